Background: an optimization exercise with open tools, aiming at small area, a short achievable clock period and few clock cycles. Do not read the settings as production practice. RTL that was checked went through simulation tests only; none was proved equivalent to the original. Runs are listed by start time; runs that overlapped did not see each other's results, and the first one shown may already differ from the original design. The series may have gaps, and a smaller design here may also do less where the tests do not look. The RTL of runs 1 and 2 was laid out without a check of its function.

File: run.sh
#!/bin/bash
# synth_recipe.tcl (not shown) runs the flow's synth.tcl, then flattens the netlist and writes it again
# the make line also repeats each setting of config.mk as NAME=value (left out here)
make -C /OpenROAD-flow-scripts/flow DESIGN_CONFIG=/design/flow/config.mk WORK_HOME=/design/flow/orfs CLKGATE_MAP_FILE= SYNTH_SCRIPT=/design/flow/synth_recipe.tcl finish
File: config.mk
export PLATFORM = sky130hd
export DESIGN_NAME = CHIP
export DESIGN_NICKNAME = CHIP
export VERILOG_FILES = /design/flow/design.v
export SDC_FILE = /design/flow/constraint.sdc
export NUM_CORES = 8
export LEC_CHECK = 0
export CAP_MARGIN = 20
export CORE_MARGIN = 2
export CORE_UTILIZATION = 30
export SETUP_SLACK_MARGIN = 1.0
export SLEW_MARGIN = 20
File: constraint.sdc
create_clock -name core_clock -period 12.0 [get_ports {clk}]
set_input_delay 2.4000 -clock core_clock [delete_from_list [all_inputs] [get_ports {clk}]]
set_output_delay 2.4000 -clock core_clock [all_outputs]
set_load 0.01 [all_outputs]
File: design.v
module CHIP(clk,
            rst_n,
            mem_wen_D,
            mem_addr_D,
            mem_wdata_D,
            mem_rdata_D,
            mem_addr_I,
            mem_rdata_I);
    input         clk, rst_n ;
    output        mem_wen_D  ;
    output reg [31:0] mem_addr_D ;
    output reg [31:0] mem_wdata_D;
    input  [31:0] mem_rdata_D;
    output [31:0] mem_addr_I ;
    input  [31:0] mem_rdata_I;
    reg    [31:0] PC          ;              
    reg   [31:0] PC_nxt      ;              
    wire          regWrite    ;              
    reg   [ 4:0] rs1, rs2, rd;              
    wire   [31:0] rs1_data    ;              
    wire   [31:0] rs2_data    ;              
    reg   [31:0] rd_data     ;              
    wire   [ 1:0] ALUOp;
    wire   [ 3:0] ALUaction;
    wire   [31:0] ALUin_B;
    wire   [31:0] ImmGen;
    wire          Branch;
    wire          MemRead;
    wire          MemtoReg;
    wire          MemWrite;
    wire          ALUSrc;
    wire          RegWrite;
    wire          jal;
    wire          jalr;
    wire          auipc;
    parameter S_IF = 3'd0, S_ID = 3'd1, S_EX = 3'd2, S_ME = 3'd3, S_WB = 3'd4;
    reg [2:0] state, state_nxt;
    wire [31:0] alu_result;
    wire [1:0] alu_compare;
    wire mul_ready;
    wire [31:0] mul_result;
    assign mem_addr_I = PC;
    assign ALUin_B = ALUSrc ? ImmGen : rs2_data;
    assign mem_wen_D = (MemWrite && (state == S_ME));
    assign regWrite = (state == S_WB) ? RegWrite : 0;
    reg_file reg0(                           
        .clk(clk),                           
        .rst_n(rst_n),                       
        .wen(regWrite),                      
        .a1(rs1),                            
        .a2(rs2),                            
        .aw(rd),                             
        .d(rd_data),                         
        .q1(rs1_data),                       
        .q2(rs2_data));                      
    control control0(
        .instruction(mem_rdata_I[6:0]),
        .Branch(Branch),
        .MemRead(MemRead),
        .MemtoReg(MemtoReg),
        .MemWrite(MemWrite),
        .ALUSrc(ALUSrc),
        .RegWrite(RegWrite),
        .jal(jal),
        .jalr(jalr),
        .auipc(auipc),
        .ALUOp(ALUOp)
    );
    IMMgenerator immgen0(
        .instruction(mem_rdata_I),
        .Imm(ImmGen)
    );
    ALUcontrol ALUcontrol0(
        .ALUOp(ALUOp),
        .funct3(mem_rdata_I[14:12]),
        .funct7_30(mem_rdata_I[30]),
        .funct7_25(mem_rdata_I[25]),
        .ALUaction(ALUaction)
    );
    ALU alu0(
        .mode(ALUaction),       
        .in_A(rs1_data),    
        .in_B(ALUin_B),      
        .result(alu_result),  
        .compare(alu_compare)
    );
    mulDiv muldiv0(
        .clk(clk),
        .rst_n(rst_n),
        .valid(state == S_EX && ALUaction[3:2] == 2'b11),
        .mode(ALUaction[0]),   
        .in_A(rs1_data), 
        .in_B(ALUin_B),
        .ready(mul_ready),
        .out(mul_result)
    );  
    always @(*) begin
        state_nxt = state;
        case(state)
            S_IF : state_nxt = S_ID;
            S_ID : state_nxt = S_EX;
            S_EX : begin
                if(ALUaction[3:2] == 2'b11) begin
                    if (mul_ready) state_nxt = S_ME;
                end
                else state_nxt = S_ME;
            end
            S_ME : state_nxt = S_WB;
            S_WB : state_nxt = S_IF;
        endcase
    end
    always @(*) begin
        PC_nxt = PC;
        rs1 = mem_rdata_I[19:15];
        rs2 = mem_rdata_I[24:20];
        rd = mem_rdata_I[11:7];
        mem_addr_D = alu_result;
        mem_wdata_D = rs2_data;
        if(auipc) rd_data = PC + (ImmGen << 12);
        else if(jal) rd_data = PC + 3'd4;
        else rd_data = (MemtoReg)? mem_rdata_D : (ALUaction[3:2] == 2'b11)? mul_result : alu_result;
        case(state)
            S_WB : begin
                if (jalr) PC_nxt = alu_result;
                else if(jal) PC_nxt = PC + $signed(ImmGen << 1);
                else if(Branch && alu_compare == 2'd1) PC_nxt = PC + $signed(ImmGen << 1);
                else if(Branch && alu_compare == 2'd2 && mem_rdata_I[14:12] == 3'b101) PC_nxt = PC + $signed(ImmGen << 1);
                else if(Branch && alu_compare == 2'd3 && mem_rdata_I[14:12] == 3'b100) PC_nxt = PC + $signed(ImmGen << 1);
                else PC_nxt = PC + 3'd4;
            end
            default : begin
            end
        endcase
    end
    always @(posedge clk or negedge rst_n) begin
        if (!rst_n) begin
            PC <= 32'h00010000;  
            state <= 3'b0;
        end
        else begin
            PC <= PC_nxt;
            state <= state_nxt;
        end
    end
endmodule
module reg_file(clk, rst_n, wen, a1, a2, aw, d, q1, q2);
    parameter BITS = 32;
    parameter word_depth = 32;
    parameter addr_width = 5;  
    input clk, rst_n, wen;  
    input [BITS-1:0] d;
    input [addr_width-1:0] a1, a2, aw;
    output [BITS-1:0] q1, q2;
    reg [BITS-1:0] mem [0:word_depth-1];
    reg [BITS-1:0] mem_nxt [0:word_depth-1];
    integer i;
    assign q1 = mem[a1];
    assign q2 = mem[a2];
    always @(*) begin
        for (i=0; i<word_depth; i=i+1)
            mem_nxt[i] = (wen && (aw == i)) ? d : mem[i];
    end
    always @(posedge clk or negedge rst_n) begin
        if (!rst_n) begin
            mem[0] <= 0;
            for (i=1; i<word_depth; i=i+1) begin
                case(i)
                    32'd2: mem[i] <= 32'hbffffff0;
                    32'd3: mem[i] <= 32'h10008000;
                    default: mem[i] <= 32'h0;
                endcase
            end
        end
        else begin
            mem[0] <= 0;
            for (i=1; i<word_depth; i=i+1)
                mem[i] <= mem_nxt[i];
        end
    end
endmodule
module mulDiv(clk, rst_n, valid, ready, mode, in_A, in_B, out);
    input clk, rst_n;
    input valid;
    input mode;        
    input [31:0] in_A, in_B;
    output ready;
    output [31:0] out;
    parameter IDLE = 3'd0;
    parameter MUL  = 3'd1;
    parameter DIV  = 3'd2;
    parameter OUT  = 3'd3;
    reg  [ 2:0] state, state_nxt;
    reg  [ 4:0] counter, counter_nxt;
    reg  [63:0] shreg, shreg_nxt;
    reg  [31:0] alu_in, alu_in_nxt;
    reg  [32:0] alu_out;
    reg  [32:0] alu;
    assign ready = (state == OUT);
    assign out = shreg[31:0];
    always @(*) begin
        case(state)
            IDLE: begin
                if (valid) begin
                    if (mode == 2'd0) state_nxt = MUL;
                    else if (mode == 2'd1) state_nxt = DIV;
                    else state_nxt = IDLE;
                end
                else state_nxt = IDLE; 
            end
            MUL : state_nxt = (counter == 5'd31) ? OUT : MUL; 
            DIV : state_nxt = (counter == 5'd31) ? OUT : DIV;
            OUT : state_nxt = IDLE;
            default : state_nxt = IDLE;
        endcase
    end
    always @(*) begin
        if (state == MUL || state == DIV) counter_nxt = counter + 1;
        else counter_nxt = 5'd0;
    end
    always @(*) begin
        case(state)
            IDLE: begin
                if (valid) alu_in_nxt = in_B;
                else       alu_in_nxt = 0;
            end
            OUT : alu_in_nxt = 0;
            default: alu_in_nxt = alu_in;
        endcase
    end
    always @(*)begin
        case(state)
            IDLE: alu_out = 33'd0; 
            MUL: alu_out = (shreg[0]) ? alu_in + shreg[63:32] : shreg[63:32];
            DIV: begin 
                if (shreg[63:32] >= alu_in) begin 
                    alu_out = shreg[63:32] - alu_in;
                    alu_out[32] = 1'b1;
                end
                else begin 
                    alu_out = shreg[63:32];
                    alu_out[32] = 1'b0;
                end
            end
            OUT : alu_out = 32'd0;  
            default : alu_out = 32'd0;
        endcase
    end
    always @(*) begin 
        shreg_nxt = shreg;
        if (state == IDLE && valid == 1'd1) begin
            if (state_nxt == DIV) shreg_nxt = in_A << 1;
            else shreg_nxt = in_A;
        end
        else if (state == MUL) begin  
            shreg_nxt = shreg >> 1;
            shreg_nxt[63:31] = alu_out;
        end
        else if (state == DIV) begin
            shreg_nxt = shreg;
            shreg_nxt[63:32] = alu_out[31:0];
            shreg_nxt =  shreg_nxt << 1;
            shreg_nxt[0] = alu_out[32];
            if (counter == 5'd31) shreg_nxt[63:32] = shreg_nxt[63:32] >> 1; 
        end
    end
    always @(posedge clk or negedge rst_n) begin
        if (!rst_n) begin
            state <= IDLE;
            shreg <= 64'd0;
            counter <= 5'd0;
            alu_in <= 32'd0;
        end
        else begin
            state <= state_nxt;
            shreg <= shreg_nxt;
            counter <= counter_nxt;
            alu_in <= alu_in_nxt;
        end
    end
endmodule
module ALU(mode, in_A, in_B, result, compare);
    input [3:0] mode;         
    input [31:0] in_A;        
    input [31:0] in_B;        
    output [31:0] result;     
    output [1:0] compare;     
    parameter AND       = 4'b0000;
    parameter OR        = 4'b0001;
    parameter ADD       = 4'b0010;
    parameter SUB       = 4'b0110;  
    parameter XOR       = 4'b0111;
    parameter SRLI      = 4'b1000;   
    parameter SLLI      = 4'b1001;   
    parameter SLTI      = 4'b1010;   
    reg  [31:0] alu_out;
    assign result = alu_out;
    assign compare = (mode == SUB)? ((alu_out == 1'd0)? 2'd1 : ((alu_out[31] == 1'd0)? 2'd2 : 2'd3)) : 1'd0;  
    always @(*)begin
        case(mode)
        AND: alu_out= in_A & in_B;
        OR : alu_out= in_A | in_B;
        ADD: alu_out= $signed(in_A) + $signed(in_B);
        SUB: alu_out= $signed(in_A) - $signed(in_B);
        XOR: alu_out= in_A ^ in_B;
        SRLI: alu_out = in_A >> in_B;
        SLLI: alu_out = in_A << in_B;
        SLTI: alu_out = (in_A < in_B);
        default: alu_out = 1'd0;
        endcase 
    end
endmodule
module control(
    input [6:0] instruction,
    output reg  Branch,
    output reg  MemRead,
    output reg  MemtoReg,
    output reg  MemWrite,
    output reg  ALUSrc,
    output reg  RegWrite,
    output reg  jal,
    output reg  jalr,
    output reg  auipc,
    output reg  [1:0] ALUOp
);
    always @(*) begin
        case(instruction)
            7'b0010111: begin   
                ALUSrc      = 1'b1;
                MemtoReg    = 1'b0;
                RegWrite    = 1'b1;
                MemRead     = 1'b0;
                MemWrite    = 1'b0;
                Branch      = 1'b0;
                jal         = 1'b0;
                jalr        = 1'b0;
                auipc       = 1'b1;
                ALUOp       = 2'd0;         
            end
            7'b1101111: begin   
                ALUSrc      = 1'b1;
                MemtoReg    = 1'b0;
                RegWrite    = 1'b1;
                MemRead     = 1'b0;
                MemWrite    = 1'b0;
                Branch      = 1'b0;
                jal         = 1'b1;
                jalr        = 1'b0;
                auipc       = 1'b0;
                ALUOp       = 2'd0;         
            end
            7'b1100111: begin   
                ALUSrc      = 1'b1;
                MemtoReg    = 1'b0;
                RegWrite    = 1'b1;
                MemRead     = 1'b0;
                MemWrite    = 1'b0;
                Branch      = 1'b0;
                jal         = 1'b0;
                jalr        = 1'b1;
                auipc       = 1'b0;
                ALUOp       = 2'd3;         
            end
            7'b1100011: begin   
                ALUSrc      = 1'b0;
                MemtoReg    = 1'b0;
                RegWrite    = 1'b0;
                MemRead     = 1'b0;
                MemWrite    = 1'b0;
                Branch      = 1'b1;
                jal         = 1'b0;
                jalr        = 1'b0;
                auipc       = 1'b0;
                ALUOp       = 2'b1;         
            end
            7'b0000011: begin   
                ALUSrc      = 1'b1;
                MemtoReg    = 1'b1;
                RegWrite    = 1'b1;
                MemRead     = 1'b1;
                MemWrite    = 1'b0;
                Branch      = 1'b0;
                jal         = 1'b0;
                jalr        = 1'b0;
                auipc       = 1'b0;
                ALUOp       = 2'd0;         
            end
            7'b0100011: begin   
                ALUSrc      = 1'b1;
                MemtoReg    = 1'b0;
                RegWrite    = 1'b0;
                MemRead     = 1'b0;
                MemWrite    = 1'b1;
                Branch      = 1'b0;
                jal         = 1'b0;
                jalr        = 1'b0;
                auipc       = 1'b0;
                ALUOp       = 2'd0;         
            end
            7'b0010011: begin   
                ALUSrc      = 1'b1;
                MemtoReg    = 1'b0;
                RegWrite    = 1'b1;
                MemRead     = 1'b0;
                MemWrite    = 1'b0;
                Branch      = 1'b0;
                jal         = 1'b0;
                jalr        = 1'b0;
                auipc       = 1'b0;
                ALUOp       = 2'd3;         
            end
            7'b0110011: begin   
                ALUSrc      = 1'b0;
                MemtoReg    = 1'b0;
                RegWrite    = 1'b1;
                MemRead     = 1'b0;
                MemWrite    = 1'b0;
                Branch      = 1'b0;
                jal         = 1'b0;
                jalr        = 1'b0;
                auipc       = 1'b0;
                ALUOp       = 2'd2;         
            end
            default: begin  
                ALUSrc      = 1'b0;
                MemtoReg    = 1'b0;
                RegWrite    = 1'b0;
                MemRead     = 1'b0;
                MemWrite    = 1'b0;
                Branch      = 1'b0;
                jal         = 1'b0;
                jalr        = 1'b0;
                auipc       = 1'b0;
                ALUOp       = 2'd0;         
            end
        endcase
    end
endmodule
module ALUcontrol(
    input       [1:0]   ALUOp,
    input       [2:0]   funct3,
    input               funct7_30,
    input               funct7_25,
    output reg  [3:0]   ALUaction
);
    parameter AND       = 4'b0000;
    parameter OR        = 4'b0001;
    parameter ADD       = 4'b0010;
    parameter SUB       = 4'b0110;  
    parameter XOR       = 4'b0111;
    parameter SRAI      = 4'b1000;   
    parameter SLLI      = 4'b1001;   
    parameter SLTI      = 4'b1010;   
    parameter MUL       = 4'b1100;
    parameter DIV       = 4'b1101;
    always @(*) begin
        case(ALUOp)
            2'b00: begin
                ALUaction = ADD;
            end
            2'b01: begin
                ALUaction = SUB;
            end
            2'b10: begin
                if      (funct3 == 3'b111) ALUaction = AND;
                else if (funct3 == 3'b110) ALUaction = OR;
                else if (funct3 == 3'b100) ALUaction = funct7_25 ? DIV : XOR;
                else begin  
                    if(funct7_25) ALUaction = MUL;
                    else ALUaction = funct7_30 ? SUB : ADD;
                end
            end
            2'b11: begin
                if      (funct3 == 3'b010) ALUaction = SLTI;
                else if (funct3 == 3'b101) ALUaction = SRAI;
                else if (funct3 == 3'b001) ALUaction = SLLI;
                else ALUaction = ADD;   
            end
        endcase
    end
endmodule
module IMMgenerator(
    input      [31:0]  instruction,
    output reg [31:0]  Imm
);
    always @(*) begin
        case(instruction[6:0])
            7'b0010111: begin   
                Imm <= {{11{instruction[31]}}, instruction[31:12]};
            end
            7'b1101111: begin   
                Imm <= {{11{instruction[31]}}, instruction[31], instruction[19:12], 
                               instruction[20], instruction[30:21]};
            end
            7'b1100111: begin   
                Imm <= {{20{instruction[31]}}, instruction[31:20]};
            end
            7'b1100011: begin   
                Imm <= {{20{instruction[31]}}, instruction[31],    instruction[7], 
                               instruction[30:25], instruction[11:8]};
            end
            7'b0000011: begin   
                Imm <= {{20{instruction[31]}}, instruction[31:20]};
            end
            7'b0100011: begin   
                Imm <= {{20{instruction[31]}}, instruction[31:25], instruction[11:7]};
            end
            7'b0010011: begin   
                Imm <= {{20{instruction[31]}}, instruction[31:20]};
            end
            default: begin  
                Imm <= {30'b0};
            end
        endcase
    end
endmodule
==> flow_summary_export.csv, run 1 <==
group,metric,value,unit
synthesis,synth_fa_ha_area_share,3.82,%
sta,report.final.slew_viol_count,0,
setup_path,crit_path_end_kind,"output pin",
synthesis,seq_area_frac_synth,37.3,%
synthesis,yosys.area_share.simple,24.3,%
setup_path,critPathLaunch,"mem_rdata_I[15]",
sta,setup_viol,0,
clock_network,clockRootBuffer,"clkbuf_16",
sta,worstMarginPinSlew,1.26,ns
floorplan,io_pins,163,
worst_hold_path,worstHoldStart,"muldiv0.counter[0]",
sta,period_needed,11.15,ns
outcome,outcome,"finished clean",
routing,drt_iter0_drc,15600,
sta,rsz0062_at_grt,"true",
synthesis,synthMuxAreaShare,2.58,%
synthesis,syn_area,75800,um^2
floorplan,start_util,30.2,%
synthesis,synth_cells,9431,
synthesis,yosys_warnings,9,
routing,route.detailed.drc,0,
synthesis,yosys.area_share.xor_xnor,1.50,%
routing,ant_nets,0,
synthesis,synth_compound_area_share,24.7,%
clock_network,clock-sinks,1130,
layout,n_fill_cell,26000,
setup_path,critPathMaxFanout,25,
floorplan,die_w,507,um
layout,area_growth,19.6,%
layout,final_cell_area,90700,um^2
clock_network,cts.clk_slew.worst_paths,0.06,ns
sta,finClkSkew,0.0752,ns
placement,dp.cells,12700,
synthesis,syn-mean-instance-area,8.04,um^2
layout,drive_gt1_share,14.1,%
grt,grt_max_degree,174,
floorplan,die-area,257000,um^2
routing,vias_per_cell,6.63,
setup_path,crit_required,9.60,ns
floorplan,coreArea,251000,um^2
synthesis,synth_top_flop_cell,"dfrtp_1",
grt,grt_use_met2,48.5,%
synthesis,post_synth_num_cell_types,108,
worst_hold_path,hold_class,"flip-flop to flip-flop",
sta,hold_viol_final,0,
layout,layoutNonFillerInstCount,13100,
flow_run,max_cap_violations,0,
setup_path,critical_path.startpoint_type,"input port",
synthesis,syn_nets,9725,
synthesis,synth_edf_count,0,
clock_network,htreeDepth,4,
sta,maxSlewHeadroom,15.6,%
grt,grt_pass1_wl,637000,um
clock_network,clk_path_buf_depth,3,
routing,drt-total-wl,466000,um
placement,place_area,84300,um^2
routing,dr.pass1.iters,10,
grt,met3_usage,14.5,%
clock_network,cts_made_buffers,135,
synthesis,synth-seq-cells,1130,
clock_network,cts_tree,"built",
grt,grt.total_usage,34.8,%
routing,wl_per_cell,35.6,um
grt,grt.busiest_layer,"met2",
setup_path,worstSetupPathType,"input port to output pin",
floorplan,rows,184,
grt,met1_usage,41.8,%
setup_path,r2r-start,"reg0.mem[19][9]",
setup_path,cp.arrival,8.75,ns
grt,grt_pass1_vias,79400,
grt,overflow,0,
placement,portBuffers,162,
synthesis,ys_async_sr_fraction,100,%
sta,fmax,89.7,MHz
sta,fin_crit_sh,92.9,%
grt,antenna_found_initial,53,
floorplan,die_h,507,um
placement,gp_congestion,1.10,
routing,vias,86700,
synthesis,synth_top_family_by_area,"compound AO/OA/AOI/OAI gates",
layout,fin_nets,9881,
clock_network,cts-hold-fix-buffers,0,
placement,dpl.hpwl,321000,um
clock_network,clock_latency,0.86,ns
cells by family (layout without fill, tap and decap cells):
logic type      count (synthesis)  count (layout)
other cells                     0              43
fa+ha+maj                     228             228
mux                           184             184
flops                        1130            1130
xor+xnor                      130             130
compound gates               2935            2935
buf+inv                      1086            1351
simple gates                 3738            3742
worst max-delay path, cell delays in order:
cell and delay (ns):
buf_4 0.22, buf_4 0.20, and2_4 0.26, buf_4 0.29
buf_4 0.26, buf_4 0.27, and3_1 0.21, a2111oi_0 0.50
nand4_1 0.27, nor4_4 0.29, buf_4 0.44, inv_1 0.15
ha_1 0.26, nand2b_1 0.22, and3_1 0.26, o21ai_1 0.22
a21oi_2 0.13, o21ai_0 0.31, a211oi_2 0.13, buf_4 0.16
a32oi_1 0.20, a31oi_1 0.14, or4_1 0.56, dlygate4sd2_1 0.31
cell usage in the layout, fill, tap and decap left out, drive strengths merged, types with 43 or more instances in the layout:
cell           instances
nor4                  63
o21ai               1314
ha                   222
mux2i                156
inv                  222
diode                 43
a2111oi              211
nand4                157
or3                   46
o211ai                81
buf                  727
a211oi               106
nor3                 115
clkinv                43
xnor2                 95
nand2               1457
nor2                 480
dfrtp               1100
nand2b                46
clkdlybuf4s50        141
a22oi                307
and3                 732
a31oi                 44
nand3                407
clkbuf               186
a221oi                98
a21oi                317
o22ai                 59
Yosys cell counts, types with 153 or more instances:
library cell,number,area [um^2]
nand2_1,1457,5470
a22oi_1,307,2300
inv_1,213,800
nand3_1,406,2030
mux2i_1,153,1530
clkbuf_1,724,2720
and3_1,732,4580
o21ai_0,1293,6470
a2111oi_0,208,1820
dfrtp_1,1100,27500
a21oi_1,315,1580
ha_1,222,2780
nor2_1,476,1790
nand4_1,157,982
cell type report:
type                            instances  area [um^2]  area share (%)
Sequential cell                      1130        28300            31.2
Clock inverter                         67          922            1.02
Antenna cell                           43          108           0.119
Multi-Input combinational cell       7219        44800            49.4
Timing Repair Buffer                  883         7820            8.62
Tap cell                             3348         4190            4.62
Inverter                              218          821           0.905
Clock buffer                          183         3720            4.10
metrics by stage:
| stage | util [%] | TNS [ns] | hold slack, ns | setup WS (ns) |
|---|---|---|---|---|
| 5_1_grt | 36.0 | 0 | 0.507 | 0.876 |
| 3_3_place_gp | 33.5 | -4.69 | 0.445 | -0.682 |
| 2_1_floorplan | - | 0 | 0.432 | 1.44 |
| 4_1_cts | 35.8 | 0 | 0.474 | 0.933 |
| 6_report | 36.1 | 0 | 0.467 | 0.852 |
| 3_5_place_dp | 33.5 | -2.85 | 0.464 | -0.516 |
sequential cells by signal, summed over array words and instances, names as in the netlist:
signal           cells
reg0.mem           992
muldiv0.shreg       64
PC                  32
muldiv0.alu_in      32
muldiv0.counter      5
state                3
muldiv0.state        2
metal layers:
layer,vias up,wire [um]
met1,41600,166000
met2,7744,184000
li1,34900,-
met4,42,48200
met3,2501,67200
met5,-,817
final timing paths:
check	to	slack, ns	cells after the start
min in group asynchronous	reg0.mem[12][13]	1.65	1
max in group asynchronous	reg0.mem[9][29]	7.98	4
worst max-delay path	mem_addr_D[28]	0.85	24
worst min register to register	muldiv0.counter[0]	0.47	1
worst max register to register	PC[20]	3.97	32
worst min-delay path	muldiv0.counter[0]	0.47	1
timing repair:
item                                    in CTS  in global routing
endpoints found under the setup margin      31                 25
cloned                                       5                  3
setup buffers                               30                 23
pin swaps                                   30                 34
endpoints found under the hold margin        0                  0
resized for setup                          169                 91
Power of run 1 is not shown: the default activity estimate is doubtful for this run.
==> run 2: changes to the inputs <==
==> design.v (replaced) <==
module CHIP(clk,
            rst_n,
            mem_wen_D,
            mem_addr_D,
            mem_wdata_D,
            mem_rdata_D,
            mem_addr_I,
            mem_rdata_I);
    input         clk, rst_n ;
    output        mem_wen_D  ;
    output [31:0] mem_addr_D ;
    output [31:0] mem_wdata_D;
    input  [31:0] mem_rdata_D;
    output [31:0] mem_addr_I ;
    input  [31:0] mem_rdata_I;
    reg  [31:0] pcF;
    reg         vD;
    reg  [31:0] irD, pcD;
    reg         vE;
    reg  [ 4:0] rdE;
    reg         wenE, loadE, storeE, brE, jalrE, mdE, divE;
    reg         brGE, brLT;
    reg         subE;
    reg         selAddE, selAndE, selOrE, selXorE, selSltE, selSllE, selSrlE;
    reg         fwdAE, fwdBE, fwdSE;
    reg  [31:0] opAE, opBE, sdE, tgtE;
    reg         wenM, loadM, storeM;
    reg  [ 4:0] rdM;
    reg  [31:0] resM, sdM;
    assign mem_addr_I  = pcF;
    assign mem_addr_D  = resM;
    assign mem_wdata_D = sdM;
    assign mem_wen_D   = storeM;
    wire [4:0] opc  = irD[6:2];
    wire [4:0] rs1D = irD[19:15];
    wire [4:0] rs2D = irD[24:20];
    wire [4:0] rdD  = irD[11:7];
    wire [2:0] f3D  = irD[14:12];
    wire isOP    = (opc == 5'b01100);
    wire isOPIMM = (opc == 5'b00100);
    wire isLOAD  = (opc == 5'b00000);
    wire isSTORE = (opc == 5'b01000);
    wire isAUIPC = (opc == 5'b00101);
    wire isJAL   = (opc == 5'b11011);
    wire isJALR  = (opc == 5'b11001);
    wire isBR    = (opc == 5'b11000);
    wire opLogic = (f3D == 3'b111) || (f3D == 3'b110);
    wire isMD    = isOP & irD[25] & ~opLogic;
    wire isDIV   = (f3D == 3'b100);
    wire usesRs1  = isOP | isOPIMM | isLOAD | isSTORE | isJALR | isBR;
    wire usesRs2  = isOP | isSTORE | isBR;
    wire writesRd = isOP | isOPIMM | isLOAD | isAUIPC | isJAL | isJALR;
    wire [31:0] immI = {{20{irD[31]}}, irD[31:20]};
    wire [31:0] immS = {{20{irD[31]}}, irD[31:25], irD[11:7]};
    wire [31:0] immB = {{20{irD[31]}}, irD[7], irD[30:25], irD[11:8], 1'b0};
    wire [31:0] immU = {irD[31:12], 12'b0};
    wire [31:0] immJ = {{12{irD[31]}}, irD[19:12], irD[20], irD[30:21], 1'b0};
    wire dSub = isBR | (isOP & ~irD[25] & irD[30] & (f3D != 3'b111) & (f3D != 3'b110) & (f3D != 3'b100));
    wire dAnd = isOP & (f3D == 3'b111);
    wire dOr  = isOP & (f3D == 3'b110);
    wire dXor = isOP & (f3D == 3'b100) & ~irD[25];
    wire dSlt = isOPIMM & (f3D == 3'b010);
    wire dSll = isOPIMM & (f3D == 3'b001);
    wire dSrl = isOPIMM & (f3D == 3'b101);
    wire dAdd = ~(dAnd | dOr | dXor | dSlt | dSll | dSrl);
    wire        wbEn = wenM;
    wire [31:0] wbData = loadM ? mem_rdata_D : resM;
    wire [31:0] rf1, rf2;
    regfile rf0(
        .clk(clk), .rst_n(rst_n),
        .we(wbEn), .wa(rdM), .wd(wbData),
        .ra1(rs1D), .ra2(rs2D),
        .q1(rf1), .q2(rf2));
    wire hitM1 = wenM & (rdM == rs1D);
    wire hitM2 = wenM & (rdM == rs2D);
    wire [31:0] rs1v = hitM1 ? (loadM ? mem_rdata_D : resM) : rf1;
    wire [31:0] rs2v = hitM2 ? (loadM ? mem_rdata_D : resM) : rf2;
    wire hitE1 = vE & wenE & (rdE == rs1D);
    wire hitE2 = vE & wenE & (rdE == rs2D);
    wire stallE;
    wire loadUse = vD & vE & loadE & wenE &
                   ((usesRs1 & (rdE == rs1D)) | (usesRs2 & (rdE == rs2D)));
    wire stallD  = stallE | loadUse;
    wire        takenE;
    wire [31:0] aluSum;
    wire        redirE = vE & (jalrE | (brE & takenE));
    wire [31:0] redirTgtE = jalrE ? aluSum : tgtE;
    wire        redirD = vD & isJAL & ~stallD & ~redirE;
    wire [31:0] tgtD   = pcD + (isJAL ? immJ : immB);
    always @(posedge clk or negedge rst_n) begin
        if (!rst_n) begin
            pcF <= 32'h00010000;
            vD  <= 1'b0;
        end
        else begin
            if (redirE)      pcF <= redirTgtE;
            else if (redirD) pcF <= tgtD;
            else if (!stallD) pcF <= pcF + 32'd4;
            if (redirE | redirD) vD <= 1'b0;
            else if (!stallD)    vD <= 1'b1;
        end
    end
    always @(posedge clk) begin
        if (!stallD) begin
            irD <= mem_rdata_I;
            pcD <= pcF;
        end
    end
    wire dAdvance = ~stallD & ~redirE;    
    always @(posedge clk or negedge rst_n) begin
        if (!rst_n) begin
            vE <= 1'b0;
            wenE <= 1'b0;
            loadE <= 1'b0;
            storeE <= 1'b0;
            brE <= 1'b0;
            jalrE <= 1'b0;
            mdE <= 1'b0;
        end
        else if (!stallE) begin
            vE     <= dAdvance & vD;
            wenE   <= dAdvance & vD & writesRd & (rdD != 5'd0);
            loadE  <= dAdvance & vD & isLOAD;
            storeE <= dAdvance & vD & isSTORE;
            brE    <= dAdvance & vD & isBR;
            jalrE  <= dAdvance & vD & isJALR;
            mdE    <= dAdvance & vD & isMD;
        end
    end
    always @(posedge clk) begin
        if (!stallE) begin
            rdE   <= rdD;
            divE  <= isDIV;
            brGE  <= (f3D == 3'b101);
            brLT  <= (f3D == 3'b100);
            subE  <= dSub | dSlt | isMD;
            selAddE <= dAdd;
            selAndE <= dAnd;
            selOrE  <= dOr;
            selXorE <= dXor;
            selSltE <= dSlt;
            selSllE <= dSll;
            selSrlE <= dSrl;
            fwdAE <= usesRs1 & hitE1;
            fwdBE <= (isOP | isBR) & hitE2;
            fwdSE <= isSTORE & hitE2;
            opAE  <= (isAUIPC | isJAL) ? pcD : rs1v;
            opBE  <= (isOP | isBR) ? rs2v :
                     isJAL   ? 32'd4 :
                     isSTORE ? immS :
                     isAUIPC ? immU : immI;
            sdE   <= rs2v;
            tgtE  <= tgtD;
        end
    end
    wire [31:0] A  = fwdAE ? resM : opAE;
    wire [31:0] B  = fwdBE ? resM : opBE;
    wire [31:0] SD = fwdSE ? resM : sdE;
    wire [32:0] addOut = {1'b0, A} + {1'b0, subE ? ~B : B} + {32'd0, subE};
    assign aluSum = addOut[31:0];
    wire   geu    = addOut[32];           
    wire   eqE    = (A == B);
    assign takenE = eqE | (brGE & ~aluSum[31]) | (brLT & aluSum[31]);
    wire [31:0] shl = A << B[4:0];
    wire [31:0] shr = A >> B[4:0];
    wire [31:0] aluRes = ({32{selAddE}} & aluSum)
                       | ({32{selAndE}} & (A & B))
                       | ({32{selOrE }} & (A | B))
                       | ({32{selXorE}} & (A ^ B))
                       | ({32{selSltE}} & {31'd0, ~geu})
                       | ({32{selSllE}} & shl)
                       | ({32{selSrlE}} & shr);
    wire        aZero = (A == 32'd0);
    wire        bZero = (B == 32'd0);
    wire        mdQuick = divE ? (bZero | ~geu) : (aZero | bZero);
    wire [31:0] mdQuickRes = (divE & bZero) ? 32'hFFFFFFFF : 32'd0;
    wire        mdDone;
    wire [31:0] mdRes;
    wire        mdStart = vE & mdE & ~mdQuick;
    muldiv md0(
        .clk(clk), .rst_n(rst_n),
        .start(mdStart), .div(divE), .swap(~geu),
        .a(A), .b(B),
        .done(mdDone), .res(mdRes));
    assign stallE = vE & mdE & ~mdQuick & ~mdDone;
    wire [31:0] resE = mdE ? (mdQuick ? mdQuickRes : mdRes) : aluRes;
    always @(posedge clk or negedge rst_n) begin
        if (!rst_n) begin
            wenM   <= 1'b0;
            loadM  <= 1'b0;
            storeM <= 1'b0;
        end
        else begin
            wenM   <= wenE & ~stallE;
            loadM  <= loadE & ~stallE;
            storeM <= storeE & ~stallE;
        end
    end
    always @(posedge clk) begin
        if (!stallE) begin
            rdM  <= rdE;
            resM <= resE;
            sdM  <= SD;
        end
    end
endmodule
module regfile(clk, rst_n, we, wa, wd, ra1, ra2, q1, q2);
    input         clk, rst_n, we;
    input  [ 4:0] wa, ra1, ra2;
    input  [31:0] wd;
    output [31:0] q1, q2;
    reg [31:0] r [0:31];
    reg [31:1] rv;
    integer i;
    always @(posedge clk) begin
        for (i = 1; i < 32; i = i + 1)
            if (we && wa == i) r[i] <= wd;
    end
    always @(posedge clk or negedge rst_n) begin
        if (!rst_n) rv <= 31'd0;
        else if (we && wa != 5'd0) rv[wa] <= 1'b1;
    end
    wire [31:0] rvx = {rv, 1'b0};
    wire [31:0] raw1 = r[ra1];
    wire [31:0] raw2 = r[ra2];
    wire [31:0] init1 = (ra1 == 5'd2) ? 32'hBFFFFFF0 : (ra1 == 5'd3) ? 32'h10008000 : 32'd0;
    wire [31:0] init2 = (ra2 == 5'd2) ? 32'hBFFFFFF0 : (ra2 == 5'd3) ? 32'h10008000 : 32'd0;
    assign q1 = rvx[ra1] ? raw1 : init1;
    assign q2 = rvx[ra2] ? raw2 : init2;
endmodule
module muldiv(clk, rst_n, start, div, swap, a, b, done, res);
    input         clk, rst_n;
    input         start, div, swap;
    input  [31:0] a, b;
    output        done;
    output [31:0] res;
    localparam IDLE = 2'd0, MUL = 2'd1, NORM = 2'd2, DIV = 2'd3;
    reg  [ 1:0] st;
    reg  [31:0] x;       
    reg  [31:0] y;       
    reg  [31:0] p;       
    reg  [ 4:0] cnt;
    wire [31:0] pp0 = y[0] ? x : 32'd0;
    wire [31:0] pp1 = y[1] ? {x[30:0], 1'b0} : 32'd0;
    wire [31:0] mulNext = p + pp0 + pp1;
    wire [31:0] xNext = {x[29:0], 2'b00};
    wire [31:0] yNext = {2'b00, y[31:2]};
    wire        mulLast = (yNext == 32'd0) | (xNext == 32'd0);
    wire [32:0] dif = {1'b0, p} - {1'b0, x};
    wire        qbit = ~dif[32];
    wire [31:0] qNext = {y[30:0], qbit};
    wire        divLast = (cnt == 5'd0);
    wire [31:0] sm;
    assign sm[31] = p[31];
    genvar g;
    generate
        for (g = 30; g >= 0; g = g - 1) begin : smear
            assign sm[g] = sm[g+1] | p[g];
        end
    endgenerate
    wire can1 = ~x[31] & ((({x[30:0], 1'b0}) & ~sm) == 32'd0);
    wire can4 = (x[31:28] == 4'd0) & ((({x[27:0], 4'b0}) & ~sm) == 32'd0);
    assign done = ((st == MUL) & mulLast) | (((st == DIV) | ((st == NORM) & ~can1)) & divLast);
    assign res  = (st == MUL) ? mulNext : qNext;
    always @(posedge clk or negedge rst_n) begin
        if (!rst_n) st <= IDLE;
        else begin
            case (st)
                IDLE: if (start) st <= div ? NORM : MUL;
                MUL:  if (mulLast) st <= IDLE;
                NORM: if (!can1) st <= divLast ? IDLE : DIV;
                DIV:  if (divLast) st <= IDLE;
            endcase
        end
    end
    always @(posedge clk) begin
        case (st)
            IDLE: begin
                cnt <= 5'd0;
                if (div) begin
                    p <= a;
                    x <= b;
                    y <= 32'd0;
                end
                else begin
                    p <= 32'd0;
                    x <= swap ? b : a;
                    y <= swap ? a : b;
                end
            end
            MUL: begin
                p <= mulNext;
                x <= xNext;
                y <= yNext;
            end
            default: begin    
                if (st == NORM && can4) begin
                    x <= {x[27:0], 4'b0};
                    cnt <= cnt + 5'd4;
                end
                else if (st == NORM && can1) begin
                    x <= {x[30:0], 1'b0};
                    cnt <= cnt + 5'd1;
                end
                else begin
                    if (qbit) p <= dif[31:0];
                    y <= qNext;
                    x <= {1'b0, x[31:1]};
                    cnt <= cnt - 5'd1;
                end
            end
        endcase
    end
endmodule
==> run 2 against run 1 <==
Net effect:
- wire length fell by 16%
- critical path depth decreased by 7
- sequential share of layout area is 16 points higher
- cell count is 18% lower
- core utilization decreased by 1.4 points
- synthesized cell count decreased by 25%
- worst hold slack better by 0.0067 ns
- flip-flop and latch count grew 316
- critical endpoint is now mdE
- largest cell class is now flip-flops and latches
==> flow_summary_export.csv, run 2 <==
group,metric,value,unit
synthesis,synth_top_flop_cell,"edfxtp_1",
routing,ant_nets,0,
setup_path,cp-endpoint,"mdE",
setup_path,crit_path_end_kind,"flip-flop",
setup_path,critPathLaunch,"fwdBE",
synthesis,syn_area,78600,um^2
synthesis,syn_nets,7346,
clock_network,clockRootBuffer,"clkbuf_16",
floorplan,die_w,516,um
sta,rsz0062_at_grt,"false",
worst_hold_path,worstHoldStart,"rf0.rv[1]",
sta,maxSlewHeadroom,6.21,%
synthesis,synth_area_leaders,"edfxtp_1 (51%), a22oi_1 (5.2%), ha_1 (3.3%), nand2_1 (3.1%), a21oi_1 (2.9%)",
sta,fin_crit_sh,58.5,%
routing,top_layer,"met5",
routing,wl_per_cell,36.5,um
outcome,outcome,"finished clean",
synthesis,yosysMostFrequentCell,"edfxtp_1",
synthesis,synth_common_cells,"edfxtp_1 (1,338), nand2_1 (646), a22oi_1 (543), nor2_1 (461), a21oi_1 (451)",
synthesis,syn-mean-instance-area,11.2,um^2
sta,setup_viol,0,
sta,worstMarginPinSlew,1.37,ns
synthesis,synth-seq-cells,1446,
clock_network,cts_setup_buffers,0,
synthesis,synth_cells,7038,
sta,finalSetupTns,0,ns
floorplan,start_util,30.2,%
synthesis,synth_edf_count,1338,
layout,regMostFlops,"rf0.r",
layout,largest_reg_flops,992,
grt,grt_max_degree,119,
routing,wl_met2,163000,um
layout,drive_gt1_share,10.2,%
routing,drt_iter0_drc,14100,
synthesis,seq_area_frac_synth,54.3,%
synthesis,ys_async_sr_fraction,5.26,%
sta,report.final.slew_viol_count,0,
routing,vias,70400,
sta,finClkSkew,0.0789,ns
clock_network,clock_latency,0.86,ns
setup_path,timing.rr.end,"mdE",
synthesis,synth_top_area_share,51.1,%
routing,drt-total-wl,391000,um
sta,hold_viol_final,0,
setup_path,r2r_cells,17,
grt,grt.total_usage,28.2,%
routing,wl_met1,137000,um
synthesis,yosys_warnings,36,
setup_path,crit_required,12.74,ns
clock_network,cts_resized,0,
worst_hold_path,hold_class,"flip-flop to flip-flop",
routing,route.detailed.drc,0,
floorplan,rows,187,
placement,dpl.hpwl,246000,um
synthesis,synth_top_area_cell,"edfxtp_1",
placement,portBuffers,160,
sta,fmax,142,MHz
synthesis,post_synth_num_cell_types,108,
routing,vias_per_cell,6.56,
grt,antenna_found_initial,27,
flow_run,max_cap_violations,0,
clock_network,clk_path_buf_depth,3,
sta,period_needed,7.02,ns
grt,grt_pass1_vias,65300,
clock_network,cts_tree,"built",
grt,grt_pass1_wl,529000,um
floorplan,coreArea,260000,um^2
routing,wl_met3,56700,um
clock_network,cts-hold-fix-buffers,0,
layout,area_growth,14.8,%
setup_path,critPathMaxFanout,78,
placement,gp_congestion,0.997,
floorplan,io_pins,163,
layout,final_cell_mix,"edfxtp_1 (1,338), nand2_1 (643), a22oi_1 (543)",
setup_path,r2r-start,"fwdBE",
layout,fin_nets,7395,
setup_path,critical_path.startpoint_type,"flip-flop",
routing,dr.pass1.iters,9,
setup_path,worstSetupPathType,"flip-flop to flip-flop",
grt,overflow,0,
floorplan,die-area,266000,um^2
clock_network,htreeDepth,4,
floorplan,die_h,516,um
layout,final_common_cell,"edfxtp_1",
setup_path,r2r_slack,4.98,ns
setup_path,cp.arrival,7.76,ns
clock_network,clock-sinks,1446,
clock_network,cts_made_buffers,147,
clock_network,cts.clk_slew.worst_paths,0.08,ns
## run 2: cell count changes after synthesis, moves of 187 or more
cell       delta
o21ai_0    -1039
a2111oi_0   -187
a22oi_1     +236
clkbuf_1    -352
nand2_1     -811
and3_1      -701
nand3_1     -273
dfrtp_1    -1025
edfxtp_1   +1338
## run 2: through the flow
step	std cells	cell area [um^2]	setup slack, ns	util, %	hold slack (ns)
after floorplan	7038	78600	2.82	-	0.437
after global placement	10400	85200	5.23	32.7	0.453
after detailed placement	10400	85200	5.16	32.7	0.455
after CTS	10700	90200	5.15	34.7	0.469
after global routing	10700	90300	4.75	34.7	0.516
final	10700	90300	4.98	34.7	0.474
## run 2: worst min path at each step
stage / end / slack, ns / cells past startpoint
after floorplan: rf0.rv[1] / 0.44 / 2
after global placement: rf0.rv[1] / 0.45 / 2
after detailed placement: rf0.rv[1] / 0.46 / 2
after CTS: rf0.rv[1] / 0.47 / 2
after global routing: rf0.rv[1] / 0.52 / 2
final: rf0.rv[1] / 0.47 / 2
## run 2: layer usage
layer	vias up	GRT usage (%)
li1	27800	-
met1	34200	34.6
met2	6585	41.1
met3	1759	9.87
met4	19	19.8
met5	-	0.505
## run 2: cell type report
| cell class | instances | area (um^2) |
|---|---|---|
| antenna | 16 | 40.0 |
| clock buffer | 180 | 3870 |
| clock inverter | 90 | 1120 |
| fill | 25700 | 170000 |
| inverter | 251 | 943 |
| multi-input combinational | 4847 | 33800 |
| sequential | 1446 | 42700 |
| tap | 3496 | 4370 |
| timing repair buffer | 394 | 3380 |
## run 2: cell families after synthesis
group	count (synthesis)	synth area share, %
AO/OA/AOI/OAI	2348	21.3
XOR/XNOR	173	1.93
adder cells (fa/ha/maj)	242	4.18
buffers and inverters	745	3.71
flip-flops	1446	54.3
multiplexers	269	3.89
AND/OR/NAND/NOR	1815	10.6
## run 2: worst max-delay path, stage by stage, from the launching register on
cell	delay [ns]
edfxtp_1	0.32
buf_4	0.59
mux2i_4	0.33
buf_4	0.60
xnor2_1	0.24
fa_1	0.50
a211oi_1	0.41
o21ai_1	0.21
nand4_1	0.28
a2111oi_2	0.19
o2111ai_1	0.66
a31oi_4	0.30
a21o_1	0.23
buf_4	0.26
clkinv_2	0.08
buf_4	0.82
nand3_2	0.37
o31ai_1	0.32
Power of run 2 is not shown: the default activity estimate is doubtful for this run.
==> run 3: changes to the inputs <==
--- a/design.v
+++ b/design.v
@@ -25,3 +25,3 @@
     reg         fwdAE, fwdBE, fwdSE;
-    reg  [31:0] opAE, opBE, sdE, tgtE;
+    reg  [31:0] opAE, opBE, sdE;
     reg         wenM, loadM, storeM;
@@ -49,5 +49,6 @@
     wire isDIV   = (f3D == 3'b100);
-    wire usesRs1  = isOP | isOPIMM | isLOAD | isSTORE | isJALR | isBR;
-    wire usesRs2  = isOP | isSTORE | isBR;
-    wire writesRd = isOP | isOPIMM | isLOAD | isAUIPC | isJAL | isJALR;
+    wire brSelf  = isBR & (rs1D == rs2D);
+    wire usesRs1  = isOP | isOPIMM | isLOAD | isSTORE | isJALR | (isBR & ~brSelf);
+    wire usesRs2  = isOP | isSTORE | (isBR & ~brSelf);
+    wire writesRd = (isOP | isOPIMM | isLOAD | isAUIPC | isJAL | isJALR) & (rdD != 5'd0);
     wire [31:0] immI = {{20{irD[31]}}, irD[31:20]};
@@ -57,6 +58,6 @@
     wire [31:0] immJ = {{12{irD[31]}}, irD[19:12], irD[20], irD[30:21], 1'b0};
-    wire dSub = isBR | (isOP & ~irD[25] & irD[30] & (f3D != 3'b111) & (f3D != 3'b110) & (f3D != 3'b100));
+    wire dSub = isBR | (isOP & ~irD[25] & irD[30] & ~opLogic & ~isDIV);
     wire dAnd = isOP & (f3D == 3'b111);
     wire dOr  = isOP & (f3D == 3'b110);
-    wire dXor = isOP & (f3D == 3'b100) & ~irD[25];
+    wire dXor = isOP & isDIV & ~irD[25];
     wire dSlt = isOPIMM & (f3D == 3'b010);
@@ -65,3 +66,2 @@
     wire dAdd = ~(dAnd | dOr | dXor | dSlt | dSll | dSrl);
-    wire        wbEn = wenM;
     wire [31:0] wbData = loadM ? mem_rdata_D : resM;
@@ -70,3 +70,3 @@
         .clk(clk), .rst_n(rst_n),
-        .we(wbEn), .wa(rdM), .wd(wbData),
+        .we(wenM), .wa(rdM), .wd(wbData),
         .ra1(rs1D), .ra2(rs2D),
@@ -75,15 +75,24 @@
     wire hitM2 = wenM & (rdM == rs2D);
-    wire [31:0] rs1v = hitM1 ? (loadM ? mem_rdata_D : resM) : rf1;
-    wire [31:0] rs2v = hitM2 ? (loadM ? mem_rdata_D : resM) : rf2;
-    wire hitE1 = vE & wenE & (rdE == rs1D);
-    wire hitE2 = vE & wenE & (rdE == rs2D);
-    wire stallE;
-    wire loadUse = vD & vE & loadE & wenE &
+    wire [31:0] rs1v = hitM1 ? wbData : rf1;
+    wire [31:0] rs2v = hitM2 ? wbData : rf2;
+    wire        mdBusy, mdDone, mdWen;
+    wire [ 4:0] mdRd;
+    wire [31:0] mdRes;
+    wire        inject = mdDone & ~vE;
+    wire        mdPend = mdBusy & ~inject & mdWen;
+    wire hitE1 = (vE & wenE & ~mdE & (rdE == rs1D)) | (inject & mdWen & (mdRd == rs1D));
+    wire hitE2 = (vE & wenE & ~mdE & (rdE == rs2D)) | (inject & mdWen & (mdRd == rs2D));
+    wire loadUse = vE & loadE & wenE &
                    ((usesRs1 & (rdE == rs1D)) | (usesRs2 & (rdE == rs2D)));
-    wire stallD  = stallE | loadUse;
+    wire mdDepE  = vE & mdE & wenE &
+                   ((usesRs1 & (rdE == rs1D)) | (usesRs2 & (rdE == rs2D)) | (writesRd & (rdE == rdD)));
+    wire mdDepU  = mdPend &
+                   ((usesRs1 & (mdRd == rs1D)) | (usesRs2 & (mdRd == rs2D)) | (writesRd & (mdRd == rdD)));
+    wire stallD  = vD & (loadUse | mdDepE | mdDepU);
     wire        takenE;
     wire [31:0] aluSum;
-    wire        redirE = vE & (jalrE | (brE & takenE));
-    wire [31:0] redirTgtE = jalrE ? aluSum : tgtE;
-    wire        redirD = vD & isJAL & ~stallD & ~redirE;
+    wire        mdReplay;
+    wire        redirE = vE & (jalrE | (brE & takenE) | mdReplay);
+    wire [31:0] redirTgtE = jalrE ? aluSum : sdE;
+    wire        redirD = vD & (isJAL | brSelf) & ~stallD & ~redirE;
     wire [31:0] tgtD   = pcD + (isJAL ? immJ : immB);
@@ -95,4 +104,4 @@
         else begin
-            if (redirE)      pcF <= redirTgtE;
-            else if (redirD) pcF <= tgtD;
+            if (redirE)       pcF <= redirTgtE;
+            else if (redirD)  pcF <= tgtD;
             else if (!stallD) pcF <= pcF + 32'd4;
@@ -108,3 +117,3 @@
     end
-    wire dAdvance = ~stallD & ~redirE;    
+    wire goE = vD & ~stallD & ~redirE;    
     always @(posedge clk or negedge rst_n) begin
@@ -119,10 +128,10 @@
         end
-        else if (!stallE) begin
-            vE     <= dAdvance & vD;
-            wenE   <= dAdvance & vD & writesRd & (rdD != 5'd0);
-            loadE  <= dAdvance & vD & isLOAD;
-            storeE <= dAdvance & vD & isSTORE;
-            brE    <= dAdvance & vD & isBR;
-            jalrE  <= dAdvance & vD & isJALR;
-            mdE    <= dAdvance & vD & isMD;
+        else begin
+            vE     <= goE;
+            wenE   <= goE & writesRd;
+            loadE  <= goE & isLOAD;
+            storeE <= goE & isSTORE;
+            brE    <= goE & isBR & ~brSelf;
+            jalrE  <= goE & isJALR;
+            mdE    <= goE & isMD;
         end
@@ -130,26 +139,23 @@
     always @(posedge clk) begin
-        if (!stallE) begin
-            rdE   <= rdD;
-            divE  <= isDIV;
-            brGE  <= (f3D == 3'b101);
-            brLT  <= (f3D == 3'b100);
-            subE  <= dSub | dSlt | isMD;
-            selAddE <= dAdd;
-            selAndE <= dAnd;
-            selOrE  <= dOr;
-            selXorE <= dXor;
-            selSltE <= dSlt;
-            selSllE <= dSll;
-            selSrlE <= dSrl;
-            fwdAE <= usesRs1 & hitE1;
-            fwdBE <= (isOP | isBR) & hitE2;
-            fwdSE <= isSTORE & hitE2;
-            opAE  <= (isAUIPC | isJAL) ? pcD : rs1v;
-            opBE  <= (isOP | isBR) ? rs2v :
-                     isJAL   ? 32'd4 :
-                     isSTORE ? immS :
-                     isAUIPC ? immU : immI;
-            sdE   <= rs2v;
-            tgtE  <= tgtD;
-        end
+        rdE   <= rdD;
+        divE  <= isDIV;
+        brGE  <= (f3D == 3'b101);
+        brLT  <= (f3D == 3'b100);
+        subE  <= dSub | dSlt | isMD;
+        selAddE <= dAdd;
+        selAndE <= dAnd;
+        selOrE  <= dOr;
+        selXorE <= dXor;
+        selSltE <= dSlt;
+        selSllE <= dSll;
+        selSrlE <= dSrl;
+        fwdAE <= usesRs1 & hitE1;
+        fwdBE <= (isOP | isBR) & hitE2;
+        fwdSE <= isSTORE & hitE2;
+        opAE  <= (isAUIPC | isJAL) ? pcD : rs1v;
+        opBE  <= (isOP | isBR) ? rs2v :
+                 isJAL   ? 32'd4 :
+                 isSTORE ? immS :
+                 isAUIPC ? immU : immI;
+        sdE   <= isBR ? tgtD : isMD ? pcD : rs2v;
     end
@@ -163,11 +169,12 @@
     assign takenE = eqE | (brGE & ~aluSum[31]) | (brLT & aluSum[31]);
-    wire [31:0] shl = A << B[4:0];
-    wire [31:0] shr = A >> B[4:0];
-    wire [31:0] aluRes = ({32{selAddE}} & aluSum)
-                       | ({32{selAndE}} & (A & B))
-                       | ({32{selOrE }} & (A | B))
-                       | ({32{selXorE}} & (A ^ B))
-                       | ({32{selSltE}} & {31'd0, ~geu})
-                       | ({32{selSllE}} & shl)
-                       | ({32{selSrlE}} & shr);
+    wire [31:0] Arev, shr, shl;
+    genvar k;
+    generate
+        for (k = 0; k < 32; k = k + 1) begin : rev
+            assign Arev[k] = A[31-k];
+            assign shl[k]  = shr[31-k];
+        end
+    endgenerate
+    wire [31:0] shIn = selSllE ? Arev : A;
+    assign shr = shIn >> B[4:0];
     wire        aZero = (A == 32'd0);
@@ -175,13 +182,19 @@
     wire        mdQuick = divE ? (bZero | ~geu) : (aZero | bZero);
-    wire [31:0] mdQuickRes = (divE & bZero) ? 32'hFFFFFFFF : 32'd0;
-    wire        mdDone;
-    wire [31:0] mdRes;
-    wire        mdStart = vE & mdE & ~mdQuick;
+    assign      mdReplay = mdE & ~mdQuick & mdBusy;
+    wire        mdStart = vE & mdE & ~mdQuick & ~mdBusy;
+    wire        mdSel = vE & mdE;
+    wire [31:0] resE = inject ? mdRes :
+                       mdSel  ? {32{divE & bZero}} :
+                       ({32{selAddE}} & aluSum)
+                     | ({32{selAndE}} & (A & B))
+                     | ({32{selOrE }} & (A | B))
+                     | ({32{selXorE}} & (A ^ B))
+                     | ({32{selSltE}} & {31'd0, ~geu})
+                     | ({32{selSllE}} & shl)
+                     | ({32{selSrlE}} & shr);
     muldiv md0(
         .clk(clk), .rst_n(rst_n),
-        .start(mdStart), .div(divE), .swap(~geu),
-        .a(A), .b(B),
-        .done(mdDone), .res(mdRes));
-    assign stallE = vE & mdE & ~mdQuick & ~mdDone;
-    wire [31:0] resE = mdE ? (mdQuick ? mdQuickRes : mdRes) : aluRes;
+        .start(mdStart), .div(divE), .swap(~geu), .rd(rdE), .wen(wenE),
+        .a(A), .b(B), .ack(inject),
+        .busy(mdBusy), .done(mdDone), .rdOut(mdRd), .wenOut(mdWen), .res(mdRes));
     always @(posedge clk or negedge rst_n) begin
@@ -193,5 +206,5 @@
         else begin
-            wenM   <= wenE & ~stallE;
-            loadM  <= loadE & ~stallE;
-            storeM <= storeE & ~stallE;
+            wenM   <= (inject & mdWen) | (wenE & ~(mdE & ~mdQuick));
+            loadM  <= loadE;
+            storeM <= storeE;
         end
@@ -199,7 +212,5 @@
     always @(posedge clk) begin
-        if (!stallE) begin
-            rdM  <= rdE;
-            resM <= resE;
-            sdM  <= SD;
-        end
+        rdM  <= inject ? mdRd : rdE;
+        resM <= resE;
+        sdM  <= SD;
     end
@@ -230,10 +241,13 @@
 endmodule
-module muldiv(clk, rst_n, start, div, swap, a, b, done, res);
+module muldiv(clk, rst_n, start, div, swap, rd, wen, a, b, ack, busy, done, rdOut, wenOut, res);
     input         clk, rst_n;
-    input         start, div, swap;
+    input         start, div, swap, wen, ack;
+    input  [ 4:0] rd;
     input  [31:0] a, b;
-    output        done;
+    output        busy, done;
+    output [ 4:0] rdOut;
+    output        wenOut;
     output [31:0] res;
-    localparam IDLE = 2'd0, MUL = 2'd1, NORM = 2'd2, DIV = 2'd3;
-    reg  [ 1:0] st;
+    localparam IDLE = 3'd0, MUL = 3'd1, NORM = 3'd2, DIV = 3'd3, DONE = 3'd4;
+    reg  [ 2:0] st;
     reg  [31:0] x;       
@@ -242,7 +256,15 @@
     reg  [ 4:0] cnt;
+    reg  [ 4:0] rdq;
+    reg         wenq, isDiv;
+    assign busy   = (st != IDLE);
+    assign done   = (st == DONE);
+    assign rdOut  = rdq;
+    assign wenOut = wenq;
+    assign res    = isDiv ? y : p;
     wire [31:0] pp0 = y[0] ? x : 32'd0;
     wire [31:0] pp1 = y[1] ? {x[30:0], 1'b0} : 32'd0;
-    wire [31:0] mulNext = p + pp0 + pp1;
-    wire [31:0] xNext = {x[29:0], 2'b00};
-    wire [31:0] yNext = {2'b00, y[31:2]};
+    wire [31:0] pp2 = y[2] ? {x[29:0], 2'b0} : 32'd0;
+    wire [31:0] mulNext = p + pp0 + pp1 + pp2;
+    wire [31:0] xNext = {x[28:0], 3'b000};
+    wire [31:0] yNext = {3'b000, y[31:3]};
     wire        mulLast = (yNext == 32'd0) | (xNext == 32'd0);
@@ -262,4 +284,2 @@
     wire can4 = (x[31:28] == 4'd0) & ((({x[27:0], 4'b0}) & ~sm) == 32'd0);
-    assign done = ((st == MUL) & mulLast) | (((st == DIV) | ((st == NORM) & ~can1)) & divLast);
-    assign res  = (st == MUL) ? mulNext : qNext;
     always @(posedge clk or negedge rst_n) begin
@@ -269,5 +289,8 @@
                 IDLE: if (start) st <= div ? NORM : MUL;
-                MUL:  if (mulLast) st <= IDLE;
-                NORM: if (!can1) st <= divLast ? IDLE : DIV;
-                DIV:  if (divLast) st <= IDLE;
+                MUL:  if (mulLast) st <= DONE;
+                NORM: if (!can1 && divLast) st <= DONE;
+                      else if (!can1) st <= DIV;
+                DIV:  if (divLast) st <= DONE;
+                DONE: if (ack) st <= IDLE;
+                default: st <= IDLE;
             endcase
@@ -279,2 +302,5 @@
                 cnt <= 5'd0;
+                rdq <= rd;
+                wenq <= wen;
+                isDiv <= div;
                 if (div) begin
@@ -295,3 +321,3 @@
             end
-            default: begin    
+            NORM, DIV: begin
                 if (st == NORM && can4) begin
@@ -311,2 +337,4 @@
             end
+            default: begin
+            end
         endcase
==> run 3 against run 2 <==
Net effect:
- wire length is 4.6% higher
- sequential share of layout area is 1.4 points lower
- design area is 2.2% lower
- largest cell class unchanged
- clock skew is 0.019 ns higher
- core utilization hardly changed
- count of clock-buffer cells in the layout is 8 higher
- register-to-register slack improved by 0.70 ns
- global-route usage grew 2.2 points
- critical endpoint is now md0.y[0]
==> flow_summary_export.csv, run 3 <==
group,metric,value,unit
outcome,outcome,"finished clean",
grt,grt.total_usage,30.4,%
synthesis,post_synth_num_cell_types,106,
layout,regMostFlops,"rf0.r",
worst_hold_path,hold_class,"flip-flop to flip-flop",
setup_path,critPathMaxFanout,65,
floorplan,die_h,510,um
layout,final_common_cell,"edfxtp_1",
sta,period_needed,6.33,ns
clock_network,clk_path_buf_depth,3,
sta,report.final.slew_viol_count,0,
sta,fmax,158,MHz
synthesis,yosysMostFrequentCell,"edfxtp_1",
synthesis,synth-seq-cells,1422,
clock_network,cts.clk_slew.worst_paths,0.06,ns
layout,fin_nets,7234,
clock_network,cts-hold-fix-buffers,0,
routing,dr.pass1.iters,14,
layout,n_fill_cell,25000,
routing,drt-total-wl,409000,um
setup_path,r2r-start,"fwdAE",
layout,seqCellArea,40500,um^2
sta,worstMarginPinSlew,1.42,ns
setup_path,path_cells,"buf_4 -> mux2i_1 -> inv_1 -> fa_1 -> a21oi_1 -> o211a_1 -> o21bai_2 -> nand2_1 -> o211ai_2 -> o211ai_1 -> or2_1 -> a21o_2 -> buf_4 -> mux2i_1 -> a31oi_1 -> o21ai_0",
placement,dp.cells,10100,
clock_network,clock_latency,0.89,ns
synthesis,synth_common_cells,"edfxtp_1 (1,162), a22oi_1 (759), nand2_1 (642), o21ai_0 (357), a21oi_1 (356)",
setup_path,crit_required,12.56,ns
grt,grt_max_degree,76,
floorplan,die_w,510,um
routing,wl_per_cell,39.3,um
setup_path,critical_path.top_delay_family,"compound AO/OA/AOI/OAI gates",
grt,grt_pass1_wl,549000,um
synthesis,synth_cells,6862,
floorplan,rows,185,
grt,antenna_found_initial,34,
placement,dpl.hpwl,254000,um
synthesis,synth_top_area_share,45.4,%
setup_path,r2r_slack,5.67,ns
synthesis,seq_area_frac_synth,52.7,%
synthesis,yosys_warnings,36,
worst_hold_path,worstHoldStart,"storeE",
routing,vias,70400,
sta,worst_slack,5.67,ns
worst_hold_path,hold_end,"storeM",
synthesis,syn_area,76900,um^2
clock_network,clockRootBuffer,"clkbuf_16",
grt,overflow,0,
setup_path,critical_path.startpoint_type,"flip-flop",
sta,maxSlewHeadroom,4.61,%
layout,multiInputGateArea,34300,um^2
floorplan,start_util,30.2,%
grt,grt_pass1_vias,65400,
synthesis,ys_async_sr_fraction,5.41,%
clock_network,htreeDepth,4,
setup_path,r2r_cells,16,
clock_network,cts_tree,"built",
sta,finalSetupTns,0,ns
layout,layoutNonFillerInstCount,10400,
setup_path,slowest_delay,0.90,ns
floorplan,coreArea,254000,um^2
floorplan,io_pins,163,
routing,drt_iter0_drc,16500,
routing,vias_per_cell,6.76,
layout,largest_reg_flops,992,
routing,ant_nets,0,
setup_path,slowest_stage,"mux2i_1",
setup_path,worstSetupPathType,"flip-flop to flip-flop",
setup_path,cp.arrival,6.89,ns
layout,final_cell_mix,"edfxtp_1 (1,162), a22oi_1 (759), nand2_1 (639)",
synthesis,syn_nets,7199,
synthesis,synth_top_flop_cell,"edfxtp_1",
sta,fin_crit_sh,52.7,%
worst_hold_path,hold-path-cell-count,0,
synthesis,synth_top_area_cell,"edfxtp_1",
clock_network,cts_resized,0,
sta,rsz0062_at_grt,"false",
setup_path,timing.rr.end,"md0.y[0]",
synthesis,synth_area_leaders,"edfxtp_1 (45%), a22oi_1 (7.4%), dfxtp_1 (4.8%), ha_1 (3.4%), nand2_1 (3.1%)",
layout,drive_gt1_share,11.1,%
clock_network,cts_made_buffers,152,
routing,route.detailed.drc,0,
placement,post-place-ws,5.86,ns
setup_path,critPathBufInv,3,
placement,gp_congestion,1.07,
clock_network,cts_setup_buffers,0,
layout,area_growth,14.8,%
synthesis,synth_edf_count,1162,
synthesis,syn-mean-instance-area,11.2,um^2
placement,portBuffers,160,
flow_run,max_cap_violations,0,
sta,setup_viol,0,
clock_network,clock-sinks,1422,
sta,finClkSkew,0.0975,ns
floorplan,die-area,260000,um^2
setup_path,crit_path_end_kind,"flip-flop",
sta,hold_viol_final,0,
==> run 3: cell count changes after synthesis, sizes merged, moves of 40 or more <==
cell,change
edfxtp,-176
nor3,-54
o21ai,+81
a211oi,-40
a22oi,+216
a22o,-125
a221oi,-140
a21oi,-92
nor2,-169
dfxtp,+151
==> run 3: how the worst max path moves through the flow <==
stage,from,end,cells past startpoint
final,fwdAE,md0.y[0],16
after global routing,fwdAE,pcF[16],16
after CTS,fwdBE,md0.y[0],17
after detailed placement,fwdAE,md0.y[0],16
after global placement,fwdBE,md0.y[0],17
after floorplan,md0.p[31],md0.p[0],10
==> run 3: routing by layer <==
metal	GRT usage, %	wire length (um)
met2	42.5	163000
met4	22.1	38400
met5	0.0365	176
met3	13.3	69600
met1	36.8	137000
==> run 3: stage by stage <==
stage          util, %  area, um^2  hold WS [ns]
2_1_floorplan        -       76900         0.331
3_3_place_gp      32.6       83000         0.334
3_5_place_dp      32.6       83000         0.336
4_1_cts           34.7       88200         0.349
5_1_grt           34.7       88200         0.369
6_report          34.7       88300         0.348
==> run 3: layout make-up <==
type / instances / share of cell area (%)
diodes: 17 / 0.0482
flip-flops and latches: 1422 / 45.9
well taps: 3366 / 4.77
clock buffers: 188 / 4.58
repair buffers: 376 / 3.65
inverters: 215 / 0.914
multi-input cells: 4730 / 38.8
clock inverters: 91 / 1.33
==> run 3: kinds of logic (layout without fill, tap and decap cells) <==
| family | Yosys count | in the layout | share of synthesized area [%] |
|---|---|---|---|
| other | 0 | 17 | 0 |
| and+or+nand+nor | 1661 | 1661 | 10.4 |
| AOI/OAI and AO/OA | 2283 | 2283 | 20.9 |
| adders and majority gates | 272 | 272 | 5.05 |
| muxes | 316 | 316 | 5.06 |
| buffers and inverters | 710 | 870 | 3.67 |
| xor gates and xnor gates | 198 | 198 | 2.26 |
| DFF | 1422 | 1422 | 52.7 |
==> run 3: worst register-to-register path, delay by kind of cell (launching register included) <==
family,cells,cell delay (ns)
AOI/OAI and AO/OA,8,2.26
buffers and inverters,3,1.46
muxes,2,1.11
adders and majority gates,1,0.49
and+or+nand+nor,2,0.43
DFF,1,0.31
Testbench counts for the RTL of run 3, summed over its fixed seeds: cycles 27,187.
Power of run 3 is not shown: the default activity estimate is doubtful for this run.
==> run 4: changes to the inputs <==
==> flow/run.sh (new file) <==
#!/bin/bash
set -euo pipefail
bash standard.sh SETUP_SLACK_MARGIN=8 finish > standard_make.log 2>&1
==> standard.sh (new file) <==
#!/bin/bash
# synth_recipe.tcl (not shown) runs the flow's synth.tcl, then flattens the netlist and writes it again
# the make line also repeats each setting of config.mk as NAME=value (left out here)
make -C /OpenROAD-flow-scripts/flow DESIGN_CONFIG=/design/flow/config.mk WORK_HOME=/design/flow/orfs CLKGATE_MAP_FILE= SYNTH_SCRIPT=/design/flow/synth_recipe.tcl "${@:-finish}"
removed: run.sh
==> run 4 against run 3 <==
Net effect:
- register-to-register slack gained 1.6 ns
- worst setup slack gained 1.6 ns
- count of clock-buffer cells in the layout grew 7
- maximum frequency grew 33%
- synthesized area is the same
- critical path type unchanged
- largest cell class unchanged
==> flow_summary_export.csv, run 4 <==
group,metric,value,unit
grt,overflow,0,
routing,vias,73800,
grt,grt_max_degree,78,
clock_network,cts_made_buffers,155,
floorplan,rows,185,
layout,area_growth,26.1,%
setup_path,crit_path_end_kind,"flip-flop",
sta,period_needed,4.75,ns
sta,report.final.slew_viol_count,0,
setup_path,cp-endpoint,"md0.p[28]",
synthesis,synth_edf_count,1162,
setup_path,worstSetupPathType,"flip-flop to flip-flop",
layout,layoutNonFillerInstCount,10900,
clock_network,clock-sinks,1422,
grt,grt.total_usage,31.6,%
sta,finClkSkew,0.0711,ns
routing,vias_per_cell,6.80,
sta,fin_crit_sh,39.6,%
synthesis,synth_top_area_share,45.4,%
sta,worst_slack,7.25,ns
placement,portBuffers,160,
routing,route.detailed.drc,0,
setup_path,critPathMaxFanout,8,
placement,post-place-ws,5.64,ns
synthesis,ys_async_sr_fraction,5.41,%
worst_hold_path,hold-path-cell-count,0,
setup_path,r2r-start,"md0.y[0]",
grt,grt_pass1_vias,68300,
setup_path,critical_path.startpoint_type,"flip-flop",
floorplan,start_util,30.2,%
sta,fmax,210,MHz
floorplan,die_w,510,um
clock_network,clk_path_buf_depth,3,
grt,antenna_found_initial,57,
synthesis,syn_area,76900,um^2
sta,finalSetupTns,0,ns
synthesis,yosys_warnings,36,
setup_path,timing.rr.end,"md0.p[28]",
setup_path,r2r_cells,18,
clock_network,clock_latency,0.88,ns
routing,wl_per_cell,39.4,um
floorplan,io_pins,163,
synthesis,synth_top_area_cell,"edfxtp_1",
setup_path,r2r_slack,7.25,ns
clock_network,cts-hold-fix-buffers,0,
floorplan,coreArea,254000,um^2
synthesis,synth-seq-cells,1422,
synthesis,syn_nets,7199,
floorplan,die-area,260000,um^2
synthesis,synth_area_leaders,"edfxtp_1 (45%), a22oi_1 (7.4%), dfxtp_1 (4.8%), ha_1 (3.4%), nand2_1 (3.1%)",
grt,grt_pass1_wl,571000,um
setup_path,cp.arrival,5.34,ns
placement,gp_congestion,1.03,
routing,ant_nets,0,
synthesis,synth_common_cells,"edfxtp_1 (1,162), a22oi_1 (759), nand2_1 (642), o21ai_0 (357), a21oi_1 (356)",
worst_hold_path,hold_class,"flip-flop to flip-flop",
layout,final_common_cell,"edfxtp_1",
placement,dpl.hpwl,250000,um
placement,dp.cells,10100,
routing,dr.pass1.iters,10,
setup_path,critPathLaunch,"md0.y[0]",
synthesis,synth_top_flop_cell,"edfxtp_1",
synthesis,synth_cells,6862,
sta,maxSlewHeadroom,19.5,%
clock_network,cts.clk_slew.worst_paths,0.06,ns
layout,fin_nets,7658,
sta,worstMarginPinSlew,1.21,ns
outcome,outcome,"finished clean",
floorplan,die_h,510,um
clock_network,clockRootBuffer,"clkbuf_16",
flow_run,max_cap_violations,0,
synthesis,seq_area_frac_synth,52.7,%
routing,drt_iter0_drc,15800,
sta,hold_viol_final,0,
layout,regMostFlops,"rf0.r",
synthesis,post_synth_num_cell_types,106,
clock_network,htreeDepth,4,
setup_path,crit_required,12.58,ns
sta,rsz0062_at_grt,"true",
layout,final_cell_mix,"edfxtp_1 (1,162), a22oi_1 (759), nand2_1 (606)",
synthesis,yosysMostFrequentCell,"edfxtp_1",
clock_network,cts_tree,"built",
routing,drt-total-wl,428000,um
synthesis,syn-mean-instance-area,11.2,um^2
layout,largest_reg_flops,992,
layout,drive_gt1_share,23.3,%
sta,setup_viol,0,
## run 4: cell counts after synthesis
No cell type changed its count.
## run 4: per-stage QoR
step	area (um^2)	hold slack [ns]	utilization (%)
2_1_floorplan	77200	0.331	-
3_3_place_gp	83100	0.344	32.7
3_5_place_dp	83100	0.358	32.7
4_1_cts	94700	0.371	37.2
5_1_grt	96800	0.376	38.1
6_report	96900	0.369	38.1
## run 4: critical path, stage by stage, from the launching register on
cell and delay, ns:
edfxtp_1 0.41, buf_12 0.16, nand2_4 0.05, fa_1 0.55, inv_2 0.04, fa_1 0.46, ha_2 0.21, fa_2 0.38
a21oi_4 0.21, o21ai_4 0.10, a221o_2 0.45, o211ai_1 0.18, buf_4 0.15, a31oi_4 0.12, a41oi_4 0.25, nand2b_1 0.11
a21oi_2 0.21, xnor2_2 0.12, a221o_1 0.31
## run 4: how the worst min path moves through the flow
stage,slack (ns),endpoint,start
floorplan,0.33,storeM,storeE
global placement,0.34,storeM,storeE
detailed placement,0.36,storeM,storeE
CTS,0.37,storeM,storeE
global route,0.38,storeM,storeE
finish,0.37,storeM,storeE
## run 4: kinds of logic after synthesis
logic type               Yosys count  share of synthesized area [%]
adder cells (fa/ha/maj)          272                           5.05
AND/OR/NAND/NOR                 1661                           10.4
buffers and inverters            710                           3.67
XOR/XNOR                         198                           2.26
flip-flops                      1422                           52.7
multiplexers                     316                           5.06
AO/OA/AOI/OAI                   2283                           20.9
## run 4: area by class of cell
class,instances,area (um^2)
Tap cell,3366,4210
Multi-Input combinational cell,4732,37600
Antenna cell,38,95.1
Clock inverter,90,1110
Timing Repair Buffer,795,8230
Sequential cell,1422,40600
Fill cell,24200,158000
Clock buffer,195,4180
Inverter,215,848
## run 4: repair_timing
item | in CTS | in global routing
setup endpoints to repair | 433 | 261
setup buffers | 294 | 86
resized for setup | 910 | 329
pin swaps | 178 | 129
cloned | 37 | 2
## run 4: layer usage
layer / share of wire, % / vias to the layer above / GRT usage, %
li1: - / 27900 / -
met1: 31 / 35400 / 35.1
met2: 41 / 7871 / 45.1
met3: 16 / 2622 / 14.7
met4: 12 / 28 / 28.5
met5: 0.057 / - / 0.0548
Power of run 4 is not shown: the default activity estimate is doubtful for this run.
==> run 5: changes to the inputs <==
--- a/design.v
+++ b/design.v
@@ -18,3 +18,3 @@
     reg  [31:0] irD, pcD;
-    reg         vE;
+    reg         vE, killE;
     reg  [ 4:0] rdE;
@@ -24,3 +24,2 @@
     reg         selAddE, selAndE, selOrE, selXorE, selSltE, selSllE, selSrlE;
-    reg         fwdAE, fwdBE, fwdSE;
     reg  [31:0] opAE, opBE, sdE;
@@ -77,2 +76,3 @@
     wire [31:0] rs2v = hitM2 ? wbData : rf2;
+    wire vEff = vE & ~killE;
     wire        mdBusy, mdDone, mdWen;
@@ -80,9 +80,12 @@
     wire [31:0] mdRes;
-    wire        inject = mdDone & ~vE;
+    wire        inject = mdDone & ~vEff;
     wire        mdPend = mdBusy & ~inject & mdWen;
-    wire hitE1 = (vE & wenE & ~mdE & (rdE == rs1D)) | (inject & mdWen & (mdRd == rs1D));
-    wire hitE2 = (vE & wenE & ~mdE & (rdE == rs2D)) | (inject & mdWen & (mdRd == rs2D));
-    wire loadUse = vE & loadE & wenE &
+    wire hitE1 = (vEff & wenE & ~mdE & (rdE == rs1D)) | (inject & mdWen & (mdRd == rs1D));
+    wire hitE2 = (vEff & wenE & ~mdE & (rdE == rs2D)) | (inject & mdWen & (mdRd == rs2D));
+    wire [31:0] resE;
+    wire [31:0] rs1f = hitE1 ? resE : rs1v;
+    wire [31:0] rs2f = hitE2 ? resE : rs2v;
+    wire loadUse = vEff & loadE & wenE &
                    ((usesRs1 & (rdE == rs1D)) | (usesRs2 & (rdE == rs2D)));
-    wire mdDepE  = vE & mdE & wenE &
+    wire mdDepE  = vEff & mdE & wenE &
                    ((usesRs1 & (rdE == rs1D)) | (usesRs2 & (rdE == rs2D)) | (writesRd & (rdE == rdD)));
@@ -94,6 +97,6 @@
     wire        mdReplay;
-    wire        redirE = vE & (jalrE | (brE & takenE) | mdReplay);
+    wire        redirE = vEff & (jalrE | (brE & takenE) | mdReplay);
     wire [31:0] redirTgtE = jalrE ? aluSum : sdE;
-    wire        redirD = vD & (isJAL | brSelf) & ~stallD & ~redirE;
-    wire [31:0] tgtD   = pcD + (isJAL ? immJ : immB);
+    wire        redirD = vD & (isJAL | brSelf) & ~stallD;
+    wire [31:0] tgtD   = pcD + (irD[3] ? immJ : immB);
     always @(posedge clk or negedge rst_n) begin
@@ -117,3 +120,3 @@
     end
-    wire goE = vD & ~stallD & ~redirE;    
+    wire goE = vD & ~stallD;
     always @(posedge clk or negedge rst_n) begin
@@ -121,2 +124,3 @@
             vE <= 1'b0;
+            killE <= 1'b0;
             wenE <= 1'b0;
@@ -130,2 +134,3 @@
             vE     <= goE;
+            killE  <= redirE;
             wenE   <= goE & writesRd;
@@ -151,7 +156,4 @@
         selSrlE <= dSrl;
-        fwdAE <= usesRs1 & hitE1;
-        fwdBE <= (isOP | isBR) & hitE2;
-        fwdSE <= isSTORE & hitE2;
-        opAE  <= (isAUIPC | isJAL) ? pcD : rs1v;
-        opBE  <= (isOP | isBR) ? rs2v :
+        opAE  <= (isAUIPC | isJAL) ? pcD : rs1f;
+        opBE  <= (isOP | isBR) ? rs2f :
                  isJAL   ? 32'd4 :
@@ -159,7 +161,7 @@
                  isAUIPC ? immU : immI;
-        sdE   <= isBR ? tgtD : isMD ? pcD : rs2v;
+        sdE   <= isBR ? tgtD : isMD ? pcD : rs2f;
     end
-    wire [31:0] A  = fwdAE ? resM : opAE;
-    wire [31:0] B  = fwdBE ? resM : opBE;
-    wire [31:0] SD = fwdSE ? resM : sdE;
+    wire [31:0] A  = opAE;
+    wire [31:0] B  = opBE;
+    wire [31:0] SD = sdE;
     wire [32:0] addOut = {1'b0, A} + {1'b0, subE ? ~B : B} + {32'd0, subE};
@@ -183,5 +185,5 @@
     assign      mdReplay = mdE & ~mdQuick & mdBusy;
-    wire        mdStart = vE & mdE & ~mdQuick & ~mdBusy;
-    wire        mdSel = vE & mdE;
-    wire [31:0] resE = inject ? mdRes :
+    wire        mdStart = vEff & mdE & ~mdQuick & ~mdBusy;
+    wire        mdSel = mdE;
+    assign      resE = inject ? mdRes :
                        mdSel  ? {32{divE & bZero}} :
@@ -206,5 +208,5 @@
         else begin
-            wenM   <= (inject & mdWen) | (wenE & ~(mdE & ~mdQuick));
-            loadM  <= loadE;
-            storeM <= storeE;
+            wenM   <= (inject & mdWen) | (wenE & ~killE & ~(mdE & ~mdQuick));
+            loadM  <= loadE & ~killE;
+            storeM <= storeE & ~killE;
         end
@@ -265,6 +267,5 @@
     wire [31:0] pp1 = y[1] ? {x[30:0], 1'b0} : 32'd0;
-    wire [31:0] pp2 = y[2] ? {x[29:0], 2'b0} : 32'd0;
-    wire [31:0] mulNext = p + pp0 + pp1 + pp2;
-    wire [31:0] xNext = {x[28:0], 3'b000};
-    wire [31:0] yNext = {3'b000, y[31:3]};
+    wire [31:0] mulNext = p + pp0 + pp1;
+    wire [31:0] xNext = {x[29:0], 2'b00};
+    wire [31:0] yNext = {2'b00, y[31:2]};
     wire        mulLast = (yNext == 32'd0) | (xNext == 32'd0);
==> run 5 against run 4 <==
Net effect:
- via count is essentially flat
- non-clock buffer count fell by 225
- maximum frequency grew 9.1%
- global-route usage decreased by 1.1 points
- critical endpoint is now sdE[25]
==> flow_summary_export.csv, run 5 <==
group,metric,value,unit
outcome,outcome,"finished clean",
routing,vias_per_cell,6.86,
layout,fin_nets,7529,
setup_path,critical_path.startpoint_type,"flip-flop",
routing,drt-total-wl,416000,um
setup_path,slowest_delay,0.56,ns
placement,dp.cells,10200,
sta,worstMarginPinSlew,1.31,ns
synthesis,synth_top_area_share,45.4,%
clock_network,cts-hold-fix-buffers,0,
synthesis,ys_async_sr_fraction,5.49,%
sta,setup_viol,0,
sta,fin_crit_sh,36.3,%
clock_network,clock-sinks,1420,
routing,vias,73800,
placement,dpl.hpwl,253000,um
floorplan,die_h,510,um
grt,grt_max_degree,58,
floorplan,start_util,30.2,%
setup_path,worstSetupPathType,"flip-flop to flip-flop",
sta,finalSetupTns,0,ns
synthesis,post_synth_num_cell_types,93,
sta,finClkSkew,0.0776,ns
grt,overflow,0,
setup_path,crit_top_cell,"buf_6",
synthesis,syn-mean-instance-area,11.0,um^2
floorplan,rows,185,
layout,final_common_cell,"edfxtp_1",
clock_network,htreeDepth,4,
clock_network,clock_latency,0.89,ns
synthesis,synth-seq-cells,1420,
grt,grt_pass1_vias,67500,
setup_path,crit_path_end_kind,"flip-flop",
sta,fmax,230,MHz
floorplan,die-area,260000,um^2
layout,regMostFlops,"rf0.r",
routing,drt_iter0_drc,16100,
placement,gp_congestion,1.02,
sta,rsz0062_at_grt,"true",
clock_network,cts.clk_slew.worst_paths,0.06,ns
synthesis,synth_top_area_cell,"edfxtp_1",
synthesis,seq_area_frac_synth,52.6,%
synthesis,yosysMostFrequentCell,"edfxtp_1",
routing,wl_per_cell,38.7,um
synthesis,syn_nets,7288,
floorplan,coreArea,254000,um^2
clock_network,clk_path_buf_depth,3,
routing,dr.pass1.iters,13,
sta,hold_viol_final,0,
synthesis,syn_area,76900,um^2
synthesis,synth_top_flop_cell,"edfxtp_1",
synthesis,synth_area_leaders,"edfxtp_1 (45%), a22oi_1 (8.2%), dfxtp_1 (4.7%), ha_1 (3.4%), dfrtp_1 (2.5%)",
grt,grt.total_usage,30.5,%
sta,period_needed,4.35,ns
worst_hold_path,hold_class,"flip-flop to flip-flop",
layout,drive_gt1_share,18.1,%
floorplan,io_pins,163,
flow_run,max_cap_violations,0,
setup_path,critPathMaxFanout,29,
layout,layoutNonFillerInstCount,10700,
layout,largest_reg_flops,992,
layout,final_cell_mix,"edfxtp_1 (1,162), a22oi_1 (837), nand2_1 (473)",
setup_path,crit_required,12.79,ns
placement,portBuffers,160,
floorplan,die_w,510,um
setup_path,cp.arrival,5.15,ns
synthesis,synth_edf_count,1162,
routing,route.detailed.drc,0,
clock_network,clockRootBuffer,"clkbuf_16",
clock_network,cts_made_buffers,157,
synthesis,synth_common_cells,"edfxtp_1 (1,162), a22oi_1 (839), nand2_1 (487), nor2_1 (403), clkbuf_1 (391)",
synthesis,yosys_warnings,36,
layout,area_growth,21.1,%
sta,report.final.slew_viol_count,0,
grt,antenna_found_initial,35,
synthesis,synth_cells,6981,
sta,maxSlewHeadroom,11.6,%
grt,grt_pass1_wl,556000,um
setup_path,path_cells,"buf_12 -> or3_1 -> nor2_4 -> buf_6 -> buf_6 -> a22oi_1 -> o21ai_0 -> nor3_1 -> a211oi_4 -> o221ai_1 -> o311a_1 -> a21oi_1 -> a21o_1",
routing,ant_nets,0,
setup_path,slowest_stage,"or3_1",
clock_network,cts_tree,"built",
[run 5: changes by cell type after synthesis, moves of 40 or more]
| cell | previous run | this run |
|---|---|---|
| nor3_1 | 94 | 147 |
| clkbuf_1 | 350 | 391 |
| and3_1 | 43 | 101 |
| a22oi_1 | 759 | 839 |
| inv_1 | 205 | 271 |
| xnor2_1 | 116 | 76 |
| nor2_1 | 294 | 403 |
| o21ai_0 | 357 | 262 |
| a221oi_1 | 81 | 38 |
| nand2_1 | 642 | 487 |
[run 5: cell families after synthesis]
| group | Yosys count | synth area share (%) |
|---|---|---|
| compound gates | 2309 | 21.2 |
| xor+xnor | 180 | 2.05 |
| fa+ha+maj | 242 | 4.28 |
| buf+inv | 776 | 3.91 |
| flops | 1420 | 52.6 |
| mux | 267 | 4.59 |
| simple gates | 1787 | 11.3 |
[run 5: final timing paths]
kind,startpoint,end,slack (ns),cells past startpoint
min in group asynchronous,rst_n,pcF[28],1.51,1
max in group asynchronous,rst_n,md0.st[1],9.24,2
min,sdE[26],sdM[26],0.35,0
min reg2reg,sdE[26],sdM[26],0.35,0
max,irD[22],sdE[25],7.65,13
max reg2reg,irD[22],sdE[25],7.65,13
[run 5: critical path: cells and delay by family, from the launching register on]
family          cells  cell delay, ns
compound gates      7            1.97
buf+inv             3            0.92
simple gates        3            0.89
flops               1            0.41
[run 5: layout make-up]
type / instances / area, um^2
Sequential cell: 1420 / 40600
Clock inverter: 106 / 1250
Antenna cell: 29 / 72.6
Clock buffer: 184 / 4210
Timing Repair Buffer: 570 / 5450
Tap cell: 3366 / 4210
Fill cell: 24700 / 161000
Multi-Input combinational cell: 4788 / 36200
Timing Repair inverter: 6 / 30.0
Inverter: 279 / 1090
[run 5: repair_timing]
| action | in CTS | in global routing |
|---|---|---|
| cloned | 16 | 9 |
| setup endpoints to repair | 481 | 264 |
| pin swaps | 47 | 83 |
| buffers inserted | 108 | 65 |
| gates resized for setup | 518 | 284 |
[run 5: routing by layer]
metal / GRT usage [%] / wire length (um)
met1: 36.9 / 140000
met2: 42.7 / 166000
met3: 13.3 / 69000
met4: 22.8 / 41100
met5: 0.987 / 675
[run 5: per-stage QoR]
step                hold slack, ns  utilization [%]  worst slack, ns  cell area [um^2]
finish                       0.352             36.6             7.65             93100
global route                 0.356             36.6             7.84             93000
CTS                          0.354             35.8             7.87             91100
detailed placement           0.343             32.7             6.30             83100
global placement             0.344             32.7             6.36             83100
floorplan                    0.324                -             8.01             76900
Testbench counts for the RTL of run 5, summed over its fixed seeds: cycles 27,649.
Power of run 5 is not shown: the default activity estimate is doubtful for this run.
==> run 6: changes to the inputs <==
--- a/design.v
+++ b/design.v
@@ -21,3 +21,3 @@
     reg         wenE, loadE, storeE, brE, jalrE, mdE, divE;
-    reg         brGE, brLT;
+    reg         brGE, brLT, off4E, off8E;
     reg         subE;
@@ -49,2 +49,4 @@
     wire brSelf  = isBR & (rs1D == rs2D);
+    wire off4D   = ~irD[31] & ~irD[7] & (irD[30:25] == 6'd0) & (irD[11:8] == 4'd2);
+    wire off8D   = ~irD[31] & ~irD[7] & (irD[30:25] == 6'd0) & (irD[11:8] == 4'd4);
     wire usesRs1  = isOP | isOPIMM | isLOAD | isSTORE | isJALR | (isBR & ~brSelf);
@@ -97,5 +99,6 @@
     wire        mdReplay;
-    wire        redirE = vEff & (jalrE | (brE & takenE) | mdReplay);
+    wire        redirE = vEff & (jalrE | (brE & takenE & ~off4E & ~off8E) | mdReplay);
+    wire        skipD  = vEff & brE & takenE & off8E;
     wire [31:0] redirTgtE = jalrE ? aluSum : sdE;
-    wire        redirD = vD & (isJAL | brSelf) & ~stallD;
+    wire        redirD = vD & (isJAL | (brSelf & ~off4D)) & ~stallD;
     wire [31:0] tgtD   = pcD + (irD[3] ? immJ : immB);
@@ -107,7 +110,7 @@
         else begin
-            if (redirE)       pcF <= redirTgtE;
-            else if (redirD)  pcF <= tgtD;
-            else if (!stallD) pcF <= pcF + 32'd4;
-            if (redirE | redirD) vD <= 1'b0;
-            else if (!stallD)    vD <= 1'b1;
+            if (redirE)                pcF <= redirTgtE;
+            else if (redirD & ~skipD)  pcF <= tgtD;
+            else if (!stallD)          pcF <= pcF + 32'd4;
+            if (redirE | (redirD & ~skipD) | (skipD & stallD)) vD <= 1'b0;
+            else if (!stallD)                                  vD <= 1'b1;
         end
@@ -134,3 +137,3 @@
             vE     <= goE;
-            killE  <= redirE;
+            killE  <= redirE | skipD;
             wenE   <= goE & writesRd;
@@ -148,2 +151,4 @@
         brLT  <= (f3D == 3'b100);
+        off4E <= off4D;
+        off8E <= off8D;
         subE  <= dSub | dSlt | isMD;
==> run 6 against run 5 <==
Net effect:
- global-route usage is 0.38 points lower
- worst setup slack better by 0.19 ns
- first-iteration DRC count is 1.4% lower
- sequential share of layout area is 0.51 points higher
- still clean on timing, DRC and antenna
- core utilization is 0.41 points lower
- clock skew is 0.014 ns higher
- maximum frequency is 4.5% higher
- cell count hardly changed
==> flow_summary_export.csv, run 6 <==
group,metric,value,unit
sta,maxSlewHeadroom,14.3,%
clock_network,clockRootBuffer,"clkbuf_16",
sta,fin_crit_sh,34.7,%
setup_path,critPathMaxFanout,29,
sta,report.final.slew_viol_count,0,
floorplan,die_h,510,um
synthesis,syn_nets,7337,
sta,hold_slack,0.355,ns
grt,grt_max_degree,65,
synthesis,synth_area_leaders,"edfxtp_1 (45%), a22oi_1 (8.4%), dfxtp_1 (4.7%), ha_1 (3.4%), a21oi_1 (2.8%)",
placement,dpl.hpwl,250000,um
routing,vias,72400,
sta,period_needed,4.17,ns
floorplan,io_pins,163,
grt,grt_pass1_vias,67200,
clock_network,cts_made_buffers,155,
synthesis,syn-mean-instance-area,10.9,um^2
grt,antenna_found_initial,27,
setup_path,worstSetupPathType,"flip-flop to flip-flop",
synthesis,synth_top_flop_cell,"edfxtp_1",
setup_path,crit_required,12.68,ns
layout,regMostFlops,"rf0.r",
placement,portBuffers,160,
sta,hold_viol_final,0,
sta,finalSetupTns,0,ns
synthesis,post_synth_num_cell_types,100,
sta,setup_viol,0,
flow_run,max_cap_violations,0,
placement,gp_congestion,1.00,
floorplan,start_util,30.2,%
layout,final_common_cell,"edfxtp_1",
layout,fin_nets,7531,
synthesis,ys_async_sr_fraction,5.49,%
routing,wl_per_cell,38.4,um
synthesis,yosys_warnings,36,
floorplan,die-area,260000,um^2
setup_path,cp.arrival,4.85,ns
clock_network,cts-hold-fix-buffers,0,
synthesis,synth_edf_count,1162,
sta,fmax,240,MHz
synthesis,syn_area,76800,um^2
clock_network,clock-sinks,1422,
clock_network,cts.clk_slew.worst_paths,0.06,ns
clock_network,cts_tree,"built",
sta,rsz0062_at_grt,"true",
clock_network,htreeDepth,4,
grt,grt_pass1_wl,550000,um
floorplan,rows,185,
grt,grt.total_usage,30.2,%
layout,area_growth,19.8,%
layout,final_cell_mix,"edfxtp_1 (1,162), a22oi_1 (854), nand2_1 (517)",
outcome,outcome,"finished clean",
synthesis,yosysMostFrequentCell,"edfxtp_1",
synthesis,synth_top_area_share,45.4,%
routing,vias_per_cell,6.74,
synthesis,synth-seq-cells,1422,
synthesis,synth_top_area_cell,"edfxtp_1",
sta,worstMarginPinSlew,1.27,ns
synthesis,seq_area_frac_synth,52.7,%
routing,route.detailed.drc,0,
routing,ant_nets,0,
worst_hold_path,hold_class,"flip-flop to flip-flop",
sta,finClkSkew,0.0915,ns
floorplan,coreArea,254000,um^2
routing,drt-total-wl,412000,um
routing,dr.pass1.iters,11,
synthesis,synth_common_cells,"edfxtp_1 (1,162), a22oi_1 (855), nand2_1 (529), a21oi_1 (430), nor2_1 (399)",
layout,n_fill_cell,24700,
routing,drt_iter0_drc,15800,
setup_path,critical_path.startpoint_type,"flip-flop",
setup_path,crit_path_end_kind,"flip-flop",
floorplan,die_w,510,um
clock_network,clk_path_buf_depth,3,
layout,largest_reg_flops,992,
layout,drive_gt1_share,17.4,%
grt,overflow,0,
synthesis,synth_cells,7030,
clock_network,clock_latency,0.87,ns
## run 6: cell count changes in the layout (fill, tap and decap cells not counted), moves of 22 or more
cell	delta
a21oi_1	+59
mux2i_1	-37
nand2_1	+44
o21ai_0	+32
nor2_4	-22
a211oi_1	+23
nor3_1	-27
## run 6: timing repair
action                     in CTS  in global routing
pin swaps                      30                 68
setup buffers                  76                 78
resized for setup             472                265
cloned                         10                  7
setup endpoints to repair     440                256
## run 6: routing by layer
metal  vias up  routed length (um)  track usage (%)
met5         -                 335                0
met4        24               37500             21.1
met3      2103               66300             12.6
met2      7310              171000             44.0
met1     35100              138000             35.8
li1      27900                   -                -
## run 6: cell families (layout without fill, tap and decap cells)
kind of cell	after synthesis	count (layout)	share of synthesized area, %
AOI/OAI and AO/OA	2328	2328	21.1
and+or+nand+nor	1815	1818	11.4
DFF	1422	1422	52.7
buffers and inverters	800	1123	4.16
adders and majority gates	241	241	4.27
muxes	235	236	4.19
xor gates and xnor gates	189	189	2.17
other	0	16	0
## run 6: metrics by stage
stage / instances / setup WS (ns) / utilization, % / area, um^2
2_1_floorplan: 7030 / 8.01 / - / 76900
3_3_place_gp: 10300 / 6.65 / 32.6 / 82800
3_5_place_dp: 10300 / 6.63 / 32.6 / 82800
4_1_cts: 10600 / 7.89 / 35.5 / 90200
5_1_grt: 10700 / 7.85 / 36.2 / 92000
6_report: 10700 / 7.83 / 36.2 / 92100
## run 6: final cells by class
cell class | count | area, um^2 | share of cell area (%)
inverter | 276 | 1070 | 1.16
clock buffer | 196 | 4150 | 4.51
tap | 3366 | 4210 | 4.57
sequential | 1422 | 40600 | 44.1
timing repair buffer | 554 | 5260 | 5.72
antenna | 16 | 40.0 | 0.0435
multi-input combinational | 4812 | 35500 | 38.6
timing repair inverter | 3 | 15.0 | 0.0163
clock inverter | 94 | 1190 | 1.30
## run 6: final timing paths
kind,startpoint,end,slack [ns],depth (start not counted)
worst min register to register,sdE[23],sdM[23],0.35,0
worst max-delay path,irD[24],sdE[8],7.83,13
min in group asynchronous,rst_n,vD,1.58,1
worst max register to register,irD[24],sdE[8],7.83,13
worst min-delay path,sdE[23],sdM[23],0.35,0
max in group asynchronous,rst_n,loadM,9.21,2
## run 6: critical path, cell delays in order (launching register included)
cell and delay (ns):
edfxtp_1 0.37, buf_12 0.25, and3b_1 0.22, buf_4 0.22, and2_2 0.38, buf_6 0.32, a22oi_1 0.25, nand4_1 0.10
or4_1 0.55, a31oi_2 0.48, a211oi_1 0.18, a21o_2 0.31, nor2_1 0.15, nor2_1 0.13
Testbench counts for the RTL of run 6, summed over its fixed seeds: cycles 27,056.
Power of run 6 is not shown: the default activity estimate is doubtful for this run.
==> run 7: changes to the inputs <==
--- a/design.v
+++ b/design.v
@@ -16,3 +16,3 @@
     reg  [31:0] pcF;
-    reg         vD;
+    reg         vD, jumpedD;
     reg  [31:0] irD, pcD;
@@ -99,7 +99,23 @@
     wire        mdReplay;
-    wire        redirE = vEff & (jalrE | (brE & takenE & ~off4E & ~off8E) | mdReplay);
-    wire        skipD  = vEff & brE & takenE & off8E;
+    wire        redirE = vEff & (jalrE | (brE & takenE & ~off4E & (~off8E | jumpedD)) | mdReplay);
+    wire        skipD  = vEff & brE & takenE & off8E & ~jumpedD;
     wire [31:0] redirTgtE = jalrE ? aluSum : sdE;
-    wire        redirD = vD & (isJAL | (brSelf & ~off4D)) & ~stallD;
+    wire [11:0] immLoD = irD[3] ? immJ[11:0] : immB[11:0];
+    wire [12:0] loD    = {1'b0, pcD[11:0]} + {1'b0, immLoD};
+    wire        hiMissD = (loD[12] != irD[31]);
+    wire        redirD = vD & ~stallD & (jumpedD ? hiMissD : (isJAL | (brSelf & ~off4D)));
+    wire [31:0] ir = mem_rdata_I;
+    wire        jalF  = (ir[6:2] == 5'b11011);
+    wire        selfF = (ir[6:2] == 5'b11000) & (ir[19:15] == ir[24:20]);
+    wire        fitF  = (ir[19:12] == {8{ir[31]}});
+    wire        jumpF = (jalF & fitF) | selfF;
+    wire [11:0] loJF  = pcF[11:0] + {ir[20], ir[30:21], 1'b0};
+    wire [11:0] loBF  = pcF[11:0] + {ir[7], ir[30:25], ir[11:8], 1'b0};
+    wire [31:0] tgtF  = {pcF[31:12], ir[3] ? loJF : loBF};
     wire [31:0] tgtD   = pcD + (irD[3] ? immJ : immB);
+    wire        keepF     = redirE | (redirD & ~skipD) | stallD;
+    wire        takeJumpF = jumpF & ~keepF;
+    wire [31:0] pcNext    = redirE ? redirTgtE :
+                            (redirD & ~skipD) ? tgtD :
+                            stallD ? pcF : pcF + 32'd4;
     always @(posedge clk or negedge rst_n) begin
@@ -110,5 +126,3 @@
         else begin
-            if (redirE)                pcF <= redirTgtE;
-            else if (redirD & ~skipD)  pcF <= tgtD;
-            else if (!stallD)          pcF <= pcF + 32'd4;
+            pcF <= takeJumpF ? tgtF : pcNext;
             if (redirE | (redirD & ~skipD) | (skipD & stallD)) vD <= 1'b0;
@@ -121,2 +135,3 @@
             pcD <= pcF;
+            jumpedD <= jumpF;
         end
==> run 7 against run 6 <==
Net effect:
- critical path type unchanged
- non-clock buffer count increased by 89
- flip-flop and latch count increased by 1
- sequential share of layout area decreased by 0.87 points
- critical endpoint is now opBE[11]
==> flow_summary_export.csv, run 7 <==
group,metric,value,unit
layout,drive_gt1_share,18.7,%
layout,largest_reg_flops,992,
routing,drt-total-wl,419000,um
synthesis,synth_top_area_cell,"edfxtp_1",
layout,n_fill_cell,25000,
grt,antenna_found_initial,42,
placement,gp_congestion,1.03,
synthesis,synth_area_leaders,"edfxtp_1 (45%), a22oi_1 (8.1%), dfxtp_1 (4.7%), ha_1 (3.5%), nand2_1 (2.7%)",
sta,period_needed,4.19,ns
floorplan,die_w,513,um
clock_network,cts.clk_slew.worst_paths,0.06,ns
sta,fin_crit_sh,34.9,%
layout,final_cell_mix,"edfxtp_1 (1,163), a22oi_1 (834), nand2_1 (548)",
synthesis,synth-seq-cells,1423,
routing,drt_iter0_drc,14800,
clock_network,clock-sinks,1423,
layout,final_common_cell,"edfxtp_1",
synthesis,synth_edf_count,1163,
outcome,outcome,"finished clean",
floorplan,io_pins,163,
layout,area_growth,20.9,%
routing,ant_nets,0,
clock_network,cts-hold-fix-buffers,0,
synthesis,syn-mean-instance-area,11.0,um^2
clock_network,cts_tree,"built",
sta,rsz0062_at_grt,"true",
synthesis,synth_fa_ha_area_share,4.43,%
synthesis,syn_area,77700,um^2
synthesis,yosysMostFrequentCell,"edfxtp_1",
synthesis,synth_compound_area_share,21.4,%
synthesis,yosys_warnings,36,
floorplan,die-area,263000,um^2
routing,route.detailed.drc,0,
layout,regMostFlops,"rf0.r",
synthesis,ys_async_sr_fraction,5.48,%
worst_hold_path,hold_class,"flip-flop to flip-flop",
clock_network,clk_path_buf_depth,3,
sta,finalSetupTns,0,ns
routing,dr.pass1.iters,11,
sta,finClkSkew,0.0590,ns
placement,dpl.hpwl,256000,um
synthesis,synth_top_area_share,44.9,%
setup_path,crit_required,12.76,ns
layout,fin_nets,7686,
clock_network,clockRootBuffer,"clkbuf_16",
placement,dp.cells,10400,
grt,grt.total_usage,30.2,%
grt,grt_max_degree,69,
synthesis,synth_top_family_by_area,"compound AO/OA/AOI/OAI gates",
routing,wl_per_cell,38.5,um
grt,grt_pass1_vias,68300,
sta,hold_viol_final,0,
sta,report.final.slew_viol_count,0,
setup_path,critical_path.startpoint_type,"flip-flop",
synthesis,synthMuxAreaShare,4.75,%
routing,vias,73600,
synthesis,synth_common_cells,"edfxtp_1 (1,163), a22oi_1 (838), nand2_1 (559), a21oi_1 (406), nor2_1 (360)",
synthesis,synth_cells,7056,
worst_hold_path,hold-path-cell-count,0,
sta,worstMarginPinSlew,1.24,ns
flow_run,max_cap_violations,0,
grt,overflow,0,
clock_network,htreeDepth,4,
setup_path,r2r_cells,10,
clock_network,clock_latency,0.85,ns
synthesis,post_synth_num_cell_types,110,
floorplan,rows,186,
floorplan,die_h,513,um
setup_path,critPathMaxFanout,30,
floorplan,coreArea,257000,um^2
grt,grt_pass1_wl,558000,um
synthesis,yosys.area_share.xor_xnor,2.56,%
routing,vias_per_cell,6.75,
sta,maxSlewHeadroom,16.3,%
synthesis,yosys.area_share.simple,10.8,%
synthesis,synth_top_flop_cell,"edfxtp_1",
layout,layoutNonFillerInstCount,10900,
placement,portBuffers,160,
setup_path,worstSetupPathType,"flip-flop to flip-flop",
floorplan,start_util,30.2,%
setup_path,crit_path_end_kind,"flip-flop",
sta,setup_viol,0,
synthesis,syn_nets,7375,
clock_network,cts_made_buffers,150,
setup_path,cp.arrival,4.95,ns
synthesis,seq_area_frac_synth,52.1,%
sta,fmax,239,MHz
[run 7: critical path, cell delays in order, from the launching register on]
cell,delay [ns]
edfxtp_1,0.41
buf_12,0.21
mux4_2,0.35
nand2_1,0.05
a21oi_1,0.43
a221o_1,0.97
o221ai_1,0.61
a21oi_1,0.74
a21o_1,0.15
nor2_1,0.04
nor2_1,0.12
[run 7: routing by layer]
layer  GRT usage [%]  vias up  part of all wire, %
met2            43.6     7524                   41
met1            35.2    35700                   33
met3            13.7     2145                   16
met4            21.6       36                  9.0
li1                -    28300                    -
met5           0.384        -                 0.10
[run 7: worst paths after layout]
| kind | slack [ns] | startpoint | endpoint |
|---|---|---|---|
| setup reg to reg | 7.81 | irD[20] | opBE[11] |
| setup / recovery | 7.81 | irD[20] | opBE[11] |
| hold reg to reg | 0.35 | sdE[28] | sdM[28] |
| hold / removal | 0.35 | sdE[28] | sdM[28] |
| min in group asynchronous | 1.50 | rst_n | pcF[29] |
| max in group asynchronous | 9.25 | rst_n | pcF[11] |
[run 7: kinds of logic (layout without fill, tap and decap cells)]
kind of cell | Yosys count | count (layout)
muxes | 279 | 279
xor gates and xnor gates | 227 | 227
AOI/OAI and AO/OA | 2366 | 2366
buffers and inverters | 777 | 1209
and+or+nand+nor | 1730 | 1732
adders and majority gates | 254 | 254
other | 0 | 30
DFF | 1423 | 1423
[run 7: layout make-up]
type	instances	area [um^2]	area share [%]
Antenna cell	30	75.1	0.0799
Sequential cell	1423	40600	43.2
Clock buffer	180	3960	4.21
Clock inverter	95	1090	1.16
Multi-Input combinational cell	4858	36900	39.3
Tap cell	3384	4230	4.51
Inverter	284	1100	1.17
Timing Repair inverter	7	35.0	0.0373
Timing Repair Buffer	643	5930	6.31
[run 7: repair_timing]
item                                    4_1_cts  5_1_grt
setup buffers                               111       97
gates resized for setup                     462      277
cloned                                       12       11
pin swaps                                    58       73
endpoints found under the setup margin      440      293
[run 7: through the flow]
| stage | cell area [um^2] | worst slack [ns] | hold WS [ns] | util [%] |
|---|---|---|---|---|
| 5_1_grt | 93900 | 7.86 | 0.350 | 36.5 |
| 4_1_cts | 91700 | 7.88 | 0.345 | 35.7 |
| 6_report | 93900 | 7.81 | 0.347 | 36.5 |
| 3_3_place_gp | 84300 | 6.26 | 0.336 | 32.8 |
| 3_5_place_dp | 84400 | 6.22 | 0.333 | 32.8 |
| 2_1_floorplan | 77800 | 7.27 | 0.324 | - |
Testbench counts for the RTL of run 7, summed over its fixed seeds: cycles 26,028.
Power of run 7 is not shown: the default activity estimate is doubtful for this run.
==> run 8: changes to the inputs <==
--- a/design.v
+++ b/design.v
@@ -16,3 +16,3 @@
     reg  [31:0] pcF;
-    reg         vD, jumpedD;
+    reg         vD, jumpedD, predD;
     reg  [31:0] irD, pcD;
@@ -20,3 +20,3 @@
     reg  [ 4:0] rdE;
-    reg         wenE, loadE, storeE, brE, jalrE, mdE, divE;
+    reg         wenE, loadE, storeE, brE, jalrE, predE, mdE, divE;
     reg         brGE, brLT, off4E, off8E;
@@ -68,3 +68,3 @@
     wire [31:0] wbData = loadM ? mem_rdata_D : resM;
-    wire [31:0] rf1, rf2;
+    wire [31:0] rf1, rf2, x1v;
     regfile rf0(
@@ -73,3 +73,3 @@
         .ra1(rs1D), .ra2(rs2D),
-        .q1(rf1), .q2(rf2));
+        .q1(rf1), .q2(rf2), .x1(x1v));
     wire hitM1 = wenM & (rdM == rs1D);
@@ -99,4 +99,5 @@
     wire        mdReplay;
-    wire        redirE = vEff & (jalrE | (brE & takenE & ~off4E & (~off8E | jumpedD)) | mdReplay);
-    wire        skipD  = vEff & brE & takenE & off8E & ~jumpedD;
+    wire        jalrOk = predE & vD & (pcD == opAE);
+    wire        redirE = vEff & ((jalrE & ~jalrOk) | (brE & takenE & ~off4E & (~off8E | jumpedD | predD)) | mdReplay);
+    wire        skipD  = vEff & brE & takenE & off8E & ~jumpedD & ~predD;
     wire [31:0] redirTgtE = jalrE ? aluSum : sdE;
@@ -114,2 +115,3 @@
     wire [31:0] tgtF  = {pcF[31:12], ir[3] ? loJF : loBF};
+    wire        jalrF = (ir[6:2] == 5'b11001) & (ir[19:15] == 5'd1) & (ir[31:20] == 12'd0);
     wire [31:0] tgtD   = pcD + (irD[3] ? immJ : immB);
@@ -117,2 +119,3 @@
     wire        takeJumpF = jumpF & ~keepF;
+    wire        takeJalrF = jalrF & ~keepF;
     wire [31:0] pcNext    = redirE ? redirTgtE :
@@ -126,3 +129,3 @@
         else begin
-            pcF <= takeJumpF ? tgtF : pcNext;
+            pcF <= takeJumpF ? tgtF : takeJalrF ? x1v : pcNext;
             if (redirE | (redirD & ~skipD) | (skipD & stallD)) vD <= 1'b0;
@@ -136,2 +139,3 @@
             jumpedD <= jumpF;
+            predD   <= jalrF;
         end
@@ -148,2 +152,3 @@
             jalrE <= 1'b0;
+            predE <= 1'b0;
             mdE <= 1'b0;
@@ -158,2 +163,3 @@
             jalrE  <= goE & isJALR;
+            predE  <= predD;
             mdE    <= goE & isMD;
@@ -239,3 +245,3 @@
 endmodule
-module regfile(clk, rst_n, we, wa, wd, ra1, ra2, q1, q2);
+module regfile(clk, rst_n, we, wa, wd, ra1, ra2, q1, q2, x1);
     input         clk, rst_n, we;
@@ -244,2 +250,3 @@
     output [31:0] q1, q2;
+    output [31:0] x1;       
     reg [31:0] r [0:31];
@@ -262,2 +269,3 @@
     assign q2 = rvx[ra2] ? raw2 : init2;
+    assign x1 = rv[1] ? r[1] : 32'd0;
 endmodule
@@ -277,2 +285,3 @@
     reg  [31:0] p;       
+    reg  [31:0] c;       
     reg  [ 4:0] cnt;
@@ -284,8 +293,14 @@
     assign wenOut = wenq;
-    assign res    = isDiv ? y : p;
+    assign res    = isDiv ? y : (p + c);
     wire [31:0] pp0 = y[0] ? x : 32'd0;
     wire [31:0] pp1 = y[1] ? {x[30:0], 1'b0} : 32'd0;
-    wire [31:0] mulNext = p + pp0 + pp1;
-    wire [31:0] xNext = {x[29:0], 2'b00};
-    wire [31:0] yNext = {2'b00, y[31:2]};
+    wire [31:0] pp2 = y[2] ? {x[29:0], 2'b0} : 32'd0;
+    wire [31:0] s1 = p ^ c ^ pp0;
+    wire [31:0] c1 = {(p[30:0] & c[30:0]) | (p[30:0] & pp0[30:0]) | (c[30:0] & pp0[30:0]), 1'b0};
+    wire [31:0] s2 = s1 ^ c1 ^ pp1;
+    wire [31:0] c2 = {(s1[30:0] & c1[30:0]) | (s1[30:0] & pp1[30:0]) | (c1[30:0] & pp1[30:0]), 1'b0};
+    wire [31:0] s3 = s2 ^ c2 ^ pp2;
+    wire [31:0] c3 = {(s2[30:0] & c2[30:0]) | (s2[30:0] & pp2[30:0]) | (c2[30:0] & pp2[30:0]), 1'b0};
+    wire [31:0] xNext = {x[28:0], 3'b000};
+    wire [31:0] yNext = {3'b000, y[31:3]};
     wire        mulLast = (yNext == 32'd0) | (xNext == 32'd0);
@@ -326,2 +341,3 @@
                 isDiv <= div;
+                c <= 32'd0;
                 if (div) begin
@@ -338,3 +354,4 @@
             MUL: begin
-                p <= mulNext;
+                p <= s3;
+                c <= c3;
                 x <= xNext;
==> run 8 against run 7 <==
Net effect:
- non-clock buffer count is 34 higher
- register-to-register slack got worse by 0.07 ns
- synthesized area up 3.3%
- count of clock-buffer cells in the layout is 21 higher
- critical endpoint is now pcF[24]
==> flow_summary_export.csv, run 8 <==
group,metric,value,unit
outcome,outcome,"finished clean",
grt,grt.total_usage,29.8,%
layout,regMostFlops,"rf0.r",
floorplan,die-area,272000,um^2
synthesis,synth_top_flop_cell,"edfxtp_1",
floorplan,die_h,521,um
synthesis,synth-seq-cells,1454,
layout,fin_nets,8096,
synthesis,seq_area_frac_synth,51.6,%
grt,overflow,0,
floorplan,coreArea,266000,um^2
synthesis,synthMuxAreaShare,3.69,%
sta,finClkSkew,0.127,ns
routing,wl_met3,69800,um
synthesis,synth_top_area_cell,"edfxtp_1",
setup_path,worstSetupPathType,"flip-flop to flip-flop",
synthesis,yosys.area_share.xor_xnor,2.83,%
worst_hold_path,hold-path-cell-count,0,
setup_path,r2r_slack,7.74,ns
sta,fmax,235,MHz
clock_network,cts_tree,"built",
layout,final_common_cell,"edfxtp_1",
synthesis,yosys.area_share.simple,11.4,%
synthesis,synth_fa_ha_area_share,5.70,%
setup_path,cp.arrival,4.99,ns
routing,drt-total-wl,428000,um
synthesis,synth_edf_count,1193,
synthesis,syn_nets,7741,
synthesis,synth_common_cells,"edfxtp_1 (1,193), a22oi_1 (889), nand2_1 (625), nor2_1 (446), a21oi_1 (415)",
sta,hold_viol_final,0,
setup_path,r2r-start,"opAE[27]",
clock_network,clk_path_buf_depth,4,
synthesis,synth_compound_area_share,20.5,%
layout,final_core_util,37.1,%
grt,grt_pass1_wl,571000,um
synthesis,ys_async_sr_fraction,5.43,%
setup_path,slowest_stage,"dfxtp_2",
setup_path,critPathMaxFanout,11,
sta,worstMarginPinSlew,1.30,ns
clock_network,cts.clk_slew.worst_paths,0.06,ns
routing,dr.pass1.iters,13,
layout,drive_gt1_share,20.0,%
sta,setup_viol,0,
layout,largest_reg_flops,992,
clock_network,cts-hold-fix-buffers,0,
clock_network,clockRootBuffer,"clkbuf_16",
sta,finalSetupTns,0,ns
synthesis,syn-mean-instance-area,10.9,um^2
routing,vias,76100,
synthesis,syn_area,80300,um^2
setup_path,slowest_delay,0.67,ns
layout,final_cell_mix,"edfxtp_1 (1,193), a22oi_1 (888), nand2_1 (578)",
placement,portBuffers,160,
synthesis,synth_top_family_by_area,"compound AO/OA/AOI/OAI gates",
sta,rsz0062_at_grt,"true",
setup_path,crit_path_end_kind,"flip-flop",
routing,wl_per_cell,37.6,um
worst_hold_path,hold_class,"flip-flop to flip-flop",
routing,top_layer,"met5",
routing,route.detailed.drc,0,
synthesis,synth_top_area_share,44.6,%
setup_path,critPathLaunch,"opAE[27]",
synthesis,yosys_warnings,36,
setup_path,r2r_cells,14,
grt,antenna_found_initial,35,
routing,wl_met1,136000,um
worst_hold_path,worstHoldStart,"predD",
setup_path,path_cells,"xor2_1 -> nor4_1 -> nand4_1 -> nor4_1 -> nand4_1 -> nand3_1 -> o31ai_4 -> buf_6 -> nor2_4 -> buf_12 -> buf_4 -> nor2_1 -> a2111oi_4 -> nor2_1",
grt,grt_pass1_vias,70500,
routing,ant_nets,0,
synthesis,synth_area_leaders,"edfxtp_1 (45%), a22oi_1 (8.3%), dfxtp_1 (4.5%), ha_1 (3.4%), nand2_1 (2.9%)",
sta,period_needed,4.26,ns
sta,maxSlewHeadroom,12.5,%
placement,gp_congestion,1.04,
placement,dpl.hpwl,263000,um
routing,vias_per_cell,6.68,
layout,area_growth,22.7,%
floorplan,start_util,30.2,%
routing,drt_iter0_drc,16400,
routing,wl_met2,176000,um
flow_run,max_cap_violations,0,
floorplan,rows,189,
setup_path,crit_required,12.73,ns
clock_network,htreeDepth,4,
sta,fin_crit_sh,35.5,%
sta,report.final.slew_viol_count,0,
floorplan,die_w,521,um
grt,grt_max_degree,67,
synthesis,synth_cells,7366,
floorplan,io_pins,163,
setup_path,timing.rr.end,"pcF[24]",
synthesis,post_synth_num_cell_types,102,
setup_path,critical_path.startpoint_type,"flip-flop",
clock_network,clock-sinks,1454,
worst_hold_path,hold_end,"predE",
synthesis,yosysMostFrequentCell,"edfxtp_1",
clock_network,cts_made_buffers,167,
clock_network,clock_latency,0.94,ns
[run 8: changes by cell type after synthesis, sizes merged, moves of 52 or more]
| cell | change |
|---|---|
| nor2 | +86 |
| o211ai | -72 |
| nand2 | +66 |
| buf | +64 |
| clkbuf | -58 |
| fa | +57 |
| o21ai | +54 |
| and2 | +52 |
| mux2i | -52 |
[run 8: repair_timing]
action,4_1_cts,5_1_grt
setup endpoints to repair,355,289
pin swaps,113,130
cloned,25,11
buffers inserted,146,79
resized for setup,721,405
[run 8: stage by stage]
stage	hold slack [ns]	worst slack [ns]	cell area, um^2	std cells
5_1_grt	0.386	7.74	98400	11400
2_1_floorplan	0.324	7.26	80400	7366
4_1_cts	0.377	7.85	95900	11300
3_3_place_gp	0.373	5.81	87000	10800
3_5_place_dp	0.363	5.86	87000	10800
6_report	0.376	7.74	98500	11400
[run 8: worst max-delay path by stage]
stage,to,slack [ns],cells past startpoint
finish,pcF[24],7.74,14
global route,pcF[26],7.74,16
CTS,md0.x[9],7.85,18
detailed placement,pcF[29],5.86,10
global placement,pcF[29],5.81,10
floorplan,pcF[11],7.26,16
[run 8: layout make-up]
| class | instances | area, um^2 |
|---|---|---|
| Antenna cell | 23 | 57.6 |
| Clock buffer | 201 | 4480 |
| Clock inverter | 93 | 822 |
| Fill cell | 25600 | 167000 |
| Inverter | 332 | 1300 |
| Multi-Input combinational cell | 5085 | 39100 |
| Sequential cell | 1454 | 41600 |
| Tap cell | 3533 | 4420 |
| Timing Repair Buffer | 677 | 6700 |
| Timing Repair inverter | 4 | 20.0 |
[run 8: layer usage]
metal | up-vias | global-route usage (%)
met2 | 7736 | 43.4
met1 | 36600 | 33.3
met4 | 40 | 23.3
li1 | 29200 | -
met5 | - | 0
met3 | 2545 | 14.2
[run 8: critical path: cells and delay by family, from the launching register on]
kind,cells,cell delay [ns]
AO/OA/AOI/OAI,2,0.50
AND/OR/NAND/NOR,8,2.23
flip-flops,1,0.67
XOR/XNOR,1,0.15
buffers and inverters,3,0.54
[run 8: kinds of logic after synthesis]
| logic type | Yosys count |
|---|---|
| AND/OR/NAND/NOR | 1918 |
| XOR/XNOR | 259 |
| buffers and inverters | 831 |
| multiplexers | 210 |
| adder cells (fa/ha/maj) | 310 |
| flip-flops | 1454 |
| AO/OA/AOI/OAI | 2384 |
Testbench counts for the RTL of run 8, summed over its fixed seeds: cycles 24,900.
Power of run 8 is not shown: the default activity estimate is doubtful for this run.
==> run 9: changes to the inputs <==
--- a/design.v
+++ b/design.v
@@ -16,3 +16,3 @@
     reg  [31:0] pcF;
-    reg         vD, jumpedD, predD;
+    reg         vD, jumpedD, predD, hiMissD;
     reg  [31:0] irD, pcD;
@@ -103,5 +103,2 @@
     wire [31:0] redirTgtE = jalrE ? aluSum : sdE;
-    wire [11:0] immLoD = irD[3] ? immJ[11:0] : immB[11:0];
-    wire [12:0] loD    = {1'b0, pcD[11:0]} + {1'b0, immLoD};
-    wire        hiMissD = (loD[12] != irD[31]);
     wire        redirD = vD & ~stallD & (jumpedD ? hiMissD : (isJAL | (brSelf & ~off4D)));
@@ -112,5 +109,6 @@
     wire        jumpF = (jalF & fitF) | selfF;
-    wire [11:0] loJF  = pcF[11:0] + {ir[20], ir[30:21], 1'b0};
-    wire [11:0] loBF  = pcF[11:0] + {ir[7], ir[30:25], ir[11:8], 1'b0};
-    wire [31:0] tgtF  = {pcF[31:12], ir[3] ? loJF : loBF};
+    wire [12:0] loJF  = {1'b0, pcF[11:0]} + {1'b0, ir[20], ir[30:21], 1'b0};
+    wire [12:0] loBF  = {1'b0, pcF[11:0]} + {1'b0, ir[7], ir[30:25], ir[11:8], 1'b0};
+    wire [31:0] tgtF  = {pcF[31:12], ir[3] ? loJF[11:0] : loBF[11:0]};
+    wire        hiMissF = ((ir[3] ? loJF[12] : loBF[12]) != ir[31]);
     wire        jalrF = (ir[6:2] == 5'b11001) & (ir[19:15] == 5'd1) & (ir[31:20] == 12'd0);
@@ -139,2 +137,3 @@
             jumpedD <= jumpF;
+            hiMissD <= hiMissF;
             predD   <= jalrF;
@@ -296,3 +295,2 @@
     wire [31:0] pp1 = y[1] ? {x[30:0], 1'b0} : 32'd0;
-    wire [31:0] pp2 = y[2] ? {x[29:0], 2'b0} : 32'd0;
     wire [31:0] s1 = p ^ c ^ pp0;
@@ -301,6 +299,4 @@
     wire [31:0] c2 = {(s1[30:0] & c1[30:0]) | (s1[30:0] & pp1[30:0]) | (c1[30:0] & pp1[30:0]), 1'b0};
-    wire [31:0] s3 = s2 ^ c2 ^ pp2;
-    wire [31:0] c3 = {(s2[30:0] & c2[30:0]) | (s2[30:0] & pp2[30:0]) | (c2[30:0] & pp2[30:0]), 1'b0};
-    wire [31:0] xNext = {x[28:0], 3'b000};
-    wire [31:0] yNext = {3'b000, y[31:3]};
+    wire [31:0] xNext = {x[29:0], 2'b00};
+    wire [31:0] yNext = {2'b00, y[31:2]};
     wire        mulLast = (yNext == 32'd0) | (xNext == 32'd0);
@@ -354,4 +350,4 @@
             MUL: begin
-                p <= s3;
-                c <= c3;
+                p <= s2;
+                c <= c2;
                 x <= xNext;
==> flow/run.sh (replaced) <==
#!/bin/bash
set -euo pipefail
bash standard.sh SETUP_SLACK_MARGIN=8 "BUFFER_PORTS_ARGS=-buffer_cell sky130_fd_sc_hd__buf_4" finish > standard_make.log 2>&1
--- a/config.mk
+++ b/config.mk
@@ -9,3 +9,3 @@
 export CORE_MARGIN = 2
-export CORE_UTILIZATION = 30
+export CORE_UTILIZATION = 55
 export SETUP_SLACK_MARGIN = 1.0
==> run 9 against run 8 <==
Net effect:
- flip-flop and latch count grew 2
- count of clock-buffer cells in the layout shrank 13
- still clean on timing, DRC and antenna
- critical path depth shrank 4
- maximum frequency shrank 1.5%
- wire length shrank 2.4%
- synthesized cell count shrank 1.6%
- die area shrank 45%
- register-to-register slack lost 0.07 ns
- cell count shrank 16%
- synthesized area shrank 0.27%
- core utilization grew 30 points
==> flow_summary_export.csv, run 9 <==
group,metric,value,unit
routing,drt-total-wl,418000,um
synthesis,synth_top_flop_cell,"edfxtp_1",
routing,drt_iter0_drc,18100,
sta,period_needed,4.33,ns
setup_path,worstSetupPathType,"flip-flop to flip-flop",
sta,maxSlewHeadroom,14.8,%
layout,final_core_util,66.6,%
clock_network,cts_tree,"built",
setup_path,crit_required,12.76,ns
layout,area_growth,19.9,%
worst_hold_path,hold_class,"flip-flop to flip-flop",
sta,fin_crit_sh,36.1,%
setup_path,cp.arrival,5.09,ns
placement,portBuffers,160,
grt,met1_usage,64.0,%
grt,grt.busiest_layer,"met2",
synthesis,seq_area_frac_synth,51.8,%
sta,rsz0062_at_grt,"true",
clock_network,clk_path_buf_depth,3,
flow_run,max_cap_violations,0,
clock_network,cts-hold-fix-buffers,0,
grt,antenna_found_initial,27,
routing,route.detailed.drc,0,
layout,fin_nets,7936,
sta,worstMarginPinSlew,1.27,ns
synthesis,synth-seq-cells,1456,
synthesis,synth_top_family_by_area,"compound AO/OA/AOI/OAI gates",
clock_network,htreeDepth,4,
routing,dr.pass1.iters,14,
sta,fmax,231,MHz
synthesis,syn_nets,7604,
layout,final_cell_mix,"edfxtp_1 (1,195), a22oi_1 (822), buf_4 (522)",
floorplan,io_pins,163,
floorplan,die_h,386,um
synthesis,yosys_warnings,36,
layout,regMostFlops,"rf0.r",
sta,finClkSkew,0.0841,ns
routing,wl_per_cell,43.4,um
synthesis,synth_fa_ha_area_share,5.13,%
synthesis,yosys.area_share.xor_xnor,2.76,%
setup_path,slowest_stage,"o211ai_1",
synthesis,synth_common_cells,"edfxtp_1 (1,195), a22oi_1 (827), a21oi_1 (457), nand2_1 (447), clkbuf_1 (411)",
clock_network,clock-sinks,1456,
clock_network,cts_made_buffers,155,
layout,final_common_cell,"edfxtp_1",
layout,drive_gt1_share,21.2,%
synthesis,synth_edf_count,1195,
synthesis,synth_cells,7250,
placement,dpl.hpwl,259000,um
sta,finalSetupTns,0,ns
clock_network,clock_latency,0.85,ns
grt,grt_pass1_vias,69900,
floorplan,die_w,386,um
sta,hold_viol_final,0,
layout,largest_reg_flops,992,
synthesis,synthMuxAreaShare,4.47,%
routing,ant_nets,0,
grt,grt_max_degree,74,
outcome,outcome,"finished clean",
synthesis,ys_async_sr_fraction,5.43,%
setup_path,slowest_delay,0.64,ns
clock_network,cts.clk_slew.worst_paths,0.07,ns
synthesis,synth_compound_area_share,20.9,%
setup_path,critPathMaxFanout,28,
setup_path,path_cells,"buf_4 -> nand2_1 -> nor3_2 -> buf_4 -> nand4_1 -> o31ai_4 -> buf_6 -> a21boi_0 -> o211ai_1 -> o2bb2ai_1",
routing,vias,77300,
synthesis,synth_top_area_cell,"edfxtp_1",
sta,setup_viol,0,
synthesis,synth_top_area_share,44.8,%
synthesis,yosys.area_share.simple,11.0,%
grt,overflow,0,
grt,grt_use_met2,73.2,%
grt,met3_usage,27.7,%
placement,gp_congestion,1.08,
synthesis,yosysMostFrequentCell,"edfxtp_1",
synthesis,syn-mean-instance-area,11.0,um^2
synthesis,post_synth_num_cell_types,103,
grt,grt_pass1_wl,553000,um
floorplan,coreArea,144000,um^2
setup_path,crit_top_cell,"buf_4",
floorplan,die-area,149000,um^2
routing,vias_per_cell,8.03,
clock_network,clockRootBuffer,"clkbuf_16",
synthesis,syn_area,80100,um^2
sta,report.final.slew_viol_count,0,
grt,grt.total_usage,53.9,%
floorplan,start_util,55.6,%
setup_path,crit_path_end_kind,"flip-flop",
setup_path,critical_path.startpoint_type,"flip-flop",
floorplan,rows,139,
synthesis,synth_area_leaders,"edfxtp_1 (45%), a22oi_1 (7.8%), dfxtp_1 (4.6%), ha_1 (3.5%), a21oi_1 (2.9%)",
-- run 9: worst max-delay path, delay by kind of cell (launching register included) --
kind                   cells  cell delay [ns]
AOI/OAI and AO/OA          4             1.44
buffers and inverters      3             1.44
DFF                        1             0.53
and+or+nand+nor            3             0.84
-- run 9: through the flow --
stage                     instances  hold WS, ns  setup WS [ns]  instance area, um^2
after floorplan                7250        0.324           7.63                80300
after global placement         9037        0.335           5.69                84200
after detailed placement       9038        0.338           5.67                84200
after CTS                      9468        0.330           7.83                92500
after global routing           9617        0.331           7.72                95900
final                          9625        0.334           7.67                96000
-- run 9: cells by family after synthesis --
kind of cell | Yosys count
AOI/OAI and AO/OA | 2409
xor gates and xnor gates | 252
adders and majority gates | 289
buffers and inverters | 796
DFF | 1456
muxes | 271
and+or+nand+nor | 1777
-- run 9: worst paths after layout --
kind / to / depth (start not counted) / from / slack, ns
worst min register to register: sdM[25] / 0 / sdE[25] / 0.33
worst min-delay path: sdM[25] / 0 / sdE[25] / 0.33
worst max register to register: sdE[14] / 10 / md0.st[2] / 7.67
worst max-delay path: sdE[14] / 10 / md0.st[2] / 7.67
min in group asynchronous: md0.st[1] / 1 / rst_n / 1.63
max in group asynchronous: rf0.rv[15] / 2 / rst_n / 9.24
-- run 9: cell type report --
class / count / area [um^2]
Clock buffer: 188 / 4130
Inverter: 274 / 1070
Fill cell: 10900 / 48000
Antenna cell: 11 / 27.5
Sequential cell: 1456 / 41600
Tap cell: 1903 / 2380
Timing Repair inverter: 7 / 38.8
Clock inverter: 98 / 1110
Multi-Input combinational cell: 5005 / 39100
Timing Repair Buffer: 683 / 6590
-- run 9: repair_timing --
action / in CTS / in global routing
setup buffers: 123 / 125
gates cloned: 21 / 19
endpoints found under the setup margin: 329 / 283
pin swaps: 80 / 145
gates resized for setup: 402 / 410
-- run 9: metal layers --
metal / share of wire [%] / up-vias
met2: 39 / 8773
met1: 32 / 36500
li1: - / 29000
met3: 19 / 2898
met5: 0.25 / -
met4: 11 / 53
Testbench counts for the RTL of run 9, summed over its fixed seeds: cycles 25,374.
Power of run 9 is not shown: the default activity estimate is doubtful for this run.
==> run 10: changes to the inputs <==
--- a/design.v
+++ b/design.v
@@ -211,2 +211,5 @@
     wire        mdStart = vEff & mdE & ~mdQuick & ~mdBusy;
+    wire        mdSwap = ((A[31:8] == 24'd0) & (B[31:8] != 24'd0)) |
+                         ((A[31:16] == 16'd0) & (B[31:16] != 16'd0)) |
+                         ((A[31:24] == 8'd0) & (B[31:24] != 8'd0));
     wire        mdSel = mdE;
@@ -223,3 +226,3 @@
         .clk(clk), .rst_n(rst_n),
-        .start(mdStart), .div(divE), .swap(~geu), .rd(rdE), .wen(wenE),
+        .start(mdStart), .div(divE), .swap(mdSwap), .rd(rdE), .wen(wenE),
         .a(A), .b(B), .ack(inject),
@@ -283,3 +286,3 @@
     reg  [31:0] y;       
-    reg  [31:0] p;       
+    reg  [32:0] p;       
     reg  [31:0] c;       
@@ -292,6 +295,6 @@
     assign wenOut = wenq;
-    assign res    = isDiv ? y : (p + c);
+    assign res    = isDiv ? y : (p[31:0] + c);
     wire [31:0] pp0 = y[0] ? x : 32'd0;
     wire [31:0] pp1 = y[1] ? {x[30:0], 1'b0} : 32'd0;
-    wire [31:0] s1 = p ^ c ^ pp0;
+    wire [31:0] s1 = p[31:0] ^ c ^ pp0;
     wire [31:0] c1 = {(p[30:0] & c[30:0]) | (p[30:0] & pp0[30:0]) | (c[30:0] & pp0[30:0]), 1'b0};
@@ -302,3 +305,5 @@
     wire        mulLast = (yNext == 32'd0) | (xNext == 32'd0);
-    wire [32:0] dif = {1'b0, p} - {1'b0, x};
+    wire [32:0] xOp = {33{~p[32]}} ^ {1'b0, x};           
+    wire [33:0] difC = {p, 1'b1} + {xOp, ~p[32]};         
+    wire [32:0] dif = difC[33:1];
     wire        qbit = ~dif[32];
@@ -307,3 +312,3 @@
     wire [31:0] sm;
-    assign sm[31] = p[31];
+    assign sm[31] = p[31];    
     genvar g;
@@ -339,3 +344,3 @@
                 if (div) begin
-                    p <= a;
+                    p <= {1'b0, a};
                     x <= b;
@@ -344,3 +349,3 @@
                 else begin
-                    p <= 32'd0;
+                    p <= 33'd0;
                     x <= swap ? b : a;
@@ -350,3 +355,3 @@
             MUL: begin
-                p <= s2;
+                p <= {1'b0, s2};
                 c <= c2;
@@ -365,3 +370,3 @@
                 else begin
-                    if (qbit) p <= dif[31:0];
+                    p <= dif;
                     y <= qNext;
--- a/config.mk
+++ b/config.mk
@@ -10,2 +10,4 @@
 export CORE_UTILIZATION = 55
+export CTS_CLUSTER_DIAMETER = 80
+export CTS_CLUSTER_SIZE = 25
 export SETUP_SLACK_MARGIN = 1.0
==> run 10 against run 9 <==
Net effect:
- worst setup slack got worse by 0.28 ns
- first-iteration DRC count decreased by 11%
- flip-flop and latch count increased by 1
- worst hold slack improved by 0.021 ns
- die area increased by 0.35%
- clock skew decreased by 0.035 ns
- cell count decreased by 1.0%
- synthesized cell count increased by 1.3%
- global-route usage decreased by 0.89 points
- register-to-register slack got worse by 0.05 ns
- sequential share of layout area increased by 1.9 points
- core utilization decreased by 3.3 points
==> flow_summary_export.csv, run 10 <==
group,metric,value,unit
setup_path,slowest_delay,0.54,ns
floorplan,die-area,149000,um^2
clock_network,clock-sinks,1457,
synthesis,synth_top_area_share,44.7,%
sta,hold_viol_final,0,
setup_path,worstSetupPathType,"input port to flip-flop",
routing,vias_per_cell,7.89,
floorplan,rows,140,
grt,overflow,0,
worst_hold_path,hold-path-cell-count,0,
floorplan,coreArea,145000,um^2
layout,final_cell_area,92100,um^2
routing,drt-total-wl,409000,um
layout,fin_nets,7885,
synthesis,synth-seq-cells,1457,
grt,grt.total_usage,53.0,%
synthesis,syn_nets,7700,
grt,grt_pass1_vias,68900,
grt,grt_pass1_wl,547000,um
sta,report.final.slew_viol_count,0,
synthesis,synth_top_area_cell,"edfxtp_1",
setup_path,critical_path.startpoint_type,"input port",
clock_network,clk_path_buf_depth,3,
synthesis,syn-mean-instance-area,10.9,um^2
grt,antenna_found_initial,27,
placement,portBuffers,160,
worst_hold_path,hold_class,"flip-flop to flip-flop",
clock_network,cts.clk_slew.worst_paths,0.11,ns
setup_path,cp.arrival,5.29,ns
layout,regMostFlops,"rf0.r",
sta,fmax,217,MHz
setup_path,timing.rr.end,"pcF[13]",
floorplan,start_util,55.3,%
layout,area_growth,14.6,%
layout,multiInputGateArea,38800,um^2
synthesis,yosys_warnings,36,
setup_path,critical_path.top_delay_family,"simple AND/OR/NAND/NOR gates",
clock_network,cts_made_buffers,84,
setup_path,slowest_stage,"or4_4",
layout,final_cell_mix,"edfxtp_1 (1,196), a22oi_1 (877), nand2_1 (538)",
synthesis,ys_async_sr_fraction,5.42,%
layout,final_common_cell,"edfxtp_1",
grt,grt_max_degree,74,
setup_path,critPathBufInv,3,
floorplan,io_pins,163,
sta,finClkSkew,0.0494,ns
worst_hold_path,hold_end,"sdM[27]",
routing,vias,75200,
setup_path,crit_required,12.69,ns
placement,dpl.hpwl,258000,um
layout,n_fill_cell,11700,
layout,drive_gt1_share,18.2,%
sta,setup_viol,0,
synthesis,synth_top_flop_cell,"edfxtp_1",
clock_network,cts_tree,"built",
floorplan,die_w,386,um
setup_path,crit_top_cell,"buf_12",
synthesis,synth_cells,7347,
setup_path,r2r-start,"irD[29]",
outcome,outcome,"finished clean",
synthesis,seq_area_frac_synth,51.7,%
sta,worstMarginPinSlew,1.25,ns
synthesis,syn_area,80300,um^2
synthesis,synth_area_leaders,"edfxtp_1 (45%), a22oi_1 (8.2%), dfxtp_1 (4.5%), ha_1 (3.5%), a21oi_1 (2.7%)",
sta,fin_crit_sh,38.4,%
sta,finalSetupTns,0,ns
setup_path,crit_path_end_kind,"flip-flop",
sta,hold_slack,0.355,ns
flow_run,max_cap_violations,0,
layout,seqCellArea,41600,um^2
synthesis,synth_edf_count,1196,
setup_path,path_cells,"buf_12 -> or4_4 -> nor3_4 -> nand4_1 -> a311oi_4 -> o211ai_1 -> a211oi_2 -> buf_6 -> and2_4 -> buf_12 -> a22oi_1 -> o21ai_1",
synthesis,synth_common_cells,"edfxtp_1 (1,196), a22oi_1 (879), nand2_1 (556), a21oi_1 (438), nor2_1 (430)",
clock_network,htreeDepth,3,
floorplan,die_h,386,um
synthesis,yosysMostFrequentCell,"edfxtp_1",
setup_path,r2r_slack,7.62,ns
routing,route.detailed.drc,0,
sta,maxSlewHeadroom,16.1,%
layout,largest_reg_flops,992,
clock_network,clockRootBuffer,"clkbuf_16",
setup_path,r2r_cells,12,
worst_hold_path,worstHoldStart,"sdE[27]",
setup_path,critPathMaxFanout,8,
routing,dr.pass1.iters,14,
placement,place_area,84700,um^2
sta,period_needed,4.61,ns
routing,drt_iter0_drc,16000,
synthesis,post_synth_num_cell_types,99,
placement,gp_congestion,1.10,
routing,wl_per_cell,42.9,um
layout,reg_top3,"rf0.r (992), md0.p (33)",
routing,ant_nets,0,
sta,rsz0062_at_grt,"true",
clock_network,clock_latency,0.77,ns
[run 10: cell types whose count changed in the layout (fill, tap and decap cells not counted), moves of 34 or more]
cell       previous run  this run
clkbuf_16           173        90
nor2_4               48        99
inv_1               262       227
a22oi_1             822       877
nand2_1             432       538
a22o_1               60        26
[run 10: what timing repair did]
action | 4_1_cts | 5_1_grt
buffers inserted | 113 | 90
hold buffers | 0 | 0
cloned | 10 | 8
pin swaps | 65 | 75
setup endpoints to repair | 267 | 164
gates resized for setup | 342 | 249
[run 10: metal layers]
layer | GRT usage, % | vias to the layer above | wire length (um)
met1 | 64.1 | 35900 | 134000
met3 | 25.1 | 2480 | 71500
met4 | 40.5 | 30 | 42100
li1 | - | 29000 | -
met5 | 0.130 | - | 255
met2 | 72.7 | 7839 | 161000
[run 10: final cells by class]
type / count / area share [%]
antenna: 19 / 0.0516
multi-input combinational: 5137 / 42.2
clock inverter: 45 / 0.669
timing repair buffer: 604 / 5.86
tap: 1917 / 2.61
inverter: 244 / 1.03
clock buffer: 98 / 2.36
sequential: 1457 / 45.2
timing repair inverter: 4 / 0.0217
[run 10: worst max path at each step]
stage                         start  endpoint  slack (ns)  cells after the start
global route        mem_rdata_I[24]    pcF[6]        7.36                     12
CTS                 mem_rdata_I[30]    pcF[6]        7.55                     12
global placement    mem_rdata_I[26]    pcF[3]        6.30                     11
detailed placement  mem_rdata_I[26]    pcF[3]        6.26                     11
finish              mem_rdata_I[24]   pcF[13]        7.39                     12
floorplan            mem_rdata_I[8]    pcF[9]        7.58                     14
[run 10: worst reg2reg max path, stage by stage, from the launching register on]
cell	delay (ns)
edfxtp_1	0.57
or4_1	0.60
nor4_1	0.59
nand3_1	0.35
a311oi_1	0.61
or3_4	0.37
o21ai_1	0.14
a211oi_2	0.29
buf_6	0.16
and2_4	0.26
buf_12	0.18
a22oi_1	0.09
o21ai_1	0.12
[run 10: cells by family after synthesis]
kind of cell	count (synthesis)	share of synthesized area (%)
multiplexers	257	4.16
adder cells (fa/ha/maj)	287	5.08
buffers and inverters	756	3.66
XOR/XNOR	293	3.19
flip-flops	1457	51.7
AND/OR/NAND/NOR	1866	11.3
AO/OA/AOI/OAI	2431	20.9
[run 10: stage by stage]
step / utilization [%] / cells / setup WS, ns
finish: 63.3 / 9525 / 7.39
floorplan: - / 7347 / 7.58
global placement: 58.2 / 9138 / 6.30
detailed placement: 58.2 / 9140 / 6.26
CTS: 61.9 / 9406 / 7.55
global route: 63.3 / 9508 / 7.36
Testbench counts for the RTL of run 10, summed over its fixed seeds: cycles 25,344.
Power of run 10 is not shown: the default activity estimate is doubtful for this run.
==> run 11: changes to the inputs <==
--- a/design.v
+++ b/design.v
@@ -67,2 +67,3 @@
     wire dAdd = ~(dAnd | dOr | dXor | dSlt | dSll | dSrl);
+    wire dSubAll = dSub | dSlt | isMD;    
     wire [31:0] wbData = loadM ? mem_rdata_D : resM;
@@ -82,3 +83,3 @@
     wire [31:0] mdRes;
-    wire        inject = mdDone & ~vEff;
+    wire        inject = mdDone & (~vEff | (~wenE & ~loadE & ~storeE & ~mdE));
     wire        mdPend = mdBusy & ~inject & mdWen;
@@ -115,8 +116,9 @@
     wire [31:0] tgtD   = pcD + (irD[3] ? immJ : immB);
-    wire        keepF     = redirE | (redirD & ~skipD) | stallD;
-    wire        takeJumpF = jumpF & ~keepF;
-    wire        takeJalrF = jalrF & ~keepF;
-    wire [31:0] pcNext    = redirE ? redirTgtE :
-                            (redirD & ~skipD) ? tgtD :
-                            stallD ? pcF : pcF + 32'd4;
+    wire [31:0] pcSeq  = stallD ? pcF :
+                         jumpF  ? tgtF :
+                         jalrF  ? x1v : pcF + 32'd4;
+    wire [31:0] pcRest = redirD ? tgtD : pcSeq;
+    wire        useSeq = skipD & ~redirE;
+    wire        useRest = ~skipD & ~redirE;
+    wire [31:0] pcNext = ({32{redirE}} & redirTgtE) | ({32{useSeq}} & pcSeq) | ({32{useRest}} & pcRest);
     always @(posedge clk or negedge rst_n) begin
@@ -127,3 +129,3 @@
         else begin
-            pcF <= takeJumpF ? tgtF : takeJalrF ? x1v : pcNext;
+            pcF <= pcNext;
             if (redirE | (redirD & ~skipD) | (skipD & stallD)) vD <= 1'b0;
@@ -173,3 +175,3 @@
         off8E <= off8D;
-        subE  <= dSub | dSlt | isMD;
+        subE  <= dSubAll;
         selAddE <= dAdd;
@@ -182,6 +184,6 @@
         opAE  <= (isAUIPC | isJAL) ? pcD : rs1f;
-        opBE  <= (isOP | isBR) ? rs2f :
-                 isJAL   ? 32'd4 :
-                 isSTORE ? immS :
-                 isAUIPC ? immU : immI;
+        opBE  <= {32{dSubAll}} ^ ((isOP | isBR) ? rs2f :
+                                  isJAL   ? 32'd4 :
+                                  isSTORE ? immS :
+                                  isAUIPC ? immU : immI);
         sdE   <= isBR ? tgtD : isMD ? pcD : rs2f;
@@ -189,8 +191,9 @@
     wire [31:0] A  = opAE;
-    wire [31:0] B  = opBE;
+    wire [31:0] Bx = opBE;                
+    wire [31:0] B  = ~Bx;                 
     wire [31:0] SD = sdE;
-    wire [32:0] addOut = {1'b0, A} + {1'b0, subE ? ~B : B} + {32'd0, subE};
+    wire [32:0] addOut = {1'b0, A} + {1'b0, Bx} + {32'd0, subE};
     assign aluSum = addOut[31:0];
     wire   geu    = addOut[32];           
-    wire   eqE    = (A == B);
+    wire   eqE    = &(A ^ Bx);            
     assign takenE = eqE | (brGE & ~aluSum[31]) | (brLT & aluSum[31]);
@@ -205,5 +208,5 @@
     wire [31:0] shIn = selSllE ? Arev : A;
-    assign shr = shIn >> B[4:0];
+    assign shr = shIn >> Bx[4:0];
     wire        aZero = (A == 32'd0);
-    wire        bZero = (B == 32'd0);
+    wire        bZero = (Bx == 32'hFFFFFFFF);    
     wire        mdQuick = divE ? (bZero | ~geu) : (aZero | bZero);
@@ -218,5 +221,5 @@
                        ({32{selAddE}} & aluSum)
-                     | ({32{selAndE}} & (A & B))
-                     | ({32{selOrE }} & (A | B))
-                     | ({32{selXorE}} & (A ^ B))
+                     | ({32{selAndE}} & (A & Bx))
+                     | ({32{selOrE }} & (A | Bx))
+                     | ({32{selXorE}} & (A ^ Bx))
                      | ({32{selSltE}} & {31'd0, ~geu})
@@ -295,3 +298,3 @@
     assign wenOut = wenq;
-    assign res    = isDiv ? y : (p[31:0] + c);
+    assign res    = isDiv ? c : (p[31:0] + c);
     wire [31:0] pp0 = y[0] ? x : 32'd0;
@@ -309,3 +312,3 @@
     wire        qbit = ~dif[32];
-    wire [31:0] qNext = {y[30:0], qbit};
+    wire [31:0] qNext = {c[30:0], qbit};
     wire        divLast = (cnt == 5'd0);
@@ -346,3 +349,3 @@
                     x <= b;
-                    y <= 32'd0;
+                    y <= b;
                 end
@@ -371,3 +374,3 @@
                     p <= dif;
-                    y <= qNext;
+                    c <= qNext;
                     x <= {1'b0, x[31:1]};
@@ -375,4 +378,7 @@
                 end
+                y <= yNext;      
             end
             default: begin
+                x <= xNext;      
+                y <= yNext;
             end
--- a/config.mk
+++ b/config.mk
@@ -9,5 +9,3 @@
 export CORE_MARGIN = 2
-export CORE_UTILIZATION = 55
-export CTS_CLUSTER_DIAMETER = 80
-export CTS_CLUSTER_SIZE = 25
+export CORE_UTILIZATION = 30
 export SETUP_SLACK_MARGIN = 1.0
==> run 11 against run 10 <==
Net effect:
- still clean on timing, DRC and antenna
- count of clock-buffer cells in the layout increased by 108
- flip-flop and latch count grew 2
- core utilization shrank 27 points
- sequential share of layout area is 3.0 points lower
- first-iteration DRC count fell by 5.9%
- design area increased by 5.5%
- wire length rose by 3.8%
- maximum frequency increased by 8.8%
- die area up 82%
- register-to-register slack better by 0.15 ns
==> flow_summary_export.csv, run 11 <==
group,metric,value,unit
outcome,outcome,"finished clean",
grt,grt_pass1_wl,571000,um
sta,worstMarginPinSlew,1.22,ns
sta,rsz0062_at_grt,"true",
layout,final_cell_area,97200,um^2
synthesis,synth_top_flop_cell,"edfxtp_1",
synthesis,yosys_warnings,36,
floorplan,coreArea,265000,um^2
clock_network,clock_latency,0.89,ns
grt,overflow,0,
layout,reg_top3,"rf0.r (992), md0.p (33)",
clock_network,cts_made_buffers,160,
routing,ant_nets,0,
synthesis,synth_top_area_share,42.5,%
sta,finalSetupTns,0,ns
sta,report.final.slew_viol_count,0,
layout,final_cell_mix,"edfxtp_1 (1,134), a22oi_1 (864), nand2_1 (541)",
clock_network,cts_tree,"built",
routing,vias,75700,
synthesis,synth_cells,7424,
sta,finClkSkew,0.0710,ns
layout,regMostFlops,"rf0.r",
routing,dr.pass1.iters,14,
routing,drt-total-wl,425000,um
flow_run,max_cap_violations,0,
clock_network,cts-hold-fix-buffers,0,
synthesis,ys_async_sr_fraction,5.41,%
layout,n_fill_cell,25800,
floorplan,rows,189,
synthesis,syn-mean-instance-area,10.8,um^2
synthesis,synth_top_area_cell,"edfxtp_1",
setup_path,critPathMaxFanout,4,
sta,maxSlewHeadroom,18.9,%
routing,drt_iter0_drc,15100,
clock_network,cts.clk_slew.worst_paths,0.07,ns
routing,wl_per_cell,37.3,um
worst_hold_path,hold_class,"flip-flop to flip-flop",
layout,multiInputGateArea,39100,um^2
setup_path,crit_path_end_kind,"flip-flop",
layout,drive_gt1_share,19.9,%
sta,period_needed,4.23,ns
synthesis,synth-seq-cells,1459,
sta,setup_viol,0,
sta,hold_viol_final,0,
placement,portBuffers,160,
synthesis,syn_nets,7750,
grt,grt_max_degree,82,
grt,grt.total_usage,29.8,%
layout,final_common_cell,"edfxtp_1",
routing,vias_per_cell,6.66,
clock_network,clock-sinks,1459,
placement,place_area,86300,um^2
clock_network,clockRootBuffer,"clkbuf_16",
floorplan,io_pins,163,
layout,fin_nets,8004,
clock_network,htreeDepth,4,
synthesis,yosysMostFrequentCell,"edfxtp_1",
setup_path,crit_required,12.73,ns
synthesis,synth_area_leaders,"edfxtp_1 (42%), a22oi_1 (8.1%), dfxtp_1 (6.1%), ha_1 (3.0%), a21oi_1 (2.9%)",
synthesis,synth_edf_count,1134,
grt,antenna_found_initial,25,
floorplan,start_util,30.2,%
routing,route.detailed.drc,0,
synthesis,seq_area_frac_synth,51.1,%
layout,largest_reg_flops,992,
floorplan,die-area,271000,um^2
sta,fin_crit_sh,35.3,%
setup_path,cp.arrival,4.96,ns
synthesis,syn_area,80100,um^2
sta,fmax,236,MHz
setup_path,worstSetupPathType,"flip-flop to flip-flop",
synthesis,post_synth_num_cell_types,103,
layout,seqCellArea,41000,um^2
synthesis,synth_common_cells,"edfxtp_1 (1,134), a22oi_1 (867), nand2_1 (561), nor2_1 (467), a21oi_1 (460)",
clock_network,clk_path_buf_depth,3,
grt,grt_pass1_vias,70500,
setup_path,critical_path.startpoint_type,"flip-flop",
floorplan,die_h,521,um
floorplan,die_w,521,um
placement,gp_congestion,1.02,
layout,area_growth,21.2,%
placement,dpl.hpwl,259000,um
## run 11: cell types whose count changed after synthesis, moves of 35 or more
cell	before	now
dfxtp_1	182	246
o22ai_1	68	29
inv_1	239	195
edfxtp_1	1196	1134
and3_1	72	37
nor3_1	118	170
nor2_1	430	467
xor2_1	151	108
## run 11: worst max-delay path, stage by stage, from the launching register on
cell,delay (ns)
edfxtp_1,0.43
buf_12,0.16
mux2_4,0.30
ha_4,0.16
fa_2,0.34
a211o_1,0.29
a21o_1,0.26
a2111oi_4,0.30
buf_4,0.19
o31ai_4,0.10
a21oi_4,0.23
nor3b_2,0.09
o41a_1,0.45
o21a_1,0.19
nor2_2,0.11
xnor3_1,0.22
a221o_1,0.29
## run 11: repair_timing
action,CTS,global route
pin swaps,130,128
gates resized for setup,405,269
endpoints found under the setup margin,302,195
setup buffers,154,85
cloned,17,6
## run 11: worst paths after layout
check                         from         end  slack, ns  depth (start not counted)
max                         irD[3]     pcF[31]       7.77                         16
min                        sdE[24]     sdM[24]       0.35                          0
max reg2reg                 irD[3]     pcF[31]       7.77                         16
min reg2reg                sdE[24]     sdM[24]       0.35                          0
max in group asynchronous    rst_n     pcF[22]       9.19                          2
min in group asynchronous    rst_n  rf0.rv[18]       1.45                          1
## run 11: cell type report
class | instances | share of cell area, %
Tap cell | 3533 | 4.55
Multi-Input combinational cell | 5195 | 40.3
Clock inverter | 94 | 1.20
Inverter | 200 | 0.791
Clock buffer | 206 | 4.41
Timing Repair Buffer | 662 | 6.50
Antenna cell | 20 | 0.0515
Sequential cell | 1459 | 42.2
## run 11: cells by family after synthesis
family,count (synthesis),synth area share (%)
and+or+nand+nor,1957,11.8
adders and majority gates,260,4.70
DFF,1459,51.1
muxes,259,4.35
buffers and inverters,775,3.83
AOI/OAI and AO/OA,2445,21.2
xor gates and xnor gates,269,2.96
## run 11: per-layer routing
layer,vias to the layer above,track usage (%),wire (um),part of all wire [%]
li1,29400,-,-,-
met1,36700,34.7,141000,33
met2,7519,43.1,175000,41
met3,2092,12.8,66000,16
met4,18,22.9,42000,9.9
met5,-,0.614,395,0.093
## run 11: per-stage QoR
step	setup WS [ns]	utilization [%]	hold slack, ns	cells
floorplan	7.31	-	0.326	7424
global placement	6.39	32.5	0.340	10800
detailed placement	6.36	32.5	0.342	10800
CTS	7.72	35.8	0.339	11300
global route	7.71	36.6	0.355	11300
finish	7.77	36.6	0.352	11400
Testbench counts for the RTL of run 11, summed over its fixed seeds: cycles 25,228.
Power of run 11 is not shown: the default activity estimate is doubtful for this run.
==> run 12: changes to the inputs <==
==> design.v: back to that of run 7 <==
==> run 12 against run 11 <==
Net effect:
- still clean
- non-clock buffer count fell by 68
- global-route usage up 0.50 points
- wire length decreased by 1.1%
- design area shrank 3.6%
- largest cell class unchanged
==> flow_summary_export.csv, run 12 <==
group,metric,value,unit
routing,dr.pass1.iters,15,
layout,area_growth,20.5,%
layout,final_cell_mix,"edfxtp_1 (1,163), a22oi_1 (833), nand2_1 (553)",
synthesis,synth_top_area_share,44.9,%
setup_path,r2r_cells,11,
floorplan,die_h,513,um
setup_path,critical_path.startpoint_type,"flip-flop",
synthesis,synth_common_cells,"edfxtp_1 (1,163), a22oi_1 (838), nand2_1 (559), a21oi_1 (406), nor2_1 (360)",
synthesis,synth_top_area_cell,"edfxtp_1",
grt,overflow,0,
worst_hold_path,hold-path-cell-count,0,
sta,worstMarginPinSlew,1.28,ns
synthesis,seq_area_frac_synth,52.1,%
routing,ant_nets,0,
synthesis,syn-mean-instance-area,11.0,um^2
synthesis,yosys_warnings,36,
synthesis,yosysMostFrequentCell,"edfxtp_1",
synthesis,syn_nets,7375,
outcome,outcome,"finished clean",
clock_network,clockRootBuffer,"clkbuf_16",
synthesis,synth_top_flop_cell,"edfxtp_1",
floorplan,io_pins,163,
synthesis,synth_cells,7056,
routing,wl_per_cell,38.6,um
floorplan,rows,186,
sta,setup_viol,0,
sta,fmax,238,MHz
sta,period_needed,4.21,ns
sta,finClkSkew,0.0894,ns
sta,hold_viol_final,0,
grt,grt_pass1_wl,560000,um
flow_run,max_cap_violations,0,
floorplan,start_util,30.2,%
synthesis,syn_area,77700,um^2
setup_path,worstSetupPathType,"flip-flop to flip-flop",
grt,grt_pass1_vias,67900,
synthesis,post_synth_num_cell_types,110,
routing,drt-total-wl,420000,um
grt,antenna_found_initial,45,
clock_network,clk_path_buf_depth,3,
placement,portBuffers,160,
setup_path,slowest_delay,0.80,ns
setup_path,critPathMaxFanout,25,
setup_path,crit_required,12.83,ns
routing,vias,73300,
worst_hold_path,hold_class,"flip-flop to flip-flop",
setup_path,r2r_slack,7.79,ns
layout,drive_gt1_share,19.7,%
layout,seqCellArea,40600,um^2
routing,route.detailed.drc,0,
setup_path,path_cells,"buf_4 -> nor3b_4 -> and2_4 -> buf_6 -> a22oi_1 -> nand4_1 -> nor4_1 -> o31ai_1 -> o211ai_1 -> o21ai_0 -> a22o_1",
clock_network,cts.clk_slew.worst_paths,0.07,ns
layout,n_fill_cell,25000,
sta,finalSetupTns,0,ns
sta,fin_crit_sh,35.1,%
setup_path,cp.arrival,5.03,ns
grt,grt.total_usage,30.3,%
synthesis,ys_async_sr_fraction,5.48,%
setup_path,crit_path_end_kind,"flip-flop",
placement,gp_congestion,1.02,
layout,regMostFlops,"rf0.r",
sta,maxSlewHeadroom,14.6,%
placement,place_area,84000,um^2
layout,final_cell_area,93700,um^2
layout,fin_nets,7643,
sta,hold_slack,0.364,ns
sta,rsz0062_at_grt,"true",
synthesis,synth-seq-cells,1423,
clock_network,htreeDepth,4,
setup_path,slowest_stage,"o31ai_1",
synthesis,synth_area_leaders,"edfxtp_1 (45%), a22oi_1 (8.1%), dfxtp_1 (4.7%), ha_1 (3.5%), nand2_1 (2.7%)",
setup_path,critical_path.top_delay_family,"compound AO/OA/AOI/OAI gates",
clock_network,cts_made_buffers,157,
clock_network,cts_tree,"built",
setup_path,path_depth,11,
layout,final_common_cell,"edfxtp_1",
layout,final_core_util,36.4,%
setup_path,critPathBufInv,2,
clock_network,clock_latency,0.89,ns
routing,drt_iter0_drc,14900,
placement,dpl.hpwl,259000,um
layout,multiInputGateArea,36800,um^2
synthesis,synth_edf_count,1163,
sta,report.final.slew_viol_count,0,
floorplan,die_w,513,um
floorplan,coreArea,257000,um^2
routing,vias_per_cell,6.75,
floorplan,die-area,263000,um^2
layout,largest_reg_flops,992,
clock_network,clock-sinks,1423,
grt,grt_max_degree,68,
## run 12: cell count changes after synthesis, sizes merged, moves of 53 or more
| cell | before | now |
|---|---|---|
| nor2 | 468 | 361 |
| dfxtp | 246 | 182 |
| clkbuf | 419 | 357 |
| nor3 | 170 | 104 |
| o211ai | 65 | 121 |
| inv | 196 | 282 |
| and2 | 97 | 28 |
| a21oi | 461 | 408 |
## run 12: area by class of cell
cell class / instances / area share (%)
timing repair inverter: 6 / 0.0321
clock buffer: 183 / 4.38
inverter: 284 / 1.17
timing repair buffer: 594 / 5.71
sequential: 1423 / 43.3
multi-input combinational: 4858 / 39.3
clock inverter: 108 / 1.55
tap: 3384 / 4.52
antenna: 25 / 0.0668
## run 12: cell families (layout without fill, tap and decap cells)
group                      Yosys count  in the layout  synth area share, %
xor gates and xnor gates           227            227                 2.56
DFF                               1423           1423                 52.1
and+or+nand+nor                   1730           1732                 10.8
buffers and inverters              777           1175                 3.95
AOI/OAI and AO/OA                 2366           2366                 21.4
adders and majority gates          254            254                 4.43
other                                0             25                    0
muxes                              279            279                 4.75
## run 12: metal layers
layer	part of all wire (%)	vias to the layer above	global-route usage, %
li1	-	28200	-
met1	34	35600	36.2
met2	42	7286	44.1
met3	16	2113	13.0
met4	8.6	50	20.3
met5	0.20	-	0.530
## run 12: repair_timing
| item | in CTS | in global routing |
|---|---|---|
| gates cloned | 16 | 6 |
| endpoints found under the setup margin | 317 | 243 |
| hold buffers | 0 | 0 |
| resized for setup | 260 | 242 |
| pin swaps | 57 | 74 |
| buffers inserted | 88 | 66 |
## run 12: metrics by stage
step / cells / setup slack [ns]
2_1_floorplan: 7056 / 7.27
3_3_place_gp: 10400 / 6.31
3_5_place_dp: 10400 / 6.32
4_1_cts: 10800 / 7.89
5_1_grt: 10800 / 7.78
6_report: 10900 / 7.79
## run 12: worst paths after layout
| path | start | end |
|---|---|---|
| worst max-delay path | irD[23] | opBE[7] |
| worst min-delay path | sdE[29] | sdM[29] |
| worst max register to register | irD[23] | opBE[7] |
| worst min register to register | sdE[29] | sdM[29] |
| max in group asynchronous | rst_n | pcF[2] |
| min in group asynchronous | rst_n | pcF[31] |
Testbench counts for the RTL of run 12, summed over its fixed seeds: cycles 26,028.
Power of run 12 is not shown: the default activity estimate is doubtful for this run.
==> run 13: changes to the inputs <==
--- a/design.v
+++ b/design.v
@@ -16,3 +16,3 @@
     reg  [31:0] pcF;
-    reg         vD, jumpedD;
+    reg         vD, jumpedD, predD, hiMissD;
     reg  [31:0] irD, pcD;
@@ -20,3 +20,3 @@
     reg  [ 4:0] rdE;
-    reg         wenE, loadE, storeE, brE, jalrE, mdE, divE;
+    reg         wenE, loadE, storeE, brE, jalrE, predE, mdE, divE;
     reg         brGE, brLT, off4E, off8E;
@@ -67,4 +67,5 @@
     wire dAdd = ~(dAnd | dOr | dXor | dSlt | dSll | dSrl);
+    wire dSubAll = dSub | dSlt | isMD;    
     wire [31:0] wbData = loadM ? mem_rdata_D : resM;
-    wire [31:0] rf1, rf2;
+    wire [31:0] rf1, rf2, x1v;
     regfile rf0(
@@ -73,3 +74,3 @@
         .ra1(rs1D), .ra2(rs2D),
-        .q1(rf1), .q2(rf2));
+        .q1(rf1), .q2(rf2), .x1(x1v));
     wire hitM1 = wenM & (rdM == rs1D);
@@ -82,3 +83,3 @@
     wire [31:0] mdRes;
-    wire        inject = mdDone & ~vEff;
+    wire        inject = mdDone & (~vEff | (~wenE & ~loadE & ~storeE & ~mdE));
     wire        mdPend = mdBusy & ~inject & mdWen;
@@ -99,8 +100,6 @@
     wire        mdReplay;
-    wire        redirE = vEff & (jalrE | (brE & takenE & ~off4E & (~off8E | jumpedD)) | mdReplay);
-    wire        skipD  = vEff & brE & takenE & off8E & ~jumpedD;
+    wire        jalrOk = predE & vD & (pcD == opAE);
+    wire        redirE = vEff & ((jalrE & ~jalrOk) | (brE & takenE & ~off4E & (~off8E | jumpedD | predD)) | mdReplay);
+    wire        skipD  = vEff & brE & takenE & off8E & ~jumpedD & ~predD;
     wire [31:0] redirTgtE = jalrE ? aluSum : sdE;
-    wire [11:0] immLoD = irD[3] ? immJ[11:0] : immB[11:0];
-    wire [12:0] loD    = {1'b0, pcD[11:0]} + {1'b0, immLoD};
-    wire        hiMissD = (loD[12] != irD[31]);
     wire        redirD = vD & ~stallD & (jumpedD ? hiMissD : (isJAL | (brSelf & ~off4D)));
@@ -110,12 +109,16 @@
     wire        fitF  = (ir[19:12] == {8{ir[31]}});
-    wire        jumpF = (jalF & fitF) | selfF;
-    wire [11:0] loJF  = pcF[11:0] + {ir[20], ir[30:21], 1'b0};
-    wire [11:0] loBF  = pcF[11:0] + {ir[7], ir[30:25], ir[11:8], 1'b0};
-    wire [31:0] tgtF  = {pcF[31:12], ir[3] ? loJF : loBF};
+    wire        jumpF = jalF | selfF;
+    wire [12:0] loJF  = {1'b0, pcF[11:0]} + {1'b0, ir[20], ir[30:21], 1'b0};
+    wire [12:0] loBF  = {1'b0, pcF[11:0]} + {1'b0, ir[7], ir[30:25], ir[11:8], 1'b0};
+    wire [31:0] tgtF  = {pcF[31:12], ir[3] ? loJF[11:0] : loBF[11:0]};
+    wire        hiMissF = ((ir[3] ? loJF[12] : loBF[12]) != ir[31]) | (jalF & ~fitF);
+    wire        jalrF = (ir[6:2] == 5'b11001) & (ir[19:15] == 5'd1);
     wire [31:0] tgtD   = pcD + (irD[3] ? immJ : immB);
-    wire        keepF     = redirE | (redirD & ~skipD) | stallD;
-    wire        takeJumpF = jumpF & ~keepF;
-    wire [31:0] pcNext    = redirE ? redirTgtE :
-                            (redirD & ~skipD) ? tgtD :
-                            stallD ? pcF : pcF + 32'd4;
+    wire [31:0] pcSeq  = stallD ? pcF :
+                         jumpF  ? tgtF :
+                         jalrF  ? x1v : pcF + 32'd4;
+    wire [31:0] pcRest = redirD ? tgtD : pcSeq;
+    wire        useSeq = skipD & ~redirE;
+    wire        useRest = ~skipD & ~redirE;
+    wire [31:0] pcNext = ({32{redirE}} & redirTgtE) | ({32{useSeq}} & pcSeq) | ({32{useRest}} & pcRest);
     always @(posedge clk or negedge rst_n) begin
@@ -126,3 +129,3 @@
         else begin
-            pcF <= takeJumpF ? tgtF : pcNext;
+            pcF <= pcNext;
             if (redirE | (redirD & ~skipD) | (skipD & stallD)) vD <= 1'b0;
@@ -136,2 +139,4 @@
             jumpedD <= jumpF;
+            hiMissD <= hiMissF;
+            predD   <= jalrF;
         end
@@ -148,2 +153,3 @@
             jalrE <= 1'b0;
+            predE <= 1'b0;
             mdE <= 1'b0;
@@ -158,2 +164,3 @@
             jalrE  <= goE & isJALR;
+            predE  <= predD & (irD[31:20] == 12'd0);    
             mdE    <= goE & isMD;
@@ -168,3 +175,3 @@
         off8E <= off8D;
-        subE  <= dSub | dSlt | isMD;
+        subE  <= dSubAll;
         selAddE <= dAdd;
@@ -177,6 +184,6 @@
         opAE  <= (isAUIPC | isJAL) ? pcD : rs1f;
-        opBE  <= (isOP | isBR) ? rs2f :
-                 isJAL   ? 32'd4 :
-                 isSTORE ? immS :
-                 isAUIPC ? immU : immI;
+        opBE  <= {32{dSubAll}} ^ ((isOP | isBR) ? rs2f :
+                                  isJAL   ? 32'd4 :
+                                  isSTORE ? immS :
+                                  isAUIPC ? immU : immI);
         sdE   <= isBR ? tgtD : isMD ? pcD : rs2f;
@@ -184,8 +191,9 @@
     wire [31:0] A  = opAE;
-    wire [31:0] B  = opBE;
+    wire [31:0] Bx = opBE;                
+    wire [31:0] B  = ~Bx;                 
     wire [31:0] SD = sdE;
-    wire [32:0] addOut = {1'b0, A} + {1'b0, subE ? ~B : B} + {32'd0, subE};
+    wire [32:0] addOut = {1'b0, A} + {1'b0, Bx} + {32'd0, subE};
     assign aluSum = addOut[31:0];
     wire   geu    = addOut[32];           
-    wire   eqE    = (A == B);
+    wire   eqE    = &(A ^ Bx);            
     assign takenE = eqE | (brGE & ~aluSum[31]) | (brLT & aluSum[31]);
@@ -200,5 +208,5 @@
     wire [31:0] shIn = selSllE ? Arev : A;
-    assign shr = shIn >> B[4:0];
+    assign shr = shIn >> Bx[4:0];
     wire        aZero = (A == 32'd0);
-    wire        bZero = (B == 32'd0);
+    wire        bZero = (Bx == 32'hFFFFFFFF);    
     wire        mdQuick = divE ? (bZero | ~geu) : (aZero | bZero);
@@ -206,2 +214,5 @@
     wire        mdStart = vEff & mdE & ~mdQuick & ~mdBusy;
+    wire        mdSwap = ((A[31:8] == 24'd0) & (B[31:8] != 24'd0)) |
+                         ((A[31:16] == 16'd0) & (B[31:16] != 16'd0)) |
+                         ((A[31:24] == 8'd0) & (B[31:24] != 8'd0));
     wire        mdSel = mdE;
@@ -210,5 +221,5 @@
                        ({32{selAddE}} & aluSum)
-                     | ({32{selAndE}} & (A & B))
-                     | ({32{selOrE }} & (A | B))
-                     | ({32{selXorE}} & (A ^ B))
+                     | ({32{selAndE}} & (A & Bx))
+                     | ({32{selOrE }} & (A | Bx))
+                     | ({32{selXorE}} & (A ^ Bx))
                      | ({32{selSltE}} & {31'd0, ~geu})
@@ -218,3 +229,3 @@
         .clk(clk), .rst_n(rst_n),
-        .start(mdStart), .div(divE), .swap(~geu), .rd(rdE), .wen(wenE),
+        .start(mdStart), .div(divE), .swap(mdSwap), .rd(rdE), .wen(wenE),
         .a(A), .b(B), .ack(inject),
@@ -239,3 +250,3 @@
 endmodule
-module regfile(clk, rst_n, we, wa, wd, ra1, ra2, q1, q2);
+module regfile(clk, rst_n, we, wa, wd, ra1, ra2, q1, q2, x1);
     input         clk, rst_n, we;
@@ -244,2 +255,3 @@
     output [31:0] q1, q2;
+    output [31:0] x1;       
     reg [31:0] r [0:31];
@@ -262,2 +274,3 @@
     assign q2 = rvx[ra2] ? raw2 : init2;
+    assign x1 = rv[1] ? r[1] : 32'd0;
 endmodule
@@ -276,3 +289,4 @@
     reg  [31:0] y;       
-    reg  [31:0] p;       
+    reg  [32:0] p;       
+    reg  [31:0] c;       
     reg  [ 4:0] cnt;
@@ -284,15 +298,23 @@
     assign wenOut = wenq;
-    assign res    = isDiv ? y : p;
+    assign res    = isDiv ? c : (p[31:0] + c);
     wire [31:0] pp0 = y[0] ? x : 32'd0;
     wire [31:0] pp1 = y[1] ? {x[30:0], 1'b0} : 32'd0;
-    wire [31:0] mulNext = p + pp0 + pp1;
-    wire [31:0] xNext = {x[29:0], 2'b00};
-    wire [31:0] yNext = {2'b00, y[31:2]};
+    wire [31:0] s1 = p[31:0] ^ c ^ pp0;
+    wire [31:0] c1 = {(p[30:0] & c[30:0]) | (p[30:0] & pp0[30:0]) | (c[30:0] & pp0[30:0]), 1'b0};
+    wire [31:0] s2 = s1 ^ c1 ^ pp1;
+    wire [31:0] c2 = {(s1[30:0] & c1[30:0]) | (s1[30:0] & pp1[30:0]) | (c1[30:0] & pp1[30:0]), 1'b0};
+    wire [31:0] pp2 = y[2] ? {x[29:0], 2'b0} : 32'd0;
+    wire [31:0] s3 = s2 ^ c2 ^ pp2;
+    wire [31:0] c3 = {(s2[30:0] & c2[30:0]) | (s2[30:0] & pp2[30:0]) | (c2[30:0] & pp2[30:0]), 1'b0};
+    wire [31:0] xNext = {x[28:0], 3'b000};
+    wire [31:0] yNext = {3'b000, y[31:3]};
     wire        mulLast = (yNext == 32'd0) | (xNext == 32'd0);
-    wire [32:0] dif = {1'b0, p} - {1'b0, x};
+    wire [32:0] xOp = {33{~p[32]}} ^ {1'b0, x};           
+    wire [33:0] difC = {p, 1'b1} + {xOp, ~p[32]};         
+    wire [32:0] dif = difC[33:1];
     wire        qbit = ~dif[32];
-    wire [31:0] qNext = {y[30:0], qbit};
+    wire [31:0] qNext = {c[30:0], qbit};
     wire        divLast = (cnt == 5'd0);
     wire [31:0] sm;
-    assign sm[31] = p[31];
+    assign sm[31] = p[31];    
     genvar g;
@@ -326,9 +348,10 @@
                 isDiv <= div;
+                c <= 32'd0;
                 if (div) begin
-                    p <= a;
+                    p <= {1'b0, a};
                     x <= b;
-                    y <= 32'd0;
+                    y <= b;
                 end
                 else begin
-                    p <= 32'd0;
+                    p <= 33'd0;
                     x <= swap ? b : a;
@@ -338,3 +361,4 @@
             MUL: begin
-                p <= mulNext;
+                p <= {1'b0, s3};
+                c <= c3;
                 x <= xNext;
@@ -352,4 +376,4 @@
                 else begin
-                    if (qbit) p <= dif[31:0];
-                    y <= qNext;
+                    p <= dif;
+                    c <= qNext;
                     x <= {1'b0, x[31:1]};
@@ -357,4 +381,7 @@
                 end
+                y <= yNext;      
             end
             default: begin
+                x <= xNext;      
+                y <= yNext;
             end
==> run 13 against run 12 <==
Net effect:
- wire length is 9.6% higher
- still clean
- register-to-register slack better by 0.07 ns
- flip-flop and latch count is 36 higher
- critical path type is now input port to flip-flop
- synthesized cell count is 8.8% higher
- core utilization is 0.24 points higher
- critical endpoint is now pcF[6]
- maximum frequency is 1.0% higher
- non-clock buffer count is 82 higher
- via count is 6.3% higher
- cell count is 7.5% higher
- die area is 5.2% higher
==> flow_summary_export.csv, run 13 <==
group,metric,value,unit
sta,hold_slack,0.433,ns
sta,finalSetupTns,0,ns
clock_network,clockRootBuffer,"clkbuf_16",
routing,dr.pass1.iters,13,
synthesis,synth_cells,7679,
grt,grt_max_degree,73,
layout,final_common_cell,"edfxtp_1",
routing,route.detailed.drc,0,
grt,grt_pass1_vias,72900,
setup_path,r2r_cells,14,
synthesis,yosys_warnings,36,
synthesis,syn_area,81800,um^2
layout,final_cell_mix,"edfxtp_1 (1,134), a22oi_1 (790), nand2_1 (617)",
routing,vias,77900,
sta,setup_viol,0,
sta,worst_slack,7.84,ns
synthesis,synth_top_area_cell,"edfxtp_1",
outcome,outcome,"finished clean",
floorplan,die_w,526,um
clock_network,clock_latency,0.89,ns
clock_network,htreeDepth,4,
layout,reg_top3,"rf0.r (992), md0.p (33)",
clock_network,cts_made_buffers,168,
floorplan,start_util,30.2,%
setup_path,critPathMaxFanout,6,
floorplan,coreArea,271000,um^2
floorplan,rows,191,
sta,maxSlewHeadroom,19.6,%
sta,period_needed,4.16,ns
synthesis,syn-mean-instance-area,10.7,um^2
sta,finClkSkew,0.107,ns
routing,vias_per_cell,6.67,
synthesis,seq_area_frac_synth,50.1,%
synthesis,ys_async_sr_fraction,5.41,%
routing,drt_iter0_drc,15700,
synthesis,syn_nets,8034,
sta,fin_crit_sh,34.7,%
floorplan,die-area,277000,um^2
setup_path,critical_path.startpoint_type,"input port",
routing,drt-total-wl,460000,um
synthesis,synth_edf_count,1134,
layout,largest_reg_flops,992,
flow_run,max_cap_violations,0,
sta,hold_viol_final,0,
clock_network,cts_tree,"built",
floorplan,io_pins,163,
grt,grt_pass1_wl,610000,um
clock_network,clock-sinks,1459,
placement,dpl.hpwl,289000,um
clock_network,cts.clk_slew.worst_paths,0.06,ns
synthesis,post_synth_num_cell_types,103,
grt,grt.total_usage,31.5,%
setup_path,worstSetupPathType,"input port to flip-flop",
synthesis,synth_top_area_share,41.6,%
layout,fin_nets,8316,
layout,final_core_util,36.7,%
sta,report.final.slew_viol_count,0,
worst_hold_path,hold-path-cell-count,0,
floorplan,die_h,526,um
layout,area_growth,21.4,%
placement,post-place-ws,6.14,ns
clock_network,cts-hold-fix-buffers,0,
clock_network,clk_path_buf_depth,4,
sta,worstMarginPinSlew,1.20,ns
sta,fmax,240,MHz
setup_path,crit_required,12.70,ns
synthesis,synth_top_flop_cell,"edfxtp_1",
setup_path,crit_path_end_kind,"flip-flop",
placement,gp_congestion,1.05,
setup_path,cp.arrival,4.87,ns
synthesis,yosysMostFrequentCell,"edfxtp_1",
placement,portBuffers,160,
grt,overflow,0,
worst_hold_path,hold_class,"flip-flop to flip-flop",
layout,drive_gt1_share,20.8,%
routing,ant_nets,0,
routing,wl_per_cell,39.4,um
grt,antenna_found_initial,37,
synthesis,synth-seq-cells,1459,
layout,regMostFlops,"rf0.r",
synthesis,synth_common_cells,"edfxtp_1 (1,134), a22oi_1 (799), nand2_1 (627), nor2_1 (434), clkbuf_1 (424)",
synthesis,synth_area_leaders,"edfxtp_1 (42%), a22oi_1 (7.3%), dfxtp_1 (6.0%), ha_1 (2.9%), nand2_1 (2.9%)",
sta,rsz0062_at_grt,"true",
run 13: cells by family (layout without fill, tap and decap cells):
group	count (synthesis)	in the layout	synth area share (%)
xor gates and xnor gates	264	264	2.83
other	0	24	0
adders and majority gates	289	289	5.31
DFF	1459	1459	50.1
AOI/OAI and AO/OA	2409	2409	20.6
buffers and inverters	875	1281	4.21
and+or+nand+nor	2133	2136	12.7
muxes	250	250	4.28
run 13: timing repair:
item / CTS / global route
pin swaps: 71 / 112
gates resized for setup: 494 / 366
buffers inserted: 112 / 102
gates cloned: 20 / 9
endpoints found under the setup margin: 316 / 177
run 13: final timing paths:
check	slack, ns	to	startpoint
min in group asynchronous	1.60	storeM	rst_n
worst max-delay path	7.84	pcF[6]	mem_rdata_I[16]
worst min register to register	0.43	sdM[23]	sdE[23]
worst min-delay path	0.43	sdM[23]	sdE[23]
max in group asynchronous	9.25	pcF[28]	rst_n
worst max register to register	7.86	opBE[20]	irD[21]
run 13: per-layer routing:
metal / global-route usage, % / vias up / wire length, um
met1: 36.3 / 37800 / 154000
met2: 45.4 / 7562 / 187000
met3: 13.3 / 2332 / 69100
li1: - / 30200 / -
met4: 25.6 / 36 / 48900
met5: 1.16 / - / 969
run 13: worst max-delay path, stage by stage:
cell,delay [ns]
buf_8,0.10
or4_4,0.52
or4_4,0.47
buf_16,0.19
inv_16,0.11
buf_12,0.11
o21ai_2,0.05
nand2_1,0.07
o21ai_1,0.06
mux2_4,0.27
mux2_4,0.26
a22oi_2,0.11
o21ai_1,0.10
run 13: cell type report:
type	count	area, um^2
sequential	1459	41100
fill	26400	172000
multi-input combinational	5348	40700
antenna	24	60.1
timing repair buffer	676	6390
clock buffer	200	4470
timing repair inverter	12	134
clock inverter	97	910
tap	3570	4470
inverter	296	1200
run 13: per-stage QoR:
step           cell area, um^2  instances
3_5_place_dp             88100      11100
3_3_place_gp             88100      11100
5_1_grt                  99300      11700
6_report                 99400      11700
2_1_floorplan            82000       7679
4_1_cts                  96600      11500
Testbench counts for the RTL of run 13, summed over its fixed seeds: cycles 24,737.
Power of run 13 is not shown: the default activity estimate is doubtful for this run.
==> run 14: changes to the inputs <==
--- a/design.v
+++ b/design.v
@@ -16,3 +16,3 @@
     reg  [31:0] pcF;
-    reg         vD, jumpedD, predD, hiMissD;
+    reg         vD, jumpedD, hiMissD;
     reg  [31:0] irD, pcD;
@@ -20,3 +20,3 @@
     reg  [ 4:0] rdE;
-    reg         wenE, loadE, storeE, brE, jalrE, predE, mdE, divE;
+    reg         wenE, loadE, storeE, brE, jalrE, mdE, divE;
     reg         brGE, brLT, off4E, off8E;
@@ -69,3 +69,3 @@
     wire [31:0] wbData = loadM ? mem_rdata_D : resM;
-    wire [31:0] rf1, rf2, x1v;
+    wire [31:0] rf1, rf2;
     regfile rf0(
@@ -74,3 +74,3 @@
         .ra1(rs1D), .ra2(rs2D),
-        .q1(rf1), .q2(rf2), .x1(x1v));
+        .q1(rf1), .q2(rf2));
     wire hitM1 = wenM & (rdM == rs1D);
@@ -100,7 +100,8 @@
     wire        mdReplay;
-    wire        jalrOk = predE & vD & (pcD == opAE);
-    wire        redirE = vEff & ((jalrE & ~jalrOk) | (brE & takenE & ~off4E & (~off8E | jumpedD | predD)) | mdReplay);
-    wire        skipD  = vEff & brE & takenE & off8E & ~jumpedD & ~predD;
+    wire        redirE = vEff & (jalrE | (brE & takenE & ~off4E & (~off8E | jumpedD)) | mdReplay);
+    wire        skipD  = vEff & brE & takenE & off8E & ~jumpedD;
     wire [31:0] redirTgtE = jalrE ? aluSum : sdE;
-    wire        redirD = vD & ~stallD & (jumpedD ? hiMissD : (isJAL | (brSelf & ~off4D)));
+    wire        jalrD  = isJALR & (irD[31:20] == 12'd0) & ~hitE1;
+    wire        redirD = vD & ~stallD & (jumpedD ? hiMissD : (isJAL | (brSelf & ~off4D) | jalrD));
+    wire [31:0] tgtDx  = (irD[2] & ~irD[3]) ? rs1v : tgtD;
     wire [31:0] ir = mem_rdata_I;
@@ -114,8 +115,6 @@
     wire        hiMissF = ((ir[3] ? loJF[12] : loBF[12]) != ir[31]) | (jalF & ~fitF);
-    wire        jalrF = (ir[6:2] == 5'b11001) & (ir[19:15] == 5'd1);
     wire [31:0] tgtD   = pcD + (irD[3] ? immJ : immB);
     wire [31:0] pcSeq  = stallD ? pcF :
-                         jumpF  ? tgtF :
-                         jalrF  ? x1v : pcF + 32'd4;
-    wire [31:0] pcRest = redirD ? tgtD : pcSeq;
+                         jumpF  ? tgtF : pcF + 32'd4;
+    wire [31:0] pcRest = redirD ? tgtDx : pcSeq;
     wire        useSeq = skipD & ~redirE;
@@ -140,3 +139,2 @@
             hiMissD <= hiMissF;
-            predD   <= jalrF;
         end
@@ -153,3 +151,2 @@
             jalrE <= 1'b0;
-            predE <= 1'b0;
             mdE <= 1'b0;
@@ -163,4 +160,3 @@
             brE    <= goE & isBR & ~brSelf;
-            jalrE  <= goE & isJALR;
-            predE  <= predD & (irD[31:20] == 12'd0);    
+            jalrE  <= goE & isJALR & ~jalrD;
             mdE    <= goE & isMD;
@@ -250,3 +246,3 @@
 endmodule
-module regfile(clk, rst_n, we, wa, wd, ra1, ra2, q1, q2, x1);
+module regfile(clk, rst_n, we, wa, wd, ra1, ra2, q1, q2);
     input         clk, rst_n, we;
@@ -255,3 +251,2 @@
     output [31:0] q1, q2;
-    output [31:0] x1;       
     reg [31:0] r [0:31];
@@ -274,3 +269,2 @@
     assign q2 = rvx[ra2] ? raw2 : init2;
-    assign x1 = rv[1] ? r[1] : 32'd0;
 endmodule
@@ -290,3 +284,2 @@
     reg  [32:0] p;       
-    reg  [31:0] c;       
     reg  [ 4:0] cnt;
@@ -298,14 +291,8 @@
     assign wenOut = wenq;
-    assign res    = isDiv ? c : (p[31:0] + c);
+    assign res    = isDiv ? y : p[31:0];
     wire [31:0] pp0 = y[0] ? x : 32'd0;
     wire [31:0] pp1 = y[1] ? {x[30:0], 1'b0} : 32'd0;
-    wire [31:0] s1 = p[31:0] ^ c ^ pp0;
-    wire [31:0] c1 = {(p[30:0] & c[30:0]) | (p[30:0] & pp0[30:0]) | (c[30:0] & pp0[30:0]), 1'b0};
-    wire [31:0] s2 = s1 ^ c1 ^ pp1;
-    wire [31:0] c2 = {(s1[30:0] & c1[30:0]) | (s1[30:0] & pp1[30:0]) | (c1[30:0] & pp1[30:0]), 1'b0};
-    wire [31:0] pp2 = y[2] ? {x[29:0], 2'b0} : 32'd0;
-    wire [31:0] s3 = s2 ^ c2 ^ pp2;
-    wire [31:0] c3 = {(s2[30:0] & c2[30:0]) | (s2[30:0] & pp2[30:0]) | (c2[30:0] & pp2[30:0]), 1'b0};
-    wire [31:0] xNext = {x[28:0], 3'b000};
-    wire [31:0] yNext = {3'b000, y[31:3]};
+    wire [31:0] mulNext = p[31:0] + pp0 + pp1;
+    wire [31:0] xNext = {x[29:0], 2'b00};
+    wire [31:0] yNext = {2'b00, y[31:2]};
     wire        mulLast = (yNext == 32'd0) | (xNext == 32'd0);
@@ -315,3 +302,3 @@
     wire        qbit = ~dif[32];
-    wire [31:0] qNext = {c[30:0], qbit};
+    wire [31:0] qNext = {y[30:0], qbit};
     wire        divLast = (cnt == 5'd0);
@@ -348,3 +335,2 @@
                 isDiv <= div;
-                c <= 32'd0;
                 if (div) begin
@@ -352,3 +338,3 @@
                     x <= b;
-                    y <= b;
+                    y <= 32'd0;
                 end
@@ -361,4 +347,3 @@
             MUL: begin
-                p <= {1'b0, s3};
-                c <= c3;
+                p <= {1'b0, mulNext};
                 x <= xNext;
@@ -377,3 +362,3 @@
                     p <= dif;
-                    c <= qNext;
+                    y <= qNext;
                     x <= {1'b0, x[31:1]};
@@ -381,3 +366,2 @@
                 end
-                y <= yNext;      
             end
@@ -385,3 +369,2 @@
                 x <= xNext;      
-                y <= yNext;
             end
==> run 14 against run 13 <==
Net effect:
- wire length decreased by 12%
- die area shrank 5.6%
- global-route usage decreased by 2.0 points
- flip-flop and latch count down 34
- synthesized area fell by 5.6%
- core utilization shrank 0.40 points
- maximum frequency is 0.80% lower
- worst hold slack worse by 0.077 ns
- via count down 6.6%
- critical path depth unchanged
- still clean
- count of clock-buffer cells in the layout fell by 14
==> flow_summary_export.csv, run 14 <==
group,metric,value,unit
synthesis,yosysMostFrequentCell,"edfxtp_1",
layout,final_core_util,36.3,%
layout,reg_top3,"rf0.r (992), md0.p (33)",
synthesis,synth_top_flop_cell,"edfxtp_1",
floorplan,start_util,30.1,%
routing,vias,72800,
routing,vias_per_cell,6.74,
synthesis,synth_edf_count,1133,
grt,overflow,0,
sta,finClkSkew,0.0788,ns
clock_network,clock_latency,0.86,ns
floorplan,io_pins,163,
placement,portBuffers,160,
grt,antenna_found_initial,35,
sta,period_needed,4.20,ns
layout,largest_reg_flops,992,
sta,fmax,238,MHz
clock_network,clock-sinks,1425,
sta,rsz0062_at_grt,"true",
floorplan,coreArea,256000,um^2
layout,fin_nets,7576,
sta,worstMarginPinSlew,1.17,ns
setup_path,crit_top_cell,"nor2_1",
grt,grt_pass1_vias,66900,
clock_network,cts_tree,"built",
sta,finalSetupTns,0,ns
sta,fin_crit_sh,35.0,%
sta,maxSlewHeadroom,22.3,%
floorplan,die_w,511,um
synthesis,syn_area,77200,um^2
sta,setup_viol,0,
routing,drt-total-wl,407000,um
synthesis,syn_nets,7360,
clock_network,clk_path_buf_depth,3,
routing,dr.pass1.iters,22,
routing,route.detailed.drc,0,
setup_path,worstSetupPathType,"flip-flop to flip-flop",
placement,dpl.hpwl,254000,um
synthesis,seq_area_frac_synth,52.1,%
setup_path,critical_path.startpoint_type,"flip-flop",
synthesis,yosys_warnings,36,
layout,regMostFlops,"rf0.r",
flow_run,max_cap_violations,0,
sta,report.final.slew_viol_count,0,
clock_network,cts.clk_slew.worst_paths,0.07,ns
setup_path,crit_path_end_kind,"flip-flop",
sta,hold_slack,0.356,ns
sta,worst_slack,7.80,ns
clock_network,clockRootBuffer,"clkbuf_16",
placement,post-place-ws,6.16,ns
synthesis,ys_async_sr_fraction,5.47,%
synthesis,synth_compound_area_share,21.1,%
outcome,outcome,"finished clean",
layout,drive_gt1_share,20.3,%
synthesis,synthMuxAreaShare,4.78,%
worst_hold_path,hold_class,"flip-flop to flip-flop",
synthesis,synth_area_leaders,"edfxtp_1 (44%), a22oi_1 (8.6%), dfxtp_1 (5.5%), ha_1 (3.1%), a21oi_1 (2.7%)",
setup_path,cp.arrival,4.91,ns
setup_path,slowest_stage,"a211oi_2",
routing,ant_nets,0,
layout,n_fill_cell,24900,
synthesis,synth_top_area_cell,"edfxtp_1",
grt,grt_pass1_wl,547000,um
setup_path,crit_required,12.71,ns
synthesis,synth_fa_ha_area_share,4.05,%
setup_path,path_cells,"buf_12 -> nand3b_1 -> buf_4 -> nor2_4 -> buf_8 -> a222oi_1 -> nand3_1 -> nor2_1 -> a211oi_2 -> o22ai_1 -> nor2_1 -> o22ai_2 -> o221ai_2",
synthesis,synth-seq-cells,1425,
grt,grt_max_degree,69,
synthesis,yosys.area_share.xor_xnor,3.07,%
layout,area_growth,20.5,%
placement,gp_congestion,1.02,
synthesis,syn-mean-instance-area,10.9,um^2
clock_network,cts-hold-fix-buffers,0,
floorplan,die_h,511,um
synthesis,synth_cells,7066,
synthesis,synth_common_cells,"edfxtp_1 (1,133), a22oi_1 (883), nand2_1 (541), a21oi_1 (422), nor2_1 (407)",
synthesis,yosys.area_share.simple,10.9,%
synthesis,post_synth_num_cell_types,103,
synthesis,synth_top_family_by_area,"compound AO/OA/AOI/OAI gates",
layout,final_common_cell,"edfxtp_1",
setup_path,critPathMaxFanout,26,
synthesis,synth_top_area_share,44.1,%
routing,drt_iter0_drc,15200,
grt,grt.total_usage,29.5,%
sta,hold_viol_final,0,
floorplan,rows,186,
setup_path,slowest_delay,0.66,ns
routing,wl_per_cell,37.7,um
clock_network,htreeDepth,4,
clock_network,cts_made_buffers,148,
floorplan,die-area,261000,um^2
layout,final_cell_mix,"edfxtp_1 (1,133), a22oi_1 (876), nand2_1 (525)",
-- run 14: cell types whose count changed after synthesis, sizes merged, moves of 57 or more --
cell / previous run / this run
a22oi: 799 / 883
clkbuf: 424 / 367
fa: 97 / 37
nand2: 627 / 541
nand3: 241 / 169
nor3: 148 / 89
-- run 14: cell type report --
type | instances | area [um^2] | area share, %
antenna | 19 | 47.5 | 0.0511
clock inverter | 86 | 945 | 1.02
timing repair inverter | 5 | 25.0 | 0.0269
inverter | 257 | 1040 | 1.11
clock buffer | 186 | 3990 | 4.29
tap | 3384 | 4230 | 4.55
sequential | 1425 | 40400 | 43.5
multi-input combinational | 4871 | 36800 | 39.5
timing repair buffer | 574 | 5510 | 5.93
-- run 14: logic make-up (layout without fill, tap and decap cells) --
group,count (synthesis),count (layout)
AOI/OAI and AO/OA,2347,2349
and+or+nand+nor,1751,1751
DFF,1425,1425
buffers and inverters,772,1108
muxes,274,274
xor gates and xnor gates,269,269
adders and majority gates,228,228
other,0,19
-- run 14: path summary, 6_finish.rpt --
check                         from      to  slack [ns]  cells past startpoint
min reg2reg                 sdE[2]  sdM[2]        0.36                      0
max reg2reg                irD[15]  pcF[9]        7.80                     13
min                         sdE[2]  sdM[2]        0.36                      0
min in group asynchronous    rst_n  storeM        1.51                      1
max in group asynchronous    rst_n  pcF[5]        9.09                      2
max                        irD[15]  pcF[9]        7.80                     13
-- run 14: per-layer routing --
| metal | global-route usage [%] | part of all wire (%) | up-vias |
|---|---|---|---|
| met4 | 19.6 | 8.6 | 20 |
| met5 | 0 | 0.051 | - |
| met3 | 13.5 | 17 | 2036 |
| met1 | 35.8 | 34 | 35400 |
| met2 | 41.6 | 40 | 7374 |
| li1 | - | - | 28000 |
-- run 14: worst max-delay path: cells and delay by family (launching register included) --
family	cells	cell delay [ns]
AOI/OAI and AO/OA	5	1.60
DFF	1	0.41
buffers and inverters	3	0.89
and+or+nand+nor	5	1.13
-- run 14: timing repair --
item                       in CTS  in global routing
gates resized for setup       464                326
setup endpoints to repair     328                235
pin swaps                      82                114
buffers inserted               96                 90
cloned                         12                  4
-- run 14: per-stage QoR --
stage / area (um^2) / std cells
floorplan: 77400 / 7066
global placement: 82900 / 10300
detailed placement: 82900 / 10300
CTS: 90700 / 10700
global route: 93000 / 10800
finish: 93000 / 10800
Testbench counts for the RTL of run 14, summed over its fixed seeds: cycles 25,547.
Power of run 14 is not shown: the default activity estimate is doubtful for this run.
==> run 15: changes to the inputs <==
--- a/design.v
+++ b/design.v
@@ -284,2 +284,3 @@
     reg  [32:0] p;       
+    reg  [31:0] c;       
     reg  [ 4:0] cnt;
@@ -291,8 +292,14 @@
     assign wenOut = wenq;
-    assign res    = isDiv ? y : p[31:0];
+    assign res    = isDiv ? c : (p[31:0] + c);
     wire [31:0] pp0 = y[0] ? x : 32'd0;
     wire [31:0] pp1 = y[1] ? {x[30:0], 1'b0} : 32'd0;
-    wire [31:0] mulNext = p[31:0] + pp0 + pp1;
-    wire [31:0] xNext = {x[29:0], 2'b00};
-    wire [31:0] yNext = {2'b00, y[31:2]};
+    wire [31:0] s1 = p[31:0] ^ c ^ pp0;
+    wire [31:0] c1 = {(p[30:0] & c[30:0]) | (p[30:0] & pp0[30:0]) | (c[30:0] & pp0[30:0]), 1'b0};
+    wire [31:0] s2 = s1 ^ c1 ^ pp1;
+    wire [31:0] c2 = {(s1[30:0] & c1[30:0]) | (s1[30:0] & pp1[30:0]) | (c1[30:0] & pp1[30:0]), 1'b0};
+    wire [31:0] pp2 = y[2] ? {x[29:0], 2'b0} : 32'd0;
+    wire [31:0] s3 = s2 ^ c2 ^ pp2;
+    wire [31:0] c3 = {(s2[30:0] & c2[30:0]) | (s2[30:0] & pp2[30:0]) | (c2[30:0] & pp2[30:0]), 1'b0};
+    wire [31:0] xNext = {x[28:0], 3'b000};
+    wire [31:0] yNext = {3'b000, y[31:3]};
     wire        mulLast = (yNext == 32'd0) | (xNext == 32'd0);
@@ -302,3 +309,3 @@
     wire        qbit = ~dif[32];
-    wire [31:0] qNext = {y[30:0], qbit};
+    wire [31:0] qNext = {c[30:0], qbit};
     wire        divLast = (cnt == 5'd0);
@@ -335,2 +342,3 @@
                 isDiv <= div;
+                c <= 32'd0;
                 if (div) begin
@@ -338,3 +346,3 @@
                     x <= b;
-                    y <= 32'd0;
+                    y <= b;
                 end
@@ -347,3 +355,4 @@
             MUL: begin
-                p <= {1'b0, mulNext};
+                p <= {1'b0, s3};
+                c <= c3;
                 x <= xNext;
@@ -362,3 +371,3 @@
                     p <= dif;
-                    y <= qNext;
+                    c <= qNext;
                     x <= {1'b0, x[31:1]};
@@ -366,2 +375,3 @@
                 end
+                y <= yNext;      
             end
@@ -369,2 +379,3 @@
                 x <= xNext;      
+                y <= yNext;
             end
==> run 15 against run 14 <==
Net effect:
- clock skew increased by 0.011 ns
- largest cell class unchanged
- sequential share of layout area down 1.3 points
- worst hold slack better by 0.027 ns
- register-to-register slack better by 0.02 ns
- flip-flop and latch count rose by 32
- critical path depth is the same
==> flow_summary_export.csv, run 15 <==
group,metric,value,unit
outcome,outcome,"finished clean",
floorplan,rows,191,
sta,worstMarginPinSlew,1.28,ns
flow_run,max_cap_violations,0,
routing,dr.pass1.iters,10,
placement,gp_congestion,1.04,
routing,vias_per_cell,6.71,
synthesis,ys_async_sr_fraction,5.35,%
setup_path,critPathMaxFanout,27,
routing,wl_per_cell,38.2,um
routing,ant_nets,0,
synthesis,yosys.area_share.simple,12.6,%
synthesis,synth_top_flop_cell,"edfxtp_1",
sta,maxSlewHeadroom,14.6,%
routing,drt-total-wl,440000,um
synthesis,syn_area,81400,um^2
floorplan,coreArea,271000,um^2
clock_network,clock-sinks,1457,
grt,grt_pass1_vias,71900,
synthesis,synth_area_leaders,"edfxtp_1 (42%), a22oi_1 (6.9%), dfxtp_1 (6.0%), ha_1 (2.9%), nand2_1 (2.8%)",
setup_path,r2r_cells,13,
clock_network,clock_latency,0.87,ns
layout,drive_gt1_share,19.0,%
worst_hold_path,hold-path-cell-count,0,
synthesis,synth_compound_area_share,20.6,%
setup_path,slowest_stage,"nor2_4",
setup_path,path_cells,"clkbuf_8 -> nand2b_1 -> nor2_4 -> buf_12 -> a22oi_1 -> nand3_1 -> nor2_1 -> a211oi_1 -> buf_4 -> o22ai_1 -> mux2_2 -> o32ai_2 -> a21o_1",
grt,antenna_found_initial,47,
floorplan,die_h,525,um
worst_hold_path,hold_class,"flip-flop to flip-flop",
synthesis,yosys.area_share.xor_xnor,2.67,%
routing,route.detailed.drc,0,
clock_network,clockRootBuffer,"clkbuf_16",
grt,grt.total_usage,30.2,%
layout,final_core_util,36.0,%
synthesis,yosys_warnings,36,
sta,finalSetupTns,0,ns
synthesis,syn-mean-instance-area,10.7,um^2
synthesis,seq_area_frac_synth,50.2,%
synthesis,post_synth_num_cell_types,113,
clock_network,htreeDepth,4,
setup_path,crit_path_end_kind,"flip-flop",
layout,fin_nets,8125,
routing,drt_iter0_drc,16200,
sta,finClkSkew,0.0899,ns
routing,vias,77200,
synthesis,yosysMostFrequentCell,"edfxtp_1",
layout,final_cell_mix,"edfxtp_1 (1,133), a22oi_1 (746), nand2_1 (605)",
layout,area_growth,19.4,%
sta,fmax,239,MHz
setup_path,r2r_slack,7.82,ns
grt,grt_pass1_wl,587000,um
setup_path,critPathLaunch,"irD[18]",
worst_hold_path,hold_end,"sdM[26]",
floorplan,die-area,276000,um^2
setup_path,cp.arrival,4.90,ns
synthesis,synth_top_family_by_area,"compound AO/OA/AOI/OAI gates",
sta,report.final.slew_viol_count,0,
setup_path,critical_path.startpoint_type,"flip-flop",
synthesis,syn_nets,7931,
clock_network,clk_path_buf_depth,3,
sta,rsz0062_at_grt,"true",
clock_network,cts_tree,"built",
layout,largest_reg_flops,992,
synthesis,synth_fa_ha_area_share,5.32,%
layout,reg_top3,"rf0.r (992), md0.p (33)",
grt,overflow,0,
worst_hold_path,worstHoldStart,"sdE[26]",
sta,setup_viol,0,
layout,regMostFlops,"rf0.r",
sta,fin_crit_sh,34.8,%
sta,period_needed,4.18,ns
setup_path,r2r-start,"irD[18]",
synthesis,synth_edf_count,1133,
floorplan,io_pins,163,
synthesis,synth-seq-cells,1457,
setup_path,slowest_delay,0.49,ns
setup_path,crit_required,12.72,ns
synthesis,synth_cells,7577,
setup_path,timing.rr.end,"pcF[9]",
synthesis,synth_top_area_share,41.8,%
layout,final_common_cell,"edfxtp_1",
setup_path,worstSetupPathType,"flip-flop to flip-flop",
placement,dpl.hpwl,279000,um
floorplan,start_util,30.1,%
sta,hold_viol_final,0,
placement,portBuffers,160,
synthesis,synthMuxAreaShare,4.49,%
synthesis,synth_top_area_cell,"edfxtp_1",
synthesis,synth_common_cells,"edfxtp_1 (1,133), a22oi_1 (749), nand2_1 (612), nor2_1 (421), clkbuf_1 (379)",
clock_network,cts_made_buffers,156,
floorplan,die_w,525,um
clock_network,cts.clk_slew.worst_paths,0.07,ns
grt,grt_max_degree,66,
## run 15: cell count changes in the layout (fill, tap and decap cells not counted), moves of 42 or more
cell,delta
a22o_1,+60
a22oi_1,-130
and2_1,+58
and3_1,+43
fa_1,+60
nand2_1,+80
nand3_1,+81
o221ai_1,-42
## run 15: area by class of cell
cell class              count  area (um^2)
clock buffers             201         4250
repair buffers            586         5460
clock inverters            90          898
fillers                 26600       173000
inverters                 274         1070
flip-flops and latches   1457        41000
diodes                     38         95.1
multi-input cells        5295        40000
repair inverters            1         5.00
well taps                3570         4470
## run 15: worst max-delay path: cells and delay by family (launching register included)
family / cells / cell delay (ns)
DFF: 1 / 0.38
muxes: 1 / 0.39
buffers and inverters: 3 / 0.97
AOI/OAI and AO/OA: 5 / 1.24
and+or+nand+nor: 4 / 1.02
## run 15: metal layers
layer | track usage, % | share of wire (%)
met3 | 12.9 | 16
met2 | 43.7 | 41
met1 | 35.4 | 34
met5 | 0.381 | 0.068
met4 | 22.4 | 9.5
## run 15: cells by family after synthesis
| logic type | Yosys count |
|---|---|
| buffers and inverters | 831 |
| xor gates and xnor gates | 248 |
| AOI/OAI and AO/OA | 2384 |
| DFF | 1457 |
| adders and majority gates | 288 |
| and+or+nand+nor | 2096 |
| muxes | 273 |
## run 15: worst max path at each step
stage / to / slack [ns] / cells after the start
finish: pcF[9] / 7.82 / 13
global route: md0.cnt[4] / 7.71 / 16
CTS: md0.cnt[4] / 7.86 / 16
detailed placement: sdE[25] / 6.09 / 13
global placement: sdE[25] / 6.20 / 13
floorplan: pcF[7] / 7.69 / 11
## run 15: repair_timing
action | 4_1_cts | 5_1_grt
hold buffers | 0 | 0
gates resized for setup | 442 | 210
endpoints found under the setup margin | 311 | 200
cloned | 5 | 14
buffers inserted | 82 | 82
pin swaps | 53 | 69
## run 15: per-stage QoR
step	hold slack [ns]	setup WS, ns	instance area [um^2]	instances
6_report	0.383	7.82	97300	11500
5_1_grt	0.393	7.71	97200	11500
4_1_cts	0.385	7.86	95300	11400
3_5_place_dp	0.380	6.09	87500	11000
3_3_place_gp	0.387	6.20	87500	11000
2_1_floorplan	0.324	7.69	81700	7577
Testbench counts for the RTL of run 15, summed over its fixed seeds: cycles 25,056.
Power of run 15 is not shown: the default activity estimate is doubtful for this run.
==> run 16: changes to the inputs <==
--- a/design.v
+++ b/design.v
@@ -18,2 +18,3 @@
     reg  [31:0] irD, pcD;
+    reg  [31:1] oh1D, oh2D;     
     reg         vE, killE;
@@ -73,3 +74,3 @@
         .we(wenM), .wa(rdM), .wd(wbData),
-        .ra1(rs1D), .ra2(rs2D),
+        .ra1(oh1D), .ra2(oh2D),
         .q1(rf1), .q2(rf2));
@@ -114,2 +115,10 @@
     wire [31:0] tgtF  = {pcF[31:12], ir[3] ? loJF[11:0] : loBF[11:0]};
+    wire [31:1] oh1F, oh2F;
+    genvar d;
+    generate
+        for (d = 1; d < 32; d = d + 1) begin : dec
+            assign oh1F[d] = (ir[19:15] == d);
+            assign oh2F[d] = (ir[24:20] == d);
+        end
+    endgenerate
     wire        hiMissF = ((ir[3] ? loJF[12] : loBF[12]) != ir[31]) | (jalF & ~fitF);
@@ -138,2 +147,4 @@
             jumpedD <= jumpF;
+            oh1D    <= oh1F;
+            oh2D    <= oh2F;
             hiMissD <= hiMissF;
@@ -248,6 +259,7 @@
     input         clk, rst_n, we;
-    input  [ 4:0] wa, ra1, ra2;
+    input  [ 4:0] wa;
+    input  [31:1] ra1, ra2;     
     input  [31:0] wd;
     output [31:0] q1, q2;
-    reg [31:0] r [0:31];
+    reg [31:0] r [1:31];
     reg [31:1] rv;
@@ -262,9 +274,20 @@
     end
-    wire [31:0] rvx = {rv, 1'b0};
-    wire [31:0] raw1 = r[ra1];
-    wire [31:0] raw2 = r[ra2];
-    wire [31:0] init1 = (ra1 == 5'd2) ? 32'hBFFFFFF0 : (ra1 == 5'd3) ? 32'h10008000 : 32'd0;
-    wire [31:0] init2 = (ra2 == 5'd2) ? 32'hBFFFFFF0 : (ra2 == 5'd3) ? 32'h10008000 : 32'd0;
-    assign q1 = rvx[ra1] ? raw1 : init1;
-    assign q2 = rvx[ra2] ? raw2 : init2;
+    reg [31:0] raw1, raw2;
+    reg        v1, v2;
+    always @(*) begin
+        raw1 = 32'd0;
+        raw2 = 32'd0;
+        for (i = 1; i < 32; i = i + 1) begin
+            raw1 = raw1 | ({32{ra1[i]}} & r[i]);
+            raw2 = raw2 | ({32{ra2[i]}} & r[i]);
+        end
+    end
+    always @(*) begin
+        v1 = |(ra1 & rv);
+        v2 = |(ra2 & rv);
+    end
+    wire [31:0] init1 = ({32{ra1[2]}} & 32'hBFFFFFF0) | ({32{ra1[3]}} & 32'h10008000);
+    wire [31:0] init2 = ({32{ra2[2]}} & 32'hBFFFFFF0) | ({32{ra2[3]}} & 32'h10008000);
+    assign q1 = v1 ? raw1 : init1;
+    assign q2 = v2 ? raw2 : init2;
 endmodule
@@ -284,3 +307,2 @@
     reg  [32:0] p;       
-    reg  [31:0] c;       
     reg  [ 4:0] cnt;
@@ -292,14 +314,8 @@
     assign wenOut = wenq;
-    assign res    = isDiv ? c : (p[31:0] + c);
+    assign res    = isDiv ? y : p[31:0];
     wire [31:0] pp0 = y[0] ? x : 32'd0;
     wire [31:0] pp1 = y[1] ? {x[30:0], 1'b0} : 32'd0;
-    wire [31:0] s1 = p[31:0] ^ c ^ pp0;
-    wire [31:0] c1 = {(p[30:0] & c[30:0]) | (p[30:0] & pp0[30:0]) | (c[30:0] & pp0[30:0]), 1'b0};
-    wire [31:0] s2 = s1 ^ c1 ^ pp1;
-    wire [31:0] c2 = {(s1[30:0] & c1[30:0]) | (s1[30:0] & pp1[30:0]) | (c1[30:0] & pp1[30:0]), 1'b0};
-    wire [31:0] pp2 = y[2] ? {x[29:0], 2'b0} : 32'd0;
-    wire [31:0] s3 = s2 ^ c2 ^ pp2;
-    wire [31:0] c3 = {(s2[30:0] & c2[30:0]) | (s2[30:0] & pp2[30:0]) | (c2[30:0] & pp2[30:0]), 1'b0};
-    wire [31:0] xNext = {x[28:0], 3'b000};
-    wire [31:0] yNext = {3'b000, y[31:3]};
+    wire [31:0] mulNext = p[31:0] + pp0 + pp1;
+    wire [31:0] xNext = {x[29:0], 2'b00};
+    wire [31:0] yNext = {2'b00, y[31:2]};
     wire        mulLast = (yNext == 32'd0) | (xNext == 32'd0);
@@ -309,3 +325,3 @@
     wire        qbit = ~dif[32];
-    wire [31:0] qNext = {c[30:0], qbit};
+    wire [31:0] qNext = {y[30:0], qbit};
     wire        divLast = (cnt == 5'd0);
@@ -342,3 +358,2 @@
                 isDiv <= div;
-                c <= 32'd0;
                 if (div) begin
@@ -346,3 +361,3 @@
                     x <= b;
-                    y <= b;
+                    y <= 32'd0;
                 end
@@ -355,4 +370,3 @@
             MUL: begin
-                p <= {1'b0, s3};
-                c <= c3;
+                p <= {1'b0, mulNext};
                 x <= xNext;
@@ -371,3 +385,3 @@
                     p <= dif;
-                    c <= qNext;
+                    y <= qNext;
                     x <= {1'b0, x[31:1]};
@@ -375,3 +389,2 @@
                 end
-                y <= yNext;      
             end
@@ -379,3 +392,2 @@
                 x <= xNext;      
-                y <= yNext;
             end
==> run 16 against run 15 <==
Net effect:
- critical path type unchanged
- synthesized cell count decreased by 8.5%
- highest routed layer unchanged
- clock skew fell by 0.026 ns
- sequential share of layout area up 3.5 points
- flip-flop and latch count increased by 30
- non-clock buffer count down 56
- die area down 3.8%
- register-to-register slack worse by 0.09 ns
- wire length down 9.2%
- maximum frequency fell by 2.1%
- core utilization decreased by 0.32 points
==> flow_summary_export.csv, run 16 <==
group,metric,value,unit
sta,worst_slack,7.73,ns
clock_network,clock_latency,0.87,ns
setup_path,crit_top_cell,"buf_4",
placement,dpl.hpwl,248000,um
grt,grt.total_usage,28.7,%
grt,antenna_found_initial,28,
setup_path,slowest_stage,"or4_1",
flow_run,max_cap_violations,0,
routing,drt_iter0_drc,15000,
setup_path,crit_path_end_kind,"flip-flop",
layout,drive_gt1_share,17.6,%
synthesis,synth_cells,6933,
sta,fmax,234,MHz
clock_network,cts_made_buffers,152,
outcome,outcome,"finished clean",
sta,report.final.slew_viol_count,0,
grt,grt_pass1_vias,66400,
synthesis,synth_area_leaders,"edfxtp_1 (46%), dfxtp_1 (5.5%), a22oi_1 (4.0%), a221oi_1 (3.4%), a22o_1 (3.3%)",
routing,drt-total-wl,400000,um
placement,portBuffers,160,
worst_hold_path,hold-path-cell-count,0,
routing,wl_met2,164000,um
clock_network,cts.clk_slew.worst_paths,0.07,ns
synthesis,synth_top_flop_cell,"edfxtp_1",
layout,final_cell_mix,"edfxtp_1 (1,195), buf_4 (472), nand2_1 (454)",
synthesis,seq_area_frac_synth,53.8,%
floorplan,start_util,30.2,%
setup_path,r2r-start,"oh1D[31]",
synthesis,yosysMostFrequentCell,"edfxtp_1",
layout,regMostFlops,"rf0.r",
sta,hold_slack,0.358,ns
placement,post-place-ws,5.68,ns
synthesis,synth_top_area_cell,"edfxtp_1",
synthesis,synth_common_cells,"edfxtp_1 (1,195), nand2_1 (467), clkbuf_1 (429), a22oi_1 (417), a21oi_1 (384)",
setup_path,timing.rr.end,"pcF[5]",
worst_hold_path,hold_end,"sdM[29]",
clock_network,htreeDepth,4,
setup_path,cp.arrival,4.99,ns
layout,area_growth,18.2,%
layout,seqCellArea,42300,um^2
layout,final_common_cell,"edfxtp_1",
routing,top_layer,"met5",
layout,largest_reg_flops,992,
routing,vias_per_cell,6.78,
clock_network,clk_path_buf_depth,3,
worst_hold_path,worstHoldStart,"sdE[29]",
floorplan,die-area,265000,um^2
synthesis,ys_async_sr_fraction,5.25,%
sta,rsz0062_at_grt,"true",
setup_path,slowest_delay,0.53,ns
placement,gp_congestion,1.03,
synthesis,syn-mean-instance-area,11.3,um^2
floorplan,rows,187,
sta,period_needed,4.27,ns
setup_path,crit_required,12.72,ns
routing,vias,72200,
floorplan,io_pins,163,
routing,wl_met1,135000,um
clock_network,clockRootBuffer,"clkbuf_16",
setup_path,r2r_cells,15,
sta,worstMarginPinSlew,1.31,ns
sta,hold_viol_final,0,
setup_path,critical_path.startpoint_type,"flip-flop",
setup_path,path_cells,"buf_4 -> a22o_1 -> a221oi_1 -> nand3_1 -> or4_1 -> buf_4 -> nor2_4 -> buf_6 -> a311oi_1 -> a21oi_2 -> buf_4 -> nor2_1 -> a21oi_1 -> o21ai_0 -> a221o_1",
sta,maxSlewHeadroom,12.3,%
setup_path,worstSetupPathType,"flip-flop to flip-flop",
sta,setup_viol,0,
clock_network,clock-sinks,1487,
clock_network,cts-hold-fix-buffers,0,
layout,reg_top3,"rf0.r (992), md0.p (33)",
synthesis,post_synth_num_cell_types,96,
sta,finClkSkew,0.0642,ns
grt,grt_pass1_wl,537000,um
sta,fin_crit_sh,35.6,%
routing,dr.pass1.iters,12,
floorplan,die_w,515,um
layout,fin_nets,7407,
routing,route.detailed.drc,0,
setup_path,r2r_slack,7.73,ns
routing,wl_per_cell,37.5,um
synthesis,syn_area,78300,um^2
synthesis,synth-seq-cells,1487,
clock_network,cts_tree,"built",
synthesis,synth_top_area_share,45.8,%
synthesis,syn_nets,7227,
synthesis,yosys_warnings,4,
layout,n_fill_cell,25200,
grt,grt_max_degree,75,
layout,multiInputGateArea,35200,um^2
synthesis,synth_edf_count,1195,
setup_path,critPathMaxFanout,34,
floorplan,coreArea,260000,um^2
routing,ant_nets,0,
routing,wl_met3,65100,um
sta,finalSetupTns,0,ns
grt,overflow,0,
worst_hold_path,hold_class,"flip-flop to flip-flop",
floorplan,die_h,515,um
-- run 16: changes by cell type after synthesis, moves of 53 or more --
cell	change
a221oi_1	+271
a22o_1	+205
a22oi_1	-332
and2_1	-63
and3_1	-53
buf_2	-76
edfxtp_1	+62
fa_1	-60
nand2_1	-145
nor2_1	-68
o221ai_1	+53
-- run 16: how the worst max path moves through the flow --
stage	start	endpoint	slack, ns	depth (start not counted)
after floorplan	mem_rdata_I[21]	pcF[9]	7.48	13
after global placement	opBE[4]	pcF[30]	5.71	15
after detailed placement	opBE[4]	pcF[30]	5.68	15
after CTS	md0.y[0]	md0.p[25]	7.83	17
after global routing	md0.y[0]	md0.p[23]	7.70	17
final	oh1D[31]	pcF[5]	7.73	15
-- run 16: routing by layer --
layer / track usage (%) / up-vias
met2: 40.7 / 7214
met3: 12.5 / 1956
met4: 21.2 / 36
met5: 0 / -
li1: - / 27800
met1: 34.2 / 35200
-- run 16: per-stage QoR --
stage	utilization, %	cell area [um^2]	instances
floorplan	-	78600	6933
global placement	32.3	83900	10200
detailed placement	32.3	83900	10200
CTS	35.0	91000	10600
global route	35.6	92500	10600
finish	35.6	92600	10700
-- run 16: logic make-up (layout without fill, tap and decap cells) --
kind of cell    count (synthesis)  count (layout)  synth area share (%)
other cells                     0              18                     0
fa+ha+maj                     228             228                  4.00
compound gates               2370            2373                  22.0
simple gates                 1608            1608                  9.81
xor+xnor                      254             254                  2.84
flops                        1487            1487                  53.8
buf+inv                       755            1060                  3.70
mux                           231             231                  3.85
-- run 16: timing repair --
action	in CTS	in global routing
setup buffers	56	66
setup endpoints to repair	390	146
pin swaps	69	73
gates cloned	8	9
gates resized for setup	313	164
-- run 16: layout make-up --
class,instances,share of cell area [%]
Sequential cell,1487,45.7
Multi-Input combinational cell,4694,38.0
Timing Repair Buffer,530,4.98
Tap cell,3402,4.60
Clock buffer,197,4.49
Clock inverter,85,1.14
Inverter,246,1.04
Antenna cell,18,0.0487
Timing Repair inverter,2,0.0108
-- run 16: critical path: cells and delay by family, from the launching register on --
family | cells | cell delay (ns)
buffers and inverters | 4 | 1.11
AO/OA/AOI/OAI | 7 | 1.63
AND/OR/NAND/NOR | 4 | 0.95
flip-flops | 1 | 0.36
Testbench counts for the RTL of run 16, summed over its fixed seeds: cycles 25,547.
Power of run 16 is not shown: the default activity estimate is doubtful for this run.
==> run 17: changes to the inputs <==
--- a/design.v
+++ b/design.v
@@ -16,3 +16,3 @@
     reg  [31:0] pcF;
-    reg         vD, jumpedD, hiMissD;
+    reg         vD, jumpedD, farD;
     reg  [31:0] irD, pcD;
@@ -105,2 +105,5 @@
     wire        jalrD  = isJALR & (irD[31:20] == 12'd0) & ~hitE1;
+    wire [11:0] immLoD = irD[3] ? immJ[11:0] : immB[11:0];
+    wire [12:0] loD    = {1'b0, pcD[11:0]} + {1'b0, immLoD};
+    wire        hiMissD = (loD[12] != irD[31]) | farD;
     wire        redirD = vD & ~stallD & (jumpedD ? hiMissD : (isJAL | (brSelf & ~off4D) | jalrD));
@@ -112,4 +115,12 @@
     wire        jumpF = jalF | selfF;
-    wire [12:0] loJF  = {1'b0, pcF[11:0]} + {1'b0, ir[20], ir[30:21], 1'b0};
-    wire [12:0] loBF  = {1'b0, pcF[11:0]} + {1'b0, ir[7], ir[30:25], ir[11:8], 1'b0};
+    wire [11:0] immJF = {ir[20], ir[30:21], 1'b0};
+    wire [11:0] immBF = {ir[7], ir[30:25], ir[11:8], 1'b0};
+    wire [6:0]  lJF  = {1'b0, pcF[5:0]} + {1'b0, immJF[5:0]};
+    wire [6:0]  hJF0 = {1'b0, pcF[11:6]} + {1'b0, immJF[11:6]};
+    wire [6:0]  hJF1 = {1'b0, pcF[11:6]} + {1'b0, immJF[11:6]} + 7'd1;
+    wire [6:0]  lBF  = {1'b0, pcF[5:0]} + {1'b0, immBF[5:0]};
+    wire [6:0]  hBF0 = {1'b0, pcF[11:6]} + {1'b0, immBF[11:6]};
+    wire [6:0]  hBF1 = {1'b0, pcF[11:6]} + {1'b0, immBF[11:6]} + 7'd1;
+    wire [12:0] loJF = {lJF[6] ? hJF1 : hJF0, lJF[5:0]};
+    wire [12:0] loBF = {lBF[6] ? hBF1 : hBF0, lBF[5:0]};
     wire [31:0] tgtF  = {pcF[31:12], ir[3] ? loJF[11:0] : loBF[11:0]};
@@ -123,3 +134,3 @@
     endgenerate
-    wire        hiMissF = ((ir[3] ? loJF[12] : loBF[12]) != ir[31]) | (jalF & ~fitF);
+    wire        farF    = jalF & ~fitF;
     wire [31:0] tgtD   = pcD + (irD[3] ? immJ : immB);
@@ -149,3 +160,3 @@
             oh2D    <= oh2F;
-            hiMissD <= hiMissF;
+            farD    <= farF;
         end
@@ -307,2 +318,3 @@
     reg  [32:0] p;       
+    reg  [31:0] c;       
     reg  [ 4:0] cnt;
@@ -314,6 +326,9 @@
     assign wenOut = wenq;
-    assign res    = isDiv ? y : p[31:0];
+    assign res    = isDiv ? c : (p[31:0] + c);
     wire [31:0] pp0 = y[0] ? x : 32'd0;
     wire [31:0] pp1 = y[1] ? {x[30:0], 1'b0} : 32'd0;
-    wire [31:0] mulNext = p[31:0] + pp0 + pp1;
+    wire [31:0] s1 = p[31:0] ^ c ^ pp0;
+    wire [31:0] c1 = {(p[30:0] & c[30:0]) | (p[30:0] & pp0[30:0]) | (c[30:0] & pp0[30:0]), 1'b0};
+    wire [31:0] s2 = s1 ^ c1 ^ pp1;
+    wire [31:0] c2 = {(s1[30:0] & c1[30:0]) | (s1[30:0] & pp1[30:0]) | (c1[30:0] & pp1[30:0]), 1'b0};
     wire [31:0] xNext = {x[29:0], 2'b00};
@@ -325,3 +340,3 @@
     wire        qbit = ~dif[32];
-    wire [31:0] qNext = {y[30:0], qbit};
+    wire [31:0] qNext = {c[30:0], qbit};
     wire        divLast = (cnt == 5'd0);
@@ -358,2 +373,3 @@
                 isDiv <= div;
+                c <= 32'd0;
                 if (div) begin
@@ -361,3 +377,3 @@
                     x <= b;
-                    y <= 32'd0;
+                    y <= b;
                 end
@@ -370,3 +386,4 @@
             MUL: begin
-                p <= {1'b0, mulNext};
+                p <= {1'b0, s2};
+                c <= c2;
                 x <= xNext;
@@ -385,3 +402,3 @@
                     p <= dif;
-                    y <= qNext;
+                    c <= qNext;
                     x <= {1'b0, x[31:1]};
@@ -389,2 +406,3 @@
                 end
+                y <= yNext;      
             end
@@ -392,2 +410,3 @@
                 x <= xNext;      
+                y <= yNext;
             end
==> run 17 against run 16 <==
Net effect:
- count of clock-buffer cells in the layout is 6 higher
- die area rose by 2.5%
- maximum frequency hardly changed
- design area grew 2.7%
- core utilization is 0.16 points higher
- register-to-register slack better by 0.04 ns
- via count increased by 1.3%
- largest cell class unchanged
- clock skew is 0.0021 ns lower
- critical path depth fell by 2
- worst hold slack gained 0.010 ns
- cell count is 2.2% higher
- critical path type is now input port to flip-flop
==> flow_summary_export.csv, run 17 <==
group,metric,value,unit
worst_hold_path,hold_end,"sdM[9]",
sta,maxSlewHeadroom,13.1,%
outcome,outcome,"finished clean",
floorplan,start_util,30.2,%
placement,place_area,86200,um^2
synthesis,syn_area,80300,um^2
layout,final_common_cell,"edfxtp_1",
synthesis,yosysMostFrequentCell,"edfxtp_1",
clock_network,clock_latency,0.87,ns
routing,dr.pass1.iters,15,
synthesis,syn-mean-instance-area,11.4,um^2
grt,grt.total_usage,29.6,%
layout,regMostFlops,"rf0.r",
grt,grt_pass1_wl,565000,um
placement,dp.cells,10400,
synthesis,synth-seq-cells,1519,
synthesis,synth_common_cells,"edfxtp_1 (1,195), nand2_1 (481), clkbuf_1 (416), a22oi_1 (413), a21oi_1 (360)",
setup_path,r2r_slack,7.77,ns
floorplan,coreArea,266000,um^2
setup_path,slowest_delay,0.55,ns
sta,hold_slack,0.368,ns
routing,drt_iter0_drc,14900,
setup_path,r2r_cells,12,
setup_path,path_cells,"buf_6 -> ha_4 -> fa_2 -> nand2_2 -> nor4_2 -> mux2_4 -> nand3_2 -> xor2_1 -> mux2i_1 -> xnor2_1 -> mux2i_1 -> a2111oi_4 -> o221ai_1",
sta,fin_crit_sh,35.6,%
layout,largest_reg_flops,992,
floorplan,io_pins,163,
routing,ant_nets,0,
routing,vias_per_cell,6.72,
sta,report.final.slew_viol_count,0,
synthesis,ys_async_sr_fraction,5.13,%
sta,finalSetupTns,0,ns
synthesis,synth_top_flop_cell,"edfxtp_1",
setup_path,crit_top_cell,"mux2i_1",
floorplan,die-area,272000,um^2
sta,period_needed,4.27,ns
clock_network,clockRootBuffer,"clkbuf_16",
flow_run,max_cap_violations,0,
synthesis,synth_area_leaders,"edfxtp_1 (45%), dfxtp_1 (6.1%), a22oi_1 (3.9%), a22o_1 (3.6%), a221oi_1 (3.3%)",
clock_network,clk_path_buf_depth,3,
clock_network,cts.clk_slew.worst_paths,0.06,ns
placement,dpl.hpwl,267000,um
layout,final_cell_area,95100,um^2
worst_hold_path,hold_class,"flip-flop to flip-flop",
sta,setup_viol,0,
placement,portBuffers,160,
grt,antenna_found_initial,28,
routing,drt-total-wl,421000,um
synthesis,post_synth_num_cell_types,100,
synthesis,synth_cells,7036,
synthesis,synth_edf_count,1195,
setup_path,crit_required,12.68,ns
layout,area_growth,18.5,%
floorplan,die_w,521,um
setup_path,cp.arrival,4.95,ns
synthesis,synth_top_area_cell,"edfxtp_1",
setup_path,slowest_stage,"fa_2",
sta,hold_viol_final,0,
worst_hold_path,hold-path-cell-count,0,
synthesis,syn_nets,7363,
setup_path,critical_path.startpoint_type,"input port",
setup_path,crit_path_end_kind,"flip-flop",
floorplan,rows,189,
grt,overflow,0,
layout,reg_top3,"rf0.r (992), md0.p (33)",
grt,grt_pass1_vias,68500,
setup_path,worstSetupPathType,"input port to flip-flop",
worst_hold_path,worstHoldStart,"sdE[9]",
setup_path,r2r-start,"oh1D[14]",
grt,grt_max_degree,83,
clock_network,clock-sinks,1519,
routing,vias,73100,
clock_network,cts_tree,"built",
setup_path,critPathMaxFanout,3,
clock_network,cts_made_buffers,165,
floorplan,die_h,521,um
layout,layoutNonFillerInstCount,10900,
layout,drive_gt1_share,18.1,%
routing,route.detailed.drc,0,
clock_network,htreeDepth,4,
sta,finClkSkew,0.0622,ns
layout,final_cell_mix,"edfxtp_1 (1,195), nand2_1 (473), buf_4 (455)",
synthesis,synth_top_area_share,44.7,%
clock_network,cts-hold-fix-buffers,0,
sta,rsz0062_at_grt,"true",
sta,fmax,234,MHz
routing,wl_per_cell,38.6,um
sta,worstMarginPinSlew,1.30,ns
synthesis,seq_area_frac_synth,53.3,%
synthesis,yosys_warnings,4,
layout,n_fill_cell,25800,
setup_path,timing.rr.end,"pcF[13]",
placement,gp_congestion,1.04,
layout,fin_nets,7528,
## run 17: changes by cell type in the layout (fill, tap and decap cells not counted), sizes merged, moves of 20 or more
cell	previous run	this run
a21oi	385	361
a22o	297	331
and2	34	78
dfxtp	214	246
fa	37	69
inv	244	172
mux2	45	79
mux2i	138	101
nand3	227	202
o211ai	47	67
o221ai	70	41
xor2	99	74
## run 17: how the worst max path moves through the flow
stage               cells past startpoint            start  slack [ns]       to
floorplan                              12  mem_rdata_I[26]        7.24  pcF[11]
global placement                       14          opBE[1]        5.69  pcF[11]
detailed placement                     14          opBE[1]        5.66  pcF[12]
CTS                                    15          opBE[1]        7.71  pcF[21]
global route                           13  mem_rdata_I[26]        7.53  pcF[11]
finish                                 13  mem_rdata_I[26]        7.73  pcF[11]
## run 17: cells by family (layout without fill, tap and decap cells)
logic type | Yosys count | in the layout | synth area share (%)
other | 0 | 19 | 0
buffers and inverters | 694 | 997 | 3.33
multiplexers | 235 | 235 | 3.92
AO/OA/AOI/OAI | 2408 | 2408 | 21.9
flip-flops | 1519 | 1519 | 53.3
AND/OR/NAND/NOR | 1675 | 1677 | 10.2
XOR/XNOR | 244 | 244 | 2.66
adder cells (fa/ha/maj) | 261 | 261 | 4.71
## run 17: layer usage
metal | routed length, um | GRT usage [%] | vias up
met1 | 141000 | 34.5 | 35700
met4 | 43900 | 24.6 | 28
li1 | - | - | 28300
met3 | 60100 | 10.8 | 2096
met5 | 509 | 0.895 | -
met2 | 176000 | 43.3 | 7057
## run 17: what timing repair did
action,in CTS,in global routing
gates cloned,6,7
hold endpoints to repair,0,0
resized for setup,262,185
pin swaps,28,59
endpoints found under the setup margin,382,126
buffers inserted,48,60
## run 17: per-stage QoR
stage | setup WS [ns] | util, %
final | 7.73 | 35.8
after global routing | 7.53 | 35.8
after CTS | 7.71 | 35.2
after detailed placement | 5.66 | 32.5
after global placement | 5.69 | 32.5
after floorplan | 7.24 | -
## run 17: worst max-delay path, delay by kind of cell
| family | cells | cell delay, ns |
|---|---|---|
| xor+xnor | 2 | 0.33 |
| simple gates | 3 | 0.36 |
| compound gates | 2 | 0.53 |
| buf+inv | 1 | 0.10 |
| mux | 3 | 0.53 |
| fa+ha+maj | 2 | 0.70 |
## run 17: cell type report
cell class	instances	area (um^2)	share of cell area [%]
repair inverters	1	5.00	0.00526
flip-flops and latches	1519	42900	45.1
diodes	19	47.5	0.0500
clock buffers	203	4380	4.60
repair buffers	515	4430	4.66
multi-input cells	4825	36700	38.6
clock inverters	104	1440	1.52
inverters	174	721	0.758
well taps	3533	4420	4.65
Testbench counts for the RTL of run 17, summed over its fixed seeds: cycles 25,547.
Power of run 17 is not shown: the default activity estimate is doubtful for this run.
==> run 18: changes to the inputs <==
==> design.v: back to that of run 14 <==
--- a/config.mk
+++ b/config.mk
@@ -9,3 +9,3 @@
 export CORE_MARGIN = 2
-export CORE_UTILIZATION = 30
+export CORE_UTILIZATION = 25
 export SETUP_SLACK_MARGIN = 1.0
==> run 18 against run 17 <==
Net effect:
- register-to-register slack hardly changed
- flip-flop and latch count fell by 94
- critical path type is now flip-flop to flip-flop
- design area fell by 0.68%
- wire length is 0.10% lower
- worst setup slack improved by 0.036 ns
- maximum frequency rose by 0.85%
- sequential share of layout area decreased by 2.3 points
- critical path depth up 2
- core utilization fell by 5.2 points
==> flow_summary_export.csv, run 18 <==
group,metric,value,unit
worst_hold_path,worstHoldStart,"sdE[21]",
clock_network,clock-sinks,1425,
grt,grt_pass1_wl,557000,um
sta,maxSlewHeadroom,11.2,%
synthesis,yosys_warnings,36,
setup_path,r2r-start,"irD[17]",
synthesis,synth-seq-cells,1425,
setup_path,critical_path.startpoint_type,"flip-flop",
setup_path,cp.arrival,4.98,ns
layout,area_growth,22.3,%
synthesis,yosysMostFrequentCell,"edfxtp_1",
sta,finClkSkew,0.0804,ns
setup_path,crit_required,12.74,ns
sta,period_needed,4.24,ns
clock_network,htreeDepth,4,
layout,final_cell_mix,"edfxtp_1 (1,133), a22oi_1 (879), nand2_1 (521)",
setup_path,critPathLaunch,"irD[17]",
sta,setup_viol,0,
synthesis,ys_async_sr_fraction,5.47,%
clock_network,clock_latency,0.87,ns
floorplan,die_h,560,um
clock_network,clk_path_buf_depth,3,
sta,worstMarginPinSlew,1.29,ns
synthesis,syn_nets,7360,
layout,largest_reg_flops,992,
grt,overflow,0,
synthesis,synth_top_flop_cell,"edfxtp_1",
sta,report.final.slew_viol_count,0,
sta,hold_viol_final,0,
synthesis,synth_cells,7066,
placement,portBuffers,160,
layout,drive_gt1_share,21.4,%
flow_run,max_cap_violations,0,
sta,fin_crit_sh,35.3,%
clock_network,cts_tree,"built",
floorplan,io_pins,163,
sta,rsz0062_at_grt,"true",
clock_network,cts-hold-fix-buffers,0,
synthesis,synth_top_area_share,44.1,%
sta,finalSetupTns,0,ns
grt,grt.total_usage,25.1,%
floorplan,die_w,560,um
synthesis,seq_area_frac_synth,52.1,%
setup_path,worstSetupPathType,"flip-flop to flip-flop",
routing,dr.pass1.iters,12,
synthesis,post_synth_num_cell_types,103,
layout,reg_top3,"rf0.r (992), md0.p (33)",
layout,regMostFlops,"rf0.r",
floorplan,rows,204,
routing,vias_per_cell,6.39,
synthesis,syn-mean-instance-area,10.9,um^2
setup_path,crit_path_end_kind,"flip-flop",
layout,final_common_cell,"edfxtp_1",
grt,antenna_found_initial,46,
worst_hold_path,hold_class,"flip-flop to flip-flop",
synthesis,synth_area_leaders,"edfxtp_1 (44%), a22oi_1 (8.6%), dfxtp_1 (5.5%), ha_1 (3.1%), a21oi_1 (2.7%)",
routing,drt-total-wl,420000,um
routing,drt_iter0_drc,15900,
layout,fin_nets,7629,
clock_network,cts_made_buffers,146,
clock_network,clockRootBuffer,"clkbuf_16",
synthesis,syn_area,77200,um^2
routing,ant_nets,0,
grt,grt_pass1_vias,67700,
routing,wl_per_cell,36.2,um
floorplan,die-area,313000,um^2
clock_network,cts.clk_slew.worst_paths,0.06,ns
routing,vias,74100,
synthesis,synth_common_cells,"edfxtp_1 (1,133), a22oi_1 (883), nand2_1 (541), a21oi_1 (422), nor2_1 (407)",
grt,grt_max_degree,87,
floorplan,start_util,25.1,%
outcome,outcome,"finished clean",
routing,route.detailed.drc,0,
floorplan,coreArea,308000,um^2
synthesis,synth_top_area_cell,"edfxtp_1",
placement,dpl.hpwl,257000,um
setup_path,critPathMaxFanout,26,
synthesis,synth_edf_count,1133,
sta,fmax,236,MHz
placement,gp_congestion,1.03,
[run 18: worst paths after layout]
check | depth (start not counted) | to | slack (ns)
setup / recovery | 15 | pcF[19] | 7.76
hold / removal | 0 | sdM[21] | 0.37
setup reg to reg | 15 | pcF[19] | 7.76
hold reg to reg | 0 | sdM[21] | 0.37
max in group asynchronous | 2 | pcF[12] | 9.20
min in group asynchronous | 1 | rf0.rv[2] | 1.49
[run 18: routing by layer]
metal | part of all wire, % | wire length, um | GRT usage [%] | vias up
li1 | - | - | - | 28000
met1 | 34 | 143000 | 30.1 | 36000
met2 | 40 | 169000 | 35.9 | 7802
met3 | 17 | 73200 | 12.5 | 2213
met4 | 8.1 | 34000 | 15.2 | 39
met5 | 0.11 | 459 | 0.335 | -
[run 18: worst max-delay path: stages (launching register included)]
cell	delay, ns
edfxtp_1	0.36
buf_6	0.36
nand3b_1	0.19
buf_4	0.21
nor2_4	0.43
buf_6	0.44
buf_4	0.34
a22oi_1	0.14
nand4_1	0.15
nor2_1	0.07
a211oi_2	0.37
o22ai_2	0.28
nand2_1	0.27
a21oi_2	0.12
a211o_1	0.31
o221ai_2	0.07
[run 18: logic make-up after synthesis]
logic type | share of synthesized area [%]
flip-flops | 52.1
multiplexers | 4.78
XOR/XNOR | 3.07
adder cells (fa/ha/maj) | 4.05
AND/OR/NAND/NOR | 10.9
buffers and inverters | 3.93
AO/OA/AOI/OAI | 21.1
[run 18: layout make-up]
| cell class | instances | area, um^2 |
|---|---|---|
| repair inverters | 6 | 30.0 |
| inverters | 257 | 1030 |
| diodes | 25 | 62.6 |
| clock buffers | 189 | 3960 |
| well taps | 4120 | 5150 |
| fillers | 31100 | 214000 |
| multi-input cells | 4873 | 37100 |
| flip-flops and latches | 1425 | 40500 |
| clock inverters | 77 | 900 |
| repair buffers | 626 | 5750 |
[run 18: per-stage QoR]
step           utilization [%]  setup WS [ns]  cells  cell area (um^2)  hold slack (ns)
6_report                  30.7           7.76  11600             94400            0.365
5_1_grt                   30.6           7.77  11600             94400            0.364
4_1_cts                   29.9           7.87  11500             92000            0.358
3_5_place_dp              27.2           5.81  11100             83900            0.355
3_3_place_gp              27.2           5.87  11100             83900            0.342
2_1_floorplan                -           7.59   7066             77400            0.324
[run 18: repair_timing]
item	4_1_cts	5_1_grt
buffers inserted	133	95
endpoints found under the hold margin	0	0
setup endpoints to repair	248	189
gates cloned	15	9
resized for setup	459	338
pin swaps	95	101
Testbench counts for the RTL of run 18, summed over its fixed seeds: cycles 25,547.
Power of run 18 is not shown: the default activity estimate is doubtful for this run.
==> run 19: changes to the inputs <==
--- a/config.mk
+++ b/config.mk
@@ -9,3 +9,3 @@
 export CORE_MARGIN = 2
-export CORE_UTILIZATION = 25
+export CORE_UTILIZATION = 36
 export SETUP_SLACK_MARGIN = 1.0
==> run 19 against run 18 <==
Net effect:
- wire length decreased by 1.5%
- worst hold slack got worse by 0.040 ns
- synthesized area unchanged
- critical endpoint is now pcF[25]
- still clean
- flip-flop and latch count unchanged
- die area decreased by 30%
- critical path depth decreased by 1
- register-to-register slack about the same
- largest cell class unchanged
==> flow_summary_export.csv, run 19 <==
group,metric,value,unit
floorplan,coreArea,213000,um^2
synthesis,synth_common_cells,"edfxtp_1 (1,133), a22oi_1 (883), nand2_1 (541), a21oi_1 (422), nor2_1 (407)",
setup_path,critPathMaxFanout,21,
floorplan,die_w,467,um
setup_path,timing.rr.end,"pcF[25]",
synthesis,synth_edf_count,1133,
setup_path,worstSetupPathType,"flip-flop to flip-flop",
synthesis,yosys_warnings,36,
routing,ant_nets,0,
setup_path,cp.arrival,4.97,ns
worst_hold_path,hold_class,"flip-flop to flip-flop",
synthesis,syn_area,77200,um^2
routing,vias,73700,
layout,fin_nets,7609,
grt,grt_pass1_vias,67800,
synthesis,synth_area_leaders,"edfxtp_1 (44%), a22oi_1 (8.6%), dfxtp_1 (5.5%), ha_1 (3.1%), a21oi_1 (2.7%)",
setup_path,critPathLaunch,"irD[19]",
setup_path,crit_path_end_kind,"flip-flop",
floorplan,start_util,36.3,%
grt,grt.total_usage,36.2,%
grt,grt_pass1_wl,551000,um
routing,route.detailed.drc,0,
synthesis,synth_cells,7066,
sta,hold_viol_final,0,
setup_path,crit_required,12.75,ns
synthesis,post_synth_num_cell_types,103,
synthesis,syn-mean-instance-area,10.9,um^2
setup_path,r2r_slack,7.78,ns
layout,area_growth,20.8,%
layout,final_common_cell,"edfxtp_1",
layout,n_fill_cell,19700,
layout,regMostFlops,"rf0.r",
grt,overflow,0,
placement,gp_congestion,1.03,
grt,antenna_found_initial,25,
setup_path,r2r-start,"irD[19]",
clock_network,cts_made_buffers,157,
floorplan,die-area,218000,um^2
clock_network,cts_tree,"built",
synthesis,synth_top_area_share,44.1,%
sta,finClkSkew,0.0758,ns
layout,reg_top3,"rf0.r (992), md0.p (33)",
layout,drive_gt1_share,21.2,%
synthesis,ys_async_sr_fraction,5.47,%
sta,setup_viol,0,
layout,largest_reg_flops,992,
sta,worstMarginPinSlew,1.20,ns
synthesis,seq_area_frac_synth,52.1,%
grt,grt_max_degree,87,
clock_network,htreeDepth,4,
placement,dpl.hpwl,253000,um
setup_path,cp-endpoint,"pcF[25]",
sta,report.final.slew_viol_count,0,
placement,portBuffers,160,
outcome,outcome,"finished clean",
clock_network,cts-hold-fix-buffers,0,
floorplan,die_h,467,um
sta,rsz0062_at_grt,"true",
setup_path,critical_path.startpoint_type,"flip-flop",
synthesis,syn_nets,7360,
routing,dr.pass1.iters,14,
routing,vias_per_cell,7.16,
synthesis,synth_top_area_cell,"edfxtp_1",
floorplan,rows,169,
clock_network,clock-sinks,1425,
synthesis,yosysMostFrequentCell,"edfxtp_1",
clock_network,clockRootBuffer,"clkbuf_16",
sta,finalSetupTns,0,ns
sta,maxSlewHeadroom,19.8,%
setup_path,r2r_cells,14,
sta,period_needed,4.22,ns
sta,fin_crit_sh,35.2,%
worst_hold_path,hold-path-cell-count,0,
flow_run,max_cap_violations,0,
floorplan,io_pins,163,
layout,final_cell_mix,"edfxtp_1 (1,133), a22oi_1 (877), nand2_1 (525)",
routing,drt-total-wl,414000,um
clock_network,clock_latency,0.89,ns
clock_network,clk_path_buf_depth,3,
sta,fmax,237,MHz
routing,drt_iter0_drc,17200,
synthesis,synth-seq-cells,1425,
synthesis,synth_top_flop_cell,"edfxtp_1",
routing,wl_per_cell,40.2,um
clock_network,cts.clk_slew.worst_paths,0.06,ns
run 19: cell types whose count changed in the layout (fill, tap and decap cells not counted), sizes merged, moves of 2 or more:
cell      before  now
clkinvlp      21   29
inv          252  257
bufinv         8   24
buf          611  580
diode         25   21
clkinv        59   56
clkbuf       197  199
bufbuf         7    5
run 19: timing repair:
item	CTS	global route
resized for setup	471	331
pin swaps	85	130
setup endpoints to repair	306	224
gates cloned	17	7
setup buffers	102	80
run 19: cells by family after synthesis:
group | Yosys count | synth area share, %
buffers and inverters | 772 | 3.93
adders and majority gates | 228 | 4.05
muxes | 274 | 4.78
xor gates and xnor gates | 269 | 3.07
AOI/OAI and AO/OA | 2347 | 21.1
DFF | 1425 | 52.1
and+or+nand+nor | 1751 | 10.9
run 19: cell type report:
cell class | instances | area (um^2) | area share [%]
clock inverters | 102 | 1340 | 1.43
diodes | 21 | 52.6 | 0.0564
repair buffers | 595 | 5640 | 6.05
multi-input cells | 4872 | 37000 | 39.7
flip-flops and latches | 1425 | 40400 | 43.3
inverters | 257 | 1020 | 1.10
well taps | 2821 | 3530 | 3.79
clock buffers | 189 | 4180 | 4.49
repair inverters | 7 | 35.0 | 0.0376
run 19: worst min path at each step:
stage / from / endpoint / slack, ns
global placement: sdE[4] / sdM[4] / 0.34
global route: sdE[4] / sdM[4] / 0.35
finish: sdE[30] / sdM[30] / 0.33
floorplan: sdE[29] / sdM[29] / 0.32
CTS: sdE[30] / sdM[30] / 0.34
detailed placement: sdE[0] / sdM[0] / 0.34
run 19: through the flow:
step | hold WS [ns] | instances | utilization, % | setup slack (ns) | cell area (um^2)
after detailed placement | 0.343 | 9770 | 38.7 | 6.29 | 82400
after global routing | 0.351 | 10300 | 43.8 | 7.69 | 93200
after global placement | 0.335 | 9769 | 38.7 | 6.28 | 82400
after floorplan | 0.324 | 7066 | - | 7.59 | 77400
final | 0.325 | 10300 | 43.8 | 7.78 | 93200
after CTS | 0.336 | 10200 | 42.8 | 7.91 | 91000
run 19: worst max-delay path, cell delays in order, from the launching register on:
cell,delay (ns)
edfxtp_1,0.38
clkbuf_8,0.29
nor2_2,0.45
and2_2,0.38
buf_6,0.33
buf_6,0.40
a21oi_1,0.12
nand4_1,0.12
nor3_1,0.10
a211oi_4,0.41
o22ai_1,0.15
buf_4,0.27
mux2_2,0.29
o32ai_2,0.23
o21bai_1,0.15
run 19: layer usage:
layer | track usage, % | share of wire (%)
met1 | 42.9 | 33
met2 | 50.1 | 40
met3 | 16.8 | 17
met4 | 28.8 | 10
met5 | 0.264 | 0.10
Power of run 19 is not shown: the default activity estimate is doubtful for this run.
==> run 20: changes to the inputs <==
--- a/design.v
+++ b/design.v
@@ -251,4 +251,6 @@
     output [31:0] q1, q2;
-    reg [31:0] r [0:31];
-    reg [31:1] rv;
+    reg [31:0] r [1:31];
+    wire [31:0] wd0 = wd & {32{rst_n}};                            
+    wire [31:0] wd2 = rst_n ? wd : 32'hBFFFFFF0;                    
+    wire [31:0] wd3 = rst_n ? wd : 32'h10008000;                    
     integer i;
@@ -256,15 +258,15 @@
         for (i = 1; i < 32; i = i + 1)
-            if (we && wa == i) r[i] <= wd;
+            if (!rst_n || (we && wa == i))
+                r[i] <= (i == 2) ? wd2 : (i == 3) ? wd3 : wd0;
     end
-    always @(posedge clk or negedge rst_n) begin
-        if (!rst_n) rv <= 31'd0;
-        else if (we && wa != 5'd0) rv[wa] <= 1'b1;
-    end
-    wire [31:0] rvx = {rv, 1'b0};
-    wire [31:0] raw1 = r[ra1];
-    wire [31:0] raw2 = r[ra2];
-    wire [31:0] init1 = (ra1 == 5'd2) ? 32'hBFFFFFF0 : (ra1 == 5'd3) ? 32'h10008000 : 32'd0;
-    wire [31:0] init2 = (ra2 == 5'd2) ? 32'hBFFFFFF0 : (ra2 == 5'd3) ? 32'h10008000 : 32'd0;
-    assign q1 = rvx[ra1] ? raw1 : init1;
-    assign q2 = rvx[ra2] ? raw2 : init2;
+    wire [31:0] rr [0:31];
+    assign rr[0] = 32'd0;
+    genvar k;
+    generate
+        for (k = 1; k < 32; k = k + 1) begin : rdp
+            assign rr[k] = r[k];
+        end
+    endgenerate
+    assign q1 = rr[ra1];
+    assign q2 = rr[ra2];
 endmodule
@@ -284,2 +286,3 @@
     reg  [32:0] p;       
+    reg  [31:0] c;       
     reg  [ 4:0] cnt;
@@ -291,6 +294,9 @@
     assign wenOut = wenq;
-    assign res    = isDiv ? y : p[31:0];
+    assign res    = isDiv ? c : (p[31:0] + c);
     wire [31:0] pp0 = y[0] ? x : 32'd0;
     wire [31:0] pp1 = y[1] ? {x[30:0], 1'b0} : 32'd0;
-    wire [31:0] mulNext = p[31:0] + pp0 + pp1;
+    wire [31:0] s1 = p[31:0] ^ c ^ pp0;
+    wire [31:0] c1 = {(p[30:0] & c[30:0]) | (p[30:0] & pp0[30:0]) | (c[30:0] & pp0[30:0]), 1'b0};
+    wire [31:0] s2 = s1 ^ c1 ^ pp1;
+    wire [31:0] c2 = {(s1[30:0] & c1[30:0]) | (s1[30:0] & pp1[30:0]) | (c1[30:0] & pp1[30:0]), 1'b0};
     wire [31:0] xNext = {x[29:0], 2'b00};
@@ -302,3 +308,3 @@
     wire        qbit = ~dif[32];
-    wire [31:0] qNext = {y[30:0], qbit};
+    wire [31:0] qNext = {c[30:0], qbit};
     wire        divLast = (cnt == 5'd0);
@@ -335,2 +341,3 @@
                 isDiv <= div;
+                c <= 32'd0;
                 if (div) begin
@@ -338,3 +345,3 @@
                     x <= b;
-                    y <= 32'd0;
+                    y <= b;
                 end
@@ -347,3 +354,4 @@
             MUL: begin
-                p <= {1'b0, mulNext};
+                p <= {1'b0, s2};
+                c <= c2;
                 x <= xNext;
@@ -362,3 +370,3 @@
                     p <= dif;
-                    y <= qNext;
+                    c <= qNext;
                     x <= {1'b0, x[31:1]};
@@ -366,2 +374,3 @@
                 end
+                y <= yNext;      
             end
@@ -369,2 +378,3 @@
                 x <= xNext;      
+                y <= yNext;
             end
--- a/config.mk
+++ b/config.mk
@@ -9,3 +9,3 @@
 export CORE_MARGIN = 2
-export CORE_UTILIZATION = 36
+export CORE_UTILIZATION = 30
 export SETUP_SLACK_MARGIN = 1.0
==> run 20 against run 19 <==
Net effect:
- critical path type unchanged
- worst hold slack better by 0.031 ns
- count of clock-buffer cells in the layout up 3
- die area up 19%
- largest cell class unchanged
- register-to-register slack is essentially flat
- clock skew down 0.013 ns
- design area is 1.1% lower
- non-clock buffer count shrank 11
- highest routed layer unchanged
- cell count rose by 4.6%
- global-route usage decreased by 5.7 points
- maximum frequency grew 0.25%
- synthesized cell count is 0.51% lower
==> flow_summary_export.csv, run 20 <==
group,metric,value,unit
outcome,outcome,"finished clean",
synthesis,synth_edf_count,1133,
layout,fin_nets,7568,
clock_network,clock_latency,0.85,ns
floorplan,die_h,509,um
clock_network,clk_path_buf_depth,3,
sta,period_needed,4.21,ns
synthesis,syn_nets,7343,
grt,overflow,0,
setup_path,worstSetupPathType,"flip-flop to flip-flop",
synthesis,syn-mean-instance-area,10.9,um^2
setup_path,critPathMaxFanout,15,
synthesis,yosys.area_share.xor_xnor,2.78,%
setup_path,slowest_delay,0.62,ns
setup_path,cp.arrival,4.97,ns
grt,grt.total_usage,30.5,%
layout,drive_gt1_share,19.7,%
sta,maxSlewHeadroom,14.3,%
setup_path,slowest_stage,"or3b_2",
routing,wl_per_cell,38.2,um
synthesis,seq_area_frac_synth,52.5,%
grt,antenna_found_initial,28,
sta,rsz0062_at_grt,"true",
setup_path,critical_path.startpoint_type,"flip-flop",
synthesis,synth_top_family_by_area,"compound AO/OA/AOI/OAI gates",
grt,grt_pass1_vias,66600,
sta,setup_viol,0,
clock_network,htreeDepth,4,
clock_network,clock-sinks,1426,
synthesis,synth_top_flop_cell,"edfxtp_1",
synthesis,synth_top_area_cell,"edfxtp_1",
placement,gp_congestion,1.02,
routing,route.detailed.drc,0,
sta,hold_viol_final,0,
setup_path,crit_path_end_kind,"flip-flop",
routing,drt-total-wl,411000,um
synthesis,synth_top_area_share,44.6,%
routing,wl_met3,68600,um
layout,final_common_cell,"edfxtp_1",
routing,wl_met2,163000,um
sta,finalSetupTns,0,ns
setup_path,crit_required,12.76,ns
floorplan,coreArea,254000,um^2
layout,reg_top3,"rf0.r (992), md0.p (33)",
clock_network,cts.clk_slew.worst_paths,0.07,ns
clock_network,cts_made_buffers,150,
synthesis,synth_common_cells,"edfxtp_1 (1,133), a22oi_1 (945), nand2_1 (692), clkbuf_1 (432), nor2_1 (390)",
routing,ant_nets,0,
synthesis,ys_async_sr_fraction,3.30,%
worst_hold_path,hold_class,"flip-flop to flip-flop",
floorplan,io_pins,163,
routing,vias_per_cell,6.67,
setup_path,path_cells,"buf_4 -> or3b_2 -> nor2_4 -> buf_8 -> buf_6 -> a222oi_1 -> and3_1 -> a31oi_4 -> a21oi_2 -> a2111oi_2 -> a21oi_2 -> o22ai_2 -> nand2b_1",
synthesis,post_synth_num_cell_types,106,
layout,area_growth,20.7,%
sta,worstMarginPinSlew,1.29,ns
synthesis,synth_cells,7030,
setup_path,crit_top_cell,"a21oi_2",
clock_network,clockRootBuffer,"clkbuf_16",
placement,portBuffers,160,
layout,largest_reg_flops,992,
grt,grt_pass1_wl,550000,um
grt,grt_max_degree,78,
sta,fin_crit_sh,35.1,%
setup_path,critPathBufInv,3,
synthesis,syn_area,76400,um^2
flow_run,max_cap_violations,0,
sta,fmax,237,MHz
synthesis,yosysMostFrequentCell,"edfxtp_1",
routing,drt_iter0_drc,15900,
synthesis,yosys_warnings,4,
placement,dpl.hpwl,254000,um
sta,report.final.slew_viol_count,0,
clock_network,cts-hold-fix-buffers,0,
floorplan,start_util,30.1,%
routing,vias,71800,
synthesis,synth_fa_ha_area_share,4.73,%
synthesis,synthMuxAreaShare,3.63,%
setup_path,critical_path.top_delay_family,"compound AO/OA/AOI/OAI gates",
clock_network,cts_tree,"built",
layout,final_cell_mix,"edfxtp_1 (1,133), a22oi_1 (935), nand2_1 (683)",
floorplan,die_w,509,um
floorplan,rows,185,
layout,regMostFlops,"rf0.r",
synthesis,yosys.area_share.simple,11.5,%
synthesis,synth_area_leaders,"edfxtp_1 (45%), a22oi_1 (9.3%), dfxtp_1 (6.4%), nand2_1 (3.4%), ha_1 (2.9%)",
sta,finClkSkew,0.0633,ns
routing,top_layer,"met5",
routing,dr.pass1.iters,12,
synthesis,synth-seq-cells,1426,
synthesis,synth_compound_area_share,21.2,%
floorplan,die-area,259000,um^2
routing,wl_met1,147000,um
==> run 20: cell count changes in the layout (fill, tap and decap cells not counted), moves of 33 or more <==
cell / before / now
nand4_1: 164 / 80
nor2_1: 354 / 313
inv_1: 237 / 164
a222oi_1: 50 / 90
o21ai_1: 34 / 69
and2_1: 18 / 96
and2_2: 35 / 2
nor3_1: 74 / 127
dfrtp_1: 68 / 34
dfxtp_1: 158 / 207
a22oi_1: 877 / 935
nand2_1: 525 / 683
o221ai_1: 55 / 10
a21oi_1: 371 / 312
==> run 20: kinds of logic after synthesis <==
kind of cell    Yosys count
simple gates           1873
buf+inv                 698
mux                     215
xor+xnor                242
compound gates         2328
fa+ha+maj               248
flops                  1426
==> run 20: layout make-up <==
class                   count  area (um^2)
clock buffers             192         4010
multi-input cells        4911        36800
flip-flops and latches   1426        40200
inverters                 182          732
clock inverters            81          916
well taps                3366         4210
repair buffers            584         5290
diodes                     23         57.6
fillers                 25000       162000
==> run 20: metal layers <==
metal / track usage, % / up-vias
met1: 38.9 / 35300
met3: 13.6 / 1703
li1: - / 27700
met2: 41.9 / 7003
met4: 18.4 / 15
met5: 0.0370 / -
==> run 20: worst paths after layout <==
kind / from / endpoint / slack [ns] / cells after the start
worst min-delay path: sdE[8] / sdM[8] / 0.36 / 0
worst max register to register: irD[15] / pcF[7] / 7.79 / 13
min in group asynchronous: rst_n / md0.st[2] / 2.15 / 2
worst min register to register: sdE[8] / sdM[8] / 0.36 / 0
worst max-delay path: irD[15] / pcF[7] / 7.79 / 13
max in group asynchronous: rst_n / pcF[11] / 8.88 / 2
==> run 20: repair_timing <==
action / 4_1_cts / 5_1_grt
resized for setup: 398 / 227
buffers inserted: 100 / 52
gates cloned: 13 / 3
endpoints found under the hold margin: 0 / 0
endpoints found under the setup margin: 326 / 159
pin swaps: 86 / 63
==> run 20: metrics by stage <==
| stage | util [%] | hold slack, ns | instances | worst slack (ns) | instance area [um^2] |
|---|---|---|---|---|---|
| 2_1_floorplan | - | 0.326 | 7030 | 7.37 | 76600 |
| 3_3_place_gp | 32.6 | 0.354 | 10300 | 6.50 | 82800 |
| 3_5_place_dp | 32.6 | 0.351 | 10300 | 6.48 | 82800 |
| 4_1_cts | 35.7 | 0.359 | 10700 | 7.81 | 90600 |
| 5_1_grt | 36.3 | 0.360 | 10800 | 7.72 | 92200 |
| 6_report | 36.3 | 0.357 | 10800 | 7.79 | 92200 |
Testbench counts for the RTL of run 20, summed over its fixed seeds: cycles 25,547.
Power of run 20 is not shown: the default activity estimate is doubtful for this run.
==> run 21: changes to the inputs <==
--- a/design.v
+++ b/design.v
@@ -301,4 +301,7 @@
     wire [31:0] c2 = {(s1[30:0] & c1[30:0]) | (s1[30:0] & pp1[30:0]) | (c1[30:0] & pp1[30:0]), 1'b0};
-    wire [31:0] xNext = {x[29:0], 2'b00};
-    wire [31:0] yNext = {2'b00, y[31:2]};
+    wire [31:0] pp2 = y[2] ? {x[29:0], 2'b0} : 32'd0;
+    wire [31:0] s3 = s2 ^ c2 ^ pp2;
+    wire [31:0] c3 = {(s2[30:0] & c2[30:0]) | (s2[30:0] & pp2[30:0]) | (c2[30:0] & pp2[30:0]), 1'b0};
+    wire [31:0] xNext = {x[28:0], 3'b000};
+    wire [31:0] yNext = {3'b000, y[31:3]};
     wire        mulLast = (yNext == 32'd0) | (xNext == 32'd0);
@@ -354,4 +357,4 @@
             MUL: begin
-                p <= {1'b0, s2};
-                c <= c2;
+                p <= {1'b0, s3};
+                c <= c3;
                 x <= xNext;
==> run 21 against run 20 <==
Net effect:
- still clean
- design area is 1.7% higher
- clock skew up 0.030 ns
- global-route usage fell by 0.56 points
- worst hold slack lost 0.00063 ns
- sequential share of layout area shrank 0.69 points
- flip-flop and latch count unchanged
- non-clock buffer count decreased by 81
- largest cell class unchanged
==> flow_summary_export.csv, run 21 <==
group,metric,value,unit
clock_network,cts-hold-fix-buffers,0,
placement,gp_congestion,1.01,
synthesis,synth_top_area_cell,"edfxtp_1",
routing,dr.pass1.iters,12,
routing,drt-total-wl,418000,um
floorplan,coreArea,262000,um^2
floorplan,die-area,267000,um^2
layout,final_cell_area,93700,um^2
floorplan,die_h,517,um
synthesis,yosysMostFrequentCell,"edfxtp_1",
grt,grt_max_degree,84,
sta,finalSetupTns,0,ns
sta,maxSlewHeadroom,13.6,%
synthesis,synth_top_area_share,43.2,%
setup_path,cp.arrival,4.96,ns
routing,route.detailed.drc,0,
layout,final_common_cell,"edfxtp_1",
clock_network,cts.clk_slew.worst_paths,0.06,ns
synthesis,synth_common_cells,"edfxtp_1 (1,133), a22oi_1 (865), nand2_1 (702), clkbuf_1 (423), nor2_1 (370)",
setup_path,critical_path.startpoint_type,"flip-flop",
placement,place_area,85000,um^2
sta,worstMarginPinSlew,1.27,ns
setup_path,crit_path_end_kind,"flip-flop",
setup_path,worstSetupPathType,"flip-flop to flip-flop",
sta,rsz0062_at_grt,"true",
synthesis,synth_area_leaders,"edfxtp_1 (43%), a22oi_1 (8.2%), dfxtp_1 (6.2%), nand2_1 (3.3%), ha_1 (2.8%)",
synthesis,ys_async_sr_fraction,3.30,%
sta,period_needed,4.21,ns
synthesis,synth_top_flop_cell,"edfxtp_1",
routing,vias,73700,
layout,fin_nets,7809,
routing,drt_iter0_drc,14500,
sta,hold_viol_final,0,
synthesis,synth_cells,7340,
clock_network,cts_made_buffers,160,
sta,setup_viol,0,
clock_network,clock-sinks,1426,
setup_path,critPathMaxFanout,21,
grt,grt.total_usage,29.9,%
sta,fin_crit_sh,35.1,%
synthesis,syn_nets,7682,
synthesis,synth-seq-cells,1426,
floorplan,start_util,30.1,%
sta,report.final.slew_viol_count,0,
synthesis,syn_area,78800,um^2
flow_run,max_cap_violations,0,
grt,antenna_found_initial,35,
placement,dpl.hpwl,258000,um
synthesis,synth_edf_count,1133,
grt,grt_pass1_vias,68400,
synthesis,syn-mean-instance-area,10.7,um^2
sta,fmax,238,MHz
layout,regMostFlops,"rf0.r",
grt,grt_pass1_wl,559000,um
clock_network,clockRootBuffer,"clkbuf_16",
clock_network,clock_latency,0.89,ns
setup_path,crit_required,12.75,ns
layout,final_cell_mix,"edfxtp_1 (1,133), a22oi_1 (856), nand2_1 (695)",
floorplan,die_w,517,um
synthesis,post_synth_num_cell_types,100,
worst_hold_path,hold_class,"flip-flop to flip-flop",
synthesis,yosys_warnings,4,
layout,drive_gt1_share,18.2,%
routing,vias_per_cell,6.61,
synthesis,seq_area_frac_synth,50.9,%
setup_path,r2r_slack,7.79,ns
clock_network,htreeDepth,4,
sta,finClkSkew,0.0937,ns
placement,portBuffers,160,
floorplan,rows,188,
clock_network,clk_path_buf_depth,3,
layout,reg_top3,"rf0.r (992), md0.p (33)",
layout,area_growth,18.9,%
floorplan,io_pins,163,
clock_network,cts_tree,"built",
layout,largest_reg_flops,992,
grt,overflow,0,
outcome,outcome,"finished clean",
routing,ant_nets,0,
routing,wl_per_cell,37.5,um
run 21: timing repair:
item | CTS | global route
setup buffers | 54 | 68
gates cloned | 3 | 8
setup endpoints to repair | 669 | 161
pin swaps | 36 | 54
gates resized for setup | 318 | 196
run 21: cell families after synthesis:
| kind of cell | after synthesis | synth area share (%) |
|---|---|---|
| AO/OA/AOI/OAI | 2294 | 20.6 |
| XOR/XNOR | 244 | 2.71 |
| adder cells (fa/ha/maj) | 276 | 5.31 |
| buffers and inverters | 819 | 4.01 |
| flip-flops | 1426 | 50.9 |
| multiplexers | 252 | 4.17 |
| AND/OR/NAND/NOR | 2029 | 12.3 |
run 21: metrics by stage:
| stage | cells | hold WS [ns] | worst slack, ns | utilization [%] |
|---|---|---|---|---|
| floorplan | 7340 | 0.324 | 7.46 | - |
| global placement | 10700 | 0.405 | 6.54 | 32.5 |
| detailed placement | 10700 | 0.399 | 6.44 | 32.5 |
| CTS | 11000 | 0.361 | 7.78 | 35.2 |
| global route | 11100 | 0.366 | 7.83 | 35.8 |
| finish | 11200 | 0.356 | 7.79 | 35.8 |
run 21: path summary, 6_finish.rpt:
path | from | to | cells past startpoint
min in group asynchronous | rst_n | pcF[2] | 2
setup reg to reg | irD[23] | opBE[0] | 12
setup / recovery | irD[23] | opBE[0] | 12
max in group asynchronous | rst_n | loadM | 3
hold / removal | sdE[12] | sdM[12] | 0
hold reg to reg | sdE[12] | sdM[12] | 0
run 21: final cells by class:
class / count / area [um^2]
Timing Repair Buffer: 503 / 4310
Multi-Input combinational cell: 5099 / 38300
Clock inverter: 98 / 1050
Clock buffer: 203 / 4320
Tap cell: 3515 / 4400
Fill cell: 25600 / 168000
Antenna cell: 32 / 80.1
Inverter: 277 / 1090
Sequential cell: 1426 / 40200
run 21: per-layer routing:
metal,GRT usage (%),share of wire [%]
met5,0.198,0.094
met4,23.3,10
met3,12.6,16
met2,43.2,41
met1,34.9,33
run 21: worst max-delay path, cell delays in order, from the launching register on:
cell and delay, ns:
edfxtp_1 0.38, buf_4 0.25, nor3_2 0.53, and2_4 0.47, buf_6 0.44, a22oi_1 0.16
nand4_1 0.16, nor3_1 0.07, a31oi_2 0.53, nor2_1 0.21, a31oi_1 0.44, a22oi_1 0.19
xnor2_1 0.16
Testbench counts for the RTL of run 21, summed over its fixed seeds: cycles 25,056.
Power of run 21 is not shown: the default activity estimate is doubtful for this run.
==> run 22: changes to the inputs <==
--- a/design.v
+++ b/design.v
@@ -25,2 +25,3 @@
     reg  [31:0] opAE, opBE, sdE;
+    reg         x31E;            
     reg         wenM, loadM, storeM;
@@ -164,2 +165,7 @@
     end
+    wire [31:0] opAD = (isAUIPC | isJAL) ? pcD : rs1f;
+    wire [31:0] opBD = {32{dSubAll}} ^ ((isOP | isBR) ? rs2f :
+                                       isJAL   ? 32'd4 :
+                                       isSTORE ? immS :
+                                       isAUIPC ? immU : immI);
     always @(posedge clk) begin
@@ -179,7 +185,5 @@
         selSrlE <= dSrl;
-        opAE  <= (isAUIPC | isJAL) ? pcD : rs1f;
-        opBE  <= {32{dSubAll}} ^ ((isOP | isBR) ? rs2f :
-                                  isJAL   ? 32'd4 :
-                                  isSTORE ? immS :
-                                  isAUIPC ? immU : immI);
+        opAE  <= opAD;
+        opBE  <= opBD;
+        x31E  <= opAD[31] ^ opBD[31];
         sdE   <= isBR ? tgtD : isMD ? pcD : rs2f;
@@ -192,5 +196,11 @@
     assign aluSum = addOut[31:0];
-    wire   geu    = addOut[32];           
-    wire   eqE    = &(A ^ Bx);            
-    assign takenE = eqE | (brGE & ~aluSum[31]) | (brLT & aluSum[31]);
+    wire [31:0] cgt = A & Bx;             
+    wire [31:0] cne = ~(A ^ Bx);          
+    wire        gt31, ne31;
+    cmptree #(.N(31)) cmp0(.gt(cgt[30:0]), .ne(cne[30:0]), .gtOut(gt31), .neOut(ne31));
+    wire   geu31  = gt31 | ~ne31;                          
+    wire   geu    = cgt[31] | (~cne[31] & geu31);          
+    wire   eqE    = ~cne[31] & ~ne31;                      
+    wire   dif31  = x31E ^ geu31;
+    assign takenE = eqE | (brGE & ~dif31) | (brLT & dif31);
     wire [31:0] Arev, shr, shl;
@@ -386 +396,19 @@
 endmodule
+module cmptree #(parameter N = 31) (gt, ne, gtOut, neOut);
+    input  [N-1:0] gt, ne;
+    output         gtOut, neOut;
+    generate
+        if (N == 1) begin : leaf
+            assign gtOut = gt[0];
+            assign neOut = ne[0];
+        end
+        else begin : node
+            localparam L = N / 2;         
+            wire gtH, neH, gtL, neL;
+            cmptree #(.N(N - L)) hi(.gt(gt[N-1:L]), .ne(ne[N-1:L]), .gtOut(gtH), .neOut(neH));
+            cmptree #(.N(L))     lo(.gt(gt[L-1:0]), .ne(ne[L-1:0]), .gtOut(gtL), .neOut(neL));
+            assign gtOut = gtH | (~neH & gtL);
+            assign neOut = neH | neL;
+        end
+    endgenerate
+endmodule
==> run 22 against run 21 <==
Net effect:
- via count shrank 0.30%
- sequential share of layout area grew 0.22 points
- flip-flop and latch count grew 1
- worst setup slack lost 0.10 ns
- die area shrank 1.2%
- design area shrank 0.48%
- maximum frequency shrank 2.4%
- cell count shrank 1.4%
- critical endpoint is now opBE[27]
==> flow_summary_export.csv, run 22 <==
group,metric,value,unit
routing,dr.pass1.iters,10,
layout,regMostFlops,"rf0.r",
floorplan,coreArea,259000,um^2
setup_path,critical_path.startpoint_type,"flip-flop",
grt,grt_max_degree,87,
layout,final_cell_mix,"edfxtp_1 (1,133), a22oi_1 (851), nand2_1 (673)",
floorplan,die_h,514,um
layout,area_growth,19.8,%
floorplan,die_w,514,um
clock_network,htreeDepth,4,
synthesis,synth_top_area_cell,"edfxtp_1",
placement,gp_congestion,1.02,
clock_network,clockRootBuffer,"clkbuf_16",
outcome,outcome,"finished clean",
routing,route.detailed.drc,0,
clock_network,cts.clk_slew.worst_paths,0.06,ns
routing,drt-total-wl,421000,um
synthesis,synth_top_area_share,43.7,%
sta,report.final.slew_viol_count,0,
setup_path,r2r_cells,14,
sta,maxSlewHeadroom,17.2,%
synthesis,syn-mean-instance-area,10.8,um^2
synthesis,yosys_warnings,4,
sta,fmax,232,MHz
setup_path,crit_path_end_kind,"flip-flop",
layout,final_common_cell,"edfxtp_1",
sta,rsz0062_at_grt,"true",
synthesis,synth_common_cells,"edfxtp_1 (1,133), a22oi_1 (854), nand2_1 (685), a21oi_1 (459), clkbuf_1 (430)",
clock_network,cts_tree,"built",
placement,dp.cells,10500,
layout,drive_gt1_share,18.6,%
sta,hold_viol_final,0,
setup_path,cp-endpoint,"opBE[27]",
layout,final_core_util,36.0,%
placement,dpl.hpwl,260000,um
routing,wl_per_cell,38.3,um
setup_path,r2r_slack,7.69,ns
floorplan,die-area,264000,um^2
routing,vias_per_cell,6.68,
setup_path,r2r-start,"irD[23]",
sta,hold_slack,0.303,ns
clock_network,clk_path_buf_depth,4,
synthesis,post_synth_num_cell_types,99,
layout,largest_reg_flops,992,
sta,setup_viol,0,
placement,portBuffers,160,
grt,overflow,0,
synthesis,synth_area_leaders,"edfxtp_1 (44%), a22oi_1 (8.2%), dfxtp_1 (6.3%), nand2_1 (3.3%), a21oi_1 (2.9%)",
grt,grt_pass1_wl,562000,um
floorplan,rows,187,
grt,met3_usage,13.7,%
setup_path,critPathMaxFanout,17,
clock_network,clock-sinks,1427,
routing,ant_nets,0,
synthesis,synth_edf_count,1133,
sta,finalSetupTns,0,ns
setup_path,crit_required,12.73,ns
setup_path,timing.rr.end,"opBE[27]",
flow_run,max_cap_violations,0,
floorplan,io_pins,163,
floorplan,start_util,30.1,%
layout,fin_nets,7799,
grt,grt_pass1_vias,68000,
synthesis,yosysMostFrequentCell,"edfxtp_1",
synthesis,synth_cells,7246,
sta,period_needed,4.31,ns
setup_path,critPathLaunch,"irD[23]",
setup_path,cp.arrival,5.04,ns
grt,grt_use_met2,41.8,%
layout,layoutNonFillerInstCount,11000,
synthesis,syn_nets,7588,
layout,reg_top3,"rf0.r (992), md0.p (33)",
setup_path,worstSetupPathType,"flip-flop to flip-flop",
clock_network,clock_latency,0.89,ns
clock_network,cts-hold-fix-buffers,0,
synthesis,syn_area,77900,um^2
routing,vias,73500,
routing,drt_iter0_drc,16900,
synthesis,synth_top_flop_cell,"edfxtp_1",
sta,fin_crit_sh,35.9,%
synthesis,seq_area_frac_synth,51.5,%
grt,met1_usage,37.6,%
synthesis,synth-seq-cells,1427,
sta,worstMarginPinSlew,1.24,ns
grt,antenna_found_initial,24,
grt,grt.total_usage,30.5,%
worst_hold_path,hold_class,"flip-flop to flip-flop",
grt,grt.busiest_layer,"met2",
synthesis,ys_async_sr_fraction,3.29,%
sta,finClkSkew,0.0948,ns
clock_network,cts_made_buffers,156,
-- run 22: changes by cell type after synthesis, moves of 23 or more --
| cell | before | now |
|---|---|---|
| a221oi_1 | 49 | 26 |
| nor2_1 | 370 | 419 |
| a221o_1 | 24 | 69 |
| o21ai_1 | 10 | 36 |
| and2_1 | 138 | 104 |
| and3_1 | 84 | 42 |
| mux2_2 | 72 | 34 |
| a21oi_1 | 337 | 459 |
| nand3_1 | 206 | 144 |
-- run 22: kinds of logic after synthesis --
kind of cell	count (synthesis)	share of synthesized area (%)
XOR/XNOR	257	2.89
multiplexers	207	3.55
buffers and inverters	817	4.03
AO/OA/AOI/OAI	2363	21.1
adder cells (fa/ha/maj)	276	5.37
AND/OR/NAND/NOR	1899	11.5
flip-flops	1427	51.5
-- run 22: worst max-delay path: stages, from the launching register on --
cell      delay [ns]
edfxtp_1        0.31
buf_4           0.36
nand3b_1        0.42
nor2_4          0.29
buf_4           0.36
buf_6           0.41
a22oi_1         0.18
nand2_1         0.10
nor4_1          0.07
a21oi_2         0.59
a21oi_2         0.15
nor2_1          0.32
a31o_2          0.27
a21oi_1         0.12
xnor2_1         0.16
-- run 22: how the worst min path moves through the flow --
stage / startpoint / endpoint / slack, ns / depth (start not counted)
floorplan: sdE[12] / sdM[12] / 0.32 / 0
detailed placement: sdE[12] / sdM[12] / 0.35 / 0
global placement: sdE[14] / sdM[14] / 0.36 / 0
CTS: sdE[26] / sdM[26] / 0.30 / 0
global route: sdE[26] / sdM[26] / 0.32 / 0
finish: sdE[26] / sdM[26] / 0.30 / 0
-- run 22: repair_timing --
action                                  in CTS  in global routing
gates resized for setup                    388                174
setup buffers                              118                 46
pin swaps                                   91                 73
endpoints found under the setup margin     904                268
gates cloned                                 8                  2
hold endpoints to repair                     0                  0
-- run 22: final cells by class --
cell class | count | area, um^2
timing repair inverter | 1 | 5.00
multi-input combinational | 5003 | 37600
sequential | 1427 | 40300
clock buffer | 197 | 4250
timing repair buffer | 583 | 5140
antenna | 24 | 60.1
clock inverter | 75 | 663
inverter | 285 | 1110
fill | 25200 | 166000
tap | 3402 | 4260
-- run 22: per-stage QoR --
| stage | instance area, um^2 | worst slack, ns |
|---|---|---|
| after detailed placement | 84300 | 6.18 |
| final | 93300 | 7.69 |
| after global routing | 93200 | 7.80 |
| after floorplan | 78200 | 7.29 |
| after global placement | 84300 | 6.27 |
| after CTS | 92000 | 7.82 |
-- run 22: metal layers --
| metal | vias to the layer above | wire length [um] |
|---|---|---|
| met3 | 2022 | 71100 |
| met1 | 35600 | 146000 |
| met5 | - | 256 |
| met4 | 22 | 38400 |
| li1 | 28300 | - |
| met2 | 7594 | 165000 |
Testbench counts for the RTL of run 22, summed over its fixed seeds: cycles 25,056.
Power of run 22 is not shown: the default activity estimate is doubtful for this run.
==> run 23: changes to the inputs <==
--- a/design.v
+++ b/design.v
@@ -25,3 +25,2 @@
     reg  [31:0] opAE, opBE, sdE;
-    reg         x31E;            
     reg         wenM, loadM, storeM;
@@ -165,7 +164,2 @@
     end
-    wire [31:0] opAD = (isAUIPC | isJAL) ? pcD : rs1f;
-    wire [31:0] opBD = {32{dSubAll}} ^ ((isOP | isBR) ? rs2f :
-                                       isJAL   ? 32'd4 :
-                                       isSTORE ? immS :
-                                       isAUIPC ? immU : immI);
     always @(posedge clk) begin
@@ -185,5 +179,7 @@
         selSrlE <= dSrl;
-        opAE  <= opAD;
-        opBE  <= opBD;
-        x31E  <= opAD[31] ^ opBD[31];
+        opAE  <= (isAUIPC | isJAL) ? pcD : rs1f;
+        opBE  <= {32{dSubAll}} ^ ((isOP | isBR) ? rs2f :
+                                  isJAL   ? 32'd4 :
+                                  isSTORE ? immS :
+                                  isAUIPC ? immU : immI);
         sdE   <= isBR ? tgtD : isMD ? pcD : rs2f;
@@ -196,11 +192,5 @@
     assign aluSum = addOut[31:0];
-    wire [31:0] cgt = A & Bx;             
-    wire [31:0] cne = ~(A ^ Bx);          
-    wire        gt31, ne31;
-    cmptree #(.N(31)) cmp0(.gt(cgt[30:0]), .ne(cne[30:0]), .gtOut(gt31), .neOut(ne31));
-    wire   geu31  = gt31 | ~ne31;                          
-    wire   geu    = cgt[31] | (~cne[31] & geu31);          
-    wire   eqE    = ~cne[31] & ~ne31;                      
-    wire   dif31  = x31E ^ geu31;
-    assign takenE = eqE | (brGE & ~dif31) | (brLT & dif31);
+    wire   geu    = addOut[32];           
+    wire   eqE    = &(A ^ Bx);            
+    assign takenE = eqE | (brGE & ~aluSum[31]) | (brLT & aluSum[31]);
     wire [31:0] Arev, shr, shl;
@@ -396,19 +386 @@
 endmodule
-module cmptree #(parameter N = 31) (gt, ne, gtOut, neOut);
-    input  [N-1:0] gt, ne;
-    output         gtOut, neOut;
-    generate
-        if (N == 1) begin : leaf
-            assign gtOut = gt[0];
-            assign neOut = ne[0];
-        end
-        else begin : node
-            localparam L = N / 2;         
-            wire gtH, neH, gtL, neL;
-            cmptree #(.N(N - L)) hi(.gt(gt[N-1:L]), .ne(ne[N-1:L]), .gtOut(gtH), .neOut(neH));
-            cmptree #(.N(L))     lo(.gt(gt[L-1:0]), .ne(ne[L-1:0]), .gtOut(gtL), .neOut(neL));
-            assign gtOut = gtH | (~neH & gtL);
-            assign neOut = neH | neL;
-        end
-    endgenerate
-endmodule
--- a/config.mk
+++ b/config.mk
@@ -10,2 +10,4 @@
 export CORE_UTILIZATION = 30
+export CTS_CLUSTER_DIAMETER = 60
+export CTS_CLUSTER_SIZE = 25
 export SETUP_SLACK_MARGIN = 1.0
==> run 23 against run 22 <==
Net effect:
- sequential share of layout area up 0.14 points
- flip-flop and latch count down 1
- highest routed layer unchanged
- still clean on timing, DRC and antenna
- worst setup slack better by 0.13 ns
- clock skew down 0.014 ns
- core utilization down 0.52 points
- non-clock buffer count down 64
- cell count up 0.88%
- first-iteration DRC count down 13%
- global-route usage down 0.58 points
==> flow_summary_export.csv, run 23 <==
group,metric,value,unit
setup_path,cp.arrival,4.83,ns
sta,fmax,239,MHz
clock_network,cts_made_buffers,118,
synthesis,syn_area,78800,um^2
setup_path,worstSetupPathType,"flip-flop to flip-flop",
clock_network,cts.clk_slew.worst_paths,0.09,ns
sta,setup_viol,0,
sta,period_needed,4.19,ns
synthesis,synth_top_flop_cell,"edfxtp_1",
floorplan,coreArea,262000,um^2
synthesis,synth-seq-cells,1426,
synthesis,post_synth_num_cell_types,100,
setup_path,critical_path.startpoint_type,"flip-flop",
grt,grt.total_usage,29.9,%
layout,n_fill_cell,25700,
layout,largest_reg_flops,992,
sta,worst_slack,7.81,ns
synthesis,synth_common_cells,"edfxtp_1 (1,133), a22oi_1 (865), nand2_1 (702), clkbuf_1 (423), nor2_1 (370)",
placement,portBuffers,160,
setup_path,r2r_cells,12,
flow_run,max_cap_violations,0,
setup_path,critical_path.top_delay_family,"simple AND/OR/NAND/NOR gates",
sta,rsz0062_at_grt,"true",
setup_path,path_cells,"buf_4 -> nand3b_1 -> nor2_4 -> buf_6 -> a22oi_1 -> nand2_1 -> nor3_1 -> nand2_1 -> a21oi_1 -> nand2_1 -> o21ai_0 -> o21ai_1",
routing,ant_nets,0,
routing,vias_per_cell,6.65,
grt,grt_max_degree,84,
layout,final_common_cell,"edfxtp_1",
clock_network,clk_path_buf_depth,3,
sta,hold_viol_final,0,
setup_path,slowest_delay,0.63,ns
worst_hold_path,hold_class,"flip-flop to flip-flop",
setup_path,crit_path_end_kind,"flip-flop",
clock_network,clock-sinks,1426,
placement,place_area,85000,um^2
clock_network,cts_tree,"built",
outcome,outcome,"finished clean",
setup_path,crit_required,12.64,ns
synthesis,synth_area_leaders,"edfxtp_1 (43%), a22oi_1 (8.2%), dfxtp_1 (6.2%), nand2_1 (3.3%), ha_1 (2.8%)",
routing,drt_iter0_drc,14800,
routing,wl_per_cell,37.8,um
routing,drt-total-wl,419000,um
synthesis,syn-mean-instance-area,10.7,um^2
clock_network,clockRootBuffer,"clkbuf_16",
floorplan,start_util,30.1,%
setup_path,crit_top_cell,"nand2_1",
layout,reg_top3,"rf0.r (992), md0.p (33)",
placement,post-place-ws,6.44,ns
layout,final_cell_mix,"edfxtp_1 (1,133), a22oi_1 (855), nand2_1 (694)",
grt,overflow,0,
clock_network,clock_latency,0.88,ns
synthesis,synth_top_area_cell,"edfxtp_1",
sta,fin_crit_sh,34.9,%
routing,wl_met1,139000,um
routing,route.detailed.drc,0,
synthesis,seq_area_frac_synth,50.9,%
floorplan,die_h,517,um
setup_path,critPathBufInv,2,
floorplan,die-area,267000,um^2
floorplan,rows,188,
setup_path,r2r_slack,7.81,ns
grt,antenna_found_initial,26,
layout,drive_gt1_share,18.4,%
sta,worstMarginPinSlew,1.27,ns
routing,vias,73700,
synthesis,yosysMostFrequentCell,"edfxtp_1",
floorplan,die_w,517,um
setup_path,path_depth,12,
setup_path,slowest_stage,"nor2_4",
sta,finClkSkew,0.0810,ns
synthesis,syn_nets,7682,
layout,multiInputGateArea,38400,um^2
layout,regMostFlops,"rf0.r",
layout,area_growth,17.9,%
floorplan,io_pins,163,
clock_network,htreeDepth,3,
worst_hold_path,hold-path-cell-count,0,
grt,grt_pass1_vias,68000,
sta,maxSlewHeadroom,13.7,%
synthesis,ys_async_sr_fraction,3.30,%
layout,fin_nets,7789,
sta,finalSetupTns,0,ns
sta,report.final.slew_viol_count,0,
clock_network,cts-hold-fix-buffers,0,
routing,dr.pass1.iters,13,
routing,wl_met2,172000,um
layout,seqCellArea,40200,um^2
synthesis,synth_cells,7340,
placement,gp_congestion,1.01,
layout,final_cell_area,92900,um^2
grt,grt_pass1_wl,559000,um
layout,final_core_util,35.5,%
routing,wl_met3,65200,um
setup_path,critPathMaxFanout,24,
routing,top_layer,"met5",
placement,dpl.hpwl,258000,um
synthesis,synth_edf_count,1133,
synthesis,synth_top_area_share,43.2,%
synthesis,yosys_warnings,4,
==> run 23: kinds of logic after synthesis <==
kind of cell | after synthesis | synth area share, %
muxes | 252 | 4.17
DFF | 1426 | 50.9
xor gates and xnor gates | 244 | 2.71
buffers and inverters | 819 | 4.01
and+or+nand+nor | 2029 | 12.3
adders and majority gates | 276 | 5.31
AOI/OAI and AO/OA | 2294 | 20.6
==> run 23: per-layer routing <==
layer	vias up	global-route usage, %
li1	28500	-
met1	35800	35.1
met2	7170	43.3
met3	2200	12.5
met4	24	22.7
met5	-	0.577
==> run 23: final timing paths <==
check / from / endpoint
min in group asynchronous: rst_n / pcF[2]
max in group asynchronous: rst_n / mdE
worst min-delay path: sdE[3] / sdM[3]
worst max register to register: irD[17] / opAE[10]
worst min register to register: sdE[3] / sdM[3]
worst max-delay path: irD[17] / opAE[10]
==> run 23: layout make-up <==
cell class	count	area share, %
Antenna cell	28	0.0754
Clock buffer	126	3.25
Clock inverter	98	1.39
Inverter	277	1.15
Multi-Input combinational cell	5105	41.3
Sequential cell	1426	43.3
Tap cell	3515	4.73
Timing Repair Buffer	519	4.82
==> run 23: worst register-to-register path, cell delays in order (launching register included) <==
cell      delay, ns
edfxtp_1       0.34
buf_4          0.37
nand3b_1       0.42
nor2_4         0.63
buf_6          0.48
a22oi_1        0.25
nand2_1        0.09
nor3_1         0.05
nand2_1        0.31
a21oi_1        0.35
nand2_1        0.15
o21ai_0        0.09
o21ai_1        0.43
==> run 23: stage by stage <==
step           hold WS (ns)  cells
2_1_floorplan         0.324   7340
3_3_place_gp          0.405  10700
3_5_place_dp          0.399  10700
4_1_cts               0.396  11000
5_1_grt               0.388  11100
6_report              0.391  11100
==> run 23: what timing repair did <==
item | CTS | global route
pin swaps | 41 | 57
setup buffers | 80 | 60
cloned | 3 | 13
resized for setup | 325 | 199
endpoints found under the hold margin | 0 | 0
endpoints found under the setup margin | 667 | 155
Testbench counts for the RTL of run 23, summed over its fixed seeds: cycles 25,056.
Power of run 23 is not shown: the default activity estimate is doubtful for this run.
==> run 24: changes to the inputs <==
--- a/design.v
+++ b/design.v
@@ -18,2 +18,3 @@
     reg  [31:0] irD, pcD;
+    reg  [31:1] oh1D, oh2D;     
     reg         vE, killE;
@@ -73,3 +74,3 @@
         .we(wenM), .wa(rdM), .wd(wbData),
-        .ra1(rs1D), .ra2(rs2D),
+        .ra1(oh1D), .ra2(oh2D),
         .q1(rf1), .q2(rf2));
@@ -114,2 +115,10 @@
     wire [31:0] tgtF  = {pcF[31:12], ir[3] ? loJF[11:0] : loBF[11:0]};
+    wire [31:1] oh1F, oh2F;
+    genvar d;
+    generate
+        for (d = 1; d < 32; d = d + 1) begin : dec
+            assign oh1F[d] = (ir[19:15] == d);
+            assign oh2F[d] = (ir[24:20] == d);
+        end
+    endgenerate
     wire        hiMissF = ((ir[3] ? loJF[12] : loBF[12]) != ir[31]) | (jalF & ~fitF);
@@ -139,2 +148,4 @@
             hiMissD <= hiMissF;
+            oh1D    <= oh1F;
+            oh2D    <= oh2F;
         end
@@ -248,3 +259,4 @@
     input         clk, rst_n, we;
-    input  [ 4:0] wa, ra1, ra2;
+    input  [ 4:0] wa;
+    input  [31:1] ra1, ra2;     
     input  [31:0] wd;
@@ -261,12 +273,13 @@
     end
-    wire [31:0] rr [0:31];
-    assign rr[0] = 32'd0;
-    genvar k;
-    generate
-        for (k = 1; k < 32; k = k + 1) begin : rdp
-            assign rr[k] = r[k];
+    reg [31:0] q1r, q2r;
+    always @(*) begin
+        q1r = 32'd0;
+        q2r = 32'd0;
+        for (i = 1; i < 32; i = i + 1) begin
+            q1r = q1r | ({32{ra1[i]}} & r[i]);
+            q2r = q2r | ({32{ra2[i]}} & r[i]);
         end
-    endgenerate
-    assign q1 = rr[ra1];
-    assign q2 = rr[ra2];
+    end
+    assign q1 = q1r;
+    assign q2 = q2r;
 endmodule
==> run 24 against run 23 <==
Net effect:
- still clean
- count of clock-buffer cells in the layout fell by 7
- critical path depth shrank 5
- register-to-register slack got worse by 0.27 ns
- non-clock buffer count increased by 10
- clock skew increased by 0.024 ns
- worst setup slack worse by 0.27 ns
- first-iteration DRC count rose by 7.1%
- cell count shrank 2.0%
- synthesized area grew 2.6%
- flip-flop and latch count up 62
- critical path type unchanged
- highest routed layer unchanged
==> flow_summary_export.csv, run 24 <==
group,metric,value,unit
synthesis,synth_cells,7110,
floorplan,coreArea,268000,um^2
synthesis,synth-seq-cells,1488,
synthesis,yosys_warnings,4,
layout,multiInputGateArea,37500,um^2
layout,fin_nets,7548,
flow_run,max_cap_violations,0,
synthesis,syn_area,80800,um^2
sta,finClkSkew,0.105,ns
sta,finalSetupTns,0,ns
grt,antenna_found_initial,37,
routing,vias,74500,
synthesis,synth_top_area_cell,"edfxtp_1",
sta,worstMarginPinSlew,1.31,ns
layout,largest_reg_flops,992,
clock_network,clock_latency,0.84,ns
floorplan,start_util,30.2,%
grt,grt_pass1_vias,68600,
synthesis,synth_edf_count,1195,
clock_network,cts_tree,"built",
sta,setup_viol,0,
routing,drt-total-wl,422000,um
grt,grt.total_usage,29.3,%
setup_path,critPathMaxFanout,31,
floorplan,io_pins,163,
routing,route.detailed.drc,0,
synthesis,seq_area_frac_synth,51.9,%
worst_hold_path,hold_class,"flip-flop to flip-flop",
setup_path,crit_path_end_kind,"flip-flop",
sta,maxSlewHeadroom,12.8,%
clock_network,cts-hold-fix-buffers,0,
clock_network,cts_made_buffers,107,
setup_path,cp.arrival,5.10,ns
synthesis,synth_top_flop_cell,"edfxtp_1",
setup_path,path_cells,"xnor2_1 -> and3_4 -> buf_6 -> nor3_1 -> a21oi_1 -> mux2i_1 -> o21ai_0",
layout,n_fill_cell,26200,
sta,hold_viol_final,0,
floorplan,die_w,523,um
clock_network,clk_path_buf_depth,3,
clock_network,clockRootBuffer,"clkbuf_16",
synthesis,syn_nets,7452,
placement,gp_congestion,1.01,
floorplan,die-area,274000,um^2
placement,dpl.hpwl,255000,um
synthesis,synth_area_leaders,"edfxtp_1 (44%), dfxtp_1 (6.1%), a22o_1 (5.2%), a221oi_1 (5.1%), ha_1 (2.8%)",
setup_path,slowest_delay,0.96,ns
worst_hold_path,worstHoldStart,"sdE[2]",
clock_network,htreeDepth,3,
synthesis,post_synth_num_cell_types,101,
sta,period_needed,4.45,ns
grt,grt_pass1_wl,563000,um
placement,dp.cells,10500,
outcome,outcome,"finished clean",
layout,layoutNonFillerInstCount,10900,
synthesis,ys_async_sr_fraction,3.16,%
worst_hold_path,hold-path-cell-count,0,
setup_path,crit_required,12.65,ns
setup_path,timing.rr.end,"opAE[9]",
layout,final_common_cell,"edfxtp_1",
routing,ant_nets,0,
sta,rsz0062_at_grt,"true",
floorplan,rows,190,
grt,grt_max_degree,86,
setup_path,r2r-start,"irD[15]",
layout,drive_gt1_share,16.5,%
synthesis,synth_top_area_share,44.4,%
clock_network,cts.clk_slew.worst_paths,0.09,ns
layout,regMostFlops,"rf0.r",
sta,fin_crit_sh,37.1,%
sta,fmax,225,MHz
grt,overflow,0,
setup_path,r2r_cells,7,
routing,wl_per_cell,38.8,um
floorplan,die_h,523,um
routing,dr.pass1.iters,15,
sta,report.final.slew_viol_count,0,
worst_hold_path,hold_end,"sdM[2]",
setup_path,worstSetupPathType,"flip-flop to flip-flop",
layout,area_growth,15.7,%
layout,seqCellArea,42100,um^2
setup_path,slowest_stage,"xnor2_1",
synthesis,synth_common_cells,"edfxtp_1 (1,195), a22o_1 (482), a221oi_1 (469), nand2_1 (466), clkbuf_1 (448)",
setup_path,critical_path.startpoint_type,"flip-flop",
synthesis,syn-mean-instance-area,11.4,um^2
placement,portBuffers,160,
synthesis,yosysMostFrequentCell,"edfxtp_1",
clock_network,clock-sinks,1488,
setup_path,r2r_slack,7.55,ns
routing,vias_per_cell,6.85,
layout,final_cell_mix,"edfxtp_1 (1,195), a22o_1 (480), buf_4 (474)",
layout,reg_top3,"rf0.r (992), md0.p (33)",
routing,drt_iter0_drc,15800,
## run 24: cell count changes in the layout (fill, tap and decap cells not counted), moves of 33 or more
cell / delta
nand3_1: -108
a221oi_1: +419
nand4_1: +70
and3_1: -50
nor2_4: -37
a21oi_1: +63
buf_4: +33
a22o_1: +412
edfxtp_1: +62
nand2_1: -233
mux2_2: -38
a22oi_1: -805
## run 24: critical path: cells and delay by family, from the launching register on
| family | cells | cell delay, ns |
|---|---|---|
| AO/OA/AOI/OAI | 2 | 1.45 |
| XOR/XNOR | 1 | 0.96 |
| flip-flops | 1 | 0.69 |
| AND/OR/NAND/NOR | 2 | 0.53 |
| buffers and inverters | 1 | 0.40 |
| multiplexers | 1 | 0.18 |
## run 24: cells by family (layout without fill, tap and decap cells)
group	count (synthesis)	in the layout	synth area share, %
flops	1488	1488	51.9
compound gates	2397	2397	22.1
other cells	0	28	0
xor+xnor	231	231	2.52
fa+ha+maj	276	276	5.17
simple gates	1665	1672	10.1
mux	242	242	4.02
buf+inv	811	987	4.11
## run 24: through the flow
stage	worst slack (ns)	area (um^2)	hold slack [ns]	utilization (%)
after floorplan	7.39	81200	0.324	-
after global placement	5.96	86700	0.342	32.4
after detailed placement	5.81	86700	0.352	32.4
after CTS	7.68	92100	0.344	34.4
after global routing	7.72	93500	0.349	34.9
final	7.55	93600	0.346	34.9
## run 24: area by class of cell
class / instances / share of cell area (%)
Tap cell: 3552 / 4.75
Clock buffer: 119 / 3.05
Antenna cell: 28 / 0.0749
Timing Repair Buffer: 529 / 4.84
Inverter: 262 / 1.11
Sequential cell: 1488 / 45.0
Multi-Input combinational cell: 4818 / 40.1
Clock inverter: 77 / 1.14
## run 24: how the worst max path moves through the flow
stage	start	to	slack, ns	cells after the start
after floorplan	mem_rdata_I[21]	pcF[11]	7.39	12
after global placement	opBE[1]	pcF[16]	5.96	13
after detailed placement	opBE[1]	pcF[16]	5.81	13
after CTS	selSllE	opAE[9]	7.68	10
after global routing	irD[19]	pcF[1]	7.72	11
final	irD[15]	opAE[9]	7.55	7
## run 24: metal layers
metal  track usage, %  routed length [um]  vias to the layer above
met5            0.225                 263                        -
met4             21.7               41300                       30
met3             13.0               71500                     2296
met2             41.9              170000                     7825
met1             34.5              139000                    36000
li1                 -                   -                    28300
## run 24: repair_timing
action | CTS | global route
buffers inserted | 50 | 61
pin swaps | 36 | 56
endpoints found under the setup margin | 1555 | 582
gates cloned | 10 | 6
gates resized for setup | 243 | 172
Testbench counts for the RTL of run 24, summed over its fixed seeds: cycles 25,056.
Power of run 24 is not shown: the default activity estimate is doubtful for this run.
==> run 25: changes to the inputs <==
--- a/design.v
+++ b/design.v
@@ -18,3 +18,2 @@
     reg  [31:0] irD, pcD;
-    reg  [31:1] oh1D, oh2D;     
     reg         vE, killE;
@@ -74,6 +73,7 @@
         .we(wenM), .wa(rdM), .wd(wbData),
-        .ra1(oh1D), .ra2(oh2D),
+        .ra1(rs1D), .ra2(rs2D),
         .q1(rf1), .q2(rf2));
-    wire hitM1 = wenM & (rdM == rs1D);
-    wire hitM2 = wenM & (rdM == rs2D);
+    reg  sameM1, sameM2;
+    wire hitM1 = wenM & sameM1;
+    wire hitM2 = wenM & sameM2;
     wire [31:0] rs1v = hitM1 ? wbData : rf1;
@@ -115,10 +115,2 @@
     wire [31:0] tgtF  = {pcF[31:12], ir[3] ? loJF[11:0] : loBF[11:0]};
-    wire [31:1] oh1F, oh2F;
-    genvar d;
-    generate
-        for (d = 1; d < 32; d = d + 1) begin : dec
-            assign oh1F[d] = (ir[19:15] == d);
-            assign oh2F[d] = (ir[24:20] == d);
-        end
-    endgenerate
     wire        hiMissF = ((ir[3] ? loJF[12] : loBF[12]) != ir[31]) | (jalF & ~fitF);
@@ -148,4 +140,2 @@
             hiMissD <= hiMissF;
-            oh1D    <= oh1F;
-            oh2D    <= oh2F;
         end
@@ -251,4 +241,7 @@
     end
+    wire [4:0] rdMNext = inject ? mdRd : rdE;
     always @(posedge clk) begin
-        rdM  <= inject ? mdRd : rdE;
+        rdM  <= rdMNext;
+        sameM1 <= (rdMNext == (stallD ? rs1D : mem_rdata_I[19:15]));
+        sameM2 <= (rdMNext == (stallD ? rs2D : mem_rdata_I[24:20]));
         resM <= resE;
@@ -259,4 +252,3 @@
     input         clk, rst_n, we;
-    input  [ 4:0] wa;
-    input  [31:1] ra1, ra2;     
+    input  [ 4:0] wa, ra1, ra2;
     input  [31:0] wd;
@@ -273,13 +265,12 @@
     end
-    reg [31:0] q1r, q2r;
-    always @(*) begin
-        q1r = 32'd0;
-        q2r = 32'd0;
-        for (i = 1; i < 32; i = i + 1) begin
-            q1r = q1r | ({32{ra1[i]}} & r[i]);
-            q2r = q2r | ({32{ra2[i]}} & r[i]);
+    wire [31:0] rr [0:31];
+    assign rr[0] = 32'd0;
+    genvar k;
+    generate
+        for (k = 1; k < 32; k = k + 1) begin : rdp
+            assign rr[k] = r[k];
         end
-    end
-    assign q1 = q1r;
-    assign q2 = q2r;
+    endgenerate
+    assign q1 = rr[ra1];
+    assign q2 = rr[ra2];
 endmodule
==> run 25 against run 24 <==
Net effect:
- maximum frequency grew 4.0%
- wire length down 6.1%
- sequential share of layout area shrank 1.2 points
- worst setup slack better by 0.17 ns
- count of clock-buffer cells in the layout rose by 2
- clock skew is 0.0023 ns lower
- first-iteration DRC count down 11%
- flip-flop and latch count shrank 60
- critical path type unchanged
- largest cell class unchanged
==> flow_summary_export.csv, run 25 <==
group,metric,value,unit
synthesis,yosys.area_share.xor_xnor,2.80,%
clock_network,cts-hold-fix-buffers,0,
routing,vias,71600,
synthesis,synth_top_area_cell,"edfxtp_1",
sta,rsz0062_at_grt,"true",
layout,layoutNonFillerInstCount,11000,
floorplan,coreArea,259000,um^2
sta,maxSlewHeadroom,17.2,%
floorplan,die_w,514,um
synthesis,syn_area,78000,um^2
grt,overflow,0,
synthesis,yosys_warnings,4,
grt,antenna_found_initial,14,
sta,worstMarginPinSlew,1.24,ns
synthesis,syn-mean-instance-area,10.7,um^2
synthesis,yosys.area_share.simple,11.4,%
sta,report.final.slew_viol_count,0,
synthesis,synth_common_cells,"edfxtp_1 (1,133), a22oi_1 (934), nand2_1 (705), clkbuf_1 (457), nor2_1 (425)",
layout,regMostFlops,"rf0.r",
setup_path,critical_path.startpoint_type,"flip-flop",
routing,drt-total-wl,396000,um
layout,area_growth,18.0,%
sta,fmax,234,MHz
synthesis,synth_edf_count,1133,
routing,wl_per_cell,36.2,um
sta,setup_viol,0,
synthesis,synth_top_flop_cell,"edfxtp_1",
sta,finalSetupTns,0,ns
grt,grt.total_usage,28.5,%
routing,route.detailed.drc,0,
synthesis,ys_async_sr_fraction,3.29,%
floorplan,start_util,30.1,%
clock_network,cts_tree,"built",
sta,fin_crit_sh,35.7,%
layout,drive_gt1_share,17.6,%
grt,grt_pass1_wl,532000,um
routing,dr.pass1.iters,13,
synthesis,syn_nets,7608,
layout,reg_top3,"rf0.r (992), md0.p (33)",
worst_hold_path,hold_class,"flip-flop to flip-flop",
clock_network,clockRootBuffer,"clkbuf_16",
setup_path,crit_required,12.63,ns
sta,hold_viol_final,0,
synthesis,synth_compound_area_share,21.3,%
clock_network,cts.clk_slew.worst_paths,0.08,ns
synthesis,synth_top_area_share,43.6,%
placement,gp_congestion,1.03,
outcome,outcome,"finished clean",
clock_network,clock_latency,0.87,ns
floorplan,die_h,514,um
routing,vias_per_cell,6.53,
synthesis,post_synth_num_cell_types,101,
floorplan,die-area,264000,um^2
synthesis,synth_top_family_by_area,"compound AO/OA/AOI/OAI gates",
layout,final_common_cell,"edfxtp_1",
sta,finClkSkew,0.102,ns
synthesis,synth_fa_ha_area_share,5.37,%
clock_network,clock-sinks,1428,
layout,final_cell_mix,"edfxtp_1 (1,133), a22oi_1 (932), nand2_1 (689)",
synthesis,yosysMostFrequentCell,"edfxtp_1",
floorplan,io_pins,163,
clock_network,cts_made_buffers,115,
floorplan,rows,187,
layout,n_fill_cell,25200,
synthesis,synthMuxAreaShare,3.67,%
routing,drt_iter0_drc,14100,
placement,portBuffers,160,
grt,grt_max_degree,73,
flow_run,max_cap_violations,0,
placement,dpl.hpwl,246000,um
clock_network,clk_path_buf_depth,3,
layout,fin_nets,7784,
synthesis,seq_area_frac_synth,51.5,%
layout,largest_reg_flops,992,
sta,period_needed,4.28,ns
synthesis,synth_area_leaders,"edfxtp_1 (44%), a22oi_1 (9.0%), dfxtp_1 (6.4%), nand2_1 (3.4%), ha_1 (2.9%)",
placement,dp.cells,10500,
grt,grt_pass1_vias,66600,
clock_network,htreeDepth,3,
setup_path,crit_path_end_kind,"flip-flop",
routing,ant_nets,0,
setup_path,worstSetupPathType,"flip-flop to flip-flop",
synthesis,synth_cells,7266,
synthesis,synth-seq-cells,1428,
setup_path,critPathMaxFanout,20,
setup_path,cp.arrival,4.91,ns
==> run 25: layer usage <==
layer	track usage (%)	vias up	wire length [um]
li1	-	28300	-
met1	33.5	34800	133000
met2	42.1	6668	166000
met3	10.4	1824	57900
met4	21.9	15	38700
met5	0.219	-	161
==> run 25: cells by family after synthesis <==
| family | Yosys count |
|---|---|
| AO/OA/AOI/OAI | 2365 |
| AND/OR/NAND/NOR | 1905 |
| flip-flops | 1428 |
| buffers and inverters | 809 |
| adder cells (fa/ha/maj) | 277 |
| XOR/XNOR | 249 |
| multiplexers | 233 |
==> run 25: layout make-up <==
class	count	area (um^2)	share of cell area (%)
Clock buffer	121	2930	3.18
Timing Repair inverter	1	5.00	0.00543
Timing Repair Buffer	582	4970	5.40
Inverter	282	1070	1.16
Multi-Input combinational cell	5032	37200	40.4
Clock inverter	90	1250	1.36
Sequential cell	1428	40300	43.8
Tap cell	3402	4260	4.62
Antenna cell	22	55.1	0.0598
==> run 25: metrics by stage <==
stage / utilization (%) / hold WS [ns] / cell area [um^2] / setup slack [ns]
5_1_grt: 35.5 / 0.367 / 92100 / 7.86
4_1_cts: 34.9 / 0.353 / 90400 / 7.85
2_1_floorplan: - / 0.324 / 78200 / 7.55
3_3_place_gp: 32.6 / 0.339 / 84300 / 6.12
6_report: 35.6 / 0.354 / 92100 / 7.72
3_5_place_dp: 32.6 / 0.340 / 84300 / 6.13
==> run 25: worst max-delay path, cell delays in order, from the launching register on <==
cell      delay (ns)
edfxtp_1        0.36
buf_4           0.20
nand2b_2        0.42
nor2_4          0.80
buf_4           0.63
a22oi_1         0.17
nand2_1         0.11
nor3_1          0.05
a21oi_1         0.46
a21oi_1         0.23
nand2_1         0.13
o21ai_0         0.09
a21oi_1         0.39
==> run 25: worst paths after layout <==
path	startpoint	endpoint	slack (ns)	cells after the start
setup / recovery	irD[15]	opAE[21]	7.72	12
hold reg to reg	sdE[29]	sdM[29]	0.35	0
min in group asynchronous	rst_n	brE	1.55	1
max in group asynchronous	rst_n	pcF[31]	9.02	2
hold / removal	sdE[29]	sdM[29]	0.35	0
setup reg to reg	irD[15]	opAE[21]	7.72	12
==> run 25: timing repair <==
action / in CTS / in global routing
setup buffers: 94 / 72
gates cloned: 10 / 5
endpoints found under the setup margin: 375 / 265
pin swaps: 52 / 67
resized for setup: 240 / 232
Testbench counts for the RTL of run 25, summed over its fixed seeds: cycles 25,056.
Power of run 25 is not shown: the default activity estimate is doubtful for this run.
==> run 26: changes to the inputs <==
--- a/design.v
+++ b/design.v
@@ -75,5 +75,4 @@
         .q1(rf1), .q2(rf2));
-    reg  sameM1, sameM2;
-    wire hitM1 = wenM & sameM1;
-    wire hitM2 = wenM & sameM2;
+    wire hitM1 = wenM & (rdM == rs1D);
+    wire hitM2 = wenM & (rdM == rs2D);
     wire [31:0] rs1v = hitM1 ? wbData : rf1;
@@ -241,7 +240,4 @@
     end
-    wire [4:0] rdMNext = inject ? mdRd : rdE;
     always @(posedge clk) begin
-        rdM  <= rdMNext;
-        sameM1 <= (rdMNext == (stallD ? rs1D : mem_rdata_I[19:15]));
-        sameM2 <= (rdMNext == (stallD ? rs2D : mem_rdata_I[24:20]));
+        rdM  <= inject ? mdRd : rdE;
         resM <= resE;
@@ -308,4 +304,7 @@
     wire [31:0] c3 = {(s2[30:0] & c2[30:0]) | (s2[30:0] & pp2[30:0]) | (c2[30:0] & pp2[30:0]), 1'b0};
-    wire [31:0] xNext = {x[28:0], 3'b000};
-    wire [31:0] yNext = {3'b000, y[31:3]};
+    wire [31:0] pp3 = y[3] ? {x[28:0], 3'b0} : 32'd0;
+    wire [31:0] s4 = s3 ^ c3 ^ pp3;
+    wire [31:0] c4 = {(s3[30:0] & c3[30:0]) | (s3[30:0] & pp3[30:0]) | (c3[30:0] & pp3[30:0]), 1'b0};
+    wire [31:0] xNext = {x[27:0], 4'b0000};
+    wire [31:0] yNext = {4'b0000, y[31:4]};
     wire        mulLast = (yNext == 32'd0) | (xNext == 32'd0);
@@ -361,4 +360,4 @@
             MUL: begin
-                p <= {1'b0, s3};
-                c <= c3;
+                p <= {1'b0, s4};
+                c <= c4;
                 x <= xNext;
==> run 26 against run 25 <==
Net effect:
- still clean
- worst hold slack improved by 0.0059 ns
- flip-flop and latch count down 2
- cell count increased by 1.4%
- worst setup slack gained 0.054 ns
- synthesized cell count rose by 1.5%
- core utilization down 0.43 points
- global-route usage rose by 2.4 points
- largest cell class unchanged
- highest routed layer unchanged
==> flow_summary_export.csv, run 26 <==
group,metric,value,unit
flow_run,max_cap_violations,0,
synthesis,syn-mean-instance-area,10.7,um^2
routing,wl_per_cell,38.8,um
setup_path,critPathMaxFanout,32,
clock_network,clockRootBuffer,"clkbuf_16",
worst_hold_path,hold_end,"sdM[20]",
synthesis,synth_common_cells,"edfxtp_1 (1,133), a22oi_1 (894), nand2_1 (736), clkbuf_1 (424), a21oi_1 (376)",
routing,dr.pass1.iters,13,
placement,dpl.hpwl,269000,um
layout,final_common_cell,"edfxtp_1",
synthesis,synth_area_leaders,"edfxtp_1 (43%), a22oi_1 (8.5%), dfxtp_1 (6.2%), nand2_1 (3.5%), fa_1 (3.2%)",
routing,vias_per_cell,6.62,
worst_hold_path,hold_class,"flip-flop to flip-flop",
grt,grt.total_usage,30.9,%
setup_path,cp.arrival,4.94,ns
floorplan,rows,188,
clock_network,clk_path_buf_depth,3,
clock_network,clock_latency,0.87,ns
sta,finClkSkew,0.116,ns
synthesis,synth_edf_count,1133,
sta,worstMarginPinSlew,1.29,ns
placement,gp_congestion,1.05,
layout,regMostFlops,"rf0.r",
grt,grt_pass1_wl,575000,um
sta,maxSlewHeadroom,12.0,%
layout,reg_top3,"rf0.r (992), md0.p (33)",
clock_network,cts_tree,"built",
setup_path,crit_path_end_kind,"flip-flop",
grt,antenna_found_initial,33,
sta,rsz0062_at_grt,"true",
setup_path,critical_path.startpoint_type,"flip-flop",
clock_network,cts.clk_slew.worst_paths,0.08,ns
sta,finalSetupTns,0,ns
synthesis,yosysMostFrequentCell,"edfxtp_1",
synthesis,syn_area,79000,um^2
sta,fin_crit_sh,35.2,%
outcome,outcome,"finished clean",
routing,vias,73600,
synthesis,ys_async_sr_fraction,3.30,%
floorplan,die_h,517,um
setup_path,r2r_slack,7.78,ns
layout,layoutNonFillerInstCount,11100,
sta,report.final.slew_viol_count,0,
setup_path,worstSetupPathType,"flip-flop to flip-flop",
synthesis,synth_cells,7372,
synthesis,synth_top_area_cell,"edfxtp_1",
sta,fmax,237,MHz
routing,route.detailed.drc,0,
worst_hold_path,worstHoldStart,"sdE[20]",
synthesis,synth-seq-cells,1426,
floorplan,coreArea,262000,um^2
grt,grt_max_degree,66,
clock_network,clock-sinks,1426,
layout,drive_gt1_share,16.4,%
setup_path,timing.rr.end,"pcF[24]",
routing,drt-total-wl,432000,um
synthesis,yosys_warnings,4,
clock_network,cts-hold-fix-buffers,0,
floorplan,start_util,30.1,%
floorplan,die_w,517,um
layout,final_cell_mix,"edfxtp_1 (1,133), a22oi_1 (893), nand2_1 (728)",
floorplan,die-area,268000,um^2
clock_network,htreeDepth,3,
layout,final_core_util,35.1,%
synthesis,seq_area_frac_synth,50.8,%
sta,period_needed,4.22,ns
grt,grt_pass1_vias,68500,
setup_path,r2r-start,"irD[17]",
routing,drt_iter0_drc,15500,
layout,fin_nets,7849,
routing,ant_nets,0,
synthesis,post_synth_num_cell_types,100,
layout,area_growth,16.6,%
sta,hold_viol_final,0,
placement,dp.cells,10800,
setup_path,crit_required,12.72,ns
worst_hold_path,hold-path-cell-count,0,
grt,overflow,0,
sta,setup_viol,0,
setup_path,r2r_cells,12,
synthesis,synth_top_flop_cell,"edfxtp_1",
floorplan,io_pins,163,
synthesis,synth_top_area_share,43.1,%
synthesis,syn_nets,7742,
clock_network,cts_made_buffers,108,
layout,largest_reg_flops,992,
placement,portBuffers,160,
==> run 26: per-layer routing <==
layer / track usage [%] / vias to the layer above / routed length [um]
met5: 0 / - / 507
met4: 21.7 / 30 / 38100
met2: 43.9 / 7167 / 176000
li1: - / 28500 / -
met1: 37.5 / 35900 / 149000
met3: 13.1 / 1910 / 67700
==> run 26: layout make-up <==
type	count	area (um^2)
Inverter	280	1070
Fill cell	25900	170000
Clock inverter	78	995
Clock buffer	123	2880
Multi-Input combinational cell	5150	38100
Antenna cell	27	67.6
Sequential cell	1426	40200
Timing Repair Buffer	513	4430
Tap cell	3515	4400
==> run 26: through the flow <==
| stage | setup WS, ns | instance area (um^2) | hold WS [ns] |
|---|---|---|---|
| after global routing | 7.96 | 92100 | 0.364 |
| after global placement | 6.55 | 85500 | 0.350 |
| after floorplan | 7.72 | 79200 | 0.324 |
| after CTS | 7.98 | 91000 | 0.359 |
| final | 7.78 | 92100 | 0.360 |
| after detailed placement | 6.58 | 85500 | 0.345 |
==> run 26: repair_timing <==
action                                  4_1_cts  5_1_grt
endpoints found under the hold margin         0        0
resized for setup                           272      168
pin swaps                                    37       23
buffers inserted                             60       31
cloned                                        2        6
endpoints found under the setup margin      237      655
==> run 26: how the worst max path moves through the flow <==
stage	startpoint	end	slack (ns)	cells past startpoint
global route	opBE[1]	pcF[9]	7.96	15
detailed placement	opAE[0]	pcF[8]	6.58	14
CTS	opBE[2]	opBE[27]	7.98	17
global placement	opAE[0]	pcF[8]	6.55	14
finish	irD[17]	pcF[24]	7.78	12
floorplan	rst_n	rf0.r[16][0]	7.72	2
==> run 26: worst max-delay path, cell delays in order, from the launching register on <==
cell and delay, ns:
edfxtp_1 0.32, buf_4 0.39, or3b_2 0.62, nor2_4 0.11, buf_4 0.73, a22oi_1 0.23
nand4_1 0.14, nor2_1 0.06, a21oi_1 0.78, a21oi_1 0.25, nor2_1 0.16, a21oi_1 0.05
o221ai_1 0.20
==> run 26: cell families (layout without fill, tap and decap cells) <==
| group | count (synthesis) | after routing | share of synthesized area [%] |
|---|---|---|---|
| AND/OR/NAND/NOR | 2027 | 2028 | 12.3 |
| XOR/XNOR | 243 | 243 | 2.69 |
| adder cells (fa/ha/maj) | 304 | 304 | 6.00 |
| multiplexers | 222 | 222 | 3.58 |
| buffers and inverters | 798 | 994 | 3.91 |
| AO/OA/AOI/OAI | 2352 | 2353 | 20.8 |
| other | 0 | 27 | 0 |
| flip-flops | 1426 | 1426 | 50.8 |
Testbench counts for the RTL of run 26, summed over its fixed seeds: cycles 24,858.
Power of run 26 is not shown: the default activity estimate is doubtful for this run.
==> run 27: changes to the inputs <==
--- a/design.v
+++ b/design.v
@@ -16,3 +16,3 @@
     reg  [31:0] pcF;
-    reg         vD, jumpedD, hiMissD;
+    reg         vD, jumpedD, predD, hiMissD;
     reg  [31:0] irD, pcD;
@@ -20,3 +20,3 @@
     reg  [ 4:0] rdE;
-    reg         wenE, loadE, storeE, brE, jalrE, mdE, divE;
+    reg         wenE, loadE, storeE, brE, jalrE, predE, mdE, divE;
     reg         brGE, brLT, off4E, off8E;
@@ -69,3 +69,3 @@
     wire [31:0] wbData = loadM ? mem_rdata_D : resM;
-    wire [31:0] rf1, rf2;
+    wire [31:0] rf1, rf2, x1v;
     regfile rf0(
@@ -74,3 +74,3 @@
         .ra1(rs1D), .ra2(rs2D),
-        .q1(rf1), .q2(rf2));
+        .q1(rf1), .q2(rf2), .x1(x1v));
     wire hitM1 = wenM & (rdM == rs1D);
@@ -100,8 +100,7 @@
     wire        mdReplay;
-    wire        redirE = vEff & (jalrE | (brE & takenE & ~off4E & (~off8E | jumpedD)) | mdReplay);
-    wire        skipD  = vEff & brE & takenE & off8E & ~jumpedD;
+    wire        jalrOk = predE & vD & (pcD == opAE);
+    wire        redirE = vEff & ((jalrE & ~jalrOk) | (brE & takenE & ~off4E & (~off8E | jumpedD | predD)) | mdReplay);
+    wire        skipD  = vEff & brE & takenE & off8E & ~jumpedD & ~predD;
     wire [31:0] redirTgtE = jalrE ? aluSum : sdE;
-    wire        jalrD  = isJALR & (irD[31:20] == 12'd0) & ~hitE1;
-    wire        redirD = vD & ~stallD & (jumpedD ? hiMissD : (isJAL | (brSelf & ~off4D) | jalrD));
-    wire [31:0] tgtDx  = (irD[2] & ~irD[3]) ? rs1v : tgtD;
+    wire        redirD = vD & ~stallD & (jumpedD ? hiMissD : (isJAL | (brSelf & ~off4D)));
     wire [31:0] ir = mem_rdata_I;
@@ -115,6 +114,8 @@
     wire        hiMissF = ((ir[3] ? loJF[12] : loBF[12]) != ir[31]) | (jalF & ~fitF);
+    wire        jalrF = (ir[6:2] == 5'b11001) & (ir[19:15] == 5'd1);
     wire [31:0] tgtD   = pcD + (irD[3] ? immJ : immB);
     wire [31:0] pcSeq  = stallD ? pcF :
-                         jumpF  ? tgtF : pcF + 32'd4;
-    wire [31:0] pcRest = redirD ? tgtDx : pcSeq;
+                         jumpF  ? tgtF :
+                         jalrF  ? x1v : pcF + 32'd4;
+    wire [31:0] pcRest = redirD ? tgtD : pcSeq;
     wire        useSeq = skipD & ~redirE;
@@ -139,2 +140,3 @@
             hiMissD <= hiMissF;
+            predD   <= jalrF;
         end
@@ -151,2 +153,3 @@
             jalrE <= 1'b0;
+            predE <= 1'b0;
             mdE <= 1'b0;
@@ -160,3 +163,4 @@
             brE    <= goE & isBR & ~brSelf;
-            jalrE  <= goE & isJALR & ~jalrD;
+            jalrE  <= goE & isJALR;
+            predE  <= predD & (irD[31:20] == 12'd0);    
             mdE    <= goE & isMD;
@@ -246,3 +250,3 @@
 endmodule
-module regfile(clk, rst_n, we, wa, wd, ra1, ra2, q1, q2);
+module regfile(clk, rst_n, we, wa, wd, ra1, ra2, q1, q2, x1);
     input         clk, rst_n, we;
@@ -251,2 +255,3 @@
     output [31:0] q1, q2;
+    output [31:0] x1;           
     reg [31:0] r [1:31];
@@ -271,2 +276,3 @@
     assign q2 = rr[ra2];
+    assign x1 = r[1];
 endmodule
@@ -304,7 +310,4 @@
     wire [31:0] c3 = {(s2[30:0] & c2[30:0]) | (s2[30:0] & pp2[30:0]) | (c2[30:0] & pp2[30:0]), 1'b0};
-    wire [31:0] pp3 = y[3] ? {x[28:0], 3'b0} : 32'd0;
-    wire [31:0] s4 = s3 ^ c3 ^ pp3;
-    wire [31:0] c4 = {(s3[30:0] & c3[30:0]) | (s3[30:0] & pp3[30:0]) | (c3[30:0] & pp3[30:0]), 1'b0};
-    wire [31:0] xNext = {x[27:0], 4'b0000};
-    wire [31:0] yNext = {4'b0000, y[31:4]};
+    wire [31:0] xNext = {x[28:0], 3'b000};
+    wire [31:0] yNext = {3'b000, y[31:3]};
     wire        mulLast = (yNext == 32'd0) | (xNext == 32'd0);
@@ -360,4 +363,4 @@
             MUL: begin
-                p <= {1'b0, s4};
-                c <= c4;
+                p <= {1'b0, s3};
+                c <= c3;
                 x <= xNext;
==> run 27 against run 26 <==
Net effect:
- highest routed layer unchanged
- critical path depth unchanged
- largest cell class unchanged
- synthesized area is 0.70% lower
- global-route usage shrank 1.0 points
- cell count is 1.6% lower
- design area up 0.57%
- still clean on timing, DRC and antenna
- count of clock-buffer cells in the layout is 3 lower
- register-to-register slack about the same
- via count grew 0.31%
- worst setup slack better by 0.015 ns
- wire length down 3.3%
- synthesized cell count decreased by 2.7%
- core utilization increased by 0.52 points
==> flow_summary_export.csv, run 27 <==
group,metric,value,unit
setup_path,cp.arrival,4.88,ns
routing,route.detailed.drc,0,
synthesis,synth_top_flop_cell,"edfxtp_1",
sta,hold_slack,0.383,ns
layout,area_growth,18.1,%
synthesis,synth_top_area_cell,"edfxtp_1",
setup_path,r2r-start,"irD[22]",
routing,vias,73800,
sta,rsz0062_at_grt,"true",
clock_network,cts.clk_slew.worst_paths,0.08,ns
routing,drt-total-wl,417000,um
setup_path,slowest_stage,"buf_4",
clock_network,clk_path_buf_depth,3,
clock_network,clock_latency,0.84,ns
setup_path,slowest_delay,0.70,ns
sta,period_needed,4.21,ns
grt,grt.total_usage,29.9,%
clock_network,clockRootBuffer,"clkbuf_16",
sta,worstMarginPinSlew,1.17,ns
sta,setup_viol,0,
synthesis,synth_top_area_share,43.4,%
setup_path,crit_top_cell,"buf_4",
setup_path,worstSetupPathType,"flip-flop to flip-flop",
synthesis,syn_nets,7518,
layout,final_cell_mix,"edfxtp_1 (1,134), a22oi_1 (551), nand2_1 (544)",
layout,drive_gt1_share,18.5,%
placement,post-place-ws,6.31,ns
sta,maxSlewHeadroom,20.0,%
placement,gp_congestion,1.02,
routing,ant_nets,0,
placement,dpl.hpwl,259000,um
synthesis,synth-seq-cells,1428,
routing,drt_iter0_drc,16600,
clock_network,clock-sinks,1428,
layout,multiInputGateArea,38000,um^2
sta,worst_slack,7.79,ns
synthesis,yosys_warnings,4,
synthesis,post_synth_num_cell_types,104,
synthesis,synth_area_leaders,"edfxtp_1 (43%), dfxtp_1 (6.3%), a22oi_1 (5.3%), ha_1 (2.9%), a22o_1 (2.8%)",
synthesis,synth_top_family_by_area,"compound AO/OA/AOI/OAI gates",
sta,fin_crit_sh,35.1,%
synthesis,synth_common_cells,"edfxtp_1 (1,134), a22oi_1 (557), nand2_1 (553), clkbuf_1 (452), nor2_1 (392)",
layout,regMostFlops,"rf0.r",
setup_path,crit_required,12.67,ns
synthesis,yosys.area_share.xor_xnor,3.07,%
sta,report.final.slew_viol_count,0,
routing,dr.pass1.iters,13,
synthesis,synth_fa_ha_area_share,5.33,%
floorplan,die-area,266000,um^2
setup_path,critical_path.startpoint_type,"flip-flop",
layout,reg_top3,"rf0.r (992), md0.p (33)",
routing,vias_per_cell,6.75,
synthesis,synth_compound_area_share,22.1,%
synthesis,yosys.area_share.simple,10.5,%
placement,portBuffers,160,
worst_hold_path,worstHoldStart,"sdE[19]",
layout,fin_nets,7657,
synthesis,ys_async_sr_fraction,3.36,%
sta,hold_viol_final,0,
synthesis,yosysMostFrequentCell,"edfxtp_1",
synthesis,synth_cells,7176,
grt,grt_pass1_vias,67400,
grt,grt_max_degree,69,
floorplan,io_pins,163,
synthesis,syn-mean-instance-area,10.9,um^2
flow_run,max_cap_violations,0,
synthesis,synthMuxAreaShare,3.68,%
layout,largest_reg_flops,992,
sta,finClkSkew,0.0802,ns
floorplan,rows,187,
clock_network,cts_made_buffers,113,
setup_path,critPathMaxFanout,27,
clock_network,cts_tree,"built",
layout,seqCellArea,40200,um^2
sta,finalSetupTns,0,ns
setup_path,path_cells,"buf_4 -> nand3_1 -> nor2_4 -> buf_4 -> a22oi_1 -> nand2_1 -> nor3_1 -> and2_0 -> o221ai_1 -> o21a_1 -> a21oi_2 -> xnor2_2",
synthesis,seq_area_frac_synth,51.2,%
layout,n_fill_cell,25400,
sta,fmax,238,MHz
layout,final_common_cell,"edfxtp_1",
floorplan,coreArea,260000,um^2
synthesis,synth_edf_count,1134,
setup_path,critPathLaunch,"irD[22]",
setup_path,crit_path_end_kind,"flip-flop",
floorplan,start_util,30.2,%
floorplan,die_h,515,um
worst_hold_path,hold_class,"flip-flop to flip-flop",
routing,wl_per_cell,38.2,um
clock_network,htreeDepth,3,
outcome,outcome,"finished clean",
grt,antenna_found_initial,25,
synthesis,syn_area,78500,um^2
grt,overflow,0,
grt,grt_pass1_wl,558000,um
floorplan,die_w,515,um
==> run 27: layer usage <==
layer | part of all wire, % | wire, um | track usage, % | vias up
met5 | 0.069 | 288 | 0.384 | -
met4 | 9.5 | 39500 | 20.8 | 20
met3 | 16 | 67400 | 12.8 | 2192
met2 | 40 | 169000 | 42.7 | 7413
met1 | 34 | 141000 | 36.1 | 36000
li1 | - | - | - | 28200
==> run 27: area by class of cell <==
class / instances / area share [%]
Sequential cell: 1428 / 43.4
Clock inverter: 92 / 1.18
Antenna cell: 21 / 0.0567
Tap cell: 3496 / 4.72
Clock buffer: 120 / 3.18
Timing Repair Buffer: 558 / 5.18
Multi-Input combinational cell: 4936 / 41.0
Timing Repair inverter: 1 / 0.00945
Inverter: 277 / 1.18
==> run 27: stage by stage <==
stage / area, um^2 / cells / utilization [%]
2_1_floorplan: 79000 / 7176 / -
3_3_place_gp: 85000 / 10500 / 32.7
3_5_place_dp: 85000 / 10500 / 32.7
4_1_cts: 90900 / 10800 / 35.0
5_1_grt: 92600 / 10900 / 35.6
6_report: 92700 / 10900 / 35.6
==> run 27: kinds of logic (layout without fill, tap and decap cells) <==
| family | after synthesis | count (layout) |
|---|---|---|
| xor gates and xnor gates | 275 | 275 |
| other | 0 | 21 |
| DFF | 1428 | 1428 |
| and+or+nand+nor | 1728 | 1731 |
| muxes | 227 | 227 |
| adders and majority gates | 276 | 276 |
| buffers and inverters | 818 | 1048 |
| AOI/OAI and AO/OA | 2424 | 2427 |
==> run 27: worst max-delay path: cells and delay by family, from the launching register on <==
kind | cells | cell delay (ns)
simple gates | 5 | 1.44
buf+inv | 2 | 1.01
compound gates | 4 | 0.91
flops | 1 | 0.34
xor+xnor | 1 | 0.32
==> run 27: path summary, 6_finish.rpt <==
check / end / slack (ns) / depth (start not counted)
worst max-delay path: opBE[29] / 7.79 / 12
worst min-delay path: sdM[19] / 0.38 / 0
worst max register to register: opBE[29] / 7.79 / 12
worst min register to register: sdM[19] / 0.38 / 0
max in group asynchronous: md0.st[0] / 9.04 / 2
min in group asynchronous: storeM / 1.63 / 1
==> run 27: what timing repair did <==
| item | 4_1_cts | 5_1_grt |
|---|---|---|
| resized for setup | 273 | 220 |
| setup buffers | 58 | 79 |
| pin swaps | 49 | 67 |
| hold buffers | 0 | 0 |
| setup endpoints to repair | 1298 | 1889 |
| gates cloned | 9 | 6 |
Testbench counts for the RTL of run 27, summed over its fixed seeds: cycles 24,737.
Power of run 27 is not shown: the default activity estimate is doubtful for this run.
==> run 28: changes to the inputs <==
--- a/design.v
+++ b/design.v
@@ -310,4 +310,7 @@
     wire [31:0] c3 = {(s2[30:0] & c2[30:0]) | (s2[30:0] & pp2[30:0]) | (c2[30:0] & pp2[30:0]), 1'b0};
-    wire [31:0] xNext = {x[28:0], 3'b000};
-    wire [31:0] yNext = {3'b000, y[31:3]};
+    wire [31:0] pp3 = y[3] ? {x[28:0], 3'b0} : 32'd0;
+    wire [31:0] s4 = s3 ^ c3 ^ pp3;
+    wire [31:0] c4 = {(s3[30:0] & c3[30:0]) | (s3[30:0] & pp3[30:0]) | (c3[30:0] & pp3[30:0]), 1'b0};
+    wire [31:0] xNext = {x[27:0], 4'b0000};
+    wire [31:0] yNext = {4'b0000, y[31:4]};
     wire        mulLast = (yNext == 32'd0) | (xNext == 32'd0);
@@ -363,4 +366,4 @@
             MUL: begin
-                p <= {1'b0, s3};
-                c <= c3;
+                p <= {1'b0, s4};
+                c <= c4;
                 x <= xNext;
==> run 28 against run 27 <==
Net effect:
- still clean on timing, DRC and antenna
- global-route usage is 0.21 points lower
- non-clock buffer count is 65 higher
- wire length hardly changed
- worst setup slack worse by 0.071 ns
- synthesized area is 0.38% higher
- flip-flop and latch count stayed put
- cell count is 0.98% higher
- core utilization is 0.33 points higher
- critical endpoint is now opBE[13]
==> flow_summary_export.csv, run 28 <==
group,metric,value,unit
routing,ant_nets,0,
setup_path,timing.rr.end,"opBE[13]",
setup_path,slowest_delay,0.47,ns
synthesis,ys_async_sr_fraction,3.36,%
setup_path,critPathMaxFanout,18,
layout,final_cell_mix,"edfxtp_1 (1,134), a22oi_1 (644), nand2_1 (557)",
sta,fin_crit_sh,35.7,%
sta,setup_viol,0,
synthesis,synth_top_area_share,43.2,%
setup_path,slowest_stage,"buf_4",
sta,maxSlewHeadroom,8.33,%
routing,wl_per_cell,37.8,um
floorplan,coreArea,262000,um^2
grt,grt.total_usage,29.7,%
layout,largest_reg_flops,992,
setup_path,r2r_slack,7.72,ns
layout,regMostFlops,"rf0.r",
flow_run,max_cap_violations,0,
synthesis,yosysMostFrequentCell,"edfxtp_1",
placement,portBuffers,160,
grt,grt_max_degree,95,
worst_hold_path,hold_end,"sdM[1]",
setup_path,crit_required,12.69,ns
synthesis,yosys_warnings,4,
setup_path,critical_path.top_delay_family,"buffers and inverters",
clock_network,cts_tree,"built",
synthesis,synth_cells,7197,
layout,area_growth,19.6,%
setup_path,critPathBufInv,5,
floorplan,die_h,516,um
layout,layoutNonFillerInstCount,11000,
placement,dpl.hpwl,257000,um
setup_path,r2r_cells,15,
clock_network,clock-sinks,1428,
placement,post-place-ws,5.93,ns
setup_path,worstSetupPathType,"flip-flop to flip-flop",
sta,fmax,234,MHz
setup_path,crit_path_end_kind,"flip-flop",
clock_network,clock_latency,0.86,ns
setup_path,r2r-start,"irD[21]",
synthesis,seq_area_frac_synth,51.0,%
outcome,outcome,"finished clean",
clock_network,clockRootBuffer,"clkbuf_16",
sta,period_needed,4.28,ns
clock_network,cts_made_buffers,110,
floorplan,rows,188,
grt,grt_pass1_wl,554000,um
worst_hold_path,hold_class,"flip-flop to flip-flop",
routing,vias_per_cell,6.66,
synthesis,synth_common_cells,"edfxtp_1 (1,134), a22oi_1 (647), nand2_1 (566), clkbuf_1 (461), o21ai_0 (381)",
worst_hold_path,worstHoldStart,"sdE[1]",
setup_path,crit_top_cell,"buf_4",
routing,drt_iter0_drc,15800,
synthesis,post_synth_num_cell_types,98,
synthesis,syn_area,78800,um^2
setup_path,cp.arrival,4.97,ns
synthesis,synth_edf_count,1134,
synthesis,syn-mean-instance-area,10.9,um^2
clock_network,cts-hold-fix-buffers,0,
layout,final_common_cell,"edfxtp_1",
synthesis,synth_top_flop_cell,"edfxtp_1",
sta,finalSetupTns,0,ns
routing,drt-total-wl,417000,um
sta,hold_viol_final,0,
routing,vias,73500,
layout,final_core_util,36.0,%
clock_network,htreeDepth,3,
synthesis,synth_area_leaders,"edfxtp_1 (43%), dfxtp_1 (6.3%), a22oi_1 (6.2%), fa_1 (3.2%), ha_1 (2.8%)",
sta,rsz0062_at_grt,"true",
placement,gp_congestion,1.02,
synthesis,syn_nets,7567,
floorplan,start_util,30.1,%
floorplan,die_w,516,um
setup_path,path_cells,"buf_12 -> buf_4 -> buf_4 -> or3_1 -> nor2_4 -> buf_4 -> buf_6 -> a22oi_1 -> nand4_1 -> nor3_1 -> nand2_1 -> a21oi_1 -> a31oi_4 -> a21oi_1 -> xnor2_1",
layout,drive_gt1_share,19.3,%
floorplan,io_pins,163,
clock_network,clk_path_buf_depth,3,
sta,report.final.slew_viol_count,0,
grt,antenna_found_initial,19,
placement,dp.cells,10600,
setup_path,critical_path.startpoint_type,"flip-flop",
sta,finClkSkew,0.0880,ns
synthesis,synth_top_area_cell,"edfxtp_1",
layout,reg_top3,"rf0.r (992), md0.p (33)",
sta,worstMarginPinSlew,1.38,ns
routing,route.detailed.drc,0,
floorplan,die-area,267000,um^2
grt,overflow,0,
grt,grt_pass1_vias,67500,
sta,worst_slack,7.72,ns
clock_network,cts.clk_slew.worst_paths,0.10,ns
layout,fin_nets,7782,
routing,dr.pass1.iters,12,
worst_hold_path,hold-path-cell-count,0,
synthesis,synth-seq-cells,1428,
[run 28: cell types whose count changed after synthesis, sizes merged, moves of 28 or more]
cell	previous run	this run
a21oi	376	317
a221oi	226	181
a22o	250	198
a22oi	557	647
and2	84	112
fa	97	125
nand3	133	183
nand4	142	107
o221ai	24	63
[run 28: cells by family after synthesis]
logic type               count (synthesis)  share of synthesized area [%]
AND/OR/NAND/NOR                       1797                           11.0
buffers and inverters                  810                           3.93
adder cells (fa/ha/maj)                304                           6.02
flip-flops                            1428                           51.0
AO/OA/AOI/OAI                         2374                           21.5
XOR/XNOR                               263                           2.92
multiplexers                           221                           3.63
[run 28: timing repair]
item	in CTS	in global routing
endpoints found under the setup margin	1220	884
resized for setup	374	244
setup buffers	88	98
pin swaps	94	92
gates cloned	11	14
[run 28: how the worst max path moves through the flow]
stage | from | to | slack, ns | depth (start not counted)
after floorplan | rst_n | rf0.r[13][0] | 7.38 | 3
after global placement | opBE[3] | opBE[15] | 5.95 | 14
after detailed placement | opBE[3] | opBE[15] | 5.93 | 14
after CTS | md0.p[24] | md0.cnt[3] | 7.83 | 18
after global routing | md0.p[24] | md0.cnt[3] | 7.58 | 18
final | irD[21] | opBE[13] | 7.72 | 15
[run 28: metrics by stage]
stage          hold WS [ns]  instance area (um^2)
6_report              0.339                 94200
5_1_grt               0.351                 94200
4_1_cts               0.359                 92000
3_5_place_dp          0.354                 85400
3_3_place_gp          0.352                 85400
2_1_floorplan         0.324                 79100
[run 28: final cells by class]
cell class | count | area, um^2
Timing Repair Buffer | 623 | 5730
Multi-Input combinational cell | 4961 | 38500
Sequential cell | 1428 | 40300
Clock buffer | 114 | 2810
Timing Repair inverter | 2 | 12.5
Inverter | 286 | 1150
Clock inverter | 90 | 1290
Antenna cell | 17 | 42.5
Fill cell | 25400 | 168000
Tap cell | 3515 | 4400
[run 28: metal layers]
layer	vias to the layer above	share of wire (%)	GRT usage [%]
met5	-	0.12	0.973
met1	35800	34	35.1
met4	18	9.0	20.0
met2	7295	41	42.7
li1	28300	-	-
met3	2075	17	13.7
Testbench counts for the RTL of run 28, summed over its fixed seeds: cycles 24,538.
Power of run 28 is not shown: the default activity estimate is doubtful for this run.
==> run 29: changes to the inputs <==
==> flow/run.sh (replaced) <==
#!/bin/bash
set -euo pipefail
bash standard.sh SETUP_SLACK_MARGIN=8.2 "BUFFER_PORTS_ARGS=-buffer_cell sky130_fd_sc_hd__buf_4" finish > standard_make.log 2>&1
==> run 29 against run 28 <==
Net effect:
- global-route usage is 0.25 points higher
- worst setup slack improved by 0.060 ns
- synthesized cell count stayed put
- critical path depth did not move
- critical endpoint is now sdE[31]
- maximum frequency is 1.4% higher
- highest routed layer unchanged
- flip-flop and latch count unchanged
- still clean on timing, DRC and antenna
- via count increased by 0.69%
- worst hold slack better by 0.042 ns
==> flow_summary_export.csv, run 29 <==
group,metric,value,unit
clock_network,clock_latency,0.87,ns
routing,wl_per_cell,37.6,um
placement,place_area,85500,um^2
layout,drive_gt1_share,22.5,%
sta,setup_viol,0,
layout,final_common_cell,"edfxtp_1",
routing,drt_iter0_drc,14700,
layout,regMostFlops,"rf0.r",
layout,n_fill_cell,25100,
floorplan,io_pins,163,
setup_path,critPathMaxFanout,6,
synthesis,synth_area_leaders,"edfxtp_1 (43%), dfxtp_1 (6.3%), a22oi_1 (6.2%), fa_1 (3.2%), ha_1 (2.8%)",
clock_network,htreeDepth,3,
clock_network,cts.clk_slew.worst_paths,0.09,ns
grt,grt_pass1_vias,68000,
sta,report.final.slew_viol_count,0,
synthesis,syn-mean-instance-area,10.9,um^2
routing,ant_nets,0,
sta,maxSlewHeadroom,14.2,%
clock_network,clockRootBuffer,"clkbuf_16",
placement,gp_congestion,1.01,
synthesis,synth_compound_area_share,21.5,%
floorplan,die_h,516,um
synthesis,synth_top_flop_cell,"edfxtp_1",
sta,worstMarginPinSlew,1.28,ns
worst_hold_path,hold-path-cell-count,0,
layout,fin_nets,7917,
sta,rsz0062_at_grt,"true",
synthesis,synth_edf_count,1134,
floorplan,start_util,30.1,%
routing,vias_per_cell,6.62,
setup_path,crit_required,12.61,ns
synthesis,synth-seq-cells,1428,
setup_path,cp.arrival,4.83,ns
synthesis,seq_area_frac_synth,51.0,%
routing,drt-total-wl,420000,um
placement,portBuffers,160,
sta,finClkSkew,0.126,ns
outcome,outcome,"finished clean",
synthesis,synth_top_family_by_area,"compound AO/OA/AOI/OAI gates",
flow_run,max_cap_violations,0,
layout,largest_reg_flops,992,
placement,dpl.hpwl,260000,um
synthesis,synth_fa_ha_area_share,6.02,%
setup_path,critical_path.startpoint_type,"flip-flop",
worst_hold_path,hold_class,"flip-flop to flip-flop",
setup_path,worstSetupPathType,"flip-flop to flip-flop",
synthesis,synthMuxAreaShare,3.63,%
setup_path,r2r_cells,15,
floorplan,rows,188,
grt,grt.total_usage,29.9,%
grt,overflow,0,
floorplan,die_w,516,um
clock_network,clock-sinks,1428,
synthesis,ys_async_sr_fraction,3.36,%
sta,fin_crit_sh,35.2,%
layout,area_growth,22.9,%
layout,final_cell_mix,"edfxtp_1 (1,134), a22oi_1 (644), buf_4 (558)",
grt,grt_max_degree,79,
synthesis,yosys_warnings,4,
synthesis,syn_nets,7567,
routing,dr.pass1.iters,14,
routing,vias,74000,
clock_network,clk_path_buf_depth,3,
clock_network,cts-hold-fix-buffers,0,
grt,grt_pass1_wl,559000,um
synthesis,post_synth_num_cell_types,98,
sta,period_needed,4.22,ns
clock_network,cts_tree,"built",
sta,hold_viol_final,0,
sta,hold_slack,0.381,ns
sta,finalSetupTns,0,ns
synthesis,synth_common_cells,"edfxtp_1 (1,134), a22oi_1 (647), nand2_1 (566), clkbuf_1 (461), o21ai_0 (381)",
synthesis,yosys.area_share.xor_xnor,2.92,%
grt,antenna_found_initial,31,
synthesis,syn_area,78800,um^2
synthesis,yosys.area_share.simple,11.0,%
routing,route.detailed.drc,0,
setup_path,crit_path_end_kind,"flip-flop",
floorplan,coreArea,262000,um^2
layout,reg_top3,"rf0.r (992), md0.p (33)",
synthesis,synth_top_area_cell,"edfxtp_1",
synthesis,synth_cells,7197,
layout,final_cell_area,96800,um^2
synthesis,synth_top_area_share,43.2,%
synthesis,yosysMostFrequentCell,"edfxtp_1",
clock_network,cts_made_buffers,114,
floorplan,die-area,267000,um^2
sta,fmax,237,MHz
==> run 29: logic make-up after synthesis <==
group / count (synthesis)
AOI/OAI and AO/OA: 2374
and+or+nand+nor: 1797
DFF: 1428
buffers and inverters: 810
adders and majority gates: 304
xor gates and xnor gates: 263
muxes: 221
==> run 29: area by class of cell <==
cell class / instances / area (um^2) / share of cell area [%]
clock inverter: 92 / 1240 / 1.28
tap: 3515 / 4400 / 4.54
antenna: 12 / 30.0 / 0.0310
clock buffer: 122 / 2930 / 3.02
sequential: 1428 / 40300 / 41.7
inverter: 286 / 1160 / 1.20
timing repair inverter: 1 / 7.51 / 0.00775
timing repair buffer: 756 / 7320 / 7.56
multi-input combinational: 4960 / 39400 / 40.7
==> run 29: layer usage <==
layer,share of wire (%),vias to the layer above,GRT usage (%)
met4,8.9,28,20.2
met1,34,36100,35.9
met3,16,2065,13.0
li1,-,28600,-
met5,0.055,-,0.108
met2,41,7159,43.2
==> run 29: per-stage QoR <==
| stage | setup WS [ns] | cells | utilization (%) |
|---|---|---|---|
| after global routing | 7.79 | 11200 | 37.0 |
| final | 7.78 | 11200 | 37.0 |
| after floorplan | 7.38 | 7197 | - |
| after CTS | 7.83 | 11000 | 36.0 |
| after global placement | 6.52 | 10600 | 32.7 |
| after detailed placement | 6.52 | 10600 | 32.7 |
==> run 29: worst max-delay path, stage by stage, from the launching register on <==
cell	delay (ns)
edfxtp_1	0.43
buf_12	0.16
mux2_4	0.31
ha_4	0.17
fa_2	0.34
a211o_1	0.31
o211ai_1	0.22
a211oi_2	0.15
o31a_1	0.32
a21o_4	0.26
a21oi_4	0.19
o31a_1	0.26
a31o_4	0.22
a311oi_2	0.09
buf_4	0.18
o311ai_1	0.39
==> run 29: worst paths after layout <==
check                       start         to  slack (ns)
min reg2reg                sdE[8]     sdM[8]        0.38
max reg2reg                irD[3]    sdE[31]        7.78
max                        irD[3]    sdE[31]        7.78
min                        sdE[8]     sdM[8]        0.38
min in group asynchronous   rst_n  md0.st[1]        1.43
max in group asynchronous   rst_n       wenM        9.57
==> run 29: repair_timing <==
| item | in CTS | in global routing |
|---|---|---|
| resized for setup | 638 | 308 |
| cloned | 17 | 11 |
| setup endpoints to repair | 1991 | 538 |
| buffers inserted | 183 | 121 |
| pin swaps | 130 | 120 |
Power of run 29 is not shown: the default activity estimate is doubtful for this run.
==> run 30: changes to the inputs <==
--- a/design.v
+++ b/design.v
@@ -184,6 +184,6 @@
         opAE  <= (isAUIPC | isJAL) ? pcD : rs1f;
-        opBE  <= {32{dSubAll}} ^ ((isOP | isBR) ? rs2f :
-                                  isJAL   ? 32'd4 :
-                                  isSTORE ? immS :
-                                  isAUIPC ? immU : immI);
+        opBE  <= (isOP | isBR) ? rs2f :
+                 isJAL   ? 32'd4 :
+                 isSTORE ? immS :
+                 isAUIPC ? immU : immI;
         sdE   <= isBR ? tgtD : isMD ? pcD : rs2f;
@@ -191,4 +191,4 @@
     wire [31:0] A  = opAE;
-    wire [31:0] Bx = opBE;                
-    wire [31:0] B  = ~Bx;                 
+    wire [31:0] B  = opBE;
+    wire [31:0] Bx = subE ? ~B : B;       
     wire [31:0] SD = sdE;
@@ -197,3 +197,3 @@
     wire   geu    = addOut[32];           
-    wire   eqE    = &(A ^ Bx);            
+    wire   eqE    = (A == B);             
     assign takenE = eqE | (brGE & ~aluSum[31]) | (brLT & aluSum[31]);
@@ -208,5 +208,5 @@
     wire [31:0] shIn = selSllE ? Arev : A;
-    assign shr = shIn >> Bx[4:0];
+    assign shr = shIn >> B[4:0];
     wire        aZero = (A == 32'd0);
-    wire        bZero = (Bx == 32'hFFFFFFFF);    
+    wire        bZero = (B == 32'd0);
     wire        mdQuick = divE ? (bZero | ~geu) : (aZero | bZero);
@@ -221,5 +221,5 @@
                        ({32{selAddE}} & aluSum)
-                     | ({32{selAndE}} & (A & Bx))
-                     | ({32{selOrE }} & (A | Bx))
-                     | ({32{selXorE}} & (A ^ Bx))
+                     | ({32{selAndE}} & (A & B))
+                     | ({32{selOrE }} & (A | B))
+                     | ({32{selXorE}} & (A ^ B))
                      | ({32{selSltE}} & {31'd0, ~geu})
@@ -237,2 +237,3 @@
             storeM <= 1'b0;
+            resM   <= 32'd0;
         end
@@ -242,2 +243,3 @@
             storeM <= storeE & ~killE;
+            resM   <= resE;
         end
@@ -246,3 +248,2 @@
         rdM  <= inject ? mdRd : rdE;
-        resM <= resE;
         sdM  <= SD;
@@ -257,3 +258,3 @@
     reg [31:0] r [1:31];
-    wire [31:0] wd0 = wd & {32{rst_n}};                            
+    wire [31:0] wd0 = wd;                                          
     wire [31:0] wd2 = rst_n ? wd : 32'hBFFFFFF0;                    
==> flow/run.sh (replaced) <==
#!/bin/bash
set -euo pipefail
bash standard.sh SETUP_SLACK_MARGIN=8 "BUFFER_PORTS_ARGS=-buffer_cell sky130_fd_sc_hd__buf_4" finish > standard_make.log 2>&1
==> run 30 against run 29 <==
Net effect:
- still clean on timing, DRC and antenna
- maximum frequency decreased by 1.3%
- first-iteration DRC count decreased by 3.6%
- worst hold slack improved by 0.021 ns
- cell count decreased by 0.55%
- wire length about the same
- critical path type unchanged
- largest cell class unchanged
==> flow_summary_export.csv, run 30 <==
group,metric,value,unit
sta,fin_crit_sh,35.6,%
clock_network,htreeDepth,3,
floorplan,die_h,520,um
placement,dp.cells,10800,
sta,hold_viol_final,0,
synthesis,ys_async_sr_fraction,5.60,%
placement,portBuffers,160,
synthesis,yosys_warnings,4,
layout,regMostFlops,"rf0.r",
setup_path,slowest_delay,0.56,ns
synthesis,syn_nets,7806,
setup_path,slowest_stage,"buf_4",
routing,route.detailed.drc,0,
sta,maxSlewHeadroom,20.3,%
clock_network,cts.clk_slew.worst_paths,0.09,ns
clock_network,clockRootBuffer,"clkbuf_16",
sta,worstMarginPinSlew,1.19,ns
synthesis,synth_common_cells,"edfxtp_1 (1,134), a22oi_1 (905), nand2_1 (717), clkbuf_1 (428), nor2_1 (377)",
layout,final_core_util,34.9,%
routing,wl_per_cell,37.9,um
floorplan,io_pins,163,
floorplan,die-area,271000,um^2
layout,multiInputGateArea,38600,um^2
synthesis,synth_area_leaders,"edfxtp_1 (43%), a22oi_1 (8.5%), dfxtp_1 (5.4%), nand2_1 (3.4%), ha_1 (3.3%)",
synthesis,synth_edf_count,1134,
clock_network,cts_tree,"built",
floorplan,start_util,30.2,%
layout,area_growth,15.8,%
synthesis,synth_cells,7406,
clock_network,cts-hold-fix-buffers,0,
clock_network,clock-sinks,1428,
placement,place_area,86200,um^2
sta,fmax,234,MHz
routing,dr.pass1.iters,11,
sta,period_needed,4.28,ns
placement,gp_congestion,0.989,
synthesis,synth_top_flop_cell,"edfxtp_1",
floorplan,coreArea,265000,um^2
routing,drt-total-wl,421000,um
sta,finClkSkew,0.123,ns
layout,drive_gt1_share,16.1,%
layout,final_cell_mix,"edfxtp_1 (1,134), a22oi_1 (897), nand2_1 (714)",
outcome,outcome,"finished clean",
grt,grt.total_usage,29.6,%
setup_path,path_cells,"buf_4 -> nor3b_2 -> and2_4 -> buf_4 -> a222oi_1 -> nand3_1 -> nor3_1 -> a21oi_2 -> a21oi_1 -> o21ai_2 -> nor2_1 -> a31oi_1",
setup_path,cp.arrival,4.88,ns
synthesis,synth_top_area_cell,"edfxtp_1",
layout,reg_top3,"rf0.r (992), md0.p (33)",
layout,largest_reg_flops,992,
synthesis,syn_area,80000,um^2
routing,drt_iter0_drc,14200,
synthesis,seq_area_frac_synth,50.4,%
worst_hold_path,hold_class,"flip-flop to flip-flop",
layout,final_common_cell,"edfxtp_1",
clock_network,clock_latency,0.85,ns
routing,ant_nets,0,
synthesis,synth-seq-cells,1428,
synthesis,yosysMostFrequentCell,"edfxtp_1",
placement,dpl.hpwl,259000,um
clock_network,cts_made_buffers,110,
flow_run,max_cap_violations,0,
grt,grt_max_degree,95,
layout,n_fill_cell,26200,
setup_path,critical_path.startpoint_type,"flip-flop",
setup_path,critPathMaxFanout,19,
sta,setup_viol,0,
synthesis,synth_top_area_share,42.6,%
setup_path,crit_top_cell,"buf_4",
layout,final_cell_area,92700,um^2
floorplan,rows,189,
grt,overflow,0,
setup_path,crit_required,12.60,ns
grt,grt_pass1_vias,67300,
layout,fin_nets,7856,
clock_network,clk_path_buf_depth,3,
setup_path,critical_path.top_delay_family,"compound AO/OA/AOI/OAI gates",
sta,rsz0062_at_grt,"true",
setup_path,crit_path_end_kind,"flip-flop",
floorplan,die_w,520,um
sta,report.final.slew_viol_count,0,
sta,finalSetupTns,0,ns
layout,layoutNonFillerInstCount,11100,
grt,grt_pass1_wl,562000,um
grt,antenna_found_initial,19,
synthesis,post_synth_num_cell_types,100,
routing,vias,73200,
synthesis,syn-mean-instance-area,10.8,um^2
setup_path,worstSetupPathType,"flip-flop to flip-flop",
setup_path,critPathBufInv,2,
layout,seqCellArea,40400,um^2
routing,vias_per_cell,6.58,
-- run 30: changes by cell type in the layout (fill, tap and decap cells not counted), sizes merged, moves of 42 or more --
cell    before  now
nor2b       87   37
o21ai      395  340
mux2        40   91
a22o       198   60
nand2      566  718
a21oi      317  376
nand3      183  141
a22oi      647  906
o221ai      63   13
a221oi     181   48
buf        737  459
-- run 30: path summary, 6_finish.rpt --
kind | cells after the start | slack [ns] | startpoint | end
setup / recovery | 12 | 7.72 | irD[23] | opBE[2]
hold / removal | 0 | 0.40 | sdE[22] | sdM[22]
setup reg to reg | 12 | 7.72 | irD[23] | opBE[2]
hold reg to reg | 0 | 0.40 | sdE[22] | sdM[22]
max in group asynchronous | 2 | 9.13 | rst_n | resM[6]
min in group asynchronous | 1 | 1.56 | rst_n | resM[30]
-- run 30: timing repair --
item                       in CTS  in global routing
setup endpoints to repair     293               1125
pin swaps                      32                 43
buffers inserted               51                 33
gates resized for setup       188                144
cloned                          5                  5
-- run 30: layout make-up --
class | count | area share, %
timing repair inverter | 1 | 0.00540
antenna | 26 | 0.0702
clock inverter | 88 | 1.34
sequential | 1428 | 43.6
tap | 3533 | 4.77
timing repair buffer | 465 | 4.45
multi-input combinational | 5174 | 41.6
clock buffer | 120 | 3.03
inverter | 276 | 1.13
-- run 30: worst reg2reg max path, cell delays in order (launching register included) --
cell	delay (ns)
edfxtp_1	0.36
buf_4	0.28
nor3b_2	0.52
and2_4	0.51
buf_4	0.60
a222oi_1	0.19
nand3_1	0.13
nor3_1	0.06
a21oi_2	0.50
a21oi_1	0.13
o21ai_2	0.35
nor2_1	0.09
a31oi_1	0.37
-- run 30: cells by family after synthesis --
kind of cell | after synthesis | share of synthesized area, %
AO/OA/AOI/OAI | 2311 | 20.2
XOR/XNOR | 273 | 2.99
adder cells (fa/ha/maj) | 335 | 6.40
buffers and inverters | 806 | 3.94
flip-flops | 1428 | 50.4
multiplexers | 291 | 4.41
AND/OR/NAND/NOR | 1962 | 11.6
-- run 30: layer usage --
metal | vias to the layer above | routed length, um | GRT usage (%)
met5 | - | 238 | 0.263
met1 | 35800 | 145000 | 35.6
met3 | 1864 | 64800 | 12.4
met4 | 18 | 35700 | 19.4
met2 | 7030 | 175000 | 43.2
li1 | 28500 | - | -
-- run 30: through the flow --
step                      hold slack (ns)  setup slack (ns)
after floorplan                     0.324              7.64
after global placement              0.386              6.73
after detailed placement            0.383              6.67
after CTS                           0.403              7.98
after global routing                0.401              7.87
final                               0.402              7.72
Testbench counts for the RTL of run 30, summed over its fixed seeds: cycles 24,538.
Power of run 30 is not shown: the default activity estimate is doubtful for this run.
==> run 31: changes to the inputs <==
--- a/design.v
+++ b/design.v
@@ -75,4 +75,5 @@
         .q1(rf1), .q2(rf2), .x1(x1v));
-    wire hitM1 = wenM & (rdM == rs1D);
-    wire hitM2 = wenM & (rdM == rs2D);
+    reg  sameM1, sameM2;
+    wire hitM1 = wenM & sameM1;
+    wire hitM2 = wenM & sameM2;
     wire [31:0] rs1v = hitM1 ? wbData : rf1;
@@ -246,4 +247,7 @@
     end
+    wire [4:0] rdMNext = inject ? mdRd : rdE;
     always @(posedge clk) begin
-        rdM  <= inject ? mdRd : rdE;
+        rdM  <= rdMNext;
+        sameM1 <= (rdMNext == (stallD ? rs1D : mem_rdata_I[19:15]));
+        sameM2 <= (rdMNext == (stallD ? rs2D : mem_rdata_I[24:20]));
         sdM  <= SD;
==> run 31 against run 30 <==
Net effect:
- sequential share of layout area shrank 0.55 points
- critical endpoint is now opBE[7]
- wire length shrank 0.15%
- synthesized area grew 0.21%
- core utilization grew 0.44 points
- global-route usage shrank 0.14 points
- largest cell class unchanged
- critical path depth is the same
==> flow_summary_export.csv, run 31 <==
group,metric,value,unit
floorplan,start_util,30.2,%
sta,fin_crit_sh,34.8,%
grt,grt_pass1_vias,68200,
setup_path,crit_path_end_kind,"flip-flop",
synthesis,synth_area_leaders,"edfxtp_1 (42%), a22oi_1 (8.6%), dfxtp_1 (5.4%), nand2_1 (3.3%), ha_1 (3.3%)",
clock_network,htreeDepth,3,
sta,maxSlewHeadroom,18.2,%
floorplan,rows,189,
routing,vias,74200,
setup_path,path_cells,"buf_4 -> buf_4 -> nor3b_1 -> and2_4 -> buf_4 -> a22oi_1 -> nand4_1 -> nor3_1 -> a21oi_1 -> o21ai_1 -> o21ai_0 -> a22o_1",
placement,portBuffers,160,
setup_path,worstSetupPathType,"flip-flop to flip-flop",
synthesis,post_synth_num_cell_types,108,
sta,hold_viol_final,0,
routing,wl_per_cell,37.5,um
sta,finClkSkew,0.0830,ns
floorplan,die-area,271000,um^2
setup_path,slowest_delay,0.61,ns
layout,multiInputGateArea,38400,um^2
synthesis,synth_top_area_cell,"edfxtp_1",
synthesis,synth-seq-cells,1430,
synthesis,yosys_warnings,4,
sta,period_needed,4.18,ns
synthesis,syn_nets,7772,
grt,antenna_found_initial,32,
layout,final_cell_mix,"edfxtp_1 (1,134), a22oi_1 (910), nand2_1 (702)",
sta,worstMarginPinSlew,1.21,ns
setup_path,critical_path.startpoint_type,"flip-flop",
setup_path,crit_top_cell,"buf_4",
clock_network,clk_path_buf_depth,3,
floorplan,die_h,521,um
sta,fmax,239,MHz
routing,dr.pass1.iters,13,
layout,seqCellArea,40400,um^2
clock_network,cts_made_buffers,115,
floorplan,die_w,521,um
setup_path,critPathLaunch,"irD[24]",
layout,area_growth,17.2,%
layout,largest_reg_flops,992,
grt,grt.total_usage,29.4,%
flow_run,max_cap_violations,0,
sta,report.final.slew_viol_count,0,
worst_hold_path,hold_class,"flip-flop to flip-flop",
clock_network,cts.clk_slew.worst_paths,0.07,ns
routing,vias_per_cell,6.62,
layout,n_fill_cell,26000,
setup_path,slowest_stage,"buf_4",
floorplan,coreArea,266000,um^2
setup_path,critPathBufInv,3,
synthesis,synth_top_area_share,42.5,%
placement,gp_congestion,1.01,
sta,finalSetupTns,0,ns
routing,ant_nets,0,
setup_path,critical_path.top_delay_family,"compound AO/OA/AOI/OAI gates",
setup_path,critPathMaxFanout,22,
synthesis,yosysMostFrequentCell,"edfxtp_1",
routing,drt-total-wl,420000,um
clock_network,clock-sinks,1430,
routing,drt_iter0_drc,14800,
setup_path,r2r-start,"irD[24]",
synthesis,synth_top_flop_cell,"edfxtp_1",
setup_path,cp.arrival,4.94,ns
layout,reg_top3,"rf0.r (992), md0.p (33)",
sta,setup_viol,0,
synthesis,seq_area_frac_synth,50.4,%
synthesis,synth_common_cells,"edfxtp_1 (1,134), a22oi_1 (916), nand2_1 (711), clkbuf_1 (424), nor2_1 (318)",
synthesis,syn-mean-instance-area,10.9,um^2
placement,dp.cells,10800,
placement,dpl.hpwl,258000,um
synthesis,synth_edf_count,1134,
layout,layoutNonFillerInstCount,11200,
setup_path,crit_required,12.76,ns
layout,final_common_cell,"edfxtp_1",
clock_network,cts-hold-fix-buffers,0,
routing,route.detailed.drc,0,
worst_hold_path,worstHoldStart,"sdE[7]",
grt,overflow,0,
layout,fin_nets,7955,
sta,rsz0062_at_grt,"true",
layout,drive_gt1_share,17.0,%
floorplan,io_pins,163,
layout,regMostFlops,"rf0.r",
clock_network,clock_latency,0.89,ns
synthesis,synth_cells,7372,
outcome,outcome,"finished clean",
synthesis,ys_async_sr_fraction,5.59,%
grt,grt_pass1_wl,561000,um
synthesis,syn_area,80200,um^2
grt,grt_max_degree,94,
clock_network,cts_tree,"built",
clock_network,clockRootBuffer,"clkbuf_16",
layout,final_core_util,35.4,%
-- run 31: metal layers --
metal	track usage [%]	share of wire [%]
met1	35.3	34
met2	42.2	41
met3	12.7	16
met4	20.3	9.0
met5	1.07	0.15
-- run 31: stage by stage --
step	hold WS, ns	cell area (um^2)	setup WS, ns
4_1_cts	0.372	92400	7.94
3_5_place_dp	0.360	86600	6.33
6_report	0.376	93900	7.82
3_3_place_gp	0.370	86600	6.39
5_1_grt	0.385	93900	7.82
2_1_floorplan	0.324	80600	7.42
-- run 31: layout make-up --
| cell class | instances | share of cell area [%] |
|---|---|---|
| inverters | 321 | 1.34 |
| repair buffers | 592 | 5.39 |
| repair inverters | 3 | 0.0280 |
| diodes | 20 | 0.0533 |
| flip-flops and latches | 1430 | 43.0 |
| multi-input cells | 5092 | 40.9 |
| clock buffers | 121 | 3.10 |
| well taps | 3533 | 4.71 |
| clock inverters | 97 | 1.43 |
-- run 31: cells by family (layout without fill, tap and decap cells) --
family,Yosys count,after routing,synth area share (%)
muxes,258,258,4.04
buffers and inverters,852,1134,4.34
other,0,20,0
xor gates and xnor gates,251,251,2.76
DFF,1430,1430,50.4
AOI/OAI and AO/OA,2337,2337,20.7
and+or+nand+nor,1909,1911,11.4
adders and majority gates,335,335,6.38
-- run 31: final timing paths --
check / to / slack, ns / cells past startpoint
hold / removal: sdM[7] / 0.38 / 0
setup reg to reg: opBE[7] / 7.82 / 12
min in group asynchronous: pcF[0] / 1.49 / 1
hold reg to reg: sdM[7] / 0.38 / 0
setup / recovery: opBE[7] / 7.82 / 12
max in group asynchronous: resM[22] / 8.94 / 3
-- run 31: repair_timing --
action                                 in CTS  in global routing
buffers inserted                           68                 94
endpoints found under the hold margin       0                  0
setup endpoints to repair                 350                196
gates resized for setup                   187                142
pin swaps                                  37                 76
gates cloned                                9                  6
Testbench counts for the RTL of run 31, summed over its fixed seeds: cycles 24,538.
Power of run 31 is not shown: the default activity estimate is doubtful for this run.

==> what the ideal ports hide <==
The flow's constraints put no driver on any port. The routed layouts listed below were extracted and timed again, unchanged, in two steps. Step 1, drivers: a clkbuf_16 drives clk and a buf_2 each remaining input, both assumed. Step 2 moves the port delays by t, midway between the first and last clock arrival at a register: inputs arrive t later, outputs are due t later. That takes back most of the time a late clock gives input paths. Slacks: ideal ports / drivers / drivers and shift; pairs: ideal ports / drivers.
run	shift t [ns]	setup slack, ns	hold WS [ns]	cell pins on the clock port's net
run 1	0.926	0.852 / 0.686 / 0.686	0.467 / 0.467 / 0.467	1
run 2	0.912	4.977 / 4.977 / 4.977	0.474 / 0.474 / 0.474	1
run 3	0.939	5.672 / 5.672 / 5.672	0.348 / 0.348 / 0.348	1
run 4	0.944	7.247 / 7.247 / 7.023	0.369 / 0.369 / 0.369	1
run 5	0.944	7.645 / 7.645 / 6.851	0.352 / 0.352 / 0.352	1
run 6	0.915	7.832 / 7.811 / 7.088	0.355 / 0.355 / 0.355	1
run 7	0.913	7.811 / 7.811 / 7.021	0.347 / 0.347 / 0.347	1
run 8	0.962	7.740 / 7.740 / 6.951	0.376 / 0.376 / 0.376	1
run 9	0.902	7.673 / 7.673 / 7.077	0.334 / 0.334 / 0.334	1
run 10	0.831	7.395 / 7.429 / 6.598	0.355 / 0.355 / 0.355	1
run 11	0.940	7.765 / 7.765 / 6.953	0.352 / 0.352 / 0.352	1
run 12	0.938	7.794 / 7.794 / 7.051	0.364 / 0.364 / 0.364	1
run 13	0.935	7.836 / 7.856 / 6.941	0.433 / 0.433 / 0.433	1
run 14	0.900	7.803 / 7.803 / 6.998	0.356 / 0.356 / 0.356	1
run 15	0.919	7.819 / 7.819 / 7.192	0.383 / 0.383 / 0.383	1
run 16	0.922	7.728 / 7.728 / 7.024	0.358 / 0.358 / 0.358	1
run 17	0.940	7.727 / 7.767 / 6.827	0.368 / 0.368 / 0.368	1
run 18	0.917	7.763 / 7.763 / 6.964	0.365 / 0.365 / 0.365	1
run 19	0.944	7.777 / 7.777 / 6.949	0.325 / 0.325 / 0.325	1
run 20	0.929	7.788 / 7.788 / 6.939	0.357 / 0.357 / 0.357	1
run 21	0.940	7.791 / 7.791 / 6.964	0.356 / 0.356 / 0.356	1
run 22	0.938	7.686 / 7.686 / 7.065	0.303 / 0.303 / 0.303	1
run 23	0.938	7.815 / 7.815 / 6.960	0.391 / 0.391 / 0.391	1
run 24	0.887	7.549 / 7.549 / 7.043	0.346 / 0.346 / 0.346	1
run 25	0.913	7.721 / 7.721 / 7.162	0.354 / 0.354 / 0.354	1
run 26	0.916	7.776 / 7.776 / 7.152	0.360 / 0.360 / 0.360	1
run 27	0.901	7.791 / 7.791 / 7.105	0.383 / 0.383 / 0.383	1
run 28	0.899	7.720 / 7.720 / 6.912	0.339 / 0.339 / 0.339	1
run 29	0.897	7.780 / 7.780 / 7.032	0.381 / 0.381 / 0.381	1
run 30	0.885	7.723 / 7.723 / 7.187	0.402 / 0.402 / 0.402	1
run 31	0.941	7.819 / 7.819 / 7.040	0.376 / 0.376 / 0.376	1
After both steps setup and hold are still met in every run listed. The setup slack of run 17, which loses most, moves by +0.040 ns with the drivers and by -0.900 ns with both steps.
